This is an optimization exercise on Yosys and OpenROAD, whose aim is small area, a short achievable clock period and few clock cycles, not a production implementation.
Where RTL was checked, it was by simulation tests only, not by an equivalence proof against the original.
Runs are listed by start time; runs that overlapped did not see each other's results, and the first one shown may already differ from the original design.
Some runs may be left out. An edit can pass the tests and still lose a function that they never use.
The RTL of runs 2 to 11, 14 to 17, 22, 30, 33 to 35, 38, 44 and 45 was laid out without a check of its function.
Power figures rest on the tool's default switching activity, not on a simulated workload.

[design/flow/design.v]
`timescale 1ns/1ns
module Riscv_core
    (
        input                   clk,
        input                   rst_n,
        output  [13:0]          rom_addr,    
        input   [31:0]          inst,
        output  [31:0]          dmem_addr,   
        input   [31:0]          dmem_rdata,  
        output  [31:0]          dmem_wdata,  
        output  [3:0]           dmem_wmask   
    );
    integer     k;
    reg  [31:2] pc_f;
    reg  [31:2] e_pc;
    reg  [31:0] e_a, e_b, e_imm;
    reg  [4:0]  e_rd;
    reg  [2:0]  e_f3;
    reg         e_alt;       
    reg         e_use_b;     
    reg         e_wen, e_aluop, e_load, e_store, e_branch, e_jal, e_jalr;
    reg         e_lui, e_auipc, e_mul, e_div;
    reg  [31:0] m_val, m_wdata;
    reg  [4:0]  m_rd;
    reg  [2:0]  m_f3;
    reg         m_wen, m_load, m_store, m_neg;
    reg  [31:0] rf [1:31];
    wire [31:0] op2   = e_use_b ? e_b : e_imm;
    wire        sub   = e_branch | (e_aluop & ((e_use_b & e_alt & (e_f3 == 3'b000)) |
                                               (e_f3 == 3'b010) | (e_f3 == 3'b011)));
    wire [32:0] sum   = {1'b0, e_a} + {1'b0, op2 ^ {32{sub}}} + {32'd0, sub};
    wire        ltu   = ~sum[32];
    wire        lts   = (e_a[31] != op2[31]) ? e_a[31] : sum[31];
    wire        eq    = (e_a == e_b);
    wire        sh_left = ~e_f3[2];
    wire        sh_fill = e_alt & e_f3[2] & e_a[31];
    reg  [31:0] sh_v, sh_out;
    always @(*) begin
        for (k = 0; k < 32; k = k + 1) sh_v[k] = sh_left ? e_a[31-k] : e_a[k];
        if (op2[4]) sh_v = {{16{sh_fill}}, sh_v[31:16]};
        if (op2[3]) sh_v = {{8{sh_fill}},  sh_v[31:8]};
        if (op2[2]) sh_v = {{4{sh_fill}},  sh_v[31:4]};
        if (op2[1]) sh_v = {{2{sh_fill}},  sh_v[31:2]};
        if (op2[0]) sh_v = {sh_fill,       sh_v[31:1]};
        for (k = 0; k < 32; k = k + 1) sh_out[k] = sh_left ? sh_v[31-k] : sh_v[k];
    end
    reg  [31:0] alu_out;
    always @(*) begin
        case (e_f3)
            3'b000: alu_out = sum[31:0];
            3'b001: alu_out = sh_out;
            3'b010: alu_out = {31'd0, lts};
            3'b011: alu_out = {31'd0, ltu};
            3'b100: alu_out = e_a ^ op2;
            3'b101: alu_out = sh_out;
            3'b110: alu_out = e_a | op2;
            default: alu_out = e_a & op2;
        endcase
    end
    wire [31:0] tgt    = {e_pc, 2'b00} + e_imm;
    wire        br_c   = e_f3[2] ? (e_f3[1] ? ltu : lts) : eq;
    wire        taken  = e_branch & (br_c ^ e_f3[0]);
    wire        redirect = taken | e_jal | e_jalr;
    wire [31:2] redirect_pc = e_jalr ? sum[31:2] : tgt[31:2];
    reg  [31:0] e_res;
    always @(*) begin
        if (e_jal | e_jalr)  e_res = {pc_f, 2'b00};
        else if (e_lui)      e_res = e_imm;
        else if (e_auipc)    e_res = tgt;
        else if (e_aluop)    e_res = alu_out;
        else                 e_res = sum[31:0];       
    end
    reg  [4:0]  md_cnt;
    wire        m_sa = (e_f3[1:0] == 2'b01) | (e_f3[1:0] == 2'b10);    
    wire        m_sb = (e_f3[1:0] == 2'b01);                            
    reg  [33:0] mh;            
    reg  [23:0] ml;            
    reg  [7:0]  m_chunk;
    always @(*) begin
        case (md_cnt[1:0])
            2'd0: m_chunk = e_b[7:0];
            2'd1: m_chunk = e_b[15:8];
            2'd2: m_chunk = e_b[23:16];
            default: m_chunk = e_b[31:24];
        endcase
    end
    wire        m_top  = (md_cnt[1:0] == 2'd3) & m_sb & e_b[31];    
    wire [41:0] m_as   = {{10{m_sa & e_a[31]}}, e_a};
    wire [41:0] m_pp   = m_as * m_chunk;
    wire [41:0] m_hin  = (md_cnt[1:0] == 2'd0) ? 42'd0 : {{8{mh[33]}}, mh};
    wire [41:0] m_corr = m_top ? ~{m_as[33:0], 8'd0} : 42'h3ffffffffff;
    wire [41:0] m_sum  = m_hin + m_pp + m_corr + 42'd1;
    wire [31:0] mul_out = (e_f3[1:0] == 2'b00) ? {m_sum[7:0], ml} : m_sum[39:8];
    wire        d_signed = ~e_f3[0];
    wire        d_na  = d_signed & e_a[31];
    wire        d_nb  = d_signed & e_b[31];
    wire [31:0] d_ua  = d_na ? -e_a : e_a;
    wire [31:0] d_ub  = d_nb ? -e_b : e_b;
    wire        d_bz  = (e_b == 32'd0);
    wire [31:0] d_ca  = d_na ? ~e_a : e_a;
    wire [31:0] d_cb  = d_nb ? ~e_b : e_b;
    reg  [5:0]  d_lza, d_lzb;
    always @(*) begin
        d_lza = 6'd32;
        d_lzb = 6'd32;
        for (k = 0; k < 32; k = k + 1) begin
            if (d_ca[k]) d_lza = 6'd31 - k;
            if (d_cb[k]) d_lzb = 6'd31 - k;
        end
    end
    wire [6:0]  d_nq  = {1'b0, d_lzb} - {1'b0, d_lza} + (d_na ? 7'd2 : 7'd1);
    wire [4:0]  d_n   = (d_bz | (~d_nq[6] & (d_nq[5:0] > 6'd32))) ? 5'd16 :
                        d_nq[6] ? 5'd0 : (d_nq[5:0] + 6'd1) >> 1;
    wire [63:0] d_rot = {d_ua, d_ua} >> {d_n[3:0], 1'b0};
    reg  [31:0] d_r0, d_q0;
    always @(*) begin
        for (k = 0; k < 32; k = k + 1) begin
            d_r0[k] = (k < 32 - 2 * d_n) ? d_rot[k] : 1'b0;
            d_q0[k] = (k < 32 - 2 * d_n) ? 1'b0 : d_rot[k];
        end
    end
    reg  [31:0] d_r, d_q, d_d;
    reg  [4:0]  d_left;
    reg  [31:0] d_r1, d_q1;
    reg  [32:0] d_t, d_diff;
    always @(*) begin
        d_r1 = d_r;
        d_q1 = d_q;
        for (k = 0; k < 2; k = k + 1) begin
            d_t    = {d_r1, d_q1[31]};
            d_diff = d_t - {1'b0, d_d};
            d_q1   = {d_q1[30:0], ~d_diff[32]};
            d_r1   = d_diff[32] ? d_t[31:0] : d_diff[31:0];
        end
    end
    wire        d_last = (d_left == 5'd0);
    wire [31:0] div_out = e_f3[1] ? (d_last ? d_r : d_r1) : (d_last ? d_q : d_q1);
    wire        div_neg = e_f3[1] ? d_na : ((d_na ^ d_nb) & ~d_bz);
    wire        md_first = (md_cnt == 5'd0);
    wire        e_done = ~(e_mul | e_div) |
                         (e_mul & (md_cnt[1:0] == 2'd3)) |
                         (e_div & ~md_first & (d_left <= 5'd1));
    always @(posedge clk or negedge rst_n) begin
        if (!rst_n)
            md_cnt <= 5'd0;
        else if (e_done)
            md_cnt <= 5'd0;
        else
            md_cnt <= md_cnt + 5'd1;
    end
    always @(posedge clk) begin
        mh <= m_sum[41:8];
        ml <= {m_sum[7:0], ml[23:8]};
        if (md_first) begin
            d_r    <= d_r0;
            d_q    <= d_q0;
            d_d    <= d_ub;
            d_left <= d_n;
        end else begin
            d_r    <= d_r1;
            d_q    <= d_q1;
            d_left <= d_left - 5'd1;
        end
    end
    assign dmem_addr  = m_val;
    assign dmem_wdata = m_wdata;
    reg  [3:0]  wmask;
    always @(*) begin
        case (m_f3[1:0])
            2'b00:   wmask = 4'b0001 << m_val[1:0];
            2'b01:   wmask = m_val[1] ? 4'b1100 : 4'b0011;
            default: wmask = 4'b1111;
        endcase
    end
    assign dmem_wmask = m_store ? wmask : 4'b0000;
    reg  [7:0]  ld_b;
    reg  [15:0] ld_h;
    reg  [31:0] ld_data;
    always @(*) begin
        case (m_val[1:0])
            2'b00: ld_b = dmem_rdata[7:0];
            2'b01: ld_b = dmem_rdata[15:8];
            2'b10: ld_b = dmem_rdata[23:16];
            default: ld_b = dmem_rdata[31:24];
        endcase
        ld_h = m_val[1] ? dmem_rdata[31:16] : dmem_rdata[15:0];
        case (m_f3[1:0])
            2'b00:   ld_data = {{24{~m_f3[2] & ld_b[7]}}, ld_b};
            2'b01:   ld_data = {{16{~m_f3[2] & ld_h[15]}}, ld_h};
            default: ld_data = dmem_rdata;
        endcase
    end
    wire [31:0] wb = m_load ? ld_data : m_neg ? -m_val : m_val;
    always @(posedge clk) begin
        if (m_wen)
            rf[m_rd] <= wb;
    end
    always @(posedge clk or negedge rst_n) begin
        if (!rst_n) begin
            m_wen   <= 1'b0;
            m_load  <= 1'b0;
            m_store <= 1'b0;
        end else begin
            m_wen   <= e_done & e_wen;
            m_load  <= e_done & e_load;
            m_store <= e_done & e_store;
        end
    end
    always @(posedge clk) begin
        m_val   <= e_mul ? mul_out : e_div ? div_out : e_res;
        m_neg   <= e_div & div_neg;
        m_rd    <= e_rd;
        m_f3    <= e_f3;
        case (e_f3[1:0])
            2'b00:   m_wdata <= {4{e_b[7:0]}};
            2'b01:   m_wdata <= {2{e_b[15:0]}};
            default: m_wdata <= e_b;
        endcase
    end
    assign rom_addr = pc_f[15:2];
    wire [6:0]  op   = inst[6:0];
    wire [4:0]  rs1  = inst[19:15];
    wire [4:0]  rs2  = inst[24:20];
    wire [4:0]  rd   = inst[11:7];
    wire        d_r_type  = (op == 7'b0110011);
    wire        d_i_alu   = (op == 7'b0010011);
    wire        d_ld      = (op == 7'b0000011);
    wire        d_st      = (op == 7'b0100011);
    wire        d_br      = (op == 7'b1100011);
    wire        d_jal     = (op == 7'b1101111);
    wire        d_jalr    = (op == 7'b1100111);
    wire        d_lui     = (op == 7'b0110111);
    wire        d_auipc   = (op == 7'b0010111);
    wire        d_m       = d_r_type & inst[25];
    reg  [31:0] d_imm;
    always @(*) begin
        if (d_st)
            d_imm = {{20{inst[31]}}, inst[31:25], inst[11:7]};
        else if (d_br)
            d_imm = {{20{inst[31]}}, inst[7], inst[30:25], inst[11:8], 1'b0};
        else if (d_jal)
            d_imm = {{12{inst[31]}}, inst[19:12], inst[20], inst[30:21], 1'b0};
        else if (d_lui | d_auipc)
            d_imm = {inst[31:12], 12'd0};
        else
            d_imm = {{20{inst[31]}}, inst[31:20]};
    end
    wire        use1 = ~(d_lui | d_auipc | d_jal);
    wire        use2 = d_r_type | d_st | d_br;
    wire        e_late = e_load | e_mul | e_div;
    wire        hazard = e_wen & e_late &
                         ((use1 & (rs1 == e_rd)) | (use2 & (rs2 == e_rd)));
    wire        fe1 = e_wen & (e_rd == rs1);
    wire        fe2 = e_wen & (e_rd == rs2);
    wire        fm1 = m_wen & (m_rd == rs1);
    wire        fm2 = m_wen & (m_rd == rs2);
    wire [31:0] rv1 = (rs1 == 5'd0) ? 32'd0 : fe1 ? e_res : fm1 ? wb : rf[rs1];
    wire [31:0] rv2 = (rs2 == 5'd0) ? 32'd0 : fe2 ? e_res : fm2 ? wb : rf[rs2];
    wire        take = e_done & ~redirect & ~hazard;    
    always @(posedge clk or negedge rst_n) begin
        if (!rst_n) begin
            pc_f     <= 30'd0;
            e_wen    <= 1'b0;
            e_aluop  <= 1'b0;
            e_load   <= 1'b0;
            e_store  <= 1'b0;
            e_branch <= 1'b0;
            e_jal    <= 1'b0;
            e_jalr   <= 1'b0;
            e_lui    <= 1'b0;
            e_auipc  <= 1'b0;
            e_mul    <= 1'b0;
            e_div    <= 1'b0;
        end else if (e_done) begin
            if (redirect)
                pc_f <= redirect_pc;
            else if (~hazard)
                pc_f <= pc_f + 30'd1;
            e_wen    <= take & (rd != 5'd0) &
                        (d_r_type | d_i_alu | d_ld | d_jal | d_jalr | d_lui | d_auipc);
            e_aluop  <= take & ((d_r_type & ~inst[25]) | d_i_alu);
            e_load   <= take & d_ld;
            e_store  <= take & d_st;
            e_branch <= take & d_br;
            e_jal    <= take & d_jal;
            e_jalr   <= take & d_jalr;
            e_lui    <= take & d_lui;
            e_auipc  <= take & d_auipc;
            e_mul    <= take & d_m & ~inst[14];
            e_div    <= take & d_m & inst[14];
        end
    end
    always @(posedge clk) begin
        if (e_done) begin
            e_pc    <= pc_f;
            e_a     <= rv1;
            e_b     <= rv2;
            e_imm   <= d_imm;
            e_rd    <= rd;
            e_f3    <= inst[14:12];
            e_alt   <= inst[30];
            e_use_b <= d_r_type | d_br;
        end
    end
endmodule
[design/flow/run.sh]
#!/bin/bash
# synth_recipe.tcl (not shown) runs the flow's synth.tcl, then flattens the netlist and writes it again
# the make line also repeats each setting of config.mk as NAME=value (left out here)
make -C /OpenROAD-flow-scripts/flow DESIGN_CONFIG=/design/flow/config.mk WORK_HOME=/design/flow/orfs CLKGATE_MAP_FILE= SYNTH_SCRIPT=/design/flow/synth_recipe.tcl finish
[design/flow/config.mk]
export PLATFORM = sky130hd
export DESIGN_NAME = Riscv_core
export DESIGN_NICKNAME = Riscv_core
export VERILOG_FILES = /design/flow/design.v
export SDC_FILE = /design/flow/constraint.sdc
export NUM_CORES = 8
export LEC_CHECK = 0
export ABC_AREA = 1
export CAP_MARGIN = 20
export CORE_MARGIN = 2
export CORE_UTILIZATION = 30
export PLACE_DENSITY = 0.55
export SLEW_MARGIN = 20
[design/flow/constraint.sdc]
create_clock -name core_clock -period 24.0 [get_ports {clk}]
set_input_delay 4.8000 -clock core_clock [delete_from_list [all_inputs] [get_ports {clk}]]
set_output_delay 4.8000 -clock core_clock [all_outputs]
set_load 0.01 [all_outputs]
==> results.json, run 1 <==
{
  "status": "timing/DRC/antenna clean",
  "grt_max_degree": 147,
  "grt_setup_unrepaired": "no",
  "min_period_over_period_pct": 42.4,
  "finalHoldViolCount": 0,
  "synth-xor-area-share_pct": 3.29,
  "r2r.worst_path.cells": 62,
  "synth_top_cells_by_area": "edfxtp_1 36%, o21ai_0 8.8%, nand2_1 8.3%, fa_1 5.8%, a21oi_1 4.9%",
  "fin_area_mm2": 0.107,
  "synth_top_family_by_area": "compound AO/OA/AOI/OAI gates",
  "layout_min_cycle_time_ns": 10.18,
  "critPathBufInv": 7,
  "yosysTopAreaCell": "edfxtp_1",
  "clk_latency_ns": 0.88,
  "synth_cell_types": 86,
  "cts-buffers-inserted": 166,
  "port_buffers": 147,
  "rows": 207,
  "first_pass_iters": 9,
  "ys_seq_area_share_pct": 41.9,
  "post_dp_cell_area_mm2": 0.102,
  "yosys_warnings": 1,
  "avgViaCountPerCell": 5.56,
  "cp_common_cell": "buf_4",
  "root_buffer": "clkbuf_16",
  "max_stage_delay_ns": 0.74,
  "dpl.hpwl_um": 288000,
  "synthCells": 11612,
  "synthArstFlopShare_pct": 3.48,
  "worstPathCellList": "buf_8, buf_4, buf_4, buf_4, buf_4, buf_4, mux2i_1, nor2_1, a2111oi_0, o311ai_1, o21ai_0, a31oi_1, o21ai_1, inv_1",
  "synth_ff_type": "edfxtp_1",
  "core_area_mm2": 0.318,
  "synthMuxAreaShare_pct": 0.514,
  "final_nets": 12077,
  "die_area_mm2": 0.323,
  "max_slew_margin_pct": 21.5,
  "syn-cell-area_mm2": 0.0956,
  "dr_wl_met2_um": 185000,
  "die_y_um": 569,
  "synth_compound_area_share_pct": 20.3,
  "r2r_slack_ns": 15.08,
  "avgSynthCellArea_um2": 8.23,
  "first_global_vias": 81119,
  "worstSetupPathType": "primary input to flip-flop",
  "tightest_slew_ns": 1.17,
  "cts_setup_buffers": 0,
  "cp_max_fo": 108,
  "ys_ff_latch": 1409,
  "cp-end-kind": "flip-flop",
  "fin_skew_ns": 0.0981,
  "wl_um": 422000,
  "area_delta_synth_final_pct": 11.9,
  "drv_cap": 0,
  "final_max_slew_viol_count": 0,
  "cp_slowest_cell": "buf_4",
  "pin_count": 148,
  "met1_length_um": 162000,
  "reg2reg_to": "d_r[9]",
  "synth_edf_count": 1160,
  "drtAntennaViolNets": 0,
  "synth.net_count": 12266,
  "fp.dieW_um": 569,
  "wl_met3_um": 43700,
  "drc": 0,
  "drive_gt1_share_pct": 6.44,
  "yosys.area_share.simple_pct": 16.3,
  "synthAdderAreaFrac_pct": 9.88,
  "drtIter0Drc": 11767,
  "antenna_found_initial": 18,
  "grt_usage_pct": 25.3,
  "r2r_start": "e_f3[0]",
  "cts_sinks": 1409,
  "wire_per_inst_um": 26.8,
  "critical_path.endpoint": "e_a[12]",
  "cpLargestDelayFamily": "buffers and inverters",
  "yosys.area.top_type_share_pct": 36.4,
  "min_path_type": "flip-flop to flip-flop",
  "setup_tns_ns": 0,
  "fmax_mhz": 98.2,
  "num_vias": 87542,
  "cts_tree": "yes",
  "worst_ep_arrival_time_ns": 10.78,
  "ctsHoldBuffers": 0,
  "start_kind": "primary input",
  "critPathLaunch": "inst[15]",
  "whs_ns": 0.342,
  "grt_remaining_overflow": 0,
  "grt_pass1_wl_um": 597000,
  "finalSetupViolCount": 0,
  "clkTransAtPathRegs_ns": 0.06,
  "highest_layer": "met5",
  "cts_resized": 0,
  "clockBufferDepth": 4,
  "htree_levels": 4,
  "required_ns": 24.60,
  "start_util_pct": 30.1,
  "place_congestion": 1.01,
  "worst-path-stages": 14
}
metrics by stage:
stage / utilization [%] / cells / setup slack, ns
2_1_floorplan: - / 11612 / 16.60
3_3_place_gp: 32.0 / 15433 / 13.21
3_5_place_dp: 32.0 / 15435 / 13.28
4_1_cts: 33.7 / 15726 / 14.15
5_1_grt: 33.7 / 15727 / 13.65
6_report: 33.7 / 15733 / 13.82
Yosys cell counts (9+ instances only):
library cell	number
o21ai_1	140
o21a_1	14
xor2_1	275
dfrtp_1	49
fa_1	278
or2_2	33
a21o_1	12
nand4_1	55
nor3_2	11
nor2_2	9
nor3_1	53
clkinv_1	36
nand2_1	2112
o221ai_1	53
edfxtp_1	1160
nor2_1	951
inv_1	1073
o21bai_1	46
ha_1	310
inv_2	38
mux2i_1	48
nand2_2	13
buf_2	66
a21oi_1	934
clkbuf_1	602
buf_1	63
o2111ai_1	81
buf_4	30
o31ai_1	13
a221oi_1	20
o21ai_0	1680
xnor2_1	81
nor4_1	21
o311ai_0	12
o211ai_1	240
a31oi_1	78
o22ai_1	72
nand3b_1	21
o21ai_2	16
dfxtp_1	200
nand3_1	499
area by class of cell:
class / count / area, um^2
Fill cell: 33106 / 211000
Multi-Input combinational cell: 8292 / 48600
Sequential cell: 1409 / 40100
Tap cell: 4180 / 5230
Clock buffer: 200 / 4360
Inverter: 1148 / 4340
Timing Repair Buffer: 406 / 3480
Clock inverter: 91 / 847
Antenna cell: 7 / 17.5
sequential cells by signal, indices dropped and copies added (netlist names), 32 cells and up:
name and cells:
rf 992, mh 34, d_d 32, d_q 32
d_r 32, e_a 32, e_b 32, e_imm 32
m_val 32, m_wdata 32
cell families after synthesis:
| family | Yosys count |
|---|---|
| DFF | 1409 |
| AOI/OAI and AO/OA | 3489 |
| buffers and inverters | 1911 |
| muxes | 49 |
| xor gates and xnor gates | 357 |
| and+or+nand+nor | 3809 |
| adders and majority gates | 588 |
layout by cell type, fill, tap and decap left out, types with 136 or more instances in the layout:
cell type	instances
buf_4	257
a21oi_1	934
ha_1	310
fa_1	278
o21ai_1	144
clkdlybuf4s50_1	136
edfxtp_1	1160
dfxtp_1	200
clkbuf_16	168
xor2_1	275
o211ai_1	240
inv_1	1061
nand3_1	499
nor2_1	908
nand2_1	2107
o21ai_0	1669
layer usage:
metal  global-route usage, %  vias to the layer above
li1                        -                    39499
met1                    31.9                    42033
met2                    39.2                     4865
met3                    5.71                     1137
met4                    15.3                        8
met5                       0                        -
worst min-delay path by stage:
stage	slack (ns)	startpoint	endpoint	cells past startpoint
finish	0.34	ml[19]	ml[11]	0
floorplan	0.33	ml[8]	ml[0]	0
detailed placement	0.33	ml[19]	ml[11]	0
global placement	0.33	ml[21]	ml[13]	0
global route	0.35	ml[19]	ml[11]	0
CTS	0.35	ml[19]	ml[11]	0
worst register-to-register path: cells and delay by family (launching register included):
kind,cells,cell delay (ns)
xor+xnor,1,0.17
compound gates,4,0.79
fa+ha+maj,4,1.26
buf+inv,7,1.48
simple gates,46,4.78
flops,1,0.32
Testbench counts, summed over its fixed seeds: cycles 37,406.
Power of run 1 is not shown: default switching activity piles up to over one toggle a cycle in this logic, so the estimate is an artifact.
==> inputs of run 2 (changes only) <==
--- a/design/flow/design.v
+++ b/design/flow/design.v
@@ -84,30 +84,53 @@
             default: m_chunk = e_b[31:24];
         endcase
     end
-    wire        m_top  = (md_cnt[1:0] == 2'd3) & m_sb & e_b[31];    
+    wire        m_prev = (md_cnt[1:0] == 2'd1) ? e_b[7] :
+                         (md_cnt[1:0] == 2'd2) ? e_b[15] :
+                         (md_cnt[1:0] == 2'd3) ? e_b[23] : 1'b0;
+    wire        m_top  = (md_cnt[1:0] == 2'd3) & ~m_sb & e_b[31];
     wire [41:0] m_as   = {{10{m_sa & e_a[31]}}, e_a};
-    wire [41:0] m_pp   = m_as * m_chunk;
+    wire [8:0]  m_bits = {m_chunk, m_prev};
+    reg  [41:0] m_row [0:3];
+    reg  [41:0] m_x;
+    reg         m_one, m_two, m_ng;
+    reg  [41:0] m_sel;
+    always @(*) begin
+        m_x = m_top ? {m_as[33:0], 8'd0} : 42'd0;
+        for (k = 0; k < 4; k = k + 1) begin
+            m_one = m_bits[2*k+1] ^ m_bits[2*k];
+            m_two = (m_bits[2*k+2] & ~m_bits[2*k+1] & ~m_bits[2*k]) |
+                    (~m_bits[2*k+2] & m_bits[2*k+1] & m_bits[2*k]);
+            m_ng  = m_bits[2*k+2];
+            m_sel = ({42{m_one}} & m_as) | ({42{m_two}} & {m_as[40:0], 1'b0});
+            m_row[k] = (m_sel ^ {42{m_ng}}) << (2 * k);
+            m_x[2*k] = m_ng;
+        end
+    end
     wire [41:0] m_hin  = (md_cnt[1:0] == 2'd0) ? 42'd0 : {{8{mh[33]}}, mh};
-    wire [41:0] m_corr = m_top ? ~{m_as[33:0], 8'd0} : 42'h3ffffffffff;
-    wire [41:0] m_sum  = m_hin + m_pp + m_corr + 42'd1;
+    wire [41:0] m_s1 = m_hin ^ m_row[0] ^ m_row[1];
+    wire [41:0] m_c1 = {(m_hin[40:0] & m_row[0][40:0]) | (m_hin[40:0] & m_row[1][40:0]) |
+                        (m_row[0][40:0] & m_row[1][40:0]), 1'b0};
+    wire [41:0] m_s2 = m_row[2] ^ m_row[3] ^ m_x;
+    wire [41:0] m_c2 = {(m_row[2][40:0] & m_row[3][40:0]) | (m_row[2][40:0] & m_x[40:0]) |
+                        (m_row[3][40:0] & m_x[40:0]), 1'b0};
+    wire [41:0] m_s3 = m_s1 ^ m_c1 ^ m_s2;
+    wire [41:0] m_c3 = {(m_s1[40:0] & m_c1[40:0]) | (m_s1[40:0] & m_s2[40:0]) |
+                        (m_c1[40:0] & m_s2[40:0]), 1'b0};
+    wire [41:0] m_s4 = m_s3 ^ m_c3 ^ m_c2;
+    wire [41:0] m_c4 = {(m_s3[40:0] & m_c3[40:0]) | (m_s3[40:0] & m_c2[40:0]) |
+                        (m_c3[40:0] & m_c2[40:0]), 1'b0};
+    wire [41:0] m_sum  = m_s4 + m_c4;
     wire [31:0] mul_out = (e_f3[1:0] == 2'b00) ? {m_sum[7:0], ml} : m_sum[39:8];
     wire        d_signed = ~e_f3[0];
     wire        d_na  = d_signed & e_a[31];
     wire        d_nb  = d_signed & e_b[31];
     wire [31:0] d_ua  = d_na ? -e_a : e_a;
-    wire [31:0] d_ub  = d_nb ? -e_b : e_b;
     wire        d_bz  = (e_b == 32'd0);
     wire [31:0] d_ca  = d_na ? ~e_a : e_a;
     wire [31:0] d_cb  = d_nb ? ~e_b : e_b;
-    reg  [5:0]  d_lza, d_lzb;
-    always @(*) begin
-        d_lza = 6'd32;
-        d_lzb = 6'd32;
-        for (k = 0; k < 32; k = k + 1) begin
-            if (d_ca[k]) d_lza = 6'd31 - k;
-            if (d_cb[k]) d_lzb = 6'd31 - k;
-        end
-    end
+    wire [5:0]  d_lza, d_lzb;
+    Lzc32 u_lza (.v(d_ca), .lz(d_lza));
+    Lzc32 u_lzb (.v(d_cb), .lz(d_lzb));
     wire [6:0]  d_nq  = {1'b0, d_lzb} - {1'b0, d_lza} + (d_na ? 7'd2 : 7'd1);
     wire [4:0]  d_n   = (d_bz | (~d_nq[6] & (d_nq[5:0] > 6'd32))) ? 5'd16 :
                         d_nq[6] ? 5'd0 : (d_nq[5:0] + 6'd1) >> 1;
@@ -119,7 +142,8 @@
             d_q0[k] = (k < 32 - 2 * d_n) ? 1'b0 : d_rot[k];
         end
     end
-    reg  [31:0] d_r, d_q, d_d;
+    reg  [31:0] d_r, d_q;
+    wire [32:0] d_nd = d_nb ? {1'b1, e_b} : {1'b1, ~e_b};
     reg  [4:0]  d_left;
     reg  [31:0] d_r1, d_q1;
     reg  [32:0] d_t, d_diff;
@@ -128,7 +152,7 @@
         d_q1 = d_q;
         for (k = 0; k < 2; k = k + 1) begin
             d_t    = {d_r1, d_q1[31]};
-            d_diff = d_t - {1'b0, d_d};
+            d_diff = d_t + d_nd + {32'd0, ~d_nb};
             d_q1   = {d_q1[30:0], ~d_diff[32]};
             d_r1   = d_diff[32] ? d_t[31:0] : d_diff[31:0];
         end
@@ -154,7 +178,6 @@
         if (md_first) begin
             d_r    <= d_r0;
             d_q    <= d_q0;
-            d_d    <= d_ub;
             d_left <= d_n;
         end else begin
             d_r    <= d_r1;
@@ -254,8 +277,17 @@
     wire        fe2 = e_wen & (e_rd == rs2);
     wire        fm1 = m_wen & (m_rd == rs1);
     wire        fm2 = m_wen & (m_rd == rs2);
-    wire [31:0] rv1 = (rs1 == 5'd0) ? 32'd0 : fe1 ? e_res : fm1 ? wb : rf[rs1];
-    wire [31:0] rv2 = (rs2 == 5'd0) ? 32'd0 : fe2 ? e_res : fm2 ? wb : rf[rs2];
+    reg  [31:0] rf1, rf2;
+    always @(*) begin
+        rf1 = 32'd0;
+        rf2 = 32'd0;
+        for (k = 1; k < 32; k = k + 1) begin
+            rf1 = rf1 | ({32{rs1 == k}} & rf[k]);
+            rf2 = rf2 | ({32{rs2 == k}} & rf[k]);
+        end
+    end
+    wire [31:0] rv1 = (rs1 == 5'd0) ? 32'd0 : fe1 ? e_res : fm1 ? wb : rf1;
+    wire [31:0] rv2 = (rs2 == 5'd0) ? 32'd0 : fe2 ? e_res : fm2 ? wb : rf2;
     wire        take = e_done & ~redirect & ~hazard;    
     always @(posedge clk or negedge rst_n) begin
         if (!rst_n) begin
@@ -303,3 +335,19 @@
         end
     end
 endmodule
+module Lzc32
+    (
+        input  [31:0] v,
+        output [5:0]  lz
+    );
+    wire        z16 = ~|v[31:16];
+    wire [15:0] v16 = z16 ? v[15:0] : v[31:16];
+    wire        z8  = ~|v16[15:8];
+    wire [7:0]  v8  = z8 ? v16[7:0] : v16[15:8];
+    wire        z4  = ~|v8[7:4];
+    wire [3:0]  v4  = z4 ? v8[3:0] : v8[7:4];
+    wire        z2  = ~|v4[3:2];
+    wire [1:0]  v2  = z2 ? v4[1:0] : v4[3:2];
+    wire        z1  = ~v2[1];
+    assign lz = (z16 & z8 & z4 & z2 & ~v2[1] & ~v2[0]) ? 6'd32 : {1'b0, z16, z8, z4, z2, z1};
+endmodule
--- a/design/flow/config.mk
+++ b/design/flow/config.mk
@@ -8,6 +8,6 @@
 export ABC_AREA = 1
 export CAP_MARGIN = 20
 export CORE_MARGIN = 2
-export CORE_UTILIZATION = 30
-export PLACE_DENSITY = 0.55
+export CORE_UTILIZATION = 45
+export PLACE_DENSITY = 0.6
 export SLEW_MARGIN = 20
==> run 2 against run 1 <==
Compared with the run above:
- still clean
- wire length rose by 16%
- non-clock buffer count rose by 87
- die area fell by 38%
- sequential share of layout area rose by 1.8 points
- via count rose by 0.75%
- utilization rose by 17 points
- largest cell class unchanged
==> results.json, run 2 <==
{
  "synth_edf_count": 1128,
  "grt_setup_unrepaired": "no",
  "clockBufferDepth": 3,
  "fmax_mhz": 97.7,
  "syn-cell-area_mm2": 0.0882,
  "worstSetupPathType": "primary input to flip-flop",
  "drtIter0Drc": 14889,
  "synthArstFlopShare_pct": 3.56,
  "area_delta_synth_final_pct": 13.0,
  "reg_top3": "rf x992, mh x34",
  "rows": 162,
  "grt_pass1_wl_um": 662000,
  "wire_per_inst_um": 36.4,
  "fin_skew_ns": 0.0623,
  "die_area_mm2": 0.200,
  "grt_max_degree": 103,
  "largest_reg_flops": 992,
  "worst_ep_arrival_time_ns": 10.83,
  "cp-end-kind": "flip-flop",
  "cts_resized": 0,
  "port_buffers": 147,
  "fp.dieW_um": 447,
  "cts_sinks": 1377,
  "synth.net_count": 11028,
  "yosys_warnings": 2,
  "required_ns": 24.59,
  "regMostFlops": "rf",
  "drtAntennaViolNets": 0,
  "yosysMostFrequentCell": "nand2_1",
  "whs_ns": 0.352,
  "ys_ff_latch": 1377,
  "cts_tree": "yes",
  "htree_levels": 4,
  "yosys.area.top_type_share_pct": 38.4,
  "final_max_slew_viol_count": 0,
  "avgSynthCellArea_um2": 8.37,
  "setup_tns_ns": 0,
  "first_pass_iters": 8,
  "yosys-top-cells-count": "2,537 x nand2_1, 1,131 x inv_1, 1,128 x edfxtp_1",
  "drive_gt1_share_pct": 7.42,
  "root_buffer": "clkbuf_16",
  "drc": 0,
  "grt_remaining_overflow": 0,
  "layout_common_cells": "2,531 x nand2_1, 1,128 x edfxtp_1, 1,126 x inv_1",
  "cts-buffers-inserted": 157,
  "drv_cap": 0,
  "cp_max_fo": 20,
  "finalHoldViolCount": 0,
  "first_global_vias": 80993,
  "final_nets": 11148,
  "finalSetupViolCount": 0,
  "layout_min_cycle_time_ns": 10.24,
  "grt_usage_pct": 48.1,
  "wl_um": 490000,
  "core_area_mm2": 0.195,
  "min_path_type": "flip-flop to flip-flop",
  "synth_top_cells_by_area": "edfxtp_1 38%, nand2_1 11%, inv_1 4.8%, dfxtp_1 4.5%, nand3_1 4.3%",
  "start_kind": "primary input",
  "avgViaCountPerCell": 6.56,
  "clk_latency_ns": 0.88,
  "ys_seq_area_share_pct": 44.3,
  "clkTransAtPathRegs_ns": 0.06,
  "ctsHoldBuffers": 0,
  "yosysTopAreaCell": "edfxtp_1",
  "pin_count": 148,
  "max_slew_margin_pct": 7.72,
  "place_congestion": 1.13,
  "fin_ws_ns": 13.76,
  "status": "timing/DRC/antenna clean",
  "die_y_um": 447,
  "antenna_found_initial": 58,
  "num_vias": 88198,
  "synthCells": 10547,
  "start_util_pct": 45.3,
  "min_period_over_period_pct": 42.7,
  "mostFrequentLayoutCell": "nand2_1",
  "synth_ff_type": "edfxtp_1",
  "tightest_slew_ns": 1.38,
  "cts_setup_buffers": 0,
  "synth_cell_types": 71,
  "pre_cts_ws_ns": 13.55,
  "dpl.hpwl_um": 358000
}
[run 2: final timing paths]
kind / cells after the start / start / slack [ns] / endpoint
worst max-delay path: 18 / inst[24] / 13.76 / e_b[11]
worst min-delay path: 0 / ml[10] / 0.35 / ml[2]
worst max register to register: 41 / e_f3[0] / 14.62 / d_r[8]
worst min register to register: 0 / ml[10] / 0.35 / ml[2]
max in group asynchronous: 2 / rst_n / 19.36 / m_load
min in group asynchronous: 2 / rst_n / 4.11 / pc_f[29]
[run 2: per-layer routing]
layer / routed length (um) / global-route usage [%]
met5: 172 / 0
met1: 167000 / 55.9
met2: 207000 / 71.3
met3: 57700 / 14.1
met4: 58300 / 44.6
[run 2: area by class of cell]
cell class                 count  area [um^2]
antenna                       31         77.6
clock buffer                 201         4250
timing repair buffer         493         4070
tap                         2624         3280
fill                       18488        95300
sequential                  1377        39100
multi-input combinational   7453        43400
clock inverter                89         1140
inverter                    1185         4460
[run 2: stage by stage]
stage	util, %	cell area (um^2)	cells
floorplan	-	88200	10547
global placement	48.2	94000	13120
detailed placement	48.3	94100	13128
CTS	51.0	99500	13418
global route	51.1	99700	13424
finish	51.1	99700	13453
[run 2: worst max-delay path: stages]
cell	delay (ns)
clkdlybuf4s50_1	0.45
buf_4	0.39
clkinv_1	0.83
nand3_1	0.63
clkinv_1	0.51
buf_4	0.39
nand2_1	0.10
o2111ai_1	0.11
a21oi_1	0.11
o21ai_0	0.10
a21oi_1	0.78
nand4_1	0.70
nor4_1	0.41
nand2_1	0.08
o21ai_0	0.10
a21oi_1	0.11
nand2_1	0.10
inv_1	0.04
[run 2: kinds of logic after synthesis]
kind of cell,after synthesis,synth area share (%)
and+or+nand+nor,4329,20.6
xor gates and xnor gates,465,4.62
adders and majority gates,415,7.13
DFF,1377,44.3
AOI/OAI and AO/OA,2234,15.8
buffers and inverters,1717,7.48
muxes,10,0.113
Power of run 2 is left out for the same reason.
--- run 3: outline of the changes from run 2 ---
design/flow/design.v: 353 -> 373 lines; modules unchanged: 1
  Riscv_core: edited, 336 -> 356 lines, shown in part
==> module Riscv_core, changes in run 3, first 48 of 274 lines <==
@@ -11,6 +11,9 @@
     );
     integer     k;
     reg  [31:2] pc_f;
+    reg         d_valid;
+    reg  [31:0] d_ir;
+    reg  [31:2] d_pc;
     reg  [31:2] e_pc;
     reg  [31:0] e_a, e_b, e_imm;
     reg  [4:0]  e_rd;
@@ -57,13 +60,14 @@
         endcase
     end
     wire [31:0] tgt    = {e_pc, 2'b00} + e_imm;
+    wire [31:2] pc4    = e_pc + 30'd1;
     wire        br_c   = e_f3[2] ? (e_f3[1] ? ltu : lts) : eq;
     wire        taken  = e_branch & (br_c ^ e_f3[0]);
     wire        redirect = taken | e_jal | e_jalr;
     wire [31:2] redirect_pc = e_jalr ? sum[31:2] : tgt[31:2];
     reg  [31:0] e_res;
     always @(*) begin
-        if (e_jal | e_jalr)  e_res = {pc_f, 2'b00};
+        if (e_jal | e_jalr)  e_res = {pc4, 2'b00};
         else if (e_lui)      e_res = e_imm;
         else if (e_auipc)    e_res = tgt;
         else if (e_aluop)    e_res = alu_out;
@@ -74,21 +78,11 @@
     wire        m_sb = (e_f3[1:0] == 2'b01);                            
     reg  [33:0] mh;            
     reg  [23:0] ml;            
-    reg  [7:0]  m_chunk;
-    always @(*) begin
-        case (md_cnt[1:0])
-            2'd0: m_chunk = e_b[7:0];
-            2'd1: m_chunk = e_b[15:8];
-            2'd2: m_chunk = e_b[23:16];
-            default: m_chunk = e_b[31:24];
-        endcase
-    end
-    wire        m_prev = (md_cnt[1:0] == 2'd1) ? e_b[7] :
-                         (md_cnt[1:0] == 2'd2) ? e_b[15] :
-                         (md_cnt[1:0] == 2'd3) ? e_b[23] : 1'b0;
-    wire        m_top  = (md_cnt[1:0] == 2'd3) & ~m_sb & e_b[31];
+    reg         mprev;         
+    wire        m_last3 = (md_cnt[1:0] == 2'd3);
+    wire        m_top  = m_last3 & ~m_sb & e_b[7];
     wire [41:0] m_as   = {{10{m_sa & e_a[31]}}, e_a};
-    wire [8:0]  m_bits = {m_chunk, m_prev};
==> run 3 against run 2 <==
Compared with the run above:
- worst hold slack got worse by 0.024 ns
- first-iteration DRC count up 19%
- critical path depth grew 8
- setup slack better by 1.4 ns
- cell count rose by 5.0%
- wire length up 7.5%
- final area increased by 5.6%
- register-to-register slack better by 0.51 ns
- area after synthesis rose by 5.7%
- critical path type is now flip-flop to flip-flop
- highest routed layer unchanged
==> results.json, run 3 <==
{
  "status": "timing/DRC/antenna clean",
  "drc": 0,
  "grt_max_degree": 93,
  "yosysTopAreaCell": "edfxtp_1",
  "required_ns": 24.72,
  "clkTransAtPathRegs_ns": 0.07,
  "core_area_mm2": 0.207,
  "use_met2_pct": 67.9,
  "layout.cells.non_filler": 14124,
  "start_kind": "flip-flop",
  "yosys_warnings": 2,
  "tightest_slew_ns": 1.38,
  "finalSetupViolCount": 0,
  "drv_cap": 0,
  "synth.net_count": 11584,
  "place_congestion": 1.13,
  "final_nets": 11718,
  "cts_setup_buffers": 0,
  "worst-path-stages": 26,
  "layout_min_cycle_time_ns": 8.87,
  "regMostFlops": "rf",
  "synthArstFlopShare_pct": 3.47,
  "yosysMostFrequentCell": "nand2_1",
  "grt_setup_unrepaired": "no",
  "die_area_mm2": 0.211,
  "grt.busiest_layer": "met2",
  "finalHoldViolCount": 0,
  "fin_skew_ns": 0.0703,
  "largest_reg_flops": 992,
  "cp-end-kind": "flip-flop",
  "synth_edf_count": 1227,
  "clockBufferDepth": 3,
  "fmax_mhz": 113,
  "root_buffer": "clkbuf_16",
  "grt_remaining_overflow": 0,
  "drtAntennaViolNets": 0,
  "htree_levels": 4,
  "pin_count": 148,
  "drive_gt1_share_pct": 8.11,
  "ys_seq_area_share_pct": 44.4,
  "multi_input_area_mm2": 0.0454,
  "cp_max_fo": 60,
  "synth_cell_types": 83,
  "synthCells": 11102,
  "r2r_slack_ns": 15.13,
  "fin_ws_ns": 15.13,
  "reg_top3": "rf x992, mh x34",
  "critical_path.endpoint": "m_val[3]",
  "max_stage_delay_ns": 0.92,
  "worst_ep_arrival_time_ns": 9.59,
  "first_global_vias": 87555,
  "avgViaCountPerCell": 6.78,
  "min_period_over_period_pct": 37.0,
  "start_util_pct": 45.1,
  "min_path_type": "flip-flop to flip-flop",
  "pre_cts_ws_ns": 14.93,
  "setup_tns_ns": 0,
  "clk_latency_ns": 0.90,
  "grt_usage_pct": 48.8,
  "synth_top_cells_by_area": "edfxtp_1 39%, nand2_1 10%, inv_1 5.0%, o21ai_0 4.7%, ha_1 3.6%",
  "cts_sinks": 1441,
  "critPathLaunch": "e_f3[1]",
  "antenna_found_initial": 59,
  "layout_common_cells": "2,525 x nand2_1, 1,227 x edfxtp_1, 1,221 x inv_1",
  "max_slew_margin_pct": 7.74,
  "seqCellArea_mm2": 0.0414,
  "dpl.hpwl_um": 367000,
  "ctsHoldBuffers": 0,
  "num_vias": 95787,
  "rows": 167,
  "yosys-top-cells-count": "2,534 x nand2_1, 1,254 x inv_1, 1,227 x edfxtp_1",
  "port_buffers": 147,
  "avgSynthCellArea_um2": 8.40,
  "fillCellCount": 19535,
  "cts-buffers-inserted": 168,
  "dp.cells": 13754,
  "post-route-util_pct": 51.0,
  "drtIter0Drc": 17686,
  "synth_ff_type": "edfxtp_1",
  "fp.dieW_um": 459,
  "worstSetupPathType": "flip-flop to flip-flop",
  "mostFrequentLayoutCell": "nand2_1",
  "cts_tree": "yes",
  "wl_um": 527000,
  "syn-cell-area_mm2": 0.0933,
  "r2r_start": "e_f3[1]",
  "ys_ff_latch": 1441,
  "r2r.worst_path.cells": 26,
  "final_max_slew_viol_count": 0,
  "cp_slowest_cell": "o21ai_0",
  "grt_util_met3_pct": 19.1,
  "met1_usage_pct": 57.6,
  "die_y_um": 459,
  "yosys.area.top_type_share_pct": 39.5,
  "area_delta_synth_final_pct": 12.9,
  "wire_per_inst_um": 37.3,
  "cpLargestDelayFamily": "buffers and inverters",
  "critPathBufInv": 8,
  "first_pass_iters": 13,
  "cts_resized": 0,
  "reg2reg_to": "m_val[3]",
  "grt_pass1_wl_um": 712000
}
run 3: cell types whose count changed in the layout (fill, tap and decap cells not counted), moves of 46 or more:
cell | before | now
o21ai_0 | 665 | 871
nand3_1 | 761 | 570
nor2_1 | 608 | 723
edfxtp_1 | 1128 | 1227
inv_1 | 1126 | 1221
a21oi_1 | 438 | 512
o211ai_1 | 77 | 141
a221oi_1 | 144 | 206
mux2i_1 | 10 | 57
xor2_1 | 372 | 326
run 3: how the worst min path moves through the flow:
| stage | from | end | slack (ns) | depth (start not counted) |
|---|---|---|---|---|
| 2_1_floorplan | e_b[0] | m_wdata[0] | 0.34 | 0 |
| 3_3_place_gp | ml[15] | ml[7] | 0.35 | 0 |
| 3_5_place_dp | ml[11] | ml[3] | 0.36 | 0 |
| 4_1_cts | ml[16] | ml[8] | 0.33 | 0 |
| 5_1_grt | ml[16] | ml[8] | 0.34 | 0 |
| 6_report | ml[16] | ml[8] | 0.33 | 0 |
run 3: cells by family after synthesis:
group	count (synthesis)	share of synthesized area, %
AND/OR/NAND/NOR	4296	19.3
AO/OA/AOI/OAI	2590	17.1
buffers and inverters	1878	7.76
flip-flops	1441	44.4
XOR/XNOR	424	4.08
adder cells (fa/ha/maj)	416	6.76
multiplexers	57	0.612
run 3: layout make-up:
type	instances	share of cell area (%)
clock buffer	213	4.30
antenna	50	0.119
inverter	1308	4.67
multi-input combinational	7783	43.1
tap	2704	3.21
clock inverter	91	1.03
sequential	1441	39.3
timing repair buffer	534	4.24
run 3: worst register-to-register path, cell delays in order, from the launching register on:
cell	delay, ns
edfxtp_1	0.76
clkinv_1	0.17
buf_4	0.68
ha_1	0.33
clkinv_1	0.48
buf_4	0.46
nand3_1	0.12
buf_4	0.44
nor2_1	0.18
fa_1	0.54
inv_1	0.05
fa_1	0.50
inv_1	0.07
fa_1	0.52
ha_1	0.40
a21oi_1	0.27
inv_1	0.09
a21oi_1	0.26
o211ai_1	0.16
a21oi_1	0.20
o21bai_1	0.11
xnor2_1	0.53
o21ai_0	0.15
nor2_1	0.14
a211oi_1	0.05
o21ai_0	0.92
nand2_1	0.15
run 3: per-stage QoR:
stage	cell area (um^2)	hold slack [ns]
2_1_floorplan	93300	0.343
3_3_place_gp	99200	0.353
3_5_place_dp	99300	0.359
4_1_cts	105000	0.332
5_1_grt	105000	0.338
6_report	105000	0.328
run 3: per-layer routing:
metal / vias to the layer above / wire [um]
met4: 40 / 60100
met1: 45923 / 180000
li1: 38877 / -
met5: - / 434
met3: 2448 / 74500
met2: 8499 / 211000
Power of run 3 is not shown: the default activity estimate is doubtful for this run.
==> inputs of run 4 (changes only) <==
--- a/design/flow/design.v
+++ b/design/flow/design.v
@@ -15,7 +15,8 @@
     reg         d_valid;
     reg  [31:0] d_ir;
     reg  [31:2] d_pc;
-    reg  [31:2] e_pc;
+    reg  [31:2] e_pc, e_tgt;
+    reg         e_pred;      
     reg  [31:0] e_a, e_b, e_imm;
     reg  [4:0]  e_rd;
     reg  [2:0]  e_f3;
@@ -60,17 +61,16 @@
             default: alu_out = e_a & op2;
         endcase
     end
-    wire [31:0] tgt    = {e_pc, 2'b00} + e_imm;
     wire [31:2] pc4    = e_pc + 30'd1;
     wire        br_c   = e_f3[2] ? (e_f3[1] ? ltu : lts) : eq;
     wire        taken  = e_branch & (br_c ^ e_f3[0]);
-    wire        redirect = taken | e_jal | e_jalr;
-    wire [31:2] redirect_pc = e_jalr ? sum[31:2] : tgt[31:2];
+    wire        redirect = e_jalr | (e_branch & (taken ^ e_pred));
+    wire [31:2] redirect_pc = e_jalr ? sum[31:2] : e_pred ? pc4 : e_tgt;
     reg  [31:0] e_res;
     always @(*) begin
         if (e_jal | e_jalr)  e_res = {pc4, 2'b00};
         else if (e_lui)      e_res = e_imm;
-        else if (e_auipc)    e_res = tgt;
+        else if (e_auipc)    e_res = {e_tgt, 2'b00};
         else if (e_aluop)    e_res = alu_out;
         else                 e_res = sum[31:0];       
     end
@@ -298,6 +298,8 @@
     wire [31:0] rv2 = (rs2 == 5'd0) ? 32'd0 : fe2 ? e_res : fm2 ? wb : rf2;
     wire        go   = e_done & ~redirect & ~hazard;    
     wire        take = go & d_valid;
+    wire [31:2] d_tgt  = d_pc + d_imm[31:2];
+    wire        d_pred = d_jal | (d_br & d_imm[31]);
     assign rom_addr = pc_f[15:2];
     always @(posedge clk or negedge rst_n) begin
         if (!rst_n) begin
@@ -319,8 +321,13 @@
                 pc_f    <= redirect_pc;
                 d_valid <= 1'b0;
             end else if (~hazard) begin
-                pc_f    <= pc_f + 30'd1;
-                d_valid <= 1'b1;
+                if (d_valid & d_pred) begin
+                    pc_f    <= d_tgt;
+                    d_valid <= 1'b0;
+                end else begin
+                    pc_f    <= pc_f + 30'd1;
+                    d_valid <= 1'b1;
+                end
             end
             e_wen    <= take & (rd != 5'd0) &
                         (d_r_type | d_i_alu | d_ld | d_jal | d_jalr | d_lui | d_auipc);
@@ -337,12 +344,14 @@
         end
     end
     always @(posedge clk) begin
-        if (go) begin
+        if (go & ~(d_valid & d_pred)) begin
             d_ir <= inst;
             d_pc <= pc_f;
         end
         if (e_done) begin
             e_pc    <= d_pc;
+            e_tgt   <= d_tgt;
+            e_pred  <= d_pred;
             e_a     <= rv1;
             e_b     <= rv2;
             e_imm   <= d_imm;
==> design/flow/flow/run.sh (new file) <==
#!/bin/bash
# Standard layout, with the timing repair aiming for a setup margin.
cp standard.sh standard_sh.txt
cp config.mk config_mk_my.txt
echo "export SETUP_SLACK_MARGIN = 17" >> config.mk
bash standard.sh > standard.log 2>&1
==> design/flow/standard.sh (new file) <==
#!/bin/bash
# synth_recipe.tcl (not shown) runs the flow's synth.tcl, then flattens the netlist and writes it again
# the make line also repeats each setting of config.mk as NAME=value (left out here)
make -C /OpenROAD-flow-scripts/flow DESIGN_CONFIG=/design/flow/config.mk WORK_HOME=/design/flow/orfs CLKGATE_MAP_FILE= SYNTH_SCRIPT=/design/flow/synth_recipe.tcl "${@:-finish}"
--- a/design/flow/config.mk
+++ b/design/flow/config.mk
@@ -6,8 +6,9 @@
 export NUM_CORES = 8
 export LEC_CHECK = 0
 export ABC_AREA = 1
-export CAP_MARGIN = 20
+export CAP_MARGIN = 30
 export CORE_MARGIN = 2
 export CORE_UTILIZATION = 45
 export PLACE_DENSITY = 0.6
 export SLEW_MARGIN = 20
+export SETUP_SLACK_MARGIN = 17
removed: design/flow/run.sh
==> run 4 against run 3 <==
Compared with the run above:
- maximum frequency rose by 25%
- sequential cell count is 31 higher
- global-route usage shrank 3.9 points
- final area up 2.4%
- utilization up 0.61 points
- area after synthesis up 1.2%
==> results.json, run 4 <==
{
  "status": "timing/DRC/antenna clean",
  "dpl.hpwl_um": 356000,
  "avgSynthCellArea_um2": 8.47,
  "max_stage_delay_ns": 0.73,
  "syn-cell-area_mm2": 0.0944,
  "place_congestion": 1.08,
  "start_util_pct": 45.1,
  "max_slew_margin_pct": 6.84,
  "first_pass_iters": 9,
  "finalSetupViolCount": 0,
  "pin_count": 148,
  "min_period_over_period_pct": 29.5,
  "synth_ff_type": "edfxtp_1",
  "synth_cell_types": 73,
  "grt_setup_unrepaired": "yes",
  "largest_reg_flops": 992,
  "cts_tree": "yes",
  "antenna_found_initial": 39,
  "synthCells": 11147,
  "critPathLaunch": "m_val[9]",
  "worstSetupPathType": "flip-flop to primary output",
  "worst_ep_arrival_time_ns": 2.28,
  "finalHoldViolCount": 0,
  "grt_usage_pct": 44.9,
  "final_nets": 11817,
  "regMostFlops": "rf",
  "tightest_slew_ns": 1.38,
  "yosys-top-cells-count": "2,497 x nand2_1, 1,269 x inv_1, 1,258 x edfxtp_1",
  "drv_cap": 0,
  "synth.net_count": 11629,
  "num_vias": 93103,
  "ys_seq_area_share_pct": 44.8,
  "fin_skew_ns": 0.0835,
  "layout.cells.non_filler": 14300,
  "reg_top3": "rf x992, mh x34",
  "min_path_type": "flip-flop to flip-flop",
  "cp-end-kind": "primary output",
  "drtIter0Drc": 16194,
  "hp-start": "ml[12]",
  "grt_max_degree": 87,
  "start_kind": "flip-flop",
  "clockBufferDepth": 3,
  "cp_max_fo": 5,
  "required_ns": 19.20,
  "layout_common_cells": "2,478 x nand2_1, 1,258 x edfxtp_1, 1,243 x inv_1",
  "fp.dieW_um": 462,
  "area_delta_synth_final_pct": 14.2,
  "avgViaCountPerCell": 6.51,
  "dp.cells": 13887,
  "synth_top_cells_by_area": "edfxtp_1 40%, nand2_1 9.9%, o21ai_0 5.2%, inv_1 5.0%, ha_1 3.6%",
  "wire_per_inst_um": 34.4,
  "yosys_warnings": 2,
  "cts-buffers-inserted": 167,
  "rows": 168,
  "wl_um": 492000,
  "worstPathCellList": "clkdlybuf4s50_1",
  "grt_pass1_wl_um": 673000,
  "yosysTopAreaCell": "edfxtp_1",
  "r2r_start": "e_a[10]",
  "htree_levels": 4,
  "clk_latency_ns": 0.90,
  "pre_cts_ws_ns": 15.21,
  "critPathBufInv": 1,
  "drtAntennaViolNets": 0,
  "yosysMostFrequentCell": "nand2_1",
  "first_global_vias": 85605,
  "synth_edf_count": 1258,
  "setup_tns_ns": 0,
  "cpLargestDelayFamily": "flip-flops",
  "layout_min_cycle_time_ns": 7.08,
  "cts_sinks": 1472,
  "root_buffer": "clkbuf_16",
  "cp_slowest_cell": "dfxtp_1",
  "synthArstFlopShare_pct": 3.40,
  "mostFrequentLayoutCell": "nand2_1",
  "ys_ff_latch": 1472,
  "grt_remaining_overflow": 0,
  "fmax_mhz": 141,
  "whs_ns": 0.335,
  "r2r_slack_ns": 17.13,
  "final_max_slew_viol_count": 0,
  "drc": 0,
  "ctsHoldBuffers": 0,
  "core_area_mm2": 0.209,
  "clkTransAtPathRegs_ns": 0.07,
  "die_y_um": 462,
  "die_area_mm2": 0.213,
  "port_buffers": 147,
  "fin_ws_ns": 16.92,
  "drive_gt1_share_pct": 9.17,
  "yosys.area.top_type_share_pct": 40.0
}
==> run 4: cell count changes in the layout (fill, tap and decap cells not counted), moves of 28 or more <==
| cell | previous run | this run |
|---|---|---|
| diode_2 | 50 | 20 |
| edfxtp_1 | 1227 | 1258 |
| inv_2 | 58 | 30 |
| nand2_1 | 2525 | 2478 |
| nand3_1 | 570 | 443 |
| nand4_1 | 158 | 119 |
| nor2_2 | 8 | 36 |
| o2111ai_1 | 46 | 82 |
| o21ai_0 | 871 | 947 |
==> run 4: repair_timing <==
item	in CTS	in global routing
gates cloned	14	5
endpoints found under the setup margin	742	429
buffers inserted	21	32
endpoints found under the hold margin	0	0
pin swaps	8	21
gates resized for setup	132	145
==> run 4: metal layers <==
metal / GRT usage (%) / routed length (um) / up-vias
li1: - / - / 39156
met1: 57.9 / 180000 / 44715
met2: 65.3 / 205000 / 7404
met3: 12.0 / 63500 / 1798
met4: 31.5 / 42700 / 30
met5: 0 / 207 / -
==> run 4: worst paths after layout <==
| path | end | cells after the start |
|---|---|---|
| max in group asynchronous | e_load | 2 |
| worst min-delay path | ml[4] | 0 |
| worst min register to register | ml[4] | 0 |
| worst max-delay path | dmem_addr[9] | 1 |
| worst max register to register | m_val[5] | 25 |
| min in group asynchronous | pc_f[31] | 2 |
==> run 4: logic make-up after synthesis <==
logic type | Yosys count | synth area share [%]
flops | 1472 | 44.8
buf+inv | 1909 | 7.80
mux | 67 | 0.710
compound gates | 2747 | 17.9
fa+ha+maj | 416 | 6.68
simple gates | 4088 | 17.8
xor+xnor | 448 | 4.30
==> run 4: cell type report <==
type,instances,area (um^2)
Inverter,1326,5080
Fill cell,19741,101000
Tap cell,2805,3510
Antenna cell,20,50.0
Timing Repair inverter,7,52.6
Sequential cell,1472,42300
Clock buffer,215,4400
Clock inverter,94,1120
Timing Repair Buffer,586,5310
Multi-Input combinational cell,7775,46000
==> run 4: stage by stage <==
stage               utilization (%)  instance area [um^2]
floorplan                         -                 94500
global placement               47.9                100000
detailed placement             48.0                100000
CTS                            51.1                107000
global route                   51.5                108000
finish                         51.6                108000
Power of run 4 is left out: the tool's default activity adds up to more than one toggle a clock period on the data nets, which glitch-free logic cannot reach.
==> inputs of run 5 (changes only) <==
==> design/flow/flow/run.sh (replaced) <==
#!/bin/bash
# Standard layout, with the timing repair aiming for a setup margin.
cp standard.sh standard_sh.txt
cp config.mk config_mk_my.txt
echo "export SETUP_SLACK_MARGIN = 15" >> config.mk
bash standard.sh > standard.log 2>&1
--- a/design/flow/config.mk
+++ b/design/flow/config.mk
@@ -11,4 +11,4 @@
 export CORE_UTILIZATION = 45
 export PLACE_DENSITY = 0.6
 export SLEW_MARGIN = 20
-export SETUP_SLACK_MARGIN = 17
+export SETUP_SLACK_MARGIN = 15
==> run 5 against run 4 <==
Compared with the run above:
- global-route usage down 1.7 points
- clock skew down 0.023 ns
- final area down 1.2%
- clock-buffer cell count down 10
- critical path depth up 32
- cell count down 0.48%
- first-iteration DRC count down 7.2%
- sequential share of layout area up 0.46 points
- via count down 1.2%
- maximum frequency down 17%
==> results.json, run 5 <==
{
  "min_period_over_period_pct": 35.6,
  "regMostFlops": "rf",
  "max_slew_margin_pct": 17.6,
  "yosys.area_share.simple_pct": 17.8,
  "final_nets": 11753,
  "synthAdderAreaFrac_pct": 6.68,
  "clockBufferDepth": 3,
  "fmax_mhz": 117,
  "dpl.hpwl_um": 346000,
  "final_max_slew_viol_count": 0,
  "critPathBufInv": 9,
  "synth_edf_count": 1258,
  "grt_remaining_overflow": 0,
  "largest_reg_flops": 992,
  "yosys_warnings": 2,
  "synth_top_cells_by_area": "edfxtp_1 40%, nand2_1 9.9%, o21ai_0 5.2%, inv_1 5.0%, ha_1 3.6%",
  "avgSynthCellArea_um2": 8.47,
  "yosysMostFrequentCell": "nand2_1",
  "finalSetupViolCount": 0,
  "min_path_type": "flip-flop to flip-flop",
  "yosys.area.top_type_share_pct": 40.0,
  "cp_max_fo": 37,
  "synth_compound_area_share_pct": 17.9,
  "cts_resized": 0,
  "first_global_vias": 85266,
  "ys_ff_latch": 1472,
  "syn-cell-area_mm2": 0.0944,
  "cts-buffers-inserted": 167,
  "ys_seq_area_share_pct": 44.8,
  "drtAntennaViolNets": 0,
  "first_pass_iters": 9,
  "worstSetupPathType": "flip-flop to flip-flop",
  "fin_ws_ns": 15.47,
  "wl_um": 472000,
  "fin_skew_ns": 0.0608,
  "core_area_mm2": 0.209,
  "drive_gt1_share_pct": 7.67,
  "clkTransAtPathRegs_ns": 0.06,
  "multi_input_area_mm2": 0.0453,
  "synthMuxAreaShare_pct": 0.710,
  "num_vias": 91940,
  "pin_count": 148,
  "yosys-top-cells-count": "2,497 x nand2_1, 1,269 x inv_1, 1,258 x edfxtp_1",
  "synthArstFlopShare_pct": 3.40,
  "reg_top3": "rf x992, mh x34",
  "tightest_slew_ns": 1.20,
  "cp-end-kind": "flip-flop",
  "start_kind": "flip-flop",
  "die_y_um": 462,
  "cts_sinks": 1472,
  "synth_cell_types": 73,
  "root_buffer": "clkbuf_16",
  "status": "timing/DRC/antenna clean",
  "rows": 168,
  "drc": 0,
  "area_delta_synth_final_pct": 12.8,
  "port_buffers": 147,
  "cp_slowest_cell": "inv_1",
  "synth_ff_type": "edfxtp_1",
  "finalHoldViolCount": 0,
  "layout_common_cells": "2,496 x nand2_1, 1,262 x inv_1, 1,258 x edfxtp_1",
  "cpLargestDelayFamily": "buffers and inverters",
  "cts_setup_buffers": 0,
  "clk_latency_ns": 0.88,
  "worst_ep_arrival_time_ns": 9.28,
  "die_area_mm2": 0.213,
  "htree_levels": 4,
  "layout_min_cycle_time_ns": 8.53,
  "avgViaCountPerCell": 6.46,
  "drv_cap": 0,
  "fillCellCount": 19744,
  "synth.net_count": 11629,
  "max_stage_delay_ns": 0.73,
  "pre_cts_ws_ns": 15.03,
  "setup_tns_ns": 0,
  "drtIter0Drc": 15024,
  "wire_per_inst_um": 33.2,
  "required_ns": 24.75,
  "synthCells": 11147,
  "grt_max_degree": 99,
  "ctsHoldBuffers": 0,
  "mostFrequentLayoutCell": "nand2_1",
  "synth-xor-area-share_pct": 4.30,
  "yosysTopAreaCell": "edfxtp_1",
  "start_util_pct": 45.1,
  "grt_usage_pct": 43.2,
  "grt_setup_unrepaired": "no",
  "synth_top_family_by_area": "compound AO/OA/AOI/OAI gates",
  "cts_tree": "yes",
  "antenna_found_initial": 46,
  "grt_pass1_wl_um": 651000,
  "seqCellArea_mm2": 0.0423,
  "place_congestion": 1.08,
  "fp.dieW_um": 462
}
## run 5: cell count changes in the layout (fill, tap and decap cells not counted), sizes merged, moves of 3 or more
cell / change
buf: -49
clkbuf: -13
clkdlybuf4s50: +4
clkinv: +3
clkinvlp: -17
inv: +13
nand2: -3
## run 5: logic make-up after synthesis
group | count (synthesis)
AND/OR/NAND/NOR | 4088
AO/OA/AOI/OAI | 2747
buffers and inverters | 1909
flip-flops | 1472
XOR/XNOR | 448
adder cells (fa/ha/maj) | 416
multiplexers | 67
## run 5: through the flow
| step | cells | hold WS, ns | area, um^2 | utilization (%) |
|---|---|---|---|---|
| 2_1_floorplan | 11147 | 0.331 | 94400 | - |
| 3_3_place_gp | 13866 | 0.338 | 100000 | 47.9 |
| 3_5_place_dp | 13886 | 0.346 | 100000 | 48.0 |
| 4_1_cts | 14192 | 0.328 | 106000 | 50.7 |
| 5_1_grt | 14216 | 0.332 | 106000 | 50.9 |
| 6_report | 14232 | 0.337 | 107000 | 50.9 |
## run 5: layer usage
layer,up-vias,routed length (um),global-route usage [%]
met4,36,43300,32.1
met2,7139,196000,62.6
li1,39018,-,-
met1,43959,173000,54.6
met5,-,284,0.181
met3,1788,59400,12.3
## run 5: worst paths after layout
check,from,endpoint,slack [ns],depth (start not counted)
min in group asynchronous,rst_n,e_branch,4.15,2
worst max register to register,e_f3[1],m_val[2],15.47,33
worst max-delay path,e_f3[1],m_val[2],15.47,33
max in group asynchronous,rst_n,e_div,19.25,2
worst min register to register,ml[9],ml[1],0.34,0
worst min-delay path,ml[9],ml[1],0.34,0
## run 5: layout make-up
type | instances | area share [%]
clock buffer | 205 | 4.19
clock inverter | 101 | 1.08
multi-input combinational | 7766 | 42.6
inverter | 1326 | 4.69
timing repair buffer | 538 | 4.42
sequential | 1472 | 39.7
antenna | 19 | 0.0446
tap | 2805 | 3.29
Power of run 5 is left out for the same reason.
==> inputs of run 6 (changes only) <==
--- a/design/flow/design.v
+++ b/design/flow/design.v
@@ -16,13 +16,12 @@
     reg  [31:0] d_ir;
     reg  [31:2] d_pc;
     reg  [31:2] e_pc, e_tgt;
-    reg         e_pred;      
     reg  [31:0] e_a, e_b, e_imm;
     reg  [4:0]  e_rd;
     reg  [2:0]  e_f3;
     reg         e_alt;       
     reg         e_use_b;     
-    reg         e_wen, e_aluop, e_load, e_store, e_branch, e_jal, e_jalr;
+    reg         e_wen, e_aluop, e_load, e_store, e_jal, e_jalr;
     reg         e_lui, e_auipc, e_mul, e_div;
     reg  [31:0] m_val, m_wdata;
     reg  [4:0]  m_rd;
@@ -30,12 +29,11 @@
     reg         m_wen, m_load, m_store, m_neg;
     reg  [31:0] rf [1:31];
     wire [31:0] op2   = e_use_b ? e_b : e_imm;
-    wire        sub   = e_branch | (e_aluop & ((e_use_b & e_alt & (e_f3 == 3'b000)) |
+    wire        sub   = (e_aluop & ((e_use_b & e_alt & (e_f3 == 3'b000)) |
                                                (e_f3 == 3'b010) | (e_f3 == 3'b011)));
     wire [32:0] sum   = {1'b0, e_a} + {1'b0, op2 ^ {32{sub}}} + {32'd0, sub};
     wire        ltu   = ~sum[32];
     wire        lts   = (e_a[31] != op2[31]) ? e_a[31] : sum[31];
-    wire        eq    = (e_a == e_b);
     wire        sh_left = ~e_f3[2];
     wire        sh_fill = e_alt & e_f3[2] & e_a[31];
     reg  [31:0] sh_v, sh_out;
@@ -62,10 +60,8 @@
         endcase
     end
     wire [31:2] pc4    = e_pc + 30'd1;
-    wire        br_c   = e_f3[2] ? (e_f3[1] ? ltu : lts) : eq;
-    wire        taken  = e_branch & (br_c ^ e_f3[0]);
-    wire        redirect = e_jalr | (e_branch & (taken ^ e_pred));
-    wire [31:2] redirect_pc = e_jalr ? sum[31:2] : e_pred ? pc4 : e_tgt;
+    wire        redirect = e_jalr;
+    wire [31:2] redirect_pc = sum[31:2];
     reg  [31:0] e_res;
     always @(*) begin
         if (e_jal | e_jalr)  e_res = {pc4, 2'b00};
@@ -141,12 +137,13 @@
                         d_nq[6] ? 5'd0 : (d_nq[5:0] + 6'd1) >> 1;
     reg  [31:0] d_r, d_q;
     reg  [4:0]  d_left;
-    wire [63:0] d_rot = {d_q, d_q} >> {d_left[3:0], 1'b0};
+    wire [31:0] d_ua  = d_na ? -e_a : e_a;
+    wire [63:0] d_rot = {d_ua, d_ua} >> {d_n[3:0], 1'b0};
     reg  [31:0] d_r0, d_q0;
     always @(*) begin
         for (k = 0; k < 32; k = k + 1) begin
-            d_r0[k] = (k < 32 - 2 * d_left) ? d_rot[k] : 1'b0;
-            d_q0[k] = (k < 32 - 2 * d_left) ? 1'b0 : d_rot[k];
+            d_r0[k] = (k < 32 - 2 * d_n) ? d_rot[k] : 1'b0;
+            d_q0[k] = (k < 32 - 2 * d_n) ? 1'b0 : d_rot[k];
         end
     end
     wire [32:0] d_nd = d_nb ? {1'b1, e_b} : {1'b1, ~e_b};
@@ -162,13 +159,12 @@
             d_r1   = d_diff[32] ? d_t[31:0] : d_diff[31:0];
         end
     end
-    wire        d_last = (d_left == 5'd0);
-    wire [31:0] div_out = e_f3[1] ? (d_last ? d_r : d_r1) : (d_last ? d_q : d_q1);
-    wire        div_neg = e_f3[1] ? d_na : ((d_na ^ d_nb) & ~d_bz);
+    wire        d_zero  = (d_n == 5'd0);
+    wire [31:0] div_out = d_c0 ? (e_f3[1] ? e_a : 32'd0) : (e_f3[1] ? d_r1 : d_q1);
+    wire        div_neg = ~d_c0 & (e_f3[1] ? d_na : ((d_na ^ d_nb) & ~d_bz));
     wire        d_c0 = (md_cnt == 5'd0);
-    wire        d_c1 = (md_cnt == 5'd1);
     wire        e_done = ~(e_mul | e_div) | (e_mul & mul_end) |
-                         (e_div & ~d_c0 & ~d_c1 & (d_left <= 5'd1));
+                         (e_div & (d_c0 ? d_zero : (d_left == 5'd1)));
     always @(posedge clk or negedge rst_n) begin
         if (!rst_n)
             md_cnt <= 5'd0;
@@ -183,11 +179,9 @@
         ml    <= {m_sum[7:0], ml[23:8]};
         mprev <= m_go & e_b[7];
         if (d_c0) begin
-            d_q    <= d_na ? -e_a : e_a;
-            d_left <= d_n;
-        end else if (d_c1) begin
             d_r    <= d_r0;
             d_q    <= d_q0;
+            d_left <= d_n;
         end else begin
             d_r    <= d_r1;
             d_q    <= d_q1;
@@ -279,8 +273,6 @@
     wire        use1 = ~(d_lui | d_auipc | d_jal);
     wire        use2 = d_r_type | d_st | d_br;
     wire        e_late = e_load | e_mul | e_div;
-    wire        hazard = d_valid & e_wen & e_late &
-                         ((use1 & (rs1 == e_rd)) | (use2 & (rs2 == e_rd)));
     reg  [31:0] rf1, rf2;
     always @(*) begin
         rf1 = 32'd0;
@@ -296,10 +288,23 @@
     wire        fm2 = m_wen & (m_rd == rs2);
     wire [31:0] rv1 = (rs1 == 5'd0) ? 32'd0 : fe1 ? e_res : fm1 ? wb : rf1;
     wire [31:0] rv2 = (rs2 == 5'd0) ? 32'd0 : fe2 ? e_res : fm2 ? wb : rf2;
+    wire        m_late = m_load | m_neg;
+    wire        hazard = d_valid & ((e_wen & e_late &
+                                     ((use1 & (rs1 == e_rd)) | (use2 & (rs2 == e_rd)))) |
+                                    (d_br & ((fe1 & (rs1 != 5'd0)) | (fe2 & (rs2 != 5'd0)) |
+                                             (m_late & fm1 & (rs1 != 5'd0)) |
+                                             (m_late & fm2 & (rs2 != 5'd0)))));
     wire        go   = e_done & ~redirect & ~hazard;    
     wire        take = go & d_valid;
+    wire [31:0] bv1 = (rs1 == 5'd0) ? 32'd0 : fm1 ? m_val : rf1;
+    wire [31:0] bv2 = (rs2 == 5'd0) ? 32'd0 : fm2 ? m_val : rf2;
+    wire [32:0] b_diff = {1'b0, bv1} - {1'b0, bv2};
+    wire        b_ltu = b_diff[32];
+    wire        b_lt  = (bv1[31] != bv2[31]) ? bv1[31] : b_diff[31];
+    wire        b_eq  = (bv1 == bv2);
+    wire        b_c   = d_ir[14] ? (d_ir[13] ? b_ltu : b_lt) : b_eq;
     wire [31:2] d_tgt  = d_pc + d_imm[31:2];
-    wire        d_pred = d_jal | (d_br & d_imm[31]);
+    wire        d_pred = d_jal | (d_br & (b_c ^ d_ir[12]));
     assign rom_addr = pc_f[15:2];
     always @(posedge clk or negedge rst_n) begin
         if (!rst_n) begin
@@ -309,7 +314,6 @@
             e_aluop  <= 1'b0;
             e_load   <= 1'b0;
             e_store  <= 1'b0;
-            e_branch <= 1'b0;
             e_jal    <= 1'b0;
             e_jalr   <= 1'b0;
             e_lui    <= 1'b0;
@@ -334,7 +338,6 @@
             e_aluop  <= take & ((d_r_type & ~d_ir[25]) | d_i_alu);
             e_load   <= take & d_ld;
             e_store  <= take & d_st;
-            e_branch <= take & d_br;
             e_jal    <= take & d_jal;
             e_jalr   <= take & d_jalr;
             e_lui    <= take & d_lui;
@@ -351,7 +354,6 @@
         if (e_done) begin
             e_pc    <= d_pc;
             e_tgt   <= d_tgt;
-            e_pred  <= d_pred;
             e_a     <= rv1;
             e_b     <= rv2;
             e_imm   <= d_imm;
==> design/flow/flow/run.sh (replaced) <==
#!/bin/bash
# Standard layout, with the timing repair aiming for a setup margin.
cp standard.sh standard_sh.txt
cp config.mk config_mk_my.txt
echo "export SETUP_SLACK_MARGIN = 16" >> config.mk
bash standard.sh > standard.log 2>&1
--- a/design/flow/config.mk
+++ b/design/flow/config.mk
@@ -11,4 +11,4 @@
 export CORE_UTILIZATION = 45
 export PLACE_DENSITY = 0.6
 export SLEW_MARGIN = 20
-export SETUP_SLACK_MARGIN = 15
+export SETUP_SLACK_MARGIN = 16
==> run 6 against run 5 <==
Compared with the run above:
- still clean
- first-iteration DRC count rose by 4.3%
- sequential cell count fell by 2
- cell count is 3.4% higher
- global-route usage grew 2.9 points
- wire length rose by 8.8%
- critical path type unchanged
==> results.json, run 6 <==
{
  "worstSetupPathType": "flip-flop to flip-flop",
  "grt_setup_unrepaired": "no",
  "cts-buffers-inserted": 164,
  "wl_um": 514000,
  "start_kind": "flip-flop",
  "setup_tns_ns": 0,
  "min_period_over_period_pct": 33.1,
  "avgViaCountPerCell": 6.52,
  "synthCells": 11591,
  "layout_common_cells": "2,607 x nand2_1, 1,363 x inv_1, 1,220 x edfxtp_1",
  "cts_tree": "yes",
  "yosysMostFrequentCell": "nand2_1",
  "num_vias": 95872,
  "ys_ff_latch": 1470,
  "clockBufferDepth": 3,
  "grt_max_degree": 74,
  "rows": 169,
  "final_nets": 12256,
  "finalHoldViolCount": 0,
  "yosys.area.top_type_share_pct": 38.4,
  "start_util_pct": 45.2,
  "max_slew_margin_pct": 25.1,
  "ys_seq_area_share_pct": 43.9,
  "tightest_slew_ns": 1.12,
  "yosys_warnings": 2,
  "cts_sinks": 1470,
  "die_y_um": 465,
  "drive_gt1_share_pct": 7.45,
  "min_path_type": "flip-flop to flip-flop",
  "grt_usage_pct": 46.1,
  "synth_top_cells_by_area": "edfxtp_1 38%, nand2_1 10%, inv_1 5.4%, nand3_1 5.4%, dfxtp_1 4.2%",
  "reg_top3": "rf x992, mh x34",
  "root_buffer": "clkbuf_16",
  "port_buffers": 147,
  "cp-end-kind": "flip-flop",
  "pin_count": 148,
  "synth_cell_types": 77,
  "drv_cap": 0,
  "wire_per_inst_um": 34.9,
  "fin_skew_ns": 0.0638,
  "core_area_mm2": 0.211,
  "drtIter0Drc": 15666,
  "avgSynthCellArea_um2": 8.24,
  "die_area_mm2": 0.216,
  "first_global_vias": 89796,
  "yosysTopAreaCell": "edfxtp_1",
  "largest_reg_flops": 992,
  "synth_edf_count": 1220,
  "clk_latency_ns": 0.89,
  "synth_ff_type": "edfxtp_1",
  "cp_slowest_cell": "clkinv_1",
  "place_congestion": 1.08,
  "fmax_mhz": 126,
  "first_pass_iters": 9,
  "max_stage_delay_ns": 0.92,
  "drtAntennaViolNets": 0,
  "cp_common_cell": "nand2_1",
  "critPathBufInv": 8,
  "worst_ep_arrival_time_ns": 8.67,
  "mostFrequentLayoutCell": "nand2_1",
  "clkTransAtPathRegs_ns": 0.07,
  "finalSetupViolCount": 0,
  "antenna_found_initial": 45,
  "yosys-top-cells-count": "2,617 x nand2_1, 1,376 x inv_1, 1,220 x edfxtp_1",
  "area_delta_synth_final_pct": 13.1,
  "status": "timing/DRC/antenna clean",
  "syn-cell-area_mm2": 0.0955,
  "drc": 0,
  "seqCellArea_mm2": 0.0419,
  "multi_input_area_mm2": 0.0470,
  "layout_min_cycle_time_ns": 7.95,
  "grt_remaining_overflow": 0,
  "synth.net_count": 12107,
  "fp.dieW_um": 465,
  "htree_levels": 4,
  "final_max_slew_viol_count": 0,
  "required_ns": 24.72,
  "fillCellCount": 20244,
  "ctsHoldBuffers": 0,
  "cpLargestDelayFamily": "buffers and inverters",
  "grt_pass1_wl_um": 701000,
  "cp_max_fo": 31,
  "regMostFlops": "rf",
  "dpl.hpwl_um": 381000,
  "synthArstFlopShare_pct": 3.33
}
-- run 6: cell families after synthesis --
kind of cell	Yosys count	share of synthesized area, %
flops	1470	43.9
simple gates	4810	21.3
compound gates	2434	15.8
buf+inv	1994	8.00
xor+xnor	433	3.97
fa+ha+maj	450	7.06
-- run 6: per-stage QoR --
stage	worst slack, ns	cells	hold slack, ns	utilization (%)	area, um^2
2_1_floorplan	16.26	11591	0.331	-	95500
3_3_place_gp	13.46	14314	0.334	47.8	101000
3_5_place_dp	13.75	14335	0.336	47.9	101000
4_1_cts	15.99	14644	0.355	50.6	107000
5_1_grt	15.99	14696	0.365	51.1	108000
6_report	16.05	14715	0.353	51.1	108000
-- run 6: worst paths after layout --
path | startpoint | endpoint | slack, ns | cells past startpoint
max | d_ir[19] | pc_f[18] | 16.05 | 33
min | ml[11] | ml[3] | 0.35 | 0
max reg2reg | d_ir[19] | pc_f[18] | 16.05 | 33
min reg2reg | ml[11] | ml[3] | 0.35 | 0
max in group asynchronous | rst_n | e_load | 19.34 | 2
min in group asynchronous | rst_n | pc_f[11] | 4.10 | 2
-- run 6: repair_timing --
action	in CTS	in global routing
gates resized for setup	51	75
hold endpoints to repair	0	0
endpoints found under the setup margin	439	435
cloned	5	7
setup buffers	7	26
pin swaps	3	8
-- run 6: final cells by class --
cell class	instances	area share, %
inverters	1427	5.01
multi-input cells	8133	43.6
repair inverters	3	0.0209
diodes	23	0.0533
clock inverters	99	0.993
well taps	2821	3.27
clock buffers	198	3.97
flip-flops and latches	1470	38.8
repair buffers	541	4.36
-- run 6: routing by layer --
metal  up-vias  global-route usage [%]  share of wire (%)
met5         -                       0              0.074
met1     45697                    52.9                 34
met3      2328                    12.2                 11
li1      40371                       -                  -
met4        38                    41.8                 11
met2      7438                    70.5                 44
Power of run 6 is not shown: the default activity estimate is doubtful for this run.
==> inputs of run 7 (changes only) <==
==> design/flow/flow/run.sh (replaced) <==
#!/bin/bash
# Standard layout, with the timing repair aiming for a setup margin.
cp standard.sh standard_sh.txt
cp config.mk config_mk_my.txt
echo "export SETUP_SLACK_MARGIN = 17" >> config.mk
bash standard.sh > standard.log 2>&1
--- a/design/flow/config.mk
+++ b/design/flow/config.mk
@@ -11,4 +11,4 @@
 export CORE_UTILIZATION = 45
 export PLACE_DENSITY = 0.6
 export SLEW_MARGIN = 20
-export SETUP_SLACK_MARGIN = 16
+export SETUP_SLACK_MARGIN = 17
==> run 7 against run 6 <==
Compared with the run above:
- utilization up 2.1 points
- register-to-register slack better by 0.71 ns
- die area stayed put
- via count rose by 3.0%
- clock skew is 0.0094 ns higher
- area after synthesis unchanged
- critical endpoint is now d_pc[22]
==> results.json, run 7 <==
{
  "clk_latency_ns": 0.88,
  "grt_usage_pct": 47.7,
  "fp.dieW_um": 465,
  "num_vias": 98767,
  "syn-cell-area_mm2": 0.0955,
  "synth_cell_types": 77,
  "status": "timing/DRC/antenna clean",
  "reg_top3": "rf x992, mh x34",
  "place_congestion": 1.06,
  "rows": 169,
  "dpl.hpwl_um": 387000,
  "grt_setup_unrepaired": "yes",
  "layout.cells.non_filler": 14903,
  "cts_tree": "yes",
  "core_area_mm2": 0.211,
  "layout_common_cells": "2,546 x nand2_1, 1,331 x inv_1, 1,220 x edfxtp_1",
  "drv_cap": 0,
  "hp-start": "ml[8]",
  "synth.net_count": 12107,
  "grt_pass1_wl_um": 724000,
  "max_slew_margin_pct": 14.9,
  "grt_max_degree": 86,
  "grt_remaining_overflow": 0,
  "clockBufferDepth": 3,
  "root_buffer": "clkbuf_16",
  "first_pass_iters": 10,
  "antenna_found_initial": 35,
  "largest_reg_flops": 992,
  "finalHoldViolCount": 0,
  "final_nets": 12441,
  "worst_ep_arrival_time_ns": 7.88,
  "max_stage_delay_ns": 0.73,
  "tightest_slew_ns": 1.27,
  "dp.cells": 14342,
  "ctsHoldBuffers": 0,
  "mostFrequentLayoutCell": "nand2_1",
  "yosys-top-cells-count": "2,617 x nand2_1, 1,376 x inv_1, 1,220 x edfxtp_1",
  "yosysMostFrequentCell": "nand2_1",
  "die_y_um": 465,
  "layout_min_cycle_time_ns": 7.24,
  "yosys_warnings": 2,
  "ys_seq_area_share_pct": 43.9,
  "yosys.area.top_type_share_pct": 38.4,
  "start_util_pct": 45.2,
  "synthArstFlopShare_pct": 3.33,
  "first_global_vias": 92293,
  "synth_ff_type": "edfxtp_1",
  "critPathLaunch": "d_ir[21]",
  "ys_ff_latch": 1470,
  "cts-buffers-inserted": 162,
  "area_delta_synth_final_pct": 17.8,
  "worstSetupPathType": "flip-flop to flip-flop",
  "cp_common_cell": "nand2_1",
  "drtAntennaViolNets": 0,
  "r2r_start": "d_ir[21]",
  "min_path_type": "flip-flop to flip-flop",
  "final_max_slew_viol_count": 0,
  "finalSetupViolCount": 0,
  "htree_levels": 4,
  "fillCellCount": 19753,
  "fin_skew_ns": 0.0731,
  "cp_max_fo": 31,
  "regMostFlops": "rf",
  "die_area_mm2": 0.216,
  "synth_top_cells_by_area": "edfxtp_1 38%, nand2_1 10%, inv_1 5.4%, nand3_1 5.4%, dfxtp_1 4.2%",
  "required_ns": 24.64,
  "wire_per_inst_um": 35.8,
  "start_kind": "flip-flop",
  "cts_sinks": 1470,
  "wl_um": 533000,
  "drc": 0,
  "setup_tns_ns": 0,
  "drtIter0Drc": 16647,
  "synth_edf_count": 1220,
  "fmax_mhz": 138,
  "pin_count": 148,
  "cp-end-kind": "flip-flop",
  "avgSynthCellArea_um2": 8.24,
  "avgViaCountPerCell": 6.63,
  "cp_slowest_cell": "a2111oi_0",
  "port_buffers": 147,
  "yosysTopAreaCell": "edfxtp_1",
  "synthCells": 11591,
  "drive_gt1_share_pct": 11.4,
  "clkTransAtPathRegs_ns": 0.07,
  "min_period_over_period_pct": 30.2
}
run 7: cell counts after synthesis:
Identical to the previous run, type by type.
run 7: area by class of cell:
cell class	count	area (um^2)	area share, %
Timing Repair Buffer	721	7150	6.36
Antenna cell	24	60.1	0.0534
Clock buffer	198	4250	3.78
Clock inverter	99	1130	1.01
Inverter	1427	5560	4.94
Multi-Input combinational cell	8137	48800	43.4
Sequential cell	1470	41900	37.3
Tap cell	2821	3530	3.14
Timing Repair inverter	6	45.0	0.0401
run 7: worst max-delay path, delay by kind of cell, from the launching register on:
kind	cells	cell delay (ns)
adder cells (fa/ha/maj)	2	0.60
AND/OR/NAND/NOR	11	1.71
flip-flops	1	0.52
buffers and inverters	8	1.81
AO/OA/AOI/OAI	11	2.25
run 7: logic make-up after synthesis:
family / count (synthesis) / share of synthesized area (%)
and+or+nand+nor: 4810 / 21.3
AOI/OAI and AO/OA: 2434 / 15.8
buffers and inverters: 1994 / 8.00
DFF: 1470 / 43.9
adders and majority gates: 450 / 7.06
xor gates and xnor gates: 433 / 3.97
run 7: metal layers:
layer  GRT usage (%)  vias to the layer above  wire length [um]
li1                -                    40750                 -
met1            55.7                    46967            179000
met2            71.3                     8532            226000
met3            14.3                     2492             68900
met4            41.2                       26             59200
met5               0                        -               189
run 7: path summary, 6_finish.rpt:
kind                              to  slack [ns]  cells past startpoint
max in group asynchronous  md_cnt[4]       19.23                      2
hold / removal                 ml[0]        0.35                      0
min in group asynchronous    pc_f[9]        4.11                      2
hold reg to reg                ml[0]        0.35                      0
setup reg to reg            d_pc[22]       16.76                     32
setup / recovery            d_pc[22]       16.76                     32
run 7: repair_timing:
action | in CTS | in global routing
setup endpoints to repair | 518 | 382
hold endpoints to repair | 0 | 0
resized for setup | 452 | 263
gates cloned | 29 | 17
pin swaps | 66 | 64
setup buffers | 137 | 50
run 7: stage by stage:
stage	area, um^2	hold WS, ns	worst slack (ns)	utilization [%]
6_report	112000	0.353	16.76	53.2
5_1_grt	112000	0.361	16.67	53.2
4_1_cts	111000	0.353	16.95	52.3
3_5_place_dp	101000	0.342	13.60	48.0
3_3_place_gp	101000	0.334	13.61	47.9
2_1_floorplan	95500	0.331	16.69	-
Power of run 7 is not shown: the default activity estimate is doubtful for this run.
==> inputs of run 8 (changes only) <==
--- a/design/flow/design.v
+++ b/design/flow/design.v
@@ -15,14 +15,13 @@
     reg         d_valid;
     reg  [31:0] d_ir;
     reg  [31:2] d_pc;
-    reg  [31:2] e_pc, e_tgt;
     reg  [31:0] e_a, e_b, e_imm;
     reg  [4:0]  e_rd;
     reg  [2:0]  e_f3;
     reg         e_alt;       
     reg         e_use_b;     
-    reg         e_wen, e_aluop, e_load, e_store, e_jal, e_jalr;
-    reg         e_lui, e_auipc, e_mul, e_div;
+    reg         e_wen, e_aluop, e_load, e_store, e_mul, e_div;
+    reg         e_useimm;    
     reg  [31:0] m_val, m_wdata;
     reg  [4:0]  m_rd;
     reg  [2:0]  m_f3;
@@ -59,14 +58,9 @@
             default: alu_out = e_a & op2;
         endcase
     end
-    wire [31:2] pc4    = e_pc + 30'd1;
-    wire        redirect = e_jalr;
-    wire [31:2] redirect_pc = sum[31:2];
     reg  [31:0] e_res;
     always @(*) begin
-        if (e_jal | e_jalr)  e_res = {pc4, 2'b00};
-        else if (e_lui)      e_res = e_imm;
-        else if (e_auipc)    e_res = {e_tgt, 2'b00};
+        if (e_useimm)        e_res = e_imm;
         else if (e_aluop)    e_res = alu_out;
         else                 e_res = sum[31:0];       
     end
@@ -291,10 +285,11 @@
     wire        m_late = m_load | m_neg;
     wire        hazard = d_valid & ((e_wen & e_late &
                                      ((use1 & (rs1 == e_rd)) | (use2 & (rs2 == e_rd)))) |
-                                    (d_br & ((fe1 & (rs1 != 5'd0)) | (fe2 & (rs2 != 5'd0)) |
-                                             (m_late & fm1 & (rs1 != 5'd0)) |
+                                    ((d_br | d_jalr) & ((fe1 & (rs1 != 5'd0)) |
+                                                        (m_late & fm1 & (rs1 != 5'd0)))) |
+                                    (d_br & ((fe2 & (rs2 != 5'd0)) |
                                              (m_late & fm2 & (rs2 != 5'd0)))));
-    wire        go   = e_done & ~redirect & ~hazard;    
+    wire        go   = e_done & ~hazard;    
     wire        take = go & d_valid;
     wire [31:0] bv1 = (rs1 == 5'd0) ? 32'd0 : fm1 ? m_val : rf1;
     wire [31:0] bv2 = (rs2 == 5'd0) ? 32'd0 : fm2 ? m_val : rf2;
@@ -304,7 +299,10 @@
     wire        b_eq  = (bv1 == bv2);
     wire        b_c   = d_ir[14] ? (d_ir[13] ? b_ltu : b_lt) : b_eq;
     wire [31:2] d_tgt  = d_pc + d_imm[31:2];
-    wire        d_pred = d_jal | (d_br & (b_c ^ d_ir[12]));
+    wire [31:0] d_jt   = bv1 + d_imm;
+    wire        d_pred = d_jal | d_jalr | (d_br & (b_c ^ d_ir[12]));
+    wire [31:2] d_npc  = d_jalr ? d_jt[31:2] : d_tgt;
+    wire [31:0] d_val  = (d_jal | d_jalr) ? {pc_f, 2'b00} : d_auipc ? {d_tgt, 2'b00} : d_imm;
     assign rom_addr = pc_f[15:2];
     always @(posedge clk or negedge rst_n) begin
         if (!rst_n) begin
@@ -314,19 +312,13 @@
             e_aluop  <= 1'b0;
             e_load   <= 1'b0;
             e_store  <= 1'b0;
-            e_jal    <= 1'b0;
-            e_jalr   <= 1'b0;
-            e_lui    <= 1'b0;
-            e_auipc  <= 1'b0;
+            e_useimm <= 1'b0;
             e_mul    <= 1'b0;
             e_div    <= 1'b0;
         end else if (e_done) begin
-            if (redirect) begin
-                pc_f    <= redirect_pc;
-                d_valid <= 1'b0;
-            end else if (~hazard) begin
+            if (~hazard) begin
                 if (d_valid & d_pred) begin
-                    pc_f    <= d_tgt;
+                    pc_f    <= d_npc;
                     d_valid <= 1'b0;
                 end else begin
                     pc_f    <= pc_f + 30'd1;
@@ -338,25 +330,20 @@
             e_aluop  <= take & ((d_r_type & ~d_ir[25]) | d_i_alu);
             e_load   <= take & d_ld;
             e_store  <= take & d_st;
-            e_jal    <= take & d_jal;
-            e_jalr   <= take & d_jalr;
-            e_lui    <= take & d_lui;
-            e_auipc  <= take & d_auipc;
+            e_useimm <= take & (d_jal | d_jalr | d_lui | d_auipc);
             e_mul    <= take & d_m & ~d_ir[14];
             e_div    <= take & d_m & d_ir[14];
         end
     end
     always @(posedge clk) begin
-        if (go & ~(d_valid & d_pred)) begin
+        if (go) begin
             d_ir <= inst;
             d_pc <= pc_f;
         end
         if (e_done) begin
-            e_pc    <= d_pc;
-            e_tgt   <= d_tgt;
             e_a     <= rv1;
             e_b     <= rv2;
-            e_imm   <= d_imm;
+            e_imm   <= d_val;
             e_rd    <= rd;
             e_f3    <= d_ir[14:12];
             e_alt   <= d_ir[30];
--- a/design/flow/config.mk
+++ b/design/flow/config.mk
@@ -5,7 +5,7 @@
 export SDC_FILE = /design/flow/constraint.sdc
 export NUM_CORES = 8
 export LEC_CHECK = 0
-export ABC_AREA = 1
+export ABC_AREA = 0
 export CAP_MARGIN = 30
 export CORE_MARGIN = 2
 export CORE_UTILIZATION = 45
==> run 8 against run 7 <==
Compared with the run above:
- global-route usage grew 4.0 points
- largest cell class unchanged
- non-clock buffer count increased by 369
- setup slack got worse by 0.35 ns
- area after synthesis fell by 0.95%
- sequential share of layout area decreased by 3.6 points
- die area decreased by 0.94%
- clock skew is 0.0048 ns higher
==> results.json, run 8 <==
{
  "cts_sinks": 1407,
  "finalSetupViolCount": 0,
  "layout_min_cycle_time_ns": 7.59,
  "start_util_pct": 45.2,
  "regMostFlops": "rf",
  "synth_cell_types": 123,
  "r2r_start": "e_a[12]",
  "dpl.hpwl_um": 362000,
  "die_area_mm2": 0.214,
  "max_slew_margin_pct": 19.9,
  "final_nets": 10620,
  "port_buffers": 147,
  "wire_per_inst_um": 44.5,
  "cts-buffers-inserted": 157,
  "rows": 168,
  "clockBufferDepth": 3,
  "finalHoldViolCount": 0,
  "ctsHoldBuffers": 0,
  "antenna_found_initial": 57,
  "synthArstFlopShare_pct": 3.27,
  "fmax_mhz": 132,
  "synthCells": 9621,
  "die_y_um": 462,
  "htree_levels": 4,
  "largest_reg_flops": 992,
  "clkTransAtPathRegs_ns": 0.08,
  "drc": 0,
  "pin_count": 148,
  "yosysMostFrequentCell": "edfxtp_1",
  "drive_gt1_share_pct": 21.8,
  "worst_ep_arrival_time_ns": 8.24,
  "grt_setup_unrepaired": "yes",
  "num_vias": 100633,
  "grt_max_degree": 70,
  "synth_ff_type": "edfxtp_1",
  "post-route-util_pct": 56.9,
  "place_congestion": 1.08,
  "synth.net_count": 10166,
  "r2r_slack_ns": 16.41,
  "wl_um": 581000,
  "required_ns": 24.65,
  "whs_ns": 0.350,
  "tightest_slew_ns": 1.20,
  "reg_top3": "rf x992, mh x34",
  "core_area_mm2": 0.209,
  "r2r.worst_path.cells": 37,
  "fp.dieW_um": 462,
  "critPathBufInv": 13,
  "first_pass_iters": 13,
  "yosysTopAreaCell": "edfxtp_1",
  "ys_ff_latch": 1407,
  "min_path_type": "flip-flop to flip-flop",
  "setup_tns_ns": 0,
  "post_dp_cell_area_mm2": 0.100,
  "final_max_slew_viol_count": 0,
  "drtAntennaViolNets": 0,
  "cp_max_fo": 28,
  "grt_usage_pct": 51.6,
  "hp-start": "ml[19]",
  "reg2reg_to": "e_mul",
  "cts_tree": "yes",
  "fin_area_mm2": 0.119,
  "layout_common_cells": "1,160 x edfxtp_1, 639 x buf_4, 623 x a21oi_1",
  "yosys.area.top_type_share_pct": 36.8,
  "cp-end-kind": "flip-flop",
  "start_kind": "flip-flop",
  "syn-cell-area_mm2": 0.0946,
  "area_delta_synth_final_pct": 25.7,
  "yosys_warnings": 2,
  "avgViaCountPerCell": 7.71,
  "first_global_vias": 91431,
  "drtIter0Drc": 20750,
  "worstSetupPathType": "flip-flop to flip-flop",
  "drv_cap": 0,
  "yosys-top-cells-count": "1,160 x edfxtp_1, 702 x a21oi_1, 648 x nor2_1",
  "status": "timing/DRC/antenna clean",
  "grt_remaining_overflow": 0,
  "cp_slowest_cell": "fa_2",
  "worstHoldPathCells": 0,
  "min_period_over_period_pct": 31.6,
  "cpLargestDelayFamily": "compound AO/OA/AOI/OAI gates",
  "fin_skew_ns": 0.0779,
  "max_stage_delay_ns": 0.50,
  "avgSynthCellArea_um2": 9.83,
  "clk_latency_ns": 0.88,
  "mostFrequentLayoutCell": "edfxtp_1",
  "synth_top_cells_by_area": "edfxtp_1 37%, ha_1 4.4%, a22oi_1 4.3%, dfxtp_1 4.3%, a21oi_1 3.7%",
  "ys_seq_area_share_pct": 42.3,
  "synth_edf_count": 1160,
  "grt_pass1_wl_um": 771000,
  "min_to": "ml[11]",
  "root_buffer": "clkbuf_16"
}
-- run 8: cell types whose count changed in the layout (fill, tap and decap cells not counted), moves of 242 or more --
cell     change
o21ai_0    -265
nand3_1    -718
nand2_1   -1965
a22oi_1    +532
o22ai_1    -245
xor2_1     -242
inv_1     -1048
-- run 8: cell type report --
class | count | area [um^2]
diodes | 43 | 108
fillers | 17757 | 90200
repair inverters | 5 | 51.3
flip-flops and latches | 1407 | 40000
clock buffers | 198 | 4150
well taps | 2805 | 3510
inverters | 338 | 1460
repair buffers | 1090 | 12100
clock inverters | 90 | 1110
multi-input cells | 7076 | 56400
-- run 8: worst max path at each step --
stage          depth (start not counted)  endpoint  slack [ns]    start
2_1_floorplan                         37  pc_f[18]       16.46  e_a[18]
3_3_place_gp                          35  pc_f[25]       12.37  e_a[31]
6_report                              37     e_mul       16.41  e_a[12]
4_1_cts                               37  pc_f[25]       16.62  e_a[20]
3_5_place_dp                          35  pc_f[25]       12.41  e_a[31]
5_1_grt                               40  pc_f[16]       16.24  e_a[19]
-- run 8: through the flow --
| step | std cells | worst slack [ns] |
|---|---|---|
| after floorplan | 9621 | 16.46 |
| after detailed placement | 12123 | 12.41 |
| after global routing | 13022 | 16.24 |
| after global placement | 12101 | 12.37 |
| after CTS | 12819 | 16.62 |
| final | 13052 | 16.41 |
-- run 8: layer usage --
layer  vias to the layer above  track usage, %  wire length [um]
met5                         -           0.290               305
met4                        38            47.7             71100
met3                      3343            21.4             90100
met2                     10330            71.8            230000
met1                     48430            60.0            190000
li1                      38492               -                 -
-- run 8: cells by family (layout without fill, tap and decap cells) --
kind of cell	Yosys count	after routing	share of synthesized area, %
AOI/OAI and AO/OA	3596	3597	26.8
and+or+nand+nor	2386	2390	12.3
DFF	1407	1407	42.3
buffers and inverters	1143	1721	4.72
adders and majority gates	479	479	7.51
xor gates and xnor gates	324	324	3.01
muxes	286	286	3.41
other	0	43	0
-- run 8: what timing repair did --
action                                  4_1_cts  5_1_grt
pin swaps                                   188      194
endpoints found under the setup margin      404      393
cloned                                       69       13
setup buffers                               339      163
gates resized for setup                     884      499
hold endpoints to repair                      0        0
Power of run 8 is not shown: the default activity estimate is doubtful for this run.
==> inputs of run 9 (changes only) <==
--- a/design/flow/config.mk
+++ b/design/flow/config.mk
@@ -5,7 +5,7 @@
 export SDC_FILE = /design/flow/constraint.sdc
 export NUM_CORES = 8
 export LEC_CHECK = 0
-export ABC_AREA = 0
+export ABC_AREA = 1
 export CAP_MARGIN = 30
 export CORE_MARGIN = 2
 export CORE_UTILIZATION = 45
==> run 9 against run 8 <==
Compared with the run above:
- sequential share of layout area rose by 1.6 points
- register-to-register slack improved by 0.20 ns
- maximum frequency rose by 2.7%
==> results.json, run 9 <==
{
  "start_util_pct": 45.2,
  "cts-buffers-inserted": 159,
  "fin_ws_ns": 16.61,
  "largest_reg_flops": 992,
  "ctsHoldBuffers": 0,
  "synthCells": 11657,
  "ys_ff_latch": 1407,
  "synth_top_cells_by_area": "edfxtp_1 37%, nand2_1 11%, inv_1 5.4%, ha_1 4.4%, nand3_1 4.3%",
  "reg_top3": "rf x992, mh x34",
  "grt_remaining_overflow": 0,
  "worstHoldPathCells": 0,
  "finalHoldViolCount": 0,
  "synth.net_count": 12202,
  "dp.cells": 14447,
  "avgViaCountPerCell": 6.78,
  "port_buffers": 147,
  "worst_ep_arrival_time_ns": 8.15,
  "final_nets": 12651,
  "grt_setup_unrepaired": "yes",
  "first_global_vias": 93324,
  "required_ns": 24.76,
  "status": "timing/DRC/antenna clean",
  "syn-cell-area_mm2": 0.0946,
  "grt_max_degree": 72,
  "wire_per_inst_um": 37.9,
  "clockBufferDepth": 3,
  "area_delta_synth_final_pct": 19.9,
  "layout_min_cycle_time_ns": 7.39,
  "root_buffer": "clkbuf_16",
  "fin_skew_ns": 0.0927,
  "max_slew_margin_pct": 8.20,
  "synthArstFlopShare_pct": 3.27,
  "num_vias": 102176,
  "finalSetupViolCount": 0,
  "die_y_um": 463,
  "cp_slowest_cell": "a2111oi_2",
  "cp_common_cell": "nand2_1",
  "rows": 168,
  "pin_count": 148,
  "synth_ff_type": "edfxtp_1",
  "yosysTopAreaCell": "edfxtp_1",
  "first_pass_iters": 10,
  "tightest_slew_ns": 1.38,
  "mostFrequentLayoutCell": "nand2_1",
  "drtIter0Drc": 18879,
  "antenna_found_initial": 60,
  "fmax_mhz": 135,
  "htree_levels": 4,
  "clkTransAtPathRegs_ns": 0.06,
  "yosys-top-cells-count": "2,719 x nand2_1, 1,361 x inv_1, 1,160 x edfxtp_1",
  "regMostFlops": "rf",
  "cts_sinks": 1407,
  "yosysMostFrequentCell": "nand2_1",
  "grt_pass1_wl_um": 763000,
  "final_max_slew_viol_count": 0,
  "start_kind": "flip-flop",
  "drive_gt1_share_pct": 13.4,
  "drtAntennaViolNets": 0,
  "synth_cell_types": 84,
  "cp-end-kind": "flip-flop",
  "pre_cts_ws_ns": 13.62,
  "worstSetupPathType": "flip-flop to flip-flop",
  "avgSynthCellArea_um2": 8.12,
  "grt_usage_pct": 51.3,
  "ys_seq_area_share_pct": 42.3,
  "max_stage_delay_ns": 0.56,
  "setup_tns_ns": 0,
  "place_congestion": 1.14,
  "min_path_type": "flip-flop to flip-flop",
  "cts_tree": "yes",
  "yosys.area.top_type_share_pct": 36.8,
  "r2r.worst_path.cells": 32,
  "synth_edf_count": 1160,
  "die_area_mm2": 0.214,
  "post-route-util_pct": 54.2,
  "cp_max_fo": 14,
  "layout_common_cells": "2,627 x nand2_1, 1,305 x inv_1, 1,160 x edfxtp_1",
  "drc": 0,
  "min_period_over_period_pct": 30.8,
  "fillCellCount": 19413,
  "layout.cells.non_filler": 15081,
  "clk_latency_ns": 0.90,
  "drv_cap": 0,
  "core_area_mm2": 0.209,
  "fp.dieW_um": 463,
  "dpl.hpwl_um": 403000,
  "yosys_warnings": 2,
  "wl_um": 572000
}
[run 9: final timing paths]
kind | from | to | slack, ns
setup / recovery | d_ir[20] | pc_f[10] | 16.61
hold / removal | ml[11] | ml[3] | 0.35
setup reg to reg | d_ir[20] | pc_f[10] | 16.61
hold reg to reg | ml[11] | ml[3] | 0.35
max in group asynchronous | rst_n | e_mul | 19.39
min in group asynchronous | rst_n | pc_f[30] | 3.98
[run 9: stage by stage]
step,hold WS (ns),instance area (um^2)
4_1_cts,0.346,110000
2_1_floorplan,0.331,94700
5_1_grt,0.360,113000
3_5_place_dp,0.341,101000
3_3_place_gp,0.340,101000
6_report,0.353,113000
[run 9: timing repair]
action,CTS,global route
endpoints found under the setup margin,677,443
pin swaps,32,106
gates cloned,27,30
gates resized for setup,436,511
setup buffers,115,115
[run 9: kinds of logic after synthesis]
| kind of cell | count (synthesis) | synth area share [%] |
|---|---|---|
| flip-flops | 1407 | 42.3 |
| XOR/XNOR | 420 | 3.97 |
| AO/OA/AOI/OAI | 2603 | 17.0 |
| multiplexers | 4 | 0.0423 |
| AND/OR/NAND/NOR | 4779 | 21.2 |
| adder cells (fa/ha/maj) | 479 | 7.51 |
| buffers and inverters | 1965 | 7.96 |
[run 9: critical path: cells and delay by family (launching register included)]
family / cells / cell delay [ns]
flops: 1 / 0.53
simple gates: 16 / 3.07
fa+ha+maj: 2 / 0.57
compound gates: 8 / 1.54
buf+inv: 6 / 1.45
[run 9: cell type report]
cell class | instances | area [um^2] | share of cell area (%)
multi-input cells | 8297 | 50500 | 44.5
flip-flops and latches | 1407 | 40000 | 35.3
repair buffers | 821 | 8130 | 7.17
inverters | 1414 | 5570 | 4.90
clock buffers | 189 | 4200 | 3.70
well taps | 2805 | 3510 | 3.09
clock inverters | 103 | 1440 | 1.27
diodes | 39 | 97.6 | 0.0860
repair inverters | 6 | 56.3 | 0.0496
[run 9: routing by layer]
metal | global-route usage (%) | vias up | share of wire [%]
met2 | 72.0 | 9639 | 40
met1 | 57.7 | 48225 | 32
met5 | 1.67 | - | 0.11
met3 | 22.8 | 2926 | 15
li1 | - | 41344 | -
met4 | 48.1 | 42 | 12
Power of run 9 is not shown: the default activity estimate is doubtful for this run.
--- run 10: outline of the changes from run 9 ---
design/flow/design.v: 371 -> 385 lines; modules unchanged: 1
  Riscv_core: edited, 354 -> 368 lines, shown in part
==> module Riscv_core, changes in run 10, first 43 of 190 lines <==
@@ -14,24 +14,28 @@
     reg         d_valid;
     reg  [31:0] d_ir;
     reg  [31:2] d_pc;
+    reg  [31:2] e_pc, e_tgt;
+    reg         e_pred;      
+    reg         e_next;      
     reg  [31:0] e_a, e_b, e_imm;
     reg  [4:0]  e_rd;
     reg  [2:0]  e_f3;
     reg         e_alt;       
     reg         e_use_b;     
-    reg         e_wen, e_aluop, e_load, e_store, e_mul, e_div;
-    reg         e_useimm;    
+    reg         e_wen, e_aluop, e_load, e_store, e_branch, e_jal, e_jalr;
+    reg         e_lui, e_auipc, e_mul, e_div;
     reg  [31:0] m_val, m_wdata;
     reg  [4:0]  m_rd;
     reg  [2:0]  m_f3;
     reg         m_wen, m_load, m_store, m_neg;
     reg  [31:0] rf [1:31];
     wire [31:0] op2   = e_use_b ? e_b : e_imm;
-    wire        sub   = (e_aluop & ((e_use_b & e_alt & (e_f3 == 3'b000)) |
+    wire        sub   = e_branch | (e_aluop & ((e_use_b & e_alt & (e_f3 == 3'b000)) |
                                                (e_f3 == 3'b010) | (e_f3 == 3'b011)));
     wire [32:0] sum   = {1'b0, e_a} + {1'b0, op2 ^ {32{sub}}} + {32'd0, sub};
     wire        ltu   = ~sum[32];
     wire        lts   = (e_a[31] != op2[31]) ? e_a[31] : sum[31];
+    wire        eq    = (e_a == e_b);
     wire        sh_left = ~e_f3[2];
     wire        sh_fill = e_alt & e_f3[2] & e_a[31];
     reg  [31:0] sh_v, sh_out;
@@ -57,9 +61,16 @@
             default: alu_out = e_a & op2;
         endcase
     end
+    wire [31:2] pc4    = e_pc + 30'd1;
+    wire        br_c   = e_f3[2] ? (e_f3[1] ? ltu : lts) : eq;
+    wire        taken  = e_branch & (br_c ^ e_f3[0]);
+    wire        redirect = e_jalr | (e_branch & ~e_next & (taken ^ e_pred));
+    wire [31:2] redirect_pc = e_jalr ? sum[31:2] : e_pred ? pc4 : e_tgt;
     reg  [31:0] e_res;
     always @(*) begin
==> design/flow/flow/run.sh (replaced) <==
#!/bin/bash
# Standard layout, with the timing repair aiming for a setup margin and
# ordinary buffers (not delay cells) on the ports.
cp standard.sh standard_sh.txt
cp config.mk config_mk_my.txt
echo "export SETUP_SLACK_MARGIN = 17" >> config.mk
echo "export BUFFER_PORTS_ARGS = -buffer_cell sky130_fd_sc_hd__buf_4" >> config.mk
bash standard.sh > standard.log 2>&1
--- a/design/flow/config.mk
+++ b/design/flow/config.mk
@@ -12,3 +12,4 @@
 export PLACE_DENSITY = 0.6
 export SLEW_MARGIN = 20
 export SETUP_SLACK_MARGIN = 17
+export BUFFER_PORTS_ARGS = -buffer_cell sky130_fd_sc_hd__buf_4
==> run 10 against run 9 <==
Compared with the run above:
- still clean on timing, DRC and antenna
- die area is 0.22% higher
- clock skew up 0.0011 ns
- wire length fell by 8.4%
- final area decreased by 5.0%
- utilization down 2.7 points
- maximum frequency grew 4.7%
- critical path depth is 15 lower
- global-route usage is 4.2 points lower
- cell count shrank 4.1%
- non-clock buffer count shrank 212
- register-to-register slack gained 0.37 ns
- setup slack improved by 0.33 ns
- critical path type is now primary input to flip-flop
==> results.json, run 10 <==
{
  "status": "timing/DRC/antenna clean",
  "drive_gt1_share_pct": 9.95,
  "grt_setup_unrepaired": "yes",
  "place_congestion": 1.05,
  "cts_tree": "yes",
  "layout.cells.non_filler": 14468,
  "wire_per_inst_um": 36.2,
  "clk_latency_ns": 0.89,
  "ys_seq_area_share_pct": 44.6,
  "regMostFlops": "rf",
  "num_vias": 95905,
  "rows": 168,
  "grt_usage_pct": 47.1,
  "start_kind": "primary input",
  "setup_tns_ns": 0,
  "grt_remaining_overflow": 0,
  "finalSetupViolCount": 0,
  "avgViaCountPerCell": 6.63,
  "synthCells": 11294,
  "final_nets": 11971,
  "largest_reg_flops": 992,
  "synthArstFlopShare_pct": 3.39,
  "pin_count": 148,
  "yosys_warnings": 2,
  "root_buffer": "clkbuf_16",
  "min_path_type": "flip-flop to flip-flop",
  "start_util_pct": 45.3,
  "syn-cell-area_mm2": 0.0949,
  "synth_edf_count": 1259,
  "first_global_vias": 88126,
  "area_delta_synth_final_pct": 13.7,
  "drtAntennaViolNets": 0,
  "fp.dieW_um": 463,
  "worstSetupPathType": "primary input to flip-flop",
  "die_area_mm2": 0.214,
  "fin_area_mm2": 0.108,
  "reg_top3": "rf x992, mh x34",
  "cp_max_fo": 28,
  "whs_ns": 0.372,
  "min_period_over_period_pct": 29.4,
  "worstHoldPathCells": 0,
  "yosysTopAreaCell": "edfxtp_1",
  "clkTransAtPathRegs_ns": 0.06,
  "r2r.worst_path.cells": 24,
  "max_slew_margin_pct": 14.9,
  "synth.net_count": 11776,
  "port_buffers": 147,
  "worst_ep_arrival_time_ns": 7.59,
  "cp-end-kind": "flip-flop",
  "finalHoldViolCount": 0,
  "die_y_um": 463,
  "ir_drop_uv": 311,
  "p_per_area_mw_per_mm2": 158,
  "layout_min_cycle_time_ns": 7.06,
  "drtIter0Drc": 16014,
  "htree_levels": 4,
  "layout_common_cells": "2,603 x nand2_1, 1,259 x edfxtp_1, 1,229 x inv_1",
  "grt_max_degree": 75,
  "mostFrequentLayoutCell": "nand2_1",
  "wl_um": 524000,
  "yosys.area.top_type_share_pct": 39.9,
  "drc": 0,
  "fmax_mhz": 142,
  "yosysMostFrequentCell": "nand2_1",
  "tightest_slew_ns": 1.28,
  "synth_ff_type": "edfxtp_1",
  "leakagePower_nw": 44.4,
  "cts_sinks": 1473,
  "synth_top_cells_by_area": "edfxtp_1 40%, nand2_1 10%, inv_1 5.0%, o21ai_0 4.8%, ha_1 3.5%",
  "cts-buffers-inserted": 167,
  "antenna_found_initial": 45,
  "first_pass_iters": 8,
  "required_ns": 24.53,
  "avgSynthCellArea_um2": 8.40,
  "ctsHoldBuffers": 0,
  "dp.cells": 14053,
  "synth_cell_types": 73,
  "post_dp_cell_area_mm2": 0.101,
  "final_max_slew_viol_count": 0,
  "drv_cap": 0,
  "ys_ff_latch": 1473,
  "core_area_mm2": 0.210,
  "clockBufferDepth": 3,
  "yosys-top-cells-count": "2,628 x nand2_1, 1,262 x inv_1, 1,259 x edfxtp_1",
  "fin_skew_ns": 0.0939,
  "dpl.hpwl_um": 376000,
  "grt_pass1_wl_um": 708000
}
run 10: cell types whose count changed in the layout (fill, tap and decap cells not counted), sizes merged, moves of 45 or more:
cell / before / now
a21oi: 590 / 530
a221oi: 184 / 250
a31oi: 86 / 41
buf: 642 / 591
clkdlybuf4s50: 142 / 0
edfxtp: 1160 / 1259
ha: 331 / 269
inv: 1367 / 1271
mux2i: 4 / 62
nand2: 2738 / 2640
nand3: 822 / 604
o21ai: 830 / 935
run 10: cell families (layout without fill, tap and decap cells):
family	after synthesis	count (layout)	synth area share, %
AND/OR/NAND/NOR	4374	4378	19.1
AO/OA/AOI/OAI	2616	2617	17.1
buffers and inverters	1896	2228	7.68
flip-flops	1473	1473	44.6
XOR/XNOR	457	457	4.24
adder cells (fa/ha/maj)	416	416	6.65
multiplexers	62	62	0.654
other	0	32	0
run 10: worst paths after layout:
path / startpoint / to / slack, ns
max in group asynchronous: rst_n / pc_f[2] / 19.04
setup reg to reg: e_a[13] / m_val[6] / 16.98
setup / recovery: dmem_rdata[23] / e_b[21] / 16.94
hold reg to reg: ml[14] / ml[6] / 0.37
hold / removal: ml[14] / ml[6] / 0.37
min in group asynchronous: rst_n / md_cnt[0] / 3.84
run 10: layout make-up:
class,instances,area [um^2]
clock inverters,88,900
clock buffers,223,4510
inverters,1307,4970
repair buffers,609,5090
multi-input cells,7930,46400
well taps,2805,3510
fillers,19899,102000
diodes,32,80.1
flip-flops and latches,1473,42300
repair inverters,1,7.51
run 10: report_power, final:
| part | switching, mW | internal, mW | leakage (nW) |
|---|---|---|---|
| combinational | 7.72 | 3.07 | 28.0 |
| sequential | 0.361 | 3.31 | 13.8 |
| clock | 1.17 | 1.43 | 2.62 |
run 10: layer usage:
metal  share of wire, %  GRT usage, %  vias up
li1                   -             -    39689
met1                 36          58.4    45834
met2                 40          66.2     8292
met3                 15          19.4     2054
met4                8.8          32.9       36
met5              0.064             0        -
run 10: worst max-delay path, cell delays in order:
cell	delay, ns
buf_4	0.11
inv_1	0.13
o21ai_0	0.12
o22ai_2	0.22
nor2_2	0.10
nand2_2	0.21
nand3_1	0.15
inv_1	0.10
nor2_1	0.05
buf_4	0.22
o21ai_0	0.18
nand2_2	0.28
buf_8	0.25
o22ai_2	0.20
a21oi_1	0.15
nand2_1	0.20
o21ai_0	0.11
run 10: repair_timing:
action / CTS / global route
setup endpoints to repair: 231 / 220
pin swaps: 1 / 10
cloned: 5 / 5
resized for setup: 88 / 119
setup buffers: 5 / 34
run 10: metrics by stage:
step,setup WS [ns],power (mW),util [%]
2_1_floorplan,16.96,9.72,-
3_3_place_gp,15.35,13.7,47.9
3_5_place_dp,15.37,13.8,48.1
4_1_cts,16.92,16.4,50.9
5_1_grt,16.88,17.8,51.4
6_report,16.94,17.1,51.5
==> inputs of run 11 (changes only) <==
--- a/design/flow/design.v
+++ b/design/flow/design.v
@@ -142,12 +142,13 @@
                         d_nq[6] ? 5'd0 : (d_nq[5:0] + 6'd1) >> 1;
     reg  [31:0] d_r, d_q;
     reg  [4:0]  d_left;
-    wire [63:0] d_rot = {d_q, d_q} >> {d_left[3:0], 1'b0};
+    wire [31:0] d_ua  = d_na ? -e_a : e_a;
+    wire [63:0] d_rot = {d_ua, d_ua} >> {d_n[3:0], 1'b0};
     reg  [31:0] d_r0, d_q0;
     always @(*) begin
         for (k = 0; k < 32; k = k + 1) begin
-            d_r0[k] = (k < 32 - 2 * d_left) ? d_rot[k] : 1'b0;
-            d_q0[k] = (k < 32 - 2 * d_left) ? 1'b0 : d_rot[k];
+            d_r0[k] = (k < 32 - 2 * d_n) ? d_rot[k] : 1'b0;
+            d_q0[k] = (k < 32 - 2 * d_n) ? 1'b0 : d_rot[k];
         end
     end
     wire [32:0] d_nd = d_nb ? {1'b1, e_b} : {1'b1, ~e_b};
@@ -163,13 +164,12 @@
             d_r1   = d_diff[32] ? d_t[31:0] : d_diff[31:0];
         end
     end
-    wire        d_last = (d_left == 5'd0);
-    wire [31:0] div_out = e_f3[1] ? (d_last ? d_r : d_r1) : (d_last ? d_q : d_q1);
-    wire        div_neg = e_f3[1] ? d_na : ((d_na ^ d_nb) & ~d_bz);
+    wire        d_zero  = (d_n == 5'd0);
+    wire [31:0] div_out = d_c0 ? (e_f3[1] ? e_a : 32'd0) : (e_f3[1] ? d_r1 : d_q1);
+    wire        div_neg = ~d_c0 & (e_f3[1] ? d_na : ((d_na ^ d_nb) & ~d_bz));
     wire        d_c0 = (md_cnt == 5'd0);
-    wire        d_c1 = (md_cnt == 5'd1);
     wire        e_done = ~(e_mul | e_div) | (e_mul & mul_end) |
-                         (e_div & ~d_c0 & ~d_c1 & (d_left <= 5'd1));
+                         (e_div & (d_c0 ? d_zero : (d_left == 5'd1)));
     always @(posedge clk or negedge rst_n) begin
         if (!rst_n)
             md_cnt <= 5'd0;
@@ -184,11 +184,9 @@
         ml    <= {m_sum[7:0], ml[23:8]};
         mprev <= m_go & e_b[7];
         if (d_c0) begin
-            d_q    <= d_na ? -e_a : e_a;
-            d_left <= d_n;
-        end else if (d_c1) begin
             d_r    <= d_r0;
             d_q    <= d_q0;
+            d_left <= d_n;
         end else begin
             d_r    <= d_r1;
             d_q    <= d_q1;
==> run 11 against run 10 <==
Compared with the run above:
- now fails the layout checks on max-capacitance violations, max-slew violations
- utilization grew 2.8 points
- register-to-register slack lost 0.47 ns
- cell count grew 1.3%
- first-iteration DRC count grew 13%
- critical path type is now flip-flop to flip-flop
- highest routed layer unchanged
==> results.json, run 11 <==
{
  "root_buffer": "clkbuf_16",
  "setup_tns_ns": 0,
  "grt_pass1_wl_um": 706000,
  "r2r_slack_ns": 16.51,
  "required_ns": 24.57,
  "ctsHoldBuffers": 0,
  "yosysMostFrequentCell": "nand2_1",
  "ys_seq_area_share_pct": 44.5,
  "area_delta_synth_final_pct": 19.5,
  "whs_ns": 0.373,
  "place_congestion": 1.09,
  "hp-start": "ml[13]",
  "worst_ep_arrival_time_ns": 8.06,
  "finalSetupViolCount": 0,
  "yosys-top-cells-count": "2,655 x nand2_1, 1,276 x inv_1, 1,222 x edfxtp_1",
  "die_y_um": 462,
  "synth_top_cells_by_area": "edfxtp_1 39%, nand2_1 11%, inv_1 5.1%, o21ai_0 4.6%, dfxtp_1 4.3%",
  "drtAntennaViolNets": 0,
  "max_stage_delay_ns": 0.49,
  "cp-end-kind": "flip-flop",
  "min_path_type": "flip-flop to flip-flop",
  "first_global_vias": 88296,
  "max_slew_margin_pct": -10.8,
  "fin_area_mm2": 0.113,
  "yosys.area.top_type_share_pct": 38.9,
  "layout_min_cycle_time_ns": 7.49,
  "cp_max_fo": 8,
  "grt_usage_pct": 47.9,
  "fillCellCount": 19016,
  "synth.net_count": 11811,
  "min_period_over_period_pct": 31.2,
  "cp_slowest_cell": "fa_1",
  "final_max_slew_viol_count": 3,
  "grt_remaining_overflow": 0,
  "synthCells": 11328,
  "fin_skew_ns": 0.0860,
  "clk_latency_ns": 0.89,
  "fp.dieW_um": 462,
  "yosysTopAreaCell": "edfxtp_1",
  "dpl.hpwl_um": 377000,
  "start_kind": "flip-flop",
  "dp.cells": 14023,
  "critPathLaunch": "e_f3[0]",
  "first_pass_iters": 12,
  "clockBufferDepth": 3,
  "synthArstFlopShare_pct": 3.39,
  "cts-buffers-inserted": 165,
  "grt_max_degree": 84,
  "layout_common_cells": "2,526 x nand2_1, 1,241 x inv_1, 1,222 x edfxtp_1",
  "final_nets": 12197,
  "so.violations": "max-capacitance violations, max-slew violations",
  "r2r_start": "e_f3[0]",
  "grt_setup_unrepaired": "yes",
  "drtIter0Drc": 18079,
  "pin_count": 148,
  "cts_tree": "yes",
  "ys_ff_latch": 1473,
  "post_dp_cell_area_mm2": 0.0999,
  "rows": 167,
  "largest_reg_flops": 992,
  "clkTransAtPathRegs_ns": 0.06,
  "antenna_found_initial": 44,
  "fmax_mhz": 133,
  "finalHoldViolCount": 0,
  "start_util_pct": 45.4,
  "status": "complete, but fails checks",
  "cp_common_cell": "buf_12",
  "synth_edf_count": 1222,
  "drive_gt1_share_pct": 14.2,
  "worstSetupPathType": "flip-flop to flip-flop",
  "regMostFlops": "rf",
  "synth_cell_types": 73,
  "syn-cell-area_mm2": 0.0942,
  "avgSynthCellArea_um2": 8.32,
  "core_area_mm2": 0.208,
  "die_area_mm2": 0.213,
  "mostFrequentLayoutCell": "nand2_1",
  "drv_cap": 1,
  "drc": 0,
  "reg_top3": "rf x992, mh x34",
  "wl_um": 532000,
  "yosys_warnings": 2,
  "wire_per_inst_um": 36.3,
  "synth_ff_type": "edfxtp_1",
  "layout.cells.non_filler": 14661,
  "port_buffers": 147,
  "avgViaCountPerCell": 6.65,
  "num_vias": 97425,
  "tightest_slew_ns": 1.64,
  "htree_levels": 4,
  "cts_sinks": 1473
}
==> run 11: cell types whose count changed in the layout (fill, tap and decap cells not counted), sizes merged, moves of 38 or more <==
cell	delta
buf	+156
nand2	+38
mux2i	-57
nand3	+136
a21oi	-43
a221oi	-65
o21ai	-41
==> run 11: stage by stage <==
step / util, % / worst slack (ns)
3_3_place_gp: 48.0 / 13.49
3_5_place_dp: 48.1 / 13.48
4_1_cts: 52.6 / 16.56
2_1_floorplan: - / 17.02
5_1_grt: 54.2 / 16.18
6_report: 54.2 / 16.51
==> run 11: critical path, delay by kind of cell (launching register included) <==
kind,cells,cell delay (ns)
DFF,1,0.41
and+or+nand+nor,21,2.31
buffers and inverters,19,2.35
adders and majority gates,4,1.21
xor gates and xnor gates,2,0.38
AOI/OAI and AO/OA,4,0.50
==> run 11: final timing paths <==
path	endpoint	cells past startpoint
max in group asynchronous	m_store	1
max	d_ir[3]	50
min	ml[5]	0
max reg2reg	d_ir[3]	50
min in group asynchronous	e_mul	1
min reg2reg	ml[5]	0
==> run 11: per-layer routing <==
| metal | up-vias | part of all wire (%) | track usage, % |
|---|---|---|---|
| li1 | 40047 | - | - |
| met2 | 8737 | 41 | 68.4 |
| met4 | 38 | 8.9 | 33.2 |
| met3 | 2066 | 16 | 19.9 |
| met1 | 46537 | 35 | 58.5 |
| met5 | - | 0.051 | 0 |
==> run 11: logic make-up (layout without fill, tap and decap cells) <==
family,after synthesis,after routing,synth area share [%]
simple gates,4529,4541,20.0
compound gates,2501,2502,16.4
buf+inv,1918,2427,7.81
flops,1473,1473,44.5
xor+xnor,485,485,4.52
fa+ha+maj,417,417,6.71
mux,5,5,0.0531
other cells,0,23,0
==> run 11: timing repair <==
action,4_1_cts,5_1_grt
resized for setup,374,507
buffers inserted,114,101
cloned,51,23
pin swaps,39,118
endpoints found under the setup margin,467,476
==> run 11: cell type report <==
class	instances	area (um^2)	area share [%]
Timing Repair Buffer	789	7970	7.07
Multi-Input combinational cell	7950	48400	43.0
Antenna cell	23	57.6	0.0511
Sequential cell	1473	42000	37.3
Inverter	1332	5100	4.53
Clock buffer	202	4380	3.89
Timing Repair inverter	3	22.5	0.0200
Clock inverter	101	1260	1.11
Tap cell	2788	3490	3.10
Power of run 11 is not shown: the default activity estimate is doubtful for this run.
==> inputs of run 12 (changes only) <==
--- a/design/flow/design.v
+++ b/design/flow/design.v
@@ -164,12 +164,12 @@
             d_r1   = d_diff[32] ? d_t[31:0] : d_diff[31:0];
         end
     end
-    wire        d_zero  = (d_n == 5'd0);
-    wire [31:0] div_out = d_c0 ? (e_f3[1] ? e_a : 32'd0) : (e_f3[1] ? d_r1 : d_q1);
-    wire        div_neg = ~d_c0 & (e_f3[1] ? d_na : ((d_na ^ d_nb) & ~d_bz));
+    wire        d_last  = (d_left == 5'd0);
+    wire [31:0] div_out = e_f3[1] ? (d_last ? d_r : d_r1) : (d_last ? d_q : d_q1);
+    wire        div_neg = e_f3[1] ? d_na : ((d_na ^ d_nb) & ~d_bz);
     wire        d_c0 = (md_cnt == 5'd0);
     wire        e_done = ~(e_mul | e_div) | (e_mul & mul_end) |
-                         (e_div & (d_c0 ? d_zero : (d_left == 5'd1)));
+                         (e_div & ~d_c0 & (d_left <= 5'd1));
     always @(posedge clk or negedge rst_n) begin
         if (!rst_n)
             md_cnt <= 5'd0;
@@ -348,18 +348,18 @@
             d_ir <= inst;
             d_pc <= pc_f;
         end
+        e_pc    <= d_pc;
+        e_tgt   <= d_tgt;
+        e_pred  <= d_pred;
+        e_next  <= d_next;
+        e_imm   <= d_imm;
+        e_alt   <= d_ir[30];
+        e_use_b <= d_r_type | d_br;
         if (e_done) begin
-            e_pc    <= d_pc;
-            e_tgt   <= d_tgt;
-            e_pred  <= d_pred;
-            e_next  <= d_next;
             e_a     <= rv1;
             e_b     <= rv2;
-            e_imm   <= d_imm;
             e_rd    <= rd;
             e_f3    <= d_ir[14:12];
-            e_alt   <= d_ir[30];
-            e_use_b <= d_r_type | d_br;
         end else if (e_mul) begin
             e_b     <= {{8{m_sb & e_b[31]}}, e_b[31:8]};
         end
==> design/flow/flow/run.sh (replaced) <==
#!/bin/bash
# Standard layout, with the timing repair aiming for a setup margin and
# ordinary buffers (not delay cells) on the ports.
cp standard.sh standard_sh.txt
cp config.mk config_mk_my.txt
echo "export SETUP_SLACK_MARGIN = 18" >> config.mk
echo "export BUFFER_PORTS_ARGS = -buffer_cell sky130_fd_sc_hd__buf_4" >> config.mk
bash standard.sh > standard.log 2>&1
--- a/design/flow/config.mk
+++ b/design/flow/config.mk
@@ -11,5 +11,5 @@
 export CORE_UTILIZATION = 45
 export PLACE_DENSITY = 0.6
 export SLEW_MARGIN = 20
-export SETUP_SLACK_MARGIN = 17
+export SETUP_SLACK_MARGIN = 18
 export BUFFER_PORTS_ARGS = -buffer_cell sky130_fd_sc_hd__buf_4
==> run 12 against run 11 <==
Compared with the run above:
- now clean on timing, DRC and antenna
- maximum frequency up 12%
- via count is 2.3% higher
- final area is 4.7% higher
- sequential share of layout area shrank 2.3 points
- area after synthesis shrank 0.75%
- wire length decreased by 1.7%
- global-route usage down 0.92 points
- critical path type is now flip-flop to primary output
==> results.json, run 12 <==
{
  "status": "timing/DRC/antenna clean",
  "cp_max_fo": 3,
  "root_buffer": "clkbuf_16",
  "avgViaCountPerCell": 6.67,
  "tightest_slew_ns": 1.29,
  "first_global_vias": 90353,
  "drtAntennaViolNets": 0,
  "synth.net_count": 11904,
  "yosysTopAreaCell": "edfxtp_1",
  "yosys_warnings": 2,
  "cts_sinks": 1473,
  "wire_per_inst_um": 35.0,
  "largest_reg_flops": 992,
  "highest_layer": "met5",
  "drc": 0,
  "grt_max_degree": 100,
  "port_buffers": 147,
  "synthArstFlopShare_pct": 3.39,
  "synth_top_family_by_area": "simple AND/OR/NAND/NOR gates",
  "drtIter0Drc": 18426,
  "required_ns": 19.20,
  "mostFrequentLayoutCell": "nand2_1",
  "synth_compound_area_share_pct": 16.6,
  "synth_ff_type": "edfxtp_1",
  "start_util_pct": 45.2,
  "clk_latency_ns": 0.89,
  "setup_tns_ns": 0,
  "core_area_mm2": 0.207,
  "dpl.hpwl_um": 344000,
  "finalSetupViolCount": 0,
  "clockBufferDepth": 3,
  "ys_seq_area_share_pct": 43.8,
  "synth_cell_types": 68,
  "rows": 167,
  "grt_usage_pct": 47.0,
  "drv_cap": 0,
  "ys_ff_latch": 1473,
  "pin_count": 148,
  "htree_levels": 4,
  "cts_tree": "yes",
  "grt_pass1_wl_um": 698000,
  "avgSynthCellArea_um2": 8.19,
  "synth-xor-area-share_pct": 4.42,
  "fmax_mhz": 150,
  "regMostFlops": "rf",
  "die_y_um": 460,
  "max_slew_margin_pct": 13.5,
  "num_vias": 99693,
  "antenna_found_initial": 34,
  "synth_top_cells_by_area": "edfxtp_1 36%, nand2_1 11%, dfxtp_1 6.4%, inv_1 5.2%, o21ai_0 4.5%",
  "dr_wl_met2_um": 203000,
  "syn-cell-area_mm2": 0.0935,
  "reg_top3": "rf x992, mh x34",
  "layout_min_cycle_time_ns": 6.69,
  "worstSetupPathType": "flip-flop to primary output",
  "fin_skew_ns": 0.106,
  "grt_remaining_overflow": 0,
  "met1_length_um": 179000,
  "yosys-top-cells-count": "2,743 x nand2_1, 1,306 x inv_1, 1,126 x edfxtp_1",
  "first_pass_iters": 13,
  "synth_edf_count": 1126,
  "clkTransAtPathRegs_ns": 0.07,
  "fp.dieW_um": 460,
  "fin_area_mm2": 0.118,
  "synthMuxAreaShare_pct": 0.0642,
  "cp-end-kind": "primary output",
  "finalHoldViolCount": 0,
  "synthCells": 11422,
  "worst_ep_arrival_time_ns": 1.89,
  "min_path_type": "flip-flop to flip-flop",
  "final_nets": 12572,
  "drive_gt1_share_pct": 20.8,
  "yosys.area.top_type_share_pct": 36.1,
  "die_area_mm2": 0.212,
  "yosysMostFrequentCell": "nand2_1",
  "cts-buffers-inserted": 167,
  "ctsHoldBuffers": 0,
  "min_period_over_period_pct": 27.9,
  "place_congestion": 1.10,
  "wl_met3_um": 87300,
  "yosys.area_share.simple_pct": 20.4,
  "start_kind": "flip-flop",
  "area_delta_synth_final_pct": 26.1,
  "wl_um": 523000,
  "layout_common_cells": "2,458 x nand2_1, 1,224 x inv_1, 1,126 x edfxtp_1",
  "post_dp_cell_area_mm2": 0.0991,
  "final_max_slew_viol_count": 0,
  "synthAdderAreaFrac_pct": 6.74,
  "grt_setup_unrepaired": "yes"
}
## run 12: what timing repair did
action / in CTS / in global routing
setup buffers: 332 / 180
setup endpoints to repair: 679 / 582
gates resized for setup: 1204 / 653
pin swaps: 197 / 215
cloned: 62 / 18
## run 12: critical path, stage by stage (launching register included)
cell and delay [ns]:
dfxtp_4 0.48, nand2_4 0.11, nor2_4 0.10, inv_2 0.05, nand2_2 0.08, a21oi_2 0.04, buf_4 0.14
## run 12: path summary, 6_finish.rpt
kind | cells after the start | to | slack (ns) | from
max | 6 | dmem_wmask[0] | 17.31 | m_f3[0]
max reg2reg | 39 | d_r[12] | 17.33 | e_f3[0]
min in group asynchronous | 1 | pc_f[3] | 4.08 | rst_n
max in group asynchronous | 1 | m_store | 19.22 | rst_n
min reg2reg | 0 | ml[4] | 0.37 | ml[12]
min | 0 | ml[4] | 0.37 | ml[12]
## run 12: cell families (layout without fill, tap and decap cells)
logic type | count (synthesis) | count (layout)
simple gates | 4597 | 4616
buf+inv | 1948 | 2730
xor+xnor | 471 | 471
other cells | 0 | 18
compound gates | 2511 | 2515
flops | 1473 | 1473
mux | 6 | 6
fa+ha+maj | 416 | 416
## run 12: metrics by stage
stage / std cells / util [%] / hold slack, ns / setup slack, ns
6_report: 14949 / 57.0 / 0.371 / 17.31
2_1_floorplan: 11422 / - / 0.343 / 17.54
4_1_cts: 14722 / 54.7 / 0.369 / 17.31
5_1_grt: 14934 / 57.0 / 0.378 / 17.07
3_5_place_dp: 14022 / 47.9 / 0.361 / 15.32
3_3_place_gp: 14009 / 47.8 / 0.354 / 15.38
## run 12: layout make-up
cell class,instances,area [um^2]
clock inverter,78,866
timing repair buffer,1050,10300
antenna,18,45.0
sequential,1473,41200
tap,2704,3380
inverter,1358,5440
timing repair inverter,16,114
fill,18338,88900
clock buffer,228,4520
multi-input combinational,8024,52100
## run 12: per-layer routing
metal	vias up	track usage [%]
met2	9201	64.4
met4	28	37.0
met1	47136	57.6
met5	-	0
met3	2571	19.8
li1	40757	-
Testbench counts for the RTL of run 12, summed over its fixed seeds: cycles 36,744.
Power of run 12 is not shown: default switching activity piles up to over one toggle a cycle in this logic, so the estimate is an artifact.
==> inputs of run 13 (changes only) <==
==> design/flow/flow/run.sh (replaced) <==
#!/bin/bash
# Standard layout, with the timing repair aiming for a setup margin and
# ordinary buffers (not delay cells) on the ports.
cp standard.sh standard_sh.txt
cp config.mk config_mk_my.txt
echo "export SETUP_SLACK_MARGIN = 17" >> config.mk
echo "export BUFFER_PORTS_ARGS = -buffer_cell sky130_fd_sc_hd__buf_4" >> config.mk
bash standard.sh > standard.log 2>&1
--- a/design/flow/config.mk
+++ b/design/flow/config.mk
@@ -11,5 +11,5 @@
 export CORE_UTILIZATION = 45
 export PLACE_DENSITY = 0.6
 export SLEW_MARGIN = 20
-export SETUP_SLACK_MARGIN = 18
+export SETUP_SLACK_MARGIN = 17
 export BUFFER_PORTS_ARGS = -buffer_cell sky130_fd_sc_hd__buf_4
==> run 13 against run 12 <==
Compared with the run above:
- synthesized cell count unchanged
- global-route usage down 0.99 points
- still clean
- first-iteration DRC count down 9.3%
- clock skew up 0.0034 ns
- area after synthesis unchanged
- register-to-register slack worse by 0.39 ns
- critical path type is now flip-flop to flip-flop
- utilization down 4.8 points
- setup slack worse by 0.38 ns
==> results.json, run 13 <==
{
  "required_ns": 24.78,
  "dpl.hpwl_um": 364000,
  "finalHoldViolCount": 0,
  "syn-cell-area_mm2": 0.0935,
  "rows": 167,
  "synthCells": 11422,
  "yosys-top-cells-count": "2,743 x nand2_1, 1,306 x inv_1, 1,126 x edfxtp_1",
  "die_y_um": 460,
  "grt_usage_pct": 46.0,
  "yosysTopAreaCell": "edfxtp_1",
  "layout.cells.non_filler": 14530,
  "layout_min_cycle_time_ns": 7.06,
  "core_area_mm2": 0.207,
  "htree_levels": 4,
  "yosys.area.top_type_share_pct": 36.1,
  "whs_ns": 0.365,
  "fp.dieW_um": 460,
  "root_buffer": "clkbuf_16",
  "final_max_slew_viol_count": 0,
  "synthArstFlopShare_pct": 3.39,
  "synth.net_count": 11904,
  "status": "timing/DRC/antenna clean",
  "dp.cells": 14053,
  "worst_ep_arrival_time_ns": 7.84,
  "finalSetupViolCount": 0,
  "grt_setup_unrepaired": "yes",
  "max_stage_delay_ns": 0.51,
  "first_pass_iters": 9,
  "grt_remaining_overflow": 0,
  "synth_cell_types": 68,
  "die_area_mm2": 0.212,
  "yosys_warnings": 2,
  "grt_pass1_wl_um": 684000,
  "pin_count": 148,
  "max_slew_margin_pct": 15.2,
  "area_delta_synth_final_pct": 15.5,
  "ys_seq_area_share_pct": 43.8,
  "cts_sinks": 1473,
  "place_congestion": 1.08,
  "wl_um": 503000,
  "cts-buffers-inserted": 166,
  "clkTransAtPathRegs_ns": 0.07,
  "min_period_over_period_pct": 29.4,
  "drtAntennaViolNets": 0,
  "tightest_slew_ns": 1.27,
  "worstSetupPathType": "flip-flop to flip-flop",
  "fmax_mhz": 142,
  "port_buffers": 147,
  "cp_max_fo": 33,
  "avgSynthCellArea_um2": 8.19,
  "final_nets": 12156,
  "num_vias": 95192,
  "fin_skew_ns": 0.109,
  "ys_ff_latch": 1473,
  "synth_top_cells_by_area": "edfxtp_1 36%, nand2_1 11%, dfxtp_1 6.4%, inv_1 5.2%, o21ai_0 4.5%",
  "regMostFlops": "rf",
  "reg_top3": "rf x992, mh x34",
  "cts_tree": "yes",
  "antenna_found_initial": 42,
  "drv_cap": 0,
  "fillCellCount": 19545,
  "layout_common_cells": "2,681 x nand2_1, 1,282 x inv_1, 1,126 x edfxtp_1",
  "cpLargestDelayFamily": "simple AND/OR/NAND/NOR gates",
  "drtIter0Drc": 16712,
  "drc": 0,
  "first_global_vias": 87093,
  "drive_gt1_share_pct": 11.2,
  "avgViaCountPerCell": 6.55,
  "yosysMostFrequentCell": "nand2_1",
  "start_kind": "flip-flop",
  "cp-end-kind": "flip-flop",
  "setup_tns_ns": 0,
  "min_path_type": "flip-flop to flip-flop",
  "start_util_pct": 45.2,
  "cp_slowest_cell": "fa_1",
  "wire_per_inst_um": 34.6,
  "synth_ff_type": "edfxtp_1",
  "grt_max_degree": 69,
  "clockBufferDepth": 3,
  "mostFrequentLayoutCell": "nand2_1",
  "clk_latency_ns": 0.90,
  "synth_edf_count": 1126,
  "largest_reg_flops": 992,
  "critPathBufInv": 11
}
## run 13: cell counts after synthesis
No cell type changed its count.
## run 13: layout make-up
cell class / count / area, um^2 / area share, %
timing repair buffer: 664 / 5780 / 5.35
timing repair inverter: 4 / 25.0 / 0.0232
tap: 2704 / 3380 / 3.13
sequential: 1473 / 41000 / 38.0
inverter: 1358 / 5170 / 4.78
multi-input combinational: 8007 / 47100 / 43.6
clock inverter: 87 / 1040 / 0.967
clock buffer: 214 / 4410 / 4.09
antenna: 19 / 47.5 / 0.0440
## run 13: cell families after synthesis
logic type,share of synthesized area [%]
AND/OR/NAND/NOR,20.4
AO/OA/AOI/OAI,16.6
buffers and inverters,7.97
flip-flops,43.8
XOR/XNOR,4.42
adder cells (fa/ha/maj),6.74
multiplexers,0.0642
## run 13: per-stage QoR
step	cell area [um^2]	util [%]	worst slack (ns)
2_1_floorplan	93600	-	17.00
3_3_place_gp	98800	47.8	14.55
3_5_place_dp	99100	47.9	14.53
4_1_cts	106000	51.3	17.00
5_1_grt	108000	52.2	16.82
6_report	108000	52.2	16.94
## run 13: worst paths after layout
check                              from   endpoint  depth (start not counted)  slack [ns]
worst max-delay path            e_f3[0]     d_r[2]                         42       16.94
worst min-delay path            d_pc[6]    e_pc[6]                          0        0.36
worst max register to register  e_f3[0]     d_r[2]                         42       16.94
worst min register to register  d_pc[6]    e_pc[6]                          0        0.36
max in group asynchronous         rst_n  md_cnt[2]                          1       19.28
min in group asynchronous         rst_n    pc_f[3]                          1        4.06
## run 13: what timing repair did
action | in CTS | in global routing
resized for setup | 222 | 222
gates cloned | 11 | 9
hold endpoints to repair | 0 | 0
hold buffers | 0 | 0
pin swaps | 21 | 44
setup buffers | 48 | 69
endpoints found under the setup margin | 232 | 228
## run 13: layer usage
metal | GRT usage, % | vias to the layer above | part of all wire (%)
li1 | - | 39862 | -
met1 | 55.5 | 45598 | 35
met2 | 67.7 | 7769 | 42
met3 | 15.7 | 1921 | 14
met4 | 34.7 | 42 | 9.3
met5 | 0 | - | 0.069
Power of run 13 is left out for the same reason.
==> inputs of run 14 (changes only) <==
--- a/design/flow/design.v
+++ b/design/flow/design.v
@@ -299,8 +299,13 @@
     wire        take = go & d_valid;
     wire [31:2] d_tgt  = d_pc + d_imm[31:2];
     wire        d_next = (d_imm == 32'd4);
-    wire        d_pred = (d_jal & ~d_next) | (d_br & d_imm[31]);
+    wire        d_pred = d_br & d_imm[31];
     assign rom_addr = pc_f[15:2];
+    wire        f_jal  = (inst[6:0] == 7'b1101111);
+    wire        f_bb   = (inst[6:0] == 7'b1100011) & inst[31];
+    wire [31:2] f_imm  = f_jal ? {{12{inst[31]}}, inst[19:12], inst[20], inst[30:22]} :
+                                 {{20{inst[31]}}, inst[7], inst[30:25], inst[11:9]};
+    wire [31:2] f_tgt  = pc_f + f_imm;
     always @(posedge clk or negedge rst_n) begin
         if (!rst_n) begin
             pc_f     <= 30'd0;
@@ -321,13 +326,8 @@
                 pc_f    <= redirect_pc;
                 d_valid <= 1'b0;
             end else if (~hazard) begin
-                if (d_valid & d_pred) begin
-                    pc_f    <= d_tgt;
-                    d_valid <= 1'b0;
-                end else begin
-                    pc_f    <= pc_f + 30'd1;
-                    d_valid <= 1'b1;
-                end
+                pc_f    <= (f_jal | f_bb) ? f_tgt : pc_f + 30'd1;
+                d_valid <= 1'b1;
             end
             e_wen    <= take & (rd != 5'd0) &
                         (d_r_type | d_i_alu | d_ld | d_jal | d_jalr | d_lui | d_auipc);
==> run 14 against run 13 <==
Compared with the run above:
- still clean on timing, DRC and antenna
- clock-buffer cell count decreased by 5
- die area increased by 0.73%
- utilization increased by 0.14 points
- critical endpoint is now pc_f[30]
==> results.json, run 14 <==
{
  "place_congestion": 1.11,
  "ys_ff_latch": 1473,
  "synth_ff_type": "edfxtp_1",
  "drtAntennaViolNets": 0,
  "drv_cap": 0,
  "antenna_found_initial": 29,
  "mostFrequentLayoutCell": "nand2_1",
  "avgViaCountPerCell": 6.51,
  "status": "timing/DRC/antenna clean",
  "synth.net_count": 11930,
  "yosysMostFrequentCell": "nand2_1",
  "fin_skew_ns": 0.0965,
  "port_buffers": 147,
  "drc": 0,
  "tightest_slew_ns": 1.25,
  "htree_levels": 4,
  "cts_tree": "yes",
  "ys_seq_area_share_pct": 43.5,
  "largest_reg_flops": 992,
  "clockBufferDepth": 3,
  "first_global_vias": 88246,
  "yosys.area.top_type_share_pct": 35.9,
  "fp.dieW_um": 462,
  "yosys-top-cells-count": "2,641 x nand2_1, 1,295 x inv_1, 1,126 x edfxtp_1",
  "layout_common_cells": "2,574 x nand2_1, 1,255 x inv_1, 1,126 x edfxtp_1",
  "start_kind": "primary input",
  "root_buffer": "clkbuf_16",
  "final_nets": 12207,
  "rows": 167,
  "cp-end-kind": "flip-flop",
  "ctsHoldBuffers": 0,
  "worst_ep_arrival_time_ns": 7.86,
  "yosysTopAreaCell": "edfxtp_1",
  "avgSynthCellArea_um2": 8.25,
  "synthArstFlopShare_pct": 3.39,
  "finalHoldViolCount": 0,
  "required_ns": 24.80,
  "die_y_um": 462,
  "area_delta_synth_final_pct": 15.4,
  "wl_um": 505000,
  "cts_sinks": 1473,
  "reg_top3": "rf x992, mh x34",
  "die_area_mm2": 0.213,
  "cts-buffers-inserted": 163,
  "whs_ns": 0.368,
  "fmax_mhz": 142,
  "max_slew_margin_pct": 16.3,
  "grt_pass1_wl_um": 685000,
  "final_max_slew_viol_count": 0,
  "grt_max_degree": 88,
  "setup_tns_ns": 0,
  "worstSetupPathType": "primary input to flip-flop",
  "synth_top_cells_by_area": "edfxtp_1 36%, nand2_1 11%, dfxtp_1 6.3%, inv_1 5.2%, o21ai_0 4.3%",
  "dpl.hpwl_um": 364000,
  "clkTransAtPathRegs_ns": 0.06,
  "num_vias": 95140,
  "yosys_warnings": 2,
  "synthCells": 11419,
  "cp_max_fo": 4,
  "core_area_mm2": 0.208,
  "wire_per_inst_um": 34.5,
  "synth_cell_types": 74,
  "first_pass_iters": 7,
  "finalSetupViolCount": 0,
  "layout_min_cycle_time_ns": 7.06,
  "regMostFlops": "rf",
  "pin_count": 148,
  "min_period_over_period_pct": 29.4,
  "start_util_pct": 45.4,
  "grt_remaining_overflow": 0,
  "drive_gt1_share_pct": 11.7,
  "synth_edf_count": 1126,
  "clk_latency_ns": 0.86,
  "syn-cell-area_mm2": 0.0942,
  "min_path_type": "flip-flop to flip-flop",
  "grt_setup_unrepaired": "yes",
  "grt_usage_pct": 45.8,
  "drtIter0Drc": 15648
}
## run 14: worst max-delay path, stage by stage
cell	delay, ns
buf_8	0.09
nand2_8	0.05
nor4_4	0.31
buf_6	0.15
nand2_2	0.06
nand3_4	0.06
ha_4	0.14
inv_2	0.04
fa_2	0.36
nand3b_1	0.18
nand2_2	0.11
nand2_2	0.05
nand2_2	0.10
a21oi_4	0.07
o21ai_4	0.22
a21oi_4	0.11
buf_6	0.14
o41ai_4	0.31
xor2_1	0.22
nand3_1	0.10
nand2_1	0.09
nand2_1	0.05
nand2_1	0.07
## run 14: area by class of cell
type                       instances  area [um^2]
sequential                      1473        41000
timing repair inverter             3         18.8
clock inverter                    87          938
clock buffer                     209         4360
antenna                            7         17.5
multi-input combinational       8052        48100
timing repair buffer             659         5580
fill                           19773        98900
inverter                        1344         5170
tap                             2788         3490
## run 14: cells by family (layout without fill, tap and decap cells)
logic type / after synthesis / count (layout) / share of synthesized area [%]
xor+xnor: 465 / 465 / 4.37
compound gates: 2535 / 2535 / 16.7
buf+inv: 1901 / 2302 / 7.79
flops: 1473 / 1473 / 43.5
other cells: 0 / 7 / 0
fa+ha+maj: 445 / 445 / 7.09
simple gates: 4588 / 4595 / 20.4
mux: 12 / 12 / 0.127
## run 14: through the flow
step | instances | area, um^2 | setup WS, ns | utilization [%]
after global placement | 14135 | 99700 | 15.14 | 48.0
after global routing | 14616 | 109000 | 16.78 | 52.4
final | 14622 | 109000 | 16.94 | 52.4
after CTS | 14511 | 107000 | 16.97 | 51.3
after detailed placement | 14157 | 100000 | 15.43 | 48.2
after floorplan | 11419 | 94300 | 16.38 | -
## run 14: timing repair
| item | CTS | global route |
|---|---|---|
| setup buffers | 54 | 69 |
| gates resized for setup | 160 | 272 |
| setup endpoints to repair | 222 | 231 |
| cloned | 4 | 15 |
| pin swaps | 21 | 71 |
## run 14: path summary, 6_finish.rpt
path	cells after the start	to	slack, ns	start
hold / removal	0	ml[3]	0.37	ml[11]
max in group asynchronous	2	pc_f[25]	19.14	rst_n
setup / recovery	23	pc_f[30]	16.94	inst[5]
min in group asynchronous	1	e_mul	3.86	rst_n
setup reg to reg	43	d_r[9]	16.96	e_b[21]
hold reg to reg	0	ml[3]	0.37	ml[11]
## run 14: per-layer routing
metal / GRT usage, % / part of all wire, %
met5: 0 / 0.027
met4: 30.7 / 8.6
met3: 16.5 / 14
met2: 65.8 / 41
met1: 57.5 / 36
Power of run 14 is not shown: the default activity estimate is doubtful for this run.
==> inputs of run 15 (changes only) <==
--- a/design/flow/config.mk
+++ b/design/flow/config.mk
@@ -9,6 +9,8 @@
 export CAP_MARGIN = 30
 export CORE_MARGIN = 2
 export CORE_UTILIZATION = 45
+export CTS_BUF_LIST = sky130_fd_sc_hd__clkbuf_8
+export CTS_CLUSTER_SIZE = 24
 export PLACE_DENSITY = 0.6
 export SLEW_MARGIN = 20
 export SETUP_SLACK_MARGIN = 17
==> run 15 against run 14 <==
Compared with the run above:
- still clean on timing, DRC and antenna
- cell count is 1.3% higher
- clock-buffer cell count up 85
- via count is 1.3% higher
- critical path type is now flip-flop to primary output
- largest cell class unchanged
==> results.json, run 15 <==
{
  "cts-buffers-inserted": 280,
  "cts_tree": "yes",
  "grt_remaining_overflow": 0,
  "fillCellCount": 19900,
  "first_global_vias": 89493,
  "dpl.hpwl_um": 364000,
  "rows": 167,
  "grt_pass1_wl_um": 688000,
  "synth_ff_type": "edfxtp_1",
  "die_y_um": 462,
  "mostFrequentLayoutCell": "nand2_1",
  "synthCells": 11419,
  "ys_seq_area_share_pct": 43.5,
  "fp.dieW_um": 462,
  "final_max_slew_viol_count": 0,
  "synthArstFlopShare_pct": 3.39,
  "finalHoldViolCount": 0,
  "root_buffer": "clkbuf_8",
  "place_congestion": 1.11,
  "cp-end-kind": "primary output",
  "port_buffers": 147,
  "largest_reg_flops": 992,
  "synth_top_cells_by_area": "edfxtp_1 36%, nand2_1 11%, dfxtp_1 6.3%, inv_1 5.2%, o21ai_0 4.3%",
  "pin_count": 148,
  "cp_max_fo": 5,
  "required_ns": 19.20,
  "synth_cell_types": 74,
  "grt_max_degree": 88,
  "worstSetupPathType": "flip-flop to primary output",
  "start_kind": "flip-flop",
  "drtAntennaViolNets": 0,
  "start_util_pct": 45.4,
  "final_nets": 12327,
  "wl_um": 507000,
  "post-route-util_pct": 52.4,
  "ctsHoldBuffers": 0,
  "yosys_warnings": 2,
  "max_slew_margin_pct": 18.4,
  "hp-start": "ml[15]",
  "r2r.worst_path.cells": 38,
  "status": "timing/DRC/antenna clean",
  "cts_sinks": 1473,
  "layout_common_cells": "2,548 x nand2_1, 1,325 x inv_1, 1,126 x edfxtp_1",
  "yosysMostFrequentCell": "nand2_1",
  "reg_top3": "rf x992, mh x34",
  "grt_usage_pct": 46.0,
  "drv_cap": 0,
  "min_period_over_period_pct": 29.0,
  "finalSetupViolCount": 0,
  "area_delta_synth_final_pct": 15.5,
  "drc": 0,
  "avgSynthCellArea_um2": 8.25,
  "r2r_start": "e_f3[0]",
  "fin_skew_ns": 0.155,
  "tightest_slew_ns": 1.22,
  "r2r_slack_ns": 17.05,
  "avgViaCountPerCell": 6.51,
  "ys_ff_latch": 1473,
  "drtIter0Drc": 15473,
  "layout_min_cycle_time_ns": 6.95,
  "clkTransAtPathRegs_ns": 0.06,
  "fmax_mhz": 144,
  "critPathLaunch": "m_val[1]",
  "antenna_found_initial": 54,
  "worst_ep_arrival_time_ns": 2.15,
  "num_vias": 96339,
  "reg2reg_to": "d_r[15]",
  "die_area_mm2": 0.213,
  "core_area_mm2": 0.208,
  "wire_per_inst_um": 34.2,
  "yosysTopAreaCell": "edfxtp_1",
  "syn-cell-area_mm2": 0.0942,
  "yosys.area.top_type_share_pct": 35.9,
  "yosys-top-cells-count": "2,641 x nand2_1, 1,295 x inv_1, 1,126 x edfxtp_1",
  "synth_edf_count": 1126,
  "min_path_type": "flip-flop to flip-flop",
  "clk_latency_ns": 1.07,
  "regMostFlops": "rf",
  "layout.cells.non_filler": 14807,
  "synth.net_count": 11930,
  "critical_path.endpoint": "dmem_wmask[0]",
  "drive_gt1_share_pct": 13.2,
  "clockBufferDepth": 4,
  "setup_tns_ns": 0,
  "dp.cells": 14157,
  "first_pass_iters": 7,
  "grt_setup_unrepaired": "yes",
  "htree_levels": 5
}
==> run 15: cell counts after synthesis <==
No cell type changed its count.
==> run 15: layout make-up <==
class	instances	area [um^2]	share of cell area, %
diodes	19	47.5	0.0437
clock buffers	294	4050	3.72
clock inverters	172	1030	0.943
inverters	1344	5170	4.75
multi-input cells	8051	48500	44.5
flip-flops and latches	1473	41000	37.7
well taps	2788	3490	3.20
repair buffers	664	5560	5.10
repair inverters	2	10.0	0.00920
==> run 15: cell families (layout without fill, tap and decap cells) <==
logic type	after synthesis	count (layout)	share of synthesized area, %
xor+xnor	465	465	4.37
flops	1473	1473	43.5
mux	12	12	0.127
buf+inv	1901	2476	7.79
other cells	0	19	0
fa+ha+maj	445	445	7.09
compound gates	2535	2535	16.7
simple gates	4588	4594	20.4
==> run 15: timing repair <==
item	CTS	global route
gates cloned	6	10
resized for setup	161	355
setup endpoints to repair	214	203
endpoints found under the hold margin	0	0
pin swaps	16	86
buffers inserted	46	80
==> run 15: per-stage QoR <==
step	hold WS, ns	setup slack [ns]	instance area, um^2
2_1_floorplan	0.343	16.38	94300
4_1_cts	0.359	16.91	106000
6_report	0.363	17.05	109000
5_1_grt	0.363	16.83	109000
3_5_place_dp	0.358	15.43	100000
3_3_place_gp	0.356	15.14	99700
==> run 15: critical path, stage by stage (launching register included) <==
cell     delay, ns
dfxtp_4       0.46
inv_4         0.09
ha_4          0.18
inv_1         0.17
a21oi_2       0.09
buf_4         0.15
==> run 15: how the worst min path moves through the flow <==
stage	to	depth (start not counted)
floorplan	m_wdata[0]	0
global placement	ml[6]	0
detailed placement	ml[6]	0
CTS	ml[7]	0
global route	ml[7]	0
finish	ml[7]	0
==> run 15: metal layers <==
layer  up-vias  wire [um]  track usage [%]
li1      40400          -                -
met5         -        595             1.13
met4        38      45000             32.9
met2      7892     206000             65.5
met3      2022      73100             18.1
met1     45987     182000             56.4
Power of run 15 is not shown: the default activity estimate is doubtful for this run.
==> inputs of run 16 (changes only) <==
--- a/design/flow/design.v
+++ b/design/flow/design.v
@@ -18,6 +18,7 @@
     reg  [31:2] e_pc, e_tgt;
     reg         e_pred;      
     reg         e_next;      
+    reg         e_skip;      
     reg  [31:0] e_a, e_b, e_imm;
     reg  [4:0]  e_rd;
     reg  [2:0]  e_f3;
@@ -65,7 +66,9 @@
     wire [31:2] pc4    = e_pc + 30'd1;
     wire        br_c   = e_f3[2] ? (e_f3[1] ? ltu : lts) : eq;
     wire        taken  = e_branch & (br_c ^ e_f3[0]);
-    wire        redirect = e_jalr | (e_branch & ~e_next & (taken ^ e_pred));
+    wire        d_fp;
+    wire        kill   = taken & e_skip & ~d_fp;
+    wire        redirect = e_jalr | (e_branch & ~e_next & ~kill & (taken ^ e_pred));
     wire [31:2] redirect_pc = e_jalr ? sum[31:2] : e_pred ? pc4 : e_tgt;
     reg  [31:0] e_res;
     always @(*) begin
@@ -278,7 +281,7 @@
     wire        use1 = ~(d_lui | d_auipc | d_jal);
     wire        use2 = d_r_type | d_st | d_br;
     wire        e_late = e_load | e_mul | e_div;
-    wire        hazard = d_valid & e_wen & e_late &
+    wire        hazard = d_valid & ~kill & e_wen & e_late &
                          ((use1 & (rs1 == e_rd)) | (use2 & (rs2 == e_rd)));
     reg  [31:0] rf1, rf2;
     always @(*) begin
@@ -296,10 +299,11 @@
     wire [31:0] rv1 = (rs1 == 5'd0) ? 32'd0 : fe1 ? e_res : fm1 ? wb : rf1;
     wire [31:0] rv2 = (rs2 == 5'd0) ? 32'd0 : fe2 ? e_res : fm2 ? wb : rf2;
     wire        go   = e_done & ~redirect & ~hazard;    
-    wire        take = go & d_valid;
+    wire        take = go & d_valid & ~kill;
     wire [31:2] d_tgt  = d_pc + d_imm[31:2];
     wire        d_next = (d_imm == 32'd4);
     wire        d_pred = d_br & d_imm[31];
+    assign      d_fp   = d_valid & (d_jal | d_pred);
     assign rom_addr = pc_f[15:2];
     wire        f_jal  = (inst[6:0] == 7'b1101111);
     wire        f_bb   = (inst[6:0] == 7'b1100011) & inst[31];
@@ -352,6 +356,7 @@
         e_tgt   <= d_tgt;
         e_pred  <= d_pred;
         e_next  <= d_next;
+        e_skip  <= (d_imm == 32'd8);
         e_imm   <= d_imm;
         e_alt   <= d_ir[30];
         e_use_b <= d_r_type | d_br;
--- a/design/flow/config.mk
+++ b/design/flow/config.mk
@@ -9,8 +9,6 @@
 export CAP_MARGIN = 30
 export CORE_MARGIN = 2
 export CORE_UTILIZATION = 45
-export CTS_BUF_LIST = sky130_fd_sc_hd__clkbuf_8
-export CTS_CLUSTER_SIZE = 24
 export PLACE_DENSITY = 0.6
 export SLEW_MARGIN = 20
 export SETUP_SLACK_MARGIN = 17
==> run 16 against run 15 <==
Compared with the run above:
- register-to-register slack better by 0.05 ns
- first-iteration DRC count down 4.0%
- maximum frequency down 4.5%
- cell count down 3.2%
- clock skew down 0.081 ns
- sequential share of layout area up 0.095 points
- final area down 0.23%
- utilization up 0.20 points
- die area down 1.0%
- wire length down 7.7%
- clock-buffer cell count down 82
- critical path type is now primary input to flip-flop
- largest cell class unchanged
==> results.json, run 16 <==
{
  "fin_skew_ns": 0.0739,
  "yosysMostFrequentCell": "nand2_1",
  "wire_per_inst_um": 32.6,
  "num_vias": 92076,
  "tightest_slew_ns": 1.23,
  "post_dp_cell_area_mm2": 0.0988,
  "grt_pass1_wl_um": 641000,
  "synth_top_cells_by_area": "edfxtp_1 36%, nand2_1 10%, dfxtp_1 6.4%, inv_1 5.1%, o21ai_0 4.7%",
  "rows": 167,
  "antenna_found_initial": 37,
  "pin_count": 148,
  "clkTransAtPathRegs_ns": 0.06,
  "grt_max_degree": 92,
  "clk_latency_ns": 0.90,
  "ctsHoldBuffers": 0,
  "synth_ff_type": "edfxtp_1",
  "root_buffer": "clkbuf_16",
  "die_y_um": 459,
  "layout.cells.non_filler": 14330,
  "cts-buffers-inserted": 166,
  "finalHoldViolCount": 0,
  "place_congestion": 1.05,
  "yosys-top-cells-count": "2,559 x nand2_1, 1,279 x inv_1, 1,126 x edfxtp_1",
  "start_kind": "primary input",
  "final_nets": 11982,
  "min_period_over_period_pct": 30.3,
  "yosysTopAreaCell": "edfxtp_1",
  "grt_setup_unrepaired": "yes",
  "drtIter0Drc": 14857,
  "ys_ff_latch": 1474,
  "critPathBufInv": 6,
  "cts_sinks": 1474,
  "synth.net_count": 11671,
  "worstSetupPathType": "primary input to flip-flop",
  "mostFrequentLayoutCell": "nand2_1",
  "cts_tree": "yes",
  "synthCells": 11160,
  "hp-start": "ml[13]",
  "first_global_vias": 84646,
  "critPathLaunch": "inst[1]",
  "wl_um": 468000,
  "grt_usage_pct": 42.8,
  "clockBufferDepth": 3,
  "cpLargestDelayFamily": "compound AO/OA/AOI/OAI gates",
  "layout_common_cells": "2,470 x nand2_1, 1,230 x inv_1, 1,126 x edfxtp_1",
  "fp.dieW_um": 459,
  "drive_gt1_share_pct": 13.0,
  "regMostFlops": "rf",
  "cp-end-kind": "flip-flop",
  "synth_cell_types": 76,
  "avgViaCountPerCell": 6.43,
  "syn-cell-area_mm2": 0.0933,
  "yosys_warnings": 2,
  "yosys.area.top_type_share_pct": 36.3,
  "setup_tns_ns": 0,
  "fmax_mhz": 137,
  "cp_slowest_cell": "nor4_4",
  "dp.cells": 13789,
  "grt_remaining_overflow": 0,
  "ys_seq_area_share_pct": 44.0,
  "final_max_slew_viol_count": 0,
  "finalSetupViolCount": 0,
  "dpl.hpwl_um": 336000,
  "htree_levels": 4,
  "max_slew_margin_pct": 18.0,
  "cp_max_fo": 7,
  "required_ns": 24.78,
  "drtAntennaViolNets": 0,
  "start_util_pct": 45.2,
  "r2r_start": "e_f3[0]",
  "largest_reg_flops": 992,
  "drc": 0,
  "port_buffers": 147,
  "min_path_type": "flip-flop to flip-flop",
  "avgSynthCellArea_um2": 8.36,
  "max_stage_delay_ns": 0.27,
  "die_area_mm2": 0.211,
  "synthArstFlopShare_pct": 3.39,
  "synth_edf_count": 1126,
  "layout_min_cycle_time_ns": 7.27,
  "status": "timing/DRC/antenna clean",
  "fin_area_mm2": 0.109,
  "core_area_mm2": 0.206,
  "first_pass_iters": 9,
  "worst_ep_arrival_time_ns": 8.06,
  "reg_top3": "rf x992, mh x34",
  "drv_cap": 0,
  "area_delta_synth_final_pct": 16.5
}
run 16: cell count changes in the layout (fill, tap and decap cells not counted), sizes merged, moves of 20 or more:
| cell | change |
|---|---|
| nand3 | -235 |
| nand2 | -87 |
| o21ai | +85 |
| clkbuf | -84 |
| inv | -84 |
| nor2 | -46 |
| a211oi | -33 |
| buf | +25 |
| a2111oi | +20 |
run 16: what timing repair did:
item                                    4_1_cts  5_1_grt
endpoints found under the setup margin      234      221
endpoints found under the hold margin         0        0
pin swaps                                    46      138
buffers inserted                             70      101
gates cloned                                 12       14
resized for setup                           198      348
run 16: metrics by stage:
step | worst slack, ns | utilization [%] | hold WS [ns]
floorplan | 16.27 | - | 0.343
global placement | 14.44 | 47.7 | 0.357
detailed placement | 14.48 | 47.9 | 0.360
CTS | 16.85 | 51.3 | 0.369
global route | 16.55 | 52.6 | 0.376
finish | 16.73 | 52.6 | 0.371
run 16: cell families (layout without fill, tap and decap cells):
| logic type | Yosys count | in the layout | synth area share, % |
|---|---|---|---|
| mux | 25 | 25 | 0.268 |
| simple gates | 4232 | 4240 | 18.9 |
| fa+ha+maj | 445 | 445 | 7.16 |
| xor+xnor | 460 | 460 | 4.38 |
| buf+inv | 1893 | 2333 | 7.81 |
| compound gates | 2631 | 2631 | 17.5 |
| flops | 1474 | 1474 | 44.0 |
| other cells | 0 | 18 | 0 |
run 16: cell type report:
cell class / count / area (um^2)
fill: 19239 / 97800
multi-input combinational: 7801 / 47300
sequential: 1474 / 41000
timing repair buffer: 689 / 5980
inverter: 1332 / 5170
clock buffer: 212 / 4560
tap: 2704 / 3380
clock inverter: 93 / 1100
timing repair inverter: 7 / 46.3
antenna: 18 / 45.0
run 16: metal layers:
layer	global-route usage (%)	wire length (um)
met1	55.0	175000
met2	61.9	194000
met3	12.1	58400
met4	30.2	39900
met5	0	241
run 16: worst paths after layout:
kind	endpoint	slack [ns]	cells after the start
worst max-delay path	pc_f[30]	16.73	26
worst min-delay path	ml[5]	0.37	0
worst max register to register	d_r[9]	17.10	50
worst min register to register	ml[5]	0.37	0
max in group asynchronous	pc_f[22]	19.50	2
min in group asynchronous	e_auipc	3.87	1
Power of run 16 is not shown: the default activity estimate is doubtful for this run.
==> inputs of run 17 (changes only) <==
--- a/design/flow/design.v
+++ b/design/flow/design.v
@@ -141,17 +141,17 @@
     Lzc32 u_lza (.v(d_ca), .lz(d_lza));
     Lzc32 u_lzb (.v(d_cb), .lz(d_lzb));
     wire [6:0]  d_nq  = {1'b0, d_lzb} - {1'b0, d_lza} + (d_na ? 7'd2 : 7'd1);
-    wire [4:0]  d_n   = (d_bz | (~d_nq[6] & (d_nq[5:0] > 6'd32))) ? 5'd16 :
-                        d_nq[6] ? 5'd0 : (d_nq[5:0] + 6'd1) >> 1;
+    wire [4:0]  d_n   = (d_bz | (~d_nq[6] & (d_nq[5:0] > 6'd32))) ? 5'd8 :
+                        d_nq[6] ? 5'd0 : (d_nq[5:0] + 6'd3) >> 2;
     reg  [31:0] d_r, d_q;
     reg  [4:0]  d_left;
     wire [31:0] d_ua  = d_na ? -e_a : e_a;
-    wire [63:0] d_rot = {d_ua, d_ua} >> {d_n[3:0], 1'b0};
+    wire [63:0] d_rot = {d_ua, d_ua} >> {d_n[2:0], 2'b00};
     reg  [31:0] d_r0, d_q0;
     always @(*) begin
         for (k = 0; k < 32; k = k + 1) begin
-            d_r0[k] = (k < 32 - 2 * d_n) ? d_rot[k] : 1'b0;
-            d_q0[k] = (k < 32 - 2 * d_n) ? 1'b0 : d_rot[k];
+            d_r0[k] = (k < 32 - 4 * d_n) ? d_rot[k] : 1'b0;
+            d_q0[k] = (k < 32 - 4 * d_n) ? 1'b0 : d_rot[k];
         end
     end
     wire [32:0] d_nd = d_nb ? {1'b1, e_b} : {1'b1, ~e_b};
@@ -160,7 +160,7 @@
     always @(*) begin
         d_r1 = d_r;
         d_q1 = d_q;
-        for (k = 0; k < 2; k = k + 1) begin
+        for (k = 0; k < 4; k = k + 1) begin
             d_t    = {d_r1, d_q1[31]};
             d_diff = d_t + d_nd + {32'd0, ~d_nb};
             d_q1   = {d_q1[30:0], ~d_diff[32]};
==> run 17 against run 16 <==
Compared with the run above:
- cell count rose by 6.4%
- setup slack got worse by 2.3 ns
- synthesized cell count is 4.8% higher
- maximum frequency shrank 24%
- register-to-register slack worse by 2.7 ns
- highest routed layer unchanged
- worst hold slack got worse by 0.0052 ns
- sequential cell count did not move
- clock-buffer cell count decreased by 6
- wire length is 19% higher
- utilization is 2.4 points higher
- non-clock buffer count rose by 220
- clock skew increased by 0.054 ns
==> results.json, run 17 <==
{
  "multi_input_area_mm2": 0.0536,
  "seqCellArea_mm2": 0.0410,
  "layout_common_cells": "2,381 x nand2_1, 1,311 x inv_1, 1,126 x edfxtp_1",
  "pin_count": 148,
  "root_buffer": "clkbuf_16",
  "min_period_over_period_pct": 40.1,
  "max_stage_delay_ns": 0.49,
  "fmax_mhz": 104,
  "first_global_vias": 93692,
  "drv_cap": 0,
  "final_max_slew_viol_count": 0,
  "largest_reg_flops": 992,
  "yosys.area.top_type_share_pct": 34.9,
  "synth_top_cells_by_area": "edfxtp_1 35%, nand2_1 9.9%, dfxtp_1 6.2%, inv_1 5.4%, o21ai_0 5.1%",
  "wl_um": 557000,
  "required_ns": 24.76,
  "ys_ff_latch": 1474,
  "start_util_pct": 45.2,
  "first_pass_iters": 9,
  "clkTransAtPathRegs_ns": 0.07,
  "grt_setup_unrepaired": "yes",
  "yosysMostFrequentCell": "nand2_1",
  "cts-buffers-inserted": 165,
  "hp-start": "d_ir[30]",
  "r2r_start": "e_f3[0]",
  "critPathBufInv": 30,
  "start_kind": "flip-flop",
  "place_congestion": 1.07,
  "mostFrequentLayoutCell": "nand2_1",
  "grt_usage_pct": 49.1,
  "cts_tree": "yes",
  "synth_cell_types": 82,
  "die_y_um": 468,
  "synth.net_count": 12270,
  "htree_levels": 4,
  "cp_max_fo": 13,
  "regMostFlops": "rf",
  "cpLargestDelayFamily": "buffers and inverters",
  "avgSynthCellArea_um2": 8.28,
  "dpl.hpwl_um": 380000,
  "worstSetupPathType": "flip-flop to flip-flop",
  "layout_min_cycle_time_ns": 9.62,
  "antenna_found_initial": 61,
  "status": "timing/DRC/antenna clean",
  "fillCellCount": 19617,
  "ctsHoldBuffers": 0,
  "num_vias": 102017,
  "synthArstFlopShare_pct": 3.39,
  "drc": 0,
  "cp-end-kind": "flip-flop",
  "max_slew_margin_pct": 6.16,
  "min_path_type": "flip-flop to flip-flop",
  "tightest_slew_ns": 1.41,
  "clockBufferDepth": 3,
  "drtIter0Drc": 17659,
  "worst_ep_arrival_time_ns": 10.38,
  "fin_skew_ns": 0.128,
  "synth_ff_type": "edfxtp_1",
  "avgViaCountPerCell": 6.69,
  "setup_tns_ns": 0,
  "fp.dieW_um": 468,
  "area_delta_synth_final_pct": 21.6,
  "rows": 170,
  "grt_remaining_overflow": 0,
  "die_area_mm2": 0.219,
  "grt_pass1_wl_um": 750000,
  "cp_slowest_cell": "edfxtp_1",
  "syn-cell-area_mm2": 0.0968,
  "yosysTopAreaCell": "edfxtp_1",
  "grt_max_degree": 99,
  "synthCells": 11695,
  "synth_edf_count": 1126,
  "finalHoldViolCount": 0,
  "clk_latency_ns": 0.92,
  "final_nets": 12805,
  "finalSetupViolCount": 0,
  "drtAntennaViolNets": 0,
  "cp_common_cell": "buf_4",
  "yosys-top-cells-count": "2,553 x nand2_1, 1,398 x inv_1, 1,126 x edfxtp_1",
  "reg_top3": "rf x992, mh x34",
  "port_buffers": 147,
  "cts_sinks": 1474,
  "wire_per_inst_um": 36.5,
  "r2r_slack_ns": 14.38,
  "ys_seq_area_share_pct": 42.4,
  "critPathLaunch": "e_f3[0]",
  "core_area_mm2": 0.214,
  "yosys_warnings": 2,
  "drive_gt1_share_pct": 17.7,
  "whs_ns": 0.366
}
## run 17: repair_timing
item	CTS	global route
pin swaps	227	171
cloned	38	6
resized for setup	873	270
setup endpoints to repair	266	245
setup buffers	269	97
## run 17: final timing paths
path | end | cells past startpoint
min reg2reg | e_alt | 0
min in group asynchronous | md_cnt[3] | 1
max in group asynchronous | e_mul | 1
min | e_alt | 0
max | m_val[10] | 67
max reg2reg | m_val[10] | 67
## run 17: cell type report
| type | instances | share of cell area [%] |
|---|---|---|
| diodes | 38 | 0.0808 |
| well taps | 2838 | 3.02 |
| clock buffers | 206 | 3.73 |
| multi-input cells | 8218 | 45.6 |
| clock inverters | 100 | 1.18 |
| flip-flops and latches | 1474 | 34.9 |
| repair inverters | 9 | 0.0818 |
| inverters | 1453 | 4.78 |
| repair buffers | 909 | 6.72 |
## run 17: cells by family after synthesis
| family | count (synthesis) | share of synthesized area [%] |
|---|---|---|
| adders and majority gates | 509 | 7.74 |
| buffers and inverters | 2026 | 8.22 |
| muxes | 30 | 0.310 |
| AOI/OAI and AO/OA | 2961 | 18.7 |
| DFF | 1474 | 42.4 |
| xor gates and xnor gates | 521 | 4.77 |
| and+or+nand+nor | 4174 | 17.9 |
## run 17: layer usage
| metal | vias to the layer above | part of all wire (%) | wire length, um | track usage [%] |
|---|---|---|---|---|
| met5 | - | 0.13 | 711 | 0.812 |
| met4 | 66 | 10 | 55900 | 39.1 |
| met3 | 2464 | 14 | 79100 | 18.2 |
| met2 | 8757 | 41 | 227000 | 69.7 |
| met1 | 49019 | 35 | 194000 | 59.5 |
| li1 | 41711 | - | - | - |
## run 17: stage by stage
step	setup slack, ns	cell area, um^2	utilization, %	std cells
floorplan	15.39	97500	-	11695
global placement	11.00	103000	48.0	14468
detailed placement	10.82	103000	48.1	14479
CTS	14.59	115000	53.9	15092
global route	14.11	118000	54.9	15211
finish	14.38	118000	55.0	15245
Power of run 17 is left out: the tool's default activity adds up to more than one toggle a clock period on the data nets, which glitch-free logic cannot reach.
==> inputs of run 18 (changes only) <==
--- a/design/flow/design.v
+++ b/design/flow/design.v
@@ -15,7 +15,7 @@
     reg         d_valid;
     reg  [31:0] d_ir;
     reg  [31:2] d_pc;
-    reg  [31:2] e_pc, e_tgt;
+    reg  [31:2] e_pc;
     reg         e_pred;      
     reg         e_next;      
     reg         e_skip;      
@@ -64,6 +64,7 @@
         endcase
     end
     wire [31:2] pc4    = e_pc + 30'd1;
+    wire [31:2] e_tgt  = e_pc + e_imm[31:2];
     wire        br_c   = e_f3[2] ? (e_f3[1] ? ltu : lts) : eq;
     wire        taken  = e_branch & (br_c ^ e_f3[0]);
     wire        d_fp;
@@ -141,17 +142,17 @@
     Lzc32 u_lza (.v(d_ca), .lz(d_lza));
     Lzc32 u_lzb (.v(d_cb), .lz(d_lzb));
     wire [6:0]  d_nq  = {1'b0, d_lzb} - {1'b0, d_lza} + (d_na ? 7'd2 : 7'd1);
-    wire [4:0]  d_n   = (d_bz | (~d_nq[6] & (d_nq[5:0] > 6'd32))) ? 5'd8 :
-                        d_nq[6] ? 5'd0 : (d_nq[5:0] + 6'd3) >> 2;
+    wire [4:0]  d_n   = (d_bz | (~d_nq[6] & (d_nq[5:0] > 6'd32))) ? 5'd16 :
+                        d_nq[6] ? 5'd0 : (d_nq[5:0] + 6'd1) >> 1;
     reg  [31:0] d_r, d_q;
     reg  [4:0]  d_left;
     wire [31:0] d_ua  = d_na ? -e_a : e_a;
-    wire [63:0] d_rot = {d_ua, d_ua} >> {d_n[2:0], 2'b00};
+    wire [63:0] d_rot = {d_ua, d_ua} >> {d_n[3:0], 1'b0};
     reg  [31:0] d_r0, d_q0;
     always @(*) begin
         for (k = 0; k < 32; k = k + 1) begin
-            d_r0[k] = (k < 32 - 4 * d_n) ? d_rot[k] : 1'b0;
-            d_q0[k] = (k < 32 - 4 * d_n) ? 1'b0 : d_rot[k];
+            d_r0[k] = (k < 32 - 2 * d_n) ? d_rot[k] : 1'b0;
+            d_q0[k] = (k < 32 - 2 * d_n) ? 1'b0 : d_rot[k];
         end
     end
     wire [32:0] d_nd = d_nb ? {1'b1, e_b} : {1'b1, ~e_b};
@@ -160,7 +161,7 @@
     always @(*) begin
         d_r1 = d_r;
         d_q1 = d_q;
-        for (k = 0; k < 4; k = k + 1) begin
+        for (k = 0; k < 2; k = k + 1) begin
             d_t    = {d_r1, d_q1[31]};
             d_diff = d_t + d_nd + {32'd0, ~d_nb};
             d_q1   = {d_q1[30:0], ~d_diff[32]};
@@ -300,7 +301,6 @@
     wire [31:0] rv2 = (rs2 == 5'd0) ? 32'd0 : fe2 ? e_res : fm2 ? wb : rf2;
     wire        go   = e_done & ~redirect & ~hazard;    
     wire        take = go & d_valid & ~kill;
-    wire [31:2] d_tgt  = d_pc + d_imm[31:2];
     wire        d_next = (d_imm == 32'd4);
     wire        d_pred = d_br & d_imm[31];
     assign      d_fp   = d_valid & (d_jal | d_pred);
@@ -353,7 +353,6 @@
             d_pc <= pc_f;
         end
         e_pc    <= d_pc;
-        e_tgt   <= d_tgt;
         e_pred  <= d_pred;
         e_next  <= d_next;
         e_skip  <= (d_imm == 32'd8);
--- a/design/flow/config.mk
+++ b/design/flow/config.mk
@@ -9,6 +9,8 @@
 export CAP_MARGIN = 30
 export CORE_MARGIN = 2
 export CORE_UTILIZATION = 45
+export CTS_BUF_LIST = sky130_fd_sc_hd__clkbuf_8
+export CTS_CLUSTER_SIZE = 24
 export PLACE_DENSITY = 0.6
 export SLEW_MARGIN = 20
 export SETUP_SLACK_MARGIN = 17
==> run 18 against run 17 <==
Compared with the run above:
- area after synthesis is 4.5% lower
- die area shrank 4.5%
- maximum frequency grew 38%
- highest routed layer unchanged
- critical path depth down 61
- critical endpoint is now dmem_wmask[3]
- still clean
==> results.json, run 18 <==
{
  "fillCellCount": 19499,
  "synthArstFlopShare_pct": 3.46,
  "pre_cts_ws_ns": 15.18,
  "cts-buffers-inserted": 278,
  "rows": 166,
  "mostFrequentLayoutCell": "nand2_1",
  "clkTransAtPathRegs_ns": 0.08,
  "worst_ep_arrival_time_ns": 2.17,
  "die_area_mm2": 0.209,
  "final_nets": 12021,
  "avgViaCountPerCell": 6.48,
  "yosys-top-cells-count": "2,481 x nand2_1, 1,287 x inv_1, 1,126 x edfxtp_1",
  "min_period_over_period_pct": 29.1,
  "r2r_slack_ns": 17.04,
  "drtIter0Drc": 15065,
  "first_pass_iters": 7,
  "port_buffers": 147,
  "wire_per_inst_um": 34.3,
  "worstSetupPathType": "flip-flop to primary output",
  "reg_top3": "rf x992, mh x34",
  "first_global_vias": 86753,
  "root_buffer": "clkbuf_8",
  "pin_count": 148,
  "post-route-util_pct": 52.5,
  "area_delta_synth_final_pct": 16.1,
  "cts_sinks": 1444,
  "reg2reg_to": "e_b[14]",
  "largest_reg_flops": 992,
  "grt_remaining_overflow": 0,
  "yosysMostFrequentCell": "nand2_1",
  "num_vias": 93241,
  "critical_path.endpoint": "dmem_wmask[3]",
  "finalHoldViolCount": 0,
  "synth_edf_count": 1126,
  "cp-end-kind": "primary output",
  "regMostFlops": "rf",
  "drv_cap": 0,
  "min_path_type": "flip-flop to flip-flop",
  "ys_ff_latch": 1444,
  "r2r.worst_path.cells": 16,
  "synth_ff_type": "edfxtp_1",
  "grt_usage_pct": 45.3,
  "fp.dieW_um": 457,
  "final_max_slew_viol_count": 0,
  "synth_cell_types": 78,
  "start_kind": "flip-flop",
  "critPathLaunch": "m_f3[0]",
  "grt_pass1_wl_um": 669000,
  "avgSynthCellArea_um2": 8.36,
  "max_slew_margin_pct": 19.4,
  "dpl.hpwl_um": 348000,
  "cp_max_fo": 3,
  "clk_latency_ns": 1.09,
  "ys_seq_area_share_pct": 43.7,
  "place_congestion": 1.04,
  "drtAntennaViolNets": 0,
  "cts_tree": "yes",
  "setup_tns_ns": 0,
  "fin_skew_ns": 0.146,
  "yosysTopAreaCell": "edfxtp_1",
  "syn-cell-area_mm2": 0.0925,
  "tightest_slew_ns": 1.21,
  "yosys_warnings": 2,
  "required_ns": 19.20,
  "grt_max_degree": 84,
  "status": "timing/DRC/antenna clean",
  "r2r_start": "d_ir[23]",
  "wl_um": 494000,
  "layout_common_cells": "2,409 x nand2_1, 1,320 x inv_1, 1,126 x edfxtp_1",
  "layout_min_cycle_time_ns": 6.97,
  "drive_gt1_share_pct": 14.0,
  "start_util_pct": 45.2,
  "finalSetupViolCount": 0,
  "synth.net_count": 11576,
  "die_y_um": 457,
  "fin_ws_ns": 17.03,
  "clockBufferDepth": 4,
  "yosys.area.top_type_share_pct": 36.6,
  "synth_top_cells_by_area": "edfxtp_1 37%, nand2_1 10%, dfxtp_1 5.8%, inv_1 5.2%, o21ai_0 4.9%",
  "grt_setup_unrepaired": "yes",
  "fmax_mhz": 143,
  "drc": 0,
  "htree_levels": 5,
  "core_area_mm2": 0.204,
  "synthCells": 11065,
  "antenna_found_initial": 42
}
==> run 18: cell count changes in the layout (fill, tap and decap cells not counted), sizes merged, moves of 79 or more <==
| cell | delta |
|---|---|
| o22ai | -82 |
| nand2 | -98 |
| o21ai | -96 |
| nor2 | -79 |
| buf | -206 |
| clkbuf | +101 |
==> run 18: timing repair <==
action,4_1_cts,5_1_grt
buffers inserted,69,97
hold buffers,0,0
resized for setup,175,362
setup endpoints to repair,225,224
cloned,8,16
pin swaps,30,100
==> run 18: cell type report <==
type                            instances  area (um^2)  share of cell area, %
Antenna cell                           21         52.6                 0.0490
Clock buffer                          292         4020                   3.75
Clock inverter                        167          882                  0.822
Inverter                             1358         5260                   4.90
Multi-Input combinational cell       7704        47000                   43.8
Sequential cell                      1444        40400                   37.7
Tap cell                             2688         3360                   3.13
Timing Repair Buffer                  719         6260                   5.83
Timing Repair inverter                  5         47.5                 0.0443
==> run 18: cells by family after synthesis <==
logic type | share of synthesized area (%)
buffers and inverters | 8.01
adders and majority gates | 7.22
AOI/OAI and AO/OA | 18.2
and+or+nand+nor | 18.2
xor gates and xnor gates | 4.44
muxes | 0.260
DFF | 43.7
==> run 18: worst max-delay path, stage by stage (launching register included) <==
cell	delay [ns]
dfxtp_4	0.45
nand2_1	0.11
nor2_1	0.13
inv_1	0.07
nand2_1	0.10
nor2_1	0.08
buf_4	0.15
==> run 18: how the worst min path moves through the flow <==
stage / from / to / slack, ns / cells past startpoint
global route: ml[10] / ml[2] / 0.31 / 0
detailed placement: d_pc[6] / e_pc[6] / 0.33 / 0
global placement: d_pc[15] / e_pc[15] / 0.33 / 0
floorplan: d_pc[10] / e_pc[10] / 0.32 / 0
CTS: ml[10] / ml[2] / 0.30 / 0
finish: ml[10] / ml[2] / 0.28 / 0
==> run 18: routing by layer <==
metal | share of wire, % | track usage [%] | wire, um | up-vias
met5 | 0.043 | 0 | 212 | -
met2 | 42 | 66.9 | 209000 | 7306
met3 | 13 | 15.4 | 64900 | 1930
met4 | 9.0 | 34.0 | 44700 | 32
li1 | - | - | - | 39276
met1 | 36 | 54.6 | 176000 | 44697
==> run 18: through the flow <==
stage | instance area, um^2 | instances | hold WS [ns]
after detailed placement | 98100 | 13707 | 0.327
after floorplan | 92600 | 11065 | 0.323
after global routing | 107000 | 14382 | 0.311
final | 107000 | 14398 | 0.281
after CTS | 105000 | 14243 | 0.297
after global placement | 97800 | 13683 | 0.327
Testbench counts for the RTL of run 18, summed over its fixed seeds: cycles 35,921.
Power of run 18 is left out for the same reason.
==> inputs of run 19 (changes only) <==
--- a/design/flow/config.mk
+++ b/design/flow/config.mk
@@ -8,10 +8,10 @@
 export ABC_AREA = 1
 export CAP_MARGIN = 30
 export CORE_MARGIN = 2
-export CORE_UTILIZATION = 45
+export CORE_UTILIZATION = 40
 export CTS_BUF_LIST = sky130_fd_sc_hd__clkbuf_8
 export CTS_CLUSTER_SIZE = 24
-export PLACE_DENSITY = 0.6
+export PLACE_DENSITY = 0.55
 export SLEW_MARGIN = 20
 export SETUP_SLACK_MARGIN = 17
 export BUFFER_PORTS_ARGS = -buffer_cell sky130_fd_sc_hd__buf_4
==> run 19 against run 18 <==
Compared with the run above:
- still clean on timing, DRC and antenna
- global-route usage is 4.4 points lower
- worst hold slack gained 0.054 ns
- non-clock buffer count rose by 41
==> results.json, run 19 <==
{
  "core_area_mm2": 0.230,
  "ys_seq_area_share_pct": 43.7,
  "yosys_warnings": 2,
  "antenna_found_initial": 35,
  "yosys.area.top_type_share_pct": 36.6,
  "synth_top_cells_by_area": "edfxtp_1 37%, nand2_1 10%, dfxtp_1 5.8%, inv_1 5.2%, o21ai_0 4.9%",
  "grt_setup_unrepaired": "yes",
  "die_area_mm2": 0.235,
  "root_buffer": "clkbuf_8",
  "drtIter0Drc": 13545,
  "cp_max_fo": 4,
  "r2r.worst_path.cells": 42,
  "port_buffers": 147,
  "layout_common_cells": "2,414 x nand2_1, 1,327 x inv_1, 1,126 x edfxtp_1",
  "avgSynthCellArea_um2": 8.36,
  "reg2reg_to": "d_r[12]",
  "first_global_vias": 86967,
  "cts_sinks": 1444,
  "synth_edf_count": 1126,
  "finalHoldViolCount": 0,
  "cp-end-kind": "primary output",
  "worstSetupPathType": "flip-flop to primary output",
  "cts-buffers-inserted": 285,
  "drc": 0,
  "drtAntennaViolNets": 0,
  "grt_usage_pct": 40.9,
  "largest_reg_flops": 992,
  "synthCells": 11065,
  "clk_latency_ns": 1.10,
  "r2r_slack_ns": 17.16,
  "pre_cts_ws_ns": 14.90,
  "setup_tns_ns": 0,
  "tightest_slew_ns": 1.17,
  "num_vias": 93084,
  "grt_remaining_overflow": 0,
  "regMostFlops": "rf",
  "dr_wl_met2_um": 215000,
  "wl_met3_um": 62100,
  "layout_min_cycle_time_ns": 6.95,
  "seqCellArea_mm2": 0.0404,
  "grt_pass1_wl_um": 680000,
  "grt_max_degree": 93,
  "drv_cap": 0,
  "synth_cell_types": 78,
  "final_nets": 12072,
  "ctsHoldBuffers": 0,
  "hp-start": "ml[10]",
  "reg_top3": "rf x992, mh x34",
  "required_ns": 19.20,
  "pin_count": 148,
  "rows": 176,
  "wire_per_inst_um": 34.1,
  "drive_gt1_share_pct": 14.4,
  "ys_ff_latch": 1444,
  "multi_input_area_mm2": 0.0470,
  "finalSetupViolCount": 0,
  "die_y_um": 485,
  "yosysMostFrequentCell": "nand2_1",
  "fin_ws_ns": 17.05,
  "cts_tree": "yes",
  "fmax_mhz": 144,
  "first_pass_iters": 11,
  "htree_levels": 5,
  "area_delta_synth_final_pct": 17.0,
  "fillCellCount": 22526,
  "post-route-util_pct": 47.1,
  "avgViaCountPerCell": 6.29,
  "max_slew_margin_pct": 21.6,
  "dpl.hpwl_um": 354000,
  "worstHoldPathCells": 0,
  "mostFrequentLayoutCell": "nand2_1",
  "yosys-top-cells-count": "2,481 x nand2_1, 1,287 x inv_1, 1,126 x edfxtp_1",
  "r2r_start": "e_f3[0]",
  "synthArstFlopShare_pct": 3.46,
  "fp.dieW_um": 485,
  "status": "timing/DRC/antenna clean",
  "fin_skew_ns": 0.103,
  "wl_um": 504000,
  "min_path_type": "flip-flop to flip-flop",
  "synth_ff_type": "edfxtp_1",
  "worst_ep_arrival_time_ns": 2.15,
  "syn-cell-area_mm2": 0.0925,
  "yosysTopAreaCell": "edfxtp_1",
  "clockBufferDepth": 4,
  "final_max_slew_viol_count": 0,
  "min_to": "ml[2]",
  "min_period_over_period_pct": 29.0,
  "synth.net_count": 11576,
  "place_congestion": 1.03,
  "clkTransAtPathRegs_ns": 0.08,
  "highest_layer": "met5",
  "met1_length_um": 183000,
  "start_util_pct": 40.2,
  "start_kind": "flip-flop"
}
-- run 19: cell counts after synthesis --
No cell type changed its count.
-- run 19: metrics by stage --
stage | cell area, um^2 | hold WS, ns | instances
after global placement | 98300 | 0.325 | 14028
final | 108000 | 0.335 | 14800
after CTS | 105000 | 0.318 | 14634
after detailed placement | 98700 | 0.327 | 14057
after global routing | 108000 | 0.346 | 14788
after floorplan | 92600 | 0.323 | 11065
-- run 19: timing repair --
item | in CTS | in global routing
setup endpoints to repair | 221 | 226
buffers inserted | 83 | 112
resized for setup | 210 | 315
endpoints found under the hold margin | 0 | 0
gates cloned | 10 | 21
pin swaps | 38 | 108
-- run 19: worst max-delay path: stages (launching register included) --
cell        delay (ns)
dfxtp_4           0.39
clkinvlp_4        0.12
nand2_4           0.08
nor2_1            0.06
inv_1             0.09
nand2_2           0.07
a21oi_2           0.13
buf_4             0.13
-- run 19: per-layer routing --
metal / track usage (%) / up-vias
met5: 0.510 / -
met4: 29.1 / 29
met3: 12.5 / 1759
met2: 61.4 / 6877
met1: 50.0 / 44984
li1: - / 39435
-- run 19: worst max path at each step --
stage	from	end	slack, ns	cells after the start
floorplan	inst[6]	pc_f[25]	16.22	25
global placement	e_f3[0]	d_q[28]	14.90	47
detailed placement	e_b[31]	d_q[28]	14.90	44
CTS	inst[6]	pc_f[31]	17.00	20
global route	inst[3]	pc_f[28]	16.90	26
finish	m_f3[1]	dmem_wmask[2]	17.05	7
-- run 19: final cells by class --
cell class                 instances  area share [%]
clock inverter                   180           0.819
antenna                           16          0.0370
sequential                      1444            37.4
inverter                        1358            4.86
multi-input combinational       7705            43.4
tap                             3026            3.50
timing repair buffer             760            6.10
clock buffer                     304            3.87
timing repair inverter             7          0.0451
-- run 19: kinds of logic (layout without fill, tap and decap cells) --
family / after synthesis / count (layout) / share of synthesized area, %
and+or+nand+nor: 4048 / 4054 / 18.2
AOI/OAI and AO/OA: 2719 / 2719 / 18.2
buffers and inverters: 1922 / 2609 / 8.01
DFF: 1444 / 1444 / 43.7
xor gates and xnor gates: 463 / 463 / 4.44
adders and majority gates: 445 / 445 / 7.22
muxes: 24 / 24 / 0.260
other: 0 / 16 / 0
Power of run 19 is left out for the same reason.
==> inputs of run 20 (changes only) <==
==> design/flow/flow/run.sh (replaced) <==
#!/bin/bash
# Standard layout, with the timing repair aiming for a setup margin and
# ordinary buffers (not delay cells) on the ports.
cp standard.sh standard_sh.txt
cp config.mk config_mk_my.txt
echo "export SETUP_SLACK_MARGIN = 17.4" >> config.mk
echo "export BUFFER_PORTS_ARGS = -buffer_cell sky130_fd_sc_hd__buf_4" >> config.mk
bash standard.sh > standard.log 2>&1
--- a/design/flow/config.mk
+++ b/design/flow/config.mk
@@ -13,5 +13,5 @@
 export CTS_CLUSTER_SIZE = 24
 export PLACE_DENSITY = 0.55
 export SLEW_MARGIN = 20
-export SETUP_SLACK_MARGIN = 17
+export SETUP_SLACK_MARGIN = 17.4
 export BUFFER_PORTS_ARGS = -buffer_cell sky130_fd_sc_hd__buf_4
==> run 20 against run 19 <==
Compared with the run above:
- still clean on timing, DRC and antenna
- final area is 2.6% higher
- clock skew up 0.037 ns
- critical path depth increased by 34
- maximum frequency decreased by 0.32%
- setup slack got worse by 0.023 ns
- non-clock buffer count grew 70
- sequential cell count unchanged
- sequential share of layout area is 0.88 points lower
- die area unchanged
- area after synthesis is the same
- critical endpoint is now d_q[27]
==> results.json, run 20 <==
{
  "fp.dieW_um": 485,
  "yosys.area.top_type_share_pct": 36.6,
  "synthCells": 11065,
  "tightest_slew_ns": 1.37,
  "pin_count": 148,
  "r2r.worst_path.cells": 41,
  "drc": 0,
  "yosys-top-cells-count": "2,481 x nand2_1, 1,287 x inv_1, 1,126 x edfxtp_1",
  "min_period_over_period_pct": 29.0,
  "synth-xor-area-share_pct": 4.44,
  "antenna_found_initial": 33,
  "cts_sinks": 1444,
  "drive_gt1_share_pct": 17.2,
  "clockBufferDepth": 4,
  "avgSynthCellArea_um2": 8.36,
  "grt_setup_unrepaired": "yes",
  "core_area_mm2": 0.230,
  "r2r_slack_ns": 17.03,
  "yosys.area_share.simple_pct": 18.2,
  "max_stage_delay_ns": 0.82,
  "root_buffer": "clkbuf_8",
  "cts_tree": "yes",
  "max_slew_margin_pct": 7.71,
  "layout.cells.non_filler": 14848,
  "ys_ff_latch": 1444,
  "wire_per_inst_um": 33.9,
  "mostFrequentLayoutCell": "nand2_1",
  "synth_top_cells_by_area": "edfxtp_1 37%, nand2_1 10%, dfxtp_1 5.8%, inv_1 5.2%, o21ai_0 4.9%",
  "yosysMostFrequentCell": "nand2_1",
  "reg_top3": "rf x992, mh x34",
  "first_pass_iters": 9,
  "yosys_warnings": 2,
  "regMostFlops": "rf",
  "grt_max_degree": 101,
  "num_vias": 93068,
  "synth.net_count": 11576,
  "synthMuxAreaShare_pct": 0.260,
  "finalSetupViolCount": 0,
  "drtAntennaViolNets": 0,
  "largest_reg_flops": 992,
  "area_delta_synth_final_pct": 20.1,
  "layout_common_cells": "2,330 x nand2_1, 1,285 x inv_1, 1,126 x edfxtp_1",
  "fmax_mhz": 143,
  "syn-cell-area_mm2": 0.0925,
  "rows": 176,
  "layout_min_cycle_time_ns": 6.97,
  "wl_um": 503000,
  "hp-start": "d_pc[29]",
  "place_congestion": 1.04,
  "worstSetupPathType": "flip-flop to flip-flop",
  "status": "timing/DRC/antenna clean",
  "avgViaCountPerCell": 6.27,
  "synthAdderAreaFrac_pct": 7.22,
  "die_area_mm2": 0.235,
  "required_ns": 24.86,
  "clk_latency_ns": 1.08,
  "dpl.hpwl_um": 355000,
  "port_buffers": 147,
  "fin_ws_ns": 17.03,
  "cp-end-kind": "flip-flop",
  "cp_max_fo": 8,
  "synth_top_family_by_area": "compound AO/OA/AOI/OAI gates",
  "synth_ff_type": "edfxtp_1",
  "setup_tns_ns": 0,
  "reg2reg_to": "d_q[27]",
  "finalHoldViolCount": 0,
  "pre_cts_ws_ns": 14.42,
  "drtIter0Drc": 14199,
  "clkTransAtPathRegs_ns": 0.06,
  "worst_ep_arrival_time_ns": 7.83,
  "start_util_pct": 40.2,
  "synth_compound_area_share_pct": 18.2,
  "ys_seq_area_share_pct": 43.7,
  "grt_pass1_wl_um": 681000,
  "grt_usage_pct": 40.8,
  "grt_remaining_overflow": 0,
  "first_global_vias": 86697,
  "die_y_um": 485,
  "cp_slowest_cell": "o21ai_0",
  "synth_cell_types": 78,
  "fin_skew_ns": 0.140,
  "final_max_slew_viol_count": 0,
  "min_path_type": "flip-flop to flip-flop",
  "min_to": "e_pc[29]",
  "synth_edf_count": 1126,
  "worstHoldPathCells": 0,
  "cts-buffers-inserted": 280,
  "drv_cap": 0,
  "dp.cells": 14029,
  "final_nets": 12138,
  "r2r_start": "e_f3[0]",
  "synthArstFlopShare_pct": 3.46,
  "yosysTopAreaCell": "edfxtp_1",
  "start_kind": "flip-flop",
  "htree_levels": 5
}
[run 20: cell counts after synthesis]
No cell type changed its count.
[run 20: metrics by stage]
stage,instance area (um^2),hold slack [ns],utilization [%]
global placement,98200,0.325,42.7
floorplan,92700,0.323,-
global route,111000,0.335,48.3
finish,111000,0.302,48.3
detailed placement,98600,0.327,42.9
CTS,109000,0.313,47.3
[run 20: cell families (layout without fill, tap and decap cells)]
kind of cell,Yosys count,in the layout
simple gates,4048,4055
other cells,0,12
flops,1444,1444
buf+inv,1922,2658
xor+xnor,463,463
mux,24,24
fa+ha+maj,445,445
compound gates,2719,2721
[run 20: how the worst max path moves through the flow]
stage	from	slack, ns	cells past startpoint	end
floorplan	inst[6]	16.22	25	pc_f[25]
global placement	e_f3[0]	14.22	45	d_q[28]
detailed placement	e_f3[0]	14.42	47	d_q[28]
CTS	m_f3[1]	17.07	7	dmem_wmask[3]
global route	e_f3[0]	16.85	49	d_q[28]
finish	e_f3[0]	17.03	41	d_q[27]
[run 20: timing repair]
action,in CTS,in global routing
cloned,26,14
endpoints found under the setup margin,278,228
hold buffers,0,0
setup buffers,202,81
pin swaps,219,183
resized for setup,776,310
[run 20: layer usage]
metal  up-vias  track usage [%]  wire length, um
met5         -                0              158
met4        24             27.6            42200
met3      1714             12.2            61100
met2      6757             62.2           216000
met1     45003             49.9           183000
li1      39570                -                -
[run 20: final cells by class]
class	count	area [um^2]
diodes	12	30.0
clock inverters	168	925
multi-input cells	7708	48600
repair inverters	5	37.5
repair buffers	830	7790
clock buffers	297	4090
flip-flops and latches	1444	40500
well taps	3026	3790
fillers	22419	119000
inverters	1358	5310
[run 20: critical path, delay by kind of cell (launching register included)]
kind,cells,cell delay (ns)
and+or+nand+nor,16,1.71
AOI/OAI and AO/OA,6,1.61
buffers and inverters,13,1.39
adders and majority gates,3,1.15
xor gates and xnor gates,3,0.47
DFF,1,0.45
Power of run 20 is left out for the same reason.
==> inputs of run 21 (changes only) <==
==> design/flow/flow/run.sh (replaced) <==
#!/bin/bash
# Standard layout, with the timing repair aiming for a setup margin and
# ordinary buffers (not delay cells) on the ports.
cp standard.sh standard_sh.txt
cp config.mk config_mk_my.txt
echo "export SETUP_SLACK_MARGIN = 17" >> config.mk
echo "export BUFFER_PORTS_ARGS = -buffer_cell sky130_fd_sc_hd__buf_4" >> config.mk
bash standard.sh > standard.log 2>&1
--- a/design/flow/config.mk
+++ b/design/flow/config.mk
@@ -11,7 +11,7 @@
 export CORE_UTILIZATION = 40
 export CTS_BUF_LIST = sky130_fd_sc_hd__clkbuf_8
 export CTS_CLUSTER_SIZE = 24
-export PLACE_DENSITY = 0.55
+export PLACE_DENSITY = 0.5
 export SLEW_MARGIN = 20
-export SETUP_SLACK_MARGIN = 17.4
+export SETUP_SLACK_MARGIN = 17
 export BUFFER_PORTS_ARGS = -buffer_cell sky130_fd_sc_hd__buf_4
==> run 21 against run 20 <==
Compared with the run above:
- die area is the same
- final area down 2.9%
- worst hold slack lost 0.033 ns
- non-clock buffer count shrank 136
- largest cell class unchanged
- clock-buffer cell count is 9 higher
- register-to-register slack improved by 0.10 ns
==> results.json, run 21 <==
{
  "antenna_found_initial": 38,
  "fin_skew_ns": 0.138,
  "num_vias": 92068,
  "pin_count": 148,
  "hp-start": "ml[11]",
  "start_util_pct": 40.2,
  "first_global_vias": 85105,
  "cts_tree": "yes",
  "worst_ep_arrival_time_ns": 2.21,
  "worstHoldPathCells": 0,
  "reg2reg_to": "d_r[2]",
  "synth_edf_count": 1126,
  "r2r_start": "e_f3[0]",
  "drv_cap": 0,
  "setup_tns_ns": 0,
  "avgViaCountPerCell": 6.25,
  "wire_per_inst_um": 34.4,
  "yosys.area.top_type_share_pct": 36.6,
  "core_area_mm2": 0.230,
  "fmax_mhz": 143,
  "die_y_um": 485,
  "regMostFlops": "rf",
  "drtAntennaViolNets": 0,
  "synthArstFlopShare_pct": 3.46,
  "place_congestion": 1.03,
  "synth_top_cells_by_area": "edfxtp_1 37%, nand2_1 10%, dfxtp_1 5.8%, inv_1 5.2%, o21ai_0 4.9%",
  "yosys-top-cells-count": "2,481 x nand2_1, 1,287 x inv_1, 1,126 x edfxtp_1",
  "dpl.hpwl_um": 366000,
  "layout_common_cells": "2,411 x nand2_1, 1,314 x inv_1, 1,126 x edfxtp_1",
  "cts-buffers-inserted": 285,
  "rows": 176,
  "mostFrequentLayoutCell": "nand2_1",
  "cpLargestDelayFamily": "buffers and inverters",
  "root_buffer": "clkbuf_8",
  "grt_setup_unrepaired": "yes",
  "ys_ff_latch": 1444,
  "cp-end-kind": "primary output",
  "synth_cell_types": 78,
  "max_stage_delay_ns": 0.40,
  "start_kind": "flip-flop",
  "r2r_slack_ns": 17.13,
  "drtIter0Drc": 13453,
  "avgSynthCellArea_um2": 8.36,
  "yosysTopAreaCell": "edfxtp_1",
  "synthCells": 11065,
  "fp.dieW_um": 485,
  "clk_latency_ns": 1.07,
  "r2r.worst_path.cells": 45,
  "yosysMostFrequentCell": "nand2_1",
  "max_slew_margin_pct": 23.4,
  "layout_min_cycle_time_ns": 7.01,
  "final_nets": 12006,
  "tightest_slew_ns": 1.14,
  "min_period_over_period_pct": 29.2,
  "port_buffers": 147,
  "synth_ff_type": "edfxtp_1",
  "cp_max_fo": 6,
  "area_delta_synth_final_pct": 16.7,
  "clkTransAtPathRegs_ns": 0.06,
  "drive_gt1_share_pct": 13.9,
  "reg_top3": "rf x992, mh x34",
  "wl_um": 507000,
  "min_path_type": "flip-flop to flip-flop",
  "min_to": "ml[3]",
  "ctsHoldBuffers": 0,
  "grt_usage_pct": 41.2,
  "finalSetupViolCount": 0,
  "cp_slowest_cell": "dfxtp_4",
  "synth.net_count": 11576,
  "status": "timing/DRC/antenna clean",
  "worstSetupPathType": "flip-flop to primary output",
  "clockBufferDepth": 4,
  "syn-cell-area_mm2": 0.0925,
  "first_pass_iters": 6,
  "htree_levels": 5,
  "grt_max_degree": 101,
  "largest_reg_flops": 992,
  "critPathBufInv": 3,
  "drc": 0,
  "yosys_warnings": 2,
  "ys_seq_area_share_pct": 43.7,
  "grt_pass1_wl_um": 683000,
  "die_area_mm2": 0.235,
  "final_max_slew_viol_count": 0,
  "required_ns": 19.20,
  "worstPathCellList": "inv_2, ha_2, inv_1, a21oi_1, buf_4",
  "finalHoldViolCount": 0,
  "cts_sinks": 1444,
  "grt_remaining_overflow": 0
}
run 21: changes by cell type in the layout (fill, tap and decap cells not counted), moves of 26 or more:
cell / delta
nand3_1: +32
buf_4: -58
o21ai_0: +63
inv_1: +29
o21ai_2: -31
dfxtp_1: +29
buf_12: -26
nand2_2: -58
nand2_1: +81
o21ai_4: -32
buf_6: -33
run 21: through the flow:
stage                     worst slack (ns)  utilization (%)  std cells  hold slack, ns  instance area, um^2
after floorplan                      16.22                -      11065           0.323                92600
after global placement               15.27             42.8      14028           0.324                98300
after detailed placement             15.29             42.9      14045           0.327                98500
after CTS                            16.91             45.8      14601           0.264               105000
after global routing                 16.75             46.9      14728           0.285               108000
final                                16.99             46.9      14739           0.269               108000
run 21: area by class of cell:
cell class	count	area, um^2
antenna	21	52.6
clock buffer	306	4210
clock inverter	178	1060
fill	22668	122000
inverter	1358	5270
multi-input combinational	7705	46800
sequential	1444	40400
tap	3026	3790
timing repair buffer	694	6190
timing repair inverter	7	46.3
run 21: cells by family (layout without fill, tap and decap cells):
group | count (synthesis) | after routing | synth area share, %
DFF | 1444 | 1444 | 43.7
and+or+nand+nor | 4048 | 4054 | 18.2
adders and majority gates | 445 | 445 | 7.22
muxes | 24 | 24 | 0.260
other | 0 | 21 | 0
AOI/OAI and AO/OA | 2719 | 2719 | 18.2
xor gates and xnor gates | 463 | 463 | 4.44
buffers and inverters | 1922 | 2543 | 8.01
run 21: worst max path at each step:
stage | to | slack, ns | from | depth (start not counted)
2_1_floorplan | pc_f[25] | 16.22 | inst[6] | 25
4_1_cts | dmem_wmask[1] | 16.91 | m_val[1] | 5
3_3_place_gp | pc_f[25] | 15.27 | inst[6] | 26
3_5_place_dp | pc_f[25] | 15.29 | inst[6] | 26
6_report | dmem_wmask[1] | 16.99 | m_val[1] | 5
5_1_grt | d_r[5] | 16.75 | e_f3[0] | 50
run 21: per-layer routing:
metal  vias to the layer above  wire length, um  track usage, %
met5                         -              108               0
met4                        16            41300            26.9
met3                      1514            52000            9.24
met2                      6202           220000            63.2
met1                     45037           193000            52.2
li1                      39299                -               -
run 21: what timing repair did:
action,4_1_cts,5_1_grt
resized for setup,191,352
gates cloned,14,18
buffers inserted,58,84
setup endpoints to repair,222,223
pin swaps,27,134
Power of run 21 is left out for the same reason.
==> inputs of run 22 (changes only) <==
--- a/design/flow/design.v
+++ b/design/flow/design.v
@@ -225,7 +225,8 @@
             default: ld_data = dmem_rdata;
         endcase
     end
-    wire [31:0] wb = m_load ? ld_data : m_neg ? -m_val : m_val;
+    wire [31:0] m_res = m_neg ? -m_val : m_val;
+    wire [31:0] wb = m_load ? ld_data : m_res;
     always @(posedge clk) begin
         if (m_wen)
             rf[m_rd] <= wb;
@@ -282,8 +283,9 @@
     wire        use1 = ~(d_lui | d_auipc | d_jal);
     wire        use2 = d_r_type | d_st | d_br;
     wire        e_late = e_load | e_mul | e_div;
-    wire        hazard = d_valid & ~kill & e_wen & e_late &
-                         ((use1 & (rs1 == e_rd)) | (use2 & (rs2 == e_rd)));
+    wire        hazard = d_valid & ~kill &
+                         ((e_wen & e_late & ((use1 & (rs1 == e_rd)) | (use2 & (rs2 == e_rd)))) |
+                          (m_wen & m_load & ((use1 & (rs1 == m_rd)) | (use2 & (rs2 == m_rd)))));
     reg  [31:0] rf1, rf2;
     always @(*) begin
         rf1 = 32'd0;
@@ -297,8 +299,8 @@
     wire        fe2 = e_wen & (e_rd == rs2);
     wire        fm1 = m_wen & (m_rd == rs1);
     wire        fm2 = m_wen & (m_rd == rs2);
-    wire [31:0] rv1 = (rs1 == 5'd0) ? 32'd0 : fe1 ? e_res : fm1 ? wb : rf1;
-    wire [31:0] rv2 = (rs2 == 5'd0) ? 32'd0 : fe2 ? e_res : fm2 ? wb : rf2;
+    wire [31:0] rv1 = (rs1 == 5'd0) ? 32'd0 : fe1 ? e_res : fm1 ? m_res : rf1;
+    wire [31:0] rv2 = (rs2 == 5'd0) ? 32'd0 : fe2 ? e_res : fm2 ? m_res : rf2;
     wire        go   = e_done & ~redirect & ~hazard;    
     wire        take = go & d_valid & ~kill;
     wire        d_next = (d_imm == 32'd4);
--- a/design/flow/config.mk
+++ b/design/flow/config.mk
@@ -11,7 +11,7 @@
 export CORE_UTILIZATION = 40
 export CTS_BUF_LIST = sky130_fd_sc_hd__clkbuf_8
 export CTS_CLUSTER_SIZE = 24
-export PLACE_DENSITY = 0.5
+export PLACE_DENSITY = 0.55
 export SLEW_MARGIN = 20
 export SETUP_SLACK_MARGIN = 17
 export BUFFER_PORTS_ARGS = -buffer_cell sky130_fd_sc_hd__buf_4
==> run 22 against run 21 <==
Compared with the run above:
- sequential share of layout area is 0.31 points lower
- area after synthesis is 0.45% higher
- first-iteration DRC count is 10% higher
- final area is 0.83% higher
- clock skew is 0.016 ns lower
- critical path depth is 23 higher
- critical path type is now primary input to flip-flop
==> results.json, run 22 <==
{
  "synth.net_count": 11662,
  "place_congestion": 1.06,
  "drtIter0Drc": 14842,
  "regMostFlops": "rf",
  "rows": 176,
  "grt_remaining_overflow": 0,
  "synth_top_cells_by_area": "edfxtp_1 36%, nand2_1 10%, dfxtp_1 5.8%, inv_1 5.2%, o21ai_0 5.0%",
  "critPathBufInv": 11,
  "die_y_um": 486,
  "grt_usage_pct": 41.8,
  "yosys_warnings": 2,
  "cp_common_cell": "buf_6",
  "start_util_pct": 40.3,
  "mostFrequentLayoutCell": "nand2_1",
  "drive_gt1_share_pct": 14.3,
  "reg_top3": "rf x992, mh x34",
  "status": "timing/DRC/antenna clean",
  "layout_min_cycle_time_ns": 7.09,
  "drv_cap": 0,
  "yosys-top-cells-count": "2,551 x nand2_1, 1,291 x inv_1, 1,126 x edfxtp_1",
  "synthArstFlopShare_pct": 3.46,
  "start_kind": "primary input",
  "root_buffer": "clkbuf_8",
  "antenna_found_initial": 41,
  "cpLargestDelayFamily": "buffers and inverters",
  "first_pass_iters": 11,
  "wire_per_inst_um": 34.6,
  "first_global_vias": 88388,
  "required_ns": 25.01,
  "htree_levels": 5,
  "final_nets": 12140,
  "fin_skew_ns": 0.122,
  "area_delta_synth_final_pct": 17.1,
  "max_stage_delay_ns": 0.36,
  "fillCellCount": 22451,
  "drc": 0,
  "layout_common_cells": "2,488 x nand2_1, 1,327 x inv_1, 1,126 x edfxtp_1",
  "clk_latency_ns": 1.09,
  "die_area_mm2": 0.236,
  "num_vias": 94455,
  "grt_max_degree": 86,
  "worstSetupPathType": "primary input to flip-flop",
  "cts_sinks": 1444,
  "tightest_slew_ns": 1.29,
  "yosysTopAreaCell": "edfxtp_1",
  "syn-cell-area_mm2": 0.0929,
  "grt_pass1_wl_um": 694000,
  "wl_um": 514000,
  "pin_count": 148,
  "synth_edf_count": 1126,
  "yosys.area.top_type_share_pct": 36.4,
  "largest_reg_flops": 992,
  "port_buffers": 147,
  "min_period_over_period_pct": 29.5,
  "cts-buffers-inserted": 278,
  "cp_max_fo": 6,
  "synth_ff_type": "edfxtp_1",
  "avgViaCountPerCell": 6.35,
  "fp.dieW_um": 486,
  "clkTransAtPathRegs_ns": 0.06,
  "drtAntennaViolNets": 0,
  "avgSynthCellArea_um2": 8.33,
  "clockBufferDepth": 4,
  "finalHoldViolCount": 0,
  "grt_setup_unrepaired": "yes",
  "setup_tns_ns": 0,
  "cp-end-kind": "flip-flop",
  "max_slew_margin_pct": 14.3,
  "ys_seq_area_share_pct": 43.5,
  "yosysMostFrequentCell": "nand2_1",
  "min_path_type": "flip-flop to flip-flop",
  "dpl.hpwl_um": 362000,
  "synthCells": 11151,
  "cp_slowest_cell": "nor4_4",
  "finalSetupViolCount": 0,
  "ys_ff_latch": 1444,
  "fmax_mhz": 141,
  "final_max_slew_viol_count": 0,
  "cts_tree": "yes",
  "core_area_mm2": 0.230,
  "worst_ep_arrival_time_ns": 8.10,
  "synth_cell_types": 83
}
run 22: cell count changes in the layout (fill, tap and decap cells not counted), moves of 15 or more:
cell,change
nand2_1,+77
buf_4,+53
nor2_1,+43
o21ai_1,-38
nand3_1,+33
o21bai_1,-22
nand2_2,-20
o2111ai_1,+19
a2111oi_0,-18
a21oi_1,-18
inv_2,-18
xnor2_1,-17
o21ai_0,-15
run 22: area by class of cell:
class	count	area (um^2)	area share (%)
tap	3026	3790	3.48
clock inverter	171	985	0.905
clock buffer	302	4160	3.82
antenna	28	70.1	0.0644
timing repair inverter	6	46.3	0.0426
inverter	1333	5140	4.73
multi-input combinational	7823	47700	43.9
sequential	1444	40400	37.2
timing repair buffer	743	6440	5.92
run 22: final timing paths:
path	startpoint	end	slack, ns	cells after the start
max in group asynchronous	rst_n	m_store	19.66	2
min reg2reg	d_pc[19]	e_pc[19]	0.34	0
max	inst[0]	pc_f[14]	16.91	28
min	d_pc[19]	e_pc[19]	0.34	0
min in group asynchronous	rst_n	pc_f[9]	3.62	1
max reg2reg	e_f3[0]	d_r[2]	17.16	38
run 22: worst reg2reg max path, delay by kind of cell (launching register included):
family | cells | cell delay, ns
AND/OR/NAND/NOR | 18 | 2.26
AO/OA/AOI/OAI | 7 | 1.26
buffers and inverters | 7 | 0.96
adder cells (fa/ha/maj) | 2 | 0.93
multiplexers | 2 | 0.57
flip-flops | 1 | 0.42
XOR/XNOR | 2 | 0.41
run 22: through the flow:
stage | cell area, um^2 | cells | worst slack [ns] | hold slack, ns | utilization, %
3_5_place_dp | 99300 | 14147 | 14.08 | 0.327 | 43.1
2_1_floorplan | 93000 | 11151 | 16.13 | 0.323 | -
6_report | 109000 | 14876 | 16.91 | 0.340 | 47.2
4_1_cts | 106000 | 14721 | 16.97 | 0.342 | 46.1
3_3_place_gp | 99000 | 14123 | 14.27 | 0.326 | 43.0
5_1_grt | 109000 | 14850 | 16.76 | 0.347 | 47.2
run 22: what timing repair did:
action / CTS / global route
endpoints found under the setup margin: 218 / 210
gates cloned: 13 / 15
hold buffers: 0 / 0
resized for setup: 245 / 334
endpoints found under the hold margin: 0 / 0
setup buffers: 88 / 103
pin swaps: 43 / 124
run 22: cell families after synthesis:
family	share of synthesized area [%]
buf+inv	7.88
compound gates	17.7
fa+ha+maj	7.19
flops	43.5
xor+xnor	4.39
simple gates	18.9
mux	0.411
run 22: routing by layer:
layer	share of wire, %	wire [um]	vias up	GRT usage, %
met3	12	62700	2000	13.0
met2	42	215000	7103	61.4
met5	0.061	316	-	0
li1	-	-	39718	-
met1	36	183000	45606	50.0
met4	10	52800	28	34.7
Power of run 22 is left out for the same reason.
==> inputs of run 23 (changes only) <==
--- a/design/flow/design.v
+++ b/design/flow/design.v
@@ -225,8 +225,7 @@
             default: ld_data = dmem_rdata;
         endcase
     end
-    wire [31:0] m_res = m_neg ? -m_val : m_val;
-    wire [31:0] wb = m_load ? ld_data : m_res;
+    wire [31:0] wb = m_load ? ld_data : m_neg ? -m_val : m_val;
     always @(posedge clk) begin
         if (m_wen)
             rf[m_rd] <= wb;
@@ -283,9 +282,8 @@
     wire        use1 = ~(d_lui | d_auipc | d_jal);
     wire        use2 = d_r_type | d_st | d_br;
     wire        e_late = e_load | e_mul | e_div;
-    wire        hazard = d_valid & ~kill &
-                         ((e_wen & e_late & ((use1 & (rs1 == e_rd)) | (use2 & (rs2 == e_rd)))) |
-                          (m_wen & m_load & ((use1 & (rs1 == m_rd)) | (use2 & (rs2 == m_rd)))));
+    wire        hazard = d_valid & ~kill & e_wen & e_late &
+                         ((use1 & (rs1 == e_rd)) | (use2 & (rs2 == e_rd)));
     reg  [31:0] rf1, rf2;
     always @(*) begin
         rf1 = 32'd0;
@@ -299,8 +297,8 @@
     wire        fe2 = e_wen & (e_rd == rs2);
     wire        fm1 = m_wen & (m_rd == rs1);
     wire        fm2 = m_wen & (m_rd == rs2);
-    wire [31:0] rv1 = (rs1 == 5'd0) ? 32'd0 : fe1 ? e_res : fm1 ? m_res : rf1;
-    wire [31:0] rv2 = (rs2 == 5'd0) ? 32'd0 : fe2 ? e_res : fm2 ? m_res : rf2;
+    wire [31:0] rv1 = (rs1 == 5'd0) ? 32'd0 : fe1 ? e_res : fm1 ? wb : rf1;
+    wire [31:0] rv2 = (rs2 == 5'd0) ? 32'd0 : fe2 ? e_res : fm2 ? wb : rf2;
     wire        go   = e_done & ~redirect & ~hazard;    
     wire        take = go & d_valid & ~kill;
     wire        d_next = (d_imm == 32'd4);
--- a/design/flow/config.mk
+++ b/design/flow/config.mk
@@ -11,7 +11,7 @@
 export CORE_UTILIZATION = 40
 export CTS_BUF_LIST = sky130_fd_sc_hd__clkbuf_8
 export CTS_CLUSTER_SIZE = 24
-export PLACE_DENSITY = 0.55
+export PLACE_DENSITY = 0.7
 export SLEW_MARGIN = 20
 export SETUP_SLACK_MARGIN = 17
 export BUFFER_PORTS_ARGS = -buffer_cell sky130_fd_sc_hd__buf_4
==> run 23 against run 22 <==
Compared with the run above:
- now fails the layout checks on max-capacitance violations, max-slew violations
- first-iteration DRC count is 18% higher
- wire length is 11% lower
- critical path depth is 20 lower
- global-route usage is 5.1 points lower
- utilization is 0.10 points lower
- sequential cell count stayed put
- register-to-register slack worse by 0.35 ns
- final area is 0.41% lower
- synthesized cell count is 0.77% lower
- sequential share of layout area is 0.15 points higher
- non-clock buffer count is 15 higher
- clock skew is 0.019 ns higher
- highest routed layer unchanged
==> results.json, run 23 <==
{
  "num_vias": 94201,
  "cpLargestDelayFamily": "buffers and inverters",
  "finalHoldViolCount": 0,
  "cp_slowest_cell": "dfxtp_4",
  "place_congestion": 1.08,
  "required_ns": 19.20,
  "reg2reg_to": "e_a[17]",
  "ys_ff_latch": 1444,
  "htree_levels": 4,
  "synth.net_count": 11576,
  "start_util_pct": 40.2,
  "cts-buffers-inserted": 236,
  "max_slew_margin_pct": -26.9,
  "wl_um": 459000,
  "grt_remaining_overflow": 0,
  "layout_common_cells": "2,404 x nand2_1, 1,324 x inv_1, 1,126 x edfxtp_1",
  "largest_reg_flops": 992,
  "grt_pass1_wl_um": 621000,
  "status": "complete, but fails checks",
  "synthCells": 11065,
  "synthArstFlopShare_pct": 3.46,
  "clkTransAtPathRegs_ns": 0.07,
  "critPathBufInv": 4,
  "ys_seq_area_share_pct": 43.7,
  "regMostFlops": "rf",
  "yosysMostFrequentCell": "nand2_1",
  "cts_tree": "yes",
  "grt_setup_unrepaired": "yes",
  "syn-cell-area_mm2": 0.0925,
  "die_area_mm2": 0.235,
  "max_stage_delay_ns": 0.44,
  "first_global_vias": 84283,
  "fmax_mhz": 136,
  "yosys_warnings": 2,
  "worst_ep_arrival_time_ns": 2.53,
  "core_area_mm2": 0.230,
  "finalSetupViolCount": 0,
  "pin_count": 148,
  "final_max_slew_viol_count": 3,
  "min_period_over_period_pct": 30.5,
  "avgViaCountPerCell": 6.38,
  "worstHoldPathCells": 0,
  "clk_latency_ns": 1.13,
  "setup_tns_ns": 0,
  "antenna_found_initial": 35,
  "fin_skew_ns": 0.141,
  "min_to": "ml[2]",
  "tightest_slew_ns": 1.88,
  "cp-end-kind": "primary output",
  "yosysTopAreaCell": "edfxtp_1",
  "dpl.hpwl_um": 317000,
  "synth_edf_count": 1126,
  "reg_top3": "rf x992, mh x34",
  "fp.dieW_um": 485,
  "grt_max_degree": 96,
  "hp-start": "ml[10]",
  "so.violations": "max-capacitance violations, max-slew violations",
  "synth_ff_type": "edfxtp_1",
  "mostFrequentLayoutCell": "nand2_1",
  "final_nets": 12023,
  "first_pass_iters": 10,
  "r2r.worst_path.cells": 50,
  "critPathLaunch": "m_f3[1]",
  "drc": 0,
  "synth_top_cells_by_area": "edfxtp_1 37%, nand2_1 10%, dfxtp_1 5.8%, inv_1 5.2%, o21ai_0 4.9%",
  "worstSetupPathType": "flip-flop to primary output",
  "drtIter0Drc": 17542,
  "cp_max_fo": 2,
  "rows": 176,
  "drive_gt1_share_pct": 14.4,
  "layout_min_cycle_time_ns": 7.33,
  "grt_usage_pct": 36.6,
  "yosys.area.top_type_share_pct": 36.6,
  "yosys-top-cells-count": "2,481 x nand2_1, 1,287 x inv_1, 1,126 x edfxtp_1",
  "min_path_type": "flip-flop to flip-flop",
  "avgSynthCellArea_um2": 8.36,
  "area_delta_synth_final_pct": 17.2,
  "wire_per_inst_um": 31.1,
  "port_buffers": 147,
  "r2r_start": "m_f3[0]",
  "cp_common_cell": "buf_6",
  "drtAntennaViolNets": 0,
  "root_buffer": "clkbuf_8",
  "worstPathCellList": "clkinvlp_4, nand2_4, nor2_4, inv_2, nand2_2, a21oi_2, buf_6, buf_6",
  "cts_sinks": 1444,
  "r2r_slack_ns": 16.81,
  "drv_cap": 1,
  "ctsHoldBuffers": 0,
  "synth_cell_types": 78,
  "start_kind": "flip-flop",
  "clockBufferDepth": 3,
  "die_y_um": 485
}
==> run 23: cell count changes after synthesis, sizes merged, moves of 15 or more <==
cell     previous run  this run
o21ai             969      1024
a2111oi            52        69
xnor2              95       110
o2111ai           105        86
clkbuf            442       460
inv              1313      1330
buf               120       104
o21bai             13        36
nor2              759       707
nand3             508       477
nand2            2564      2506
==> run 23: how the worst max path moves through the flow <==
| stage | to | slack (ns) | depth (start not counted) |
|---|---|---|---|
| finish | dmem_wmask[2] | 16.67 | 8 |
| global route | d_r[12] | 16.69 | 50 |
| floorplan | pc_f[25] | 16.22 | 25 |
| global placement | d_q[28] | 14.87 | 46 |
| detailed placement | d_q[28] | 14.97 | 46 |
| CTS | dmem_wmask[2] | 16.75 | 8 |
==> run 23: per-layer routing <==
layer	wire [um]	GRT usage [%]
met2	184000	52.3
met5	533	0.388
met4	46500	28.1
met3	73300	14.5
met1	155000	44.1
==> run 23: metrics by stage <==
step	cells	cell area, um^2	setup WS [ns]	hold WS [ns]	util (%)
6_report	14754	108000	16.67	0.278	47.1
2_1_floorplan	11065	92600	16.22	0.323	-
3_3_place_gp	13993	98100	14.87	0.324	42.7
5_1_grt	14740	108000	16.69	0.284	47.1
4_1_cts	14571	105000	16.75	0.259	45.7
3_5_place_dp	14012	98400	14.97	0.327	42.8
==> run 23: kinds of logic (layout without fill, tap and decap cells) <==
logic type	Yosys count	count (layout)	synth area share, %
adder cells (fa/ha/maj)	445	445	7.22
multiplexers	24	24	0.260
other	0	21	0
flip-flops	1444	1444	43.7
AO/OA/AOI/OAI	2719	2719	18.2
buffers and inverters	1922	2557	8.01
AND/OR/NAND/NOR	4048	4055	18.2
XOR/XNOR	463	463	4.44
==> run 23: repair_timing <==
action	CTS	global route
pin swaps	34	150
setup buffers	115	126
setup endpoints to repair	225	360
gates resized for setup	181	433
hold endpoints to repair	0	0
gates cloned	11	19
==> run 23: area by class of cell <==
class,instances,area [um^2]
timing repair buffer,758,6770
sequential,1444,40400
fill,22073,122000
clock buffer,247,3400
timing repair inverter,8,58.8
antenna,21,52.6
multi-input combinational,7706,47000
inverter,1358,5270
tap,3026,3790
clock inverter,186,1550
Testbench counts for the RTL of run 23, summed over its fixed seeds: cycles 35,921.
Power of run 23 is left out for the same reason.
==> inputs of run 24 (changes only) <==
--- a/design/flow/config.mk
+++ b/design/flow/config.mk
@@ -11,7 +11,8 @@
 export CORE_UTILIZATION = 40
 export CTS_BUF_LIST = sky130_fd_sc_hd__clkbuf_8
 export CTS_CLUSTER_SIZE = 24
-export PLACE_DENSITY = 0.7
+export PLACE_DENSITY = 0.55
 export SLEW_MARGIN = 20
+export TNS_END_PERCENT = 10
 export SETUP_SLACK_MARGIN = 17
 export BUFFER_PORTS_ARGS = -buffer_cell sky130_fd_sc_hd__buf_4
==> run 24 against run 23 <==
Compared with the run above:
- now clean on timing, DRC and antenna
- register-to-register slack gained 0.20 ns
- final area about the same
- via count decreased by 1.2%
- area after synthesis unchanged
- critical path type unchanged
- non-clock buffer count stayed put
- sequential cell count unchanged
- maximum frequency increased by 3.2%
- largest cell class unchanged
- clock-buffer cell count grew 57
- cell count is 0.39% higher
- utilization about the same
==> results.json, run 24 <==
{
  "worstSetupPathType": "flip-flop to primary output",
  "worstHoldPathCells": 0,
  "post_dp_cell_area_mm2": 0.0987,
  "clk_latency_ns": 1.12,
  "synthArstFlopShare_pct": 3.46,
  "fin_skew_ns": 0.159,
  "drive_gt1_share_pct": 14.2,
  "ys_ff_latch": 1444,
  "synthCells": 11065,
  "grt_pass1_wl_um": 682000,
  "largest_reg_flops": 992,
  "pin_count": 148,
  "cp_max_fo": 6,
  "avgSynthCellArea_um2": 8.36,
  "min_period_over_period_pct": 29.6,
  "yosys_warnings": 2,
  "finalHoldViolCount": 0,
  "fillCellCount": 22760,
  "layout_min_cycle_time_ns": 7.10,
  "worst_ep_arrival_time_ns": 2.30,
  "root_buffer": "clkbuf_8",
  "fmax_mhz": 141,
  "first_global_vias": 86935,
  "drtIter0Drc": 13189,
  "port_buffers": 147,
  "place_congestion": 1.04,
  "max_slew_margin_pct": 17.0,
  "finalSetupViolCount": 0,
  "layout_common_cells": "2,423 x nand2_1, 1,322 x inv_1, 1,126 x edfxtp_1",
  "yosys.area.top_type_share_pct": 36.6,
  "cts-buffers-inserted": 287,
  "hp-start": "d_pc[5]",
  "ctsHoldBuffers": 0,
  "min_to": "e_pc[5]",
  "yosys-top-cells-count": "2,481 x nand2_1, 1,287 x inv_1, 1,126 x edfxtp_1",
  "reg_top3": "rf x992, mh x34",
  "wl_um": 504000,
  "min_path_type": "flip-flop to flip-flop",
  "antenna_found_initial": 39,
  "die_area_mm2": 0.235,
  "clockBufferDepth": 4,
  "r2r_slack_ns": 17.01,
  "grt_usage_pct": 41.0,
  "avgViaCountPerCell": 6.28,
  "wire_per_inst_um": 34.0,
  "yosysMostFrequentCell": "nand2_1",
  "clkTransAtPathRegs_ns": 0.05,
  "rows": 176,
  "synth_edf_count": 1126,
  "dpl.hpwl_um": 358000,
  "cp-end-kind": "primary output",
  "final_max_slew_viol_count": 0,
  "reg2reg_to": "pc_f[17]",
  "area_delta_synth_final_pct": 17.2,
  "synth_ff_type": "edfxtp_1",
  "yosysTopAreaCell": "edfxtp_1",
  "r2r.worst_path.cells": 39,
  "status": "timing/DRC/antenna clean",
  "drv_cap": 0,
  "tightest_slew_ns": 1.25,
  "start_util_pct": 40.2,
  "synth.net_count": 11576,
  "htree_levels": 5,
  "synth_top_cells_by_area": "edfxtp_1 37%, nand2_1 10%, dfxtp_1 5.8%, inv_1 5.2%, o21ai_0 4.9%",
  "seqCellArea_mm2": 0.0404,
  "fp.dieW_um": 485,
  "regMostFlops": "rf",
  "first_pass_iters": 8,
  "cts_tree": "yes",
  "grt_max_degree": 82,
  "required_ns": 19.20,
  "mostFrequentLayoutCell": "nand2_1",
  "r2r_start": "e_f3[0]",
  "die_y_um": 485,
  "drc": 0,
  "post-route-util_pct": 47.1,
  "core_area_mm2": 0.230,
  "num_vias": 93059,
  "cts_sinks": 1444,
  "setup_tns_ns": 0,
  "multi_input_area_mm2": 0.0468,
  "ys_seq_area_share_pct": 43.7,
  "start_kind": "flip-flop",
  "drtAntennaViolNets": 0,
  "fin_area_mm2": 0.108,
  "grt_remaining_overflow": 0,
  "grt_setup_unrepaired": "yes",
  "syn-cell-area_mm2": 0.0925,
  "synth_cell_types": 78,
  "final_nets": 12075,
  "whs_ns": 0.307
}
run 24: logic make-up after synthesis:
family | after synthesis | share of synthesized area, %
simple gates | 4048 | 18.2
compound gates | 2719 | 18.2
buf+inv | 1922 | 8.01
flops | 1444 | 43.7
xor+xnor | 463 | 4.44
fa+ha+maj | 445 | 7.22
mux | 24 | 0.260
run 24: final cells by class:
class / count / area share [%]
tap: 3026 / 3.49
clock buffer: 304 / 3.86
inverter: 1358 / 4.87
clock inverter: 186 / 1.15
sequential: 1444 / 37.3
multi-input combinational: 7707 / 43.2
timing repair buffer: 758 / 5.99
antenna: 20 / 0.0462
timing repair inverter: 8 / 0.0670
run 24: worst max-delay path by stage:
stage          slack (ns)  cells after the start     start            end
3_5_place_dp        14.97                     46   e_f3[0]        d_r[17]
6_report            16.90                      5  m_val[0]  dmem_wmask[2]
4_1_cts             16.83                     31    e_b[7]      m_val[28]
3_3_place_gp        14.85                     46   e_f3[0]        d_r[17]
2_1_floorplan       16.22                     25   inst[6]       pc_f[25]
5_1_grt             16.72                     25   inst[1]       pc_f[28]
run 24: stage by stage:
step,setup slack [ns],cells
2_1_floorplan,16.22,11065
6_report,16.90,14811
4_1_cts,16.83,14624
5_1_grt,16.72,14793
3_5_place_dp,14.97,14065
3_3_place_gp,14.85,14034
run 24: critical path, cell delays in order (launching register included):
cell,delay [ns]
dfxtp_2,0.43
inv_1,0.12
ha_1,0.30
inv_1,0.18
a21oi_1,0.09
buf_4,0.16
run 24: per-layer routing:
| layer | GRT usage [%] | vias to the layer above | routed length [um] |
|---|---|---|---|
| met3 | 11.8 | 1765 | 59900 |
| li1 | - | 39430 | - |
| met4 | 29.8 | 30 | 43900 |
| met5 | 0 | - | 278 |
| met1 | 50.0 | 44947 | 183000 |
| met2 | 62.0 | 6887 | 217000 |
run 24: timing repair:
item	CTS	global route
endpoints found under the setup margin	229	222
pin swaps	20	93
cloned	10	19
setup buffers	59	133
resized for setup	161	312
Power of run 24 is left out for the same reason.
==> inputs of run 25 (changes only) <==
--- a/design/flow/config.mk
+++ b/design/flow/config.mk
@@ -9,10 +9,9 @@
 export CAP_MARGIN = 30
 export CORE_MARGIN = 2
 export CORE_UTILIZATION = 40
-export CTS_BUF_LIST = sky130_fd_sc_hd__clkbuf_8
-export CTS_CLUSTER_SIZE = 24
+export CTS_BUF_LIST = sky130_fd_sc_hd__clkbuf_4 sky130_fd_sc_hd__clkbuf_8
+export CTS_CLUSTER_SIZE = 30
 export PLACE_DENSITY = 0.55
 export SLEW_MARGIN = 20
-export TNS_END_PERCENT = 10
 export SETUP_SLACK_MARGIN = 17
 export BUFFER_PORTS_ARGS = -buffer_cell sky130_fd_sc_hd__buf_4
==> run 25 against run 24 <==
Compared with the run above:
- clock-buffer cell count rose by 85
- highest routed layer unchanged
- non-clock buffer count rose by 11
- utilization rose by 0.19 points
- sequential share of layout area fell by 0.14 points
- critical path type unchanged
- via count barely moved
- die area did not move
- worst hold slack improved by 0.023 ns
- sequential cell count did not move
- first-iteration DRC count rose by 9.9%
- wire length barely moved
- cell count did not move
==> results.json, run 25 <==
{
  "status": "timing/DRC/antenna clean",
  "drv_cap": 0,
  "fp.dieW_um": 485,
  "worst_ep_arrival_time_ns": 2.15,
  "max_slew_margin_pct": 20.0,
  "reg_top3": "rf x992, mh x34",
  "finalHoldViolCount": 0,
  "ctsHoldBuffers": 0,
  "min_path_type": "flip-flop to flip-flop",
  "cts_tree": "yes",
  "wire_per_inst_um": 34.0,
  "min_period_over_period_pct": 28.9,
  "num_vias": 93061,
  "regMostFlops": "rf",
  "start_util_pct": 40.2,
  "first_global_vias": 86979,
  "largest_reg_flops": 992,
  "synth_ff_type": "edfxtp_1",
  "fmax_mhz": 144,
  "layout_min_cycle_time_ns": 6.95,
  "fin_skew_ns": 0.107,
  "critPathBufInv": 3,
  "place_congestion": 1.03,
  "worstSetupPathType": "flip-flop to primary output",
  "grt_max_degree": 93,
  "yosysMostFrequentCell": "nand2_1",
  "yosys_warnings": 2,
  "wl_um": 504000,
  "grt_remaining_overflow": 0,
  "synth_edf_count": 1126,
  "root_buffer": "clkbuf_8",
  "drtAntennaViolNets": 0,
  "finalSetupViolCount": 0,
  "clk_latency_ns": 1.10,
  "pin_count": 148,
  "core_area_mm2": 0.230,
  "ys_seq_area_share_pct": 43.7,
  "cts_sinks": 1444,
  "setup_tns_ns": 0,
  "cp-end-kind": "primary output",
  "dpl.hpwl_um": 354000,
  "mostFrequentLayoutCell": "nand2_1",
  "synthCells": 11065,
  "required_ns": 19.20,
  "antenna_found_initial": 30,
  "cp_max_fo": 4,
  "final_nets": 12082,
  "synthArstFlopShare_pct": 3.46,
  "yosysTopAreaCell": "edfxtp_1",
  "synth.net_count": 11576,
  "max_stage_delay_ns": 0.39,
  "first_pass_iters": 10,
  "cpLargestDelayFamily": "flip-flops",
  "ys_ff_latch": 1444,
  "rows": 176,
  "yosys-top-cells-count": "2,481 x nand2_1, 1,287 x inv_1, 1,126 x edfxtp_1",
  "drc": 0,
  "drtIter0Drc": 14497,
  "clockBufferDepth": 4,
  "final_max_slew_viol_count": 0,
  "cts-buffers-inserted": 285,
  "area_delta_synth_final_pct": 17.6,
  "tightest_slew_ns": 1.19,
  "yosys.area.top_type_share_pct": 36.6,
  "die_y_um": 485,
  "worstPathCellList": "clkinvlp_4, nand2_4, nor2_1, inv_1, nand2_2, a21oi_2, buf_4",
  "grt_pass1_wl_um": 680000,
  "die_area_mm2": 0.235,
  "grt_usage_pct": 40.9,
  "avgViaCountPerCell": 6.28,
  "synth_top_cells_by_area": "edfxtp_1 37%, nand2_1 10%, dfxtp_1 5.8%, inv_1 5.2%, o21ai_0 4.9%",
  "clkTransAtPathRegs_ns": 0.07,
  "port_buffers": 147,
  "start_kind": "flip-flop",
  "cp_slowest_cell": "dfxtp_4",
  "drive_gt1_share_pct": 15.5,
  "syn-cell-area_mm2": 0.0925,
  "post-route-util_pct": 47.3,
  "grt_setup_unrepaired": "yes",
  "layout_common_cells": "2,403 x nand2_1, 1,237 x inv_1, 1,126 x edfxtp_1",
  "synth_cell_types": 78,
  "avgSynthCellArea_um2": 8.36,
  "htree_levels": 5
}
==> run 25: cell families (layout without fill, tap and decap cells) <==
kind of cell	Yosys count	count (layout)	synth area share, %
buffers and inverters	1922	2619	8.01
AO/OA/AOI/OAI	2719	2719	18.2
flip-flops	1444	1444	43.7
other	0	17	0
multiplexers	24	24	0.260
XOR/XNOR	463	463	4.44
adder cells (fa/ha/maj)	445	445	7.22
AND/OR/NAND/NOR	4048	4054	18.2
==> run 25: area by class of cell <==
class	instances	area, um^2
inverter	1358	5270
tap	3026	3790
multi-input combinational	7705	47100
clock inverter	95	567
sequential	1444	40400
timing repair inverter	8	60.1
timing repair buffer	769	6670
antenna	17	42.5
fill	22481	121000
clock buffer	389	4820
==> run 25: per-layer routing <==
layer | part of all wire, % | track usage (%) | up-vias
li1 | - | - | 39428
met2 | 43 | 61.3 | 6896
met1 | 36 | 50.2 | 45016
met5 | 0.060 | 0.429 | -
met4 | 8.9 | 29.3 | 22
met3 | 12 | 12.2 | 1699
==> run 25: timing repair <==
action,CTS,global route
setup buffers,83,121
resized for setup,210,361
pin swaps,38,141
cloned,10,22
hold endpoints to repair,0,0
setup endpoints to repair,221,225
==> run 25: worst paths after layout <==
path	startpoint	to	slack [ns]	cells past startpoint
hold / removal	ml[10]	ml[2]	0.33	0
setup / recovery	m_f3[1]	dmem_wmask[2]	17.05	7
min in group asynchronous	rst_n	pc_f[30]	3.60	1
max in group asynchronous	rst_n	md_cnt[0]	19.76	2
setup reg to reg	e_f3[0]	d_q[14]	17.07	43
hold reg to reg	ml[10]	ml[2]	0.33	0
==> run 25: worst reg2reg max path: cells and delay by family, from the launching register on <==
kind            cells  cell delay [ns]
compound gates      4             0.55
buf+inv             9             1.21
xor+xnor            2             0.48
simple gates       26             3.19
flops               1             0.45
fa+ha+maj           2             0.90
==> run 25: stage by stage <==
stage                     cell area, um^2  hold slack (ns)  setup slack [ns]  cells
final                              109000            0.330             17.05  14811
after detailed placement            98700            0.327             14.90  14057
after global placement              98300            0.325             14.90  14028
after global routing               109000            0.346             16.84  14796
after floorplan                     92600            0.323             16.22  11065
after CTS                          106000            0.318             17.00  14634
Power of run 25 is left out for the same reason.
==> inputs of run 26 (changes only) <==
--- a/design/flow/config.mk
+++ b/design/flow/config.mk
@@ -9,7 +9,8 @@
 export CAP_MARGIN = 30
 export CORE_MARGIN = 2
 export CORE_UTILIZATION = 40
-export CTS_BUF_LIST = sky130_fd_sc_hd__clkbuf_4 sky130_fd_sc_hd__clkbuf_8
+export CTS_BUF_LIST = sky130_fd_sc_hd__clkbuf_16
+export CTS_CLUSTER_DIAMETER = 60
 export CTS_CLUSTER_SIZE = 30
 export PLACE_DENSITY = 0.55
 export SLEW_MARGIN = 20
==> run 26 against run 25 <==
Compared with the run above:
- the layout now fails its checks (max-capacitance violations, max-slew violations)
- register-to-register slack worse by 0.04 ns
- utilization down 0.055 points
- area after synthesis unchanged
- sequential share of layout area about the same
- cell count down 1.4%
- die area unchanged
==> results.json, run 26 <==
{
  "status": "complete, but fails checks",
  "so.violations": "max-capacitance violations, max-slew violations",
  "r2r_start": "e_f3[0]",
  "min_to": "e_pc[25]",
  "cp-end-kind": "flip-flop",
  "final_nets": 11954,
  "min_period_over_period_pct": 29.6,
  "largest_reg_flops": 992,
  "yosysTopAreaCell": "edfxtp_1",
  "finalHoldViolCount": 0,
  "fmax_mhz": 141,
  "cp_max_fo": 5,
  "whs_ns": 0.342,
  "yosys-top-cells-count": "2,481 x nand2_1, 1,287 x inv_1, 1,126 x edfxtp_1",
  "worstSetupPathType": "primary input to flip-flop",
  "grt_usage_pct": 40.7,
  "min_path_type": "flip-flop to flip-flop",
  "layout_min_cycle_time_ns": 7.10,
  "pin_count": 148,
  "die_area_mm2": 0.235,
  "drc": 0,
  "port_buffers": 147,
  "num_vias": 92450,
  "clk_latency_ns": 0.86,
  "synthCells": 11065,
  "first_global_vias": 85663,
  "cts_tree": "yes",
  "layout_common_cells": "2,405 x nand2_1, 1,247 x inv_1, 1,126 x edfxtp_1",
  "fillCellCount": 22345,
  "clockBufferDepth": 3,
  "drtAntennaViolNets": 0,
  "grt_max_degree": 93,
  "finalSetupViolCount": 0,
  "wire_per_inst_um": 34.4,
  "drive_gt1_share_pct": 14.2,
  "synth_top_cells_by_area": "edfxtp_1 37%, nand2_1 10%, dfxtp_1 5.8%, inv_1 5.2%, o21ai_0 4.9%",
  "r2r_slack_ns": 17.03,
  "wl_um": 502000,
  "tightest_slew_ns": 1.74,
  "avgViaCountPerCell": 6.33,
  "die_y_um": 485,
  "r2r.worst_path.cells": 39,
  "layout.cells.non_filler": 14600,
  "max_slew_margin_pct": -16.9,
  "yosys_warnings": 2,
  "htree_levels": 4,
  "synth_cell_types": 78,
  "ys_seq_area_share_pct": 43.7,
  "synthArstFlopShare_pct": 3.46,
  "start_kind": "primary input",
  "dpl.hpwl_um": 354000,
  "hp-start": "d_pc[25]",
  "ys_ff_latch": 1444,
  "synth_edf_count": 1126,
  "cts_sinks": 1444,
  "setup_tns_ns": 0,
  "drtIter0Drc": 13709,
  "reg_top3": "rf x992, mh x34",
  "root_buffer": "clkbuf_16",
  "area_delta_synth_final_pct": 17.5,
  "antenna_found_initial": 41,
  "synth_ff_type": "edfxtp_1",
  "rows": 176,
  "place_congestion": 1.03,
  "grt_setup_unrepaired": "yes",
  "worst_ep_arrival_time_ns": 7.83,
  "final_max_slew_viol_count": 3,
  "reg2reg_to": "d_q[20]",
  "regMostFlops": "rf",
  "grt_pass1_wl_um": 675000,
  "mostFrequentLayoutCell": "nand2_1",
  "synth.net_count": 11576,
  "core_area_mm2": 0.230,
  "grt_remaining_overflow": 0,
  "clkTransAtPathRegs_ns": 0.07,
  "fin_skew_ns": 0.0753,
  "worstHoldPathCells": 0,
  "required_ns": 24.72,
  "yosysMostFrequentCell": "nand2_1",
  "drv_cap": 1,
  "post-route-util_pct": 47.3,
  "cp_common_cell": "nand2_1",
  "first_pass_iters": 8,
  "cts-buffers-inserted": 134,
  "ctsHoldBuffers": 0,
  "fp.dieW_um": 485,
  "syn-cell-area_mm2": 0.0925,
  "avgSynthCellArea_um2": 8.36,
  "dp.cells": 14057,
  "yosys.area.top_type_share_pct": 36.6,
  "max_stage_delay_ns": 0.29,
  "cp_slowest_cell": "nor4_4",
  "start_util_pct": 40.2
}
## run 26: cell counts after synthesis
Identical to the previous run, type by type.
## run 26: cells by family (layout without fill, tap and decap cells)
group | Yosys count | in the layout | synth area share, %
AND/OR/NAND/NOR | 4048 | 4055 | 18.2
flip-flops | 1444 | 1444 | 43.7
other | 0 | 19 | 0
multiplexers | 24 | 24 | 0.260
buffers and inverters | 1922 | 2405 | 8.01
XOR/XNOR | 463 | 463 | 4.44
adder cells (fa/ha/maj) | 445 | 445 | 7.22
AO/OA/AOI/OAI | 2719 | 2719 | 18.2
## run 26: cell type report
class / count / area, um^2 / share of cell area [%]
flip-flops and latches: 1444 / 40400 / 37.2
well taps: 3026 / 3790 / 3.48
clock buffers: 135 / 3380 / 3.11
inverters: 1358 / 5280 / 4.86
repair inverters: 5 / 38.8 / 0.0357
diodes: 19 / 47.5 / 0.0438
multi-input cells: 7706 / 47300 / 43.6
repair buffers: 794 / 6990 / 6.43
clock inverters: 113 / 1350 / 1.24
## run 26: worst max path at each step
| stage | from | endpoint | slack, ns |
|---|---|---|---|
| 2_1_floorplan | inst[6] | pc_f[25] | 16.22 |
| 3_3_place_gp | e_f3[0] | d_q[28] | 14.90 |
| 3_5_place_dp | e_b[31] | d_q[28] | 14.90 |
| 4_1_cts | dmem_rdata[15] | e_a[26] | 16.88 |
| 5_1_grt | inst[6] | pc_f[28] | 16.75 |
| 6_report | inst[6] | pc_f[23] | 16.90 |
## run 26: repair_timing
item	CTS	global route
pin swaps	59	122
buffers inserted	99	129
gates resized for setup	232	395
setup endpoints to repair	233	244
gates cloned	10	22
## run 26: layer usage
metal  wire [um]  part of all wire (%)  up-vias  global-route usage, %
li1            -                     -    39142                      -
met1      183000                    36    44990                   49.7
met2      214000                    43     6635                   60.8
met3       60100                    12     1652                   12.3
met4       44500                   8.9       31                   29.5
met5         256                 0.051        -                  0.184
## run 26: stage by stage
stage,setup WS [ns],cell area [um^2]
5_1_grt,16.75,109000
4_1_cts,16.88,105000
3_5_place_dp,14.90,98700
6_report,16.90,109000
3_3_place_gp,14.90,98300
2_1_floorplan,16.22,92600
## run 26: worst max-delay path, delay by kind of cell
kind	cells	cell delay, ns
compound gates	9	1.17
xor+xnor	1	0.17
fa+ha+maj	1	0.21
buf+inv	7	0.71
simple gates	9	0.77
Power of run 26 is left out for the same reason.
==> inputs of run 27 (changes only) <==
--- a/design/flow/config.mk
+++ b/design/flow/config.mk
@@ -10,8 +10,8 @@
 export CORE_MARGIN = 2
 export CORE_UTILIZATION = 40
 export CTS_BUF_LIST = sky130_fd_sc_hd__clkbuf_16
-export CTS_CLUSTER_DIAMETER = 60
-export CTS_CLUSTER_SIZE = 30
+export CTS_CLUSTER_DIAMETER = 80
+export CTS_CLUSTER_SIZE = 40
 export PLACE_DENSITY = 0.55
 export SLEW_MARGIN = 20
 export SETUP_SLACK_MARGIN = 17
==> run 27 against run 26 <==
Compared with the run above:
- now clean on timing, DRC and antenna
- die area unchanged
- critical endpoint is now pc_f[25]
- utilization decreased by 0.28 points
- critical path type unchanged
- first-iteration DRC count increased by 0.63%
- area after synthesis unchanged
- via count decreased by 0.68%
==> results.json, run 27 <==
{
  "grt_pass1_wl_um": 674000,
  "worst-path-stages": 27,
  "avgViaCountPerCell": 6.31,
  "final_nets": 11940,
  "avgSynthCellArea_um2": 8.36,
  "root_buffer": "clkbuf_16",
  "drive_gt1_share_pct": 14.4,
  "r2r_start": "e_f3[0]",
  "yosys-top-cells-count": "2,481 x nand2_1, 1,287 x inv_1, 1,126 x edfxtp_1",
  "antenna_found_initial": 37,
  "ctsHoldBuffers": 0,
  "start_util_pct": 40.2,
  "htree_levels": 3,
  "synth_cell_types": 78,
  "whs_ns": 0.346,
  "yosysMostFrequentCell": "nand2_1",
  "yosys_warnings": 2,
  "drv_cap": 0,
  "drtIter0Drc": 13795,
  "cts-buffers-inserted": 96,
  "reg_top3": "rf x992, mh x34",
  "cp_slowest_cell": "nor4_4",
  "grt_usage_pct": 40.6,
  "grt_setup_unrepaired": "yes",
  "wl_um": 502000,
  "grt_remaining_overflow": 0,
  "core_area_mm2": 0.230,
  "tightest_slew_ns": 1.16,
  "clockBufferDepth": 3,
  "setup_tns_ns": 0,
  "min_path_type": "flip-flop to flip-flop",
  "largest_reg_flops": 992,
  "finalHoldViolCount": 0,
  "critPathBufInv": 4,
  "synth.net_count": 11576,
  "finalSetupViolCount": 0,
  "met1_usage_pct": 49.8,
  "min_period_over_period_pct": 29.5,
  "drc": 0,
  "clk_latency_ns": 0.85,
  "cp_common_cell": "nand2_1",
  "grt_util_met3_pct": 12.0,
  "clkTransAtPathRegs_ns": 0.08,
  "worst_ep_arrival_time_ns": 7.76,
  "pin_count": 148,
  "start_kind": "primary input",
  "drtAntennaViolNets": 0,
  "rows": 176,
  "synth_top_cells_by_area": "edfxtp_1 37%, nand2_1 10%, dfxtp_1 5.8%, inv_1 5.2%, o21ai_0 4.9%",
  "num_vias": 91817,
  "required_ns": 24.67,
  "dpl.hpwl_um": 354000,
  "cts_tree": "yes",
  "first_global_vias": 85218,
  "die_area_mm2": 0.235,
  "fp.dieW_um": 485,
  "die_y_um": 485,
  "mostFrequentLayoutCell": "nand2_1",
  "r2r.worst_path.cells": 48,
  "cp-end-kind": "flip-flop",
  "final_max_slew_viol_count": 0,
  "critPathLaunch": "inst[6]",
  "wire_per_inst_um": 34.5,
  "max_slew_margin_pct": 22.5,
  "seqCellArea_mm2": 0.0404,
  "layout_common_cells": "2,390 x nand2_1, 1,243 x inv_1, 1,126 x edfxtp_1",
  "syn-cell-area_mm2": 0.0925,
  "cts_sinks": 1444,
  "grt_max_degree": 93,
  "synthCells": 11065,
  "fmax_mhz": 141,
  "synth_ff_type": "edfxtp_1",
  "area_delta_synth_final_pct": 16.8,
  "synthArstFlopShare_pct": 3.46,
  "port_buffers": 147,
  "ys_ff_latch": 1444,
  "grt.busiest_layer": "met2",
  "layout_min_cycle_time_ns": 7.09,
  "max_stage_delay_ns": 0.23,
  "use_met2_pct": 60.9,
  "hp-start": "d_pc[25]",
  "worstSetupPathType": "primary input to flip-flop",
  "fin_skew_ns": 0.0872,
  "regMostFlops": "rf",
  "first_pass_iters": 10,
  "yosys.area.top_type_share_pct": 36.6,
  "place_congestion": 1.03,
  "ys_seq_area_share_pct": 43.7,
  "multi_input_area_mm2": 0.0475,
  "synth_edf_count": 1126,
  "status": "timing/DRC/antenna clean",
  "cp_max_fo": 4,
  "yosysTopAreaCell": "edfxtp_1",
  "fillCellCount": 22357,
  "cpLargestDelayFamily": "compound AO/OA/AOI/OAI gates",
  "worstHoldPathCells": 0
}
[run 27: cell counts after synthesis]
No cell type changed its count.
[run 27: routing by layer]
metal	share of wire, %	vias up
met1	36	44527
met4	8.8	28
met2	43	6597
met5	0.051	-
met3	12	1607
li1	-	39058
[run 27: through the flow]
step | area (um^2) | util [%] | setup slack (ns) | instances
detailed placement | 98700 | 42.9 | 14.90 | 14057
finish | 108000 | 47.0 | 16.91 | 14551
CTS | 104000 | 45.4 | 16.92 | 14355
global route | 108000 | 47.0 | 16.72 | 14538
floorplan | 92600 | - | 16.22 | 11065
global placement | 98300 | 42.8 | 14.90 | 14028
[run 27: layout make-up]
cell class                      count  area share [%]
Timing Repair Buffer              819            6.76
Sequential cell                  1444            37.4
Clock inverter                     83            1.12
Tap cell                         3026            3.51
Antenna cell                       14          0.0324
Clock buffer                       97            2.25
Timing Repair inverter              5          0.0324
Inverter                         1358            4.87
Multi-Input combinational cell   7705            44.0
[run 27: logic make-up (layout without fill, tap and decap cells)]
logic type / Yosys count / after routing / synth area share [%]
buffers and inverters: 1922 / 2362 / 8.01
multiplexers: 24 / 24 / 0.260
other: 0 / 14 / 0
AO/OA/AOI/OAI: 2719 / 2719 / 18.2
adder cells (fa/ha/maj): 445 / 445 / 7.22
XOR/XNOR: 463 / 463 / 4.44
AND/OR/NAND/NOR: 4048 / 4054 / 18.2
flip-flops: 1444 / 1444 / 43.7
[run 27: what timing repair did]
item                       in CTS  in global routing
pin swaps                      66                138
resized for setup             259                443
gates cloned                   11                 23
buffers inserted              107                143
setup endpoints to repair     237                223
[run 27: path summary, 6_finish.rpt]
check                            to  slack [ns]
max                        pc_f[25]       16.91
min                        e_pc[25]        0.35
max reg2reg                 d_r[20]       17.02
min reg2reg                e_pc[25]        0.35
max in group asynchronous   e_aluop       19.52
min in group asynchronous  pc_f[31]        3.88
Power of run 27 is left out for the same reason.
==> inputs of run 28 (changes only) <==
==> design/flow/config.mk (replaced) <==
export PLATFORM = sky130hd
export DESIGN_NAME = Riscv_core
export DESIGN_NICKNAME = Riscv_core
export VERILOG_FILES = /design/flow/design.v
export SDC_FILE = /design/flow/constraint.sdc
export NUM_CORES = 8
export LEC_CHECK = 0
export ABC_AREA = 1
export CAP_MARGIN = 30
export CORE_MARGIN = 2
export CORE_UTILIZATION = 35
export CTS_BUF_LIST = sky130_fd_sc_hd__clkbuf_8
export CTS_CLUSTER_SIZE = 24
export PLACE_DENSITY = 0.5
export SLEW_MARGIN = 20
export SETUP_SLACK_MARGIN = 17
export BUFFER_PORTS_ARGS = -buffer_cell sky130_fd_sc_hd__buf_4
==> run 28 against run 27 <==
Compared with the run above:
- wire length is 0.35% lower
- area after synthesis unchanged
- worst hold slack got worse by 0.023 ns
- critical endpoint is now dmem_wmask[1]
- critical path type is now flip-flop to primary output
- non-clock buffer count shrank 85
==> results.json, run 28 <==
{
  "start_util_pct": 35.2,
  "clockBufferDepth": 4,
  "yosys-top-cells-count": "2,481 x nand2_1, 1,287 x inv_1, 1,126 x edfxtp_1",
  "synthCells": 11065,
  "core_area_mm2": 0.263,
  "reg2reg_to": "d_q[8]",
  "synth_edf_count": 1126,
  "grt_usage_pct": 35.4,
  "max_slew_margin_pct": 15.7,
  "worst_ep_arrival_time_ns": 2.23,
  "final_max_slew_viol_count": 0,
  "wl_um": 500000,
  "yosys_warnings": 2,
  "yosys.area.top_type_share_pct": 36.6,
  "ys_seq_area_share_pct": 43.7,
  "mostFrequentLayoutCell": "nand2_1",
  "largest_reg_flops": 992,
  "htree_levels": 5,
  "synth.net_count": 11576,
  "cts_sinks": 1444,
  "avgViaCountPerCell": 6.03,
  "grt_pass1_wl_um": 675000,
  "cp-end-kind": "primary output",
  "min_to": "e_pc[16]",
  "finalHoldViolCount": 0,
  "synthArstFlopShare_pct": 3.46,
  "layout_common_cells": "2,409 x nand2_1, 1,336 x inv_1, 1,126 x edfxtp_1",
  "start_kind": "flip-flop",
  "clkTransAtPathRegs_ns": 0.06,
  "regMostFlops": "rf",
  "clk_latency_ns": 1.08,
  "port_buffers": 147,
  "pin_count": 148,
  "drv_cap": 0,
  "ctsHoldBuffers": 0,
  "required_ns": 19.20,
  "fin_area_mm2": 0.109,
  "drc": 0,
  "wire_per_inst_um": 32.8,
  "r2r_start": "e_b[25]",
  "layout_min_cycle_time_ns": 7.03,
  "grt_remaining_overflow": 0,
  "reg_top3": "rf x992, mh x34",
  "max_stage_delay_ns": 0.39,
  "critPathBufInv": 3,
  "grt_setup_unrepaired": "yes",
  "min_path_type": "flip-flop to flip-flop",
  "r2r_slack_ns": 17.07,
  "synth_ff_type": "edfxtp_1",
  "min_period_over_period_pct": 29.3,
  "tightest_slew_ns": 1.25,
  "grt_max_degree": 96,
  "fin_skew_ns": 0.119,
  "root_buffer": "clkbuf_8",
  "avgSynthCellArea_um2": 8.36,
  "hp-start": "d_pc[16]",
  "fmax_mhz": 142,
  "cp_max_fo": 6,
  "num_vias": 91970,
  "area_delta_synth_final_pct": 17.7,
  "fp.dieW_um": 518,
  "post_dp_cell_area_mm2": 0.0993,
  "yosysTopAreaCell": "edfxtp_1",
  "die_y_um": 518,
  "ys_ff_latch": 1444,
  "rows": 188,
  "synth_top_cells_by_area": "edfxtp_1 37%, nand2_1 10%, dfxtp_1 5.8%, inv_1 5.2%, o21ai_0 4.9%",
  "worstPathCellList": "inv_2, ha_2, inv_1, a21oi_1, buf_4",
  "synth_cell_types": 78,
  "final_nets": 12034,
  "drtAntennaViolNets": 0,
  "first_pass_iters": 6,
  "status": "timing/DRC/antenna clean",
  "worstSetupPathType": "flip-flop to primary output",
  "cts_tree": "yes",
  "syn-cell-area_mm2": 0.0925,
  "setup_tns_ns": 0,
  "first_global_vias": 85865,
  "drtIter0Drc": 12899,
  "dpl.hpwl_um": 355000,
  "place_congestion": 1.01,
  "yosysMostFrequentCell": "nand2_1",
  "die_area_mm2": 0.268,
  "cp_slowest_cell": "dfxtp_4",
  "drive_gt1_share_pct": 14.4,
  "antenna_found_initial": 34,
  "finalSetupViolCount": 0,
  "worstHoldPathCells": 0,
  "cpLargestDelayFamily": "buffers and inverters",
  "cts-buffers-inserted": 276,
  "r2r.worst_path.cells": 41,
  "fillCellCount": 26539
}
-- run 28: cell counts after synthesis --
Identical to the previous run, type by type.
-- run 28: worst max path at each step --
stage | from | end | slack [ns] | depth (start not counted)
after global routing | e_f3[0] | d_q[8] | 16.74 | 45
after global placement | e_a[31] | d_q[28] | 15.00 | 44
final | m_val[1] | dmem_wmask[1] | 16.97 | 5
after floorplan | inst[6] | pc_f[25] | 16.22 | 25
after CTS | m_val[1] | dmem_wmask[1] | 16.85 | 5
after detailed placement | inst[6] | pc_f[25] | 15.11 | 26
-- run 28: cell families (layout without fill, tap and decap cells) --
logic type	count (synthesis)	count (layout)	share of synthesized area [%]
AND/OR/NAND/NOR	4048	4053	18.2
AO/OA/AOI/OAI	2719	2719	18.2
buffers and inverters	1922	2582	8.01
flip-flops	1444	1444	43.7
XOR/XNOR	463	463	4.44
adder cells (fa/ha/maj)	445	445	7.22
multiplexers	24	24	0.260
other	0	15	0
-- run 28: layout make-up --
class                      count  area [um^2]  area share, %
clock buffer                 292         4020           3.69
clock inverter               193         1110           1.02
inverter                    1358         5260           4.84
timing repair buffer         734         6400           5.88
antenna                       15         37.5         0.0345
tap                         3515         4400           4.04
sequential                  1444        40400           37.2
multi-input combinational   7704        47100           43.3
timing repair inverter         5         57.6         0.0529
-- run 28: repair_timing --
| item | CTS | global route |
|---|---|---|
| cloned | 10 | 13 |
| resized for setup | 218 | 352 |
| buffers inserted | 55 | 126 |
| endpoints found under the setup margin | 233 | 226 |
| pin swaps | 33 | 117 |
-- run 28: routing by layer --
layer  GRT usage (%)  wire length [um]  vias to the layer above
met4            22.6             39200                       16
met1            43.9            188000                    44887
met3            9.32             55600                     1500
met2            54.4            217000                     6201
li1                -                 -                    39366
met5          0.0711               132                        -
-- run 28: through the flow --
step	instances	util (%)	setup slack [ns]	hold slack, ns
6_report	15260	41.4	16.97	0.323
5_1_grt	15249	41.4	16.74	0.332
4_1_cts	15090	40.4	16.85	0.326
3_5_place_dp	14540	37.8	15.11	0.327
3_3_place_gp	14517	37.7	15.00	0.326
2_1_floorplan	11065	-	16.22	0.323
Power of run 28 is left out for the same reason.
==> inputs of run 29 (changes only) <==
--- a/design/flow/config.mk
+++ b/design/flow/config.mk
@@ -8,10 +8,11 @@
 export ABC_AREA = 1
 export CAP_MARGIN = 30
 export CORE_MARGIN = 2
-export CORE_UTILIZATION = 35
+export CORE_UTILIZATION = 40
 export CTS_BUF_LIST = sky130_fd_sc_hd__clkbuf_8
 export CTS_CLUSTER_SIZE = 24
-export PLACE_DENSITY = 0.5
+export GPL_ROUTABILITY_DRIVEN = 0
+export PLACE_DENSITY = 0.55
 export SLEW_MARGIN = 20
 export SETUP_SLACK_MARGIN = 17
 export BUFFER_PORTS_ARGS = -buffer_cell sky130_fd_sc_hd__buf_4
==> run 29 against run 28 <==
Compared with the run above:
- still clean on timing, DRC and antenna
- sequential cell count did not move
- worst hold slack gained 0.013 ns
- clock-buffer cell count increased by 7
==> results.json, run 29 <==
{
  "ys_ff_latch": 1444,
  "cts_sinks": 1444,
  "ys_seq_area_share_pct": 43.7,
  "layout_min_cycle_time_ns": 7.24,
  "first_global_vias": 86534,
  "grt_max_degree": 81,
  "port_buffers": 147,
  "start_kind": "flip-flop",
  "setup_tns_ns": 0,
  "grt_setup_unrepaired": "yes",
  "ctsHoldBuffers": 0,
  "final_nets": 12018,
  "finalHoldViolCount": 0,
  "die_y_um": 485,
  "min_path_type": "flip-flop to flip-flop",
  "antenna_found_initial": 35,
  "dpl.hpwl_um": 327000,
  "fin_area_mm2": 0.108,
  "cts_tree": "yes",
  "wire_per_inst_um": 32.2,
  "cp_slowest_cell": "fa_1",
  "synth_compound_area_share_pct": 18.2,
  "core_area_mm2": 0.230,
  "first_pass_iters": 17,
  "max_stage_delay_ns": 0.52,
  "fp.dieW_um": 485,
  "num_vias": 93525,
  "synth_ff_type": "edfxtp_1",
  "worstSetupPathType": "flip-flop to flip-flop",
  "cp_common_cell": "nand2_4",
  "cp-end-kind": "flip-flop",
  "required_ns": 24.98,
  "post_dp_cell_area_mm2": 0.0984,
  "start_util_pct": 40.2,
  "yosys.area_share.simple_pct": 18.2,
  "grt_remaining_overflow": 0,
  "clockBufferDepth": 4,
  "root_buffer": "clkbuf_8",
  "finalSetupViolCount": 0,
  "yosys-top-cells-count": "2,481 x nand2_1, 1,287 x inv_1, 1,126 x edfxtp_1",
  "min_period_over_period_pct": 30.2,
  "synthCells": 11065,
  "drc": 0,
  "htree_levels": 5,
  "max_slew_margin_pct": 17.3,
  "yosys.area.top_type_share_pct": 36.6,
  "cts-buffers-inserted": 278,
  "cp_max_fo": 7,
  "synthArstFlopShare_pct": 3.46,
  "drv_cap": 0,
  "tightest_slew_ns": 1.24,
  "final_max_slew_viol_count": 0,
  "synthAdderAreaFrac_pct": 7.22,
  "grt_usage_pct": 38.2,
  "post-route-util_pct": 46.9,
  "grt_pass1_wl_um": 645000,
  "yosysTopAreaCell": "edfxtp_1",
  "clkTransAtPathRegs_ns": 0.06,
  "synth_top_family_by_area": "compound AO/OA/AOI/OAI gates",
  "avgSynthCellArea_um2": 8.36,
  "die_area_mm2": 0.235,
  "fin_skew_ns": 0.144,
  "worst_ep_arrival_time_ns": 8.22,
  "rows": 176,
  "layout_common_cells": "2,424 x nand2_1, 1,316 x inv_1, 1,126 x edfxtp_1",
  "yosysMostFrequentCell": "nand2_1",
  "synth_edf_count": 1126,
  "pin_count": 148,
  "avgViaCountPerCell": 6.35,
  "status": "timing/DRC/antenna clean",
  "syn-cell-area_mm2": 0.0925,
  "area_delta_synth_final_pct": 16.5,
  "drive_gt1_share_pct": 13.8,
  "fmax_mhz": 138,
  "synth_top_cells_by_area": "edfxtp_1 37%, nand2_1 10%, dfxtp_1 5.8%, inv_1 5.2%, o21ai_0 4.9%",
  "yosys_warnings": 2,
  "synth_cell_types": 78,
  "regMostFlops": "rf",
  "drtAntennaViolNets": 0,
  "drtIter0Drc": 15231,
  "synth.net_count": 11576,
  "wl_um": 474000,
  "synth-xor-area-share_pct": 4.44,
  "mostFrequentLayoutCell": "nand2_1",
  "largest_reg_flops": 992,
  "synthMuxAreaShare_pct": 0.260,
  "clk_latency_ns": 1.12,
  "reg_top3": "rf x992, mh x34",
  "fillCellCount": 22211
}
[run 29: path summary, 6_finish.rpt]
kind | startpoint | endpoint | slack, ns | cells past startpoint
max in group asynchronous | rst_n | pc_f[13] | 19.49 | 1
worst max register to register | e_b[23] | d_q[28] | 16.76 | 42
worst min register to register | d_pc[2] | e_pc[2] | 0.34 | 0
worst max-delay path | e_b[23] | d_q[28] | 16.76 | 42
min in group asynchronous | rst_n | pc_f[28] | 3.87 | 1
worst min-delay path | d_pc[2] | e_pc[2] | 0.34 | 0
[run 29: layout make-up]
type                            instances  area [um^2]  share of cell area (%)
Sequential cell                      1444        40400                    37.5
Multi-Input combinational cell       7707        46900                    43.6
Tap cell                             3026         3790                    3.51
Inverter                             1358         5260                    4.88
Antenna cell                           13         32.5                  0.0302
Clock inverter                        163          916                   0.850
Timing Repair Buffer                  712         6190                    5.74
Clock buffer                          299         4120                    3.82
Timing Repair inverter                  6         50.0                  0.0465
[run 29: cell families after synthesis]
logic type / after synthesis
and+or+nand+nor: 4048
AOI/OAI and AO/OA: 2719
buffers and inverters: 1922
DFF: 1444
xor gates and xnor gates: 463
adders and majority gates: 445
muxes: 24
[run 29: per-layer routing]
| layer | GRT usage [%] | routed length [um] | vias to the layer above |
|---|---|---|---|
| li1 | - | - | 39324 |
| met1 | 45.0 | 162000 | 44398 |
| met2 | 56.5 | 197000 | 7723 |
| met3 | 14.3 | 69200 | 2064 |
| met4 | 29.0 | 45200 | 16 |
| met5 | 0 | 123 | - |
[run 29: repair_timing]
item                       in CTS  in global routing
gates cloned                   12                 18
pin swaps                      18                105
resized for setup             202                316
buffers inserted               50                133
setup endpoints to repair     223                223
[run 29: critical path: cells and delay by family (launching register included)]
kind,cells,cell delay (ns)
and+or+nand+nor,19,2.00
AOI/OAI and AO/OA,9,1.78
buffers and inverters,10,1.39
adders and majority gates,2,0.93
xor gates and xnor gates,2,0.50
DFF,1,0.49
[run 29: stage by stage]
stage,setup slack (ns),hold WS (ns),instances
floorplan,16.22,0.323,11065
CTS,16.92,0.340,14544
global placement,15.24,0.325,14003
global route,16.74,0.343,14716
detailed placement,15.11,0.327,14020
finish,16.76,0.337,14728
Power of run 29 is left out for the same reason.
==> inputs of run 30 (changes only) <==
--- a/design/flow/design.v
+++ b/design/flow/design.v
@@ -86,9 +86,12 @@
     reg  [23:0] ml;            
     reg         mprev;         
     wire        m_last3 = (md_cnt[1:0] == 2'd3);
+    wire        m_rest = (e_b[31:7] == 25'd0) | (m_sb & (e_b[31:7] == {25{1'b1}}));
     wire        m_top  = m_last3 & ~m_sb & e_b[7];
-    wire [41:0] m_as   = {{10{m_sa & e_a[31]}}, e_a};
-    wire [8:0]  m_bits = {e_b[7:0], mprev};
+    wire        m_afit = (e_a[31:7] == 25'd0) | (m_sa & (e_a[31:7] == {25{1'b1}}));
+    wire        m_swap = (md_cnt[1:0] == 2'd0) & m_afit & ~m_rest;
+    wire [41:0] m_as   = m_swap ? {{10{m_sb & e_b[31]}}, e_b} : {{10{m_sa & e_a[31]}}, e_a};
+    wire [8:0]  m_bits = m_swap ? {e_a[7:0], 1'b0} : {e_b[7:0], mprev};
     reg  [41:0] m_row [0:3];
     reg  [41:0] m_x;
     reg         m_one, m_two, m_ng;
@@ -119,8 +122,7 @@
     wire [41:0] m_c4 = {(m_s3[40:0] & m_c3[40:0]) | (m_s3[40:0] & m_c2[40:0]) |
                         (m_c3[40:0] & m_c2[40:0]), 1'b0};
     wire [41:0] m_sum  = m_s4 + m_c4;
-    wire        m_rest = (e_b[31:7] == 25'd0) | (m_sb & (e_b[31:7] == {25{1'b1}}));
-    wire        mul_end = m_last3 | m_rest;
+    wire        mul_end = m_last3 | m_rest | m_swap;
     wire [63:0] m_ext = {{22{m_sum[41]}}, m_sum};
     reg  [63:0] m_p;
     always @(*) begin
--- a/design/flow/config.mk
+++ b/design/flow/config.mk
@@ -11,7 +11,6 @@
 export CORE_UTILIZATION = 40
 export CTS_BUF_LIST = sky130_fd_sc_hd__clkbuf_8
 export CTS_CLUSTER_SIZE = 24
-export GPL_ROUTABILITY_DRIVEN = 0
 export PLACE_DENSITY = 0.55
 export SLEW_MARGIN = 20
 export SETUP_SLACK_MARGIN = 17
==> run 30 against run 29 <==
Compared with the run above:
- final area grew 5.6%
- sequential cell count is the same
- sequential share of layout area shrank 2.0 points
- global-route usage grew 2.2 points
- wire length grew 5.5%
- critical path depth shrank 3
- register-to-register slack lost 0.31 ns
- utilization grew 2.2 points
- die area grew 0.65%
- maximum frequency shrank 4.1%
- cell count grew 2.4%
==> results.json, run 30 <==
{
  "status": "timing/DRC/antenna clean",
  "required_ns": 24.97,
  "cp_max_fo": 16,
  "fillCellCount": 22284,
  "cp_slowest_cell": "fa_1",
  "finalHoldViolCount": 0,
  "wl_um": 500000,
  "fmax_mhz": 132,
  "cts_sinks": 1444,
  "multi_input_area_mm2": 0.0507,
  "synth_cell_types": 75,
  "yosys_warnings": 2,
  "r2r.worst_path.cells": 39,
  "largest_reg_flops": 992,
  "seqCellArea_mm2": 0.0404,
  "yosysTopAreaCell": "edfxtp_1",
  "reg_top3": "rf x992, mh x34",
  "num_vias": 94266,
  "worstHoldPathCells": 0,
  "synth_compound_area_share_pct": 18.3,
  "final_max_slew_viol_count": 0,
  "tightest_slew_ns": 1.27,
  "fp.dieW_um": 486,
  "grt_max_degree": 100,
  "synthMuxAreaShare_pct": 0.387,
  "cts-buffers-inserted": 276,
  "first_pass_iters": 7,
  "r2r_slack_ns": 16.45,
  "worst_ep_arrival_time_ns": 8.52,
  "synth-xor-area-share_pct": 4.60,
  "place_congestion": 1.04,
  "drive_gt1_share_pct": 19.0,
  "die_y_um": 486,
  "yosys.area.top_type_share_pct": 36.3,
  "ys_seq_area_share_pct": 43.4,
  "finalSetupViolCount": 0,
  "core_area_mm2": 0.232,
  "synthAdderAreaFrac_pct": 7.18,
  "wire_per_inst_um": 33.1,
  "yosys-top-cells-count": "2,555 x nand2_1, 1,287 x inv_1, 1,126 x edfxtp_1",
  "synth_edf_count": 1126,
  "final_nets": 12348,
  "layout_min_cycle_time_ns": 7.55,
  "die_area_mm2": 0.237,
  "port_buffers": 147,
  "grt_pass1_wl_um": 677000,
  "clkTransAtPathRegs_ns": 0.06,
  "max_slew_margin_pct": 15.3,
  "grt_remaining_overflow": 0,
  "grt_usage_pct": 40.4,
  "synth_ff_type": "edfxtp_1",
  "max_stage_delay_ns": 0.58,
  "synth_top_cells_by_area": "edfxtp_1 36%, nand2_1 10%, dfxtp_1 5.8%, o21ai_0 5.6%, inv_1 5.2%",
  "cts_tree": "yes",
  "ys_ff_latch": 1444,
  "drtAntennaViolNets": 0,
  "area_delta_synth_final_pct": 22.3,
  "first_global_vias": 87559,
  "yosysMostFrequentCell": "nand2_1",
  "min_to": "e_pc[17]",
  "cp_common_cell": "nand2_4",
  "start_util_pct": 40.1,
  "clk_latency_ns": 1.07,
  "clockBufferDepth": 4,
  "grt_setup_unrepaired": "yes",
  "root_buffer": "clkbuf_8",
  "setup_tns_ns": 0,
  "r2r_start": "e_a[9]",
  "synthCells": 11190,
  "regMostFlops": "rf",
  "avgSynthCellArea_um2": 8.32,
  "htree_levels": 5,
  "min_period_over_period_pct": 31.5,
  "layout_common_cells": "2,407 x nand2_1, 1,268 x inv_1, 1,126 x edfxtp_1",
  "min_path_type": "flip-flop to flip-flop",
  "synth.net_count": 11701,
  "drv_cap": 0,
  "reg2reg_to": "m_val[26]",
  "dpl.hpwl_um": 351000,
  "cp-end-kind": "flip-flop",
  "rows": 177,
  "syn-cell-area_mm2": 0.0931,
  "pin_count": 148,
  "synthArstFlopShare_pct": 3.46,
  "yosys.area_share.simple_pct": 18.1,
  "fin_skew_ns": 0.111,
  "synth_top_family_by_area": "compound AO/OA/AOI/OAI gates",
  "ctsHoldBuffers": 0,
  "mostFrequentLayoutCell": "nand2_1",
  "start_kind": "flip-flop",
  "drtIter0Drc": 14624,
  "drc": 0,
  "hp-start": "d_pc[17]",
  "avgViaCountPerCell": 6.25,
  "worstSetupPathType": "flip-flop to flip-flop",
  "antenna_found_initial": 22
}
==> run 30: cell types whose count changed in the layout (fill, tap and decap cells not counted), sizes merged, moves of 18 or more <==
cell | before | now
buf | 690 | 888
a211oi | 37 | 69
a221oi | 219 | 198
nand3 | 477 | 437
a21oi | 516 | 547
nand2 | 2514 | 2578
o21ai | 1024 | 1099
o221ai | 76 | 58
a22o | 21 | 40
inv | 1386 | 1366
==> run 30: timing repair <==
action                                  in CTS  in global routing
cloned                                      23                 15
resized for setup                          630                807
endpoints found under the setup margin     270                264
buffers inserted                           203                181
pin swaps                                  144                284
==> run 30: kinds of logic (layout without fill, tap and decap cells) <==
group	count (synthesis)	in the layout
muxes	36	36
adders and majority gates	445	445
other	0	11
and+or+nand+nor	4084	4092
AOI/OAI and AO/OA	2794	2794
xor gates and xnor gates	483	483
buffers and inverters	1904	2727
DFF	1444	1444
==> run 30: metrics by stage <==
| step | util, % | std cells | instance area [um^2] | hold WS (ns) | worst slack [ns] |
|---|---|---|---|---|---|
| floorplan | - | 11190 | 93300 | 0.323 | 16.14 |
| global placement | 42.6 | 14144 | 98900 | 0.328 | 13.56 |
| detailed placement | 42.7 | 14160 | 99000 | 0.329 | 13.56 |
| CTS | 46.9 | 14848 | 109000 | 0.329 | 16.46 |
| global route | 49.1 | 15067 | 114000 | 0.348 | 16.23 |
| finish | 49.1 | 15075 | 114000 | 0.332 | 16.45 |
==> run 30: worst max-delay path: cells and delay by family (launching register included) <==
kind | cells | cell delay, ns
AOI/OAI and AO/OA | 11 | 1.62
xor gates and xnor gates | 2 | 0.33
adders and majority gates | 4 | 1.88
buffers and inverters | 11 | 1.69
DFF | 1 | 0.38
and+or+nand+nor | 11 | 1.55
==> run 30: cell type report <==
class,instances,share of cell area (%)
Timing Repair Buffer,917,7.49
Antenna cell,11,0.0242
Sequential cell,1444,35.5
Clock inverter,165,0.737
Tap cell,3043,3.35
Inverter,1343,4.69
Timing Repair inverter,5,0.0385
Multi-Input combinational cell,7850,44.6
Clock buffer,297,3.59
==> run 30: worst max-delay path by stage <==
stage	from	to	slack (ns)	cells after the start
floorplan	inst[6]	pc_f[28]	16.14	24
global placement	e_f3[1]	m_val[30]	13.56	36
detailed placement	e_f3[1]	m_val[29]	13.56	41
CTS	e_f3[0]	m_val[29]	16.46	44
global route	e_a[14]	m_val[30]	16.23	39
finish	e_a[9]	m_val[26]	16.45	39
==> run 30: routing by layer <==
| metal | part of all wire, % | vias up | global-route usage, % |
|---|---|---|---|
| met5 | 0.019 | - | 0 |
| met1 | 38 | 45845 | 52.1 |
| li1 | - | 40085 | - |
| met4 | 7.8 | 14 | 25.1 |
| met2 | 42 | 6833 | 59.8 |
| met3 | 12 | 1489 | 11.3 |
Power of run 30 is left out for the same reason.
==> inputs of run 31 (changes only) <==
--- a/design/flow/design.v
+++ b/design/flow/design.v
@@ -86,12 +86,9 @@
     reg  [23:0] ml;            
     reg         mprev;         
     wire        m_last3 = (md_cnt[1:0] == 2'd3);
-    wire        m_rest = (e_b[31:7] == 25'd0) | (m_sb & (e_b[31:7] == {25{1'b1}}));
     wire        m_top  = m_last3 & ~m_sb & e_b[7];
-    wire        m_afit = (e_a[31:7] == 25'd0) | (m_sa & (e_a[31:7] == {25{1'b1}}));
-    wire        m_swap = (md_cnt[1:0] == 2'd0) & m_afit & ~m_rest;
-    wire [41:0] m_as   = m_swap ? {{10{m_sb & e_b[31]}}, e_b} : {{10{m_sa & e_a[31]}}, e_a};
-    wire [8:0]  m_bits = m_swap ? {e_a[7:0], 1'b0} : {e_b[7:0], mprev};
+    wire [41:0] m_as   = {{10{m_sa & e_a[31]}}, e_a};
+    wire [8:0]  m_bits = {e_b[7:0], mprev};
     reg  [41:0] m_row [0:3];
     reg  [41:0] m_x;
     reg         m_one, m_two, m_ng;
@@ -122,7 +119,8 @@
     wire [41:0] m_c4 = {(m_s3[40:0] & m_c3[40:0]) | (m_s3[40:0] & m_c2[40:0]) |
                         (m_c3[40:0] & m_c2[40:0]), 1'b0};
     wire [41:0] m_sum  = m_s4 + m_c4;
-    wire        mul_end = m_last3 | m_rest | m_swap;
+    wire        m_rest = (e_b[31:7] == 25'd0) | (m_sb & (e_b[31:7] == {25{1'b1}}));
+    wire        mul_end = m_last3 | m_rest;
     wire [63:0] m_ext = {{22{m_sum[41]}}, m_sum};
     reg  [63:0] m_p;
     always @(*) begin
==> design/flow/flow/run.sh (replaced) <==
#!/bin/bash
# Standard layout, with the timing repair aiming for a setup margin and
# ordinary buffers (not delay cells) on the ports.
cp standard.sh standard_sh.txt
cp config.mk config_mk_my.txt
echo "export SETUP_SLACK_MARGIN = 17.2" >> config.mk
echo "export BUFFER_PORTS_ARGS = -buffer_cell sky130_fd_sc_hd__buf_4" >> config.mk
bash standard.sh > standard.log 2>&1
--- a/design/flow/config.mk
+++ b/design/flow/config.mk
@@ -13,5 +13,5 @@
 export CTS_CLUSTER_SIZE = 24
 export PLACE_DENSITY = 0.55
 export SLEW_MARGIN = 20
-export SETUP_SLACK_MARGIN = 17
+export SETUP_SLACK_MARGIN = 17.2
 export BUFFER_PORTS_ARGS = -buffer_cell sky130_fd_sc_hd__buf_4
==> run 31 against run 30 <==
Compared with the run above:
- the layout now fails its checks (max-capacitance violations, max-slew violations)
- critical path depth is 12 lower
- sequential share of layout area rose by 1.1 points
- critical path type is now primary input to flip-flop
- final area fell by 3.0%
==> results.json, run 31 <==
{
  "ctsHoldBuffers": 0,
  "grt_setup_unrepaired": "yes",
  "cp-end-kind": "flip-flop",
  "grt_usage_pct": 41.5,
  "layout_min_cycle_time_ns": 6.94,
  "synth_ff_type": "edfxtp_1",
  "max_stage_delay_ns": 0.37,
  "min_period_over_period_pct": 28.9,
  "fin_skew_ns": 0.0890,
  "grt_max_degree": 91,
  "grt_util_met3_pct": 11.5,
  "cts_sinks": 1444,
  "final_nets": 12139,
  "grt_pass1_wl_um": 690000,
  "yosysTopAreaCell": "edfxtp_1",
  "min_path_type": "flip-flop to flip-flop",
  "setup_tns_ns": 0,
  "met1_usage_pct": 51.0,
  "avgSynthCellArea_um2": 8.36,
  "dp.cells": 14039,
  "wl_um": 513000,
  "port_buffers": 147,
  "area_delta_synth_final_pct": 19.4,
  "root_buffer": "clkbuf_8",
  "worstSetupPathType": "primary input to flip-flop",
  "final_max_slew_viol_count": 7,
  "start_kind": "primary input",
  "num_vias": 93532,
  "cp_slowest_cell": "nor4_4",
  "drv_cap": 2,
  "synth_cell_types": 78,
  "cts_tree": "yes",
  "mostFrequentLayoutCell": "nand2_1",
  "cpLargestDelayFamily": "compound AO/OA/AOI/OAI gates",
  "place_congestion": 1.04,
  "drc": 0,
  "yosys_warnings": 2,
  "tightest_slew_ns": 2.34,
  "grt_remaining_overflow": 0,
  "yosysMostFrequentCell": "nand2_1",
  "fmax_mhz": 144,
  "synth_edf_count": 1126,
  "finalHoldViolCount": 0,
  "cp_max_fo": 5,
  "drive_gt1_share_pct": 16.6,
  "dpl.hpwl_um": 361000,
  "seqCellArea_mm2": 0.0405,
  "layout.cells.non_filler": 14874,
  "first_pass_iters": 9,
  "first_global_vias": 87747,
  "status": "complete, but fails checks",
  "clk_latency_ns": 1.08,
  "reg_top3": "rf x992, mh x34",
  "finalSetupViolCount": 0,
  "worst_ep_arrival_time_ns": 7.90,
  "ys_seq_area_share_pct": 43.7,
  "drtAntennaViolNets": 0,
  "critPathBufInv": 6,
  "yosys.area.top_type_share_pct": 36.6,
  "antenna_found_initial": 46,
  "synth.net_count": 11576,
  "synthArstFlopShare_pct": 3.46,
  "start_util_pct": 40.2,
  "multi_input_area_mm2": 0.0480,
  "layout_common_cells": "2,359 x nand2_1, 1,303 x inv_1, 1,126 x edfxtp_1",
  "drtIter0Drc": 14298,
  "so.violations": "max-capacitance violations, max-slew violations",
  "htree_levels": 5,
  "core_area_mm2": 0.230,
  "synthCells": 11065,
  "pin_count": 148,
  "use_met2_pct": 63.2,
  "cp_common_cell": "nand2_1",
  "cts-buffers-inserted": 287,
  "synth_top_cells_by_area": "edfxtp_1 37%, nand2_1 10%, dfxtp_1 5.8%, inv_1 5.2%, o21ai_0 4.9%",
  "yosys-top-cells-count": "2,481 x nand2_1, 1,287 x inv_1, 1,126 x edfxtp_1",
  "wire_per_inst_um": 34.5,
  "grt.busiest_layer": "met2",
  "ys_ff_latch": 1444,
  "rows": 176,
  "max_slew_margin_pct": -57.8,
  "clockBufferDepth": 4,
  "fp.dieW_um": 485,
  "die_area_mm2": 0.235,
  "die_y_um": 485,
  "syn-cell-area_mm2": 0.0925,
  "avgViaCountPerCell": 6.29,
  "fillCellCount": 22525,
  "regMostFlops": "rf",
  "required_ns": 24.96,
  "largest_reg_flops": 992,
  "clkTransAtPathRegs_ns": 0.06
}
==> run 31: changes by cell type in the layout (fill, tap and decap cells not counted), moves of 30 or more <==
cell / before / now
inv_1: 1268 / 1303
buf_4: 728 / 681
o21ai_0: 823 / 793
buf_6: 72 / 27
o22ai_2: 50 / 2
a211oi_1: 68 / 37
ha_4: 43 / 12
nand2_1: 2407 / 2359
o22ai_1: 255 / 308
nand3_1: 405 / 451
==> run 31: layer usage <==
layer	vias to the layer above	routed length [um]
li1	39585	-
met1	45454	187000
met2	6728	221000
met3	1735	60600
met4	30	43100
met5	-	194
==> run 31: stage by stage <==
step | worst slack [ns] | util [%] | hold slack (ns) | area, um^2
6_report | 17.06 | 48.0 | 0.331 | 110000
2_1_floorplan | 16.22 | - | 0.323 | 92600
3_3_place_gp | 14.96 | 42.8 | 0.325 | 98300
3_5_place_dp | 14.96 | 42.9 | 0.327 | 98600
4_1_cts | 17.07 | 46.3 | 0.340 | 106000
5_1_grt | 16.82 | 48.0 | 0.348 | 110000
==> run 31: worst paths after layout <==
path,slack (ns),endpoint,depth (start not counted),start
hold reg to reg,0.33,e_pc[19],0,d_pc[19]
hold / removal,0.33,e_pc[19],0,d_pc[19]
max in group asynchronous,19.43,m_store,1,rst_n
setup / recovery,17.06,pc_f[19],27,inst[6]
setup reg to reg,17.24,d_q[3],43,e_a[28]
min in group asynchronous,3.89,e_aluop,1,rst_n
==> run 31: worst register-to-register path, delay by kind of cell, from the launching register on <==
kind,cells,cell delay [ns]
compound gates,5,0.67
xor+xnor,2,0.51
fa+ha+maj,2,0.91
buf+inv,12,1.73
flops,1,0.36
simple gates,22,2.51
==> run 31: logic make-up (layout without fill, tap and decap cells) <==
kind of cell    after synthesis  count (layout)  share of synthesized area (%)
flops                      1444            1444                           43.7
mux                          24              24                          0.260
other cells                   0              22                              0
buf+inv                    1922            2671                           8.01
fa+ha+maj                   445             445                           7.22
xor+xnor                    463             463                           4.44
compound gates             2719            2720                           18.2
simple gates               4048            4059                           18.2
==> run 31: final cells by class <==
cell class              instances  area share (%)
multi-input cells            7711            43.5
flip-flops and latches       1444            36.7
repair buffers                819            6.71
inverters                    1358            4.85
clock buffers                 306            3.82
well taps                    3026            3.43
clock inverters               181           0.924
repair inverters                7          0.0771
diodes                         22          0.0499
==> run 31: what timing repair did <==
action	4_1_cts	5_1_grt
pin swaps	74	208
resized for setup	345	561
endpoints found under the hold margin	0	0
endpoints found under the setup margin	467	230
cloned	16	23
setup buffers	112	155
Testbench counts for the RTL of run 31, summed over its fixed seeds: cycles 35,921.
Power of run 31 is left out for the same reason.
==> inputs of run 32 (changes only) <==
==> design/flow/flow/run.sh (replaced) <==
#!/bin/bash
# Standard layout, with the timing repair aiming for a setup margin and
# ordinary buffers (not delay cells) on the ports.
cp standard.sh standard_sh.txt
cp config.mk config_mk_my.txt
echo "export SETUP_SLACK_MARGIN = 16.8" >> config.mk
echo "export BUFFER_PORTS_ARGS = -buffer_cell sky130_fd_sc_hd__buf_4" >> config.mk
bash standard.sh > standard.log 2>&1
--- a/design/flow/config.mk
+++ b/design/flow/config.mk
@@ -13,5 +13,5 @@
 export CTS_CLUSTER_SIZE = 24
 export PLACE_DENSITY = 0.55
 export SLEW_MARGIN = 20
-export SETUP_SLACK_MARGIN = 17.2
+export SETUP_SLACK_MARGIN = 16.8
 export BUFFER_PORTS_ARGS = -buffer_cell sky130_fd_sc_hd__buf_4
==> run 32 against run 31 <==
Compared with the run above:
- the run now finishes clean
- area after synthesis unchanged
- register-to-register slack worse by 0.29 ns
- final area shrank 3.4%
- wire length down 4.3%
- global-route usage shrank 1.5 points
- non-clock buffer count down 146
- setup slack got worse by 0.16 ns
- utilization decreased by 1.6 points
- maximum frequency down 2.2%
- die area did not move
- sequential share of layout area increased by 1.3 points
- critical endpoint is now dmem_wmask[0]
- largest cell class unchanged
==> results.json, run 32 <==
{
  "min_period_over_period_pct": 29.6,
  "cts-buffers-inserted": 282,
  "final_max_slew_viol_count": 0,
  "drive_gt1_share_pct": 12.5,
  "avgSynthCellArea_um2": 8.36,
  "yosysTopAreaCell": "edfxtp_1",
  "pre_cts_ws_ns": 14.97,
  "avgViaCountPerCell": 6.27,
  "layout_min_cycle_time_ns": 7.09,
  "grt_max_degree": 73,
  "fmax_mhz": 141,
  "area_delta_synth_final_pct": 15.3,
  "start_util_pct": 40.2,
  "met1_length_um": 178000,
  "synth_cell_types": 78,
  "synth_ff_type": "edfxtp_1",
  "die_area_mm2": 0.235,
  "finalSetupViolCount": 0,
  "htree_levels": 5,
  "drtAntennaViolNets": 0,
  "grt_pass1_wl_um": 667000,
  "reg_top3": "rf x992, mh x34",
  "clkTransAtPathRegs_ns": 0.06,
  "fp.dieW_um": 485,
  "setup_tns_ns": 0,
  "ys_seq_area_share_pct": 43.7,
  "yosys.area.top_type_share_pct": 36.6,
  "wl_met3_um": 61200,
  "fin_ws_ns": 16.91,
  "dpl.hpwl_um": 348000,
  "first_pass_iters": 7,
  "synth_edf_count": 1126,
  "fin_skew_ns": 0.114,
  "start_kind": "flip-flop",
  "drtIter0Drc": 13650,
  "yosys_warnings": 2,
  "port_buffers": 147,
  "ctsHoldBuffers": 0,
  "ys_ff_latch": 1444,
  "largest_reg_flops": 992,
  "synthArstFlopShare_pct": 3.46,
  "cts_sinks": 1444,
  "regMostFlops": "rf",
  "mostFrequentLayoutCell": "nand2_1",
  "required_ns": 19.20,
  "rows": 176,
  "yosysMostFrequentCell": "nand2_1",
  "pin_count": 148,
  "final_nets": 11978,
  "yosys-top-cells-count": "2,481 x nand2_1, 1,287 x inv_1, 1,126 x edfxtp_1",
  "core_area_mm2": 0.230,
  "clk_latency_ns": 1.09,
  "wl_um": 490000,
  "synthCells": 11065,
  "synth_top_cells_by_area": "edfxtp_1 37%, nand2_1 10%, dfxtp_1 5.8%, inv_1 5.2%, o21ai_0 4.9%",
  "drc": 0,
  "cts_tree": "yes",
  "first_global_vias": 86258,
  "syn-cell-area_mm2": 0.0925,
  "cp_max_fo": 8,
  "cp-end-kind": "primary output",
  "grt_setup_unrepaired": "yes",
  "wire_per_inst_um": 33.3,
  "finalHoldViolCount": 0,
  "min_path_type": "flip-flop to flip-flop",
  "highest_layer": "met5",
  "max_slew_margin_pct": 21.9,
  "root_buffer": "clkbuf_8",
  "grt_remaining_overflow": 0,
  "num_vias": 92248,
  "grt_usage_pct": 40.0,
  "clockBufferDepth": 4,
  "worstSetupPathType": "flip-flop to primary output",
  "synth.net_count": 11576,
  "drv_cap": 0,
  "tightest_slew_ns": 1.16,
  "layout_common_cells": "2,453 x nand2_1, 1,352 x inv_1, 1,126 x edfxtp_1",
  "dr_wl_met2_um": 209000,
  "place_congestion": 1.06,
  "status": "timing/DRC/antenna clean",
  "die_y_um": 485,
  "antenna_found_initial": 30,
  "worst_ep_arrival_time_ns": 2.29
}
## run 32: changes by cell type in the layout (fill, tap and decap cells not counted), moves of 49 or more
cell,previous run,this run
buf_4,681,591
inv_1,1303,1352
nand2_1,2359,2453
nand2_2,112,41
o21ai_0,793,861
o21ai_2,92,38
## run 32: cells by family (layout without fill, tap and decap cells)
family,count (synthesis),in the layout,synth area share (%)
other cells,0,31,0
simple gates,4048,4056,18.2
flops,1444,1444,43.7
compound gates,2719,2719,18.2
mux,24,24,0.260
xor+xnor,463,463,4.44
buf+inv,1922,2505,8.01
fa+ha+maj,445,445,7.22
## run 32: per-layer routing
metal,vias up,global-route usage (%)
li1,39253,-
met1,44336,48.0
met2,6916,59.9
met3,1723,13.4
met4,20,28.7
met5,-,0
## run 32: worst max-delay path, cell delays in order (launching register included)
cell and delay, ns:
dfxtp_2 0.38, inv_1 0.12, ha_2 0.31, inv_1 0.13
a21oi_1 0.14, buf_4 0.14
## run 32: layout make-up
cell class	count	area, um^2
inverter	1358	5220
clock buffer	307	4230
fill	22663	123000
timing repair buffer	673	5680
timing repair inverter	1	11.3
tap	3026	3790
sequential	1444	40400
antenna	31	77.6
multi-input combinational	7707	46400
clock inverter	166	812
## run 32: metrics by stage
stage	hold slack (ns)	utilization, %	std cells	cell area (um^2)
floorplan	0.323	-	11065	92600
global placement	0.324	42.8	14029	98300
detailed placement	0.327	42.9	14052	98600
CTS	0.311	45.5	14566	105000
global route	0.317	46.3	14685	107000
finish	0.306	46.4	14713	107000
## run 32: final timing paths
| kind | slack (ns) | from | depth (start not counted) | to |
|---|---|---|---|---|
| setup reg to reg | 16.95 | e_a[5] | 29 | m_val[15] |
| min in group asynchronous | 3.65 | rst_n | 1 | pc_f[27] |
| hold / removal | 0.31 | d_pc[25] | 0 | e_pc[25] |
| setup / recovery | 16.91 | m_val[0] | 5 | dmem_wmask[0] |
| max in group asynchronous | 19.67 | rst_n | 2 | md_cnt[0] |
| hold reg to reg | 0.31 | d_pc[25] | 0 | e_pc[25] |
## run 32: repair_timing
action / CTS / global route
resized for setup: 126 / 216
gates cloned: 5 / 14
endpoints found under the setup margin: 226 / 221
pin swaps: 14 / 51
setup buffers: 36 / 80
Power of run 32 is left out for the same reason.
==> inputs of run 33 (changes only) <==
--- a/design/flow/design.v
+++ b/design/flow/design.v
@@ -142,7 +142,9 @@
     Lzc32 u_lza (.v(d_ca), .lz(d_lza));
     Lzc32 u_lzb (.v(d_cb), .lz(d_lzb));
     wire [6:0]  d_nq  = {1'b0, d_lzb} - {1'b0, d_lza} + (d_na ? 7'd2 : 7'd1);
-    wire [4:0]  d_n   = (d_bz | (~d_nq[6] & (d_nq[5:0] > 6'd32))) ? 5'd16 :
+    wire        d_b1  = (e_b == 32'd1) | (d_nb & (e_b == 32'hffffffff));
+    wire [4:0]  d_n   = d_bz ? 5'd0 :
+                        (d_b1 | (~d_nq[6] & (d_nq[5:0] > 6'd32))) ? 5'd16 :
                         d_nq[6] ? 5'd0 : (d_nq[5:0] + 6'd1) >> 1;
     reg  [31:0] d_r, d_q;
     reg  [4:0]  d_left;
@@ -189,8 +191,8 @@
         mprev <= m_go & e_b[7];
         if (d_c0) begin
             d_r    <= d_r0;
-            d_q    <= d_q0;
-            d_left <= d_n;
+            d_q    <= d_q0 | {32{d_bz}};
+            d_left <= (d_bz | d_b1) ? 5'd0 : d_n;
         end else begin
             d_r    <= d_r1;
             d_q    <= d_q1;
==> design/flow/flow/run.sh (replaced) <==
#!/bin/bash
# Standard layout, with the timing repair aiming for a setup margin and
# ordinary buffers (not delay cells) on the ports.
cp standard.sh standard_sh.txt
cp config.mk config_mk_my.txt
echo "export SETUP_SLACK_MARGIN = 17" >> config.mk
echo "export BUFFER_PORTS_ARGS = -buffer_cell sky130_fd_sc_hd__buf_4" >> config.mk
bash standard.sh > standard.log 2>&1
--- a/design/flow/config.mk
+++ b/design/flow/config.mk
@@ -13,5 +13,5 @@
 export CTS_CLUSTER_SIZE = 24
 export PLACE_DENSITY = 0.55
 export SLEW_MARGIN = 20
-export SETUP_SLACK_MARGIN = 16.8
+export SETUP_SLACK_MARGIN = 17
 export BUFFER_PORTS_ARGS = -buffer_cell sky130_fd_sc_hd__buf_4
==> run 33 against run 32 <==
Compared with the run above:
- still clean on timing, DRC and antenna
- via count decreased by 0.64%
- worst hold slack better by 0.024 ns
- area after synthesis decreased by 0.24%
- setup slack got worse by 0.30 ns
- cell count barely moved
- sequential share of layout area shrank 0.98 points
- largest cell class unchanged
==> results.json, run 33 <==
{
  "status": "timing/DRC/antenna clean",
  "min_path_type": "flip-flop to flip-flop",
  "tightest_slew_ns": 1.18,
  "fp.dieW_um": 484,
  "synthCells": 10994,
  "core_area_mm2": 0.230,
  "fmax_mhz": 135,
  "ctsHoldBuffers": 0,
  "grt_max_degree": 96,
  "grt_usage_pct": 39.4,
  "dpl.hpwl_um": 341000,
  "max_stage_delay_ns": 0.30,
  "cp-end-kind": "flip-flop",
  "drive_gt1_share_pct": 15.6,
  "clockBufferDepth": 4,
  "layout_min_cycle_time_ns": 7.40,
  "final_max_slew_viol_count": 0,
  "yosys-top-cells-count": "2,517 x nand2_1, 1,213 x inv_1, 1,126 x edfxtp_1",
  "finalHoldViolCount": 0,
  "setup_tns_ns": 0,
  "synth_edf_count": 1126,
  "final_nets": 12001,
  "worst_ep_arrival_time_ns": 8.33,
  "grt_remaining_overflow": 0,
  "cts_sinks": 1444,
  "drtAntennaViolNets": 0,
  "ys_seq_area_share_pct": 43.8,
  "grt_pass1_wl_um": 657000,
  "start_util_pct": 40.2,
  "cp_common_cell": "nand2_1",
  "largest_reg_flops": 992,
  "clkTransAtPathRegs_ns": 0.06,
  "cts-buffers-inserted": 281,
  "regMostFlops": "rf",
  "yosys_warnings": 2,
  "first_pass_iters": 8,
  "root_buffer": "clkbuf_8",
  "avgSynthCellArea_um2": 8.39,
  "critPathBufInv": 6,
  "die_area_mm2": 0.234,
  "finalSetupViolCount": 0,
  "ys_ff_latch": 1444,
  "htree_levels": 5,
  "wire_per_inst_um": 32.9,
  "fin_skew_ns": 0.102,
  "cp_slowest_cell": "nor4_4",
  "area_delta_synth_final_pct": 18.7,
  "die_y_um": 484,
  "required_ns": 24.94,
  "synth_top_cells_by_area": "edfxtp_1 37%, nand2_1 10%, dfxtp_1 5.8%, o21ai_0 5.0%, inv_1 4.9%",
  "synthArstFlopShare_pct": 3.46,
  "port_buffers": 147,
  "place_congestion": 1.04,
  "clk_latency_ns": 1.11,
  "antenna_found_initial": 32,
  "synth.net_count": 11505,
  "fillCellCount": 22310,
  "yosysMostFrequentCell": "nand2_1",
  "drc": 0,
  "grt_setup_unrepaired": "yes",
  "synth_cell_types": 79,
  "max_slew_margin_pct": 21.0,
  "yosys.area.top_type_share_pct": 36.7,
  "synth_ff_type": "edfxtp_1",
  "num_vias": 91658,
  "layout_common_cells": "2,434 x nand2_1, 1,247 x inv_1, 1,126 x edfxtp_1",
  "drtIter0Drc": 14409,
  "pin_count": 148,
  "start_kind": "primary input",
  "worstSetupPathType": "primary input to flip-flop",
  "mostFrequentLayoutCell": "nand2_1",
  "cpLargestDelayFamily": "simple AND/OR/NAND/NOR gates",
  "wl_um": 485000,
  "cts_tree": "yes",
  "rows": 176,
  "reg_top3": "rf x992, mh x34",
  "multi_input_area_mm2": 0.0481,
  "first_global_vias": 84566,
  "min_period_over_period_pct": 30.8,
  "cp_max_fo": 5,
  "avgViaCountPerCell": 6.23,
  "yosysTopAreaCell": "edfxtp_1",
  "syn-cell-area_mm2": 0.0922,
  "drv_cap": 0,
  "seqCellArea_mm2": 0.0404
}
## run 33: changes by cell type in the layout (fill, tap and decap cells not counted), moves of 21 or more
cell	change
buf_4	+47
a21oi_2	+21
nand3_2	+28
nand2_2	+28
o21ai_2	+51
nand3_1	-87
inv_1	-105
buf_6	+30
diode_2	-21
o21ai_0	-63
o21ai_1	-45
## run 33: kinds of logic after synthesis
group / share of synthesized area [%]
AND/OR/NAND/NOR: 18.0
buffers and inverters: 7.69
adder cells (fa/ha/maj): 7.24
multiplexers: 0.250
AO/OA/AOI/OAI: 18.5
flip-flops: 43.8
XOR/XNOR: 4.51
## run 33: layer usage
layer | track usage [%] | vias up | part of all wire [%]
met4 | 24.0 | 26 | 7.3
met5 | 0 | - | 0.037
li1 | - | 39243 | -
met1 | 51.6 | 44401 | 39
met3 | 10.9 | 1441 | 12
met2 | 57.8 | 6547 | 42
## run 33: repair_timing
action                     CTS  global route
setup endpoints to repair  254           248
resized for setup          349           532
gates cloned                13            17
pin swaps                   80           151
setup buffers              134           105
## run 33: path summary, 6_finish.rpt
check | from | end | slack [ns] | cells past startpoint
min in group asynchronous | rst_n | e_mul | 3.56 | 1
worst max-delay path | inst[5] | pc_f[31] | 16.60 | 28
worst min register to register | d_pc[12] | e_pc[12] | 0.33 | 0
max in group asynchronous | rst_n | m_store | 19.38 | 2
worst max register to register | e_a[22] | d_q[5] | 17.10 | 45
worst min-delay path | d_pc[12] | e_pc[12] | 0.33 | 0
## run 33: final cells by class
type | count | share of cell area [%]
Antenna cell | 10 | 0.0229
Sequential cell | 1444 | 36.9
Clock buffer | 303 | 3.81
Multi-Input combinational cell | 7713 | 44.0
Timing Repair inverter | 11 | 0.0960
Inverter | 1272 | 4.56
Timing Repair Buffer | 767 | 6.22
Tap cell | 3026 | 3.46
Clock inverter | 173 | 0.914
## run 33: stage by stage
stage                     worst slack, ns  cell area (um^2)  utilization [%]  hold slack, ns  std cells
after global placement              14.35             98000             42.7           0.325      13927
after global routing                16.40            109000             47.7           0.342      14710
after CTS                           16.69            106000             46.2           0.321      14568
after floorplan                     16.18             92400                -           0.323      10994
final                               16.60            109000             47.7           0.330      14719
after detailed placement            14.42             98200             42.8           0.327      13945
Power of run 33 is left out for the same reason.
==> inputs of run 34 (changes only) <==
--- a/design/flow/design.v
+++ b/design/flow/design.v
@@ -309,9 +309,8 @@
     assign rom_addr = pc_f[15:2];
     wire        f_jal  = (inst[6:0] == 7'b1101111);
     wire        f_bb   = (inst[6:0] == 7'b1100011) & inst[31];
-    wire [31:2] f_imm  = f_jal ? {{12{inst[31]}}, inst[19:12], inst[20], inst[30:22]} :
-                                 {{20{inst[31]}}, inst[7], inst[30:25], inst[11:9]};
-    wire [31:2] f_tgt  = pc_f + f_imm;
+    wire [31:2] f_tj   = pc_f + {{12{inst[31]}}, inst[19:12], inst[20], inst[30:22]};
+    wire [31:2] f_tb   = pc_f + {{20{inst[31]}}, inst[7], inst[30:25], inst[11:9]};
     always @(posedge clk or negedge rst_n) begin
         if (!rst_n) begin
             pc_f     <= 30'd0;
@@ -332,7 +331,7 @@
                 pc_f    <= redirect_pc;
                 d_valid <= 1'b0;
             end else if (~hazard) begin
-                pc_f    <= (f_jal | f_bb) ? f_tgt : pc_f + 30'd1;
+                pc_f    <= f_jal ? f_tj : f_bb ? f_tb : pc_f + 30'd1;
                 d_valid <= 1'b1;
             end
             e_wen    <= take & (rd != 5'd0) &
==> run 34 against run 33 <==
Compared with the run above:
- via count is 4.8% higher
- utilization up 0.11 points
- maximum frequency grew 3.0%
- clock-buffer cell count shrank 2
- global-route usage rose by 3.6 points
- final area rose by 1.4%
- highest routed layer unchanged
==> results.json, run 34 <==
{
  "ys_ff_latch": 1444,
  "mostFrequentLayoutCell": "nand2_1",
  "area_delta_synth_final_pct": 18.9,
  "dpl.hpwl_um": 372000,
  "synth.net_count": 11800,
  "wire_per_inst_um": 35.2,
  "use_met2_pct": 64.9,
  "synthCells": 11289,
  "start_kind": "flip-flop",
  "core_area_mm2": 0.232,
  "drv_cap": 0,
  "max_slew_margin_pct": 15.6,
  "fin_skew_ns": 0.115,
  "layout_common_cells": "2,486 x nand2_1, 1,356 x inv_1, 1,126 x edfxtp_1",
  "synthArstFlopShare_pct": 3.46,
  "port_buffers": 147,
  "r2r.worst_path.cells": 41,
  "place_congestion": 1.10,
  "whs_ns": 0.300,
  "tightest_slew_ns": 1.26,
  "final_nets": 12304,
  "fillCellCount": 22441,
  "drive_gt1_share_pct": 15.7,
  "yosys_warnings": 2,
  "root_buffer": "clkbuf_8",
  "hp-start": "d_pc[13]",
  "grt_util_met3_pct": 11.9,
  "worst_ep_arrival_time_ns": 8.08,
  "finalHoldViolCount": 0,
  "synth_edf_count": 1126,
  "avgViaCountPerCell": 6.38,
  "reg2reg_to": "d_r[25]",
  "min_path_type": "flip-flop to flip-flop",
  "r2r_start": "e_f3[0]",
  "min_period_over_period_pct": 29.9,
  "yosysTopAreaCell": "edfxtp_1",
  "min_to": "e_pc[13]",
  "grt.busiest_layer": "met2",
  "start_util_pct": 40.2,
  "drtIter0Drc": 14583,
  "syn-cell-area_mm2": 0.0934,
  "cts_tree": "yes",
  "ctsHoldBuffers": 0,
  "cp_max_fo": 16,
  "grt_usage_pct": 43.1,
  "fp.dieW_um": 487,
  "cp_slowest_cell": "fa_1",
  "htree_levels": 5,
  "status": "timing/DRC/antenna clean",
  "pin_count": 148,
  "layout_min_cycle_time_ns": 7.18,
  "grt_remaining_overflow": 0,
  "yosys-top-cells-count": "2,598 x nand2_1, 1,324 x inv_1, 1,126 x edfxtp_1",
  "reg_top3": "rf x992, mh x34",
  "required_ns": 24.90,
  "r2r_slack_ns": 16.82,
  "finalSetupViolCount": 0,
  "setup_tns_ns": 0,
  "die_y_um": 487,
  "antenna_found_initial": 46,
  "rows": 177,
  "drc": 0,
  "first_global_vias": 89973,
  "wl_um": 529000,
  "synth_top_cells_by_area": "edfxtp_1 36%, nand2_1 10%, dfxtp_1 5.7%, inv_1 5.3%, o21ai_0 4.8%",
  "regMostFlops": "rf",
  "yosys.area.top_type_share_pct": 36.2,
  "avgSynthCellArea_um2": 8.27,
  "synth_ff_type": "edfxtp_1",
  "grt_max_degree": 98,
  "cts_sinks": 1444,
  "die_area_mm2": 0.237,
  "met1_usage_pct": 48.5,
  "dp.cells": 14259,
  "clockBufferDepth": 4,
  "post-route-util_pct": 47.8,
  "final_max_slew_viol_count": 0,
  "worstSetupPathType": "flip-flop to flip-flop",
  "clkTransAtPathRegs_ns": 0.06,
  "max_stage_delay_ns": 0.54,
  "layout.cells.non_filler": 15056,
  "grt_pass1_wl_um": 714000,
  "fmax_mhz": 139,
  "clk_latency_ns": 1.09,
  "grt_setup_unrepaired": "yes",
  "first_pass_iters": 7,
  "worstHoldPathCells": 0,
  "cp_common_cell": "nor2_4",
  "cts-buffers-inserted": 283,
  "ys_seq_area_share_pct": 43.3,
  "drtAntennaViolNets": 0,
  "cp-end-kind": "flip-flop",
  "largest_reg_flops": 992,
  "synth_cell_types": 84,
  "yosysMostFrequentCell": "nand2_1",
  "num_vias": 96100
}
==> run 34: how the worst max path moves through the flow <==
stage / start / cells after the start / end
after detailed placement: e_f3[0] / 39 / d_r[16]
final: e_f3[0] / 41 / d_r[25]
after floorplan: inst[6] / 27 / pc_f[26]
after global routing: e_f3[0] / 45 / d_r[25]
after CTS: m_val[1] / 5 / dmem_wmask[0]
after global placement: e_f3[0] / 37 / d_r[16]
==> run 34: layout make-up <==
cell class | instances | area, um^2 | share of cell area (%)
Sequential cell | 1444 | 40400 | 36.4
Timing Repair inverter | 5 | 68.8 | 0.0620
Tap cell | 3043 | 3810 | 3.43
Inverter | 1377 | 5420 | 4.88
Clock inverter | 178 | 1100 | 0.990
Antenna cell | 26 | 65.1 | 0.0586
Clock buffer | 301 | 4140 | 3.73
Multi-Input combinational cell | 7893 | 48900 | 44.1
Timing Repair Buffer | 789 | 7000 | 6.31
==> run 34: stage by stage <==
stage                     setup slack, ns  instance area (um^2)
after floorplan                     15.92                 93500
after global placement              14.69                 99100
after detailed placement            14.81                 99400
after CTS                           16.90                107000
after global routing                16.62                111000
final                               16.82                111000
==> run 34: per-layer routing <==
metal / vias up / routed length [um]
li1: 40152 / -
met1: 46163 / 178000
met2: 7439 / 225000
met3: 2322 / 59800
met4: 24 / 66200
met5: - / 148
==> run 34: cell families (layout without fill, tap and decap cells) <==
| logic type | Yosys count | in the layout | share of synthesized area (%) |
|---|---|---|---|
| buffers and inverters | 1961 | 2650 | 8.16 |
| adder cells (fa/ha/maj) | 445 | 445 | 7.15 |
| XOR/XNOR | 458 | 458 | 4.34 |
| other | 0 | 26 | 0 |
| multiplexers | 18 | 18 | 0.193 |
| flip-flops | 1444 | 1444 | 43.3 |
| AND/OR/NAND/NOR | 4218 | 4227 | 18.7 |
| AO/OA/AOI/OAI | 2745 | 2745 | 18.1 |
==> run 34: critical path: cells and delay by family, from the launching register on <==
kind / cells / cell delay [ns]
AO/OA/AOI/OAI: 7 / 1.14
XOR/XNOR: 3 / 0.54
adder cells (fa/ha/maj): 3 / 1.09
flip-flops: 1 / 0.46
AND/OR/NAND/NOR: 15 / 1.78
buffers and inverters: 13 / 1.98
==> run 34: repair_timing <==
| action | in CTS | in global routing |
|---|---|---|
| gates cloned | 16 | 12 |
| setup endpoints to repair | 244 | 226 |
| pin swaps | 59 | 198 |
| resized for setup | 302 | 576 |
| setup buffers | 88 | 161 |
Power of run 34 is left out for the same reason.
==> inputs of run 35 (changes only) <==
--- a/design/flow/config.mk
+++ b/design/flow/config.mk
@@ -8,10 +8,10 @@
 export ABC_AREA = 1
 export CAP_MARGIN = 30
 export CORE_MARGIN = 2
-export CORE_UTILIZATION = 40
+export CORE_UTILIZATION = 45
 export CTS_BUF_LIST = sky130_fd_sc_hd__clkbuf_8
 export CTS_CLUSTER_SIZE = 24
-export PLACE_DENSITY = 0.55
+export PLACE_DENSITY = 0.6
 export SLEW_MARGIN = 20
 export SETUP_SLACK_MARGIN = 17
 export BUFFER_PORTS_ARGS = -buffer_cell sky130_fd_sc_hd__buf_4
==> run 35 against run 34 <==
Compared with the run above:
- cell count decreased by 2.3%
- critical path depth decreased by 20
- clock-buffer cell count increased by 1
- maximum frequency decreased by 1.1%
- final area decreased by 1.3%
- utilization increased by 5.2 points
- setup slack got worse by 0.079 ns
- first-iteration DRC count increased by 13%
- global-route usage increased by 4.4 points
- clock skew decreased by 0.012 ns
- critical path type is now primary input to flip-flop
==> results.json, run 35 <==
{
  "area_delta_synth_final_pct": 17.3,
  "cp-end-kind": "flip-flop",
  "dpl.hpwl_um": 373000,
  "antenna_found_initial": 57,
  "wire_per_inst_um": 35.6,
  "synth_ff_type": "edfxtp_1",
  "first_pass_iters": 10,
  "worst_ep_arrival_time_ns": 8.20,
  "synthCells": 11289,
  "setup_tns_ns": 0,
  "cts-buffers-inserted": 283,
  "drtAntennaViolNets": 0,
  "final_max_slew_viol_count": 0,
  "cpLargestDelayFamily": "compound AO/OA/AOI/OAI gates",
  "reg_top3": "rf x992, mh x34",
  "min_path_type": "flip-flop to flip-flop",
  "status": "timing/DRC/antenna clean",
  "grt_pass1_wl_um": 701000,
  "layout_common_cells": "2,532 x nand2_1, 1,366 x inv_1, 1,126 x edfxtp_1",
  "regMostFlops": "rf",
  "start_util_pct": 45.2,
  "max_stage_delay_ns": 0.50,
  "grt_max_degree": 100,
  "worstPathCellList": "buf_4, inv_2, nor4_4, buf_4, inv_4, buf_4, o21ai_0, inv_1, ha_1, nand2_1, o21ai_1, a21oi_1, o221ai_4, a21oi_2, nor2_1, nor2_1, xnor2_1, nand3_1, nand2_1, nand2_1, nand2_1",
  "cp_max_fo": 5,
  "place_congestion": 1.13,
  "yosys_warnings": 2,
  "layout_min_cycle_time_ns": 7.26,
  "mostFrequentLayoutCell": "nand2_1",
  "min_period_over_period_pct": 30.2,
  "ys_ff_latch": 1444,
  "clockBufferDepth": 4,
  "clkTransAtPathRegs_ns": 0.06,
  "synthArstFlopShare_pct": 3.46,
  "r2r_start": "e_f3[0]",
  "yosys-top-cells-count": "2,598 x nand2_1, 1,324 x inv_1, 1,126 x edfxtp_1",
  "grt_remaining_overflow": 0,
  "rows": 167,
  "ys_seq_area_share_pct": 43.3,
  "grt_setup_unrepaired": "yes",
  "drv_cap": 0,
  "fmax_mhz": 138,
  "finalSetupViolCount": 0,
  "start_kind": "primary input",
  "cp_slowest_cell": "o21ai_1",
  "max_slew_margin_pct": 21.2,
  "core_area_mm2": 0.207,
  "reg2reg_to": "d_r[16]",
  "syn-cell-area_mm2": 0.0934,
  "yosys.area.top_type_share_pct": 36.2,
  "critical_path.endpoint": "pc_f[30]",
  "synth_edf_count": 1126,
  "first_global_vias": 88749,
  "yosysMostFrequentCell": "nand2_1",
  "clk_latency_ns": 1.07,
  "fp.dieW_um": 460,
  "required_ns": 24.94,
  "yosysTopAreaCell": "edfxtp_1",
  "whs_ns": 0.323,
  "cts_tree": "yes",
  "r2r.worst_path.cells": 45,
  "die_y_um": 460,
  "fin_skew_ns": 0.103,
  "die_area_mm2": 0.211,
  "wl_um": 524000,
  "port_buffers": 147,
  "drc": 0,
  "cts_sinks": 1444,
  "critPathLaunch": "inst[2]",
  "synth.net_count": 11800,
  "ctsHoldBuffers": 0,
  "largest_reg_flops": 992,
  "num_vias": 97481,
  "finalHoldViolCount": 0,
  "tightest_slew_ns": 1.18,
  "root_buffer": "clkbuf_8",
  "synth_cell_types": 84,
  "grt_usage_pct": 47.4,
  "worst-path-stages": 21,
  "avgViaCountPerCell": 6.63,
  "cp_common_cell": "nand2_1",
  "htree_levels": 5,
  "drive_gt1_share_pct": 14.2,
  "critPathBufInv": 6,
  "synth_top_cells_by_area": "edfxtp_1 36%, nand2_1 10%, dfxtp_1 5.7%, inv_1 5.3%, o21ai_0 4.8%",
  "drtIter0Drc": 16428,
  "worstSetupPathType": "primary input to flip-flop",
  "r2r_slack_ns": 16.92,
  "final_nets": 12287,
  "pin_count": 148,
  "avgSynthCellArea_um2": 8.27
}
==> run 35: repair_timing <==
action                     in CTS  in global routing
setup endpoints to repair     351                230
gates resized for setup       262                410
cloned                         13                 23
pin swaps                      53                129
hold endpoints to repair        0                  0
buffers inserted               82                134
==> run 35: cell type report <==
cell class	count	area (um^2)
Clock buffer	302	4160
Sequential cell	1444	40400
Fill cell	19505	97200
Timing Repair inverter	11	92.6
Tap cell	2704	3380
Clock inverter	177	945
Timing Repair Buffer	767	6860
Inverter	1377	5410
Multi-Input combinational cell	7892	48100
Antenna cell	40	100
==> run 35: how the worst min path moves through the flow <==
| stage | start | end | cells past startpoint | slack, ns |
|---|---|---|---|---|
| finish | ml[18] | ml[10] | 0 | 0.32 |
| CTS | ml[18] | ml[10] | 0 | 0.31 |
| floorplan | d_pc[10] | e_pc[10] | 0 | 0.32 |
| global placement | d_pc[29] | e_pc[29] | 0 | 0.32 |
| global route | ml[18] | ml[10] | 0 | 0.33 |
| detailed placement | d_pc[17] | e_pc[17] | 0 | 0.33 |
==> run 35: cells by family (layout without fill, tap and decap cells) <==
| group | after synthesis | in the layout | share of synthesized area (%) |
|---|---|---|---|
| AO/OA/AOI/OAI | 2745 | 2745 | 18.1 |
| buffers and inverters | 1961 | 2634 | 8.16 |
| multiplexers | 18 | 18 | 0.193 |
| adder cells (fa/ha/maj) | 445 | 445 | 7.15 |
| other | 0 | 40 | 0 |
| flip-flops | 1444 | 1444 | 43.3 |
| XOR/XNOR | 458 | 458 | 4.34 |
| AND/OR/NAND/NOR | 4218 | 4226 | 18.7 |
==> run 35: worst reg2reg max path, delay by kind of cell, from the launching register on <==
kind / cells / cell delay (ns)
simple gates: 18 / 2.52
buf+inv: 14 / 1.62
fa+ha+maj: 4 / 0.99
compound gates: 6 / 0.87
xor+xnor: 3 / 0.59
flops: 1 / 0.42
==> run 35: metal layers <==
| layer | vias to the layer above | global-route usage (%) | wire (um) |
|---|---|---|---|
| met4 | 47 | 41.0 | 57900 |
| met2 | 8593 | 66.4 | 209000 |
| met1 | 46246 | 57.8 | 182000 |
| met5 | - | 0.367 | 434 |
| met3 | 2438 | 16.6 | 74300 |
| li1 | 40157 | - | - |
==> run 35: through the flow <==
step	std cells	utilization [%]	cell area [um^2]	setup WS, ns
after global placement	13903	47.8	98700	13.98
after global routing	14678	52.9	109000	16.57
after floorplan	11289	-	93500	15.92
after CTS	14496	51.3	106000	16.82
after detailed placement	13922	47.9	99000	14.12
final	14714	53.0	109000	16.74
Power of run 35 is left out for the same reason.
==> inputs of run 36 (changes only) <==
--- a/design/flow/design.v
+++ b/design/flow/design.v
@@ -148,13 +148,13 @@
                         d_nq[6] ? 5'd0 : (d_nq[5:0] + 6'd1) >> 1;
     reg  [31:0] d_r, d_q;
     reg  [4:0]  d_left;
-    wire [31:0] d_ua  = d_na ? -e_a : e_a;
-    wire [63:0] d_rot = {d_ua, d_ua} >> {d_n[3:0], 1'b0};
+    reg         d_fast, d_zero;      
+    wire [63:0] d_rot = {d_q, d_q} >> {d_left[3:0], 1'b0};
     reg  [31:0] d_r0, d_q0;
     always @(*) begin
         for (k = 0; k < 32; k = k + 1) begin
-            d_r0[k] = (k < 32 - 2 * d_n) ? d_rot[k] : 1'b0;
-            d_q0[k] = (k < 32 - 2 * d_n) ? 1'b0 : d_rot[k];
+            d_r0[k] = (k < 32 - 2 * d_left) ? d_rot[k] : 1'b0;
+            d_q0[k] = (k < 32 - 2 * d_left) ? 1'b0 : d_rot[k];
         end
     end
     wire [32:0] d_nd = d_nb ? {1'b1, e_b} : {1'b1, ~e_b};
@@ -174,8 +174,9 @@
     wire [31:0] div_out = e_f3[1] ? (d_last ? d_r : d_r1) : (d_last ? d_q : d_q1);
     wire        div_neg = e_f3[1] ? d_na : ((d_na ^ d_nb) & ~d_bz);
     wire        d_c0 = (md_cnt == 5'd0);
+    wire        d_c1 = (md_cnt == 5'd1);
     wire        e_done = ~(e_mul | e_div) | (e_mul & mul_end) |
-                         (e_div & ~d_c0 & (d_left <= 5'd1));
+                         (e_div & ~d_c0 & ~d_c1 & (d_left <= 5'd1));
     always @(posedge clk or negedge rst_n) begin
         if (!rst_n)
             md_cnt <= 5'd0;
@@ -190,9 +191,15 @@
         ml    <= {m_sum[7:0], ml[23:8]};
         mprev <= m_go & e_b[7];
         if (d_c0) begin
+            d_q    <= d_na ? -e_a : e_a;
+            d_left <= d_n;
+            d_fast <= d_bz | d_b1;
+            d_zero <= d_bz;
+        end else if (d_c1) begin
             d_r    <= d_r0;
-            d_q    <= d_q0 | {32{d_bz}};
-            d_left <= (d_bz | d_b1) ? 5'd0 : d_n;
+            d_q    <= d_q0 | {32{d_zero}};
+            if (d_fast)
+                d_left <= 5'd0;
         end else begin
             d_r    <= d_r1;
             d_q    <= d_q1;
--- a/design/flow/config.mk
+++ b/design/flow/config.mk
@@ -8,10 +8,10 @@
 export ABC_AREA = 1
 export CAP_MARGIN = 30
 export CORE_MARGIN = 2
-export CORE_UTILIZATION = 45
+export CORE_UTILIZATION = 40
 export CTS_BUF_LIST = sky130_fd_sc_hd__clkbuf_8
 export CTS_CLUSTER_SIZE = 24
-export PLACE_DENSITY = 0.6
+export PLACE_DENSITY = 0.55
 export SLEW_MARGIN = 20
 export SETUP_SLACK_MARGIN = 17
 export BUFFER_PORTS_ARGS = -buffer_cell sky130_fd_sc_hd__buf_4
==> run 36 against run 35 <==
Compared with the run above:
- final area down 1.4%
- via count down 3.1%
- critical path depth down 13
- clock-buffer cell count up 7
- highest routed layer unchanged
- wire length up 0.52%
- utilization down 6.4 points
- first-iteration DRC count down 9.2%
- maximum frequency about the same
- largest cell class unchanged
- non-clock buffer count down 88
==> results.json, run 36 <==
{
  "status": "timing/DRC/antenna clean",
  "clk_latency_ns": 1.08,
  "ys_seq_area_share_pct": 43.8,
  "cp-end-kind": "primary output",
  "antenna_found_initial": 58,
  "num_vias": 94439,
  "grt_usage_pct": 42.8,
  "fin_skew_ns": 0.0976,
  "syn-cell-area_mm2": 0.0932,
  "grt_remaining_overflow": 0,
  "ys_ff_latch": 1446,
  "grt_pass1_wl_um": 710000,
  "cts_tree": "yes",
  "fp.dieW_um": 487,
  "rows": 177,
  "start_util_pct": 40.2,
  "worstSetupPathType": "flip-flop to primary output",
  "port_buffers": 147,
  "first_pass_iters": 11,
  "mostFrequentLayoutCell": "nand2_1",
  "synth_edf_count": 1165,
  "root_buffer": "clkbuf_8",
  "start_kind": "flip-flop",
  "die_y_um": 487,
  "yosys.area.top_type_share_pct": 37.5,
  "layout_min_cycle_time_ns": 7.25,
  "clkTransAtPathRegs_ns": 0.07,
  "synth_top_cells_by_area": "edfxtp_1 38%, nand2_1 9.9%, o21ai_0 5.3%, inv_1 5.2%, dfxtp_1 5.0%",
  "clockBufferDepth": 4,
  "synthArstFlopShare_pct": 3.46,
  "pin_count": 148,
  "drive_gt1_share_pct": 12.5,
  "synth_ff_type": "edfxtp_1",
  "finalSetupViolCount": 0,
  "tightest_slew_ns": 1.31,
  "min_period_over_period_pct": 30.2,
  "yosys_warnings": 2,
  "core_area_mm2": 0.232,
  "worst_ep_arrival_time_ns": 2.45,
  "cts_sinks": 1446,
  "drc": 0,
  "setup_tns_ns": 0,
  "avgSynthCellArea_um2": 8.40,
  "final_nets": 12010,
  "yosys-top-cells-count": "2,454 x nand2_1, 1,284 x inv_1, 1,165 x edfxtp_1",
  "grt_setup_unrepaired": "yes",
  "cts-buffers-inserted": 285,
  "layout_common_cells": "2,423 x nand2_1, 1,316 x inv_1, 1,165 x edfxtp_1",
  "final_max_slew_viol_count": 0,
  "ctsHoldBuffers": 0,
  "synthCells": 11101,
  "min_path_type": "flip-flop to flip-flop",
  "drtIter0Drc": 14912,
  "die_area_mm2": 0.237,
  "yosysTopAreaCell": "edfxtp_1",
  "largest_reg_flops": 992,
  "reg_top3": "rf x992, mh x34",
  "max_slew_margin_pct": 12.7,
  "fmax_mhz": 138,
  "htree_levels": 5,
  "synth.net_count": 11612,
  "whs_ns": 0.331,
  "place_congestion": 1.08,
  "yosysMostFrequentCell": "nand2_1",
  "first_global_vias": 88260,
  "wire_per_inst_um": 35.6,
  "wl_um": 526000,
  "drv_cap": 0,
  "required_ns": 19.20,
  "area_delta_synth_final_pct": 15.8,
  "fillCellCount": 22741,
  "grt_max_degree": 98,
  "avgViaCountPerCell": 6.40,
  "dpl.hpwl_um": 375000,
  "finalHoldViolCount": 0,
  "drtAntennaViolNets": 0,
  "cp_max_fo": 2,
  "synth_cell_types": 79,
  "regMostFlops": "rf"
}
run 36: changes by cell type in the layout (fill, tap and decap cells not counted), sizes merged, moves of 33 or more:
cell    change
edfxtp     +39
dfxtp      -37
mux2i      +41
nand3      -91
buf        -74
o211ai     +33
inv        -79
nand2     -154
run 36: final timing paths:
path	start	end	slack (ns)	depth (start not counted)
setup / recovery	m_f3[0]	dmem_wmask[3]	16.75	8
hold / removal	ml[8]	ml[0]	0.33	0
setup reg to reg	e_f3[1]	m_val[7]	17.07	28
hold reg to reg	ml[8]	ml[0]	0.33	0
max in group asynchronous	rst_n	pc_f[4]	19.57	1
min in group asynchronous	rst_n	pc_f[19]	3.83	1
run 36: cell type report:
type / instances / area (um^2) / share of cell area (%)
flip-flops and latches: 1446 / 40900 / 37.8
clock inverters: 173 / 1150 / 1.07
multi-input cells: 7748 / 46800 / 43.4
inverters: 1333 / 5100 / 4.73
repair buffers: 679 / 5860 / 5.43
repair inverters: 6 / 37.5 / 0.0348
clock buffers: 309 / 4250 / 3.94
diodes: 30 / 75.1 / 0.0695
well taps: 3043 / 3810 / 3.53
run 36: kinds of logic (layout without fill, tap and decap cells):
logic type	after synthesis	after routing	share of synthesized area (%)
adders and majority gates	445	445	7.16
xor gates and xnor gates	444	444	4.23
other	0	30	0
buffers and inverters	1913	2500	7.91
muxes	61	61	0.658
and+or+nand+nor	3975	3979	17.6
AOI/OAI and AO/OA	2817	2819	18.6
DFF	1446	1446	43.8
run 36: repair_timing:
item | in CTS | in global routing
pin swaps | 28 | 56
endpoints found under the setup margin | 241 | 285
setup buffers | 51 | 65
gates resized for setup | 154 | 193
cloned | 9 | 9
run 36: stage by stage:
step                      cells  worst slack (ns)  instance area (um^2)  utilization (%)
after floorplan           11101             16.16                 93400                -
after global placement    14087             15.10                 99400             42.8
after detailed placement  14112             15.04                 99800             43.0
after CTS                 14654             16.66                106000             45.8
after global routing      14747             16.67                108000             46.5
final                     14767             16.75                108000             46.5
run 36: per-layer routing:
| layer | global-route usage [%] | share of wire (%) | vias up |
|---|---|---|---|
| li1 | - | - | 39529 |
| met1 | 50.8 | 35 | 45458 |
| met2 | 63.9 | 42 | 7310 |
| met3 | 13.5 | 12 | 2102 |
| met4 | 34.3 | 10 | 40 |
| met5 | 0.327 | 0.060 | - |
run 36: worst max-delay path: stages (launching register included):
cell and delay (ns):
dfxtp_4 0.41, buf_6 0.14, nor2_4 0.08, buf_6 0.14, clkinvlp_4 0.15, nor2_4 0.14, nor2_2 0.04, buf_6 0.15
buf_6 0.13
Testbench counts for the RTL of run 36, summed over its fixed seeds: cycles 34,435.
Power of run 36 is left out for the same reason.
==> inputs of run 37 (changes only) <==
--- a/design/flow/design.v
+++ b/design/flow/design.v
@@ -29,7 +29,8 @@
     reg  [31:0] m_val, m_wdata;
     reg  [4:0]  m_rd;
     reg  [2:0]  m_f3;
-    reg         m_wen, m_load, m_store, m_neg;
+    reg         m_wen, m_load, m_neg;
+    reg  [3:0]  m_wmask;
     reg  [31:0] rf [1:31];
     wire [31:0] op2   = e_use_b ? e_b : e_imm;
     wire        sub   = e_branch | (e_aluop & ((e_use_b & e_alt & (e_f3 == 3'b000)) |
@@ -208,15 +209,15 @@
     end
     assign dmem_addr  = m_val;
     assign dmem_wdata = m_wdata;
+    assign dmem_wmask = m_wmask;
     reg  [3:0]  wmask;
     always @(*) begin
-        case (m_f3[1:0])
-            2'b00:   wmask = 4'b0001 << m_val[1:0];
-            2'b01:   wmask = m_val[1] ? 4'b1100 : 4'b0011;
+        case (e_f3[1:0])
+            2'b00:   wmask = 4'b0001 << sum[1:0];
+            2'b01:   wmask = sum[1] ? 4'b1100 : 4'b0011;
             default: wmask = 4'b1111;
         endcase
     end
-    assign dmem_wmask = m_store ? wmask : 4'b0000;
     reg  [7:0]  ld_b;
     reg  [15:0] ld_h;
     reg  [31:0] ld_data;
@@ -243,11 +244,11 @@
         if (!rst_n) begin
             m_wen   <= 1'b0;
             m_load  <= 1'b0;
-            m_store <= 1'b0;
+            m_wmask <= 4'b0000;
         end else begin
             m_wen   <= e_done & e_wen;
             m_load  <= e_done & e_load;
-            m_store <= e_done & e_store;
+            m_wmask <= (e_done & e_store) ? wmask : 4'b0000;
         end
     end
     always @(posedge clk) begin
==> design/flow/flow/run.sh (replaced) <==
#!/bin/bash
# Standard layout, with the timing repair aiming for a setup margin and
# ordinary buffers (not delay cells) on the ports.
cp standard.sh standard_sh.txt
cp config.mk config_mk_my.txt
echo "export SETUP_SLACK_MARGIN = 17.3" >> config.mk
echo "export BUFFER_PORTS_ARGS = -buffer_cell sky130_fd_sc_hd__buf_4" >> config.mk
bash standard.sh > standard.log 2>&1
--- a/design/flow/config.mk
+++ b/design/flow/config.mk
@@ -13,5 +13,5 @@
 export CTS_CLUSTER_SIZE = 24
 export PLACE_DENSITY = 0.55
 export SLEW_MARGIN = 20
-export SETUP_SLACK_MARGIN = 17
+export SETUP_SLACK_MARGIN = 17.3
 export BUFFER_PORTS_ARGS = -buffer_cell sky130_fd_sc_hd__buf_4
==> run 37 against run 36 <==
Compared with the run above:
- now fails the layout checks on max-capacitance violations, max-slew violations
- die area down 0.14%
- register-to-register slack improved by 0.37 ns
- final area down 0.28%
- sequential cell count increased by 3
- critical path type is now primary input to flip-flop
==> results.json, run 37 <==
{
  "status": "complete, but fails checks",
  "so.violations": "max-capacitance violations, max-slew violations",
  "grt_usage_pct": 40.7,
  "start_util_pct": 40.1,
  "avgViaCountPerCell": 6.30,
  "final_nets": 11983,
  "layout_common_cells": "2,442 x nand2_1, 1,289 x inv_1, 1,165 x edfxtp_1",
  "yosysTopAreaCell": "edfxtp_1",
  "core_area_mm2": 0.232,
  "grt_max_degree": 85,
  "synthCells": 11078,
  "synthArstFlopShare_pct": 3.66,
  "regMostFlops": "rf",
  "layout.cells.non_filler": 14725,
  "dpl.hpwl_um": 360000,
  "drc": 0,
  "synthMuxAreaShare_pct": 0.613,
  "yosys_warnings": 2,
  "cp-end-kind": "flip-flop",
  "grt_pass1_wl_um": 680000,
  "root_buffer": "clkbuf_8",
  "avgSynthCellArea_um2": 8.40,
  "synth-xor-area-share_pct": 4.25,
  "start_kind": "primary input",
  "ys_seq_area_share_pct": 44.0,
  "area_delta_synth_final_pct": 15.7,
  "pin_count": 148,
  "cts_tree": "yes",
  "fp.dieW_um": 486,
  "dp.cells": 14055,
  "syn-cell-area_mm2": 0.0931,
  "wl_um": 501000,
  "worst_ep_arrival_time_ns": 7.92,
  "synth_ff_type": "edfxtp_1",
  "max_slew_margin_pct": -17.1,
  "mostFrequentLayoutCell": "nand2_1",
  "final_max_slew_viol_count": 3,
  "drv_cap": 1,
  "cts-buffers-inserted": 285,
  "grt_remaining_overflow": 0,
  "synth_edf_count": 1165,
  "drtIter0Drc": 14575,
  "wire_per_inst_um": 34.0,
  "clkTransAtPathRegs_ns": 0.06,
  "drtAntennaViolNets": 0,
  "htree_levels": 5,
  "fmax_mhz": 143,
  "worstSetupPathType": "primary input to flip-flop",
  "port_buffers": 147,
  "layout_min_cycle_time_ns": 6.98,
  "die_y_um": 486,
  "synthAdderAreaFrac_pct": 7.16,
  "largest_reg_flops": 992,
  "min_period_over_period_pct": 29.1,
  "clk_latency_ns": 1.09,
  "synth_cell_types": 76,
  "min_path_type": "flip-flop to flip-flop",
  "ys_ff_latch": 1449,
  "yosysMostFrequentCell": "nand2_1",
  "first_global_vias": 86374,
  "tightest_slew_ns": 1.74,
  "yosys.area.top_type_share_pct": 37.6,
  "num_vias": 92796,
  "synth_compound_area_share_pct": 18.6,
  "finalHoldViolCount": 0,
  "yosys-top-cells-count": "2,484 x nand2_1, 1,254 x inv_1, 1,165 x edfxtp_1",
  "antenna_found_initial": 28,
  "setup_tns_ns": 0,
  "cts_sinks": 1449,
  "cp_max_fo": 7,
  "synth_top_cells_by_area": "edfxtp_1 38%, nand2_1 10%, o21ai_0 5.4%, inv_1 5.1%, dfxtp_1 5.0%",
  "finalSetupViolCount": 0,
  "fin_skew_ns": 0.155,
  "grt_setup_unrepaired": "yes",
  "place_congestion": 1.01,
  "required_ns": 24.94,
  "rows": 177,
  "ctsHoldBuffers": 0,
  "yosys.area_share.simple_pct": 17.6,
  "synth.net_count": 11588,
  "reg_top3": "rf x992, mh x34",
  "synth_top_family_by_area": "compound AO/OA/AOI/OAI gates",
  "die_area_mm2": 0.237,
  "clockBufferDepth": 4,
  "drive_gt1_share_pct": 13.2,
  "first_pass_iters": 7
}
-- run 37: cell count changes after synthesis, sizes merged, moves of 15 or more --
cell	delta
nand2	+35
xnor2	+19
nand3	-33
o211ai	-24
o21ai	+23
xor2	-15
inv	-30
-- run 37: logic make-up after synthesis --
family	after synthesis
buffers and inverters	1886
XOR/XNOR	448
AND/OR/NAND/NOR	3978
flip-flops	1449
multiplexers	57
AO/OA/AOI/OAI	2816
adder cells (fa/ha/maj)	444
-- run 37: path summary, 6_finish.rpt --
path                            cells past startpoint        end  startpoint  slack [ns]
worst max-delay path                               26   pc_f[26]     inst[6]       17.02
worst min-delay path                                0   e_pc[21]    d_pc[21]        0.33
worst max register to register                     33   m_val[4]     e_b[25]       17.44
worst min register to register                      0   e_pc[21]    d_pc[21]        0.33
max in group asynchronous                           2  md_cnt[3]       rst_n       19.27
min in group asynchronous                           1   pc_f[12]       rst_n        3.63
-- run 37: worst max-delay path, cell delays in order --
cell and delay [ns]:
buf_8 0.08, nand2_4 0.05, nor2_4 0.11, nand4_1 0.25, buf_6 0.23, nand2_2 0.05, o211ai_1 0.08, ha_2 0.22
fa_2 0.35, nand3_2 0.07, nand2_2 0.06, nand2_2 0.06, nand2_2 0.07, a21oi_4 0.14, o21ai_2 0.09, a21oi_4 0.22
o21bai_4 0.08, inv_2 0.08, o21ai_4 0.08, a21oi_2 0.19, buf_4 0.14, xnor2_1 0.10, nand3_1 0.09, nand2_1 0.10
nand2_1 0.05, nand2_1 0.06
-- run 37: through the flow --
step | worst slack [ns] | util [%] | hold WS, ns | instance area (um^2)
3_3_place_gp | 15.20 | 42.6 | 0.325 | 98900
5_1_grt | 16.85 | 46.4 | 0.338 | 108000
6_report | 17.02 | 46.4 | 0.332 | 108000
2_1_floorplan | 16.23 | - | 0.323 | 93300
4_1_cts | 17.17 | 45.5 | 0.337 | 106000
3_5_place_dp | 15.22 | 42.8 | 0.327 | 99200
-- run 37: cell type report --
| type | instances | area, um^2 |
|---|---|---|
| Fill cell | 22885 | 124000 |
| Multi-Input combinational cell | 7754 | 47100 |
| Sequential cell | 1449 | 40900 |
| Timing Repair Buffer | 664 | 5560 |
| Inverter | 1312 | 5020 |
| Clock buffer | 307 | 4230 |
| Tap cell | 3043 | 3810 |
| Clock inverter | 172 | 927 |
| Antenna cell | 17 | 42.5 |
| Timing Repair inverter | 7 | 40.0 |
-- run 37: routing by layer --
layer / vias to the layer above / GRT usage, % / share of wire [%]
li1: 39409 / - / -
met1: 44783 / 51.0 / 37
met2: 6868 / 62.1 / 43
met3: 1716 / 9.31 / 11
met4: 20 / 28.3 / 8.5
met5: - / 0 / 0.026
-- run 37: repair_timing --
item	4_1_cts	5_1_grt
pin swaps	46	72
endpoints found under the setup margin	233	261
setup buffers	60	81
cloned	13	9
gates resized for setup	162	264
Testbench counts for the RTL of run 37, summed over its fixed seeds: cycles 34,435.
Power of run 37 is left out for the same reason.
==> inputs of run 38 (changes only) <==
--- a/design/flow/design.v
+++ b/design/flow/design.v
@@ -144,12 +144,11 @@
     Lzc32 u_lzb (.v(d_cb), .lz(d_lzb));
     wire [6:0]  d_nq  = {1'b0, d_lzb} - {1'b0, d_lza} + (d_na ? 7'd2 : 7'd1);
     wire        d_b1  = (e_b == 32'd1) | (d_nb & (e_b == 32'hffffffff));
-    wire [4:0]  d_n   = d_bz ? 5'd0 :
-                        (d_b1 | (~d_nq[6] & (d_nq[5:0] > 6'd32))) ? 5'd16 :
+    wire [4:0]  d_n   = (~d_nq[6] & (d_nq[5:0] > 6'd32)) ? 5'd16 :
                         d_nq[6] ? 5'd0 : (d_nq[5:0] + 6'd1) >> 1;
     reg  [31:0] d_r, d_q;
     reg  [4:0]  d_left;
-    reg         d_fast, d_zero;      
+    reg         d_zero, d_one;       
     wire [63:0] d_rot = {d_q, d_q} >> {d_left[3:0], 1'b0};
     reg  [31:0] d_r0, d_q0;
     always @(*) begin
@@ -171,13 +170,15 @@
             d_r1   = d_diff[32] ? d_t[31:0] : d_diff[31:0];
         end
     end
-    wire        d_last  = (d_left == 5'd0);
-    wire [31:0] div_out = e_f3[1] ? (d_last ? d_r : d_r1) : (d_last ? d_q : d_q1);
+    wire        d_short = (d_left == 5'd0) | d_zero | d_one;
+    wire [31:0] d_sq    = d_zero ? 32'hffffffff : d_one ? d_q : 32'd0;
+    wire [31:0] d_sr    = d_one ? 32'd0 : d_q;
+    wire [31:0] div_out = d_c1 ? (e_f3[1] ? d_sr : d_sq) : (e_f3[1] ? d_r1 : d_q1);
     wire        div_neg = e_f3[1] ? d_na : ((d_na ^ d_nb) & ~d_bz);
     wire        d_c0 = (md_cnt == 5'd0);
     wire        d_c1 = (md_cnt == 5'd1);
     wire        e_done = ~(e_mul | e_div) | (e_mul & mul_end) |
-                         (e_div & ~d_c0 & ~d_c1 & (d_left <= 5'd1));
+                         (e_div & ~d_c0 & (d_c1 ? d_short : (d_left == 5'd1)));
     always @(posedge clk or negedge rst_n) begin
         if (!rst_n)
             md_cnt <= 5'd0;
@@ -194,13 +195,11 @@
         if (d_c0) begin
             d_q    <= d_na ? -e_a : e_a;
             d_left <= d_n;
-            d_fast <= d_bz | d_b1;
             d_zero <= d_bz;
+            d_one  <= d_b1;
         end else if (d_c1) begin
             d_r    <= d_r0;
-            d_q    <= d_q0 | {32{d_zero}};
-            if (d_fast)
-                d_left <= 5'd0;
+            d_q    <= d_q0;
         end else begin
             d_r    <= d_r1;
             d_q    <= d_q1;
==> design/flow/flow/run.sh (replaced) <==
#!/bin/bash
# Standard layout, with the timing repair aiming for a setup margin and
# ordinary buffers (not delay cells) on the ports.
cp standard.sh standard_sh.txt
cp config.mk config_mk_my.txt
echo "export SETUP_SLACK_MARGIN = 17" >> config.mk
echo "export BUFFER_PORTS_ARGS = -buffer_cell sky130_fd_sc_hd__buf_4" >> config.mk
bash standard.sh > standard.log 2>&1
--- a/design/flow/config.mk
+++ b/design/flow/config.mk
@@ -13,5 +13,5 @@
 export CTS_CLUSTER_SIZE = 24
 export PLACE_DENSITY = 0.55
 export SLEW_MARGIN = 20
-export SETUP_SLACK_MARGIN = 17.3
+export SETUP_SLACK_MARGIN = 17
 export BUFFER_PORTS_ARGS = -buffer_cell sky130_fd_sc_hd__buf_4
==> run 38 against run 37 <==
Compared with the run above:
- now clean on timing, DRC and antenna
- cell count shrank 0.95%
- sequential share of layout area grew 0.41 points
- clock-buffer cell count fell by 3
==> results.json, run 38 <==
{
  "status": "timing/DRC/antenna clean",
  "drtAntennaViolNets": 0,
  "fillCellCount": 22738,
  "root_buffer": "clkbuf_8",
  "cp_slowest_cell": "nor4_4",
  "drive_gt1_share_pct": 11.9,
  "die_area_mm2": 0.236,
  "core_area_mm2": 0.232,
  "cp_common_cell": "nand2_1",
  "pin_count": 148,
  "regMostFlops": "rf",
  "start_kind": "primary input",
  "r2r.worst_path.cells": 34,
  "avgSynthCellArea_um2": 8.46,
  "worstSetupPathType": "primary input to flip-flop",
  "drtIter0Drc": 13270,
  "cts_sinks": 1449,
  "drv_cap": 0,
  "tightest_slew_ns": 1.27,
  "yosys.area.top_type_share_pct": 37.6,
  "cp_max_fo": 9,
  "avgViaCountPerCell": 6.29,
  "final_max_slew_viol_count": 0,
  "yosysMostFrequentCell": "nand2_1",
  "layout_min_cycle_time_ns": 7.08,
  "synth_cell_types": 77,
  "yosys_warnings": 2,
  "rows": 177,
  "max_slew_margin_pct": 15.5,
  "grt_max_degree": 92,
  "clkTransAtPathRegs_ns": 0.06,
  "synth_edf_count": 1165,
  "start_util_pct": 40.1,
  "clockBufferDepth": 4,
  "fp.dieW_um": 486,
  "port_buffers": 147,
  "synthArstFlopShare_pct": 3.66,
  "mostFrequentLayoutCell": "nand2_1",
  "synth_top_cells_by_area": "edfxtp_1 38%, nand2_1 9.3%, inv_1 5.4%, dfxtp_1 5.0%, o21ai_0 4.9%",
  "setup_tns_ns": 0,
  "max_stage_delay_ns": 0.27,
  "hp-start": "d_pc[9]",
  "htree_levels": 5,
  "cts-buffers-inserted": 285,
  "grt_pass1_wl_um": 673000,
  "ys_seq_area_share_pct": 44.0,
  "first_pass_iters": 8,
  "fmax_mhz": 141,
  "first_global_vias": 86013,
  "ys_ff_latch": 1449,
  "worstHoldPathCells": 0,
  "antenna_found_initial": 30,
  "drc": 0,
  "place_congestion": 1.03,
  "die_y_um": 486,
  "grt_usage_pct": 40.3,
  "r2r_slack_ns": 17.14,
  "grt_remaining_overflow": 0,
  "cts_tree": "yes",
  "synth.net_count": 11511,
  "min_period_over_period_pct": 29.5,
  "finalSetupViolCount": 0,
  "cp-end-kind": "flip-flop",
  "required_ns": 24.96,
  "final_nets": 11841,
  "syn-cell-area_mm2": 0.0930,
  "area_delta_synth_final_pct": 14.5,
  "min_path_type": "flip-flop to flip-flop",
  "num_vias": 91682,
  "layout_common_cells": "2,278 x nand2_1, 1,394 x inv_1, 1,165 x edfxtp_1",
  "grt_setup_unrepaired": "yes",
  "yosysTopAreaCell": "edfxtp_1",
  "yosys-top-cells-count": "2,310 x nand2_1, 1,328 x inv_1, 1,165 x edfxtp_1",
  "wl_um": 495000,
  "reg2reg_to": "m_val[24]",
  "synthCells": 11001,
  "fin_skew_ns": 0.112,
  "finalHoldViolCount": 0,
  "min_to": "e_pc[9]",
  "largest_reg_flops": 992,
  "wire_per_inst_um": 33.9,
  "r2r_start": "e_f3[1]",
  "synth_ff_type": "edfxtp_1",
  "worst_ep_arrival_time_ns": 8.04,
  "dpl.hpwl_um": 359000,
  "reg_top3": "rf x992, mh x34",
  "clk_latency_ns": 1.09
}
==> run 38: changes by cell type in the layout (fill, tap and decap cells not counted), moves of 17 or more <==
| cell | previous run | this run |
|---|---|---|
| nand2_1 | 2442 | 2278 |
| inv_1 | 1289 | 1394 |
| nand3_1 | 383 | 478 |
| buf_4 | 603 | 536 |
| o21ai_0 | 922 | 875 |
| o21ai_1 | 78 | 49 |
| o211ai_1 | 116 | 139 |
| clkinvlp_4 | 29 | 11 |
| xor2_1 | 314 | 332 |
| or2_2 | 51 | 68 |
==> run 38: repair_timing <==
item | CTS | global route
cloned | 5 | 7
hold buffers | 0 | 0
hold endpoints to repair | 0 | 0
buffers inserted | 38 | 41
pin swaps | 39 | 34
setup endpoints to repair | 194 | 194
gates resized for setup | 103 | 153
==> run 38: per-stage QoR <==
| step | utilization (%) | worst slack [ns] | instances | hold slack [ns] | cell area [um^2] |
|---|---|---|---|---|---|
| 2_1_floorplan | - | 15.98 | 11001 | 0.323 | 93200 |
| 3_3_place_gp | 42.7 | 15.06 | 13965 | 0.326 | 98900 |
| 3_5_place_dp | 42.8 | 15.05 | 13982 | 0.327 | 99200 |
| 4_1_cts | 45.4 | 16.98 | 14508 | 0.286 | 105000 |
| 5_1_grt | 45.9 | 16.69 | 14572 | 0.304 | 107000 |
| 6_report | 46.0 | 16.92 | 14585 | 0.301 | 107000 |
==> run 38: critical path, delay by kind of cell <==
| family | cells | cell delay, ns |
|---|---|---|
| compound gates | 9 | 1.37 |
| xor+xnor | 1 | 0.18 |
| fa+ha+maj | 1 | 0.24 |
| buf+inv | 4 | 0.39 |
| simple gates | 11 | 1.04 |
==> run 38: area by class of cell <==
type / count / area (um^2) / share of cell area, %
multi-input combinational: 7615 / 46200 / 43.4
antenna: 15 / 37.5 / 0.0352
timing repair buffer: 601 / 5080 / 4.76
tap: 3043 / 3810 / 3.57
sequential: 1449 / 40900 / 38.4
inverter: 1379 / 5240 / 4.92
clock inverter: 179 / 1030 / 0.963
clock buffer: 304 / 4180 / 3.93
==> run 38: logic make-up after synthesis <==
logic type      share of synthesized area, %
compound gates                          18.4
xor+xnor                                4.17
fa+ha+maj                               7.17
buf+inv                                 8.05
flops                                   44.0
mux                                    0.742
simple gates                            17.5
==> run 38: worst max-delay path by stage <==
stage                     startpoint       end  cells after the start
after global placement       inst[6]  pc_f[26]                     25
after global routing         inst[1]  pc_f[26]                     26
final                        inst[5]  pc_f[26]                     26
after CTS                    inst[5]  pc_f[26]                     25
after detailed placement     inst[6]  pc_f[26]                     25
after floorplan              inst[6]  pc_f[26]                     25
==> run 38: routing by layer <==
layer / wire [um] / GRT usage, % / vias to the layer above
met5: 157 / 0 / -
met4: 40500 / 26.9 / 24
met3: 54200 / 9.46 / 1601
met2: 217000 / 62.5 / 6514
met1: 183000 / 49.9 / 44471
li1: - / - / 39072
Power of run 38 is not shown: the default activity estimate is doubtful for this run.
==> inputs of run 39 (changes only) <==
--- a/design/flow/design.v
+++ b/design/flow/design.v
@@ -144,11 +144,12 @@
     Lzc32 u_lzb (.v(d_cb), .lz(d_lzb));
     wire [6:0]  d_nq  = {1'b0, d_lzb} - {1'b0, d_lza} + (d_na ? 7'd2 : 7'd1);
     wire        d_b1  = (e_b == 32'd1) | (d_nb & (e_b == 32'hffffffff));
-    wire [4:0]  d_n   = (~d_nq[6] & (d_nq[5:0] > 6'd32)) ? 5'd16 :
+    wire [4:0]  d_n   = d_bz ? 5'd0 :
+                        (d_b1 | (~d_nq[6] & (d_nq[5:0] > 6'd32))) ? 5'd16 :
                         d_nq[6] ? 5'd0 : (d_nq[5:0] + 6'd1) >> 1;
     reg  [31:0] d_r, d_q;
     reg  [4:0]  d_left;
-    reg         d_zero, d_one;       
+    reg         d_fast, d_zero;      
     wire [63:0] d_rot = {d_q, d_q} >> {d_left[3:0], 1'b0};
     reg  [31:0] d_r0, d_q0;
     always @(*) begin
@@ -170,15 +171,13 @@
             d_r1   = d_diff[32] ? d_t[31:0] : d_diff[31:0];
         end
     end
-    wire        d_short = (d_left == 5'd0) | d_zero | d_one;
-    wire [31:0] d_sq    = d_zero ? 32'hffffffff : d_one ? d_q : 32'd0;
-    wire [31:0] d_sr    = d_one ? 32'd0 : d_q;
-    wire [31:0] div_out = d_c1 ? (e_f3[1] ? d_sr : d_sq) : (e_f3[1] ? d_r1 : d_q1);
+    wire        d_last  = (d_left == 5'd0);
+    wire [31:0] div_out = e_f3[1] ? (d_last ? d_r : d_r1) : (d_last ? d_q : d_q1);
     wire        div_neg = e_f3[1] ? d_na : ((d_na ^ d_nb) & ~d_bz);
     wire        d_c0 = (md_cnt == 5'd0);
     wire        d_c1 = (md_cnt == 5'd1);
     wire        e_done = ~(e_mul | e_div) | (e_mul & mul_end) |
-                         (e_div & ~d_c0 & (d_c1 ? d_short : (d_left == 5'd1)));
+                         (e_div & ~d_c0 & ~d_c1 & (d_left <= 5'd1));
     always @(posedge clk or negedge rst_n) begin
         if (!rst_n)
             md_cnt <= 5'd0;
@@ -195,11 +194,13 @@
         if (d_c0) begin
             d_q    <= d_na ? -e_a : e_a;
             d_left <= d_n;
+            d_fast <= d_bz | d_b1;
             d_zero <= d_bz;
-            d_one  <= d_b1;
         end else if (d_c1) begin
             d_r    <= d_r0;
-            d_q    <= d_q0;
+            d_q    <= d_q0 | {32{d_zero}};
+            if (d_fast)
+                d_left <= 5'd0;
         end else begin
             d_r    <= d_r1;
             d_q    <= d_q1;
==> run 39 against run 38 <==
Compared with the run above:
- register-to-register slack lost 0.06 ns
- final area grew 0.12%
- sequential share of layout area is essentially flat
- critical path depth is the same
- first-iteration DRC count grew 4.1%
- utilization is essentially flat
- maximum frequency grew 1.9%
==> results.json, run 39 <==
{
  "yosys_warnings": 2,
  "cts_sinks": 1449,
  "core_area_mm2": 0.232,
  "cts_tree": "yes",
  "final_nets": 11933,
  "syn-cell-area_mm2": 0.0931,
  "port_buffers": 147,
  "largest_reg_flops": 992,
  "antenna_found_initial": 28,
  "status": "timing/DRC/antenna clean",
  "wl_um": 501000,
  "synth_cell_types": 76,
  "synth.net_count": 11588,
  "drtAntennaViolNets": 0,
  "rows": 177,
  "layout_common_cells": "2,457 x nand2_1, 1,306 x inv_1, 1,165 x edfxtp_1",
  "first_global_vias": 86008,
  "clk_latency_ns": 1.08,
  "synthArstFlopShare_pct": 3.66,
  "yosys.area.top_type_share_pct": 37.6,
  "fmax_mhz": 144,
  "worst_ep_arrival_time_ns": 7.80,
  "cts-buffers-inserted": 284,
  "start_kind": "primary input",
  "cp-end-kind": "flip-flop",
  "layout.cells.non_filler": 14668,
  "clkTransAtPathRegs_ns": 0.06,
  "grt_max_degree": 93,
  "yosysTopAreaCell": "edfxtp_1",
  "start_util_pct": 40.1,
  "dpl.hpwl_um": 364000,
  "tightest_slew_ns": 1.31,
  "required_ns": 24.86,
  "fin_skew_ns": 0.108,
  "area_delta_synth_final_pct": 14.6,
  "place_congestion": 1.02,
  "min_period_over_period_pct": 28.9,
  "setup_tns_ns": 0,
  "min_path_type": "flip-flop to flip-flop",
  "reg_top3": "rf x992, mh x34",
  "ys_ff_latch": 1449,
  "num_vias": 92561,
  "grt_setup_unrepaired": "yes",
  "synth_top_cells_by_area": "edfxtp_1 38%, nand2_1 10%, o21ai_0 5.4%, inv_1 5.1%, dfxtp_1 5.0%",
  "synthCells": 11078,
  "avgViaCountPerCell": 6.31,
  "drtIter0Drc": 13812,
  "grt_usage_pct": 40.8,
  "htree_levels": 5,
  "cp_max_fo": 4,
  "yosysMostFrequentCell": "nand2_1",
  "avgSynthCellArea_um2": 8.40,
  "post-route-util_pct": 46.0,
  "die_y_um": 486,
  "finalHoldViolCount": 0,
  "root_buffer": "clkbuf_8",
  "finalSetupViolCount": 0,
  "grt_pass1_wl_um": 680000,
  "synth_edf_count": 1165,
  "regMostFlops": "rf",
  "drc": 0,
  "final_max_slew_viol_count": 0,
  "max_slew_margin_pct": 11.6,
  "layout_min_cycle_time_ns": 6.94,
  "mostFrequentLayoutCell": "nand2_1",
  "grt_remaining_overflow": 0,
  "yosys-top-cells-count": "2,484 x nand2_1, 1,254 x inv_1, 1,165 x edfxtp_1",
  "ys_seq_area_share_pct": 44.0,
  "synth_ff_type": "edfxtp_1",
  "pin_count": 148,
  "dp.cells": 14066,
  "drv_cap": 0,
  "clockBufferDepth": 4,
  "worstSetupPathType": "primary input to flip-flop",
  "first_pass_iters": 10,
  "die_area_mm2": 0.237,
  "wire_per_inst_um": 34.1,
  "fp.dieW_um": 486,
  "drive_gt1_share_pct": 11.9
}
## run 39: cell count changes after synthesis, moves of 15 or more
| cell | previous run | this run |
|---|---|---|
| o211ai_1 | 139 | 116 |
| xnor2_1 | 90 | 108 |
| nand3_1 | 487 | 393 |
| nand2_1 | 2310 | 2484 |
| or2_2 | 69 | 51 |
| inv_1 | 1328 | 1254 |
| o21ai_1 | 39 | 54 |
| o21ai_0 | 920 | 996 |
## run 39: final timing paths
kind / endpoint / slack (ns) / start / cells past startpoint
worst min-delay path: e_pc[24] / 0.28 / d_pc[24] / 0
max in group asynchronous: m_load / 19.21 / rst_n / 2
worst min register to register: e_pc[24] / 0.28 / d_pc[24] / 0
worst max register to register: m_val[14] / 17.08 / e_b[0] / 27
worst max-delay path: pc_f[28] / 17.06 / inst[6] / 26
min in group asynchronous: pc_f[11] / 3.63 / rst_n / 1
## run 39: kinds of logic after synthesis
logic type | count (synthesis) | share of synthesized area, %
multiplexers | 57 | 0.613
AND/OR/NAND/NOR | 3978 | 17.6
flip-flops | 1449 | 44.0
AO/OA/AOI/OAI | 2816 | 18.6
XOR/XNOR | 448 | 4.25
buffers and inverters | 1886 | 7.85
adder cells (fa/ha/maj) | 444 | 7.16
## run 39: per-stage QoR
stage,hold slack (ns),setup slack (ns),instance area (um^2)
after floorplan,0.323,16.23,93200
after global placement,0.326,15.09,99000
after detailed placement,0.327,15.14,99100
after CTS,0.266,16.99,105000
after global routing,0.304,16.89,107000
final,0.278,17.06,107000
## run 39: what timing repair did
item | 4_1_cts | 5_1_grt
gates cloned | 9 | 6
endpoints found under the setup margin | 198 | 194
gates resized for setup | 84 | 193
hold buffers | 0 | 0
pin swaps | 19 | 53
buffers inserted | 33 | 54
## run 39: worst max-delay path, cell delays in order
cell and delay, ns:
buf_6 0.08, nand2_4 0.05, nor2_4 0.08, nand4_1 0.14, buf_4 0.18, nand2_4 0.08
o211ai_1 0.10, ha_2 0.22, fa_2 0.37, nand3_2 0.08, nand2_2 0.06, nand2_2 0.06
nand2_2 0.07, a21oi_4 0.19, o21ai_4 0.10, a21oi_4 0.22, o21bai_4 0.08, inv_2 0.08
o21ai_4 0.07, a21oi_4 0.19, o21ai_2 0.07, xor2_1 0.16, nand3_1 0.07, nand2_1 0.07
nand2_1 0.05, nand2_1 0.05
## run 39: layout make-up
type / instances / area [um^2]
timing repair buffer: 621 / 5030
antenna: 15 / 37.5
sequential: 1449 / 40900
tap: 3043 / 3810
timing repair inverter: 4 / 22.5
clock buffer: 308 / 4240
fill: 22934 / 125000
inverter: 1312 / 4980
multi-input combinational: 7751 / 46500
clock inverter: 165 / 1090
## run 39: layer usage
| layer | GRT usage (%) | routed length, um | vias up |
|---|---|---|---|
| li1 | - | - | 39307 |
| met3 | 9.45 | 54900 | 1722 |
| met4 | 28.5 | 42600 | 20 |
| met5 | 0 | 139 | - |
| met2 | 62.1 | 217000 | 6747 |
| met1 | 51.3 | 186000 | 44765 |
Testbench counts for the RTL of run 39, summed over its fixed seeds: cycles 34,435.
Power of run 39 is left out: the tool's default activity adds up to more than one toggle a clock period on the data nets, which glitch-free logic cannot reach.
==> inputs of run 40 (changes only) <==
--- a/design/flow/design.v
+++ b/design/flow/design.v
@@ -88,8 +88,9 @@
     reg         mprev;         
     wire        m_last3 = (md_cnt[1:0] == 2'd3);
     wire        m_top  = m_last3 & ~m_sb & e_b[7];
-    wire [41:0] m_as   = {{10{m_sa & e_a[31]}}, e_a};
-    wire [8:0]  m_bits = {e_b[7:0], mprev};
+    reg         m_sw;
+    wire [41:0] m_as   = m_sw ? {{10{m_sb & e_b[31]}}, e_b} : {{10{m_sa & e_a[31]}}, e_a};
+    wire [8:0]  m_bits = m_sw ? {e_a[7:0], 1'b0} : {e_b[7:0], mprev};
     reg  [41:0] m_row [0:3];
     reg  [41:0] m_x;
     reg         m_one, m_two, m_ng;
@@ -121,11 +122,13 @@
                         (m_c3[40:0] & m_c2[40:0]), 1'b0};
     wire [41:0] m_sum  = m_s4 + m_c4;
     wire        m_rest = (e_b[31:7] == 25'd0) | (m_sb & (e_b[31:7] == {25{1'b1}}));
-    wire        mul_end = m_last3 | m_rest;
+    wire        m_afit = (e_a[31:7] == 25'd0) | (m_sa & (e_a[31:7] == {25{1'b1}}));
+    wire        m_swap = e_mul & (md_cnt == 5'd0) & ~m_rest & m_afit;
+    wire        mul_end = m_last3 | m_rest | m_sw;
     wire [63:0] m_ext = {{22{m_sum[41]}}, m_sum};
     reg  [63:0] m_p;
     always @(*) begin
-        case (md_cnt[1:0])
+        case (md_cnt[1:0] & {2{~m_sw}})
             2'd0:    m_p = m_ext;
             2'd1:    m_p = {m_ext[55:0], ml[23:16]};
             2'd2:    m_p = {m_ext[47:0], ml[23:8]};
@@ -144,12 +147,11 @@
     Lzc32 u_lzb (.v(d_cb), .lz(d_lzb));
     wire [6:0]  d_nq  = {1'b0, d_lzb} - {1'b0, d_lza} + (d_na ? 7'd2 : 7'd1);
     wire        d_b1  = (e_b == 32'd1) | (d_nb & (e_b == 32'hffffffff));
-    wire [4:0]  d_n   = d_bz ? 5'd0 :
-                        (d_b1 | (~d_nq[6] & (d_nq[5:0] > 6'd32))) ? 5'd16 :
+    wire [4:0]  d_n   = (~d_nq[6] & (d_nq[5:0] > 6'd32)) ? 5'd16 :
                         d_nq[6] ? 5'd0 : (d_nq[5:0] + 6'd1) >> 1;
     reg  [31:0] d_r, d_q;
     reg  [4:0]  d_left;
-    reg         d_fast, d_zero;      
+    reg         d_zero, d_one;       
     wire [63:0] d_rot = {d_q, d_q} >> {d_left[3:0], 1'b0};
     reg  [31:0] d_r0, d_q0;
     always @(*) begin
@@ -171,13 +173,15 @@
             d_r1   = d_diff[32] ? d_t[31:0] : d_diff[31:0];
         end
     end
-    wire        d_last  = (d_left == 5'd0);
-    wire [31:0] div_out = e_f3[1] ? (d_last ? d_r : d_r1) : (d_last ? d_q : d_q1);
+    wire        d_short = (d_left == 5'd0) | d_zero | d_one;
+    wire [31:0] d_sq    = d_zero ? 32'hffffffff : d_one ? d_q : 32'd0;
+    wire [31:0] d_sr    = d_one ? 32'd0 : d_q;
+    wire [31:0] div_out = d_c1 ? (e_f3[1] ? d_sr : d_sq) : (e_f3[1] ? d_r1 : d_q1);
     wire        div_neg = e_f3[1] ? d_na : ((d_na ^ d_nb) & ~d_bz);
     wire        d_c0 = (md_cnt == 5'd0);
     wire        d_c1 = (md_cnt == 5'd1);
     wire        e_done = ~(e_mul | e_div) | (e_mul & mul_end) |
-                         (e_div & ~d_c0 & ~d_c1 & (d_left <= 5'd1));
+                         (e_div & ~d_c0 & (d_c1 ? d_short : (d_left == 5'd1)));
     always @(posedge clk or negedge rst_n) begin
         if (!rst_n)
             md_cnt <= 5'd0;
@@ -188,19 +192,18 @@
     end
     wire        m_go = e_mul & ~e_done;
     always @(posedge clk) begin
-        mh    <= m_go ? m_sum[41:8] : 34'd0;
+        mh    <= (m_go & ~m_swap) ? m_sum[41:8] : 34'd0;
+        m_sw  <= m_swap;
         ml    <= {m_sum[7:0], ml[23:8]};
         mprev <= m_go & e_b[7];
         if (d_c0) begin
             d_q    <= d_na ? -e_a : e_a;
             d_left <= d_n;
-            d_fast <= d_bz | d_b1;
             d_zero <= d_bz;
+            d_one  <= d_b1;
         end else if (d_c1) begin
             d_r    <= d_r0;
-            d_q    <= d_q0 | {32{d_zero}};
-            if (d_fast)
-                d_left <= 5'd0;
+            d_q    <= d_q0;
         end else begin
             d_r    <= d_r1;
             d_q    <= d_q1;
@@ -373,7 +376,7 @@
             e_b     <= rv2;
             e_rd    <= rd;
             e_f3    <= d_ir[14:12];
-        end else if (e_mul) begin
+        end else if (e_mul & ~m_swap) begin
             e_b     <= {{8{m_sb & e_b[31]}}, e_b[31:8]};
         end
     end
==> run 40 against run 39 <==
Compared with the run above:
- non-clock buffer count increased by 58
- first-iteration DRC count increased by 6.9%
- utilization increased by 0.60 points
- maximum frequency decreased by 1.6%
- critical endpoint is now pc_f[19]
- global-route usage increased by 1.1 points
- register-to-register slack improved by 0.09 ns
- setup slack got worse by 0.11 ns
- via count increased by 1.0%
- still clean on timing, DRC and antenna
- final area increased by 1.4%
- largest cell class unchanged
- sequential share of layout area decreased by 0.51 points
==> results.json, run 40 <==
{
  "status": "timing/DRC/antenna clean",
  "r2r_slack_ns": 17.17,
  "setup_tns_ns": 0,
  "required_ns": 25.00,
  "synthArstFlopShare_pct": 3.66,
  "die_area_mm2": 0.237,
  "synthCells": 11107,
  "pin_count": 148,
  "synth.net_count": 11616,
  "layout_min_cycle_time_ns": 7.06,
  "drive_gt1_share_pct": 12.9,
  "critPathLaunch": "inst[5]",
  "tightest_slew_ns": 1.19,
  "synthMuxAreaShare_pct": 0.783,
  "regMostFlops": "rf",
  "antenna_found_initial": 75,
  "fin_ws_ns": 16.94,
  "first_global_vias": 87025,
  "finalHoldViolCount": 0,
  "yosysTopAreaCell": "edfxtp_1",
  "core_area_mm2": 0.232,
  "min_period_over_period_pct": 29.4,
  "min_path_type": "flip-flop to flip-flop",
  "rows": 177,
  "htree_levels": 5,
  "yosys.area_share.simple_pct": 18.0,
  "finalSetupViolCount": 0,
  "fin_skew_ns": 0.128,
  "port_buffers": 147,
  "layout_common_cells": "2,443 x nand2_1, 1,329 x inv_1, 1,165 x edfxtp_1",
  "dpl.hpwl_um": 378000,
  "p_per_area_mw_per_mm2": 157,
  "num_vias": 93482,
  "drc": 0,
  "ys_ff_latch": 1450,
  "grt_pass1_wl_um": 698000,
  "cts_tree": "yes",
  "synth_edf_count": 1165,
  "clkTransAtPathRegs_ns": 0.06,
  "grt_setup_unrepaired": "yes",
  "synth-xor-area-share_pct": 4.28,
  "final_nets": 12031,
  "fp.dieW_um": 487,
  "wl_um": 515000,
  "start_util_pct": 40.2,
  "cts-buffers-inserted": 284,
  "grt_usage_pct": 42.0,
  "yosys-top-cells-count": "2,493 x nand2_1, 1,266 x inv_1, 1,165 x edfxtp_1",
  "ir_drop_uv": 236,
  "worstSetupPathType": "primary input to flip-flop",
  "worst_ep_arrival_time_ns": 8.06,
  "grt_max_degree": 68,
  "r2r_start": "e_b[26]",
  "synth_top_family_by_area": "compound AO/OA/AOI/OAI gates",
  "synthAdderAreaFrac_pct": 7.13,
  "die_y_um": 487,
  "ctsHoldBuffers": 0,
  "cts_sinks": 1450,
  "clockBufferDepth": 4,
  "ys_seq_area_share_pct": 43.9,
  "reg_top3": "rf x992, mh x34",
  "final_max_slew_viol_count": 0,
  "root_buffer": "clkbuf_8",
  "yosysMostFrequentCell": "nand2_1",
  "largest_reg_flops": 992,
  "pre_cts_ws_ns": 14.91,
  "drtIter0Drc": 14761,
  "avgViaCountPerCell": 6.32,
  "leakagePower_nw": 44.5,
  "start_kind": "primary input",
  "fmax_mhz": 142,
  "synth_compound_area_share_pct": 18.2,
  "avgSynthCellArea_um2": 8.40,
  "synth_ff_type": "edfxtp_1",
  "syn-cell-area_mm2": 0.0933,
  "synth_top_cells_by_area": "edfxtp_1 37%, nand2_1 10%, inv_1 5.1%, o21ai_0 5.0%, dfxtp_1 5.0%",
  "clk_latency_ns": 1.09,
  "drtAntennaViolNets": 0,
  "first_pass_iters": 8,
  "yosys.area.top_type_share_pct": 37.5,
  "wire_per_inst_um": 34.8,
  "place_congestion": 1.08,
  "synth_cell_types": 75,
  "drv_cap": 0,
  "hp-start": "d_pc[12]",
  "yosys_warnings": 2,
  "mostFrequentLayoutCell": "nand2_1",
  "cp_max_fo": 8,
  "max_slew_margin_pct": 20.3,
  "area_delta_synth_final_pct": 15.9,
  "cp-end-kind": "flip-flop",
  "grt_remaining_overflow": 0
}
==> run 40: cell types whose count changed after synthesis, moves of 13 or more <==
cell | before | now
nor2_1 | 731 | 700
o21ai_1 | 54 | 102
o2111ai_1 | 104 | 117
o211ai_1 | 116 | 102
nand3_1 | 393 | 467
o221ai_1 | 80 | 58
nor4_1 | 71 | 85
or2_2 | 51 | 70
o22ai_1 | 341 | 293
mux2i_1 | 57 | 73
a21oi_1 | 566 | 591
a22o_1 | 28 | 44
o21ai_0 | 996 | 934
==> run 40: area by class of cell <==
class	count	area, um^2
flip-flops and latches	1450	41000
clock buffers	309	4250
clock inverters	172	986
fillers	22682	124000
well taps	3043	3810
multi-input cells	7792	47200
diodes	30	75.1
repair inverters	2	16.3
inverters	1313	5020
repair buffers	679	5900
==> run 40: worst paths after layout <==
check                       endpoint  depth (start not counted)
max in group asynchronous    pc_f[2]                          2
setup reg to reg            m_val[9]                         24
hold / removal              e_pc[12]                          0
hold reg to reg             e_pc[12]                          0
setup / recovery            pc_f[19]                         28
min in group asynchronous  md_cnt[2]                          1
==> run 40: per-stage QoR <==
stage / power, mW / util (%) / hold slack [ns] / instance area (um^2) / instances
after floorplan: 9.14 / - / 0.323 / 93500 / 11107
after global placement: 13.2 / 42.8 / 0.324 / 99400 / 14097
after detailed placement: 13.2 / 42.9 / 0.327 / 99600 / 14122
after CTS: 16.1 / 45.7 / 0.309 / 106000 / 14665
after global routing: 17.9 / 46.6 / 0.312 / 108000 / 14771
final: 17.0 / 46.6 / 0.331 / 108000 / 14790
==> run 40: what timing repair did <==
item / CTS / global route
setup endpoints to repair: 191 / 140
gates cloned: 11 / 9
setup buffers: 51 / 58
pin swaps: 30 / 58
resized for setup: 187 / 209
==> run 40: cell families (layout without fill, tap and decap cells) <==
group,Yosys count,in the layout
compound gates,2766,2766
xor+xnor,450,450
fa+ha+maj,443,443
buf+inv,1868,2475
flops,1450,1450
mux,73,73
other cells,0,30
simple gates,4057,4060
==> run 40: layer usage <==
metal | global-route usage [%] | share of wire [%] | vias up
li1 | - | - | 39584
met1 | 51.3 | 36 | 45151
met2 | 60.2 | 41 | 6931
met3 | 14.5 | 13 | 1753
met4 | 32.8 | 9.7 | 63
met5 | 0.388 | 0.14 | -
==> run 40: worst max-delay path: stages <==
cell and delay [ns]:
buf_12 0.11, nand2_8 0.05, nor4_4 0.32, buf_12 0.19, inv_12 0.06, o21ai_4 0.14, inv_2 0.05, ha_4 0.26
a21oi_4 0.14, nand2_2 0.08, nand2_2 0.08, nand2_2 0.06, a21oi_2 0.19, o21ai_2 0.10, inv_1 0.08, o21a_4 0.15
o21ai_4 0.06, a21boi_2 0.22, inv_1 0.08, a21oi_2 0.16, buf_4 0.12, buf_4 0.09, buf_4 0.10, xnor2_2 0.10
nand2_1 0.07, nand2_1 0.08, nand2_1 0.05, nand2_1 0.06
==> run 40: power breakdown <==
| group | switching, mW | total, mW | internal, mW |
|---|---|---|---|
| Clock | 1.15 | 2.43 | 1.29 |
| Sequential | 0.291 | 3.48 | 3.19 |
| Combinational | 7.62 | 11.1 | 3.44 |
| Total | 9.06 | 17.0 | 7.91 |
Testbench counts for the RTL of run 40, summed over its fixed seeds: cycles 33,706.
==> inputs of run 41 (changes only) <==
==> design/flow/design.v: back to that of run 37 <==
--- a/design/flow/config.mk
+++ b/design/flow/config.mk
@@ -12,6 +12,6 @@
 export CTS_BUF_LIST = sky130_fd_sc_hd__clkbuf_8
 export CTS_CLUSTER_SIZE = 24
 export PLACE_DENSITY = 0.55
-export SLEW_MARGIN = 20
+export SLEW_MARGIN = 30
 export SETUP_SLACK_MARGIN = 17
 export BUFFER_PORTS_ARGS = -buffer_cell sky130_fd_sc_hd__buf_4
==> run 41 against run 40 <==
Compared with the run above:
- still clean on timing, DRC and antenna
- synthesized cell count shrank 0.26%
- register-to-register slack better by 0.02 ns
- wire length is 2.6% lower
- clock skew shrank 0.0023 ns
- cell count fell by 0.80%
- highest routed layer unchanged
==> results.json, run 41 <==
{
  "start_kind": "primary input",
  "yosys_warnings": 2,
  "drive_gt1_share_pct": 11.7,
  "worst_ep_arrival_time_ns": 7.77,
  "avgViaCountPerCell": 6.29,
  "hp-start": "d_pc[24]",
  "reg2reg_to": "m_val[6]",
  "synth.net_count": 11588,
  "die_y_um": 486,
  "fmax_mhz": 142,
  "syn-cell-area_mm2": 0.0931,
  "dr_wl_met2_um": 217000,
  "grt_max_degree": 93,
  "finalHoldViolCount": 0,
  "clkTransAtPathRegs_ns": 0.06,
  "layout.cells.non_filler": 14671,
  "reg_top3": "rf x992, mh x34",
  "regMostFlops": "rf",
  "cts_sinks": 1449,
  "synthArstFlopShare_pct": 3.66,
  "final_max_slew_viol_count": 0,
  "fin_ws_ns": 16.96,
  "synthMuxAreaShare_pct": 0.613,
  "finalSetupViolCount": 0,
  "cp_max_fo": 17,
  "synth_top_family_by_area": "compound AO/OA/AOI/OAI gates",
  "min_path_type": "flip-flop to flip-flop",
  "synth-xor-area-share_pct": 4.25,
  "fillCellCount": 22845,
  "area_delta_synth_final_pct": 14.1,
  "dpl.hpwl_um": 363000,
  "rows": 177,
  "cp-end-kind": "flip-flop",
  "wire_per_inst_um": 34.2,
  "yosys.area_share.simple_pct": 17.6,
  "port_buffers": 147,
  "drv_cap": 0,
  "r2r.worst_path.cells": 36,
  "antenna_found_initial": 31,
  "final_nets": 11914,
  "first_global_vias": 86365,
  "ys_seq_area_share_pct": 44.0,
  "cts-buffers-inserted": 285,
  "layout_common_cells": "2,462 x nand2_1, 1,304 x inv_1, 1,165 x edfxtp_1",
  "wl_met3_um": 53200,
  "root_buffer": "clkbuf_8",
  "num_vias": 92256,
  "r2r_start": "e_f3[0]",
  "htree_levels": 5,
  "synth_cell_types": 76,
  "grt_pass1_wl_um": 681000,
  "setup_tns_ns": 0,
  "tightest_slew_ns": 1.16,
  "critPathLaunch": "dmem_rdata[15]",
  "worstSetupPathType": "primary input to flip-flop",
  "yosysTopAreaCell": "edfxtp_1",
  "pre_cts_ws_ns": 15.15,
  "layout_min_cycle_time_ns": 7.04,
  "yosysMostFrequentCell": "nand2_1",
  "status": "timing/DRC/antenna clean",
  "required_ns": 24.72,
  "yosys.area.top_type_share_pct": 37.6,
  "drtIter0Drc": 13835,
  "synth_top_cells_by_area": "edfxtp_1 38%, nand2_1 10%, o21ai_0 5.4%, inv_1 5.1%, dfxtp_1 5.0%",
  "mostFrequentLayoutCell": "nand2_1",
  "min_period_over_period_pct": 29.3,
  "grt_usage_pct": 40.9,
  "drc": 0,
  "start_util_pct": 40.1,
  "drtAntennaViolNets": 0,
  "first_pass_iters": 7,
  "ctsHoldBuffers": 0,
  "r2r_slack_ns": 17.19,
  "critical_path.endpoint": "e_b[18]",
  "clk_latency_ns": 1.08,
  "yosys-top-cells-count": "2,484 x nand2_1, 1,254 x inv_1, 1,165 x edfxtp_1",
  "synthAdderAreaFrac_pct": 7.16,
  "cts_tree": "yes",
  "place_congestion": 1.02,
  "fin_skew_ns": 0.125,
  "wl_um": 502000,
  "largest_reg_flops": 992,
  "grt_setup_unrepaired": "yes",
  "die_area_mm2": 0.237,
  "fp.dieW_um": 486,
  "grt_remaining_overflow": 0,
  "synth_ff_type": "edfxtp_1",
  "dp.cells": 14056,
  "highest_layer": "met5",
  "synth_compound_area_share_pct": 18.6,
  "ys_ff_latch": 1449,
  "core_area_mm2": 0.232,
  "clockBufferDepth": 4,
  "pin_count": 148,
  "synth_edf_count": 1165,
  "met1_length_um": 188000,
  "synthCells": 11078,
  "avgSynthCellArea_um2": 8.40,
  "max_slew_margin_pct": 22.2
}
==> run 41: final cells by class <==
type                    instances  area, um^2  area share (%)
inverters                    1312        4970            4.68
flip-flops and latches       1449       40900            38.5
clock buffers                 297        4090            3.85
diodes                         14        35.0          0.0330
repair buffers                599        4810            4.52
repair inverters                6        37.5          0.0353
clock inverters               200        1120            1.06
multi-input cells            7751       46500            43.7
well taps                    3043        3810            3.58
==> run 41: critical path: stages <==
cell	delay, ns
buf_4	0.12
inv_1	0.06
o21ai_0	0.07
o22ai_1	0.17
nor2_1	0.06
nand2_1	0.24
nand3_1	0.14
nand2_1	0.16
o21ai_0	0.11
nand2_1	0.48
clkinvlp_4	0.50
o22ai_2	0.42
a21oi_1	0.12
nand2_1	0.19
o21ai_0	0.11
==> run 41: how the worst min path moves through the flow <==
stage | to | slack (ns) | depth (start not counted)
floorplan | e_pc[10] | 0.32 | 0
finish | e_pc[24] | 0.31 | 0
CTS | ml[7] | 0.29 | 0
global route | ml[7] | 0.31 | 0
detailed placement | e_pc[15] | 0.33 | 0
global placement | e_pc[10] | 0.33 | 0
==> run 41: logic make-up after synthesis <==
| group | after synthesis |
|---|---|
| AND/OR/NAND/NOR | 3978 |
| multiplexers | 57 |
| flip-flops | 1449 |
| AO/OA/AOI/OAI | 2816 |
| buffers and inverters | 1886 |
| XOR/XNOR | 448 |
| adder cells (fa/ha/maj) | 444 |
==> run 41: layer usage <==
layer	vias up	track usage, %
met4	22	30.0
met3	1690	8.98
met5	-	0
met2	6519	61.9
li1	39299	-
met1	44726	51.3
==> run 41: per-stage QoR <==
stage	util (%)	cell area, um^2	hold WS, ns
3_3_place_gp	42.7	99000	0.326
2_1_floorplan	-	93200	0.323
4_1_cts	45.2	105000	0.294
3_5_place_dp	42.7	99100	0.327
5_1_grt	45.8	106000	0.311
6_report	45.8	106000	0.309
==> run 41: repair_timing <==
action	in CTS	in global routing
pin swaps	16	55
endpoints found under the setup margin	197	211
resized for setup	76	168
setup buffers	33	51
cloned	9	8
Testbench counts for the RTL of run 41, summed over its fixed seeds: cycles 34,435.
Power of run 41 is not shown: default switching activity piles up to over one toggle a cycle in this logic, so the estimate is an artifact.
==> inputs of run 42 (changes only) <==
==> design/flow/design.v: back to that of run 40 <==
==> design/flow/config.mk (replaced) <==
export PLATFORM = sky130hd
export DESIGN_NAME = Riscv_core
export DESIGN_NICKNAME = Riscv_core
export VERILOG_FILES = /design/flow/design.v
export SDC_FILE = /design/flow/constraint.sdc
export NUM_CORES = 8
export LEC_CHECK = 0
export ABC_AREA = 1
export CAP_MARGIN = 30
export CORE_MARGIN = 2
export CORE_UTILIZATION = 45
export PLACE_DENSITY = 0.6
export SLEW_MARGIN = 20
export SETUP_SLACK_MARGIN = 17
export BUFFER_PORTS_ARGS = -buffer_cell sky130_fd_sc_hd__buf_4
==> run 42 against run 41 <==
Compared with the run above:
- non-clock buffer count rose by 72
- first-iteration DRC count grew 15%
- setup slack lost 0.15 ns
- register-to-register slack lost 0.11 ns
- area after synthesis is 0.24% higher
- final area is 1.2% higher
- global-route usage up 5.1 points
- sequential cell count increased by 1
- via count is 1.1% higher
- clock skew down 0.026 ns
- cell count shrank 2.9%
- critical path type unchanged
==> results.json, run 42 <==
{
  "status": "timing/DRC/antenna clean",
  "clkTransAtPathRegs_ns": 0.07,
  "core_area_mm2": 0.207,
  "synth_ff_type": "edfxtp_1",
  "synth_edf_count": 1165,
  "start_kind": "primary input",
  "grt_max_degree": 73,
  "cts_sinks": 1450,
  "wire_per_inst_um": 35.2,
  "dpl.hpwl_um": 364000,
  "die_area_mm2": 0.211,
  "start_util_pct": 45.2,
  "synth_top_cells_by_area": "edfxtp_1 37%, nand2_1 10%, inv_1 5.1%, o21ai_0 5.0%, dfxtp_1 5.0%",
  "ys_ff_latch": 1450,
  "cpLargestDelayFamily": "compound AO/OA/AOI/OAI gates",
  "yosys_warnings": 2,
  "pin_count": 148,
  "antenna_found_initial": 33,
  "drtIter0Drc": 15951,
  "tightest_slew_ns": 1.20,
  "drtAntennaViolNets": 0,
  "num_vias": 93228,
  "fp.dieW_um": 459,
  "fmax_mhz": 139,
  "cp-end-kind": "flip-flop",
  "reg_top3": "rf x992, mh x34",
  "ys_seq_area_share_pct": 43.9,
  "largest_reg_flops": 992,
  "p_per_area_mw_per_mm2": 152,
  "final_max_slew_viol_count": 0,
  "mostFrequentLayoutCell": "nand2_1",
  "drv_cap": 0,
  "max_stage_delay_ns": 0.34,
  "clockBufferDepth": 3,
  "grt_remaining_overflow": 0,
  "setup_tns_ns": 0,
  "final_nets": 11902,
  "cp_max_fo": 6,
  "worstSetupPathType": "primary input to flip-flop",
  "whs_ns": 0.336,
  "worst-path-stages": 24,
  "port_buffers": 147,
  "area_delta_synth_final_pct": 15.2,
  "syn-cell-area_mm2": 0.0933,
  "first_global_vias": 86393,
  "grt_pass1_wl_um": 680000,
  "ir_drop_uv": 288,
  "cts_tree": "yes",
  "r2r_slack_ns": 17.08,
  "drive_gt1_share_pct": 12.0,
  "drc": 0,
  "worstHoldPathCells": 0,
  "clk_latency_ns": 0.88,
  "required_ns": 24.77,
  "finalHoldViolCount": 0,
  "cp_common_cell": "o21ai_2",
  "yosysTopAreaCell": "edfxtp_1",
  "reg2reg_to": "m_val[25]",
  "finalSetupViolCount": 0,
  "min_period_over_period_pct": 30.0,
  "critical_path.endpoint": "pc_f[28]",
  "worst_ep_arrival_time_ns": 7.96,
  "first_pass_iters": 14,
  "yosys-top-cells-count": "2,493 x nand2_1, 1,266 x inv_1, 1,165 x edfxtp_1",
  "multi_input_area_mm2": 0.0471,
  "layout_min_cycle_time_ns": 7.19,
  "root_buffer": "clkbuf_16",
  "leakagePower_nw": 43.9,
  "seqCellArea_mm2": 0.0410,
  "wl_um": 502000,
  "regMostFlops": "rf",
  "grt_setup_unrepaired": "yes",
  "die_y_um": 459,
  "fin_area_mm2": 0.108,
  "synthArstFlopShare_pct": 3.66,
  "rows": 167,
  "total_power_mw": 16.4,
  "avgViaCountPerCell": 6.54,
  "fin_skew_ns": 0.0992,
  "fillCellCount": 19444,
  "htree_levels": 4,
  "r2r_start": "e_a[4]",
  "avgSynthCellArea_um2": 8.40,
  "grt_usage_pct": 46.0,
  "layout_common_cells": "2,442 x nand2_1, 1,241 x inv_1, 1,165 x edfxtp_1",
  "yosysMostFrequentCell": "nand2_1",
  "place_congestion": 1.06,
  "min_path_type": "flip-flop to flip-flop",
  "cts-buffers-inserted": 164,
  "synthCells": 11107,
  "synth.net_count": 11616,
  "critPathLaunch": "inst[5]",
  "r2r.worst_path.cells": 30,
  "critPathBufInv": 3,
  "worstPathCellList": "buf_8, nand2_8, nor4_4, inv_2, buf_6, nor2_4, nor2_4, ha_4, fa_2, nand3_2, nand3_4, a21oi_4, o21ai_2, a31oi_2, o21ai_2, a21oi_2, o21ai_2, a21oi_2, o21ai_2, a21oi_2, xor2_1, o21ai_1, nand2_1, nand2_1",
  "max_slew_margin_pct": 18.7,
  "synth_cell_types": 75,
  "yosys.area.top_type_share_pct": 37.5,
  "post_dp_cell_area_mm2": 0.0992,
  "cp_slowest_cell": "fa_2"
}
-- run 42: cell count changes after synthesis, sizes merged, moves of 13 or more --
cell and delta:
or2 +20, nor2 -38, a22o +16, o21ai -19
o2111ai +13, a21oi +25, o221ai -22, nand3 +76
mux2i +16, o22ai -48, buf -17, o211ai -14
nor4 +15
-- run 42: how the worst min path moves through the flow --
stage / from / to / slack (ns)
floorplan: d_pc[10] / e_pc[10] / 0.32
global placement: d_pc[19] / e_pc[19] / 0.32
detailed placement: d_pc[26] / e_pc[26] / 0.33
CTS: d_pc[30] / e_pc[30] / 0.34
global route: d_pc[19] / e_pc[19] / 0.34
finish: d_pc[30] / e_pc[30] / 0.34
-- run 42: cell families (layout without fill, tap and decap cells) --
group | after synthesis | in the layout | share of synthesized area, %
fa+ha+maj | 443 | 443 | 7.13
mux | 73 | 73 | 0.783
flops | 1450 | 1450 | 43.9
other cells | 0 | 17 | 0
xor+xnor | 450 | 450 | 4.28
compound gates | 2766 | 2766 | 18.2
simple gates | 4057 | 4060 | 18.0
buf+inv | 1868 | 2285 | 7.72
-- run 42: worst reg2reg max path: cells and delay by family (launching register included) --
family                   cells  cell delay [ns]
buffers and inverters        8             1.20
XOR/XNOR                     2             0.58
adder cells (fa/ha/maj)      4             1.90
AND/OR/NAND/NOR              6             1.13
AO/OA/AOI/OAI               10             1.57
flip-flops                   1             0.36
-- run 42: metrics by stage --
step	std cells	setup WS [ns]	utilization, %
after detailed placement	13785	14.86	48.0
after global routing	14234	16.61	52.0
after CTS	14150	16.91	51.2
after global placement	13765	14.83	47.9
after floorplan	11107	16.02	-
final	14248	16.81	52.0
-- run 42: metal layers --
metal,share of wire [%],track usage [%]
met5,0.059,0.666
met4,9.1,32.7
met1,37,57.6
met2,41,65.8
met3,13,15.8
-- run 42: area by class of cell --
cell class	count	area share, %
clock buffer	201	4.00
clock inverter	99	1.08
tap	2704	3.15
inverter	1313	4.64
timing repair inverter	1	0.00465
antenna	17	0.0396
multi-input combinational	7792	43.8
timing repair buffer	671	5.24
sequential	1450	38.1
-- run 42: what timing repair did --
action | CTS | global route
pin swaps | 48 | 45
cloned | 5 | 6
setup endpoints to repair | 249 | 207
hold buffers | 0 | 0
buffers inserted | 60 | 54
resized for setup | 182 | 194
-- run 42: report_power, final --
group          switching, mW  internal [mW]
Combinational           7.07           3.19
Sequential             0.321           3.19
Clock                   1.14           1.45
Testbench counts for the RTL of run 42, summed over its fixed seeds: cycles 33,706.
==> inputs of run 43 (changes only) <==
--- a/design/flow/config.mk
+++ b/design/flow/config.mk
@@ -8,8 +8,10 @@
 export ABC_AREA = 1
 export CAP_MARGIN = 30
 export CORE_MARGIN = 2
-export CORE_UTILIZATION = 45
-export PLACE_DENSITY = 0.6
+export CORE_UTILIZATION = 42
+export CTS_BUF_LIST = sky130_fd_sc_hd__clkbuf_8
+export CTS_CLUSTER_SIZE = 24
+export PLACE_DENSITY = 0.58
 export SLEW_MARGIN = 20
 export SETUP_SLACK_MARGIN = 17
 export BUFFER_PORTS_ARGS = -buffer_cell sky130_fd_sc_hd__buf_4
==> run 43 against run 42 <==
Compared with the run above:
- register-to-register slack improved by 0.10 ns
- via count rose by 1.8%
- area after synthesis did not move
- clock-buffer cell count rose by 110
- synthesized cell count did not move
- die area rose by 7.1%
- non-clock buffer count rose by 4
- worst hold slack got worse by 0.031 ns
- utilization fell by 3.4 points
- sequential share of layout area fell by 0.058 points
- setup slack improved by 0.097 ns
- sequential cell count did not move
- largest cell class unchanged
- highest routed layer unchanged
==> results.json, run 43 <==
{
  "synth_top_family_by_area": "compound AO/OA/AOI/OAI gates",
  "hp-start": "d_pc[12]",
  "synthMuxAreaShare_pct": 0.783,
  "yosys.area_share.simple_pct": 18.0,
  "clockBufferDepth": 4,
  "num_vias": 94934,
  "clk_latency_ns": 1.13,
  "multi_input_area_mm2": 0.0472,
  "finalHoldViolCount": 0,
  "drtIter0Drc": 15961,
  "synth_edf_count": 1165,
  "wire_per_inst_um": 35.9,
  "wl_um": 528000,
  "dpl.hpwl_um": 384000,
  "syn-cell-area_mm2": 0.0933,
  "ys_ff_latch": 1450,
  "die_y_um": 475,
  "min_period_over_period_pct": 29.6,
  "worstHoldPathCells": 0,
  "htree_levels": 5,
  "grt_usage_pct": 45.1,
  "cp_common_cell": "nand2_1",
  "cts_tree": "yes",
  "fp.dieW_um": 475,
  "final_nets": 12031,
  "port_buffers": 147,
  "synth.net_count": 11616,
  "root_buffer": "clkbuf_8",
  "synth_cell_types": 75,
  "fmax_mhz": 141,
  "ys_seq_area_share_pct": 43.9,
  "synth-xor-area-share_pct": 4.28,
  "r2r.worst_path.cells": 34,
  "worst_ep_arrival_time_ns": 8.13,
  "cp-end-kind": "flip-flop",
  "min_path_type": "flip-flop to flip-flop",
  "finalSetupViolCount": 0,
  "setup_tns_ns": 0,
  "start_kind": "primary input",
  "cts-buffers-inserted": 286,
  "max_slew_margin_pct": 19.0,
  "yosys.area.top_type_share_pct": 37.5,
  "die_area_mm2": 0.226,
  "final_max_slew_viol_count": 0,
  "fin_skew_ns": 0.122,
  "required_ns": 25.04,
  "grt_remaining_overflow": 0,
  "synth_top_cells_by_area": "edfxtp_1 37%, nand2_1 10%, inv_1 5.1%, o21ai_0 5.0%, dfxtp_1 5.0%",
  "drc": 0,
  "r2r_start": "e_b[10]",
  "yosysTopAreaCell": "edfxtp_1",
  "layout_common_cells": "2,451 x nand2_1, 1,322 x inv_1, 1,165 x edfxtp_1",
  "fillCellCount": 21583,
  "r2r_slack_ns": 17.18,
  "start_util_pct": 42.1,
  "yosys-top-cells-count": "2,493 x nand2_1, 1,266 x inv_1, 1,165 x edfxtp_1",
  "cp_slowest_cell": "nor4_4",
  "synth_ff_type": "edfxtp_1",
  "reg2reg_to": "d_r[27]",
  "synth_compound_area_share_pct": 18.2,
  "regMostFlops": "rf",
  "layout_min_cycle_time_ns": 7.10,
  "place_congestion": 1.08,
  "area_delta_synth_final_pct": 15.4,
  "synthCells": 11107,
  "rows": 173,
  "avgSynthCellArea_um2": 8.40,
  "core_area_mm2": 0.222,
  "yosysMostFrequentCell": "nand2_1",
  "max_stage_delay_ns": 0.30,
  "largest_reg_flops": 992,
  "grt_pass1_wl_um": 707000,
  "first_global_vias": 87107,
  "cp_max_fo": 7,
  "first_pass_iters": 10,
  "status": "timing/DRC/antenna clean",
  "grt_setup_unrepaired": "yes",
  "critPathLaunch": "inst[6]",
  "yosys_warnings": 2,
  "synthArstFlopShare_pct": 3.66,
  "synthAdderAreaFrac_pct": 7.13,
  "tightest_slew_ns": 1.20,
  "reg_top3": "rf x992, mh x34",
  "min_to": "e_pc[12]",
  "drtAntennaViolNets": 0,
  "avgViaCountPerCell": 6.44,
  "drive_gt1_share_pct": 12.9,
  "seqCellArea_mm2": 0.0410,
  "cts_sinks": 1450,
  "grt_max_degree": 95,
  "worstSetupPathType": "primary input to flip-flop",
  "mostFrequentLayoutCell": "nand2_1",
  "pin_count": 148,
  "antenna_found_initial": 62,
  "clkTransAtPathRegs_ns": 0.06,
  "drv_cap": 0
}
[run 43: worst max path at each step]
stage / endpoint / slack (ns)
floorplan: pc_f[28] / 16.02
global placement: pc_f[28] / 14.57
detailed placement: pc_f[28] / 14.64
CTS: e_b[28] / 17.00
global route: pc_f[23] / 16.73
finish: pc_f[23] / 16.90
[run 43: layer usage]
metal | vias to the layer above | routed length (um) | track usage, %
li1 | 39560 | - | -
met1 | 45834 | 191000 | 55.5
met2 | 7570 | 218000 | 65.3
met3 | 1932 | 66900 | 13.9
met4 | 38 | 52200 | 36.3
met5 | - | 255 | 0
[run 43: stage by stage]
| step | util (%) | area [um^2] | instances | worst slack (ns) | hold slack (ns) |
|---|---|---|---|---|---|
| 5_1_grt | 48.6 | 108000 | 14703 | 16.73 | 0.294 |
| 3_3_place_gp | 44.8 | 99200 | 14024 | 14.57 | 0.326 |
| 4_1_cts | 47.7 | 106000 | 14600 | 17.00 | 0.286 |
| 2_1_floorplan | - | 93500 | 11107 | 16.02 | 0.323 |
| 6_report | 48.6 | 108000 | 14730 | 16.90 | 0.305 |
| 3_5_place_dp | 44.9 | 99500 | 14055 | 14.64 | 0.327 |
[run 43: cell type report]
type                    instances  share of cell area (%)
clock inverters               172                   0.749
multi-input cells            7794                    43.8
repair buffers                675                    5.22
repair inverters                2                 0.00929
well taps                    2975                    3.46
diodes                         38                  0.0883
clock buffers                 311                    3.97
flip-flops and latches       1450                    38.0
inverters                    1313                    4.67
[run 43: kinds of logic after synthesis]
group | after synthesis
compound gates | 2766
xor+xnor | 450
fa+ha+maj | 443
buf+inv | 1868
flops | 1450
mux | 73
simple gates | 4057
[run 43: repair_timing]
item,CTS,global route
hold buffers,0,0
endpoints found under the setup margin,214,199
endpoints found under the hold margin,0,0
gates resized for setup,164,219
cloned,5,11
pin swaps,30,59
setup buffers,57,65
[run 43: worst max-delay path, delay by kind of cell]
family	cells	cell delay (ns)
simple gates	10	0.87
xor+xnor	1	0.13
fa+ha+maj	1	0.20
buf+inv	8	0.92
compound gates	9	1.20
Power of run 43 is not shown: the default activity estimate is doubtful for this run.
==> inputs of run 44 (changes only) <==
--- a/design/flow/design.v
+++ b/design/flow/design.v
@@ -316,12 +316,11 @@
     wire        take = go & d_valid & ~kill;
     wire        d_next = (d_imm == 32'd4);
     wire        d_pred = d_br & d_imm[31];
-    assign      d_fp   = d_valid & (d_jal | d_pred);
+    wire [31:2] d_tgt  = d_pc + d_imm[31:2];
+    assign      d_fp   = d_valid & d_jal;
     assign rom_addr = pc_f[15:2];
     wire        f_jal  = (inst[6:0] == 7'b1101111);
-    wire        f_bb   = (inst[6:0] == 7'b1100011) & inst[31];
     wire [31:2] f_tj   = pc_f + {{12{inst[31]}}, inst[19:12], inst[20], inst[30:22]};
-    wire [31:2] f_tb   = pc_f + {{20{inst[31]}}, inst[7], inst[30:25], inst[11:9]};
     always @(posedge clk or negedge rst_n) begin
         if (!rst_n) begin
             pc_f     <= 30'd0;
@@ -342,8 +341,13 @@
                 pc_f    <= redirect_pc;
                 d_valid <= 1'b0;
             end else if (~hazard) begin
-                pc_f    <= f_jal ? f_tj : f_bb ? f_tb : pc_f + 30'd1;
-                d_valid <= 1'b1;
+                if (d_valid & d_pred & ~kill) begin
+                    pc_f    <= d_tgt;
+                    d_valid <= 1'b0;
+                end else begin
+                    pc_f    <= f_jal ? f_tj : pc_f + 30'd1;
+                    d_valid <= 1'b1;
+                end
             end
             e_wen    <= take & (rd != 5'd0) &
                         (d_r_type | d_i_alu | d_ld | d_jal | d_jalr | d_lui | d_auipc);
--- a/design/flow/config.mk
+++ b/design/flow/config.mk
@@ -8,10 +8,10 @@
 export ABC_AREA = 1
 export CAP_MARGIN = 30
 export CORE_MARGIN = 2
-export CORE_UTILIZATION = 42
+export CORE_UTILIZATION = 45
 export CTS_BUF_LIST = sky130_fd_sc_hd__clkbuf_8
 export CTS_CLUSTER_SIZE = 24
-export PLACE_DENSITY = 0.58
+export PLACE_DENSITY = 0.6
 export SLEW_MARGIN = 20
 export SETUP_SLACK_MARGIN = 17
 export BUFFER_PORTS_ARGS = -buffer_cell sky130_fd_sc_hd__buf_4
==> run 44 against run 43 <==
Compared with the run above:
- sequential share of layout area shrank 0.72 points
- clock-buffer cell count down 3
- first-iteration DRC count rose by 6.1%
- register-to-register slack got worse by 0.10 ns
- via count up 4.4%
- cell count grew 1.7%
- utilization increased by 3.3 points
- global-route usage rose by 1.4 points
- setup slack improved by 0.038 ns
- critical path depth decreased by 15
- non-clock buffer count shrank 4
- wire length decreased by 1.3%
==> results.json, run 44 <==
{
  "status": "timing/DRC/antenna clean",
  "r2r_slack_ns": 17.08,
  "core_area_mm2": 0.211,
  "tightest_slew_ns": 1.33,
  "synth_compound_area_share_pct": 18.2,
  "synth-xor-area-share_pct": 4.21,
  "start_kind": "primary input",
  "fp.dieW_um": 465,
  "die_area_mm2": 0.216,
  "ctsHoldBuffers": 0,
  "min_to": "ml[8]",
  "r2r.worst_path.cells": 26,
  "htree_levels": 5,
  "reg2reg_to": "m_val[13]",
  "synthAdderAreaFrac_pct": 7.37,
  "root_buffer": "clkbuf_8",
  "wire_per_inst_um": 34.8,
  "fmax_mhz": 142,
  "final_nets": 12475,
  "synthCells": 11544,
  "grt_setup_unrepaired": "yes",
  "drc": 0,
  "grt_remaining_overflow": 0,
  "clkTransAtPathRegs_ns": 0.06,
  "wl_um": 522000,
  "setup_tns_ns": 0,
  "largest_reg_flops": 992,
  "synth.net_count": 12083,
  "synth_ff_type": "edfxtp_1",
  "cts-buffers-inserted": 279,
  "synth_top_family_by_area": "simple AND/OR/NAND/NOR gates",
  "min_path_type": "flip-flop to flip-flop",
  "synthArstFlopShare_pct": 3.66,
  "drv_cap": 0,
  "worstSetupPathType": "primary input to flip-flop",
  "start_util_pct": 45.2,
  "layout_min_cycle_time_ns": 7.06,
  "dp.cells": 14332,
  "clk_latency_ns": 1.09,
  "finalSetupViolCount": 0,
  "worstHoldPathCells": 0,
  "synthMuxAreaShare_pct": 0.744,
  "avgSynthCellArea_um2": 8.27,
  "drive_gt1_share_pct": 12.5,
  "r2r_start": "e_b[4]",
  "antenna_found_initial": 56,
  "synth_top_cells_by_area": "edfxtp_1 37%, nand2_1 10%, inv_1 5.6%, o21ai_0 5.1%, dfxtp_1 4.9%",
  "yosys.area.top_type_share_pct": 36.6,
  "rows": 169,
  "area_delta_synth_final_pct": 14.9,
  "fin_skew_ns": 0.126,
  "max_slew_margin_pct": 8.95,
  "cp_max_fo": 27,
  "mostFrequentLayoutCell": "nand2_1",
  "first_global_vias": 91724,
  "finalHoldViolCount": 0,
  "dpl.hpwl_um": 360000,
  "min_period_over_period_pct": 29.4,
  "num_vias": 99133,
  "regMostFlops": "rf",
  "cp-end-kind": "flip-flop",
  "synth_edf_count": 1165,
  "reg_top3": "rf x992, mh x34",
  "layout_common_cells": "2,528 x nand2_1, 1,451 x inv_1, 1,165 x edfxtp_1",
  "avgViaCountPerCell": 6.62,
  "die_y_um": 465,
  "grt_pass1_wl_um": 708000,
  "synth_cell_types": 73,
  "pin_count": 148,
  "syn-cell-area_mm2": 0.0955,
  "drtAntennaViolNets": 0,
  "cts_sinks": 1450,
  "ys_ff_latch": 1450,
  "drtIter0Drc": 16935,
  "ys_seq_area_share_pct": 42.9,
  "yosysTopAreaCell": "edfxtp_1",
  "worst_ep_arrival_time_ns": 7.77,
  "first_pass_iters": 10,
  "yosysMostFrequentCell": "nand2_1",
  "yosys_warnings": 2,
  "layout.cells.non_filler": 14977,
  "cts_tree": "yes",
  "yosys-top-cells-count": "2,583 x nand2_1, 1,419 x inv_1, 1,165 x edfxtp_1",
  "grt_usage_pct": 46.5,
  "final_max_slew_viol_count": 0,
  "hp-start": "ml[16]",
  "place_congestion": 1.08,
  "port_buffers": 147,
  "clockBufferDepth": 4,
  "yosys.area_share.simple_pct": 18.4,
  "required_ns": 24.71,
  "grt_max_degree": 70
}
-- run 44: per-layer routing --
layer | global-route usage [%] | up-vias | wire, um
met1 | 56.5 | 47178 | 183000
met2 | 65.2 | 8577 | 209000
met4 | 36.0 | 52 | 50500
li1 | - | 40975 | -
met3 | 18.9 | 2351 | 78200
met5 | 0.602 | - | 843
-- run 44: worst max-delay path by stage --
stage                             start        end  slack (ns)  cells after the start
after floorplan                 inst[3]   pc_f[28]       16.30                     25
after detailed placement        e_f3[0]  m_val[18]       14.81                     43
after CTS                        e_b[1]  m_val[23]       16.94                     33
final                     dmem_rdata[7]    e_a[13]       16.94                     14
after global placement          e_f3[0]  m_val[18]       14.93                     43
after global routing             e_b[1]   m_val[8]       16.91                     35
-- run 44: cell type report --
type                            count  area [um^2]
Inverter                         1468         5610
Multi-Input combinational cell   8061        48800
Antenna cell                       32         80.1
Tap cell                         2821         3530
Clock inverter                    161          843
Clock buffer                      308         4240
Timing Repair Buffer              671         5650
Sequential cell                  1450        41000
Fill cell                       20333       102000
Timing Repair inverter              5         27.5
-- run 44: per-stage QoR --
stage | instance area (um^2) | hold slack (ns) | setup slack, ns | util [%]
after floorplan | 95600 | 0.331 | 16.30 | -
after detailed placement | 101000 | 0.340 | 14.81 | 48.0
after CTS | 108000 | 0.352 | 16.94 | 50.9
after global routing | 110000 | 0.364 | 16.91 | 51.9
final | 110000 | 0.352 | 16.94 | 51.9
after global placement | 101000 | 0.336 | 14.93 | 47.9
-- run 44: cell families after synthesis --
| group | Yosys count |
|---|---|
| multiplexers | 71 |
| flip-flops | 1450 |
| buffers and inverters | 2036 |
| AND/OR/NAND/NOR | 4237 |
| XOR/XNOR | 453 |
| AO/OA/AOI/OAI | 2824 |
| adder cells (fa/ha/maj) | 473 |
-- run 44: worst max-delay path, cell delays in order --
cell,delay (ns)
buf_4,0.13
nand2_1,0.07
nand4_1,0.10
o21ai_0,0.13
nor2_1,0.09
nand2_2,0.18
o2111ai_1,0.36
nand2_1,0.55
inv_1,0.32
buf_16,0.25
o21ai_0,0.47
nand2_1,0.18
nand2_1,0.10
a21oi_1,0.04
-- run 44: repair_timing --
| item | CTS | global route |
|---|---|---|
| resized for setup | 157 | 240 |
| cloned | 10 | 4 |
| pin swaps | 10 | 67 |
| setup endpoints to repair | 218 | 217 |
| setup buffers | 30 | 81 |
Power of run 44 is not shown: the default activity estimate is doubtful for this run.
==> inputs of run 45 (changes only) <==
--- a/design/flow/config.mk
+++ b/design/flow/config.mk
@@ -8,10 +8,10 @@
 export ABC_AREA = 1
 export CAP_MARGIN = 30
 export CORE_MARGIN = 2
-export CORE_UTILIZATION = 45
+export CORE_UTILIZATION = 40
 export CTS_BUF_LIST = sky130_fd_sc_hd__clkbuf_8
 export CTS_CLUSTER_SIZE = 24
-export PLACE_DENSITY = 0.6
+export PLACE_DENSITY = 0.55
 export SLEW_MARGIN = 20
 export SETUP_SLACK_MARGIN = 17
 export BUFFER_PORTS_ARGS = -buffer_cell sky130_fd_sc_hd__buf_4
==> run 45 against run 44 <==
Compared with the run above:
- still clean on timing, DRC and antenna
- register-to-register slack got worse by 0.05 ns
- critical path depth rose by 2
- sequential share of layout area fell by 0.16 points
- clock-buffer cell count rose by 7
- critical endpoint is now e_b[26]
- highest routed layer unchanged
==> results.json, run 45 <==
{
  "pin_count": 148,
  "ys_seq_area_share_pct": 42.9,
  "dpl.hpwl_um": 372000,
  "first_global_vias": 90691,
  "port_buffers": 147,
  "finalHoldViolCount": 0,
  "max_stage_delay_ns": 0.55,
  "max_slew_margin_pct": 14.1,
  "ys_ff_latch": 1450,
  "die_area_mm2": 0.243,
  "required_ns": 24.77,
  "cp-end-kind": "flip-flop",
  "yosys.area.top_type_share_pct": 36.6,
  "clkTransAtPathRegs_ns": 0.06,
  "area_delta_synth_final_pct": 15.4,
  "min_period_over_period_pct": 29.2,
  "htree_levels": 5,
  "reg_top3": "rf x992, mh x34",
  "synth_cell_types": 73,
  "mostFrequentLayoutCell": "nand2_1",
  "worst_ep_arrival_time_ns": 7.77,
  "grt_pass1_wl_um": 711000,
  "synth_top_cells_by_area": "edfxtp_1 37%, nand2_1 10%, inv_1 5.6%, o21ai_0 5.1%, dfxtp_1 4.9%",
  "core_area_mm2": 0.238,
  "synth.net_count": 12083,
  "clockBufferDepth": 4,
  "wl_um": 526000,
  "min_path_type": "flip-flop to flip-flop",
  "yosys-top-cells-count": "2,583 x nand2_1, 1,419 x inv_1, 1,165 x edfxtp_1",
  "fp.dieW_um": 493,
  "grt_setup_unrepaired": "yes",
  "synthArstFlopShare_pct": 3.66,
  "cp_slowest_cell": "a32oi_1",
  "drc": 0,
  "syn-cell-area_mm2": 0.0955,
  "grt_remaining_overflow": 0,
  "avgViaCountPerCell": 6.40,
  "worstPathCellList": "buf_4, nand2_1, nand4_1, o21ai_0, nor2_1, nand2_1, nand3_1, o21ai_2, nor2_4, a32oi_1, inv_1, buf_4, o21ai_1, a21oi_1, nand2_1, nand2_1",
  "layout_common_cells": "2,531 x nand2_1, 1,452 x inv_1, 1,165 x edfxtp_1",
  "regMostFlops": "rf",
  "critPathBufInv": 3,
  "cp_common_cell": "nand2_1",
  "antenna_found_initial": 55,
  "final_nets": 12490,
  "wire_per_inst_um": 34.3,
  "fmax_mhz": 143,
  "largest_reg_flops": 992,
  "tightest_slew_ns": 1.29,
  "cpLargestDelayFamily": "compound AO/OA/AOI/OAI gates",
  "place_congestion": 1.07,
  "grt_max_degree": 75,
  "drtAntennaViolNets": 0,
  "layout_min_cycle_time_ns": 7.00,
  "status": "timing/DRC/antenna clean",
  "first_pass_iters": 9,
  "synthCells": 11544,
  "setup_tns_ns": 0,
  "fin_skew_ns": 0.112,
  "cts_tree": "yes",
  "clk_latency_ns": 1.12,
  "cp_max_fo": 32,
  "final_max_slew_viol_count": 0,
  "drv_cap": 0,
  "drive_gt1_share_pct": 12.5,
  "cts-buffers-inserted": 288,
  "yosysMostFrequentCell": "nand2_1",
  "grt_usage_pct": 41.5,
  "drtIter0Drc": 16601,
  "die_y_um": 493,
  "worstSetupPathType": "primary input to flip-flop",
  "start_kind": "primary input",
  "synth_ff_type": "edfxtp_1",
  "avgSynthCellArea_um2": 8.27,
  "yosysTopAreaCell": "edfxtp_1",
  "yosys_warnings": 2,
  "start_util_pct": 40.2,
  "rows": 179,
  "synth_edf_count": 1165,
  "root_buffer": "clkbuf_8",
  "finalSetupViolCount": 0,
  "num_vias": 98106,
  "cts_sinks": 1450
}
[run 45: logic make-up after synthesis]
kind of cell	synth area share, %
and+or+nand+nor	18.4
AOI/OAI and AO/OA	18.2
buffers and inverters	8.15
DFF	42.9
adders and majority gates	7.37
xor gates and xnor gates	4.21
muxes	0.744
[run 45: what timing repair did]
item | 4_1_cts | 5_1_grt
setup buffers | 32 | 82
hold buffers | 0 | 0
pin swaps | 15 | 54
gates cloned | 7 | 8
endpoints found under the setup margin | 214 | 215
resized for setup | 144 | 180
[run 45: final cells by class]
| class | count | area, um^2 |
|---|---|---|
| fill | 23357 | 127000 |
| multi-input combinational | 8061 | 48700 |
| sequential | 1450 | 41000 |
| timing repair buffer | 679 | 5690 |
| inverter | 1468 | 5610 |
| clock buffer | 315 | 4340 |
| tap | 3167 | 3960 |
| clock inverter | 171 | 881 |
| antenna | 23 | 57.6 |
| timing repair inverter | 3 | 15.0 |
[run 45: final timing paths]
| path | slack [ns] | to | cells after the start | startpoint |
|---|---|---|---|---|
| setup / recovery | 17.00 | e_b[26] | 16 | dmem_rdata[7] |
| hold / removal | 0.37 | ml[8] | 0 | ml[16] |
| setup reg to reg | 17.03 | m_val[26] | 31 | e_a[6] |
| hold reg to reg | 0.37 | ml[8] | 0 | ml[16] |
| max in group asynchronous | 19.30 | m_load | 2 | rst_n |
| min in group asynchronous | 3.62 | md_cnt[4] | 1 | rst_n |
[run 45: metrics by stage]
stage	hold WS (ns)	cell area, um^2	setup WS (ns)	cells	util, %
after floorplan	0.331	95600	16.30	11544	-
after global placement	0.339	102000	15.06	14663	42.9
after detailed placement	0.353	102000	14.99	14690	43.0
after CTS	0.362	108000	16.91	15215	45.6
after global routing	0.372	110000	16.89	15315	46.4
final	0.365	110000	17.00	15337	46.4
[run 45: routing by layer]
layer  up-vias  GRT usage [%]  wire length (um)
li1      40981              -                 -
met5         -          0.568               557
met2      7989           59.1            212000
met3      1938           13.7             73000
met1     47158           52.9            195000
met4        40           28.8             45600
Power of run 45 is not shown: the default activity estimate is doubtful for this run.
==> inputs of run 46 (changes only) <==
--- a/design/flow/design.v
+++ b/design/flow/design.v
@@ -316,11 +316,12 @@
     wire        take = go & d_valid & ~kill;
     wire        d_next = (d_imm == 32'd4);
     wire        d_pred = d_br & d_imm[31];
-    wire [31:2] d_tgt  = d_pc + d_imm[31:2];
-    assign      d_fp   = d_valid & d_jal;
+    assign      d_fp   = d_valid & (d_jal | d_pred);
     assign rom_addr = pc_f[15:2];
     wire        f_jal  = (inst[6:0] == 7'b1101111);
+    wire        f_bb   = (inst[6:0] == 7'b1100011) & inst[31];
     wire [31:2] f_tj   = pc_f + {{12{inst[31]}}, inst[19:12], inst[20], inst[30:22]};
+    wire [31:2] f_tb   = pc_f + {{20{inst[31]}}, inst[7], inst[30:25], inst[11:9]};
     always @(posedge clk or negedge rst_n) begin
         if (!rst_n) begin
             pc_f     <= 30'd0;
@@ -341,13 +342,8 @@
                 pc_f    <= redirect_pc;
                 d_valid <= 1'b0;
             end else if (~hazard) begin
-                if (d_valid & d_pred & ~kill) begin
-                    pc_f    <= d_tgt;
-                    d_valid <= 1'b0;
-                end else begin
-                    pc_f    <= f_jal ? f_tj : pc_f + 30'd1;
-                    d_valid <= 1'b1;
-                end
+                pc_f    <= f_jal ? f_tj : f_bb ? f_tb : pc_f + 30'd1;
+                d_valid <= 1'b1;
             end
             e_wen    <= take & (rd != 5'd0) &
                         (d_r_type | d_i_alu | d_ld | d_jal | d_jalr | d_lui | d_auipc);
--- a/design/flow/config.mk
+++ b/design/flow/config.mk
@@ -8,10 +8,10 @@
 export ABC_AREA = 1
 export CAP_MARGIN = 30
 export CORE_MARGIN = 2
-export CORE_UTILIZATION = 40
+export CORE_UTILIZATION = 45
 export CTS_BUF_LIST = sky130_fd_sc_hd__clkbuf_8
 export CTS_CLUSTER_SIZE = 24
-export PLACE_DENSITY = 0.55
+export PLACE_DENSITY = 0.6
 export SLEW_MARGIN = 20
 export SETUP_SLACK_MARGIN = 17
 export BUFFER_PORTS_ARGS = -buffer_cell sky130_fd_sc_hd__buf_4
==> run 46 against run 45 <==
Compared with the run above:
- die area down 13%
- wire length down 3.9%
- utilization up 5.3 points
- sequential cell count unchanged
- synthesized cell count down 3.8%
- first-iteration DRC count down 5.3%
- global-route usage up 4.7 points
- cell count down 6.1%
- clock skew down 0.0034 ns
- setup slack worse by 0.059 ns
- sequential share of layout area up 1.2 points
- non-clock buffer count down 30
- critical path type unchanged
- largest cell class unchanged
- highest routed layer unchanged
==> results.json, run 46 <==
{
  "final_max_slew_viol_count": 0,
  "wl_um": 506000,
  "leakagePower_nw": 44.1,
  "finalSetupViolCount": 0,
  "synth_top_cells_by_area": "edfxtp_1 37%, nand2_1 10%, inv_1 5.1%, o21ai_0 5.0%, dfxtp_1 5.0%",
  "synth_ff_type": "edfxtp_1",
  "pin_count": 148,
  "wire_per_inst_um": 35.1,
  "synthCells": 11107,
  "post_dp_cell_area_mm2": 0.0992,
  "min_path_type": "flip-flop to flip-flop",
  "max_stage_delay_ns": 0.38,
  "cts_tree": "yes",
  "fmax_mhz": 142,
  "worst_ep_arrival_time_ns": 8.00,
  "place_congestion": 1.06,
  "synth_cell_types": 75,
  "r2r_slack_ns": 17.09,
  "fin_skew_ns": 0.108,
  "yosysMostFrequentCell": "nand2_1",
  "synth.net_count": 11616,
  "cts-buffers-inserted": 275,
  "drc": 0,
  "avgSynthCellArea_um2": 8.40,
  "finalHoldViolCount": 0,
  "grt_setup_unrepaired": "yes",
  "fp.dieW_um": 459,
  "final_nets": 11994,
  "pre_cts_ws_ns": 14.86,
  "p_per_area_mw_per_mm2": 151,
  "synth_edf_count": 1165,
  "ctsHoldBuffers": 0,
  "cp_common_cell": "o21ai_2",
  "reg2reg_to": "d_r[27]",
  "grt_remaining_overflow": 0,
  "fin_ws_ns": 16.94,
  "tightest_slew_ns": 1.23,
  "ys_seq_area_share_pct": 43.9,
  "status": "timing/DRC/antenna clean",
  "max_slew_margin_pct": 17.6,
  "total_power_mw": 16.1,
  "first_pass_iters": 8,
  "mostFrequentLayoutCell": "nand2_1",
  "ir_drop_uv": 327,
  "synthArstFlopShare_pct": 3.66,
  "cpLargestDelayFamily": "compound AO/OA/AOI/OAI gates",
  "worstPathCellList": "buf_8, nand2_4, nor4_4, inv_2, nor2_2, nor2_1, ha_2, fa_2, nand3_2, nand3_2, a21oi_4, o21ai_2, a31oi_2, o21ai_2, a21oi_2, o21ai_2, a21oi_2, o21ai_2, a21oi_1, xor2_1, o21ai_1, nand2_1, nand2_1",
  "dpl.hpwl_um": 364000,
  "yosys.area.top_type_share_pct": 37.5,
  "core_area_mm2": 0.207,
  "clk_latency_ns": 1.09,
  "dp.cells": 13785,
  "drtAntennaViolNets": 0,
  "reg_top3": "rf x992, mh x34",
  "critical_path.endpoint": "pc_f[28]",
  "port_buffers": 147,
  "cp-end-kind": "flip-flop",
  "setup_tns_ns": 0,
  "grt_pass1_wl_um": 684000,
  "first_global_vias": 87489,
  "required_ns": 24.94,
  "fin_area_mm2": 0.107,
  "antenna_found_initial": 47,
  "start_kind": "primary input",
  "clockBufferDepth": 4,
  "start_util_pct": 45.2,
  "yosys_warnings": 2,
  "yosys.area_share.simple_pct": 18.0,
  "layout_common_cells": "2,445 x nand2_1, 1,331 x inv_1, 1,165 x edfxtp_1",
  "cts_sinks": 1450,
  "ys_ff_latch": 1450,
  "area_delta_synth_final_pct": 14.4,
  "avgViaCountPerCell": 6.54,
  "synthMuxAreaShare_pct": 0.783,
  "grt_max_degree": 73,
  "cp_max_fo": 6,
  "grt_usage_pct": 46.2,
  "worstSetupPathType": "primary input to flip-flop",
  "clkTransAtPathRegs_ns": 0.06,
  "r2r_start": "e_b[25]",
  "min_period_over_period_pct": 29.4,
  "layout_min_cycle_time_ns": 7.06,
  "die_area_mm2": 0.211,
  "root_buffer": "clkbuf_8",
  "cp_slowest_cell": "fa_2",
  "syn-cell-area_mm2": 0.0933,
  "htree_levels": 5,
  "die_y_um": 459,
  "layout.cells.non_filler": 14403,
  "r2r.worst_path.cells": 34,
  "worst-path-stages": 23,
  "synth_top_family_by_area": "compound AO/OA/AOI/OAI gates",
  "synthAdderAreaFrac_pct": 7.13,
  "critPathBufInv": 2,
  "yosysTopAreaCell": "edfxtp_1",
  "whs_ns": 0.341,
  "synth_compound_area_share_pct": 18.2,
  "post-route-util_pct": 51.7,
  "yosys-top-cells-count": "2,493 x nand2_1, 1,266 x inv_1, 1,165 x edfxtp_1",
  "drv_cap": 0,
  "drtIter0Drc": 15718,
  "num_vias": 94163,
  "largest_reg_flops": 992,
  "regMostFlops": "rf",
  "synth-xor-area-share_pct": 4.28,
  "critPathLaunch": "inst[0]",
  "drive_gt1_share_pct": 12.4,
  "rows": 167
}
run 46: cell count changes in the layout (fill, tap and decap cells not counted), sizes merged, moves of 25 or more:
| cell | change |
|---|---|
| inv | -125 |
| nand2 | -89 |
| nand3 | -57 |
| o22ai | -44 |
| buf | -35 |
| ha | -29 |
| clkinv | -25 |
run 46: what timing repair did:
action,CTS,global route
resized for setup,142,209
cloned,5,11
pin swaps,18,45
setup buffers,41,48
setup endpoints to repair,209,197
run 46: worst min path at each step:
stage / startpoint / endpoint / slack (ns) / cells past startpoint
5_1_grt: d_pc[19] / e_pc[19] / 0.35 / 0
3_3_place_gp: d_pc[19] / e_pc[19] / 0.32 / 0
3_5_place_dp: d_pc[26] / e_pc[26] / 0.33 / 0
6_report: d_pc[2] / e_pc[2] / 0.34 / 0
4_1_cts: d_pc[2] / e_pc[2] / 0.34 / 0
2_1_floorplan: d_pc[10] / e_pc[10] / 0.32 / 0
run 46: logic make-up after synthesis:
group,count (synthesis)
compound gates,2766
xor+xnor,450
fa+ha+maj,443
buf+inv,1868
flops,1450
mux,73
simple gates,4057
run 46: metal layers:
layer | GRT usage [%] | vias to the layer above | wire (um)
li1 | - | 39499 | -
met5 | 0 | - | 264
met4 | 34.0 | 38 | 46300
met1 | 57.7 | 44855 | 184000
met2 | 65.4 | 7803 | 205000
met3 | 16.5 | 1968 | 69900
run 46: final cells by class:
class | instances | area, um^2
Antenna cell | 24 | 60.1
Clock buffer | 291 | 4010
Clock inverter | 176 | 866
Fill cell | 19714 | 99900
Inverter | 1313 | 4990
Multi-Input combinational cell | 7794 | 47000
Sequential cell | 1450 | 41000
Tap cell | 2704 | 3380
Timing Repair Buffer | 649 | 5490
Timing Repair inverter | 2 | 12.5
run 46: where the power goes:
part	leakage [nW]	switching, mW	internal, mW	total (mW)
logic	27.8	7.05	3.23	10.3
clock network	2.86	1.15	1.17	2.32
registers	13.4	0.320	3.19	3.51
total	44.1	8.52	7.59	16.1
Testbench counts for the RTL of run 46, summed over its fixed seeds: cycles 33,706.
==> inputs of run 47 (changes only) <==
--- a/design/flow/config.mk
+++ b/design/flow/config.mk
@@ -8,10 +8,10 @@
 export ABC_AREA = 1
 export CAP_MARGIN = 30
 export CORE_MARGIN = 2
-export CORE_UTILIZATION = 45
+export CORE_UTILIZATION = 48
 export CTS_BUF_LIST = sky130_fd_sc_hd__clkbuf_8
 export CTS_CLUSTER_SIZE = 24
-export PLACE_DENSITY = 0.6
+export PLACE_DENSITY = 0.64
 export SLEW_MARGIN = 20
 export SETUP_SLACK_MARGIN = 17
 export BUFFER_PORTS_ARGS = -buffer_cell sky130_fd_sc_hd__buf_4
==> run 47 against run 46 <==
Compared with the run above:
- combinational power barely moved
- wire length fell by 3.2%
- area after synthesis did not move
- non-clock buffer count rose by 7
- register-to-register slack got worse by 0.03 ns
- cell count fell by 1.1%
- first-iteration DRC count rose by 7.1%
- utilization rose by 3.6 points
- clock skew fell by 0.0044 ns
- maximum frequency fell by 0.79%
- sequential share of layout area barely moved
==> results.json, run 47 <==
{
  "r2r_slack_ns": 17.06,
  "hp-start": "d_pc[17]",
  "whs_ns": 0.332,
  "yosysMostFrequentCell": "nand2_1",
  "avgViaCountPerCell": 6.67,
  "drive_gt1_share_pct": 12.3,
  "required_ns": 25.00,
  "syn-cell-area_mm2": 0.0933,
  "root_buffer": "clkbuf_8",
  "min_period_over_period_pct": 29.7,
  "num_vias": 94952,
  "grt_usage_pct": 47.9,
  "synth_edf_count": 1165,
  "synth.net_count": 11616,
  "first_pass_iters": 10,
  "yosys.area.top_type_share_pct": 37.5,
  "synthCells": 11107,
  "ir_drop_uv": 248,
  "reg_top3": "rf x992, mh x34",
  "die_area_mm2": 0.198,
  "fp.dieW_um": 445,
  "place_congestion": 1.08,
  "dpl.hpwl_um": 353000,
  "synth_cell_types": 75,
  "htree_levels": 5,
  "r2r.worst_path.cells": 35,
  "grt_max_degree": 80,
  "fmax_mhz": 141,
  "mostFrequentLayoutCell": "nand2_1",
  "max_slew_margin_pct": 11.9,
  "area_delta_synth_final_pct": 14.2,
  "finalHoldViolCount": 0,
  "worst_ep_arrival_time_ns": 8.12,
  "avgSynthCellArea_um2": 8.40,
  "worstHoldPathCells": 0,
  "fillCellCount": 17777,
  "yosys_warnings": 2,
  "layout_min_cycle_time_ns": 7.12,
  "cp_max_fo": 6,
  "ys_ff_latch": 1450,
  "final_nets": 12003,
  "grt_setup_unrepaired": "yes",
  "largest_reg_flops": 992,
  "synth_top_cells_by_area": "edfxtp_1 37%, nand2_1 10%, inv_1 5.1%, o21ai_0 5.0%, dfxtp_1 5.0%",
  "grt_pass1_wl_um": 668000,
  "cp-end-kind": "flip-flop",
  "fin_skew_ns": 0.104,
  "grt_remaining_overflow": 0,
  "finalSetupViolCount": 0,
  "fin_ws_ns": 16.88,
  "start_kind": "primary input",
  "drtAntennaViolNets": 0,
  "pre_cts_ws_ns": 15.08,
  "reg2reg_to": "m_val[31]",
  "wire_per_inst_um": 34.4,
  "yosysTopAreaCell": "edfxtp_1",
  "first_global_vias": 87096,
  "clk_latency_ns": 1.06,
  "regMostFlops": "rf",
  "yosys-top-cells-count": "2,493 x nand2_1, 1,266 x inv_1, 1,165 x edfxtp_1",
  "worstSetupPathType": "primary input to flip-flop",
  "leakagePower_nw": 44.0,
  "cts-buffers-inserted": 278,
  "drc": 0,
  "min_path_type": "flip-flop to flip-flop",
  "post-route-util_pct": 55.3,
  "p_per_area_mw_per_mm2": 154,
  "rows": 161,
  "synthArstFlopShare_pct": 3.66,
  "clockBufferDepth": 4,
  "core_area_mm2": 0.193,
  "status": "timing/DRC/antenna clean",
  "die_y_um": 445,
  "drtIter0Drc": 16841,
  "antenna_found_initial": 56,
  "port_buffers": 147,
  "cts_sinks": 1450,
  "setup_tns_ns": 0,
  "synth_ff_type": "edfxtp_1",
  "min_to": "e_pc[17]",
  "pin_count": 148,
  "r2r_start": "e_b[27]",
  "drv_cap": 0,
  "final_max_slew_viol_count": 0,
  "ctsHoldBuffers": 0,
  "tightest_slew_ns": 1.31,
  "wl_um": 490000,
  "ys_seq_area_share_pct": 43.9,
  "clkTransAtPathRegs_ns": 0.06,
  "cts_tree": "yes",
  "layout_common_cells": "2,460 x nand2_1, 1,306 x inv_1, 1,165 x edfxtp_1",
  "start_util_pct": 48.4
}
[run 47: cell counts after synthesis]
Identical to the previous run, type by type.
[run 47: power by group]
group	internal, mW	leakage, nW	switching [mW]
Combinational	3.17	27.8	7.36
Clock	1.25	2.89	1.16
Sequential	3.19	13.4	0.331
Total	7.61	44.0	8.85
[run 47: cells by family after synthesis]
logic type / share of synthesized area [%]
buffers and inverters: 7.72
XOR/XNOR: 4.28
AO/OA/AOI/OAI: 18.2
flip-flops: 43.9
AND/OR/NAND/NOR: 18.0
multiplexers: 0.783
adder cells (fa/ha/maj): 7.13
[run 47: critical path, stage by stage]
cell and delay (ns):
buf_8 0.08, nand2_4 0.05, nor4_4 0.30, inv_2 0.15, buf_4 0.18, o21ai_4 0.14
inv_2 0.07, ha_1 0.28, nand3_1 0.09, nand2_1 0.10, nand2_1 0.06, nand2_1 0.08
a21oi_2 0.07, o21ai_2 0.17, inv_1 0.08, o21a_4 0.24, o21ai_4 0.17, a21boi_2 0.10
o21ai_2 0.17, a21boi_2 0.10, o21bai_1 0.19, xor2_1 0.16, nand2_1 0.07, nand2_1 0.09
nand2_1 0.05, nand2_1 0.06
[run 47: repair_timing]
item                                    in CTS  in global routing
pin swaps                                   19                 56
buffers inserted                            53                 73
resized for setup                          128                166
gates cloned                                 6                  6
endpoints found under the setup margin     210                210
[run 47: final cells by class]
type,count,area (um^2),share of cell area (%)
multi-input cells,7792,46800,43.9
inverters,1313,5040,4.72
diodes,34,85.1,0.0798
clock inverters,172,998,0.936
clock buffers,298,4100,3.85
repair inverters,3,16.3,0.0153
flip-flops and latches,1450,41000,38.4
well taps,2526,3160,2.96
repair buffers,656,5480,5.14
[run 47: worst max path at each step]
stage | cells past startpoint | from | slack [ns] | to
after floorplan | 23 | inst[6] | 16.02 | pc_f[28]
after global placement | 30 | m_sw | 14.92 | m_val[26]
after detailed placement | 29 | m_sw | 15.08 | m_val[26]
after CTS | 32 | e_a[7] | 16.97 | m_val[26]
after global routing | 23 | inst[1] | 16.70 | pc_f[28]
final | 26 | inst[3] | 16.88 | pc_f[25]
[run 47: stage by stage]
step,instance area (um^2),power [mW],std cells
after floorplan,93500,9.14,11107
final,107000,16.5,14244
after CTS,105000,15.7,14104
after global placement,98500,13.0,13553
after detailed placement,98700,13.0,13575
after global routing,107000,17.1,14217
[run 47: metal layers]
metal	share of wire, %	GRT usage, %	wire, um	up-vias
met5	0.12	1.12	569	-
met4	9.1	35.3	44800	38
met3	15	17.9	74200	2049
met2	41	68.6	201000	8260
met1	34	58.6	169000	45087
li1	-	-	-	39518

## port drivers added, routing unchanged
How much do the figures lean on ideal ports? The routed layouts below were timed once more, with nothing changed but the port constraints.
Step 1 (the two cells are an assumption about what drives the block):
set clk [get_ports {clk}]
set_driving_cell -lib_cell sky130_fd_sc_hd__clkbuf_16 $clk
set_driving_cell -lib_cell sky130_fd_sc_hd__buf_2 [delete_from_list [all_inputs] $clk]
Step 2 times the ports against the registers' clock, not the clock port: input delays grow and output delays shrink by t, the midpoint of the rising clock arrivals with the driver on.
a / b / c = no drivers / after step 1 / after step 2; a / b = the first two.
run | shift t [ns] | setup WS [ns] | worst setup path after step 2 | clock arrival spread, ns | worst register clock-pin slew, ns
run 1 | 0.932 | 13.816 / 13.813 / 12.880 | input to register | 0.104 / 0.103 | 0.07 / 0.07
run 2 | 0.945 | 13.760 / 13.838 / 12.893 | input to register | 0.063 / 0.063 | 0.07 / 0.07
run 3 | 0.967 | 15.127 / 15.127 / 14.948 | input to register | 0.083 / 0.083 | 0.09 / 0.09
run 4 | 0.940 | 16.920 / 16.836 / 16.222 | input to register | 0.085 / 0.085 | 0.07 / 0.07
run 5 | 0.938 | 15.468 / 15.468 / 14.913 | input to register | 0.064 / 0.063 | 0.07 / 0.07
run 6 | 0.952 | 16.049 / 15.962 / 15.332 | input to register | 0.066 / 0.065 | 0.07 / 0.07
run 7 | 0.945 | 16.761 / 16.761 / 16.057 | input to register | 0.074 / 0.073 | 0.07 / 0.07
run 8 | 0.948 | 16.411 / 16.411 / 15.854 | input to register | 0.078 / 0.078 | 0.08 / 0.08
run 9 | 0.958 | 16.607 / 16.607 / 16.135 | input to register | 0.093 / 0.093 | 0.08 / 0.08
run 10 | 0.941 | 16.938 / 16.967 / 16.070 | input to register | 0.094 / 0.094 | 0.08 / 0.08
run 11 | 0.955 | 16.507 / 16.507 / 15.809 | input to register | 0.086 / 0.086 | 0.07 / 0.07
run 12 | 0.934 | 17.313 / 17.218 / 16.928 | input to register | 0.107 / 0.107 | 0.08 / 0.08
run 13 | 0.939 | 16.937 / 16.908 / 16.089 | input to register | 0.109 / 0.109 | 0.08 / 0.08
run 14 | 0.911 | 16.939 / 16.959 / 16.068 | input to register | 0.109 / 0.109 | 0.07 / 0.07
run 15 | 1.092 | 17.051 / 16.953 / 16.048 | input to register | 0.156 / 0.155 | 0.07 / 0.07
run 16 | 0.954 | 16.726 / 16.768 / 15.814 | input to register | 0.074 / 0.074 | 0.07 / 0.07
run 17 | 0.958 | 14.382 / 14.382 / 14.382 | register to register | 0.128 / 0.129 | 0.08 / 0.08
run 18 | 1.118 | 17.027 / 16.926 / 16.006 | input to register | 0.148 / 0.148 | 0.08 / 0.08
run 19 | 1.146 | 17.052 / 16.961 / 15.994 | input to register | 0.110 / 0.111 | 0.08 / 0.08
run 20 | 1.115 | 17.029 / 17.026 / 16.009 | input to register | 0.140 / 0.140 | 0.07 / 0.07
run 21 | 1.089 | 16.993 / 16.901 / 15.981 | input to register | 0.141 / 0.141 | 0.07 / 0.07
run 22 | 1.121 | 16.912 / 16.895 / 15.820 | input to register | 0.125 / 0.125 | 0.07 / 0.07
run 23 | 1.147 | 16.671 / 16.576 / 15.975 | input to register | 0.145 / 0.145 | 0.09 / 0.09
run 24 | 1.139 | 16.896 / 16.806 / 15.825 | input to register | 0.165 / 0.165 | 0.07 / 0.07
run 25 | 1.146 | 17.052 / 16.961 / 15.969 | input to register | 0.118 / 0.118 | 0.07 / 0.07
run 26 | 0.926 | 16.897 / 16.935 / 16.009 | input to register | 0.091 / 0.091 | 0.11 / 0.11
run 27 | 0.905 | 16.911 / 16.954 / 16.049 | input to register | 0.094 / 0.095 | 0.11 / 0.11
run 28 | 1.115 | 16.966 / 16.867 / 16.000 | input to register | 0.123 / 0.123 | 0.08 / 0.08
run 29 | 1.134 | 16.761 / 16.761 / 15.926 | input to register | 0.150 / 0.151 | 0.08 / 0.08
run 30 | 1.115 | 16.448 / 16.448 / 15.555 | input to register | 0.116 / 0.116 | 0.07 / 0.07
run 31 | 1.149 | 17.064 / 17.029 / 15.968 | input to register | 0.112 / 0.113 | 0.08 / 0.08
run 32 | 1.130 | 16.907 / 16.805 / 15.907 | input to register | 0.131 / 0.131 | 0.09 / 0.09
run 33 | 1.151 | 16.604 / 16.651 / 15.501 | input to register | 0.121 / 0.121 | 0.08 / 0.08
run 34 | 1.121 | 16.819 / 16.819 / 15.772 | input to register | 0.120 / 0.121 | 0.08 / 0.08
run 35 | 1.115 | 16.740 / 16.737 / 15.680 | input to register | 0.113 / 0.113 | 0.07 / 0.07
run 36 | 1.129 | 16.747 / 16.651 / 15.815 | input to register | 0.105 / 0.104 | 0.09 / 0.09
run 37 | 1.111 | 17.017 / 17.060 / 15.948 | input to register | 0.157 / 0.157 | 0.07 / 0.07
run 38 | 1.124 | 16.924 / 16.963 / 15.838 | input to register | 0.127 / 0.127 | 0.07 / 0.07
run 39 | 1.119 | 17.058 / 17.078 / 15.999 | input to register | 0.116 / 0.116 | 0.07 / 0.07
run 40 | 1.133 | 16.944 / 16.948 / 15.840 | input to register | 0.133 / 0.133 | 0.07 / 0.07
run 41 | 1.118 | 16.956 / 17.028 / 15.910 | input to register | 0.138 / 0.138 | 0.08 / 0.08
run 42 | 0.921 | 16.806 / 16.848 / 15.926 | input to register | 0.100 / 0.099 | 0.07 / 0.07
run 43 | 1.161 | 16.903 / 16.932 / 15.771 | input to register | 0.134 / 0.134 | 0.08 / 0.08
run 44 | 1.123 | 16.941 / 16.982 / 15.858 | input to register | 0.127 / 0.127 | 0.07 / 0.07
run 45 | 1.137 | 16.999 / 16.982 / 15.918 | input to register | 0.121 / 0.121 | 0.07 / 0.07
run 46 | 1.133 | 16.940 / 16.980 / 15.847 | input to register | 0.122 / 0.122 | 0.08 / 0.08
run 47 | 1.129 | 16.884 / 16.930 / 15.801 | input to register | 0.153 / 0.154 | 0.09 / 0.09
The setup slack of run 43, which loses most, moves by +0.029 ns with the drivers and by -1.132 ns with both steps.
